Context: an optimization exercise on an open-source flow, tuned for small area and a short achievable clock period. The choices shown serve that exercise and are no tape-out recipe.
Where RTL was checked, it was by simulation tests only, not by an equivalence proof against the original.
Runs are listed by start time; runs that overlapped did not see each other's results, and the first one shown may already differ from the original design.
The series may have gaps, and a smaller design here may also do less where the tests do not look.
The RTL of run 16 was laid out without a check of its function.
The clock port is modelled as an ideal driver; clocking choices that lean on that would not hold on a real chip.

`flow/run.sh`:
```
#!/bin/bash
# synth_recipe.tcl (not shown) runs the flow's synth.tcl, then flattens the netlist and writes it again
# the make line also repeats each setting of config.mk as NAME=value (left out here)
make -C /OpenROAD-flow-scripts/flow DESIGN_CONFIG=/design/flow/config.mk WORK_HOME=/design/flow/orfs CLKGATE_MAP_FILE= SYNTH_SCRIPT=/design/flow/synth_recipe.tcl finish
```
`flow/config.mk`:
```
export PLATFORM = sky130hd
export DESIGN_NAME = div16_reg
export DESIGN_NICKNAME = div16_reg
export VERILOG_FILES = /design/flow/design.v
export SDC_FILE = /design/flow/constraint.sdc
export NUM_CORES = 4
export LEC_CHECK = 0
export CAP_MARGIN = 20
export CORE_MARGIN = 2
export CORE_UTILIZATION = 40
export SLEW_MARGIN = 20
export SYNTH_HIERARCHICAL = 1
export SYNTH_MINIMUM_KEEP_SIZE = 0
```
`flow/constraint.sdc`:
```
create_clock -name core_clock -period 36.0 [get_ports {clk}]
set_input_delay 7.2000 -clock core_clock [delete_from_list [all_inputs] [get_ports {clk}]]
set_output_delay 7.2000 -clock core_clock [all_outputs]
set_load 0.01 [all_outputs]
```
`flow/design.v`:
```
module div16_reg (
    input wire clk,
    input wire [15:0] A,
    input wire [7:0] B,
    output reg [15:0] result,
    output reg [15:0] odd
);
reg [15:0] a_q;
reg [7:0] b_q;
wire [15:0] result_d;
wire [15:0] odd_d;
div_16bit u_div (
    .A(a_q),
    .B(b_q),
    .result(result_d),
    .odd(odd_d)
);
always @(posedge clk) begin
    a_q <= A;
    b_q <= B;
    result <= result_d;
    odd <= odd_d;
end
endmodule

module div_16bit (
    input  [15:0] A,
    input  [7:0]  B,
    output [15:0] result,
    output [15:0] odd
);
wire [7:0] nb = ~B;
wire zero = ~|B;
wire [7:1] zb, zbn;
genvar w;
generate for (w = 1; w < 8; w = w + 1) begin : zbg
    assign zb[w] = ~|B[7:w];
    assign zbn[w] = |B[7:w];
end endgenerate
wire [15:0] q;
wire g15_1;
g_nor2 u1_nor2 (.y(g15_1), .a(A[15]), .b(nb[0]));
g_nor2 u2_nor2 (.y(q[15]), .a(zbn[1]), .b(g15_1));
wire m15_3;
g_nand2 u3_nand2 (.y(m15_3), .a(q[15]), .b(B[0]));
wire r15_4;
g_xnor2 u4_xnor2 (.y(r15_4), .a(A[15]), .b(m15_3));
wire g14_5;
g_nor2 u5_nor2 (.y(g14_5), .a(A[14]), .b(nb[0]));
wire g14_6;
g_nand2 u6_nand2 (.y(g14_6), .a(r15_4), .b(nb[1]));
wire p14_7;
g_nor2 u7_nor2 (.y(p14_7), .a(r15_4), .b(nb[1]));
wire G14_8;
g_o21ai u8_o21ai (.y(G14_8), .a(p14_7), .b(g14_5), .c(g14_6));
g_and2 u9_and2 (.y(q[14]), .a(zb[2]), .b(G14_8));
wire m14_10;
g_nand2 u10_nand2 (.y(m14_10), .a(q[14]), .b(B[0]));
wire r14_11;
g_xnor2 u11_xnor2 (.y(r14_11), .a(A[14]), .b(m14_10));
wire t14_12;
g_xor2 u12_xor2 (.y(t14_12), .a(nb[1]), .b(g14_5));
wire iv_13;
g_inv u13_inv (.y(iv_13), .a(t14_12));
wire m14_14;
g_nand2 u14_nand2 (.y(m14_14), .a(q[14]), .b(iv_13));
wire r14_15;
g_xnor2 u15_xnor2 (.y(r14_15), .a(r15_4), .b(m14_14));
wire g13_16;
g_nor2 u16_nor2 (.y(g13_16), .a(A[13]), .b(nb[0]));
wire g13_17;
g_nand2 u17_nand2 (.y(g13_17), .a(r14_11), .b(nb[1]));
wire p13_18;
g_nor2 u18_nor2 (.y(p13_18), .a(r14_11), .b(nb[1]));
wire g13_19;
g_nand2 u19_nand2 (.y(g13_19), .a(r14_15), .b(nb[2]));
wire p13_20;
g_nor2 u20_nor2 (.y(p13_20), .a(r14_15), .b(nb[2]));
wire G13_21;
g_o21ai u21_o21ai (.y(G13_21), .a(p13_18), .b(g13_16), .c(g13_17));
wire iv_22;
g_inv u22_inv (.y(iv_22), .a(G13_21));
wire G13_23;
g_o21ai u23_o21ai (.y(G13_23), .a(p13_20), .b(iv_22), .c(g13_19));
g_and2 u24_and2 (.y(q[13]), .a(zb[3]), .b(G13_23));
wire m13_25;
g_nand2 u25_nand2 (.y(m13_25), .a(q[13]), .b(B[0]));
wire r13_26;
g_xnor2 u26_xnor2 (.y(r13_26), .a(A[13]), .b(m13_25));
wire t13_27;
g_xor2 u27_xor2 (.y(t13_27), .a(nb[1]), .b(g13_16));
wire iv_28;
g_inv u28_inv (.y(iv_28), .a(t13_27));
wire m13_29;
g_nand2 u29_nand2 (.y(m13_29), .a(q[13]), .b(iv_28));
wire r13_30;
g_xnor2 u30_xnor2 (.y(r13_30), .a(r14_11), .b(m13_29));
wire t13_31;
g_xor2 u31_xor2 (.y(t13_31), .a(nb[2]), .b(G13_21));
wire m13_32;
g_nand2 u32_nand2 (.y(m13_32), .a(q[13]), .b(t13_31));
wire r13_33;
g_xnor2 u33_xnor2 (.y(r13_33), .a(r14_15), .b(m13_32));
wire g12_34;
g_nor2 u34_nor2 (.y(g12_34), .a(A[12]), .b(nb[0]));
wire g12_35;
g_nand2 u35_nand2 (.y(g12_35), .a(r13_26), .b(nb[1]));
wire p12_36;
g_nor2 u36_nor2 (.y(p12_36), .a(r13_26), .b(nb[1]));
wire g12_37;
g_nand2 u37_nand2 (.y(g12_37), .a(r13_30), .b(nb[2]));
wire p12_38;
g_nor2 u38_nor2 (.y(p12_38), .a(r13_30), .b(nb[2]));
wire g12_39;
g_nand2 u39_nand2 (.y(g12_39), .a(r13_33), .b(nb[3]));
wire p12_40;
g_nor2 u40_nor2 (.y(p12_40), .a(r13_33), .b(nb[3]));
wire G12_41;
g_o21ai u41_o21ai (.y(G12_41), .a(p12_36), .b(g12_34), .c(g12_35));
wire G12_42;
g_o21ai u42_o21ai (.y(G12_42), .a(p12_40), .b(g12_37), .c(g12_39));
wire P12_43;
g_nor2 u43_nor2 (.y(P12_43), .a(p12_40), .b(p12_38));
wire G12_44;
g_a21oi u44_a21oi (.y(G12_44), .a(P12_43), .b(G12_41), .c(G12_42));
wire iv_45;
g_inv u45_inv (.y(iv_45), .a(G12_41));
wire G12_46;
g_o21ai u46_o21ai (.y(G12_46), .a(p12_38), .b(iv_45), .c(g12_37));
g_nor2 u47_nor2 (.y(q[12]), .a(zbn[4]), .b(G12_44));
wire m12_48;
g_nand2 u48_nand2 (.y(m12_48), .a(q[12]), .b(B[0]));
wire r12_49;
g_xnor2 u49_xnor2 (.y(r12_49), .a(A[12]), .b(m12_48));
wire t12_50;
g_xor2 u50_xor2 (.y(t12_50), .a(nb[1]), .b(g12_34));
wire iv_51;
g_inv u51_inv (.y(iv_51), .a(t12_50));
wire m12_52;
g_nand2 u52_nand2 (.y(m12_52), .a(q[12]), .b(iv_51));
wire r12_53;
g_xnor2 u53_xnor2 (.y(r12_53), .a(r13_26), .b(m12_52));
wire t12_54;
g_xor2 u54_xor2 (.y(t12_54), .a(nb[2]), .b(G12_41));
wire m12_55;
g_nand2 u55_nand2 (.y(m12_55), .a(q[12]), .b(t12_54));
wire r12_56;
g_xnor2 u56_xnor2 (.y(r12_56), .a(r13_30), .b(m12_55));
wire t12_57;
g_xor2 u57_xor2 (.y(t12_57), .a(nb[3]), .b(G12_46));
wire m12_58;
g_nand2 u58_nand2 (.y(m12_58), .a(q[12]), .b(t12_57));
wire r12_59;
g_xnor2 u59_xnor2 (.y(r12_59), .a(r13_33), .b(m12_58));
wire g11_60;
g_nor2 u60_nor2 (.y(g11_60), .a(A[11]), .b(nb[0]));
wire g11_61;
g_nand2 u61_nand2 (.y(g11_61), .a(r12_49), .b(nb[1]));
wire p11_62;
g_nor2 u62_nor2 (.y(p11_62), .a(r12_49), .b(nb[1]));
wire g11_63;
g_nand2 u63_nand2 (.y(g11_63), .a(r12_53), .b(nb[2]));
wire p11_64;
g_nor2 u64_nor2 (.y(p11_64), .a(r12_53), .b(nb[2]));
wire g11_65;
g_nand2 u65_nand2 (.y(g11_65), .a(r12_56), .b(nb[3]));
wire p11_66;
g_nor2 u66_nor2 (.y(p11_66), .a(r12_56), .b(nb[3]));
wire g11_67;
g_nand2 u67_nand2 (.y(g11_67), .a(r12_59), .b(nb[4]));
wire p11_68;
g_nor2 u68_nor2 (.y(p11_68), .a(r12_59), .b(nb[4]));
wire G11_69;
g_o21ai u69_o21ai (.y(G11_69), .a(p11_62), .b(g11_60), .c(g11_61));
wire G11_70;
g_o21ai u70_o21ai (.y(G11_70), .a(p11_66), .b(g11_63), .c(g11_65));
wire P11_71;
g_nor2 u71_nor2 (.y(P11_71), .a(p11_66), .b(p11_64));
wire G11_72;
g_a21oi u72_a21oi (.y(G11_72), .a(P11_71), .b(G11_69), .c(G11_70));
wire iv_73;
g_inv u73_inv (.y(iv_73), .a(G11_69));
wire G11_74;
g_o21ai u74_o21ai (.y(G11_74), .a(p11_64), .b(iv_73), .c(g11_63));
wire G11_75;
g_o21ai u75_o21ai (.y(G11_75), .a(p11_68), .b(G11_72), .c(g11_67));
g_and2 u76_and2 (.y(q[11]), .a(zb[5]), .b(G11_75));
wire m11_77;
g_nand2 u77_nand2 (.y(m11_77), .a(q[11]), .b(B[0]));
wire r11_78;
g_xnor2 u78_xnor2 (.y(r11_78), .a(A[11]), .b(m11_77));
wire t11_79;
g_xor2 u79_xor2 (.y(t11_79), .a(nb[1]), .b(g11_60));
wire iv_80;
g_inv u80_inv (.y(iv_80), .a(t11_79));
wire m11_81;
g_nand2 u81_nand2 (.y(m11_81), .a(q[11]), .b(iv_80));
wire r11_82;
g_xnor2 u82_xnor2 (.y(r11_82), .a(r12_49), .b(m11_81));
wire t11_83;
g_xor2 u83_xor2 (.y(t11_83), .a(nb[2]), .b(G11_69));
wire m11_84;
g_nand2 u84_nand2 (.y(m11_84), .a(q[11]), .b(t11_83));
wire r11_85;
g_xnor2 u85_xnor2 (.y(r11_85), .a(r12_53), .b(m11_84));
wire t11_86;
g_xor2 u86_xor2 (.y(t11_86), .a(nb[3]), .b(G11_74));
wire m11_87;
g_nand2 u87_nand2 (.y(m11_87), .a(q[11]), .b(t11_86));
wire r11_88;
g_xnor2 u88_xnor2 (.y(r11_88), .a(r12_56), .b(m11_87));
wire t11_89;
g_xor2 u89_xor2 (.y(t11_89), .a(nb[4]), .b(G11_72));
wire iv_90;
g_inv u90_inv (.y(iv_90), .a(t11_89));
wire m11_91;
g_nand2 u91_nand2 (.y(m11_91), .a(q[11]), .b(iv_90));
wire r11_92;
g_xnor2 u92_xnor2 (.y(r11_92), .a(r12_59), .b(m11_91));
wire g10_93;
g_nor2 u93_nor2 (.y(g10_93), .a(A[10]), .b(nb[0]));
wire g10_94;
g_nand2 u94_nand2 (.y(g10_94), .a(r11_78), .b(nb[1]));
wire p10_95;
g_nor2 u95_nor2 (.y(p10_95), .a(r11_78), .b(nb[1]));
wire g10_96;
g_nand2 u96_nand2 (.y(g10_96), .a(r11_82), .b(nb[2]));
wire p10_97;
g_nor2 u97_nor2 (.y(p10_97), .a(r11_82), .b(nb[2]));
wire g10_98;
g_nand2 u98_nand2 (.y(g10_98), .a(r11_85), .b(nb[3]));
wire p10_99;
g_nor2 u99_nor2 (.y(p10_99), .a(r11_85), .b(nb[3]));
wire g10_100;
g_nand2 u100_nand2 (.y(g10_100), .a(r11_88), .b(nb[4]));
wire p10_101;
g_nor2 u101_nor2 (.y(p10_101), .a(r11_88), .b(nb[4]));
wire g10_102;
g_nand2 u102_nand2 (.y(g10_102), .a(r11_92), .b(nb[5]));
wire p10_103;
g_nor2 u103_nor2 (.y(p10_103), .a(r11_92), .b(nb[5]));
wire G10_104;
g_o21ai u104_o21ai (.y(G10_104), .a(p10_95), .b(g10_93), .c(g10_94));
wire G10_105;
g_o21ai u105_o21ai (.y(G10_105), .a(p10_99), .b(g10_96), .c(g10_98));
wire P10_106;
g_nor2 u106_nor2 (.y(P10_106), .a(p10_99), .b(p10_97));
wire G10_107;
g_o21ai u107_o21ai (.y(G10_107), .a(p10_103), .b(g10_100), .c(g10_102));
wire P10_108;
g_nor2 u108_nor2 (.y(P10_108), .a(p10_103), .b(p10_101));
wire G10_109;
g_a21oi u109_a21oi (.y(G10_109), .a(P10_106), .b(G10_104), .c(G10_105));
wire iv_110;
g_inv u110_inv (.y(iv_110), .a(G10_109));
wire G10_111;
g_a21oi u111_a21oi (.y(G10_111), .a(P10_108), .b(iv_110), .c(G10_107));
wire iv_112;
g_inv u112_inv (.y(iv_112), .a(G10_104));
wire G10_113;
g_o21ai u113_o21ai (.y(G10_113), .a(p10_97), .b(iv_112), .c(g10_96));
wire G10_114;
g_o21ai u114_o21ai (.y(G10_114), .a(p10_101), .b(G10_109), .c(g10_100));
g_nor2 u115_nor2 (.y(q[10]), .a(zbn[6]), .b(G10_111));
wire m10_116;
g_nand2 u116_nand2 (.y(m10_116), .a(q[10]), .b(B[0]));
wire r10_117;
g_xnor2 u117_xnor2 (.y(r10_117), .a(A[10]), .b(m10_116));
wire t10_118;
g_xor2 u118_xor2 (.y(t10_118), .a(nb[1]), .b(g10_93));
wire iv_119;
g_inv u119_inv (.y(iv_119), .a(t10_118));
wire m10_120;
g_nand2 u120_nand2 (.y(m10_120), .a(q[10]), .b(iv_119));
wire r10_121;
g_xnor2 u121_xnor2 (.y(r10_121), .a(r11_78), .b(m10_120));
wire t10_122;
g_xor2 u122_xor2 (.y(t10_122), .a(nb[2]), .b(G10_104));
wire m10_123;
g_nand2 u123_nand2 (.y(m10_123), .a(q[10]), .b(t10_122));
wire r10_124;
g_xnor2 u124_xnor2 (.y(r10_124), .a(r11_82), .b(m10_123));
wire t10_125;
g_xor2 u125_xor2 (.y(t10_125), .a(nb[3]), .b(G10_113));
wire m10_126;
g_nand2 u126_nand2 (.y(m10_126), .a(q[10]), .b(t10_125));
wire r10_127;
g_xnor2 u127_xnor2 (.y(r10_127), .a(r11_85), .b(m10_126));
wire t10_128;
g_xor2 u128_xor2 (.y(t10_128), .a(nb[4]), .b(G10_109));
wire iv_129;
g_inv u129_inv (.y(iv_129), .a(t10_128));
wire m10_130;
g_nand2 u130_nand2 (.y(m10_130), .a(q[10]), .b(iv_129));
wire r10_131;
g_xnor2 u131_xnor2 (.y(r10_131), .a(r11_88), .b(m10_130));
wire t10_132;
g_xor2 u132_xor2 (.y(t10_132), .a(nb[5]), .b(G10_114));
wire m10_133;
g_nand2 u133_nand2 (.y(m10_133), .a(q[10]), .b(t10_132));
wire r10_134;
g_xnor2 u134_xnor2 (.y(r10_134), .a(r11_92), .b(m10_133));
wire g9_135;
g_nor2 u135_nor2 (.y(g9_135), .a(A[9]), .b(nb[0]));
wire g9_136;
g_nand2 u136_nand2 (.y(g9_136), .a(r10_117), .b(nb[1]));
wire p9_137;
g_nor2 u137_nor2 (.y(p9_137), .a(r10_117), .b(nb[1]));
wire g9_138;
g_nand2 u138_nand2 (.y(g9_138), .a(r10_121), .b(nb[2]));
wire p9_139;
g_nor2 u139_nor2 (.y(p9_139), .a(r10_121), .b(nb[2]));
wire g9_140;
g_nand2 u140_nand2 (.y(g9_140), .a(r10_124), .b(nb[3]));
wire p9_141;
g_nor2 u141_nor2 (.y(p9_141), .a(r10_124), .b(nb[3]));
wire g9_142;
g_nand2 u142_nand2 (.y(g9_142), .a(r10_127), .b(nb[4]));
wire p9_143;
g_nor2 u143_nor2 (.y(p9_143), .a(r10_127), .b(nb[4]));
wire g9_144;
g_nand2 u144_nand2 (.y(g9_144), .a(r10_131), .b(nb[5]));
wire p9_145;
g_nor2 u145_nor2 (.y(p9_145), .a(r10_131), .b(nb[5]));
wire g9_146;
g_nand2 u146_nand2 (.y(g9_146), .a(r10_134), .b(nb[6]));
wire p9_147;
g_nor2 u147_nor2 (.y(p9_147), .a(r10_134), .b(nb[6]));
wire G9_148;
g_o21ai u148_o21ai (.y(G9_148), .a(p9_137), .b(g9_135), .c(g9_136));
wire G9_149;
g_o21ai u149_o21ai (.y(G9_149), .a(p9_141), .b(g9_138), .c(g9_140));
wire P9_150;
g_nor2 u150_nor2 (.y(P9_150), .a(p9_141), .b(p9_139));
wire G9_151;
g_o21ai u151_o21ai (.y(G9_151), .a(p9_145), .b(g9_142), .c(g9_144));
wire P9_152;
g_nor2 u152_nor2 (.y(P9_152), .a(p9_145), .b(p9_143));
wire G9_153;
g_a21oi u153_a21oi (.y(G9_153), .a(P9_150), .b(G9_148), .c(G9_149));
wire iv_154;
g_inv u154_inv (.y(iv_154), .a(G9_153));
wire G9_155;
g_a21oi u155_a21oi (.y(G9_155), .a(P9_152), .b(iv_154), .c(G9_151));
wire iv_156;
g_inv u156_inv (.y(iv_156), .a(G9_148));
wire G9_157;
g_o21ai u157_o21ai (.y(G9_157), .a(p9_139), .b(iv_156), .c(g9_138));
wire G9_158;
g_o21ai u158_o21ai (.y(G9_158), .a(p9_143), .b(G9_153), .c(g9_142));
wire G9_159;
g_o21ai u159_o21ai (.y(G9_159), .a(p9_147), .b(G9_155), .c(g9_146));
g_and2 u160_and2 (.y(q[9]), .a(zb[7]), .b(G9_159));
wire m9_161;
g_nand2 u161_nand2 (.y(m9_161), .a(q[9]), .b(B[0]));
wire r9_162;
g_xnor2 u162_xnor2 (.y(r9_162), .a(A[9]), .b(m9_161));
wire t9_163;
g_xor2 u163_xor2 (.y(t9_163), .a(nb[1]), .b(g9_135));
wire iv_164;
g_inv u164_inv (.y(iv_164), .a(t9_163));
wire m9_165;
g_nand2 u165_nand2 (.y(m9_165), .a(q[9]), .b(iv_164));
wire r9_166;
g_xnor2 u166_xnor2 (.y(r9_166), .a(r10_117), .b(m9_165));
wire t9_167;
g_xor2 u167_xor2 (.y(t9_167), .a(nb[2]), .b(G9_148));
wire m9_168;
g_nand2 u168_nand2 (.y(m9_168), .a(q[9]), .b(t9_167));
wire r9_169;
g_xnor2 u169_xnor2 (.y(r9_169), .a(r10_121), .b(m9_168));
wire t9_170;
g_xor2 u170_xor2 (.y(t9_170), .a(nb[3]), .b(G9_157));
wire m9_171;
g_nand2 u171_nand2 (.y(m9_171), .a(q[9]), .b(t9_170));
wire r9_172;
g_xnor2 u172_xnor2 (.y(r9_172), .a(r10_124), .b(m9_171));
wire t9_173;
g_xor2 u173_xor2 (.y(t9_173), .a(nb[4]), .b(G9_153));
wire iv_174;
g_inv u174_inv (.y(iv_174), .a(t9_173));
wire m9_175;
g_nand2 u175_nand2 (.y(m9_175), .a(q[9]), .b(iv_174));
wire r9_176;
g_xnor2 u176_xnor2 (.y(r9_176), .a(r10_127), .b(m9_175));
wire t9_177;
g_xor2 u177_xor2 (.y(t9_177), .a(nb[5]), .b(G9_158));
wire m9_178;
g_nand2 u178_nand2 (.y(m9_178), .a(q[9]), .b(t9_177));
wire r9_179;
g_xnor2 u179_xnor2 (.y(r9_179), .a(r10_131), .b(m9_178));
wire t9_180;
g_xor2 u180_xor2 (.y(t9_180), .a(nb[6]), .b(G9_155));
wire iv_181;
g_inv u181_inv (.y(iv_181), .a(t9_180));
wire m9_182;
g_nand2 u182_nand2 (.y(m9_182), .a(q[9]), .b(iv_181));
wire r9_183;
g_xnor2 u183_xnor2 (.y(r9_183), .a(r10_134), .b(m9_182));
wire g8_184;
g_nor2 u184_nor2 (.y(g8_184), .a(A[8]), .b(nb[0]));
wire g8_185;
g_nand2 u185_nand2 (.y(g8_185), .a(r9_162), .b(nb[1]));
wire p8_186;
g_nor2 u186_nor2 (.y(p8_186), .a(r9_162), .b(nb[1]));
wire g8_187;
g_nand2 u187_nand2 (.y(g8_187), .a(r9_166), .b(nb[2]));
wire p8_188;
g_nor2 u188_nor2 (.y(p8_188), .a(r9_166), .b(nb[2]));
wire g8_189;
g_nand2 u189_nand2 (.y(g8_189), .a(r9_169), .b(nb[3]));
wire p8_190;
g_nor2 u190_nor2 (.y(p8_190), .a(r9_169), .b(nb[3]));
wire g8_191;
g_nand2 u191_nand2 (.y(g8_191), .a(r9_172), .b(nb[4]));
wire p8_192;
g_nor2 u192_nor2 (.y(p8_192), .a(r9_172), .b(nb[4]));
wire g8_193;
g_nand2 u193_nand2 (.y(g8_193), .a(r9_176), .b(nb[5]));
wire p8_194;
g_nor2 u194_nor2 (.y(p8_194), .a(r9_176), .b(nb[5]));
wire g8_195;
g_nand2 u195_nand2 (.y(g8_195), .a(r9_179), .b(nb[6]));
wire p8_196;
g_nor2 u196_nor2 (.y(p8_196), .a(r9_179), .b(nb[6]));
wire g8_197;
g_nand2 u197_nand2 (.y(g8_197), .a(r9_183), .b(nb[7]));
wire p8_198;
g_nor2 u198_nor2 (.y(p8_198), .a(r9_183), .b(nb[7]));
wire G8_199;
g_o21ai u199_o21ai (.y(G8_199), .a(p8_186), .b(g8_184), .c(g8_185));
wire G8_200;
g_o21ai u200_o21ai (.y(G8_200), .a(p8_190), .b(g8_187), .c(g8_189));
wire P8_201;
g_nor2 u201_nor2 (.y(P8_201), .a(p8_190), .b(p8_188));
wire G8_202;
g_o21ai u202_o21ai (.y(G8_202), .a(p8_194), .b(g8_191), .c(g8_193));
wire P8_203;
g_nor2 u203_nor2 (.y(P8_203), .a(p8_194), .b(p8_192));
wire G8_204;
g_o21ai u204_o21ai (.y(G8_204), .a(p8_198), .b(g8_195), .c(g8_197));
wire P8_205;
g_nor2 u205_nor2 (.y(P8_205), .a(p8_198), .b(p8_196));
wire G8_206;
g_a21oi u206_a21oi (.y(G8_206), .a(P8_201), .b(G8_199), .c(G8_200));
wire G8_207;
g_a21oi u207_a21oi (.y(G8_207), .a(P8_205), .b(G8_202), .c(G8_204));
wire P8_208;
g_nand2 u208_nand2 (.y(P8_208), .a(P8_205), .b(P8_203));
wire G8_209;
g_o21ai u209_o21ai (.y(G8_209), .a(P8_208), .b(G8_206), .c(G8_207));
wire iv_210;
g_inv u210_inv (.y(iv_210), .a(G8_206));
wire G8_211;
g_a21oi u211_a21oi (.y(G8_211), .a(P8_203), .b(iv_210), .c(G8_202));
wire iv_212;
g_inv u212_inv (.y(iv_212), .a(G8_199));
wire G8_213;
g_o21ai u213_o21ai (.y(G8_213), .a(p8_188), .b(iv_212), .c(g8_187));
wire G8_214;
g_o21ai u214_o21ai (.y(G8_214), .a(p8_192), .b(G8_206), .c(g8_191));
wire G8_215;
g_o21ai u215_o21ai (.y(G8_215), .a(p8_196), .b(G8_211), .c(g8_195));
g_buf u216_buf (.y(q[8]), .a(G8_209));
wire m8_217;
g_nand2 u217_nand2 (.y(m8_217), .a(q[8]), .b(B[0]));
wire r8_218;
g_xnor2 u218_xnor2 (.y(r8_218), .a(A[8]), .b(m8_217));
wire t8_219;
g_xor2 u219_xor2 (.y(t8_219), .a(nb[1]), .b(g8_184));
wire iv_220;
g_inv u220_inv (.y(iv_220), .a(t8_219));
wire m8_221;
g_nand2 u221_nand2 (.y(m8_221), .a(q[8]), .b(iv_220));
wire r8_222;
g_xnor2 u222_xnor2 (.y(r8_222), .a(r9_162), .b(m8_221));
wire t8_223;
g_xor2 u223_xor2 (.y(t8_223), .a(nb[2]), .b(G8_199));
wire m8_224;
g_nand2 u224_nand2 (.y(m8_224), .a(q[8]), .b(t8_223));
wire r8_225;
g_xnor2 u225_xnor2 (.y(r8_225), .a(r9_166), .b(m8_224));
wire t8_226;
g_xor2 u226_xor2 (.y(t8_226), .a(nb[3]), .b(G8_213));
wire m8_227;
g_nand2 u227_nand2 (.y(m8_227), .a(q[8]), .b(t8_226));
wire r8_228;
g_xnor2 u228_xnor2 (.y(r8_228), .a(r9_169), .b(m8_227));
wire t8_229;
g_xor2 u229_xor2 (.y(t8_229), .a(nb[4]), .b(G8_206));
wire iv_230;
g_inv u230_inv (.y(iv_230), .a(t8_229));
wire m8_231;
g_nand2 u231_nand2 (.y(m8_231), .a(q[8]), .b(iv_230));
wire r8_232;
g_xnor2 u232_xnor2 (.y(r8_232), .a(r9_172), .b(m8_231));
wire t8_233;
g_xor2 u233_xor2 (.y(t8_233), .a(nb[5]), .b(G8_214));
wire m8_234;
g_nand2 u234_nand2 (.y(m8_234), .a(q[8]), .b(t8_233));
wire r8_235;
g_xnor2 u235_xnor2 (.y(r8_235), .a(r9_176), .b(m8_234));
wire t8_236;
g_xor2 u236_xor2 (.y(t8_236), .a(nb[6]), .b(G8_211));
wire iv_237;
g_inv u237_inv (.y(iv_237), .a(t8_236));
wire m8_238;
g_nand2 u238_nand2 (.y(m8_238), .a(q[8]), .b(iv_237));
wire r8_239;
g_xnor2 u239_xnor2 (.y(r8_239), .a(r9_179), .b(m8_238));
wire t8_240;
g_xor2 u240_xor2 (.y(t8_240), .a(nb[7]), .b(G8_215));
wire m8_241;
g_nand2 u241_nand2 (.y(m8_241), .a(q[8]), .b(t8_240));
wire r8_242;
g_xnor2 u242_xnor2 (.y(r8_242), .a(r9_183), .b(m8_241));
wire g7_243;
g_nor2 u243_nor2 (.y(g7_243), .a(A[7]), .b(nb[0]));
wire g7_244;
g_nand2 u244_nand2 (.y(g7_244), .a(r8_218), .b(nb[1]));
wire p7_245;
g_nor2 u245_nor2 (.y(p7_245), .a(r8_218), .b(nb[1]));
wire g7_246;
g_nand2 u246_nand2 (.y(g7_246), .a(r8_222), .b(nb[2]));
wire p7_247;
g_nor2 u247_nor2 (.y(p7_247), .a(r8_222), .b(nb[2]));
wire g7_248;
g_nand2 u248_nand2 (.y(g7_248), .a(r8_225), .b(nb[3]));
wire p7_249;
g_nor2 u249_nor2 (.y(p7_249), .a(r8_225), .b(nb[3]));
wire g7_250;
g_nand2 u250_nand2 (.y(g7_250), .a(r8_228), .b(nb[4]));
wire p7_251;
g_nor2 u251_nor2 (.y(p7_251), .a(r8_228), .b(nb[4]));
wire g7_252;
g_nand2 u252_nand2 (.y(g7_252), .a(r8_232), .b(nb[5]));
wire p7_253;
g_nor2 u253_nor2 (.y(p7_253), .a(r8_232), .b(nb[5]));
wire g7_254;
g_nand2 u254_nand2 (.y(g7_254), .a(r8_235), .b(nb[6]));
wire p7_255;
g_nor2 u255_nor2 (.y(p7_255), .a(r8_235), .b(nb[6]));
wire g7_256;
g_nand2 u256_nand2 (.y(g7_256), .a(r8_239), .b(nb[7]));
wire p7_257;
g_nor2 u257_nor2 (.y(p7_257), .a(r8_239), .b(nb[7]));
wire G7_258;
g_o21ai u258_o21ai (.y(G7_258), .a(p7_245), .b(g7_243), .c(g7_244));
wire G7_259;
g_o21ai u259_o21ai (.y(G7_259), .a(p7_249), .b(g7_246), .c(g7_248));
wire P7_260;
g_nor2 u260_nor2 (.y(P7_260), .a(p7_249), .b(p7_247));
wire G7_261;
g_o21ai u261_o21ai (.y(G7_261), .a(p7_253), .b(g7_250), .c(g7_252));
wire P7_262;
g_nor2 u262_nor2 (.y(P7_262), .a(p7_253), .b(p7_251));
wire G7_263;
g_o21ai u263_o21ai (.y(G7_263), .a(p7_257), .b(g7_254), .c(g7_256));
wire P7_264;
g_nor2 u264_nor2 (.y(P7_264), .a(p7_257), .b(p7_255));
wire G7_265;
g_a21oi u265_a21oi (.y(G7_265), .a(P7_260), .b(G7_258), .c(G7_259));
wire G7_266;
g_a21oi u266_a21oi (.y(G7_266), .a(P7_264), .b(G7_261), .c(G7_263));
wire P7_267;
g_nand2 u267_nand2 (.y(P7_267), .a(P7_264), .b(P7_262));
wire G7_268;
g_o21ai u268_o21ai (.y(G7_268), .a(P7_267), .b(G7_265), .c(G7_266));
wire iv_269;
g_inv u269_inv (.y(iv_269), .a(G7_265));
wire G7_270;
g_a21oi u270_a21oi (.y(G7_270), .a(P7_262), .b(iv_269), .c(G7_261));
wire iv_271;
g_inv u271_inv (.y(iv_271), .a(G7_258));
wire G7_272;
g_o21ai u272_o21ai (.y(G7_272), .a(p7_247), .b(iv_271), .c(g7_246));
wire G7_273;
g_o21ai u273_o21ai (.y(G7_273), .a(p7_251), .b(G7_265), .c(g7_250));
wire G7_274;
g_o21ai u274_o21ai (.y(G7_274), .a(p7_255), .b(G7_270), .c(g7_254));
wire iv_275;
g_inv u275_inv (.y(iv_275), .a(r8_242));
wire iv_276;
g_inv u276_inv (.y(iv_276), .a(G7_268));
g_nand2 u277_nand2 (.y(q[7]), .a(iv_275), .b(iv_276));
wire m7_278;
g_nand2 u278_nand2 (.y(m7_278), .a(q[7]), .b(B[0]));
wire r7_279;
g_xnor2 u279_xnor2 (.y(r7_279), .a(A[7]), .b(m7_278));
wire t7_280;
g_xor2 u280_xor2 (.y(t7_280), .a(nb[1]), .b(g7_243));
wire iv_281;
g_inv u281_inv (.y(iv_281), .a(t7_280));
wire m7_282;
g_nand2 u282_nand2 (.y(m7_282), .a(q[7]), .b(iv_281));
wire r7_283;
g_xnor2 u283_xnor2 (.y(r7_283), .a(r8_218), .b(m7_282));
wire t7_284;
g_xor2 u284_xor2 (.y(t7_284), .a(nb[2]), .b(G7_258));
wire m7_285;
g_nand2 u285_nand2 (.y(m7_285), .a(q[7]), .b(t7_284));
wire r7_286;
g_xnor2 u286_xnor2 (.y(r7_286), .a(r8_222), .b(m7_285));
wire t7_287;
g_xor2 u287_xor2 (.y(t7_287), .a(nb[3]), .b(G7_272));
wire m7_288;
g_nand2 u288_nand2 (.y(m7_288), .a(q[7]), .b(t7_287));
wire r7_289;
g_xnor2 u289_xnor2 (.y(r7_289), .a(r8_225), .b(m7_288));
wire t7_290;
g_xor2 u290_xor2 (.y(t7_290), .a(nb[4]), .b(G7_265));
wire iv_291;
g_inv u291_inv (.y(iv_291), .a(t7_290));
wire m7_292;
g_nand2 u292_nand2 (.y(m7_292), .a(q[7]), .b(iv_291));
wire r7_293;
g_xnor2 u293_xnor2 (.y(r7_293), .a(r8_228), .b(m7_292));
wire t7_294;
g_xor2 u294_xor2 (.y(t7_294), .a(nb[5]), .b(G7_273));
wire m7_295;
g_nand2 u295_nand2 (.y(m7_295), .a(q[7]), .b(t7_294));
wire r7_296;
g_xnor2 u296_xnor2 (.y(r7_296), .a(r8_232), .b(m7_295));
wire t7_297;
g_xor2 u297_xor2 (.y(t7_297), .a(nb[6]), .b(G7_270));
wire iv_298;
g_inv u298_inv (.y(iv_298), .a(t7_297));
wire m7_299;
g_nand2 u299_nand2 (.y(m7_299), .a(q[7]), .b(iv_298));
wire r7_300;
g_xnor2 u300_xnor2 (.y(r7_300), .a(r8_235), .b(m7_299));
wire t7_301;
g_xor2 u301_xor2 (.y(t7_301), .a(nb[7]), .b(G7_274));
wire m7_302;
g_nand2 u302_nand2 (.y(m7_302), .a(q[7]), .b(t7_301));
wire r7_303;
g_xnor2 u303_xnor2 (.y(r7_303), .a(r8_239), .b(m7_302));
wire g6_304;
g_nor2 u304_nor2 (.y(g6_304), .a(A[6]), .b(nb[0]));
wire g6_305;
g_nand2 u305_nand2 (.y(g6_305), .a(r7_279), .b(nb[1]));
wire p6_306;
g_nor2 u306_nor2 (.y(p6_306), .a(r7_279), .b(nb[1]));
wire g6_307;
g_nand2 u307_nand2 (.y(g6_307), .a(r7_283), .b(nb[2]));
wire p6_308;
g_nor2 u308_nor2 (.y(p6_308), .a(r7_283), .b(nb[2]));
wire g6_309;
g_nand2 u309_nand2 (.y(g6_309), .a(r7_286), .b(nb[3]));
wire p6_310;
g_nor2 u310_nor2 (.y(p6_310), .a(r7_286), .b(nb[3]));
wire g6_311;
g_nand2 u311_nand2 (.y(g6_311), .a(r7_289), .b(nb[4]));
wire p6_312;
g_nor2 u312_nor2 (.y(p6_312), .a(r7_289), .b(nb[4]));
wire g6_313;
g_nand2 u313_nand2 (.y(g6_313), .a(r7_293), .b(nb[5]));
wire p6_314;
g_nor2 u314_nor2 (.y(p6_314), .a(r7_293), .b(nb[5]));
wire g6_315;
g_nand2 u315_nand2 (.y(g6_315), .a(r7_296), .b(nb[6]));
wire p6_316;
g_nor2 u316_nor2 (.y(p6_316), .a(r7_296), .b(nb[6]));
wire g6_317;
g_nand2 u317_nand2 (.y(g6_317), .a(r7_300), .b(nb[7]));
wire p6_318;
g_nor2 u318_nor2 (.y(p6_318), .a(r7_300), .b(nb[7]));
wire G6_319;
g_o21ai u319_o21ai (.y(G6_319), .a(p6_306), .b(g6_304), .c(g6_305));
wire G6_320;
g_o21ai u320_o21ai (.y(G6_320), .a(p6_310), .b(g6_307), .c(g6_309));
wire P6_321;
g_nor2 u321_nor2 (.y(P6_321), .a(p6_310), .b(p6_308));
wire G6_322;
g_o21ai u322_o21ai (.y(G6_322), .a(p6_314), .b(g6_311), .c(g6_313));
wire P6_323;
g_nor2 u323_nor2 (.y(P6_323), .a(p6_314), .b(p6_312));
wire G6_324;
g_o21ai u324_o21ai (.y(G6_324), .a(p6_318), .b(g6_315), .c(g6_317));
wire P6_325;
g_nor2 u325_nor2 (.y(P6_325), .a(p6_318), .b(p6_316));
wire G6_326;
g_a21oi u326_a21oi (.y(G6_326), .a(P6_321), .b(G6_319), .c(G6_320));
wire G6_327;
g_a21oi u327_a21oi (.y(G6_327), .a(P6_325), .b(G6_322), .c(G6_324));
wire P6_328;
g_nand2 u328_nand2 (.y(P6_328), .a(P6_325), .b(P6_323));
wire G6_329;
g_o21ai u329_o21ai (.y(G6_329), .a(P6_328), .b(G6_326), .c(G6_327));
wire iv_330;
g_inv u330_inv (.y(iv_330), .a(G6_326));
wire G6_331;
g_a21oi u331_a21oi (.y(G6_331), .a(P6_323), .b(iv_330), .c(G6_322));
wire iv_332;
g_inv u332_inv (.y(iv_332), .a(G6_319));
wire G6_333;
g_o21ai u333_o21ai (.y(G6_333), .a(p6_308), .b(iv_332), .c(g6_307));
wire G6_334;
g_o21ai u334_o21ai (.y(G6_334), .a(p6_312), .b(G6_326), .c(g6_311));
wire G6_335;
g_o21ai u335_o21ai (.y(G6_335), .a(p6_316), .b(G6_331), .c(g6_315));
wire iv_336;
g_inv u336_inv (.y(iv_336), .a(r7_303));
wire iv_337;
g_inv u337_inv (.y(iv_337), .a(G6_329));
g_nand2 u338_nand2 (.y(q[6]), .a(iv_336), .b(iv_337));
wire m6_339;
g_nand2 u339_nand2 (.y(m6_339), .a(q[6]), .b(B[0]));
wire r6_340;
g_xnor2 u340_xnor2 (.y(r6_340), .a(A[6]), .b(m6_339));
wire t6_341;
g_xor2 u341_xor2 (.y(t6_341), .a(nb[1]), .b(g6_304));
wire iv_342;
g_inv u342_inv (.y(iv_342), .a(t6_341));
wire m6_343;
g_nand2 u343_nand2 (.y(m6_343), .a(q[6]), .b(iv_342));
wire r6_344;
g_xnor2 u344_xnor2 (.y(r6_344), .a(r7_279), .b(m6_343));
wire t6_345;
g_xor2 u345_xor2 (.y(t6_345), .a(nb[2]), .b(G6_319));
wire m6_346;
g_nand2 u346_nand2 (.y(m6_346), .a(q[6]), .b(t6_345));
wire r6_347;
g_xnor2 u347_xnor2 (.y(r6_347), .a(r7_283), .b(m6_346));
wire t6_348;
g_xor2 u348_xor2 (.y(t6_348), .a(nb[3]), .b(G6_333));
wire m6_349;
g_nand2 u349_nand2 (.y(m6_349), .a(q[6]), .b(t6_348));
wire r6_350;
g_xnor2 u350_xnor2 (.y(r6_350), .a(r7_286), .b(m6_349));
wire t6_351;
g_xor2 u351_xor2 (.y(t6_351), .a(nb[4]), .b(G6_326));
wire iv_352;
g_inv u352_inv (.y(iv_352), .a(t6_351));
wire m6_353;
g_nand2 u353_nand2 (.y(m6_353), .a(q[6]), .b(iv_352));
wire r6_354;
g_xnor2 u354_xnor2 (.y(r6_354), .a(r7_289), .b(m6_353));
wire t6_355;
g_xor2 u355_xor2 (.y(t6_355), .a(nb[5]), .b(G6_334));
wire m6_356;
g_nand2 u356_nand2 (.y(m6_356), .a(q[6]), .b(t6_355));
wire r6_357;
g_xnor2 u357_xnor2 (.y(r6_357), .a(r7_293), .b(m6_356));
wire t6_358;
g_xor2 u358_xor2 (.y(t6_358), .a(nb[6]), .b(G6_331));
wire iv_359;
g_inv u359_inv (.y(iv_359), .a(t6_358));
wire m6_360;
g_nand2 u360_nand2 (.y(m6_360), .a(q[6]), .b(iv_359));
wire r6_361;
g_xnor2 u361_xnor2 (.y(r6_361), .a(r7_296), .b(m6_360));
wire t6_362;
g_xor2 u362_xor2 (.y(t6_362), .a(nb[7]), .b(G6_335));
wire m6_363;
g_nand2 u363_nand2 (.y(m6_363), .a(q[6]), .b(t6_362));
wire r6_364;
g_xnor2 u364_xnor2 (.y(r6_364), .a(r7_300), .b(m6_363));
wire g5_365;
g_nor2 u365_nor2 (.y(g5_365), .a(A[5]), .b(nb[0]));
wire g5_366;
g_nand2 u366_nand2 (.y(g5_366), .a(r6_340), .b(nb[1]));
wire p5_367;
g_nor2 u367_nor2 (.y(p5_367), .a(r6_340), .b(nb[1]));
wire g5_368;
g_nand2 u368_nand2 (.y(g5_368), .a(r6_344), .b(nb[2]));
wire p5_369;
g_nor2 u369_nor2 (.y(p5_369), .a(r6_344), .b(nb[2]));
wire g5_370;
g_nand2 u370_nand2 (.y(g5_370), .a(r6_347), .b(nb[3]));
wire p5_371;
g_nor2 u371_nor2 (.y(p5_371), .a(r6_347), .b(nb[3]));
wire g5_372;
g_nand2 u372_nand2 (.y(g5_372), .a(r6_350), .b(nb[4]));
wire p5_373;
g_nor2 u373_nor2 (.y(p5_373), .a(r6_350), .b(nb[4]));
wire g5_374;
g_nand2 u374_nand2 (.y(g5_374), .a(r6_354), .b(nb[5]));
wire p5_375;
g_nor2 u375_nor2 (.y(p5_375), .a(r6_354), .b(nb[5]));
wire g5_376;
g_nand2 u376_nand2 (.y(g5_376), .a(r6_357), .b(nb[6]));
wire p5_377;
g_nor2 u377_nor2 (.y(p5_377), .a(r6_357), .b(nb[6]));
wire g5_378;
g_nand2 u378_nand2 (.y(g5_378), .a(r6_361), .b(nb[7]));
wire p5_379;
g_nor2 u379_nor2 (.y(p5_379), .a(r6_361), .b(nb[7]));
wire G5_380;
g_o21ai u380_o21ai (.y(G5_380), .a(p5_367), .b(g5_365), .c(g5_366));
wire G5_381;
g_o21ai u381_o21ai (.y(G5_381), .a(p5_371), .b(g5_368), .c(g5_370));
wire P5_382;
g_nor2 u382_nor2 (.y(P5_382), .a(p5_371), .b(p5_369));
wire G5_383;
g_o21ai u383_o21ai (.y(G5_383), .a(p5_375), .b(g5_372), .c(g5_374));
wire P5_384;
g_nor2 u384_nor2 (.y(P5_384), .a(p5_375), .b(p5_373));
wire G5_385;
g_o21ai u385_o21ai (.y(G5_385), .a(p5_379), .b(g5_376), .c(g5_378));
wire P5_386;
g_nor2 u386_nor2 (.y(P5_386), .a(p5_379), .b(p5_377));
wire G5_387;
g_a21oi u387_a21oi (.y(G5_387), .a(P5_382), .b(G5_380), .c(G5_381));
wire G5_388;
g_a21oi u388_a21oi (.y(G5_388), .a(P5_386), .b(G5_383), .c(G5_385));
wire P5_389;
g_nand2 u389_nand2 (.y(P5_389), .a(P5_386), .b(P5_384));
wire G5_390;
g_o21ai u390_o21ai (.y(G5_390), .a(P5_389), .b(G5_387), .c(G5_388));
wire iv_391;
g_inv u391_inv (.y(iv_391), .a(G5_387));
wire G5_392;
g_a21oi u392_a21oi (.y(G5_392), .a(P5_384), .b(iv_391), .c(G5_383));
wire iv_393;
g_inv u393_inv (.y(iv_393), .a(G5_380));
wire G5_394;
g_o21ai u394_o21ai (.y(G5_394), .a(p5_369), .b(iv_393), .c(g5_368));
wire G5_395;
g_o21ai u395_o21ai (.y(G5_395), .a(p5_373), .b(G5_387), .c(g5_372));
wire G5_396;
g_o21ai u396_o21ai (.y(G5_396), .a(p5_377), .b(G5_392), .c(g5_376));
wire iv_397;
g_inv u397_inv (.y(iv_397), .a(r6_364));
wire iv_398;
g_inv u398_inv (.y(iv_398), .a(G5_390));
g_nand2 u399_nand2 (.y(q[5]), .a(iv_397), .b(iv_398));
wire m5_400;
g_nand2 u400_nand2 (.y(m5_400), .a(q[5]), .b(B[0]));
wire r5_401;
g_xnor2 u401_xnor2 (.y(r5_401), .a(A[5]), .b(m5_400));
wire t5_402;
g_xor2 u402_xor2 (.y(t5_402), .a(nb[1]), .b(g5_365));
wire iv_403;
g_inv u403_inv (.y(iv_403), .a(t5_402));
wire m5_404;
g_nand2 u404_nand2 (.y(m5_404), .a(q[5]), .b(iv_403));
wire r5_405;
g_xnor2 u405_xnor2 (.y(r5_405), .a(r6_340), .b(m5_404));
wire t5_406;
g_xor2 u406_xor2 (.y(t5_406), .a(nb[2]), .b(G5_380));
wire m5_407;
g_nand2 u407_nand2 (.y(m5_407), .a(q[5]), .b(t5_406));
wire r5_408;
g_xnor2 u408_xnor2 (.y(r5_408), .a(r6_344), .b(m5_407));
wire t5_409;
g_xor2 u409_xor2 (.y(t5_409), .a(nb[3]), .b(G5_394));
wire m5_410;
g_nand2 u410_nand2 (.y(m5_410), .a(q[5]), .b(t5_409));
wire r5_411;
g_xnor2 u411_xnor2 (.y(r5_411), .a(r6_347), .b(m5_410));
wire t5_412;
g_xor2 u412_xor2 (.y(t5_412), .a(nb[4]), .b(G5_387));
wire iv_413;
g_inv u413_inv (.y(iv_413), .a(t5_412));
wire m5_414;
g_nand2 u414_nand2 (.y(m5_414), .a(q[5]), .b(iv_413));
wire r5_415;
g_xnor2 u415_xnor2 (.y(r5_415), .a(r6_350), .b(m5_414));
wire t5_416;
g_xor2 u416_xor2 (.y(t5_416), .a(nb[5]), .b(G5_395));
wire m5_417;
g_nand2 u417_nand2 (.y(m5_417), .a(q[5]), .b(t5_416));
wire r5_418;
g_xnor2 u418_xnor2 (.y(r5_418), .a(r6_354), .b(m5_417));
wire t5_419;
g_xor2 u419_xor2 (.y(t5_419), .a(nb[6]), .b(G5_392));
wire iv_420;
g_inv u420_inv (.y(iv_420), .a(t5_419));
wire m5_421;
g_nand2 u421_nand2 (.y(m5_421), .a(q[5]), .b(iv_420));
wire r5_422;
g_xnor2 u422_xnor2 (.y(r5_422), .a(r6_357), .b(m5_421));
wire t5_423;
g_xor2 u423_xor2 (.y(t5_423), .a(nb[7]), .b(G5_396));
wire m5_424;
g_nand2 u424_nand2 (.y(m5_424), .a(q[5]), .b(t5_423));
wire r5_425;
g_xnor2 u425_xnor2 (.y(r5_425), .a(r6_361), .b(m5_424));
wire g4_426;
g_nor2 u426_nor2 (.y(g4_426), .a(A[4]), .b(nb[0]));
wire g4_427;
g_nand2 u427_nand2 (.y(g4_427), .a(r5_401), .b(nb[1]));
wire p4_428;
g_nor2 u428_nor2 (.y(p4_428), .a(r5_401), .b(nb[1]));
wire g4_429;
g_nand2 u429_nand2 (.y(g4_429), .a(r5_405), .b(nb[2]));
wire p4_430;
g_nor2 u430_nor2 (.y(p4_430), .a(r5_405), .b(nb[2]));
wire g4_431;
g_nand2 u431_nand2 (.y(g4_431), .a(r5_408), .b(nb[3]));
wire p4_432;
g_nor2 u432_nor2 (.y(p4_432), .a(r5_408), .b(nb[3]));
wire g4_433;
g_nand2 u433_nand2 (.y(g4_433), .a(r5_411), .b(nb[4]));
wire p4_434;
g_nor2 u434_nor2 (.y(p4_434), .a(r5_411), .b(nb[4]));
wire g4_435;
g_nand2 u435_nand2 (.y(g4_435), .a(r5_415), .b(nb[5]));
wire p4_436;
g_nor2 u436_nor2 (.y(p4_436), .a(r5_415), .b(nb[5]));
wire g4_437;
g_nand2 u437_nand2 (.y(g4_437), .a(r5_418), .b(nb[6]));
wire p4_438;
g_nor2 u438_nor2 (.y(p4_438), .a(r5_418), .b(nb[6]));
wire g4_439;
g_nand2 u439_nand2 (.y(g4_439), .a(r5_422), .b(nb[7]));
wire p4_440;
g_nor2 u440_nor2 (.y(p4_440), .a(r5_422), .b(nb[7]));
wire G4_441;
g_o21ai u441_o21ai (.y(G4_441), .a(p4_428), .b(g4_426), .c(g4_427));
wire G4_442;
g_o21ai u442_o21ai (.y(G4_442), .a(p4_432), .b(g4_429), .c(g4_431));
wire P4_443;
g_nor2 u443_nor2 (.y(P4_443), .a(p4_432), .b(p4_430));
wire G4_444;
g_o21ai u444_o21ai (.y(G4_444), .a(p4_436), .b(g4_433), .c(g4_435));
wire P4_445;
g_nor2 u445_nor2 (.y(P4_445), .a(p4_436), .b(p4_434));
wire G4_446;
g_o21ai u446_o21ai (.y(G4_446), .a(p4_440), .b(g4_437), .c(g4_439));
wire P4_447;
g_nor2 u447_nor2 (.y(P4_447), .a(p4_440), .b(p4_438));
wire G4_448;
g_a21oi u448_a21oi (.y(G4_448), .a(P4_443), .b(G4_441), .c(G4_442));
wire G4_449;
g_a21oi u449_a21oi (.y(G4_449), .a(P4_447), .b(G4_444), .c(G4_446));
wire P4_450;
g_nand2 u450_nand2 (.y(P4_450), .a(P4_447), .b(P4_445));
wire G4_451;
g_o21ai u451_o21ai (.y(G4_451), .a(P4_450), .b(G4_448), .c(G4_449));
wire iv_452;
g_inv u452_inv (.y(iv_452), .a(G4_448));
wire G4_453;
g_a21oi u453_a21oi (.y(G4_453), .a(P4_445), .b(iv_452), .c(G4_444));
wire iv_454;
g_inv u454_inv (.y(iv_454), .a(G4_441));
wire G4_455;
g_o21ai u455_o21ai (.y(G4_455), .a(p4_430), .b(iv_454), .c(g4_429));
wire G4_456;
g_o21ai u456_o21ai (.y(G4_456), .a(p4_434), .b(G4_448), .c(g4_433));
wire G4_457;
g_o21ai u457_o21ai (.y(G4_457), .a(p4_438), .b(G4_453), .c(g4_437));
wire iv_458;
g_inv u458_inv (.y(iv_458), .a(r5_425));
wire iv_459;
g_inv u459_inv (.y(iv_459), .a(G4_451));
g_nand2 u460_nand2 (.y(q[4]), .a(iv_458), .b(iv_459));
wire m4_461;
g_nand2 u461_nand2 (.y(m4_461), .a(q[4]), .b(B[0]));
wire r4_462;
g_xnor2 u462_xnor2 (.y(r4_462), .a(A[4]), .b(m4_461));
wire t4_463;
g_xor2 u463_xor2 (.y(t4_463), .a(nb[1]), .b(g4_426));
wire iv_464;
g_inv u464_inv (.y(iv_464), .a(t4_463));
wire m4_465;
g_nand2 u465_nand2 (.y(m4_465), .a(q[4]), .b(iv_464));
wire r4_466;
g_xnor2 u466_xnor2 (.y(r4_466), .a(r5_401), .b(m4_465));
wire t4_467;
g_xor2 u467_xor2 (.y(t4_467), .a(nb[2]), .b(G4_441));
wire m4_468;
g_nand2 u468_nand2 (.y(m4_468), .a(q[4]), .b(t4_467));
wire r4_469;
g_xnor2 u469_xnor2 (.y(r4_469), .a(r5_405), .b(m4_468));
wire t4_470;
g_xor2 u470_xor2 (.y(t4_470), .a(nb[3]), .b(G4_455));
wire m4_471;
g_nand2 u471_nand2 (.y(m4_471), .a(q[4]), .b(t4_470));
wire r4_472;
g_xnor2 u472_xnor2 (.y(r4_472), .a(r5_408), .b(m4_471));
wire t4_473;
g_xor2 u473_xor2 (.y(t4_473), .a(nb[4]), .b(G4_448));
wire iv_474;
g_inv u474_inv (.y(iv_474), .a(t4_473));
wire m4_475;
g_nand2 u475_nand2 (.y(m4_475), .a(q[4]), .b(iv_474));
wire r4_476;
g_xnor2 u476_xnor2 (.y(r4_476), .a(r5_411), .b(m4_475));
wire t4_477;
g_xor2 u477_xor2 (.y(t4_477), .a(nb[5]), .b(G4_456));
wire m4_478;
g_nand2 u478_nand2 (.y(m4_478), .a(q[4]), .b(t4_477));
wire r4_479;
g_xnor2 u479_xnor2 (.y(r4_479), .a(r5_415), .b(m4_478));
wire t4_480;
g_xor2 u480_xor2 (.y(t4_480), .a(nb[6]), .b(G4_453));
wire iv_481;
g_inv u481_inv (.y(iv_481), .a(t4_480));
wire m4_482;
g_nand2 u482_nand2 (.y(m4_482), .a(q[4]), .b(iv_481));
wire r4_483;
g_xnor2 u483_xnor2 (.y(r4_483), .a(r5_418), .b(m4_482));
wire t4_484;
g_xor2 u484_xor2 (.y(t4_484), .a(nb[7]), .b(G4_457));
wire m4_485;
g_nand2 u485_nand2 (.y(m4_485), .a(q[4]), .b(t4_484));
wire r4_486;
g_xnor2 u486_xnor2 (.y(r4_486), .a(r5_422), .b(m4_485));
wire g3_487;
g_nor2 u487_nor2 (.y(g3_487), .a(A[3]), .b(nb[0]));
wire g3_488;
g_nand2 u488_nand2 (.y(g3_488), .a(r4_462), .b(nb[1]));
wire p3_489;
g_nor2 u489_nor2 (.y(p3_489), .a(r4_462), .b(nb[1]));
wire g3_490;
g_nand2 u490_nand2 (.y(g3_490), .a(r4_466), .b(nb[2]));
wire p3_491;
g_nor2 u491_nor2 (.y(p3_491), .a(r4_466), .b(nb[2]));
wire g3_492;
g_nand2 u492_nand2 (.y(g3_492), .a(r4_469), .b(nb[3]));
wire p3_493;
g_nor2 u493_nor2 (.y(p3_493), .a(r4_469), .b(nb[3]));
wire g3_494;
g_nand2 u494_nand2 (.y(g3_494), .a(r4_472), .b(nb[4]));
wire p3_495;
g_nor2 u495_nor2 (.y(p3_495), .a(r4_472), .b(nb[4]));
wire g3_496;
g_nand2 u496_nand2 (.y(g3_496), .a(r4_476), .b(nb[5]));
wire p3_497;
g_nor2 u497_nor2 (.y(p3_497), .a(r4_476), .b(nb[5]));
wire g3_498;
g_nand2 u498_nand2 (.y(g3_498), .a(r4_479), .b(nb[6]));
wire p3_499;
g_nor2 u499_nor2 (.y(p3_499), .a(r4_479), .b(nb[6]));
wire g3_500;
g_nand2 u500_nand2 (.y(g3_500), .a(r4_483), .b(nb[7]));
wire p3_501;
g_nor2 u501_nor2 (.y(p3_501), .a(r4_483), .b(nb[7]));
wire G3_502;
g_o21ai u502_o21ai (.y(G3_502), .a(p3_489), .b(g3_487), .c(g3_488));
wire G3_503;
g_o21ai u503_o21ai (.y(G3_503), .a(p3_493), .b(g3_490), .c(g3_492));
wire P3_504;
g_nor2 u504_nor2 (.y(P3_504), .a(p3_493), .b(p3_491));
wire G3_505;
g_o21ai u505_o21ai (.y(G3_505), .a(p3_497), .b(g3_494), .c(g3_496));
wire P3_506;
g_nor2 u506_nor2 (.y(P3_506), .a(p3_497), .b(p3_495));
wire G3_507;
g_o21ai u507_o21ai (.y(G3_507), .a(p3_501), .b(g3_498), .c(g3_500));
wire P3_508;
g_nor2 u508_nor2 (.y(P3_508), .a(p3_501), .b(p3_499));
wire G3_509;
g_a21oi u509_a21oi (.y(G3_509), .a(P3_504), .b(G3_502), .c(G3_503));
wire G3_510;
g_a21oi u510_a21oi (.y(G3_510), .a(P3_508), .b(G3_505), .c(G3_507));
wire P3_511;
g_nand2 u511_nand2 (.y(P3_511), .a(P3_508), .b(P3_506));
wire G3_512;
g_o21ai u512_o21ai (.y(G3_512), .a(P3_511), .b(G3_509), .c(G3_510));
wire iv_513;
g_inv u513_inv (.y(iv_513), .a(G3_509));
wire G3_514;
g_a21oi u514_a21oi (.y(G3_514), .a(P3_506), .b(iv_513), .c(G3_505));
wire iv_515;
g_inv u515_inv (.y(iv_515), .a(G3_502));
wire G3_516;
g_o21ai u516_o21ai (.y(G3_516), .a(p3_491), .b(iv_515), .c(g3_490));
wire G3_517;
g_o21ai u517_o21ai (.y(G3_517), .a(p3_495), .b(G3_509), .c(g3_494));
wire G3_518;
g_o21ai u518_o21ai (.y(G3_518), .a(p3_499), .b(G3_514), .c(g3_498));
wire iv_519;
g_inv u519_inv (.y(iv_519), .a(r4_486));
wire iv_520;
g_inv u520_inv (.y(iv_520), .a(G3_512));
g_nand2 u521_nand2 (.y(q[3]), .a(iv_519), .b(iv_520));
wire m3_522;
g_nand2 u522_nand2 (.y(m3_522), .a(q[3]), .b(B[0]));
wire r3_523;
g_xnor2 u523_xnor2 (.y(r3_523), .a(A[3]), .b(m3_522));
wire t3_524;
g_xor2 u524_xor2 (.y(t3_524), .a(nb[1]), .b(g3_487));
wire iv_525;
g_inv u525_inv (.y(iv_525), .a(t3_524));
wire m3_526;
g_nand2 u526_nand2 (.y(m3_526), .a(q[3]), .b(iv_525));
wire r3_527;
g_xnor2 u527_xnor2 (.y(r3_527), .a(r4_462), .b(m3_526));
wire t3_528;
g_xor2 u528_xor2 (.y(t3_528), .a(nb[2]), .b(G3_502));
wire m3_529;
g_nand2 u529_nand2 (.y(m3_529), .a(q[3]), .b(t3_528));
wire r3_530;
g_xnor2 u530_xnor2 (.y(r3_530), .a(r4_466), .b(m3_529));
wire t3_531;
g_xor2 u531_xor2 (.y(t3_531), .a(nb[3]), .b(G3_516));
wire m3_532;
g_nand2 u532_nand2 (.y(m3_532), .a(q[3]), .b(t3_531));
wire r3_533;
g_xnor2 u533_xnor2 (.y(r3_533), .a(r4_469), .b(m3_532));
wire t3_534;
g_xor2 u534_xor2 (.y(t3_534), .a(nb[4]), .b(G3_509));
wire iv_535;
g_inv u535_inv (.y(iv_535), .a(t3_534));
wire m3_536;
g_nand2 u536_nand2 (.y(m3_536), .a(q[3]), .b(iv_535));
wire r3_537;
g_xnor2 u537_xnor2 (.y(r3_537), .a(r4_472), .b(m3_536));
wire t3_538;
g_xor2 u538_xor2 (.y(t3_538), .a(nb[5]), .b(G3_517));
wire m3_539;
g_nand2 u539_nand2 (.y(m3_539), .a(q[3]), .b(t3_538));
wire r3_540;
g_xnor2 u540_xnor2 (.y(r3_540), .a(r4_476), .b(m3_539));
wire t3_541;
g_xor2 u541_xor2 (.y(t3_541), .a(nb[6]), .b(G3_514));
wire iv_542;
g_inv u542_inv (.y(iv_542), .a(t3_541));
wire m3_543;
g_nand2 u543_nand2 (.y(m3_543), .a(q[3]), .b(iv_542));
wire r3_544;
g_xnor2 u544_xnor2 (.y(r3_544), .a(r4_479), .b(m3_543));
wire t3_545;
g_xor2 u545_xor2 (.y(t3_545), .a(nb[7]), .b(G3_518));
wire m3_546;
g_nand2 u546_nand2 (.y(m3_546), .a(q[3]), .b(t3_545));
wire r3_547;
g_xnor2 u547_xnor2 (.y(r3_547), .a(r4_483), .b(m3_546));
wire g2_548;
g_nor2 u548_nor2 (.y(g2_548), .a(A[2]), .b(nb[0]));
wire g2_549;
g_nand2 u549_nand2 (.y(g2_549), .a(r3_523), .b(nb[1]));
wire p2_550;
g_nor2 u550_nor2 (.y(p2_550), .a(r3_523), .b(nb[1]));
wire g2_551;
g_nand2 u551_nand2 (.y(g2_551), .a(r3_527), .b(nb[2]));
wire p2_552;
g_nor2 u552_nor2 (.y(p2_552), .a(r3_527), .b(nb[2]));
wire g2_553;
g_nand2 u553_nand2 (.y(g2_553), .a(r3_530), .b(nb[3]));
wire p2_554;
g_nor2 u554_nor2 (.y(p2_554), .a(r3_530), .b(nb[3]));
wire g2_555;
g_nand2 u555_nand2 (.y(g2_555), .a(r3_533), .b(nb[4]));
wire p2_556;
g_nor2 u556_nor2 (.y(p2_556), .a(r3_533), .b(nb[4]));
wire g2_557;
g_nand2 u557_nand2 (.y(g2_557), .a(r3_537), .b(nb[5]));
wire p2_558;
g_nor2 u558_nor2 (.y(p2_558), .a(r3_537), .b(nb[5]));
wire g2_559;
g_nand2 u559_nand2 (.y(g2_559), .a(r3_540), .b(nb[6]));
wire p2_560;
g_nor2 u560_nor2 (.y(p2_560), .a(r3_540), .b(nb[6]));
wire g2_561;
g_nand2 u561_nand2 (.y(g2_561), .a(r3_544), .b(nb[7]));
wire p2_562;
g_nor2 u562_nor2 (.y(p2_562), .a(r3_544), .b(nb[7]));
wire G2_563;
g_o21ai u563_o21ai (.y(G2_563), .a(p2_550), .b(g2_548), .c(g2_549));
wire G2_564;
g_o21ai u564_o21ai (.y(G2_564), .a(p2_554), .b(g2_551), .c(g2_553));
wire P2_565;
g_nor2 u565_nor2 (.y(P2_565), .a(p2_554), .b(p2_552));
wire G2_566;
g_o21ai u566_o21ai (.y(G2_566), .a(p2_558), .b(g2_555), .c(g2_557));
wire P2_567;
g_nor2 u567_nor2 (.y(P2_567), .a(p2_558), .b(p2_556));
wire G2_568;
g_o21ai u568_o21ai (.y(G2_568), .a(p2_562), .b(g2_559), .c(g2_561));
wire P2_569;
g_nor2 u569_nor2 (.y(P2_569), .a(p2_562), .b(p2_560));
wire G2_570;
g_a21oi u570_a21oi (.y(G2_570), .a(P2_565), .b(G2_563), .c(G2_564));
wire G2_571;
g_a21oi u571_a21oi (.y(G2_571), .a(P2_569), .b(G2_566), .c(G2_568));
wire P2_572;
g_nand2 u572_nand2 (.y(P2_572), .a(P2_569), .b(P2_567));
wire G2_573;
g_o21ai u573_o21ai (.y(G2_573), .a(P2_572), .b(G2_570), .c(G2_571));
wire iv_574;
g_inv u574_inv (.y(iv_574), .a(G2_570));
wire G2_575;
g_a21oi u575_a21oi (.y(G2_575), .a(P2_567), .b(iv_574), .c(G2_566));
wire iv_576;
g_inv u576_inv (.y(iv_576), .a(G2_563));
wire G2_577;
g_o21ai u577_o21ai (.y(G2_577), .a(p2_552), .b(iv_576), .c(g2_551));
wire G2_578;
g_o21ai u578_o21ai (.y(G2_578), .a(p2_556), .b(G2_570), .c(g2_555));
wire G2_579;
g_o21ai u579_o21ai (.y(G2_579), .a(p2_560), .b(G2_575), .c(g2_559));
wire iv_580;
g_inv u580_inv (.y(iv_580), .a(r3_547));
wire iv_581;
g_inv u581_inv (.y(iv_581), .a(G2_573));
g_nand2 u582_nand2 (.y(q[2]), .a(iv_580), .b(iv_581));
wire m2_583;
g_nand2 u583_nand2 (.y(m2_583), .a(q[2]), .b(B[0]));
wire r2_584;
g_xnor2 u584_xnor2 (.y(r2_584), .a(A[2]), .b(m2_583));
wire t2_585;
g_xor2 u585_xor2 (.y(t2_585), .a(nb[1]), .b(g2_548));
wire iv_586;
g_inv u586_inv (.y(iv_586), .a(t2_585));
wire m2_587;
g_nand2 u587_nand2 (.y(m2_587), .a(q[2]), .b(iv_586));
wire r2_588;
g_xnor2 u588_xnor2 (.y(r2_588), .a(r3_523), .b(m2_587));
wire t2_589;
g_xor2 u589_xor2 (.y(t2_589), .a(nb[2]), .b(G2_563));
wire m2_590;
g_nand2 u590_nand2 (.y(m2_590), .a(q[2]), .b(t2_589));
wire r2_591;
g_xnor2 u591_xnor2 (.y(r2_591), .a(r3_527), .b(m2_590));
wire t2_592;
g_xor2 u592_xor2 (.y(t2_592), .a(nb[3]), .b(G2_577));
wire m2_593;
g_nand2 u593_nand2 (.y(m2_593), .a(q[2]), .b(t2_592));
wire r2_594;
g_xnor2 u594_xnor2 (.y(r2_594), .a(r3_530), .b(m2_593));
wire t2_595;
g_xor2 u595_xor2 (.y(t2_595), .a(nb[4]), .b(G2_570));
wire iv_596;
g_inv u596_inv (.y(iv_596), .a(t2_595));
wire m2_597;
g_nand2 u597_nand2 (.y(m2_597), .a(q[2]), .b(iv_596));
wire r2_598;
g_xnor2 u598_xnor2 (.y(r2_598), .a(r3_533), .b(m2_597));
wire t2_599;
g_xor2 u599_xor2 (.y(t2_599), .a(nb[5]), .b(G2_578));
wire m2_600;
g_nand2 u600_nand2 (.y(m2_600), .a(q[2]), .b(t2_599));
wire r2_601;
g_xnor2 u601_xnor2 (.y(r2_601), .a(r3_537), .b(m2_600));
wire t2_602;
g_xor2 u602_xor2 (.y(t2_602), .a(nb[6]), .b(G2_575));
wire iv_603;
g_inv u603_inv (.y(iv_603), .a(t2_602));
wire m2_604;
g_nand2 u604_nand2 (.y(m2_604), .a(q[2]), .b(iv_603));
wire r2_605;
g_xnor2 u605_xnor2 (.y(r2_605), .a(r3_540), .b(m2_604));
wire t2_606;
g_xor2 u606_xor2 (.y(t2_606), .a(nb[7]), .b(G2_579));
wire m2_607;
g_nand2 u607_nand2 (.y(m2_607), .a(q[2]), .b(t2_606));
wire r2_608;
g_xnor2 u608_xnor2 (.y(r2_608), .a(r3_544), .b(m2_607));
wire g1_609;
g_nor2 u609_nor2 (.y(g1_609), .a(A[1]), .b(nb[0]));
wire g1_610;
g_nand2 u610_nand2 (.y(g1_610), .a(r2_584), .b(nb[1]));
wire p1_611;
g_nor2 u611_nor2 (.y(p1_611), .a(r2_584), .b(nb[1]));
wire g1_612;
g_nand2 u612_nand2 (.y(g1_612), .a(r2_588), .b(nb[2]));
wire p1_613;
g_nor2 u613_nor2 (.y(p1_613), .a(r2_588), .b(nb[2]));
wire g1_614;
g_nand2 u614_nand2 (.y(g1_614), .a(r2_591), .b(nb[3]));
wire p1_615;
g_nor2 u615_nor2 (.y(p1_615), .a(r2_591), .b(nb[3]));
wire g1_616;
g_nand2 u616_nand2 (.y(g1_616), .a(r2_594), .b(nb[4]));
wire p1_617;
g_nor2 u617_nor2 (.y(p1_617), .a(r2_594), .b(nb[4]));
wire g1_618;
g_nand2 u618_nand2 (.y(g1_618), .a(r2_598), .b(nb[5]));
wire p1_619;
g_nor2 u619_nor2 (.y(p1_619), .a(r2_598), .b(nb[5]));
wire g1_620;
g_nand2 u620_nand2 (.y(g1_620), .a(r2_601), .b(nb[6]));
wire p1_621;
g_nor2 u621_nor2 (.y(p1_621), .a(r2_601), .b(nb[6]));
wire g1_622;
g_nand2 u622_nand2 (.y(g1_622), .a(r2_605), .b(nb[7]));
wire p1_623;
g_nor2 u623_nor2 (.y(p1_623), .a(r2_605), .b(nb[7]));
wire G1_624;
g_o21ai u624_o21ai (.y(G1_624), .a(p1_611), .b(g1_609), .c(g1_610));
wire G1_625;
g_o21ai u625_o21ai (.y(G1_625), .a(p1_615), .b(g1_612), .c(g1_614));
wire P1_626;
g_nor2 u626_nor2 (.y(P1_626), .a(p1_615), .b(p1_613));
wire G1_627;
g_o21ai u627_o21ai (.y(G1_627), .a(p1_619), .b(g1_616), .c(g1_618));
wire P1_628;
g_nor2 u628_nor2 (.y(P1_628), .a(p1_619), .b(p1_617));
wire G1_629;
g_o21ai u629_o21ai (.y(G1_629), .a(p1_623), .b(g1_620), .c(g1_622));
wire P1_630;
g_nor2 u630_nor2 (.y(P1_630), .a(p1_623), .b(p1_621));
wire G1_631;
g_a21oi u631_a21oi (.y(G1_631), .a(P1_626), .b(G1_624), .c(G1_625));
wire G1_632;
g_a21oi u632_a21oi (.y(G1_632), .a(P1_630), .b(G1_627), .c(G1_629));
wire P1_633;
g_nand2 u633_nand2 (.y(P1_633), .a(P1_630), .b(P1_628));
wire G1_634;
g_o21ai u634_o21ai (.y(G1_634), .a(P1_633), .b(G1_631), .c(G1_632));
wire iv_635;
g_inv u635_inv (.y(iv_635), .a(G1_631));
wire G1_636;
g_a21oi u636_a21oi (.y(G1_636), .a(P1_628), .b(iv_635), .c(G1_627));
wire iv_637;
g_inv u637_inv (.y(iv_637), .a(G1_624));
wire G1_638;
g_o21ai u638_o21ai (.y(G1_638), .a(p1_613), .b(iv_637), .c(g1_612));
wire G1_639;
g_o21ai u639_o21ai (.y(G1_639), .a(p1_617), .b(G1_631), .c(g1_616));
wire G1_640;
g_o21ai u640_o21ai (.y(G1_640), .a(p1_621), .b(G1_636), .c(g1_620));
wire iv_641;
g_inv u641_inv (.y(iv_641), .a(r2_608));
wire iv_642;
g_inv u642_inv (.y(iv_642), .a(G1_634));
g_nand2 u643_nand2 (.y(q[1]), .a(iv_641), .b(iv_642));
wire m1_644;
g_nand2 u644_nand2 (.y(m1_644), .a(q[1]), .b(B[0]));
wire r1_645;
g_xnor2 u645_xnor2 (.y(r1_645), .a(A[1]), .b(m1_644));
wire t1_646;
g_xor2 u646_xor2 (.y(t1_646), .a(nb[1]), .b(g1_609));
wire iv_647;
g_inv u647_inv (.y(iv_647), .a(t1_646));
wire m1_648;
g_nand2 u648_nand2 (.y(m1_648), .a(q[1]), .b(iv_647));
wire r1_649;
g_xnor2 u649_xnor2 (.y(r1_649), .a(r2_584), .b(m1_648));
wire t1_650;
g_xor2 u650_xor2 (.y(t1_650), .a(nb[2]), .b(G1_624));
wire m1_651;
g_nand2 u651_nand2 (.y(m1_651), .a(q[1]), .b(t1_650));
wire r1_652;
g_xnor2 u652_xnor2 (.y(r1_652), .a(r2_588), .b(m1_651));
wire t1_653;
g_xor2 u653_xor2 (.y(t1_653), .a(nb[3]), .b(G1_638));
wire m1_654;
g_nand2 u654_nand2 (.y(m1_654), .a(q[1]), .b(t1_653));
wire r1_655;
g_xnor2 u655_xnor2 (.y(r1_655), .a(r2_591), .b(m1_654));
wire t1_656;
g_xor2 u656_xor2 (.y(t1_656), .a(nb[4]), .b(G1_631));
wire iv_657;
g_inv u657_inv (.y(iv_657), .a(t1_656));
wire m1_658;
g_nand2 u658_nand2 (.y(m1_658), .a(q[1]), .b(iv_657));
wire r1_659;
g_xnor2 u659_xnor2 (.y(r1_659), .a(r2_594), .b(m1_658));
wire t1_660;
g_xor2 u660_xor2 (.y(t1_660), .a(nb[5]), .b(G1_639));
wire m1_661;
g_nand2 u661_nand2 (.y(m1_661), .a(q[1]), .b(t1_660));
wire r1_662;
g_xnor2 u662_xnor2 (.y(r1_662), .a(r2_598), .b(m1_661));
wire t1_663;
g_xor2 u663_xor2 (.y(t1_663), .a(nb[6]), .b(G1_636));
wire iv_664;
g_inv u664_inv (.y(iv_664), .a(t1_663));
wire m1_665;
g_nand2 u665_nand2 (.y(m1_665), .a(q[1]), .b(iv_664));
wire r1_666;
g_xnor2 u666_xnor2 (.y(r1_666), .a(r2_601), .b(m1_665));
wire t1_667;
g_xor2 u667_xor2 (.y(t1_667), .a(nb[7]), .b(G1_640));
wire m1_668;
g_nand2 u668_nand2 (.y(m1_668), .a(q[1]), .b(t1_667));
wire r1_669;
g_xnor2 u669_xnor2 (.y(r1_669), .a(r2_605), .b(m1_668));
wire g0_670;
g_nor2 u670_nor2 (.y(g0_670), .a(A[0]), .b(nb[0]));
wire g0_671;
g_nand2 u671_nand2 (.y(g0_671), .a(r1_645), .b(nb[1]));
wire p0_672;
g_nor2 u672_nor2 (.y(p0_672), .a(r1_645), .b(nb[1]));
wire g0_673;
g_nand2 u673_nand2 (.y(g0_673), .a(r1_649), .b(nb[2]));
wire p0_674;
g_nor2 u674_nor2 (.y(p0_674), .a(r1_649), .b(nb[2]));
wire g0_675;
g_nand2 u675_nand2 (.y(g0_675), .a(r1_652), .b(nb[3]));
wire p0_676;
g_nor2 u676_nor2 (.y(p0_676), .a(r1_652), .b(nb[3]));
wire g0_677;
g_nand2 u677_nand2 (.y(g0_677), .a(r1_655), .b(nb[4]));
wire p0_678;
g_nor2 u678_nor2 (.y(p0_678), .a(r1_655), .b(nb[4]));
wire g0_679;
g_nand2 u679_nand2 (.y(g0_679), .a(r1_659), .b(nb[5]));
wire p0_680;
g_nor2 u680_nor2 (.y(p0_680), .a(r1_659), .b(nb[5]));
wire g0_681;
g_nand2 u681_nand2 (.y(g0_681), .a(r1_662), .b(nb[6]));
wire p0_682;
g_nor2 u682_nor2 (.y(p0_682), .a(r1_662), .b(nb[6]));
wire g0_683;
g_nand2 u683_nand2 (.y(g0_683), .a(r1_666), .b(nb[7]));
wire p0_684;
g_nor2 u684_nor2 (.y(p0_684), .a(r1_666), .b(nb[7]));
wire G0_685;
g_o21ai u685_o21ai (.y(G0_685), .a(p0_672), .b(g0_670), .c(g0_671));
wire G0_686;
g_o21ai u686_o21ai (.y(G0_686), .a(p0_676), .b(g0_673), .c(g0_675));
wire P0_687;
g_nor2 u687_nor2 (.y(P0_687), .a(p0_676), .b(p0_674));
wire G0_688;
g_o21ai u688_o21ai (.y(G0_688), .a(p0_680), .b(g0_677), .c(g0_679));
wire P0_689;
g_nor2 u689_nor2 (.y(P0_689), .a(p0_680), .b(p0_678));
wire G0_690;
g_o21ai u690_o21ai (.y(G0_690), .a(p0_684), .b(g0_681), .c(g0_683));
wire P0_691;
g_nor2 u691_nor2 (.y(P0_691), .a(p0_684), .b(p0_682));
wire G0_692;
g_a21oi u692_a21oi (.y(G0_692), .a(P0_687), .b(G0_685), .c(G0_686));
wire G0_693;
g_a21oi u693_a21oi (.y(G0_693), .a(P0_691), .b(G0_688), .c(G0_690));
wire P0_694;
g_nand2 u694_nand2 (.y(P0_694), .a(P0_691), .b(P0_689));
wire G0_695;
g_o21ai u695_o21ai (.y(G0_695), .a(P0_694), .b(G0_692), .c(G0_693));
wire iv_696;
g_inv u696_inv (.y(iv_696), .a(G0_692));
wire G0_697;
g_a21oi u697_a21oi (.y(G0_697), .a(P0_689), .b(iv_696), .c(G0_688));
wire iv_698;
g_inv u698_inv (.y(iv_698), .a(G0_685));
wire G0_699;
g_o21ai u699_o21ai (.y(G0_699), .a(p0_674), .b(iv_698), .c(g0_673));
wire G0_700;
g_o21ai u700_o21ai (.y(G0_700), .a(p0_678), .b(G0_692), .c(g0_677));
wire G0_701;
g_o21ai u701_o21ai (.y(G0_701), .a(p0_682), .b(G0_697), .c(g0_681));
wire iv_702;
g_inv u702_inv (.y(iv_702), .a(r1_669));
wire iv_703;
g_inv u703_inv (.y(iv_703), .a(G0_695));
g_nand2 u704_nand2 (.y(q[0]), .a(iv_702), .b(iv_703));
wire m0_705;
g_nand2 u705_nand2 (.y(m0_705), .a(q[0]), .b(B[0]));
wire r0_706;
g_xnor2 u706_xnor2 (.y(r0_706), .a(A[0]), .b(m0_705));
wire t0_707;
g_xor2 u707_xor2 (.y(t0_707), .a(nb[1]), .b(g0_670));
wire iv_708;
g_inv u708_inv (.y(iv_708), .a(t0_707));
wire m0_709;
g_nand2 u709_nand2 (.y(m0_709), .a(q[0]), .b(iv_708));
wire r0_710;
g_xnor2 u710_xnor2 (.y(r0_710), .a(r1_645), .b(m0_709));
wire t0_711;
g_xor2 u711_xor2 (.y(t0_711), .a(nb[2]), .b(G0_685));
wire m0_712;
g_nand2 u712_nand2 (.y(m0_712), .a(q[0]), .b(t0_711));
wire r0_713;
g_xnor2 u713_xnor2 (.y(r0_713), .a(r1_649), .b(m0_712));
wire t0_714;
g_xor2 u714_xor2 (.y(t0_714), .a(nb[3]), .b(G0_699));
wire m0_715;
g_nand2 u715_nand2 (.y(m0_715), .a(q[0]), .b(t0_714));
wire r0_716;
g_xnor2 u716_xnor2 (.y(r0_716), .a(r1_652), .b(m0_715));
wire t0_717;
g_xor2 u717_xor2 (.y(t0_717), .a(nb[4]), .b(G0_692));
wire iv_718;
g_inv u718_inv (.y(iv_718), .a(t0_717));
wire m0_719;
g_nand2 u719_nand2 (.y(m0_719), .a(q[0]), .b(iv_718));
wire r0_720;
g_xnor2 u720_xnor2 (.y(r0_720), .a(r1_655), .b(m0_719));
wire t0_721;
g_xor2 u721_xor2 (.y(t0_721), .a(nb[5]), .b(G0_700));
wire m0_722;
g_nand2 u722_nand2 (.y(m0_722), .a(q[0]), .b(t0_721));
wire r0_723;
g_xnor2 u723_xnor2 (.y(r0_723), .a(r1_659), .b(m0_722));
wire t0_724;
g_xor2 u724_xor2 (.y(t0_724), .a(nb[6]), .b(G0_697));
wire iv_725;
g_inv u725_inv (.y(iv_725), .a(t0_724));
wire m0_726;
g_nand2 u726_nand2 (.y(m0_726), .a(q[0]), .b(iv_725));
wire r0_727;
g_xnor2 u727_xnor2 (.y(r0_727), .a(r1_662), .b(m0_726));
wire t0_728;
g_xor2 u728_xor2 (.y(t0_728), .a(nb[7]), .b(G0_701));
wire m0_729;
g_nand2 u729_nand2 (.y(m0_729), .a(q[0]), .b(t0_728));
wire r0_730;
g_xnor2 u730_xnor2 (.y(r0_730), .a(r1_666), .b(m0_729));
assign result = zero ? 16'd0 : q;
assign odd    = {zero ? A[15:8] : 8'd0, r0_730, r0_727, r0_723, r0_720, r0_716, r0_713, r0_710, r0_706};
endmodule
module g_a21oi (input a, b, c, output y);
assign y = ~((a & b) | c);
endmodule
module g_and2 (input a, b, output y);
assign y = a & b;
endmodule
module g_buf (input a, output y);
assign y = a;
endmodule
module g_inv (input a, output y);
assign y = ~a;
endmodule
module g_nand2 (input a, b, output y);
assign y = ~(a & b);
endmodule
module g_nor2 (input a, b, output y);
assign y = ~(a | b);
endmodule
module g_o21ai (input a, b, c, output y);
assign y = ~((a | b) & c);
endmodule
module g_xnor2 (input a, b, output y);
assign y = ~(a ^ b);
endmodule
module g_xor2 (input a, b, output y);
assign y = a ^ b;
endmodule
```
==> results.yml, run 1 <==
critical_path:
  cp.arrival_ps: 20550
  rr_endpoint: "odd[7]$_DFF_P_"
  end_kind: "flip-flop"
  rrSetupSlack_ps: 15620
  cpMostUsedCell: "o21ai_1"
  critPathLaunchType: "flip-flop"
  worstPathMaxFanout: 43
  crit-reg2reg-launch: "b_q[2]$_DFF_P_"
  slowest_delay_ps: 500
  r2r.worst_path.cells: 119
  crit_path_top_delay_cell: "o21ai_1"
  critPathKind: "reg2reg"
  cp.required_ps: 36170
job:
  drv_cap: 0
die:
  pin_count: 57
  dieArea_sq_um: 14600
  fp.dieW_um: 121
  dieHeight_um: 121
  initial_core_util_pct: 41.0
  num_rows: 42
  core_sq_um: 13300
synth:
  synth_warnings: 7
  syn_area_per_cell_sq_um: 6.50
  synth-seq-area-share_pct: 20.6
  synth.distinct_cells: 19
  ys_seq_elements: 56
  syn_inst: 838
  netlist_area_sq_um: 5450
  synthesis.nets: 863
global_routing:
  antenna_found_initial: 0
  grt_max_degree: 47
  grt_pass1_vias: 4576
  grt_pass1_wl_um: 20800
  track_usage_pct: 17.1
  grt_overflow: 0
cts:
  htreeDepth: 2
  hold_buffers: 0
  cts_setup_buffers: 0
  insertion_delay_ps: 290
  cts_root_buf: "clkbuf_16"
  ctsResizeCount: 0
  cts_buffers: 5
  cts_buffer_depth: 2
  cts.clk_slew.worst_paths_ps: 70
  numClockSinks: 56
  cts_tree: "yes"
min_path:
  hold_depth: 1
  hold_end: "odd[0]$_DFF_P_"
  hold_path.class: "reg2reg"
  hold_path_startpoint: "a_q[0]$_DFF_P_"
placement:
  gp_congestion: 0.822
  io_buffers: 56
  place_hpwl_um: 8970
sta:
  fmax_ghz: 0.0491
  hold_viol: 0
  min_period_ps: 20380
  worstMarginPinSlew_ps: 1030
  skew_ps: 4.41
  slew_viol_final: 0
  tns_ps: 0
  rsz0062_at_grt: "false"
  final.period_utilization_pct: 56.6
  setup_viol: 0
  max_slew_margin_pct: 31.2
cells_and_area:
  area_growth_pct: 16.8
  antenna_cells: 0
  layout-drive-gt1-share_pct: 6.47
  finalCoreUtilization_pct: 47.9
  nNetsFinal: 921
routing:
  post-route-drc-count: 0
  totalWireLength_um: 11900
  ant_nets: 0
  wl_per_cell_um: 11.1
  drt-initial-drc-count: 194
  post_drt_via_cell_ratio: 4.64
  vias: 4983
  dr.pass1.iters: 4
outcome:
  status: "complete, no violations"
-- critical path, delay by kind of cell, from the launching register on --
family | cells | cell delay, ps
buf+inv | 13 | 1160
compound gates | 41 | 7410
simple gates | 48 | 6480
xor+xnor | 17 | 4850
flops | 1 | 350
-- cells by family (layout without fill, tap and decap cells) --
logic type | count (synthesis) | in the layout | share of synthesized area, %
AO/OA/AOI/OAI | 142 | 142 | 16.0
XOR/XNOR | 184 | 184 | 29.6
flip-flops | 56 | 56 | 20.6
AND/OR/NAND/NOR | 356 | 356 | 26.0
buffers and inverters | 100 | 159 | 7.81
-- final cells by class --
class	instances	area, sq um
fill	1378	6930
multi-input combinational	682	3900
sequential	56	1120
timing repair buffer	64	621
inverter	87	327
tap	176	220
clock buffer	5	125
clock inverter	3	46.3
-- stage by stage --
step | hold WS, ps | cells | instance area (sq um) | worst slack [ps]
detailed placement | 443 | 1065 | 6190 | 15660
floorplan | 487 | 838 | 5450 | 17600
global route | 484 | 1073 | 6360 | 12690
CTS | 453 | 1073 | 6360 | 15500
global placement | 444 | 1065 | 6190 | 16150
finish | 449 | 1073 | 6360 | 15620
-- worst max path at each step --
stage | startpoint | to | slack (ps)
6_report | b_q[2]$_DFF_P_ | odd[7]$_DFF_P_ | 15620
5_1_grt | b_q[3]$_DFF_P_ | odd[2]$_DFF_P_ | 12690
4_1_cts | b_q[3]$_DFF_P_ | odd[7]$_DFF_P_ | 15500
3_5_place_dp | b_q[3]$_DFF_P_ | odd[7]$_DFF_P_ | 15660
3_3_place_gp | b_q[3]$_DFF_P_ | odd[7]$_DFF_P_ | 16150
2_1_floorplan | b_q[1]$_DFF_P_ | odd[7]$_DFF_P_ | 17600
-- modules after synthesis (local to each module, per instance), a selection --
module,copies in the design,area [sq um],cells inside
div16_reg,1,1120,56
g_xor2,84,8.76,1
g_o21ai,93,5.00,1
g_nand2,201,3.75,1
g_xnor2,100,8.76,1
g_nor2,136,3.75,1
g_and2,4,6.26,1
div_16bit,1,373,52
-- layout by cell type (no fill, tap or decap) --
cell / n
nand2_1: 201
nor2_1: 138
xnor2_1: 100
o21ai_1: 93
inv_1: 86
xor2_1: 84
dfxtp_1: 56
clkdlybuf4s50_1: 56
a21oi_2: 33
a21boi_0: 16
buf_4: 8
clkbuf_16: 5
and3_1: 4
and3_2: 4
and2_1: 4
nor4_4: 2
or2_2: 1
inv_2: 1
nor3_2: 1
nand4_1: 1
clkinvlp_4: 1
bufinv_16: 1
inv_6: 1
-- sequential cells by signal, indices dropped and copies added (netlist names) --
name	count
result	16
a_q	16
odd	16
b_q	8
-- cells in the mapped netlist, drive strengths merged --
| library cell | instances | area (sq um) |
|---|---|---|
| xor2 | 84 | 736 |
| nand4 | 1 | 6.26 |
| dfxtp | 56 | 1120 |
| nor4 | 2 | 42.5 |
| nand2 | 201 | 754 |
| a21oi | 33 | 289 |
| clkbuf | 1 | 5.00 |
| o21ai | 93 | 465 |
| and2 | 4 | 25.0 |
| nor2 | 138 | 518 |
| and3 | 8 | 55.1 |
| inv | 87 | 327 |
| xnor2 | 100 | 876 |
| or2 | 1 | 6.26 |
| buf | 12 | 93.8 |
| a21boi | 16 | 120 |
| nor3 | 1 | 10.0 |
-- metal layers --
layer	up-vias	global-route usage, %	part of all wire (%)
met1	2165	21.4	47
met5	-	0	0
met4	0	4.00	1.7
met2	81	30.8	49
li1	2723	-	-
met3	14	2.45	2.6
Power of run 1 is not shown: default switching activity piles up to over one toggle a cycle in this logic, so the estimate is an artifact.
==> inputs of run 2 (changes only) <==
==> flow/flow/run.sh (new file) <==
#!/bin/bash
set -euo pipefail
bash standard.sh \
  BUFFER_PORTS_ARGS="-buffer_cell sky130_fd_sc_hd__buf_1" \
  SETUP_SLACK_MARGIN=20 \
  finish > standard.log 2>&1
==> flow/standard.sh (new file) <==
#!/bin/bash
# synth_recipe.tcl (not shown) runs the flow's synth.tcl, then flattens the netlist and writes it again
# the make line also repeats each setting of config.mk as NAME=value (left out here)
make -C /OpenROAD-flow-scripts/flow DESIGN_CONFIG=/design/flow/config.mk WORK_HOME=/design/flow/orfs CLKGATE_MAP_FILE= SYNTH_SCRIPT=/design/flow/synth_recipe.tcl "${@:-finish}"
removed: flow/run.sh
==> run 2 against run 1 <==
Against the previous run: still clean on timing, DRC and antenna; via count grew 21%; synthesized area stayed put; worst hold slack gained 0.77 ps; clock skew is essentially flat; routed wire length grew 39%; maximum frequency up 22%.
==> results.yml, run 2 <==
outcome:
  status: "complete, no violations"
sta:
  fmax_ghz: 0.0599
  max_slew_margin_pct: 18.2
  tns_ps: 0
  setup_viol: 0
  rsz0062_at_grt: "true"
  worstMarginPinSlew_ps: 1230
  hold_viol: 0
  min_period_ps: 16710
  skew_ps: 4.44
  final.period_utilization_pct: 46.4
  slew_viol_final: 0
critical_path:
  startpoint: "b_q[5]$_DFF_P_"
  worstPathBufferInverterCount: 15
  cp.arrival_ps: 16920
  crit_path_top_delay_cell: "dfxtp_4"
  worstPathMaxFanout: 8
  critPathKind: "reg2reg"
  end_kind: "flip-flop"
  critPathLaunchType: "flip-flop"
  crit_family: "simple AND/OR/NAND/NOR gates"
  path_depth: 120
  crit-reg2reg-launch: "b_q[5]$_DFF_P_"
  r2r.worst_path.cells: 120
  slowest_delay_ps: 360
  cp.required_ps: 36210
cts:
  cts_tree: "yes"
  cts_buffer_depth: 2
  cts_root_buf: "clkbuf_16"
  cts_buffers: 5
  htreeDepth: 2
  cts.clk_slew.worst_paths_ps: 70
  insertion_delay_ps: 290
  numClockSinks: 56
  hold_buffers: 0
cells_and_area:
  finalCoreUtilization_pct: 66.6
  layout_common_cells: "buf_4, nand2_1, nor2_1, xor2_1, inv_1"
  fillers: 1054
  layout-drive-gt1-share_pct: 46.4
  final_common_cell: "buf_4"
  area_growth_pct: 62.5
  nNetsFinal: 1091
  antenna_cells: 0
  reg_top3: "a_q (16), odd (16), result (16)"
routing:
  post-route-drc-count: 0
  wl_per_cell_um: 13.3
  totalWireLength_um: 16500
  drt-initial-drc-count: 209
  dr.pass1.iters: 5
  post_drt_via_cell_ratio: 4.86
  vias: 6028
  ant_nets: 0
synth:
  syn_area_per_cell_sq_um: 6.50
  syn_inst: 838
  netlist_area_sq_um: 5450
  synth_warnings: 7
  synth_edf_count: 0
  synth.distinct_cells: 19
  synth-seq-area-share_pct: 20.6
  synth_top_area_share_pct: 20.6
  synthTopCellsByCount: "nand2_1, nor2_1, xnor2_1, o21ai_1, inv_1"
  synth.most_common_cell: "nand2_1"
  async_flop_share_pct: 0
  synth_flop_cell: "dfxtp_1"
  ys_seq_elements: 56
  synthesis.nets: 863
  ys_top_cells_by_area: "dfxtp_1, xnor2_1, nand2_1"
  yosys.area.top_type: "dfxtp_1"
die:
  dieHeight_um: 121
  num_rows: 42
  dieArea_sq_um: 14600
  fp.dieW_um: 121
  initial_core_util_pct: 41.0
  pin_count: 57
  core_sq_um: 13300
min_path:
  hold_path_startpoint: "a_q[0]$_DFF_P_"
  hold_path.class: "reg2reg"
  hold_depth: 1
global_routing:
  grt_pass1_vias: 5187
  antenna_found_initial: 0
  grt_pass1_wl_um: 23400
  grt_busiest_layer: "met2"
  use_met1_pct: 23.0
  grt.met3_usage_pct: 2.55
  use_met2_pct: 38.3
  grt_max_degree: 37
  track_usage_pct: 19.6
  grt_overflow: 0
job:
  drv_cap: 0
placement:
  place_hpwl_um: 8830
  io_buffers: 56
  gp_congestion: 0.802
## run 2: routing by layer
metal / up-vias / wire length [um]
met5: - / 0
met4: 0 / 218
met3: 20 / 396
met2: 98 / 9350
met1: 2850 / 6580
li1: 3060 / -
## run 2: Yosys stat by module (local to each module, per instance)
module	cell area [sq um]	cells
div16_reg	1120	56
g_a21oi	8.76	1
g_xnor2	8.76	1
g_buf	7.51	1
g_xor2	8.76	1
g_nor2	3.75	1
g_o21ai	5.00	1
div_16bit	373	52
g_inv	3.75	1
g_nand2	3.75	1
g_and2	6.26	1
## run 2: repair_timing
| item | in CTS | in global routing |
|---|---|---|
| setup buffers | 85 | 79 |
| setup endpoints to repair | 11 | 10 |
| endpoints found under the hold margin | 0 | 0 |
| resized for setup | 103 | 192 |
| cloned | 9 | 1 |
| pin swaps | 118 | 202 |
## run 2: layout make-up
type	instances	area [sq um]	area share [%]
Multi-Input combinational cell	685	5450	61.5
Timing Repair Buffer	225	1530	17.3
Sequential cell	56	1130	12.7
Inverter	87	342	3.86
Tap cell	176	220	2.49
Clock buffer	5	125	1.41
Clock inverter	1	30.0	0.339
Timing Repair inverter	6	30.0	0.339
## run 2: cells by family after synthesis
logic type,synth area share (%)
buf+inv,7.81
xor+xnor,29.6
flops,20.6
simple gates,26.0
compound gates,16.0
## run 2: path summary, 6_finish.rpt
check	end	slack (ps)
max	odd[3]$_DFF_P_	19290
min	odd[0]$_DFF_P_	450
max reg2reg	odd[3]$_DFF_P_	19290
min reg2reg	odd[0]$_DFF_P_	450
## run 2: per-stage QoR
| step | area (sq um) | cells | hold slack [ps] | setup slack [ps] |
|---|---|---|---|---|
| after floorplan | 5680 | 838 | 507 | 20010 |
| after global placement | 6040 | 1061 | 445 | 17180 |
| after detailed placement | 6040 | 1061 | 442 | 17160 |
| after CTS | 7490 | 1161 | 452 | 20010 |
| after global routing | 8860 | 1241 | 475 | 18120 |
| final | 8860 | 1241 | 450 | 19290 |
Power of run 2 is left out for the same reason.
==> inputs of run 3 (changes only) <==
==> flow/flow/run.sh (replaced) <==
#!/bin/bash
set -euo pipefail
bash standard.sh \
  BUFFER_PORTS_ARGS="-buffer_cell sky130_fd_sc_hd__buf_1" \
  SETUP_SLACK_MARGIN=17 \
  finish > standard.log 2>&1
==> run 3 against run 2 <==
Against the previous run: still clean; first-iteration DRC count shrank 7.7%; maximum frequency shrank 3.1%; clock skew shrank 1.4 ps; clock-buffer cell count is the same; via count shrank 14%; sequential cell count is the same; design area shrank 24%.
==> results.yml, run 3 <==
sta:
  min_period_ps: 17250
  hold_viol: 0
  max_slew_margin_pct: 70.6
  whs_ps: 463
  final.period_utilization_pct: 47.9
  slew_viol_final: 0
  skew_ps: 3.05
  fmax_ghz: 0.0580
  setup_slack_ps: 18750
  worstMarginPinSlew_ps: 438
  tns_ps: 0
  rsz0062_at_grt: "false"
  setup_viol: 0
global_routing:
  grt_pass1_vias: 4704
  grt.met3_usage_pct: 2.26
  grt_overflow: 0
  antenna_found_initial: 0
  track_usage_pct: 17.3
  use_met1_pct: 20.8
  grt_max_degree: 47
  grt_busiest_layer: "met2"
  use_met2_pct: 32.2
  grt_pass1_wl_um: 21000
critical_path:
  cp.required_ps: 36180
  rrSetupSlack_ps: 18750
  crit-reg2reg-launch: "b_q[3]$_DFF_P_"
  startpoint: "b_q[3]$_DFF_P_"
  end_kind: "flip-flop"
  critPathLaunchType: "flip-flop"
  cpMostUsedCell: "nand2_1"
  critPathKind: "reg2reg"
  rr_endpoint: "odd[7]$_DFF_P_"
  cp.arrival_ps: 17430
  crit_path_top_delay_cell: "dfxtp_1"
  r2r.worst_path.cells: 119
  worstPathMaxFanout: 40
  slowest_delay_ps: 370
routing:
  vias: 5157
  totalWireLength_um: 12500
  post_drt_via_cell_ratio: 4.74
  drt-initial-drc-count: 193
  post-route-drc-count: 0
  wl_per_cell_um: 11.4
  ant_nets: 0
  dr.pass1.iters: 4
cells_and_area:
  layout_common_cells: "nand2_1, nor2_1, inv_1, xor2_1, o21ai_1"
  final_common_cell: "nand2_1"
  layout-drive-gt1-share_pct: 17.6
  nNetsFinal: 937
  area_growth_pct: 23.7
  fillers: 1305
  reg_top3: "a_q (16), odd (16), result (16)"
  antenna_cells: 0
cts:
  cts_buffer_depth: 2
  cts_tree: "yes"
  hold_buffers: 0
  cts_buffers: 5
  numClockSinks: 56
  insertion_delay_ps: 300
  cts_root_buf: "clkbuf_16"
  cts.clk_slew.worst_paths_ps: 70
  htreeDepth: 2
synth:
  synth_edf_count: 0
  async_flop_share_pct: 0
  synthTopCellsByCount: "nand2_1, nor2_1, xnor2_1, o21ai_1, inv_1"
  synth.most_common_cell: "nand2_1"
  syn_inst: 838
  synth_warnings: 7
  synthesis.nets: 863
  synth_top_area_share_pct: 20.6
  yosys.area.top_type: "dfxtp_1"
  synth_flop_cell: "dfxtp_1"
  ys_seq_elements: 56
  syn_area_per_cell_sq_um: 6.50
  synth.distinct_cells: 19
  ys_top_cells_by_area: "dfxtp_1, xnor2_1, nand2_1"
  synth-seq-area-share_pct: 20.6
  netlist_area_sq_um: 5450
die:
  dieArea_sq_um: 14600
  fp.dieW_um: 121
  initial_core_util_pct: 41.0
  num_rows: 42
  dieHeight_um: 121
  pin_count: 57
  core_sq_um: 13300
min_path:
  hold_depth: 1
  hold_path_startpoint: "a_q[0]$_DFF_P_"
  hold_end: "odd[0]$_DFF_P_"
  hold_path.class: "reg2reg"
job:
  drv_cap: 0
outcome:
  status: "complete, no violations"
placement:
  dp_slack_ps: 15460
  place_hpwl_um: 8850
  io_buffers: 56
  gp_congestion: 0.781
## run 3: cell counts after synthesis
No cell type changed its count.
## run 3: worst max-delay path by stage
stage                     end  slack (ps)
2_1_floorplan  odd[7]$_DFF_P_       17600
3_3_place_gp   odd[7]$_DFF_P_       15880
3_5_place_dp   odd[7]$_DFF_P_       15460
4_1_cts        odd[7]$_DFF_P_       17020
5_1_grt        odd[7]$_DFF_P_       16810
6_report       odd[7]$_DFF_P_       18750
## run 3: layer usage
| metal | share of wire [%] | routed length [um] |
|---|---|---|
| met3 | 3.3 | 406 |
| met4 | 1.6 | 195 |
| met1 | 45 | 5630 |
| met5 | 0 | 0 |
| met2 | 50 | 6240 |
## run 3: cell type report
cell class              instances  area (sq um)  area share (%)
repair buffers                 80           448            6.64
flip-flops and latches         56          1120            16.6
clock buffers                   5           125            1.86
inverters                      87           330            4.90
multi-input cells             682          4470            66.3
clock inverters                 3          26.3           0.390
well taps                     176           220            3.27
## run 3: timing repair
item | 4_1_cts | 5_1_grt
gates resized for setup | 26 | 76
pin swaps | 0 | 25
setup buffers | 1 | 13
endpoints found under the setup margin | 10 | 10
cloned | 0 | 0
## run 3: cell families after synthesis
group,after synthesis,synth area share (%)
flops,56,20.6
compound gates,142,16.0
xor+xnor,184,29.6
simple gates,356,26.0
buf+inv,100,7.81
## run 3: critical path, delay by kind of cell, from the launching register on
family | cells | cell delay [ps]
flops | 1 | 370
compound gates | 40 | 5400
simple gates | 49 | 6120
xor+xnor | 17 | 4150
buf+inv | 13 | 1070
## run 3: modules after synthesis (local to each module, per instance)
module / cell area (sq um) / flops+latches / cells / times used
g_buf: 7.51 / 0 / 1 / 1
g_xor2: 8.76 / 0 / 1 / 84
g_xnor2: 8.76 / 0 / 1 / 100
g_and2: 6.26 / 0 / 1 / 4
g_nor2: 3.75 / 0 / 1 / 136
div16_reg: 1120 / 56 / 56 / 1
g_a21oi: 8.76 / 0 / 1 / 33
g_nand2: 3.75 / 0 / 1 / 201
g_inv: 3.75 / 0 / 1 / 78
g_o21ai: 5.00 / 0 / 1 / 93
div_16bit: 373 / 0 / 52 / 1
## run 3: through the flow
step / instances / cell area (sq um) / utilization, %
2_1_floorplan: 838 / 5450 / -
3_5_place_dp: 1066 / 5850 / 44.0
3_3_place_gp: 1066 / 5850 / 44.0
4_1_cts: 1075 / 6130 / 46.1
6_report: 1089 / 6740 / 50.7
5_1_grt: 1089 / 6740 / 50.7
Power of run 3 is left out for the same reason.
==> inputs of run 4 (changes only) <==
==> flow/flow/run.sh (replaced) <==
#!/bin/bash
# The standard layout, except that the port buffers are the smallest
# buffer (buf_1) rather than the resizer's pick.
set -euo pipefail
bash standard.sh \
  BUFFER_PORTS_ARGS="-buffer_cell sky130_fd_sc_hd__buf_1" \
  finish > standard.log 2>&1
==> run 4 against run 3 <==
Against the previous run: synthesized cell count did not move; cell count down 1.3%; highest routed layer unchanged; worst hold slack improved by 1.1 ps; largest cell class unchanged; synthesized area unchanged; critical path depth fell by 1; die area unchanged.
==> results.yml, run 4 <==
global_routing:
  grt_max_degree: 47
  track_usage_pct: 17.1
  antenna_found_initial: 0
  grt_overflow: 0
  grt_pass1_wl_um: 20800
  grt_pass1_vias: 4658
sta:
  skew_ps: 4.43
  hold_viol: 0
  max_slew_margin_pct: 56.6
  worstMarginPinSlew_ps: 650
  rsz0062_at_grt: "false"
  slew_viol_final: 0
  fmax_ghz: 0.0486
  setup_viol: 0
  min_period_ps: 20570
  final.period_utilization_pct: 57.1
  tns_ps: 0
cells_and_area:
  layout-drive-gt1-share_pct: 6.56
  final_common_cell: "nand2_1"
  reg_top3: "a_q (16), odd (16), result (16)"
  layout_common_cells: "nand2_1, nor2_1, xnor2_1, o21ai_1, inv_1"
  nNetsFinal: 923
  area_growth_pct: 10.6
  antenna_cells: 0
  finalCoreUtilization_pct: 45.3
  layout.cells.non_filler: 1075
job:
  drv_cap: 0
routing:
  wl_per_cell_um: 11.1
  dr.pass1.iters: 5
  post_drt_via_cell_ratio: 4.66
  ant_nets: 0
  drt-initial-drc-count: 248
  vias: 5010
  top_layer: "met4"
  wl_met2_um: 5660
  totalWireLength_um: 11900
  post-route-drc-count: 0
  wl_met3_um: 266
  drt-met1-wl_um: 5790
synth:
  ys_top_cells_by_area: "dfxtp_1, xnor2_1, nand2_1"
  synth_flop_cell: "dfxtp_1"
  ys_seq_elements: 56
  syn_area_per_cell_sq_um: 6.50
  async_flop_share_pct: 0
  synth_edf_count: 0
  synth-seq-area-share_pct: 20.6
  synth.distinct_cells: 19
  synthTopCellsByCount: "nand2_1, nor2_1, xnor2_1, o21ai_1, inv_1"
  yosys.area.top_type: "dfxtp_1"
  syn_inst: 838
  synthesis.nets: 863
  netlist_area_sq_um: 5450
  synth_warnings: 7
  synth_top_area_share_pct: 20.6
  synth.most_common_cell: "nand2_1"
die:
  initial_core_util_pct: 41.0
  core_sq_um: 13300
  fp.dieW_um: 121
  num_rows: 42
  dieArea_sq_um: 14600
  dieHeight_um: 121
  pin_count: 57
placement:
  dp.cells: 1066
  gp_congestion: 0.781
  io_buffers: 56
  place_hpwl_um: 8850
cts:
  hold_buffers: 0
  ctsResizeCount: 0
  cts_buffer_depth: 2
  cts_tree: "yes"
  numClockSinks: 56
  cts.clk_slew.worst_paths_ps: 70
  htreeDepth: 2
  cts_root_buf: "clkbuf_16"
  cts_setup_buffers: 0
  insertion_delay_ps: 300
  cts_buffers: 5
critical_path:
  critPathLaunchType: "flip-flop"
  cp.required_ps: 36180
  cp.arrival_ps: 20750
  crit_path_top_delay_cell: "inv_1"
  critPathKind: "reg2reg"
  crit-reg2reg-launch: "b_q[0]$_DFF_P_"
  startpoint: "b_q[0]$_DFF_P_"
  worstPathBufferInverterCount: 13
  cpMostUsedCell: "o21ai_1"
  slowest_delay_ps: 510
  worstPathMaxFanout: 18
  end_kind: "flip-flop"
  crit_family: "compound AO/OA/AOI/OAI gates"
min_path:
  hold_path_startpoint: "a_q[0]$_DFF_P_"
  hold_path.class: "reg2reg"
outcome:
  status: "complete, no violations"
[run 4: cell counts after synthesis]
Identical to the previous run, type by type.
[run 4: logic make-up after synthesis]
| group | count (synthesis) | share of synthesized area (%) |
|---|---|---|
| flops | 56 | 20.6 |
| simple gates | 356 | 26.0 |
| xor+xnor | 184 | 29.6 |
| buf+inv | 100 | 7.81 |
| compound gates | 142 | 16.0 |
[run 4: path summary, 6_finish.rpt]
path / endpoint / slack [ps] / cells past startpoint
hold reg to reg: odd[0]$_DFF_P_ / 460 / 1
hold / removal: odd[0]$_DFF_P_ / 460 / 1
setup reg to reg: odd[1]$_DFF_P_ / 15430 / 118
setup / recovery: odd[1]$_DFF_P_ / 15430 / 118
[run 4: cell type report]
class / instances / area (sq um)
Fill cell: 1387 / 7270
Multi-Input combinational cell: 682 / 3900
Sequential cell: 56 / 1120
Inverter: 87 / 327
Timing Repair Buffer: 66 / 305
Tap cell: 176 / 220
Clock buffer: 5 / 125
Clock inverter: 3 / 26.3
[run 4: through the flow]
| step | setup WS, ps | cell area [sq um] | hold slack, ps |
|---|---|---|---|
| floorplan | 17600 | 5450 | 487 |
| global placement | 15880 | 5850 | 461 |
| detailed placement | 15460 | 5850 | 447 |
| CTS | 15340 | 6000 | 462 |
| global route | 12650 | 6030 | 473 |
| finish | 15430 | 6030 | 464 |
[run 4: per-layer routing]
| layer | GRT usage, % | up-vias |
|---|---|---|
| li1 | - | 2727 |
| met1 | 20.7 | 2206 |
| met2 | 31.8 | 63 |
| met3 | 2.26 | 14 |
| met4 | 3.85 | 0 |
| met5 | 0 | - |
[run 4: worst reg2reg max path, delay by kind of cell, from the launching register on]
kind | cells | cell delay (ps)
buffers and inverters | 13 | 1370
and+or+nand+nor | 47 | 6380
AOI/OAI and AO/OA | 42 | 7820
DFF | 1 | 300
xor gates and xnor gates | 16 | 4640
[run 4: modules after synthesis, one instance, submodules excluded]
module / cells inside / cell area [sq um] / copies in the design / flip-flops and latches
g_and2: 1 / 6.26 / 4 / 0
g_o21ai: 1 / 5.00 / 93 / 0
g_nand2: 1 / 3.75 / 201 / 0
div16_reg: 56 / 1120 / 1 / 56
g_buf: 1 / 7.51 / 1 / 0
g_inv: 1 / 3.75 / 78 / 0
g_xor2: 1 / 8.76 / 84 / 0
g_nor2: 1 / 3.75 / 136 / 0
g_xnor2: 1 / 8.76 / 100 / 0
div_16bit: 52 / 373 / 1 / 0
g_a21oi: 1 / 8.76 / 33 / 0
Power of run 4 is left out for the same reason.
==> inputs of run 5 (changes only) <==
==> flow/flow/run.sh (replaced) <==
#!/bin/bash
set -euo pipefail
bash standard.sh \
  BUFFER_PORTS_ARGS="-buffer_cell sky130_fd_sc_hd__buf_1" \
  SETUP_SLACK_MARGIN=15 \
  finish > standard.log 2>&1
==> run 5 against run 4 <==
Against the previous run: non-clock buffer count increased by 2; highest routed layer unchanged; critical path type unchanged; register-to-register slack improved by 1900 ps; sequential share of layout area decreased by 0.75 points; sequential cell count unchanged; largest cell class unchanged.
==> results.yml, run 5 <==
die:
  num_rows: 42
  fp.dieW_um: 121
  dieHeight_um: 121
  pin_count: 57
  dieArea_sq_um: 14600
  initial_core_util_pct: 41.0
  core_sq_um: 13300
global_routing:
  grt_pass1_wl_um: 20800
  antenna_found_initial: 0
  grt_max_degree: 47
  grt_overflow: 0
  track_usage_pct: 17.1
  grt_pass1_vias: 4658
synth:
  synth.distinct_cells: 19
  async_flop_share_pct: 0
  synthTopCellsByCount: "nand2_1, nor2_1, xnor2_1, o21ai_1, inv_1"
  netlist_area_sq_um: 5450
  synthesis.nets: 863
  synth_flop_cell: "dfxtp_1"
  yosys.area.top_type: "dfxtp_1"
  synth-seq-area-share_pct: 20.6
  synth_top_area_share_pct: 20.6
  ys_seq_elements: 56
  synth.most_common_cell: "nand2_1"
  synth_warnings: 7
  ys_top_cells_by_area: "dfxtp_1, xnor2_1, nand2_1"
  syn_area_per_cell_sq_um: 6.50
  synth_edf_count: 0
  syn_inst: 838
sta:
  slew_viol_final: 0
  hold_viol: 0
  setup_viol: 0
  skew_ps: 3.90
  max_slew_margin_pct: 69.9
  fmax_ghz: 0.0535
  tns_ps: 0
  rsz0062_at_grt: "false"
  min_period_ps: 18710
  worstMarginPinSlew_ps: 448
  final.period_utilization_pct: 52.0
cells_and_area:
  final_common_cell: "nand2_1"
  layout_common_cells: "nand2_1, nor2_1, inv_1, o21ai_1, xor2_1"
  nNetsFinal: 925
  reg_top3: "a_q (16), odd (16), result (16)"
  area_growth_pct: 15.2
  antenna_cells: 0
  layout-drive-gt1-share_pct: 10.9
critical_path:
  end_kind: "flip-flop"
  cp.required_ps: 36180
  crit-reg2reg-launch: "b_q[2]$_DFF_P_"
  cp.arrival_ps: 18890
  critPathLaunchType: "flip-flop"
  crit_path_top_delay_cell: "xnor2_1"
  startpoint: "b_q[2]$_DFF_P_"
  worstPathMaxFanout: 43
  critPathKind: "reg2reg"
  slowest_delay_ps: 370
routing:
  drt-initial-drc-count: 207
  ant_nets: 0
  vias: 5069
  wl_per_cell_um: 11.2
  totalWireLength_um: 12000
  post_drt_via_cell_ratio: 4.71
  post-route-drc-count: 0
  dr.pass1.iters: 5
placement:
  io_buffers: 56
  place_hpwl_um: 8850
  gp_congestion: 0.781
cts:
  cts.clk_slew.worst_paths_ps: 70
  hold_buffers: 0
  cts_buffer_depth: 2
  cts_root_buf: "clkbuf_16"
  htreeDepth: 2
  cts_buffers: 5
  cts_tree: "yes"
  numClockSinks: 56
  insertion_delay_ps: 300
min_path:
  hold_path_startpoint: "a_q[0]$_DFF_P_"
  hold_path.class: "reg2reg"
outcome:
  status: "complete, no violations"
job:
  drv_cap: 0
-- run 5: cell counts after synthesis --
Identical to the previous run, type by type.
-- run 5: critical path, delay by kind of cell (launching register included) --
| family | cells | cell delay (ps) |
|---|---|---|
| simple gates | 46 | 5890 |
| buf+inv | 13 | 1100 |
| flops | 1 | 360 |
| xor+xnor | 17 | 4380 |
| compound gates | 43 | 6820 |
-- run 5: logic make-up (layout without fill, tap and decap cells) --
kind of cell	count (synthesis)	in the layout	synth area share, %
AO/OA/AOI/OAI	142	142	16.0
XOR/XNOR	184	184	29.6
buffers and inverters	100	163	7.81
flip-flops	56	56	20.6
AND/OR/NAND/NOR	356	356	26.0
-- run 5: cell type report --
| class | count | area (sq um) |
|---|---|---|
| timing repair buffer | 68 | 337 |
| inverter | 87 | 330 |
| clock buffer | 5 | 125 |
| multi-input combinational | 682 | 4120 |
| sequential | 56 | 1120 |
| tap | 176 | 220 |
| fill | 1363 | 7010 |
| clock inverter | 3 | 26.3 |
-- run 5: final timing paths --
check,cells after the start,endpoint,slack [ps]
worst max-delay path,119,odd[7]$_DFF_P_,17290
worst min-delay path,1,odd[0]$_DFF_P_,460
worst max register to register,119,odd[7]$_DFF_P_,17290
worst min register to register,1,odd[0]$_DFF_P_,460
-- run 5: per-layer routing --
metal / wire [um] / share of wire, % / up-vias / track usage (%)
li1: - / - / 2730 / -
met1: 5720 / 48 / 2257 / 20.7
met2: 5850 / 49 / 69 / 31.8
met3: 333 / 2.8 / 13 / 2.26
met4: 139 / 1.2 / 0 / 3.85
met5: 0 / 0 / - / 0
-- run 5: through the flow --
step	area (sq um)	hold WS (ps)	utilization, %	cells	setup WS, ps
finish	6280	464	47.2	1077	17290
global route	6280	473	47.2	1077	14970
CTS	6000	462	45.1	1074	15340
detailed placement	5850	447	44.0	1066	15460
global placement	5850	461	44.0	1066	15880
floorplan	5450	487	-	838	17600
-- run 5: repair_timing --
item | 4_1_cts | 5_1_grt
endpoints found under the setup margin | 0 | 10
resized for setup | 0 | 43
setup buffers | 0 | 2
-- run 5: Yosys stat by module (local to each module, per instance) --
| module | flops+latches | area (sq um) |
|---|---|---|
| g_and2 | 0 | 6.26 |
| div_16bit | 0 | 373 |
| g_nor2 | 0 | 3.75 |
| g_xor2 | 0 | 8.76 |
| div16_reg | 56 | 1120 |
| g_inv | 0 | 3.75 |
| g_a21oi | 0 | 8.76 |
| g_xnor2 | 0 | 8.76 |
| g_nand2 | 0 | 3.75 |
| g_o21ai | 0 | 5.00 |
| g_buf | 0 | 7.51 |
Power of run 5 is left out for the same reason.
==> inputs of run 6 (changes only) <==
==> flow/flow/run.sh (replaced) <==
#!/bin/bash
set -euo pipefail
bash standard.sh \
  BUFFER_PORTS_ARGS="-buffer_cell sky130_fd_sc_hd__buf_1" \
  SETUP_SLACK_MARGIN=18 \
  finish > standard.log 2>&1
==> run 6 against run 5 <==
Against the previous run: clock skew up 3.1 ps; global-route usage about the same; synthesized cell count unchanged; die area unchanged; utilization up 8.4 points; design area up 18%; sequential share of layout area down 2.6 points; highest routed layer unchanged.
==> results.yml, run 6 <==
cells_and_area:
  final_cell_area_sq_um: 7400
  area_growth_pct: 35.7
  antenna_cells: 0
  reg_top3: "a_q (16), odd (16), result (16)"
  layout-drive-gt1-share_pct: 27.7
  nNetsFinal: 988
  layout_common_cells: "nand2_1, nor2_1, xor2_1, inv_1, xnor2_2"
  final_common_cell: "nand2_1"
job:
  drv_cap: 0
sta:
  rsz0062_at_grt: "false"
  max_slew_margin_pct: 30.2
  min_period_ps: 17010
  worstMarginPinSlew_ps: 1050
  skew_ps: 7.03
  final.period_utilization_pct: 47.3
  tns_ps: 0
  slew_viol_final: 0
  fmax_ghz: 0.0588
  hold_viol: 0
  setup_viol: 0
critical_path:
  slowest_delay_ps: 650
  r2r.worst_path.cells: 120
  cp.arrival_ps: 17190
  critPathKind: "reg2reg"
  crit_path_top_delay_cell: "dfxtp_2"
  critPathLaunchType: "flip-flop"
  worstPathMaxFanout: 18
  cpMostUsedCell: "nand2_1"
  end_kind: "flip-flop"
  cp.required_ps: 36180
synth:
  synthTopCellsByCount: "nand2_1, nor2_1, xnor2_1, o21ai_1, inv_1"
  synth.most_common_cell: "nand2_1"
  synthesis.nets: 863
  synth-seq-area-share_pct: 20.6
  synth_flop_cell: "dfxtp_1"
  synth_edf_count: 0
  synth.distinct_cells: 19
  syn_area_per_cell_sq_um: 6.50
  async_flop_share_pct: 0
  yosys.area.top_type: "dfxtp_1"
  synth_top_area_share_pct: 20.6
  ys_top_cells_by_area: "dfxtp_1, xnor2_1, nand2_1"
  syn_inst: 838
  synth_warnings: 7
  netlist_area_sq_um: 5450
  ys_seq_elements: 56
outcome:
  status: "complete, no violations"
routing:
  wl_met2_um: 7490
  drt-met1-wl_um: 6040
  vias: 5437
  ant_nets: 0
  dr.pass1.iters: 4
  totalWireLength_um: 14200
  post-route-drc-count: 0
  post_drt_via_cell_ratio: 4.77
  wl_per_cell_um: 12.5
  top_layer: "met4"
  wl_met3_um: 459
  drt-initial-drc-count: 223
global_routing:
  grt_pass1_vias: 4617
  antenna_found_initial: 0
  grt_max_degree: 41
  track_usage_pct: 17.1
  grt_overflow: 0
  grt_pass1_wl_um: 20800
die:
  fp.dieW_um: 121
  core_sq_um: 13300
  initial_core_util_pct: 41.0
  num_rows: 42
  pin_count: 57
  dieArea_sq_um: 14600
  dieHeight_um: 121
placement:
  place_hpwl_um: 8750
  dpl_cell_area_sq_um: 5830
  io_buffers: 56
  gp_congestion: 0.848
min_path:
  hold_path.class: "reg2reg"
  hold_depth: 1
cts:
  htreeDepth: 2
  cts_buffers: 5
  cts.clk_slew.worst_paths_ps: 70
  cts_tree: "yes"
  hold_buffers: 0
  cts_buffer_depth: 2
  insertion_delay_ps: 300
  numClockSinks: 56
  cts_root_buf: "clkbuf_16"
[run 6: layout make-up]
class	count	area (sq um)
multi-input combinational	686	4790
tap	176	220
fill	1228	5900
clock buffer	6	129
timing repair inverter	4	20.0
inverter	87	338
sequential	56	1120
clock inverter	2	13.8
timing repair buffer	123	758
[run 6: cell families (layout without fill, tap and decap cells)]
group                  after synthesis  count (layout)  share of synthesized area, %
AO/OA/AOI/OAI                      142             142                          16.0
buffers and inverters              100             222                          7.81
AND/OR/NAND/NOR                    356             360                          26.0
XOR/XNOR                           184             184                          29.6
flip-flops                          56              56                          20.6
[run 6: Yosys stat by module (local to each module, per instance)]
| module | cells | copies in the design | flops+latches |
|---|---|---|---|
| g_a21oi | 1 | 33 | 0 |
| g_nor2 | 1 | 136 | 0 |
| g_xnor2 | 1 | 100 | 0 |
| g_buf | 1 | 1 | 0 |
| g_o21ai | 1 | 93 | 0 |
| g_xor2 | 1 | 84 | 0 |
| div16_reg | 56 | 1 | 56 |
| div_16bit | 52 | 1 | 0 |
| g_nand2 | 1 | 201 | 0 |
| g_inv | 1 | 78 | 0 |
| g_and2 | 1 | 4 | 0 |
[run 6: layer usage]
metal,global-route usage [%],up-vias
met5,0,-
met4,3.34,0
met3,2.97,19
met2,32.1,72
met1,20.1,2488
li1,-,2858
[run 6: through the flow]
| stage | utilization [%] | setup WS (ps) | cells | hold slack, ps |
|---|---|---|---|---|
| 2_1_floorplan | - | 18030 | 838 | 487 |
| 3_3_place_gp | 43.7 | 15090 | 1060 | 453 |
| 3_5_place_dp | 43.8 | 14640 | 1061 | 445 |
| 4_1_cts | 47.6 | 18000 | 1076 | 456 |
| 5_1_grt | 55.6 | 17500 | 1140 | 476 |
| 6_report | 55.6 | 18990 | 1140 | 453 |
[run 6: critical path: cells and delay by family (launching register included)]
kind	cells	cell delay, ps
flip-flops	1	650
XOR/XNOR	20	3830
AND/OR/NAND/NOR	49	5270
buffers and inverters	16	1510
AO/OA/AOI/OAI	35	5620
[run 6: repair_timing]
| item | CTS | global route |
|---|---|---|
| pin swaps | 1 | 96 |
| buffers inserted | 3 | 58 |
| setup endpoints to repair | 11 | 10 |
| gates resized for setup | 58 | 108 |
| cloned | 4 | 5 |
[run 6: final timing paths]
| path | from | endpoint | slack (ps) |
|---|---|---|---|
| setup / recovery | b_q[0]$_DFF_P_ | odd[7]$_DFF_P_ | 18990 |
| hold / removal | a_q[0]$_DFF_P_ | odd[0]$_DFF_P_ | 450 |
| setup reg to reg | b_q[0]$_DFF_P_ | odd[7]$_DFF_P_ | 18990 |
| hold reg to reg | a_q[0]$_DFF_P_ | odd[0]$_DFF_P_ | 450 |
Power of run 6 is left out for the same reason.
==> inputs of run 7 (changes only) <==
==> flow/design.v (replaced) <==
module div16_reg (
    input wire clk,
    input wire [15:0] A,
    input wire [7:0] B,
    output reg [15:0] result,
    output reg [15:0] odd
);
reg [15:0] a_q;
reg [7:0] b_q;
wire [15:0] result_d;
wire [15:0] odd_d;
div_16bit u_div (
    .A(a_q),
    .B(b_q),
    .result(result_d),
    .odd(odd_d)
);
always @(posedge clk) begin
    a_q <= A;
    b_q <= B;
    result <= result_d;
    odd <= odd_d;
end
endmodule

module div_16bit (
    input  [15:0] A,
    input  [7:0]  B,
    output [15:0] result,
    output [15:0] odd
);
wire [7:0] nb = ~B;
wire zero = ~|B;
wire [7:1] zb, zbn;
genvar w;
generate for (w = 1; w < 8; w = w + 1) begin : zbg
    assign zb[w] = ~|B[7:w] & |B[w-1:0];
    assign zbn[w] = ~zb[w];
end endgenerate
wire [15:0] q;
wire g15_1;
g_nor2 u1 (.y(g15_1), .a(A[15]), .b(nb[0]));
wire q15_2;
g_nor2 u2 (.y(q15_2), .a(g15_1), .b(zbn[1]));
assign q[15] = q15_2;
wire m15_3;
g_nand2 u3 (.y(m15_3), .a(q15_2), .b(B[0]));
wire r15_4;
g_xnor2 u4 (.y(r15_4), .a(A[15]), .b(m15_3));
wire g14_5;
g_nor2 u5 (.y(g14_5), .a(A[14]), .b(nb[0]));
wire g14_6;
g_nand2 u6 (.y(g14_6), .a(r15_4), .b(nb[1]));
wire p14_7;
g_nor2 u7 (.y(p14_7), .a(r15_4), .b(nb[1]));
wire G14_8;
g_o21ai u8 (.y(G14_8), .a(p14_7), .b(g14_5), .c(g14_6));
wire q14_9;
g_nor2b u9 (.y(q14_9), .a(G14_8), .b(zbn[2]));
assign q[14] = q14_9;
wire m14_10;
g_nand2 u10 (.y(m14_10), .a(q14_9), .b(B[0]));
wire r14_11;
g_xnor2 u11 (.y(r14_11), .a(A[14]), .b(m14_10));
wire t14_12;
g_xnor2 u12 (.y(t14_12), .a(nb[1]), .b(g14_5));
wire m14_13;
g_nand2 u13 (.y(m14_13), .a(q14_9), .b(t14_12));
wire r14_14;
g_xnor2 u14 (.y(r14_14), .a(r15_4), .b(m14_13));
wire g13_15;
g_nor2 u15 (.y(g13_15), .a(A[13]), .b(nb[0]));
wire g13_16;
g_nand2 u16 (.y(g13_16), .a(r14_11), .b(nb[1]));
wire p13_17;
g_nor2 u17 (.y(p13_17), .a(r14_11), .b(nb[1]));
wire g13_18;
g_nand2 u18 (.y(g13_18), .a(r14_14), .b(nb[2]));
wire p13_19;
g_nor2 u19 (.y(p13_19), .a(r14_14), .b(nb[2]));
wire G13_20;
g_o21ai u20 (.y(G13_20), .a(p13_17), .b(g13_15), .c(g13_16));
wire iv_21;
g_inv u21 (.y(iv_21), .a(G13_20));
wire G13_22;
g_o21ai u22 (.y(G13_22), .a(p13_19), .b(iv_21), .c(g13_18));
wire q13_23;
g_nor2b u23 (.y(q13_23), .a(G13_22), .b(zbn[3]));
assign q[13] = q13_23;
wire m13_24;
g_nand2 u24 (.y(m13_24), .a(q13_23), .b(B[0]));
wire r13_25;
g_xnor2 u25 (.y(r13_25), .a(A[13]), .b(m13_24));
wire t13_26;
g_xnor2 u26 (.y(t13_26), .a(nb[1]), .b(g13_15));
wire m13_27;
g_nand2 u27 (.y(m13_27), .a(q13_23), .b(t13_26));
wire r13_28;
g_xnor2 u28 (.y(r13_28), .a(r14_11), .b(m13_27));
wire t13_29;
g_xor2 u29 (.y(t13_29), .a(nb[2]), .b(G13_20));
wire m13_30;
g_nand2 u30 (.y(m13_30), .a(q13_23), .b(t13_29));
wire r13_31;
g_xnor2 u31 (.y(r13_31), .a(r14_14), .b(m13_30));
wire g12_32;
g_nor2 u32 (.y(g12_32), .a(A[12]), .b(nb[0]));
wire g12_33;
g_nand2 u33 (.y(g12_33), .a(r13_25), .b(nb[1]));
wire p12_34;
g_nor2 u34 (.y(p12_34), .a(r13_25), .b(nb[1]));
wire g12_35;
g_nand2 u35 (.y(g12_35), .a(r13_28), .b(nb[2]));
wire p12_36;
g_nor2 u36 (.y(p12_36), .a(r13_28), .b(nb[2]));
wire g12_37;
g_nand2 u37 (.y(g12_37), .a(r13_31), .b(nb[3]));
wire p12_38;
g_nor2 u38 (.y(p12_38), .a(r13_31), .b(nb[3]));
wire G12_39;
g_o21ai u39 (.y(G12_39), .a(p12_34), .b(g12_32), .c(g12_33));
wire G12_40;
g_o21ai u40 (.y(G12_40), .a(p12_38), .b(g12_35), .c(g12_37));
wire P12_41;
g_nor2 u41 (.y(P12_41), .a(p12_38), .b(p12_36));
wire G12_42;
g_a21oi u42 (.y(G12_42), .a(P12_41), .b(G12_39), .c(G12_40));
wire iv_43;
g_inv u43 (.y(iv_43), .a(G12_39));
wire G12_44;
g_o21ai u44 (.y(G12_44), .a(p12_36), .b(iv_43), .c(g12_35));
wire q12_45;
g_nor2 u45 (.y(q12_45), .a(G12_42), .b(zbn[4]));
assign q[12] = q12_45;
wire m12_46;
g_nand2 u46 (.y(m12_46), .a(q12_45), .b(B[0]));
wire r12_47;
g_xnor2 u47 (.y(r12_47), .a(A[12]), .b(m12_46));
wire t12_48;
g_xnor2 u48 (.y(t12_48), .a(nb[1]), .b(g12_32));
wire m12_49;
g_nand2 u49 (.y(m12_49), .a(q12_45), .b(t12_48));
wire r12_50;
g_xnor2 u50 (.y(r12_50), .a(r13_25), .b(m12_49));
wire t12_51;
g_xor2 u51 (.y(t12_51), .a(nb[2]), .b(G12_39));
wire m12_52;
g_nand2 u52 (.y(m12_52), .a(q12_45), .b(t12_51));
wire r12_53;
g_xnor2 u53 (.y(r12_53), .a(r13_28), .b(m12_52));
wire t12_54;
g_xor2 u54 (.y(t12_54), .a(nb[3]), .b(G12_44));
wire m12_55;
g_nand2 u55 (.y(m12_55), .a(q12_45), .b(t12_54));
wire r12_56;
g_xnor2 u56 (.y(r12_56), .a(r13_31), .b(m12_55));
wire g11_57;
g_nor2 u57 (.y(g11_57), .a(A[11]), .b(nb[0]));
wire g11_58;
g_nand2 u58 (.y(g11_58), .a(r12_47), .b(nb[1]));
wire p11_59;
g_nor2 u59 (.y(p11_59), .a(r12_47), .b(nb[1]));
wire g11_60;
g_nand2 u60 (.y(g11_60), .a(r12_50), .b(nb[2]));
wire p11_61;
g_nor2 u61 (.y(p11_61), .a(r12_50), .b(nb[2]));
wire g11_62;
g_nand2 u62 (.y(g11_62), .a(r12_53), .b(nb[3]));
wire p11_63;
g_nor2 u63 (.y(p11_63), .a(r12_53), .b(nb[3]));
wire g11_64;
g_nand2 u64 (.y(g11_64), .a(r12_56), .b(nb[4]));
wire p11_65;
g_nor2 u65 (.y(p11_65), .a(r12_56), .b(nb[4]));
wire G11_66;
g_o21ai u66 (.y(G11_66), .a(p11_59), .b(g11_57), .c(g11_58));
wire G11_67;
g_o21ai u67 (.y(G11_67), .a(p11_63), .b(g11_60), .c(g11_62));
wire P11_68;
g_nor2 u68 (.y(P11_68), .a(p11_63), .b(p11_61));
wire G11_69;
g_a21oi u69 (.y(G11_69), .a(P11_68), .b(G11_66), .c(G11_67));
wire iv_70;
g_inv u70 (.y(iv_70), .a(G11_66));
wire G11_71;
g_o21ai u71 (.y(G11_71), .a(p11_61), .b(iv_70), .c(g11_60));
wire G11_72;
g_o21ai u72 (.y(G11_72), .a(p11_65), .b(G11_69), .c(g11_64));
wire q11_73;
g_nor2b u73 (.y(q11_73), .a(G11_72), .b(zbn[5]));
assign q[11] = q11_73;
wire m11_74;
g_nand2 u74 (.y(m11_74), .a(q11_73), .b(B[0]));
wire r11_75;
g_xnor2 u75 (.y(r11_75), .a(A[11]), .b(m11_74));
wire t11_76;
g_xnor2 u76 (.y(t11_76), .a(nb[1]), .b(g11_57));
wire m11_77;
g_nand2 u77 (.y(m11_77), .a(q11_73), .b(t11_76));
wire r11_78;
g_xnor2 u78 (.y(r11_78), .a(r12_47), .b(m11_77));
wire t11_79;
g_xor2 u79 (.y(t11_79), .a(nb[2]), .b(G11_66));
wire m11_80;
g_nand2 u80 (.y(m11_80), .a(q11_73), .b(t11_79));
wire r11_81;
g_xnor2 u81 (.y(r11_81), .a(r12_50), .b(m11_80));
wire t11_82;
g_xor2 u82 (.y(t11_82), .a(nb[3]), .b(G11_71));
wire m11_83;
g_nand2 u83 (.y(m11_83), .a(q11_73), .b(t11_82));
wire r11_84;
g_xnor2 u84 (.y(r11_84), .a(r12_53), .b(m11_83));
wire t11_85;
g_xnor2 u85 (.y(t11_85), .a(nb[4]), .b(G11_69));
wire m11_86;
g_nand2 u86 (.y(m11_86), .a(q11_73), .b(t11_85));
wire r11_87;
g_xnor2 u87 (.y(r11_87), .a(r12_56), .b(m11_86));
wire g10_88;
g_nor2 u88 (.y(g10_88), .a(A[10]), .b(nb[0]));
wire g10_89;
g_nand2 u89 (.y(g10_89), .a(r11_75), .b(nb[1]));
wire p10_90;
g_nor2 u90 (.y(p10_90), .a(r11_75), .b(nb[1]));
wire g10_91;
g_nand2 u91 (.y(g10_91), .a(r11_78), .b(nb[2]));
wire p10_92;
g_nor2 u92 (.y(p10_92), .a(r11_78), .b(nb[2]));
wire g10_93;
g_nand2 u93 (.y(g10_93), .a(r11_81), .b(nb[3]));
wire p10_94;
g_nor2 u94 (.y(p10_94), .a(r11_81), .b(nb[3]));
wire g10_95;
g_nand2 u95 (.y(g10_95), .a(r11_84), .b(nb[4]));
wire p10_96;
g_nor2 u96 (.y(p10_96), .a(r11_84), .b(nb[4]));
wire g10_97;
g_nand2 u97 (.y(g10_97), .a(r11_87), .b(nb[5]));
wire p10_98;
g_nor2 u98 (.y(p10_98), .a(r11_87), .b(nb[5]));
wire G10_99;
g_o21ai u99 (.y(G10_99), .a(p10_90), .b(g10_88), .c(g10_89));
wire G10_100;
g_o21ai u100 (.y(G10_100), .a(p10_94), .b(g10_91), .c(g10_93));
wire P10_101;
g_nor2 u101 (.y(P10_101), .a(p10_94), .b(p10_92));
wire G10_102;
g_o21ai u102 (.y(G10_102), .a(p10_98), .b(g10_95), .c(g10_97));
wire P10_103;
g_nor2 u103 (.y(P10_103), .a(p10_98), .b(p10_96));
wire G10_104;
g_a21oi u104 (.y(G10_104), .a(P10_101), .b(G10_99), .c(G10_100));
wire iv_105;
g_inv u105 (.y(iv_105), .a(G10_104));
wire G10_106;
g_a21oi u106 (.y(G10_106), .a(P10_103), .b(iv_105), .c(G10_102));
wire iv_107;
g_inv u107 (.y(iv_107), .a(G10_99));
wire G10_108;
g_o21ai u108 (.y(G10_108), .a(p10_92), .b(iv_107), .c(g10_91));
wire G10_109;
g_o21ai u109 (.y(G10_109), .a(p10_96), .b(G10_104), .c(g10_95));
wire q10_110;
g_nor2 u110 (.y(q10_110), .a(G10_106), .b(zbn[6]));
assign q[10] = q10_110;
wire m10_111;
g_nand2 u111 (.y(m10_111), .a(q10_110), .b(B[0]));
wire r10_112;
g_xnor2 u112 (.y(r10_112), .a(A[10]), .b(m10_111));
wire t10_113;
g_xnor2 u113 (.y(t10_113), .a(nb[1]), .b(g10_88));
wire m10_114;
g_nand2 u114 (.y(m10_114), .a(q10_110), .b(t10_113));
wire r10_115;
g_xnor2 u115 (.y(r10_115), .a(r11_75), .b(m10_114));
wire t10_116;
g_xor2 u116 (.y(t10_116), .a(nb[2]), .b(G10_99));
wire m10_117;
g_nand2 u117 (.y(m10_117), .a(q10_110), .b(t10_116));
wire r10_118;
g_xnor2 u118 (.y(r10_118), .a(r11_78), .b(m10_117));
wire t10_119;
g_xor2 u119 (.y(t10_119), .a(nb[3]), .b(G10_108));
wire m10_120;
g_nand2 u120 (.y(m10_120), .a(q10_110), .b(t10_119));
wire r10_121;
g_xnor2 u121 (.y(r10_121), .a(r11_81), .b(m10_120));
wire t10_122;
g_xnor2 u122 (.y(t10_122), .a(nb[4]), .b(G10_104));
wire m10_123;
g_nand2 u123 (.y(m10_123), .a(q10_110), .b(t10_122));
wire r10_124;
g_xnor2 u124 (.y(r10_124), .a(r11_84), .b(m10_123));
wire t10_125;
g_xor2 u125 (.y(t10_125), .a(nb[5]), .b(G10_109));
wire m10_126;
g_nand2 u126 (.y(m10_126), .a(q10_110), .b(t10_125));
wire r10_127;
g_xnor2 u127 (.y(r10_127), .a(r11_87), .b(m10_126));
wire g9_128;
g_nor2 u128 (.y(g9_128), .a(A[9]), .b(nb[0]));
wire g9_129;
g_nand2 u129 (.y(g9_129), .a(r10_112), .b(nb[1]));
wire p9_130;
g_nor2 u130 (.y(p9_130), .a(r10_112), .b(nb[1]));
wire g9_131;
g_nand2 u131 (.y(g9_131), .a(r10_115), .b(nb[2]));
wire p9_132;
g_nor2 u132 (.y(p9_132), .a(r10_115), .b(nb[2]));
wire g9_133;
g_nand2 u133 (.y(g9_133), .a(r10_118), .b(nb[3]));
wire p9_134;
g_nor2 u134 (.y(p9_134), .a(r10_118), .b(nb[3]));
wire g9_135;
g_nand2 u135 (.y(g9_135), .a(r10_121), .b(nb[4]));
wire p9_136;
g_nor2 u136 (.y(p9_136), .a(r10_121), .b(nb[4]));
wire g9_137;
g_nand2 u137 (.y(g9_137), .a(r10_124), .b(nb[5]));
wire p9_138;
g_nor2 u138 (.y(p9_138), .a(r10_124), .b(nb[5]));
wire g9_139;
g_nand2 u139 (.y(g9_139), .a(r10_127), .b(nb[6]));
wire p9_140;
g_nor2 u140 (.y(p9_140), .a(r10_127), .b(nb[6]));
wire G9_141;
g_o21ai u141 (.y(G9_141), .a(p9_130), .b(g9_128), .c(g9_129));
wire G9_142;
g_o21ai u142 (.y(G9_142), .a(p9_134), .b(g9_131), .c(g9_133));
wire P9_143;
g_nor2 u143 (.y(P9_143), .a(p9_134), .b(p9_132));
wire G9_144;
g_o21ai u144 (.y(G9_144), .a(p9_138), .b(g9_135), .c(g9_137));
wire P9_145;
g_nor2 u145 (.y(P9_145), .a(p9_138), .b(p9_136));
wire G9_146;
g_a21oi u146 (.y(G9_146), .a(P9_143), .b(G9_141), .c(G9_142));
wire iv_147;
g_inv u147 (.y(iv_147), .a(G9_146));
wire G9_148;
g_a21oi u148 (.y(G9_148), .a(P9_145), .b(iv_147), .c(G9_144));
wire iv_149;
g_inv u149 (.y(iv_149), .a(G9_141));
wire G9_150;
g_o21ai u150 (.y(G9_150), .a(p9_132), .b(iv_149), .c(g9_131));
wire G9_151;
g_o21ai u151 (.y(G9_151), .a(p9_136), .b(G9_146), .c(g9_135));
wire G9_152;
g_o21ai u152 (.y(G9_152), .a(p9_140), .b(G9_148), .c(g9_139));
wire q9_153;
g_nor2b u153 (.y(q9_153), .a(G9_152), .b(zbn[7]));
assign q[9] = q9_153;
wire m9_154;
g_nand2 u154 (.y(m9_154), .a(q9_153), .b(B[0]));
wire r9_155;
g_xnor2 u155 (.y(r9_155), .a(A[9]), .b(m9_154));
wire t9_156;
g_xnor2 u156 (.y(t9_156), .a(nb[1]), .b(g9_128));
wire m9_157;
g_nand2 u157 (.y(m9_157), .a(q9_153), .b(t9_156));
wire r9_158;
g_xnor2 u158 (.y(r9_158), .a(r10_112), .b(m9_157));
wire t9_159;
g_xor2 u159 (.y(t9_159), .a(nb[2]), .b(G9_141));
wire m9_160;
g_nand2 u160 (.y(m9_160), .a(q9_153), .b(t9_159));
wire r9_161;
g_xnor2 u161 (.y(r9_161), .a(r10_115), .b(m9_160));
wire t9_162;
g_xor2 u162 (.y(t9_162), .a(nb[3]), .b(G9_150));
wire m9_163;
g_nand2 u163 (.y(m9_163), .a(q9_153), .b(t9_162));
wire r9_164;
g_xnor2 u164 (.y(r9_164), .a(r10_118), .b(m9_163));
wire t9_165;
g_xnor2 u165 (.y(t9_165), .a(nb[4]), .b(G9_146));
wire m9_166;
g_nand2 u166 (.y(m9_166), .a(q9_153), .b(t9_165));
wire r9_167;
g_xnor2 u167 (.y(r9_167), .a(r10_121), .b(m9_166));
wire t9_168;
g_xor2 u168 (.y(t9_168), .a(nb[5]), .b(G9_151));
wire m9_169;
g_nand2 u169 (.y(m9_169), .a(q9_153), .b(t9_168));
wire r9_170;
g_xnor2 u170 (.y(r9_170), .a(r10_124), .b(m9_169));
wire t9_171;
g_xnor2 u171 (.y(t9_171), .a(nb[6]), .b(G9_148));
wire m9_172;
g_nand2 u172 (.y(m9_172), .a(q9_153), .b(t9_171));
wire r9_173;
g_xnor2 u173 (.y(r9_173), .a(r10_127), .b(m9_172));
wire g8_174;
g_nor2 u174 (.y(g8_174), .a(A[8]), .b(nb[0]));
wire g8_175;
g_nand2 u175 (.y(g8_175), .a(r9_155), .b(nb[1]));
wire p8_176;
g_nor2 u176 (.y(p8_176), .a(r9_155), .b(nb[1]));
wire g8_177;
g_nand2 u177 (.y(g8_177), .a(r9_158), .b(nb[2]));
wire p8_178;
g_nor2 u178 (.y(p8_178), .a(r9_158), .b(nb[2]));
wire g8_179;
g_nand2 u179 (.y(g8_179), .a(r9_161), .b(nb[3]));
wire p8_180;
g_nor2 u180 (.y(p8_180), .a(r9_161), .b(nb[3]));
wire g8_181;
g_nand2 u181 (.y(g8_181), .a(r9_164), .b(nb[4]));
wire p8_182;
g_nor2 u182 (.y(p8_182), .a(r9_164), .b(nb[4]));
wire g8_183;
g_nand2 u183 (.y(g8_183), .a(r9_167), .b(nb[5]));
wire p8_184;
g_nor2 u184 (.y(p8_184), .a(r9_167), .b(nb[5]));
wire g8_185;
g_nand2 u185 (.y(g8_185), .a(r9_170), .b(nb[6]));
wire p8_186;
g_nor2 u186 (.y(p8_186), .a(r9_170), .b(nb[6]));
wire g8_187;
g_nand2 u187 (.y(g8_187), .a(r9_173), .b(nb[7]));
wire p8_188;
g_nor2 u188 (.y(p8_188), .a(r9_173), .b(nb[7]));
wire G8_189;
g_o21ai u189 (.y(G8_189), .a(p8_176), .b(g8_174), .c(g8_175));
wire G8_190;
g_o21ai u190 (.y(G8_190), .a(p8_180), .b(g8_177), .c(g8_179));
wire P8_191;
g_nor2 u191 (.y(P8_191), .a(p8_180), .b(p8_178));
wire G8_192;
g_o21ai u192 (.y(G8_192), .a(p8_184), .b(g8_181), .c(g8_183));
wire P8_193;
g_nor2 u193 (.y(P8_193), .a(p8_184), .b(p8_182));
wire G8_194;
g_o21ai u194 (.y(G8_194), .a(p8_188), .b(g8_185), .c(g8_187));
wire P8_195;
g_nor2 u195 (.y(P8_195), .a(p8_188), .b(p8_186));
wire G8_196;
g_a21oi u196 (.y(G8_196), .a(P8_191), .b(G8_189), .c(G8_190));
wire G8_197;
g_a21oi u197 (.y(G8_197), .a(P8_195), .b(G8_192), .c(G8_194));
wire P8_198;
g_nand2 u198 (.y(P8_198), .a(P8_195), .b(P8_193));
wire G8_199;
g_o21ai u199 (.y(G8_199), .a(P8_198), .b(G8_196), .c(G8_197));
wire iv_200;
g_inv u200 (.y(iv_200), .a(G8_196));
wire G8_201;
g_a21oi u201 (.y(G8_201), .a(P8_193), .b(iv_200), .c(G8_192));
wire iv_202;
g_inv u202 (.y(iv_202), .a(G8_189));
wire G8_203;
g_o21ai u203 (.y(G8_203), .a(p8_178), .b(iv_202), .c(g8_177));
wire G8_204;
g_o21ai u204 (.y(G8_204), .a(p8_182), .b(G8_196), .c(g8_181));
wire G8_205;
g_o21ai u205 (.y(G8_205), .a(p8_186), .b(G8_201), .c(g8_185));
assign q[8] = G8_199;
wire m8_206;
g_nand2 u206 (.y(m8_206), .a(G8_199), .b(B[0]));
wire r8_207;
g_xnor2 u207 (.y(r8_207), .a(A[8]), .b(m8_206));
wire t8_208;
g_xnor2 u208 (.y(t8_208), .a(nb[1]), .b(g8_174));
wire m8_209;
g_nand2 u209 (.y(m8_209), .a(G8_199), .b(t8_208));
wire r8_210;
g_xnor2 u210 (.y(r8_210), .a(r9_155), .b(m8_209));
wire t8_211;
g_xor2 u211 (.y(t8_211), .a(nb[2]), .b(G8_189));
wire m8_212;
g_nand2 u212 (.y(m8_212), .a(G8_199), .b(t8_211));
wire r8_213;
g_xnor2 u213 (.y(r8_213), .a(r9_158), .b(m8_212));
wire t8_214;
g_xor2 u214 (.y(t8_214), .a(nb[3]), .b(G8_203));
wire m8_215;
g_nand2 u215 (.y(m8_215), .a(G8_199), .b(t8_214));
wire r8_216;
g_xnor2 u216 (.y(r8_216), .a(r9_161), .b(m8_215));
wire t8_217;
g_xnor2 u217 (.y(t8_217), .a(nb[4]), .b(G8_196));
wire m8_218;
g_nand2 u218 (.y(m8_218), .a(G8_199), .b(t8_217));
wire r8_219;
g_xnor2 u219 (.y(r8_219), .a(r9_164), .b(m8_218));
wire t8_220;
g_xor2 u220 (.y(t8_220), .a(nb[5]), .b(G8_204));
wire m8_221;
g_nand2 u221 (.y(m8_221), .a(G8_199), .b(t8_220));
wire r8_222;
g_xnor2 u222 (.y(r8_222), .a(r9_167), .b(m8_221));
wire t8_223;
g_xnor2 u223 (.y(t8_223), .a(nb[6]), .b(G8_201));
wire m8_224;
g_nand2 u224 (.y(m8_224), .a(G8_199), .b(t8_223));
wire r8_225;
g_xnor2 u225 (.y(r8_225), .a(r9_170), .b(m8_224));
wire t8_226;
g_xor2 u226 (.y(t8_226), .a(nb[7]), .b(G8_205));
wire m8_227;
g_nand2 u227 (.y(m8_227), .a(G8_199), .b(t8_226));
wire r8_228;
g_xnor2 u228 (.y(r8_228), .a(r9_173), .b(m8_227));
wire g7_229;
g_nor2 u229 (.y(g7_229), .a(A[7]), .b(nb[0]));
wire g7_230;
g_nand2 u230 (.y(g7_230), .a(r8_207), .b(nb[1]));
wire p7_231;
g_nor2 u231 (.y(p7_231), .a(r8_207), .b(nb[1]));
wire g7_232;
g_nand2 u232 (.y(g7_232), .a(r8_210), .b(nb[2]));
wire p7_233;
g_nor2 u233 (.y(p7_233), .a(r8_210), .b(nb[2]));
wire g7_234;
g_nand2 u234 (.y(g7_234), .a(r8_213), .b(nb[3]));
wire p7_235;
g_nor2 u235 (.y(p7_235), .a(r8_213), .b(nb[3]));
wire g7_236;
g_nand2 u236 (.y(g7_236), .a(r8_216), .b(nb[4]));
wire p7_237;
g_nor2 u237 (.y(p7_237), .a(r8_216), .b(nb[4]));
wire g7_238;
g_nand2 u238 (.y(g7_238), .a(r8_219), .b(nb[5]));
wire p7_239;
g_nor2 u239 (.y(p7_239), .a(r8_219), .b(nb[5]));
wire g7_240;
g_nand2 u240 (.y(g7_240), .a(r8_222), .b(nb[6]));
wire p7_241;
g_nor2 u241 (.y(p7_241), .a(r8_222), .b(nb[6]));
wire g7_242;
g_nand2 u242 (.y(g7_242), .a(r8_225), .b(nb[7]));
wire p7_243;
g_nor2 u243 (.y(p7_243), .a(r8_225), .b(nb[7]));
wire G7_244;
g_o21ai u244 (.y(G7_244), .a(p7_231), .b(g7_229), .c(g7_230));
wire G7_245;
g_o21ai u245 (.y(G7_245), .a(p7_235), .b(g7_232), .c(g7_234));
wire P7_246;
g_nor2 u246 (.y(P7_246), .a(p7_235), .b(p7_233));
wire G7_247;
g_o21ai u247 (.y(G7_247), .a(p7_239), .b(g7_236), .c(g7_238));
wire P7_248;
g_nor2 u248 (.y(P7_248), .a(p7_239), .b(p7_237));
wire G7_249;
g_o21ai u249 (.y(G7_249), .a(p7_243), .b(g7_240), .c(g7_242));
wire P7_250;
g_nor2 u250 (.y(P7_250), .a(p7_243), .b(p7_241));
wire G7_251;
g_a21oi u251 (.y(G7_251), .a(P7_246), .b(G7_244), .c(G7_245));
wire G7_252;
g_a21oi u252 (.y(G7_252), .a(P7_250), .b(G7_247), .c(G7_249));
wire P7_253;
g_nand2 u253 (.y(P7_253), .a(P7_250), .b(P7_248));
wire G7_254;
g_o21ai u254 (.y(G7_254), .a(P7_253), .b(G7_251), .c(G7_252));
wire iv_255;
g_inv u255 (.y(iv_255), .a(G7_251));
wire G7_256;
g_a21oi u256 (.y(G7_256), .a(P7_248), .b(iv_255), .c(G7_247));
wire iv_257;
g_inv u257 (.y(iv_257), .a(G7_244));
wire G7_258;
g_o21ai u258 (.y(G7_258), .a(p7_233), .b(iv_257), .c(g7_232));
wire G7_259;
g_o21ai u259 (.y(G7_259), .a(p7_237), .b(G7_251), .c(g7_236));
wire G7_260;
g_o21ai u260 (.y(G7_260), .a(p7_241), .b(G7_256), .c(g7_240));
wire q7_261;
g_nor2 u261 (.y(q7_261), .a(G7_254), .b(r8_228));
assign q[7] = ~q7_261;
wire m7_262;
g_nor2 u262 (.y(m7_262), .a(q7_261), .b(nb[0]));
wire r7_263;
g_xor2 u263 (.y(r7_263), .a(A[7]), .b(m7_262));
wire t7_264;
g_xor2 u264 (.y(t7_264), .a(nb[1]), .b(g7_229));
wire m7_265;
g_nor2 u265 (.y(m7_265), .a(q7_261), .b(t7_264));
wire r7_266;
g_xor2 u266 (.y(r7_266), .a(r8_207), .b(m7_265));
wire t7_267;
g_xnor2 u267 (.y(t7_267), .a(nb[2]), .b(G7_244));
wire m7_268;
g_nor2 u268 (.y(m7_268), .a(q7_261), .b(t7_267));
wire r7_269;
g_xor2 u269 (.y(r7_269), .a(r8_210), .b(m7_268));
wire t7_270;
g_xnor2 u270 (.y(t7_270), .a(nb[3]), .b(G7_258));
wire m7_271;
g_nor2 u271 (.y(m7_271), .a(q7_261), .b(t7_270));
wire r7_272;
g_xor2 u272 (.y(r7_272), .a(r8_213), .b(m7_271));
wire t7_273;
g_xor2 u273 (.y(t7_273), .a(nb[4]), .b(G7_251));
wire m7_274;
g_nor2 u274 (.y(m7_274), .a(q7_261), .b(t7_273));
wire r7_275;
g_xor2 u275 (.y(r7_275), .a(r8_216), .b(m7_274));
wire t7_276;
g_xnor2 u276 (.y(t7_276), .a(nb[5]), .b(G7_259));
wire m7_277;
g_nor2 u277 (.y(m7_277), .a(q7_261), .b(t7_276));
wire r7_278;
g_xor2 u278 (.y(r7_278), .a(r8_219), .b(m7_277));
wire t7_279;
g_xor2 u279 (.y(t7_279), .a(nb[6]), .b(G7_256));
wire m7_280;
g_nor2 u280 (.y(m7_280), .a(q7_261), .b(t7_279));
wire r7_281;
g_xor2 u281 (.y(r7_281), .a(r8_222), .b(m7_280));
wire t7_282;
g_xnor2 u282 (.y(t7_282), .a(nb[7]), .b(G7_260));
wire m7_283;
g_nor2 u283 (.y(m7_283), .a(q7_261), .b(t7_282));
wire r7_284;
g_xor2 u284 (.y(r7_284), .a(r8_225), .b(m7_283));
wire g6_285;
g_nor2 u285 (.y(g6_285), .a(A[6]), .b(nb[0]));
wire g6_286;
g_nand2 u286 (.y(g6_286), .a(r7_263), .b(nb[1]));
wire p6_287;
g_nor2 u287 (.y(p6_287), .a(r7_263), .b(nb[1]));
wire g6_288;
g_nand2 u288 (.y(g6_288), .a(r7_266), .b(nb[2]));
wire p6_289;
g_nor2 u289 (.y(p6_289), .a(r7_266), .b(nb[2]));
wire g6_290;
g_nand2 u290 (.y(g6_290), .a(r7_269), .b(nb[3]));
wire p6_291;
g_nor2 u291 (.y(p6_291), .a(r7_269), .b(nb[3]));
wire g6_292;
g_nand2 u292 (.y(g6_292), .a(r7_272), .b(nb[4]));
wire p6_293;
g_nor2 u293 (.y(p6_293), .a(r7_272), .b(nb[4]));
wire g6_294;
g_nand2 u294 (.y(g6_294), .a(r7_275), .b(nb[5]));
wire p6_295;
g_nor2 u295 (.y(p6_295), .a(r7_275), .b(nb[5]));
wire g6_296;
g_nand2 u296 (.y(g6_296), .a(r7_278), .b(nb[6]));
wire p6_297;
g_nor2 u297 (.y(p6_297), .a(r7_278), .b(nb[6]));
wire g6_298;
g_nand2 u298 (.y(g6_298), .a(r7_281), .b(nb[7]));
wire p6_299;
g_nor2 u299 (.y(p6_299), .a(r7_281), .b(nb[7]));
wire G6_300;
g_o21ai u300 (.y(G6_300), .a(p6_287), .b(g6_285), .c(g6_286));
wire G6_301;
g_o21ai u301 (.y(G6_301), .a(p6_291), .b(g6_288), .c(g6_290));
wire P6_302;
g_nor2 u302 (.y(P6_302), .a(p6_291), .b(p6_289));
wire G6_303;
g_o21ai u303 (.y(G6_303), .a(p6_295), .b(g6_292), .c(g6_294));
wire P6_304;
g_nor2 u304 (.y(P6_304), .a(p6_295), .b(p6_293));
wire G6_305;
g_o21ai u305 (.y(G6_305), .a(p6_299), .b(g6_296), .c(g6_298));
wire P6_306;
g_nor2 u306 (.y(P6_306), .a(p6_299), .b(p6_297));
wire G6_307;
g_a21oi u307 (.y(G6_307), .a(P6_302), .b(G6_300), .c(G6_301));
wire G6_308;
g_a21oi u308 (.y(G6_308), .a(P6_306), .b(G6_303), .c(G6_305));
wire P6_309;
g_nand2 u309 (.y(P6_309), .a(P6_306), .b(P6_304));
wire G6_310;
g_o21ai u310 (.y(G6_310), .a(P6_309), .b(G6_307), .c(G6_308));
wire iv_311;
g_inv u311 (.y(iv_311), .a(G6_307));
wire G6_312;
g_a21oi u312 (.y(G6_312), .a(P6_304), .b(iv_311), .c(G6_303));
wire iv_313;
g_inv u313 (.y(iv_313), .a(G6_300));
wire G6_314;
g_o21ai u314 (.y(G6_314), .a(p6_289), .b(iv_313), .c(g6_288));
wire G6_315;
g_o21ai u315 (.y(G6_315), .a(p6_293), .b(G6_307), .c(g6_292));
wire G6_316;
g_o21ai u316 (.y(G6_316), .a(p6_297), .b(G6_312), .c(g6_296));
wire q6_317;
g_nor2 u317 (.y(q6_317), .a(G6_310), .b(r7_284));
assign q[6] = ~q6_317;
wire m6_318;
g_nor2 u318 (.y(m6_318), .a(q6_317), .b(nb[0]));
wire r6_319;
g_xor2 u319 (.y(r6_319), .a(A[6]), .b(m6_318));
wire t6_320;
g_xor2 u320 (.y(t6_320), .a(nb[1]), .b(g6_285));
wire m6_321;
g_nor2 u321 (.y(m6_321), .a(q6_317), .b(t6_320));
wire r6_322;
g_xor2 u322 (.y(r6_322), .a(r7_263), .b(m6_321));
wire t6_323;
g_xnor2 u323 (.y(t6_323), .a(nb[2]), .b(G6_300));
wire m6_324;
g_nor2 u324 (.y(m6_324), .a(q6_317), .b(t6_323));
wire r6_325;
g_xor2 u325 (.y(r6_325), .a(r7_266), .b(m6_324));
wire t6_326;
g_xnor2 u326 (.y(t6_326), .a(nb[3]), .b(G6_314));
wire m6_327;
g_nor2 u327 (.y(m6_327), .a(q6_317), .b(t6_326));
wire r6_328;
g_xor2 u328 (.y(r6_328), .a(r7_269), .b(m6_327));
wire t6_329;
g_xor2 u329 (.y(t6_329), .a(nb[4]), .b(G6_307));
wire m6_330;
g_nor2 u330 (.y(m6_330), .a(q6_317), .b(t6_329));
wire r6_331;
g_xor2 u331 (.y(r6_331), .a(r7_272), .b(m6_330));
wire t6_332;
g_xnor2 u332 (.y(t6_332), .a(nb[5]), .b(G6_315));
wire m6_333;
g_nor2 u333 (.y(m6_333), .a(q6_317), .b(t6_332));
wire r6_334;
g_xor2 u334 (.y(r6_334), .a(r7_275), .b(m6_333));
wire t6_335;
g_xor2 u335 (.y(t6_335), .a(nb[6]), .b(G6_312));
wire m6_336;
g_nor2 u336 (.y(m6_336), .a(q6_317), .b(t6_335));
wire r6_337;
g_xor2 u337 (.y(r6_337), .a(r7_278), .b(m6_336));
wire t6_338;
g_xnor2 u338 (.y(t6_338), .a(nb[7]), .b(G6_316));
wire m6_339;
g_nor2 u339 (.y(m6_339), .a(q6_317), .b(t6_338));
wire r6_340;
g_xor2 u340 (.y(r6_340), .a(r7_281), .b(m6_339));
wire g5_341;
g_nor2 u341 (.y(g5_341), .a(A[5]), .b(nb[0]));
wire g5_342;
g_nand2 u342 (.y(g5_342), .a(r6_319), .b(nb[1]));
wire p5_343;
g_nor2 u343 (.y(p5_343), .a(r6_319), .b(nb[1]));
wire g5_344;
g_nand2 u344 (.y(g5_344), .a(r6_322), .b(nb[2]));
wire p5_345;
g_nor2 u345 (.y(p5_345), .a(r6_322), .b(nb[2]));
wire g5_346;
g_nand2 u346 (.y(g5_346), .a(r6_325), .b(nb[3]));
wire p5_347;
g_nor2 u347 (.y(p5_347), .a(r6_325), .b(nb[3]));
wire g5_348;
g_nand2 u348 (.y(g5_348), .a(r6_328), .b(nb[4]));
wire p5_349;
g_nor2 u349 (.y(p5_349), .a(r6_328), .b(nb[4]));
wire g5_350;
g_nand2 u350 (.y(g5_350), .a(r6_331), .b(nb[5]));
wire p5_351;
g_nor2 u351 (.y(p5_351), .a(r6_331), .b(nb[5]));
wire g5_352;
g_nand2 u352 (.y(g5_352), .a(r6_334), .b(nb[6]));
wire p5_353;
g_nor2 u353 (.y(p5_353), .a(r6_334), .b(nb[6]));
wire g5_354;
g_nand2 u354 (.y(g5_354), .a(r6_337), .b(nb[7]));
wire p5_355;
g_nor2 u355 (.y(p5_355), .a(r6_337), .b(nb[7]));
wire G5_356;
g_o21ai u356 (.y(G5_356), .a(p5_343), .b(g5_341), .c(g5_342));
wire G5_357;
g_o21ai u357 (.y(G5_357), .a(p5_347), .b(g5_344), .c(g5_346));
wire P5_358;
g_nor2 u358 (.y(P5_358), .a(p5_347), .b(p5_345));
wire G5_359;
g_o21ai u359 (.y(G5_359), .a(p5_351), .b(g5_348), .c(g5_350));
wire P5_360;
g_nor2 u360 (.y(P5_360), .a(p5_351), .b(p5_349));
wire G5_361;
g_o21ai u361 (.y(G5_361), .a(p5_355), .b(g5_352), .c(g5_354));
wire P5_362;
g_nor2 u362 (.y(P5_362), .a(p5_355), .b(p5_353));
wire G5_363;
g_a21oi u363 (.y(G5_363), .a(P5_358), .b(G5_356), .c(G5_357));
wire G5_364;
g_a21oi u364 (.y(G5_364), .a(P5_362), .b(G5_359), .c(G5_361));
wire P5_365;
g_nand2 u365 (.y(P5_365), .a(P5_362), .b(P5_360));
wire G5_366;
g_o21ai u366 (.y(G5_366), .a(P5_365), .b(G5_363), .c(G5_364));
wire iv_367;
g_inv u367 (.y(iv_367), .a(G5_363));
wire G5_368;
g_a21oi u368 (.y(G5_368), .a(P5_360), .b(iv_367), .c(G5_359));
wire iv_369;
g_inv u369 (.y(iv_369), .a(G5_356));
wire G5_370;
g_o21ai u370 (.y(G5_370), .a(p5_345), .b(iv_369), .c(g5_344));
wire G5_371;
g_o21ai u371 (.y(G5_371), .a(p5_349), .b(G5_363), .c(g5_348));
wire G5_372;
g_o21ai u372 (.y(G5_372), .a(p5_353), .b(G5_368), .c(g5_352));
wire q5_373;
g_nor2 u373 (.y(q5_373), .a(G5_366), .b(r6_340));
assign q[5] = ~q5_373;
wire m5_374;
g_nor2 u374 (.y(m5_374), .a(q5_373), .b(nb[0]));
wire r5_375;
g_xor2 u375 (.y(r5_375), .a(A[5]), .b(m5_374));
wire t5_376;
g_xor2 u376 (.y(t5_376), .a(nb[1]), .b(g5_341));
wire m5_377;
g_nor2 u377 (.y(m5_377), .a(q5_373), .b(t5_376));
wire r5_378;
g_xor2 u378 (.y(r5_378), .a(r6_319), .b(m5_377));
wire t5_379;
g_xnor2 u379 (.y(t5_379), .a(nb[2]), .b(G5_356));
wire m5_380;
g_nor2 u380 (.y(m5_380), .a(q5_373), .b(t5_379));
wire r5_381;
g_xor2 u381 (.y(r5_381), .a(r6_322), .b(m5_380));
wire t5_382;
g_xnor2 u382 (.y(t5_382), .a(nb[3]), .b(G5_370));
wire m5_383;
g_nor2 u383 (.y(m5_383), .a(q5_373), .b(t5_382));
wire r5_384;
g_xor2 u384 (.y(r5_384), .a(r6_325), .b(m5_383));
wire t5_385;
g_xor2 u385 (.y(t5_385), .a(nb[4]), .b(G5_363));
wire m5_386;
g_nor2 u386 (.y(m5_386), .a(q5_373), .b(t5_385));
wire r5_387;
g_xor2 u387 (.y(r5_387), .a(r6_328), .b(m5_386));
wire t5_388;
g_xnor2 u388 (.y(t5_388), .a(nb[5]), .b(G5_371));
wire m5_389;
g_nor2 u389 (.y(m5_389), .a(q5_373), .b(t5_388));
wire r5_390;
g_xor2 u390 (.y(r5_390), .a(r6_331), .b(m5_389));
wire t5_391;
g_xor2 u391 (.y(t5_391), .a(nb[6]), .b(G5_368));
wire m5_392;
g_nor2 u392 (.y(m5_392), .a(q5_373), .b(t5_391));
wire r5_393;
g_xor2 u393 (.y(r5_393), .a(r6_334), .b(m5_392));
wire t5_394;
g_xnor2 u394 (.y(t5_394), .a(nb[7]), .b(G5_372));
wire m5_395;
g_nor2 u395 (.y(m5_395), .a(q5_373), .b(t5_394));
wire r5_396;
g_xor2 u396 (.y(r5_396), .a(r6_337), .b(m5_395));
wire g4_397;
g_nor2 u397 (.y(g4_397), .a(A[4]), .b(nb[0]));
wire g4_398;
g_nand2 u398 (.y(g4_398), .a(r5_375), .b(nb[1]));
wire p4_399;
g_nor2 u399 (.y(p4_399), .a(r5_375), .b(nb[1]));
wire g4_400;
g_nand2 u400 (.y(g4_400), .a(r5_378), .b(nb[2]));
wire p4_401;
g_nor2 u401 (.y(p4_401), .a(r5_378), .b(nb[2]));
wire g4_402;
g_nand2 u402 (.y(g4_402), .a(r5_381), .b(nb[3]));
wire p4_403;
g_nor2 u403 (.y(p4_403), .a(r5_381), .b(nb[3]));
wire g4_404;
g_nand2 u404 (.y(g4_404), .a(r5_384), .b(nb[4]));
wire p4_405;
g_nor2 u405 (.y(p4_405), .a(r5_384), .b(nb[4]));
wire g4_406;
g_nand2 u406 (.y(g4_406), .a(r5_387), .b(nb[5]));
wire p4_407;
g_nor2 u407 (.y(p4_407), .a(r5_387), .b(nb[5]));
wire g4_408;
g_nand2 u408 (.y(g4_408), .a(r5_390), .b(nb[6]));
wire p4_409;
g_nor2 u409 (.y(p4_409), .a(r5_390), .b(nb[6]));
wire g4_410;
g_nand2 u410 (.y(g4_410), .a(r5_393), .b(nb[7]));
wire p4_411;
g_nor2 u411 (.y(p4_411), .a(r5_393), .b(nb[7]));
wire G4_412;
g_o21ai u412 (.y(G4_412), .a(p4_399), .b(g4_397), .c(g4_398));
wire G4_413;
g_o21ai u413 (.y(G4_413), .a(p4_403), .b(g4_400), .c(g4_402));
wire P4_414;
g_nor2 u414 (.y(P4_414), .a(p4_403), .b(p4_401));
wire G4_415;
g_o21ai u415 (.y(G4_415), .a(p4_407), .b(g4_404), .c(g4_406));
wire P4_416;
g_nor2 u416 (.y(P4_416), .a(p4_407), .b(p4_405));
wire G4_417;
g_o21ai u417 (.y(G4_417), .a(p4_411), .b(g4_408), .c(g4_410));
wire P4_418;
g_nor2 u418 (.y(P4_418), .a(p4_411), .b(p4_409));
wire G4_419;
g_a21oi u419 (.y(G4_419), .a(P4_414), .b(G4_412), .c(G4_413));
wire G4_420;
g_a21oi u420 (.y(G4_420), .a(P4_418), .b(G4_415), .c(G4_417));
wire P4_421;
g_nand2 u421 (.y(P4_421), .a(P4_418), .b(P4_416));
wire G4_422;
g_o21ai u422 (.y(G4_422), .a(P4_421), .b(G4_419), .c(G4_420));
wire iv_423;
g_inv u423 (.y(iv_423), .a(G4_419));
wire G4_424;
g_a21oi u424 (.y(G4_424), .a(P4_416), .b(iv_423), .c(G4_415));
wire iv_425;
g_inv u425 (.y(iv_425), .a(G4_412));
wire G4_426;
g_o21ai u426 (.y(G4_426), .a(p4_401), .b(iv_425), .c(g4_400));
wire G4_427;
g_o21ai u427 (.y(G4_427), .a(p4_405), .b(G4_419), .c(g4_404));
wire G4_428;
g_o21ai u428 (.y(G4_428), .a(p4_409), .b(G4_424), .c(g4_408));
wire q4_429;
g_nor2 u429 (.y(q4_429), .a(G4_422), .b(r5_396));
assign q[4] = ~q4_429;
wire m4_430;
g_nor2 u430 (.y(m4_430), .a(q4_429), .b(nb[0]));
wire r4_431;
g_xor2 u431 (.y(r4_431), .a(A[4]), .b(m4_430));
wire t4_432;
g_xor2 u432 (.y(t4_432), .a(nb[1]), .b(g4_397));
wire m4_433;
g_nor2 u433 (.y(m4_433), .a(q4_429), .b(t4_432));
wire r4_434;
g_xor2 u434 (.y(r4_434), .a(r5_375), .b(m4_433));
wire t4_435;
g_xnor2 u435 (.y(t4_435), .a(nb[2]), .b(G4_412));
wire m4_436;
g_nor2 u436 (.y(m4_436), .a(q4_429), .b(t4_435));
wire r4_437;
g_xor2 u437 (.y(r4_437), .a(r5_378), .b(m4_436));
wire t4_438;
g_xnor2 u438 (.y(t4_438), .a(nb[3]), .b(G4_426));
wire m4_439;
g_nor2 u439 (.y(m4_439), .a(q4_429), .b(t4_438));
wire r4_440;
g_xor2 u440 (.y(r4_440), .a(r5_381), .b(m4_439));
wire t4_441;
g_xor2 u441 (.y(t4_441), .a(nb[4]), .b(G4_419));
wire m4_442;
g_nor2 u442 (.y(m4_442), .a(q4_429), .b(t4_441));
wire r4_443;
g_xor2 u443 (.y(r4_443), .a(r5_384), .b(m4_442));
wire t4_444;
g_xnor2 u444 (.y(t4_444), .a(nb[5]), .b(G4_427));
wire m4_445;
g_nor2 u445 (.y(m4_445), .a(q4_429), .b(t4_444));
wire r4_446;
g_xor2 u446 (.y(r4_446), .a(r5_387), .b(m4_445));
wire t4_447;
g_xor2 u447 (.y(t4_447), .a(nb[6]), .b(G4_424));
wire m4_448;
g_nor2 u448 (.y(m4_448), .a(q4_429), .b(t4_447));
wire r4_449;
g_xor2 u449 (.y(r4_449), .a(r5_390), .b(m4_448));
wire t4_450;
g_xnor2 u450 (.y(t4_450), .a(nb[7]), .b(G4_428));
wire m4_451;
g_nor2 u451 (.y(m4_451), .a(q4_429), .b(t4_450));
wire r4_452;
g_xor2 u452 (.y(r4_452), .a(r5_393), .b(m4_451));
wire g3_453;
g_nor2 u453 (.y(g3_453), .a(A[3]), .b(nb[0]));
wire g3_454;
g_nand2 u454 (.y(g3_454), .a(r4_431), .b(nb[1]));
wire p3_455;
g_nor2 u455 (.y(p3_455), .a(r4_431), .b(nb[1]));
wire g3_456;
g_nand2 u456 (.y(g3_456), .a(r4_434), .b(nb[2]));
wire p3_457;
g_nor2 u457 (.y(p3_457), .a(r4_434), .b(nb[2]));
wire g3_458;
g_nand2 u458 (.y(g3_458), .a(r4_437), .b(nb[3]));
wire p3_459;
g_nor2 u459 (.y(p3_459), .a(r4_437), .b(nb[3]));
wire g3_460;
g_nand2 u460 (.y(g3_460), .a(r4_440), .b(nb[4]));
wire p3_461;
g_nor2 u461 (.y(p3_461), .a(r4_440), .b(nb[4]));
wire g3_462;
g_nand2 u462 (.y(g3_462), .a(r4_443), .b(nb[5]));
wire p3_463;
g_nor2 u463 (.y(p3_463), .a(r4_443), .b(nb[5]));
wire g3_464;
g_nand2 u464 (.y(g3_464), .a(r4_446), .b(nb[6]));
wire p3_465;
g_nor2 u465 (.y(p3_465), .a(r4_446), .b(nb[6]));
wire g3_466;
g_nand2 u466 (.y(g3_466), .a(r4_449), .b(nb[7]));
wire p3_467;
g_nor2 u467 (.y(p3_467), .a(r4_449), .b(nb[7]));
wire G3_468;
g_o21ai u468 (.y(G3_468), .a(p3_455), .b(g3_453), .c(g3_454));
wire G3_469;
g_o21ai u469 (.y(G3_469), .a(p3_459), .b(g3_456), .c(g3_458));
wire P3_470;
g_nor2 u470 (.y(P3_470), .a(p3_459), .b(p3_457));
wire G3_471;
g_o21ai u471 (.y(G3_471), .a(p3_463), .b(g3_460), .c(g3_462));
wire P3_472;
g_nor2 u472 (.y(P3_472), .a(p3_463), .b(p3_461));
wire G3_473;
g_o21ai u473 (.y(G3_473), .a(p3_467), .b(g3_464), .c(g3_466));
wire P3_474;
g_nor2 u474 (.y(P3_474), .a(p3_467), .b(p3_465));
wire G3_475;
g_a21oi u475 (.y(G3_475), .a(P3_470), .b(G3_468), .c(G3_469));
wire G3_476;
g_a21oi u476 (.y(G3_476), .a(P3_474), .b(G3_471), .c(G3_473));
wire P3_477;
g_nand2 u477 (.y(P3_477), .a(P3_474), .b(P3_472));
wire G3_478;
g_o21ai u478 (.y(G3_478), .a(P3_477), .b(G3_475), .c(G3_476));
wire iv_479;
g_inv u479 (.y(iv_479), .a(G3_475));
wire G3_480;
g_a21oi u480 (.y(G3_480), .a(P3_472), .b(iv_479), .c(G3_471));
wire iv_481;
g_inv u481 (.y(iv_481), .a(G3_468));
wire G3_482;
g_o21ai u482 (.y(G3_482), .a(p3_457), .b(iv_481), .c(g3_456));
wire G3_483;
g_o21ai u483 (.y(G3_483), .a(p3_461), .b(G3_475), .c(g3_460));
wire G3_484;
g_o21ai u484 (.y(G3_484), .a(p3_465), .b(G3_480), .c(g3_464));
wire q3_485;
g_nor2 u485 (.y(q3_485), .a(G3_478), .b(r4_452));
assign q[3] = ~q3_485;
wire m3_486;
g_nor2 u486 (.y(m3_486), .a(q3_485), .b(nb[0]));
wire r3_487;
g_xor2 u487 (.y(r3_487), .a(A[3]), .b(m3_486));
wire t3_488;
g_xor2 u488 (.y(t3_488), .a(nb[1]), .b(g3_453));
wire m3_489;
g_nor2 u489 (.y(m3_489), .a(q3_485), .b(t3_488));
wire r3_490;
g_xor2 u490 (.y(r3_490), .a(r4_431), .b(m3_489));
wire t3_491;
g_xnor2 u491 (.y(t3_491), .a(nb[2]), .b(G3_468));
wire m3_492;
g_nor2 u492 (.y(m3_492), .a(q3_485), .b(t3_491));
wire r3_493;
g_xor2 u493 (.y(r3_493), .a(r4_434), .b(m3_492));
wire t3_494;
g_xnor2 u494 (.y(t3_494), .a(nb[3]), .b(G3_482));
wire m3_495;
g_nor2 u495 (.y(m3_495), .a(q3_485), .b(t3_494));
wire r3_496;
g_xor2 u496 (.y(r3_496), .a(r4_437), .b(m3_495));
wire t3_497;
g_xor2 u497 (.y(t3_497), .a(nb[4]), .b(G3_475));
wire m3_498;
g_nor2 u498 (.y(m3_498), .a(q3_485), .b(t3_497));
wire r3_499;
g_xor2 u499 (.y(r3_499), .a(r4_440), .b(m3_498));
wire t3_500;
g_xnor2 u500 (.y(t3_500), .a(nb[5]), .b(G3_483));
wire m3_501;
g_nor2 u501 (.y(m3_501), .a(q3_485), .b(t3_500));
wire r3_502;
g_xor2 u502 (.y(r3_502), .a(r4_443), .b(m3_501));
wire t3_503;
g_xor2 u503 (.y(t3_503), .a(nb[6]), .b(G3_480));
wire m3_504;
g_nor2 u504 (.y(m3_504), .a(q3_485), .b(t3_503));
wire r3_505;
g_xor2 u505 (.y(r3_505), .a(r4_446), .b(m3_504));
wire t3_506;
g_xnor2 u506 (.y(t3_506), .a(nb[7]), .b(G3_484));
wire m3_507;
g_nor2 u507 (.y(m3_507), .a(q3_485), .b(t3_506));
wire r3_508;
g_xor2 u508 (.y(r3_508), .a(r4_449), .b(m3_507));
wire g2_509;
g_nor2 u509 (.y(g2_509), .a(A[2]), .b(nb[0]));
wire g2_510;
g_nand2 u510 (.y(g2_510), .a(r3_487), .b(nb[1]));
wire p2_511;
g_nor2 u511 (.y(p2_511), .a(r3_487), .b(nb[1]));
wire g2_512;
g_nand2 u512 (.y(g2_512), .a(r3_490), .b(nb[2]));
wire p2_513;
g_nor2 u513 (.y(p2_513), .a(r3_490), .b(nb[2]));
wire g2_514;
g_nand2 u514 (.y(g2_514), .a(r3_493), .b(nb[3]));
wire p2_515;
g_nor2 u515 (.y(p2_515), .a(r3_493), .b(nb[3]));
wire g2_516;
g_nand2 u516 (.y(g2_516), .a(r3_496), .b(nb[4]));
wire p2_517;
g_nor2 u517 (.y(p2_517), .a(r3_496), .b(nb[4]));
wire g2_518;
g_nand2 u518 (.y(g2_518), .a(r3_499), .b(nb[5]));
wire p2_519;
g_nor2 u519 (.y(p2_519), .a(r3_499), .b(nb[5]));
wire g2_520;
g_nand2 u520 (.y(g2_520), .a(r3_502), .b(nb[6]));
wire p2_521;
g_nor2 u521 (.y(p2_521), .a(r3_502), .b(nb[6]));
wire g2_522;
g_nand2 u522 (.y(g2_522), .a(r3_505), .b(nb[7]));
wire p2_523;
g_nor2 u523 (.y(p2_523), .a(r3_505), .b(nb[7]));
wire G2_524;
g_o21ai u524 (.y(G2_524), .a(p2_511), .b(g2_509), .c(g2_510));
wire G2_525;
g_o21ai u525 (.y(G2_525), .a(p2_515), .b(g2_512), .c(g2_514));
wire P2_526;
g_nor2 u526 (.y(P2_526), .a(p2_515), .b(p2_513));
wire G2_527;
g_o21ai u527 (.y(G2_527), .a(p2_519), .b(g2_516), .c(g2_518));
wire P2_528;
g_nor2 u528 (.y(P2_528), .a(p2_519), .b(p2_517));
wire G2_529;
g_o21ai u529 (.y(G2_529), .a(p2_523), .b(g2_520), .c(g2_522));
wire P2_530;
g_nor2 u530 (.y(P2_530), .a(p2_523), .b(p2_521));
wire G2_531;
g_a21oi u531 (.y(G2_531), .a(P2_526), .b(G2_524), .c(G2_525));
wire G2_532;
g_a21oi u532 (.y(G2_532), .a(P2_530), .b(G2_527), .c(G2_529));
wire P2_533;
g_nand2 u533 (.y(P2_533), .a(P2_530), .b(P2_528));
wire G2_534;
g_o21ai u534 (.y(G2_534), .a(P2_533), .b(G2_531), .c(G2_532));
wire iv_535;
g_inv u535 (.y(iv_535), .a(G2_531));
wire G2_536;
g_a21oi u536 (.y(G2_536), .a(P2_528), .b(iv_535), .c(G2_527));
wire iv_537;
g_inv u537 (.y(iv_537), .a(G2_524));
wire G2_538;
g_o21ai u538 (.y(G2_538), .a(p2_513), .b(iv_537), .c(g2_512));
wire G2_539;
g_o21ai u539 (.y(G2_539), .a(p2_517), .b(G2_531), .c(g2_516));
wire G2_540;
g_o21ai u540 (.y(G2_540), .a(p2_521), .b(G2_536), .c(g2_520));
wire q2_541;
g_nor2 u541 (.y(q2_541), .a(G2_534), .b(r3_508));
assign q[2] = ~q2_541;
wire m2_542;
g_nor2 u542 (.y(m2_542), .a(q2_541), .b(nb[0]));
wire r2_543;
g_xor2 u543 (.y(r2_543), .a(A[2]), .b(m2_542));
wire t2_544;
g_xor2 u544 (.y(t2_544), .a(nb[1]), .b(g2_509));
wire m2_545;
g_nor2 u545 (.y(m2_545), .a(q2_541), .b(t2_544));
wire r2_546;
g_xor2 u546 (.y(r2_546), .a(r3_487), .b(m2_545));
wire t2_547;
g_xnor2 u547 (.y(t2_547), .a(nb[2]), .b(G2_524));
wire m2_548;
g_nor2 u548 (.y(m2_548), .a(q2_541), .b(t2_547));
wire r2_549;
g_xor2 u549 (.y(r2_549), .a(r3_490), .b(m2_548));
wire t2_550;
g_xnor2 u550 (.y(t2_550), .a(nb[3]), .b(G2_538));
wire m2_551;
g_nor2 u551 (.y(m2_551), .a(q2_541), .b(t2_550));
wire r2_552;
g_xor2 u552 (.y(r2_552), .a(r3_493), .b(m2_551));
wire t2_553;
g_xor2 u553 (.y(t2_553), .a(nb[4]), .b(G2_531));
wire m2_554;
g_nor2 u554 (.y(m2_554), .a(q2_541), .b(t2_553));
wire r2_555;
g_xor2 u555 (.y(r2_555), .a(r3_496), .b(m2_554));
wire t2_556;
g_xnor2 u556 (.y(t2_556), .a(nb[5]), .b(G2_539));
wire m2_557;
g_nor2 u557 (.y(m2_557), .a(q2_541), .b(t2_556));
wire r2_558;
g_xor2 u558 (.y(r2_558), .a(r3_499), .b(m2_557));
wire t2_559;
g_xor2 u559 (.y(t2_559), .a(nb[6]), .b(G2_536));
wire m2_560;
g_nor2 u560 (.y(m2_560), .a(q2_541), .b(t2_559));
wire r2_561;
g_xor2 u561 (.y(r2_561), .a(r3_502), .b(m2_560));
wire t2_562;
g_xnor2 u562 (.y(t2_562), .a(nb[7]), .b(G2_540));
wire m2_563;
g_nor2 u563 (.y(m2_563), .a(q2_541), .b(t2_562));
wire r2_564;
g_xor2 u564 (.y(r2_564), .a(r3_505), .b(m2_563));
wire g1_565;
g_nor2 u565 (.y(g1_565), .a(A[1]), .b(nb[0]));
wire g1_566;
g_nand2 u566 (.y(g1_566), .a(r2_543), .b(nb[1]));
wire p1_567;
g_nor2 u567 (.y(p1_567), .a(r2_543), .b(nb[1]));
wire g1_568;
g_nand2 u568 (.y(g1_568), .a(r2_546), .b(nb[2]));
wire p1_569;
g_nor2 u569 (.y(p1_569), .a(r2_546), .b(nb[2]));
wire g1_570;
g_nand2 u570 (.y(g1_570), .a(r2_549), .b(nb[3]));
wire p1_571;
g_nor2 u571 (.y(p1_571), .a(r2_549), .b(nb[3]));
wire g1_572;
g_nand2 u572 (.y(g1_572), .a(r2_552), .b(nb[4]));
wire p1_573;
g_nor2 u573 (.y(p1_573), .a(r2_552), .b(nb[4]));
wire g1_574;
g_nand2 u574 (.y(g1_574), .a(r2_555), .b(nb[5]));
wire p1_575;
g_nor2 u575 (.y(p1_575), .a(r2_555), .b(nb[5]));
wire g1_576;
g_nand2 u576 (.y(g1_576), .a(r2_558), .b(nb[6]));
wire p1_577;
g_nor2 u577 (.y(p1_577), .a(r2_558), .b(nb[6]));
wire g1_578;
g_nand2 u578 (.y(g1_578), .a(r2_561), .b(nb[7]));
wire p1_579;
g_nor2 u579 (.y(p1_579), .a(r2_561), .b(nb[7]));
wire G1_580;
g_o21ai u580 (.y(G1_580), .a(p1_567), .b(g1_565), .c(g1_566));
wire G1_581;
g_o21ai u581 (.y(G1_581), .a(p1_571), .b(g1_568), .c(g1_570));
wire P1_582;
g_nor2 u582 (.y(P1_582), .a(p1_571), .b(p1_569));
wire G1_583;
g_o21ai u583 (.y(G1_583), .a(p1_575), .b(g1_572), .c(g1_574));
wire P1_584;
g_nor2 u584 (.y(P1_584), .a(p1_575), .b(p1_573));
wire G1_585;
g_o21ai u585 (.y(G1_585), .a(p1_579), .b(g1_576), .c(g1_578));
wire P1_586;
g_nor2 u586 (.y(P1_586), .a(p1_579), .b(p1_577));
wire G1_587;
g_a21oi u587 (.y(G1_587), .a(P1_582), .b(G1_580), .c(G1_581));
wire G1_588;
g_a21oi u588 (.y(G1_588), .a(P1_586), .b(G1_583), .c(G1_585));
wire P1_589;
g_nand2 u589 (.y(P1_589), .a(P1_586), .b(P1_584));
wire G1_590;
g_o21ai u590 (.y(G1_590), .a(P1_589), .b(G1_587), .c(G1_588));
wire iv_591;
g_inv u591 (.y(iv_591), .a(G1_587));
wire G1_592;
g_a21oi u592 (.y(G1_592), .a(P1_584), .b(iv_591), .c(G1_583));
wire iv_593;
g_inv u593 (.y(iv_593), .a(G1_580));
wire G1_594;
g_o21ai u594 (.y(G1_594), .a(p1_569), .b(iv_593), .c(g1_568));
wire G1_595;
g_o21ai u595 (.y(G1_595), .a(p1_573), .b(G1_587), .c(g1_572));
wire G1_596;
g_o21ai u596 (.y(G1_596), .a(p1_577), .b(G1_592), .c(g1_576));
wire q1_597;
g_nor2 u597 (.y(q1_597), .a(G1_590), .b(r2_564));
assign q[1] = ~q1_597;
wire m1_598;
g_nor2 u598 (.y(m1_598), .a(q1_597), .b(nb[0]));
wire r1_599;
g_xor2 u599 (.y(r1_599), .a(A[1]), .b(m1_598));
wire t1_600;
g_xor2 u600 (.y(t1_600), .a(nb[1]), .b(g1_565));
wire m1_601;
g_nor2 u601 (.y(m1_601), .a(q1_597), .b(t1_600));
wire r1_602;
g_xor2 u602 (.y(r1_602), .a(r2_543), .b(m1_601));
wire t1_603;
g_xnor2 u603 (.y(t1_603), .a(nb[2]), .b(G1_580));
wire m1_604;
g_nor2 u604 (.y(m1_604), .a(q1_597), .b(t1_603));
wire r1_605;
g_xor2 u605 (.y(r1_605), .a(r2_546), .b(m1_604));
wire t1_606;
g_xnor2 u606 (.y(t1_606), .a(nb[3]), .b(G1_594));
wire m1_607;
g_nor2 u607 (.y(m1_607), .a(q1_597), .b(t1_606));
wire r1_608;
g_xor2 u608 (.y(r1_608), .a(r2_549), .b(m1_607));
wire t1_609;
g_xor2 u609 (.y(t1_609), .a(nb[4]), .b(G1_587));
wire m1_610;
g_nor2 u610 (.y(m1_610), .a(q1_597), .b(t1_609));
wire r1_611;
g_xor2 u611 (.y(r1_611), .a(r2_552), .b(m1_610));
wire t1_612;
g_xnor2 u612 (.y(t1_612), .a(nb[5]), .b(G1_595));
wire m1_613;
g_nor2 u613 (.y(m1_613), .a(q1_597), .b(t1_612));
wire r1_614;
g_xor2 u614 (.y(r1_614), .a(r2_555), .b(m1_613));
wire t1_615;
g_xor2 u615 (.y(t1_615), .a(nb[6]), .b(G1_592));
wire m1_616;
g_nor2 u616 (.y(m1_616), .a(q1_597), .b(t1_615));
wire r1_617;
g_xor2 u617 (.y(r1_617), .a(r2_558), .b(m1_616));
wire t1_618;
g_xnor2 u618 (.y(t1_618), .a(nb[7]), .b(G1_596));
wire m1_619;
g_nor2 u619 (.y(m1_619), .a(q1_597), .b(t1_618));
wire r1_620;
g_xor2 u620 (.y(r1_620), .a(r2_561), .b(m1_619));
wire g0_621;
g_nor2 u621 (.y(g0_621), .a(A[0]), .b(nb[0]));
wire g0_622;
g_nand2 u622 (.y(g0_622), .a(r1_599), .b(nb[1]));
wire p0_623;
g_nor2 u623 (.y(p0_623), .a(r1_599), .b(nb[1]));
wire g0_624;
g_nand2 u624 (.y(g0_624), .a(r1_602), .b(nb[2]));
wire p0_625;
g_nor2 u625 (.y(p0_625), .a(r1_602), .b(nb[2]));
wire g0_626;
g_nand2 u626 (.y(g0_626), .a(r1_605), .b(nb[3]));
wire p0_627;
g_nor2 u627 (.y(p0_627), .a(r1_605), .b(nb[3]));
wire g0_628;
g_nand2 u628 (.y(g0_628), .a(r1_608), .b(nb[4]));
wire p0_629;
g_nor2 u629 (.y(p0_629), .a(r1_608), .b(nb[4]));
wire g0_630;
g_nand2 u630 (.y(g0_630), .a(r1_611), .b(nb[5]));
wire p0_631;
g_nor2 u631 (.y(p0_631), .a(r1_611), .b(nb[5]));
wire g0_632;
g_nand2 u632 (.y(g0_632), .a(r1_614), .b(nb[6]));
wire p0_633;
g_nor2 u633 (.y(p0_633), .a(r1_614), .b(nb[6]));
wire g0_634;
g_nand2 u634 (.y(g0_634), .a(r1_617), .b(nb[7]));
wire p0_635;
g_nor2 u635 (.y(p0_635), .a(r1_617), .b(nb[7]));
wire G0_636;
g_o21ai u636 (.y(G0_636), .a(p0_623), .b(g0_621), .c(g0_622));
wire G0_637;
g_o21ai u637 (.y(G0_637), .a(p0_627), .b(g0_624), .c(g0_626));
wire P0_638;
g_nor2 u638 (.y(P0_638), .a(p0_627), .b(p0_625));
wire G0_639;
g_o21ai u639 (.y(G0_639), .a(p0_631), .b(g0_628), .c(g0_630));
wire P0_640;
g_nor2 u640 (.y(P0_640), .a(p0_631), .b(p0_629));
wire G0_641;
g_o21ai u641 (.y(G0_641), .a(p0_635), .b(g0_632), .c(g0_634));
wire P0_642;
g_nor2 u642 (.y(P0_642), .a(p0_635), .b(p0_633));
wire G0_643;
g_a21oi u643 (.y(G0_643), .a(P0_638), .b(G0_636), .c(G0_637));
wire G0_644;
g_a21oi u644 (.y(G0_644), .a(P0_642), .b(G0_639), .c(G0_641));
wire P0_645;
g_nand2 u645 (.y(P0_645), .a(P0_642), .b(P0_640));
wire G0_646;
g_o21ai u646 (.y(G0_646), .a(P0_645), .b(G0_643), .c(G0_644));
wire iv_647;
g_inv u647 (.y(iv_647), .a(G0_643));
wire G0_648;
g_a21oi u648 (.y(G0_648), .a(P0_640), .b(iv_647), .c(G0_639));
wire iv_649;
g_inv u649 (.y(iv_649), .a(G0_636));
wire G0_650;
g_o21ai u650 (.y(G0_650), .a(p0_625), .b(iv_649), .c(g0_624));
wire G0_651;
g_o21ai u651 (.y(G0_651), .a(p0_629), .b(G0_643), .c(g0_628));
wire G0_652;
g_o21ai u652 (.y(G0_652), .a(p0_633), .b(G0_648), .c(g0_632));
wire q0_653;
g_nor2 u653 (.y(q0_653), .a(G0_646), .b(r1_620));
assign q[0] = ~q0_653;
wire m0_654;
g_nor2 u654 (.y(m0_654), .a(q0_653), .b(nb[0]));
wire r0_655;
g_xor2 u655 (.y(r0_655), .a(A[0]), .b(m0_654));
wire t0_656;
g_xor2 u656 (.y(t0_656), .a(nb[1]), .b(g0_621));
wire m0_657;
g_nor2 u657 (.y(m0_657), .a(q0_653), .b(t0_656));
wire r0_658;
g_xor2 u658 (.y(r0_658), .a(r1_599), .b(m0_657));
wire t0_659;
g_xnor2 u659 (.y(t0_659), .a(nb[2]), .b(G0_636));
wire m0_660;
g_nor2 u660 (.y(m0_660), .a(q0_653), .b(t0_659));
wire r0_661;
g_xor2 u661 (.y(r0_661), .a(r1_602), .b(m0_660));
wire t0_662;
g_xnor2 u662 (.y(t0_662), .a(nb[3]), .b(G0_650));
wire m0_663;
g_nor2 u663 (.y(m0_663), .a(q0_653), .b(t0_662));
wire r0_664;
g_xor2 u664 (.y(r0_664), .a(r1_605), .b(m0_663));
wire t0_665;
g_xor2 u665 (.y(t0_665), .a(nb[4]), .b(G0_643));
wire m0_666;
g_nor2 u666 (.y(m0_666), .a(q0_653), .b(t0_665));
wire r0_667;
g_xor2 u667 (.y(r0_667), .a(r1_608), .b(m0_666));
wire t0_668;
g_xnor2 u668 (.y(t0_668), .a(nb[5]), .b(G0_651));
wire m0_669;
g_nor2 u669 (.y(m0_669), .a(q0_653), .b(t0_668));
wire r0_670;
g_xor2 u670 (.y(r0_670), .a(r1_611), .b(m0_669));
wire t0_671;
g_xor2 u671 (.y(t0_671), .a(nb[6]), .b(G0_648));
wire m0_672;
g_nor2 u672 (.y(m0_672), .a(q0_653), .b(t0_671));
wire r0_673;
g_xor2 u673 (.y(r0_673), .a(r1_614), .b(m0_672));
wire t0_674;
g_xnor2 u674 (.y(t0_674), .a(nb[7]), .b(G0_652));
wire m0_675;
g_nor2 u675 (.y(m0_675), .a(q0_653), .b(t0_674));
wire r0_676;
g_xor2 u676 (.y(r0_676), .a(r1_617), .b(m0_675));
assign result = {q[15:9], zero ? 9'd0 : q[8:0]};
assign odd    = {zero ? A[15:8] : 8'd0, r0_676, r0_673, r0_670, r0_667, r0_664, r0_661, r0_658, r0_655};
endmodule
module g_a21oi (input a, b, c, output y);
assign y = ~((a & b) | c);
endmodule
module g_inv (input a, output y);
assign y = ~a;
endmodule
module g_nand2 (input a, b, output y);
assign y = ~(a & b);
endmodule
module g_nor2 (input a, b, output y);
assign y = ~(a | b);
endmodule
module g_nor2b (input a, b, output y);
assign y = ~(~a | b);
endmodule
module g_o21ai (input a, b, c, output y);
assign y = ~((a | b) & c);
endmodule
module g_xnor2 (input a, b, output y);
assign y = ~(a ^ b);
endmodule
module g_xor2 (input a, b, output y);
assign y = a ^ b;
endmodule
==> flow/flow/run.sh (replaced) <==
#!/bin/bash
set -euo pipefail
bash standard.sh \
  BUFFER_PORTS_ARGS="-buffer_cell sky130_fd_sc_hd__buf_1" \
  SETUP_SLACK_MARGIN=16 \
  ABC_LOAD_IN_FF=1 \
  finish > standard.log 2>&1
==> run 7 against run 6 <==
Against the previous run: still clean on timing, DRC and antenna; first-iteration DRC count down 4.9%; utilization down 7.5 points; clock-buffer cell count down 1; non-clock buffer count down 51; synthesized cell count down 6.1%; via count down 10%; routed wire length down 17%; sequential share of layout area up 3.3 points; design area down 18%; maximum frequency down 6.3%; die area down 5.9%; critical path type unchanged; critical endpoint unchanged.
==> results.yml, run 7 <==
die:
  dieHeight_um: 117
  pin_count: 57
  dieArea_sq_um: 13700
  fp.dieW_um: 117
  initial_core_util_pct: 40.7
  core_sq_um: 12600
  num_rows: 41
routing:
  wl_per_cell_um: 11.5
  totalWireLength_um: 11800
  wl_met2_um: 5480
  dr.pass1.iters: 5
  drt-initial-drc-count: 212
  drt-met1-wl_um: 5830
  top_layer: "met4"
  wl_met3_um: 409
  vias: 4890
  post-route-drc-count: 0
  ant_nets: 0
  post_drt_via_cell_ratio: 4.78
global_routing:
  antenna_found_initial: 0
  track_usage_pct: 17.4
  grt_pass1_wl_um: 19300
  grt_overflow: 0
  grt_pass1_vias: 4153
  grt_max_degree: 46
min_path:
  hold_path.class: "reg2reg"
  hold_path_startpoint: "a_q[0]$_DFF_P_"
  hold_end: "odd[0]$_DFF_P_"
  hold_depth: 1
critical_path:
  cp.arrival_ps: 18350
  r2r.worst_path.cells: 114
  slowest_delay_ps: 360
  crit_path_top_delay_cell: "xnor2_1"
  startpoint: "b_q[5]$_DFF_P_"
  crit-reg2reg-launch: "b_q[5]$_DFF_P_"
  critPathKind: "reg2reg"
  rrSetupSlack_ps: 17840
  cpMostUsedCell: "nor2_1"
  critPathLaunchType: "flip-flop"
  worstPathMaxFanout: 21
  cp.required_ps: 36190
  rr_endpoint: "odd[7]$_DFF_P_"
  end_kind: "flip-flop"
synth:
  synth_top_family_by_area: "XOR/XNOR gates"
  synthAdderAreaFrac_pct: 0
  netlist_area_sq_um: 5120
  synth.distinct_cells: 25
  synth.area.mux_share_pct: 0
  ys_seq_elements: 56
  yosys.area.top_type: "dfxtp_1"
  synthSimpleGateAreaFrac_pct: 27.5
  synth_flop_cell: "dfxtp_1"
  synth-seq-area-share_pct: 21.9
  synth.most_common_cell: "nor2_1"
  synth_edf_count: 0
  async_flop_share_pct: 0
  synthXorXnorAreaFrac_pct: 31.5
  syn_area_per_cell_sq_um: 6.50
  synth_top_area_share_pct: 21.9
  synthTopCellsByCount: "nor2_1, nand2_1, xor2_1, o21ai_1, xnor2_1"
  synth_warnings: 7
  syn_inst: 787
  ys_top_cells_by_area: "dfxtp_1, xor2_1, nor2_1"
  synthesis.nets: 812
  synth_compound_area_share_pct: 14.1
placement:
  place_hpwl_um: 8390
  io_buffers: 56
  gp_congestion: 0.802
cts:
  cts_tree: "yes"
  cts.clk_slew.worst_paths_ps: 80
  htreeDepth: 2
  numClockSinks: 56
  insertion_delay_ps: 310
  cts_buffer_depth: 2
  cts_root_buf: "clkbuf_16"
  cts_buffers: 5
cells_and_area:
  layout-drive-gt1-share_pct: 11.5
  layout_common_cells: "nor2_1, nand2_1, xor2_1, o21ai_1, xnor2_1"
  area_growth_pct: 18.3
  finalCoreUtilization_pct: 48.2
  antenna_cells: 0
  final_common_cell: "nor2_1"
  nNetsFinal: 874
  reg_top3: "a_q (16), odd (16), result (16)"
sta:
  fmax_ghz: 0.0551
  worstMarginPinSlew_ps: 642
  rsz0062_at_grt: "false"
  hold_viol: 0
  tns_ps: 0
  setup_viol: 0
  skew_ps: 8.82
  min_period_ps: 18160
  final.period_utilization_pct: 50.4
  slew_viol_final: 0
  max_slew_margin_pct: 57.2
outcome:
  status: "complete, no violations"
job:
  drv_cap: 0
run 7: cell count changes after synthesis, moves of 3 or more:
cell,previous run,this run
xor2_1,84,103
and3_1,4,1
and2_1,4,0
a21oi_2,33,0
nor2b_1,0,4
and3_2,4,7
buf_4,11,15
nand2_1,201,130
inv_1,87,33
nor2_1,138,210
a21oi_1,0,41
a21boi_0,16,1
xnor2_1,100,81
run 7: Yosys stat by module, one instance, submodules excluded:
module / copies in the design / flops+latches
g_nand2: 129 / 0
g_nor2b: 4 / 0
g_o21ai: 93 / 0
g_xnor2: 81 / 0
g_nor2: 208 / 0
g_xor2: 103 / 0
div16_reg: 1 / 56
g_inv: 25 / 0
g_a21oi: 33 / 0
div_16bit: 1 / 0
run 7: area by class of cell:
class / instances / area [sq um]
repair buffers: 72 / 342
inverters: 33 / 128
fillers: 1303 / 6520
clock buffers: 5 / 125
multi-input cells: 680 / 4090
repair inverters: 1 / 5.00
well taps: 172 / 215
clock inverters: 3 / 26.3
flip-flops and latches: 56 / 1120
run 7: cell families after synthesis:
kind of cell | Yosys count
AOI/OAI and AO/OA | 140
DFF | 56
buffers and inverters | 51
and+or+nand+nor | 356
xor gates and xnor gates | 184
run 7: layer usage:
layer	up-vias	GRT usage, %
met4	0	3.53
met3	6	2.52
li1	2629	-
met2	86	29.3
met1	2169	23.7
met5	-	0
run 7: worst max-delay path by stage:
stage | slack (ps) | end
after global placement | 14050 | odd[5]$_DFF_P_
after CTS | 16060 | odd[7]$_DFF_P_
after floorplan | 16640 | odd[7]$_DFF_P_
after global routing | 15940 | odd[7]$_DFF_P_
after detailed placement | 13640 | odd[1]$_DFF_P_
final | 17840 | odd[7]$_DFF_P_
run 7: worst max-delay path: cells and delay by family (launching register included):
family	cells	cell delay [ps]
xor gates and xnor gates	18	4100
DFF	1	350
and+or+nand+nor	51	6420
AOI/OAI and AO/OA	39	6490
buffers and inverters	6	600
run 7: stage by stage:
stage | area (sq um) | hold slack, ps | setup WS (ps) | cells
after floorplan | 5120 | 487 | 16640 | 787
after global placement | 5470 | 443 | 14050 | 1004
after detailed placement | 5470 | 454 | 13640 | 1004
after CTS | 5700 | 465 | 16060 | 1014
after global routing | 6050 | 501 | 15940 | 1022
final | 6050 | 462 | 17840 | 1022
run 7: timing repair:
action,in CTS,in global routing
endpoints found under the setup margin,10,10
gates cloned,1,0
buffers inserted,1,7
resized for setup,19,52
pin swaps,1,8
hold buffers,0,0
Power of run 7 is left out for the same reason.
==> inputs of run 8 (changes only) <==
--- a/flow/config.mk
+++ b/flow/config.mk
@@ -10,2 +10,3 @@
 export CORE_UTILIZATION = 40
+export CTS_BUF_LIST = sky130_fd_sc_hd__clkbuf_8
 export SLEW_MARGIN = 20
==> run 8 against run 7 <==
Against the previous run: still clean on timing, DRC and antenna; routed wire length is essentially flat; sequential share of layout area is 0.17 points higher; synthesized cell count is the same; sequential cell count unchanged; critical path depth unchanged; first-iteration DRC count rose by 25%; cell count unchanged; utilization fell by 0.45 points; worst setup slack worse by 28 ps; non-clock buffer count unchanged; register-to-register slack worse by 30 ps; critical path type unchanged.
==> results.yml, run 8 <==
sta:
  max_slew_margin_pct: 57.1
  slew_viol_final: 0
  tns_ps: 0
  final.period_utilization_pct: 50.5
  hold_viol: 0
  skew_ps: 8.81
  min_period_ps: 18190
  rsz0062_at_grt: "false"
  fmax_ghz: 0.0550
  worstMarginPinSlew_ps: 643
  setup_viol: 0
routing:
  post-route-drc-count: 0
  dr.pass1.iters: 5
  wl_per_cell_um: 11.5
  vias: 4893
  drt-initial-drc-count: 266
  totalWireLength_um: 11800
  ant_nets: 0
  post_drt_via_cell_ratio: 4.79
die:
  fp.dieW_um: 117
  initial_core_util_pct: 40.7
  dieArea_sq_um: 13700
  num_rows: 41
  dieHeight_um: 117
  core_sq_um: 12600
  pin_count: 57
cells_and_area:
  final_cell_area_sq_um: 6000
  finalCoreUtilization_pct: 47.7
  layout-drive-gt1-share_pct: 11.5
  antenna_cells: 0
  reg_top3: "a_q (16), odd (16), result (16)"
  layout_common_cells: "nor2_1, nand2_1, xor2_1, o21ai_1, xnor2_1"
  fillers: 1318
  layout.cells.non_filler: 1022
  final_common_cell: "nor2_1"
  area_growth_pct: 17.2
  nNetsFinal: 874
critical_path:
  crit-reg2reg-launch: "b_q[5]$_DFF_P_"
  crit_path_top_delay_cell: "dfxtp_1"
  slowest_delay_ps: 360
  worstPathMaxFanout: 21
  end_kind: "flip-flop"
  critPathLaunchType: "flip-flop"
  startpoint: "b_q[5]$_DFF_P_"
  cp.arrival_ps: 18410
  critPathKind: "reg2reg"
  cpMostUsedCell: "nor2_1"
  cp.required_ps: 36220
synth:
  synth_warnings: 7
  async_flop_share_pct: 0
  synth-seq-area-share_pct: 21.9
  synthTopCellsByCount: "nor2_1, nand2_1, xor2_1, o21ai_1, xnor2_1"
  synth_flop_cell: "dfxtp_1"
  ys_seq_elements: 56
  synthesis.nets: 812
  netlist_area_sq_um: 5120
  yosys.area.top_type: "dfxtp_1"
  syn_area_per_cell_sq_um: 6.50
  synth.distinct_cells: 25
  synth_top_area_share_pct: 21.9
  ys_top_cells_by_area: "dfxtp_1, xor2_1, nor2_1"
  synth_edf_count: 0
  synth.most_common_cell: "nor2_1"
  syn_inst: 787
global_routing:
  grt_pass1_vias: 4166
  grt_pass1_wl_um: 19300
  antenna_found_initial: 0
  track_usage_pct: 17.4
  grt_overflow: 0
  grt_max_degree: 46
placement:
  gp_congestion: 0.802
  place_hpwl_um: 8390
  dpl_cell_area_sq_um: 5470
  io_buffers: 56
  dp.cells: 1004
cts:
  htreeDepth: 2
  cts_root_buf: "clkbuf_8"
  cts.clk_slew.worst_paths_ps: 110
  numClockSinks: 56
  insertion_delay_ps: 340
  cts_buffers: 5
  cts_tree: "yes"
  hold_buffers: 0
  cts_buffer_depth: 2
min_path:
  hold_path_startpoint: "a_q[0]$_DFF_P_"
  hold_path.class: "reg2reg"
outcome:
  status: "complete, no violations"
job:
  drv_cap: 0
[run 8: cell counts after synthesis]
Identical to the previous run, type by type.
[run 8: critical path, delay by kind of cell (launching register included)]
kind | cells | cell delay, ps
AO/OA/AOI/OAI | 39 | 6500
AND/OR/NAND/NOR | 51 | 6470
XOR/XNOR | 18 | 4120
flip-flops | 1 | 360
buffers and inverters | 6 | 590
[run 8: cell type report]
type                    instances  area [sq um]  area share (%)
multi-input cells             680          4090            68.2
well taps                     172           215            3.59
flip-flops and latches         56          1120            18.7
clock buffers                   5          68.8            1.15
repair inverters                1          5.00          0.0835
repair buffers                 72           342            5.70
clock inverters                 3          26.3           0.438
inverters                      33           128            2.13
[run 8: Yosys stat by module (local to each module, per instance)]
module / cells inside / times used / cell area (sq um)
g_nor2b: 1 / 4 / 6.26
g_xnor2: 1 / 81 / 8.76
g_inv: 1 / 25 / 3.75
div16_reg: 56 / 1 / 1120
div_16bit: 55 / 1 / 372
g_a21oi: 1 / 33 / 5.00
g_xor2: 1 / 103 / 8.76
g_nor2: 1 / 208 / 3.75
g_o21ai: 1 / 93 / 5.00
g_nand2: 1 / 129 / 3.75
[run 8: worst paths after layout]
check | to | slack [ps] | cells past startpoint
max | odd[7]$_DFF_P_ | 17810 | 114
min reg2reg | odd[0]$_DFF_P_ | 470 | 1
min | odd[0]$_DFF_P_ | 470 | 1
max reg2reg | odd[7]$_DFF_P_ | 17810 | 114
[run 8: through the flow]
step,hold WS [ps],setup WS (ps)
floorplan,487,16640
global placement,443,14050
detailed placement,454,13640
CTS,470,16040
global route,507,15940
finish,467,17810
[run 8: kinds of logic after synthesis]
logic type	Yosys count	synth area share (%)
AO/OA/AOI/OAI	140	14.1
XOR/XNOR	184	31.5
buffers and inverters	51	5.01
flip-flops	56	21.9
AND/OR/NAND/NOR	356	27.5
[run 8: what timing repair did]
action,4_1_cts,5_1_grt
pin swaps,1,8
endpoints found under the setup margin,10,10
endpoints found under the hold margin,0,0
resized for setup,20,51
gates cloned,1,0
setup buffers,1,7
[run 8: per-layer routing]
layer | GRT usage (%) | vias up | wire length (um)
met1 | 23.6 | 2168 | 5890
met4 | 3.06 | 0 | 72
met5 | 0 | - | 0
met2 | 29.5 | 85 | 5410
li1 | - | 2633 | -
met3 | 2.68 | 7 | 428
Power of run 8 is left out for the same reason.
==> inputs of run 9 (changes only) <==
--- a/flow/config.mk
+++ b/flow/config.mk
@@ -9,4 +9,4 @@
 export CORE_MARGIN = 2
-export CORE_UTILIZATION = 40
-export CTS_BUF_LIST = sky130_fd_sc_hd__clkbuf_8
+export CORE_UTILIZATION = 60
+export PLACE_DENSITY = 0.7
 export SLEW_MARGIN = 20
==> run 9 against run 8 <==
Against the previous run: still clean; synthesized cell count did not move; clock-buffer cell count rose by 1; maximum frequency fell by 2.2%; design area fell by 1.8%; synthesized area did not move; critical path depth fell by 3; via count rose by 3.1%; utilization rose by 24 points; die area fell by 32%; cell count fell by 6.7%; clock skew fell by 5.9 ps; non-clock buffer count fell by 1.
==> results.yml, run 9 <==
synth:
  netlist_area_sq_um: 5120
  ys_top_cells_by_area: "dfxtp_1, xor2_1, nor2_1"
  synthTopCellsByCount: "nor2_1, nand2_1, xor2_1, o21ai_1, xnor2_1"
  syn_area_per_cell_sq_um: 6.50
  synth_edf_count: 0
  yosys.area.top_type: "dfxtp_1"
  ys_seq_elements: 56
  synth_warnings: 7
  synth_top_area_share_pct: 21.9
  async_flop_share_pct: 0
  syn_inst: 787
  synth.distinct_cells: 25
  synth-seq-area-share_pct: 21.9
  synth.most_common_cell: "nor2_1"
  synth_flop_cell: "dfxtp_1"
  synthesis.nets: 812
global_routing:
  grt_pass1_vias: 4284
  grt_overflow: 0
  grt_pass1_wl_um: 18900
  track_usage_pct: 25.3
  antenna_found_initial: 0
  grt_max_degree: 46
critical_path:
  worstPathMaxFanout: 9
  rr_endpoint: "odd[7]$_DFF_P_"
  critPathLaunchType: "flip-flop"
  crit-reg2reg-launch: "b_q[4]$_DFF_P_"
  crit_path_top_delay_cell: "dfxtp_1"
  cp.required_ps: 36180
  rrSetupSlack_ps: 17400
  startpoint: "b_q[4]$_DFF_P_"
  crit_family: "compound AO/OA/AOI/OAI gates"
  end_kind: "flip-flop"
  cpMostUsedCell: "nor2_1"
  slowest_delay_ps: 370
  cp.arrival_ps: 18790
  r2r.worst_path.cells: 111
  worstPathBufferInverterCount: 4
  critPathKind: "reg2reg"
sta:
  worstMarginPinSlew_ps: 1050
  rsz0062_at_grt: "false"
  min_period_ps: 18600
  slew_viol_final: 0
  fmax_ghz: 0.0538
  final.period_utilization_pct: 51.7
  setup_viol: 0
  setup_slack_ps: 17400
  max_slew_margin_pct: 29.9
  tns_ps: 0
  skew_ps: 2.94
  hold_viol: 0
die:
  dieHeight_um: 96.4
  pin_count: 57
  fp.dieW_um: 96.4
  num_rows: 33
  initial_core_util_pct: 62.0
  dieArea_sq_um: 9290
  core_sq_um: 8260
routing:
  vias: 5046
  wl_per_cell_um: 12.6
  ant_nets: 0
  drt-initial-drc-count: 201
  post_drt_via_cell_ratio: 5.29
  post-route-drc-count: 0
  totalWireLength_um: 12000
  dr.pass1.iters: 4
min_path:
  hold_depth: 1
  hold_end: "odd[0]$_DFF_P_"
  hold_path.class: "reg2reg"
  hold_path_startpoint: "a_q[0]$_DFF_P_"
outcome:
  status: "complete, no violations"
cells_and_area:
  finalCoreUtilization_pct: 71.3
  reg_top3: "a_q (16), odd (16), result (16)"
  antenna_cells: 0
  nNetsFinal: 873
  regArea_sq_um: 1120
  fillers: 683
  layout_common_cells: "nor2_1, nand2_1, xor2_1, o21ai_1, xnor2_1"
  layout-drive-gt1-share_pct: 10.8
  area_growth_pct: 15.0
  multi_input_area_sq_um: 4070
  final_common_cell: "nor2_1"
cts:
  cts_buffers: 5
  cts_tree: "yes"
  cts_root_buf: "clkbuf_8"
  cts.clk_slew.worst_paths_ps: 100
  insertion_delay_ps: 300
  numClockSinks: 56
  cts_buffer_depth: 2
  hold_buffers: 0
  htreeDepth: 2
placement:
  io_buffers: 56
  gp_congestion: 0.846
  place_hpwl_um: 8520
  dp_slack_ps: 13650
job:
  drv_cap: 0
## run 9: layout make-up
cell class | count | share of cell area [%]
multi-input cells | 680 | 69.1
flip-flops and latches | 56 | 19.1
repair buffers | 71 | 5.48
well taps | 105 | 2.23
inverters | 33 | 2.17
clock buffers | 6 | 1.23
clock inverters | 2 | 0.659
repair inverters | 1 | 0.0850
## run 9: per-stage QoR
stage               hold slack, ps  area [sq um]  std cells
floorplan                      487          5120        787
global placement               444          5390        937
detailed placement             454          5390        937
CTS                            469          5580        947
global route                   487          5890        954
finish                         468          5890        954
## run 9: Yosys stat by module, one instance, submodules excluded
module	cells	times used	flops+latches	cell area [sq um]
g_nand2	1	129	0	3.75
g_nor2	1	208	0	3.75
div16_reg	56	1	56	1120
g_xor2	1	103	0	8.76
div_16bit	55	1	0	372
g_o21ai	1	93	0	5.00
g_inv	1	25	0	3.75
g_nor2b	1	4	0	6.26
g_a21oi	1	33	0	5.00
g_xnor2	1	81	0	8.76
## run 9: cell families (layout without fill, tap and decap cells)
| logic type | Yosys count | count (layout) | synth area share [%] |
|---|---|---|---|
| buf+inv | 51 | 113 | 5.01 |
| flops | 56 | 56 | 21.9 |
| compound gates | 140 | 140 | 14.1 |
| xor+xnor | 184 | 184 | 31.5 |
| simple gates | 356 | 356 | 27.5 |
## run 9: timing repair
action / in CTS / in global routing
cloned: 1 / 0
setup endpoints to repair: 10 / 10
buffers inserted: 1 / 7
resized for setup: 20 / 46
pin swaps: 1 / 10
## run 9: metal layers
metal  track usage [%]  up-vias  routed length (um)
li1                  -     2630                   -
met1              31.2     2318                5340
met2              47.5       90                6200
met3              3.05        8                 399
met4              4.34        0                  73
met5                 0        -                   0
## run 9: worst max-delay path by stage
stage	end	cells past startpoint	slack, ps
final	odd[7]$_DFF_P_	111	17400
after global routing	odd[7]$_DFF_P_	113	15740
after CTS	odd[7]$_DFF_P_	111	16040
after detailed placement	odd[7]$_DFF_P_	109	13650
after global placement	odd[1]$_DFF_P_	109	14470
after floorplan	odd[7]$_DFF_P_	112	16640
Power of run 9 is left out for the same reason.
==> inputs of run 10 (changes only) <==
--- a/flow/design.v
+++ b/flow/design.v
@@ -32,3 +32,6 @@
 wire [7:0] nb = ~B;
-wire zero = ~|B;
+wire zero, zlo, zhi;
+g_nor4 uz0 (.y(zhi), .a(B[7]), .b(B[6]), .c(B[5]), .d(B[4]));
+g_nor4 uz1 (.y(zlo), .a(B[3]), .b(B[2]), .c(B[1]), .d(B[0]));
+g_and2 uz2 (.y(zero), .a(zhi), .b(zlo));
 wire [7:1] zb, zbn;
@@ -1414,2 +1417,5 @@
 endmodule
+module g_and2 (input a, b, output y);
+assign y = a & b;
+endmodule
 module g_inv (input a, output y);
@@ -1426,2 +1432,5 @@
 endmodule
+module g_nor4 (input a, b, c, d, output y);
+assign y = ~(a | b | c | d);
+endmodule
 module g_o21ai (input a, b, c, output y);
--- a/flow/config.mk
+++ b/flow/config.mk
@@ -9,4 +9,4 @@
 export CORE_MARGIN = 2
-export CORE_UTILIZATION = 60
-export PLACE_DENSITY = 0.7
+export CORE_UTILIZATION = 40
+export CTS_BUF_LIST = sky130_fd_sc_hd__clkbuf_8
 export SLEW_MARGIN = 20
==> run 10 against run 9 <==
Against the previous run: still clean on timing, DRC and antenna; worst hold slack worse by 6.1 ps; critical path depth unchanged; synthesized area down 0.90%; worst setup slack better by 630 ps; clock-buffer cell count down 1; critical endpoint unchanged; largest cell class unchanged; highest routed layer unchanged.
==> results.yml, run 10 <==
outcome:
  status: "complete, no violations"
sta:
  final.period_utilization_pct: 49.9
  skew_ps: 7.93
  setup_viol: 0
  hold_viol: 0
  slew_viol_final: 0
  worstMarginPinSlew_ps: 576
  max_slew_margin_pct: 61.1
  rsz0062_at_grt: "false"
  fmax_ghz: 0.0556
  min_period_ps: 17980
  tns_ps: 0
critical_path:
  r2r.worst_path.cells: 111
  slowest_delay_ps: 380
  end_kind: "flip-flop"
  crit_path_top_delay_cell: "dfxtp_1"
  startpoint: "b_q[5]$_DFF_P_"
  cp.arrival_ps: 18210
  rrSetupSlack_ps: 18020
  critPathKind: "reg2reg"
  crit-reg2reg-launch: "b_q[5]$_DFF_P_"
  cp.required_ps: 36230
  rr_endpoint: "odd[7]$_DFF_P_"
  cpMostUsedCell: "nor2_1"
  worstPathMaxFanout: 9
  crit_path_end: "odd[7]$_DFF_P_"
  critPathLaunchType: "flip-flop"
synth:
  synth_warnings: 7
  syn_area_per_cell_sq_um: 6.45
  synth_top_area_share_pct: 22.1
  netlist_area_sq_um: 5070
  async_flop_share_pct: 0
  synth.distinct_cells: 20
  synthTopCellsByCount: "nor2_1, nand2_1, xor2_1, o21ai_1, xnor2_1"
  syn_inst: 786
  synthesis.nets: 811
  ys_seq_elements: 56
  yosys.area.top_type: "dfxtp_1"
  synth_edf_count: 0
  synth-seq-area-share_pct: 22.1
  synth.most_common_cell: "nor2_1"
  ys_top_cells_by_area: "dfxtp_1, xor2_1, nor2_1"
  synth_flop_cell: "dfxtp_1"
cells_and_area:
  layout-drive-gt1-share_pct: 10.7
  reg_top3: "a_q (16), odd (16), result (16)"
  area_growth_pct: 17.9
  final_cell_area_sq_um: 5980
  layout_common_cells: "nor2_1, nand2_1, xor2_1, o21ai_1, xnor2_1"
  nNetsFinal: 874
  final_common_cell: "nor2_1"
  antenna_cells: 0
  fillers: 1353
cts:
  insertion_delay_ps: 340
  cts_root_buf: "clkbuf_8"
  htreeDepth: 2
  cts_tree: "yes"
  cts_buffers: 5
  hold_buffers: 0
  cts.clk_slew.worst_paths_ps: 110
  numClockSinks: 56
  cts_buffer_depth: 2
die:
  dieHeight_um: 117
  fp.dieW_um: 117
  num_rows: 41
  initial_core_util_pct: 40.5
  dieArea_sq_um: 13600
  core_sq_um: 12500
  pin_count: 57
routing:
  totalWireLength_um: 11500
  vias: 4873
  drt-initial-drc-count: 193
  dr.pass1.iters: 5
  post_drt_via_cell_ratio: 4.77
  post-route-drc-count: 0
  wl_per_cell_um: 11.3
  ant_nets: 0
placement:
  gp_congestion: 0.773
  place_hpwl_um: 8150
  dpl_cell_area_sq_um: 5440
  io_buffers: 56
global_routing:
  grt_pass1_vias: 4031
  track_usage_pct: 17.2
  grt_overflow: 0
  grt_pass1_wl_um: 19000
  antenna_found_initial: 0
  grt_max_degree: 46
min_path:
  hold_path.class: "reg2reg"
  hold_path_startpoint: "a_q[0]$_DFF_P_"
job:
  drv_cap: 0
## run 10: how the worst min path moves through the flow
| stage | cells after the start | end |
|---|---|---|
| 4_1_cts | 1 | odd[0]$_DFF_P_ |
| 3_3_place_gp | 1 | odd[0]$_DFF_P_ |
| 2_1_floorplan | 1 | odd[10]$_DFF_P_ |
| 6_report | 1 | odd[0]$_DFF_P_ |
| 3_5_place_dp | 1 | odd[0]$_DFF_P_ |
| 5_1_grt | 1 | odd[0]$_DFF_P_ |
## run 10: layout make-up
class / count / area, sq um / share of cell area, %
multi-input combinational: 681 / 4090 / 68.4
sequential: 56 / 1120 / 18.8
timing repair buffer: 71 / 323 / 5.40
tap: 172 / 215 / 3.60
inverter: 33 / 128 / 2.13
clock buffer: 5 / 68.8 / 1.15
clock inverter: 3 / 26.3 / 0.439
timing repair inverter: 1 / 5.00 / 0.0837
## run 10: per-layer routing
metal  vias to the layer above  part of all wire, %  track usage, %
met3                        10                  3.4            2.91
met5                         -                    0               0
met4                         0                  1.0            3.22
met1                      2178                   49            23.5
li1                       2625                    -               -
met2                        60                   47            29.0
## run 10: logic make-up (layout without fill, tap and decap cells)
kind of cell / count (synthesis) / after routing / synth area share (%)
xor gates and xnor gates: 184 / 184 / 31.8
and+or+nand+nor: 366 / 366 / 28.1
AOI/OAI and AO/OA: 131 / 131 / 13.3
buffers and inverters: 49 / 113 / 4.74
DFF: 56 / 56 / 22.1
## run 10: what timing repair did
action                     4_1_cts  5_1_grt
buffers inserted                 2        5
gates cloned                     1        0
setup endpoints to repair       10       10
resized for setup               16       61
pin swaps                        1        8
## run 10: per-stage QoR
step,util [%],worst slack (ps),hold slack [ps],std cells
after floorplan,-,16690,478,786
after global placement,43.5,14050,441,1006
after detailed placement,43.5,13600,443,1006
after CTS,44.8,16020,460,1017
after global routing,47.8,15880,469,1022
final,47.8,18020,462,1022
## run 10: Yosys stat by module (local to each module, per instance), excerpt
module	cells inside	flip-flops and latches	times used
g_nor2	1	0	208
g_and2	1	0	1
g_nand2	1	0	129
g_xnor2	1	0	81
g_a21oi	1	0	33
div_16bit	51	0	1
g_inv	1	0	25
## run 10: worst max-delay path: cells and delay by family (launching register included)
family | cells | cell delay [ps]
buffers and inverters | 4 | 310
AO/OA/AOI/OAI | 41 | 7010
AND/OR/NAND/NOR | 49 | 6050
XOR/XNOR | 17 | 4090
flip-flops | 1 | 380
Power of run 10 is left out for the same reason.
==> inputs of run 11 (changes only) <==
==> flow/flow/run.sh (replaced) <==
#!/bin/bash
set -euo pipefail
bash standard.sh \
  BUFFER_PORTS_ARGS="-buffer_cell sky130_fd_sc_hd__buf_1" \
  SETUP_SLACK_MARGIN=15 \
  ABC_LOAD_IN_FF=1 \
  finish > standard.log 2>&1
==> run 11 against run 10 <==
Against the previous run: synthesized area is the same; worst hold slack lost 5.8 ps; die area is the same; non-clock buffer count shrank 3; critical path depth is the same; critical endpoint unchanged; largest cell class unchanged.
==> results.yml, run 11 <==
outcome:
  status: "complete, no violations"
synth:
  synth_top_family_by_area: "XOR/XNOR gates"
  yosys.area.top_type: "dfxtp_1"
  synth_compound_area_share_pct: 13.3
  netlist_area_sq_um: 5070
  synth.distinct_cells: 20
  synthAdderAreaFrac_pct: 0
  synth_warnings: 7
  synth_flop_cell: "dfxtp_1"
  synthXorXnorAreaFrac_pct: 31.8
  ys_top_cells_by_area: "dfxtp_1, xor2_1, nor2_1"
  synth.area.mux_share_pct: 0
  synthesis.nets: 811
  synth-seq-area-share_pct: 22.1
  synth.most_common_cell: "nor2_1"
  synthSimpleGateAreaFrac_pct: 28.1
  async_flop_share_pct: 0
  ys_seq_elements: 56
  synthTopCellsByCount: "nor2_1, nand2_1, xor2_1, o21ai_1, xnor2_1"
  syn_area_per_cell_sq_um: 6.45
  synth_edf_count: 0
  syn_inst: 786
  synth_top_area_share_pct: 22.1
critical_path:
  worstPathMaxFanout: 9
  r2r.worst_path.cells: 111
  cpMostUsedCell: "nor2_1"
  slowest_delay_ps: 380
  crit_path_top_delay_cell: "dfxtp_1"
  cp.arrival_ps: 18850
  critPathLaunchType: "flip-flop"
  cp.required_ps: 36230
  end_kind: "flip-flop"
  critPathKind: "reg2reg"
die:
  fp.dieW_um: 117
  core_sq_um: 12500
  pin_count: 57
  initial_core_util_pct: 40.5
  num_rows: 41
  dieArea_sq_um: 13600
  dieHeight_um: 117
cells_and_area:
  reg_top3: "a_q (16), odd (16), result (16)"
  layout_common_cells: "nor2_1, nand2_1, xor2_1, o21ai_1, xnor2_1"
  nNetsFinal: 871
  final_common_cell: "nor2_1"
  area_growth_pct: 14.7
  layout.cells.non_filler: 1019
  finalCoreUtilization_pct: 46.5
  antenna_cells: 0
  fillers: 1370
  layout-drive-gt1-share_pct: 7.56
routing:
  wl_per_cell_um: 11.1
  post-route-drc-count: 0
  totalWireLength_um: 11300
  post_drt_via_cell_ratio: 4.76
  drt-initial-drc-count: 225
  ant_nets: 0
  vias: 4852
  dr.pass1.iters: 5
placement:
  place_hpwl_um: 8150
  dp.cells: 1006
  gp_congestion: 0.773
  io_buffers: 56
sta:
  setup_viol: 0
  min_period_ps: 18620
  tns_ps: 0
  skew_ps: 8.37
  rsz0062_at_grt: "false"
  fmax_ghz: 0.0537
  max_slew_margin_pct: 61.2
  hold_viol: 0
  final.period_utilization_pct: 51.7
  slew_viol_final: 0
  worstMarginPinSlew_ps: 575
global_routing:
  grt_pass1_vias: 3999
  grt_pass1_wl_um: 19000
  grt_overflow: 0
  antenna_found_initial: 0
  grt_max_degree: 46
  track_usage_pct: 17.2
min_path:
  hold_path.class: "reg2reg"
  hold_depth: 1
cts:
  numClockSinks: 56
  cts.clk_slew.worst_paths_ps: 110
  htreeDepth: 2
  cts_buffer_depth: 2
  cts_tree: "yes"
  cts_root_buf: "clkbuf_8"
  cts_buffers: 5
  hold_buffers: 0
  insertion_delay_ps: 340
job:
  drv_cap: 0
## run 11: cell counts after synthesis
No cell type changed its count.
## run 11: layout make-up
type | count | area, sq um | share of cell area [%]
clock buffers | 5 | 68.8 | 1.18
clock inverters | 3 | 26.3 | 0.452
inverters | 33 | 128 | 2.19
multi-input cells | 681 | 3950 | 67.9
flip-flops and latches | 56 | 1120 | 19.3
well taps | 172 | 215 | 3.70
repair buffers | 68 | 300 | 5.16
repair inverters | 1 | 5.00 | 0.0861
## run 11: critical path, delay by kind of cell (launching register included)
family | cells | cell delay, ps
buf+inv | 4 | 290
flops | 1 | 380
simple gates | 49 | 6090
compound gates | 41 | 7590
xor+xnor | 17 | 4110
## run 11: per-layer routing
metal / part of all wire, % / global-route usage (%)
met1: 49 / 23.4
met2: 46 / 28.6
met3: 4.6 / 2.85
met4: 1.0 / 3.69
met5: 0 / 0
## run 11: final timing paths
kind / slack [ps] / end / from
max: 17380 / odd[7]$_DFF_P_ / b_q[5]$_DFF_P_
min reg2reg: 460 / odd[0]$_DFF_P_ / a_q[0]$_DFF_P_
min: 460 / odd[0]$_DFF_P_ / a_q[0]$_DFF_P_
max reg2reg: 17380 / odd[7]$_DFF_P_ / b_q[5]$_DFF_P_
## run 11: per-stage QoR
| step | instance area, sq um | worst slack (ps) | hold WS, ps |
|---|---|---|---|
| 2_1_floorplan | 5070 | 16690 | 478 |
| 3_3_place_gp | 5440 | 14050 | 441 |
| 3_5_place_dp | 5440 | 13600 | 443 |
| 4_1_cts | 5570 | 15150 | 460 |
| 5_1_grt | 5820 | 14950 | 469 |
| 6_report | 5820 | 17380 | 456 |
## run 11: cells by family (layout without fill, tap and decap cells)
family,Yosys count,after routing
and+or+nand+nor,366,366
xor gates and xnor gates,184,184
AOI/OAI and AO/OA,131,131
DFF,56,56
buffers and inverters,49,110
## run 11: modules after synthesis (local to each module, per instance), a selection
module	flops+latches	cells	cell area, sq um
div16_reg	56	56	1120
div_16bit	0	51	307
g_a21oi	0	1	5.00
g_and2	0	1	6.26
g_nand2	0	1	3.75
g_nor2	0	1	3.75
g_nor2b	0	1	6.26
g_o21ai	0	1	5.00
g_xnor2	0	1	8.76
## run 11: repair_timing
item / CTS / global route
setup endpoints to repair: 9 / 10
buffers inserted: 0 / 4
gates resized for setup: 10 / 42
cloned: 1 / 0
pin swaps: 0 / 3
Power of run 11 is left out for the same reason.
==> inputs of run 12 (changes only) <==
==> flow/flow/run.sh (replaced) <==
#!/bin/bash
set -euo pipefail
bash standard.sh \
  BUFFER_PORTS_ARGS="-buffer_cell sky130_fd_sc_hd__buf_1" \
  SETUP_SLACK_MARGIN=17 \
  ABC_LOAD_IN_FF=1 \
  finish > standard.log 2>&1
==> run 12 against run 11 <==
Against the previous run: still clean; synthesized cell count did not move; clock skew up 6.9 ps; critical path type unchanged; global-route usage about the same; non-clock buffer count rose by 40; die area unchanged; highest routed layer unchanged; via count increased by 3.8%.
==> results.yml, run 12 <==
global_routing:
  grt_max_degree: 43
  grt_overflow: 0
  grt_pass1_wl_um: 19000
  track_usage_pct: 17.2
  grt_pass1_vias: 4147
  antenna_found_initial: 1
min_path:
  hold_path_startpoint: "a_q[0]$_DFF_P_"
  hold_depth: 1
  hold_end: "odd[0]$_DFF_P_"
  hold_path.class: "reg2reg"
routing:
  wl_per_cell_um: 11.3
  ant_nets: 0
  dr.pass1.iters: 4
  post-route-drc-count: 0
  totalWireLength_um: 12000
  post_drt_via_cell_ratio: 4.74
  vias: 5034
  drt-initial-drc-count: 229
cts:
  cts_tree: "yes"
  cts_root_buf: "clkbuf_8"
  numClockSinks: 56
  cts.clk_slew.worst_paths_ps: 130
  insertion_delay_ps: 340
  cts_buffers: 5
  htreeDepth: 2
  cts_buffer_depth: 2
placement:
  gp_congestion: 0.818
  io_buffers: 56
  dp_slack_ps: 13430
  dpl_cell_area_sq_um: 5440
  place_hpwl_um: 7940
cells_and_area:
  antenna_cells: 0
  layout_common_cells: "nor2_1, nand2_1, xor2_1, o21ai_1, buf_1"
  reg_top3: "a_q (16), odd (16), result (16)"
  final_cell_area_sq_um: 6420
  final_common_cell: "nor2_1"
  layout-drive-gt1-share_pct: 17.4
  area_growth_pct: 26.7
  nNetsFinal: 913
sta:
  skew_ps: 15.3
  final.period_utilization_pct: 48.6
  max_slew_margin_pct: 42.5
  setup_slack_ps: 18490
  worstMarginPinSlew_ps: 859
  min_period_ps: 17510
  whs_ps: 469
  setup_viol: 0
  rsz0062_at_grt: "false"
  slew_viol_final: 0
  tns_ps: 0
  fmax_ghz: 0.0571
  hold_viol: 0
critical_path:
  slowest_delay_ps: 380
  end_kind: "flip-flop"
  rrSetupSlack_ps: 18490
  cp.arrival_ps: 17750
  cp.required_ps: 36240
  critPathKind: "reg2reg"
  cpMostUsedCell: "nor2_1"
  crit_path_top_delay_cell: "dfxtp_1"
  critPathLaunchType: "flip-flop"
  worstPathMaxFanout: 9
  r2r.worst_path.cells: 113
  crit-reg2reg-launch: "b_q[5]$_DFF_P_"
  rr_endpoint: "odd[7]$_DFF_P_"
synth:
  yosys.area.top_type: "dfxtp_1"
  ys_seq_elements: 56
  syn_area_per_cell_sq_um: 6.45
  syn_inst: 786
  synth-seq-area-share_pct: 22.1
  ys_top_cells_by_area: "dfxtp_1, xor2_1, nor2_1"
  synth.most_common_cell: "nor2_1"
  async_flop_share_pct: 0
  synth_top_area_share_pct: 22.1
  synth_flop_cell: "dfxtp_1"
  synth_warnings: 7
  synth_edf_count: 0
  synthTopCellsByCount: "nor2_1, nand2_1, xor2_1, o21ai_1, xnor2_1"
  synth.distinct_cells: 20
  synthesis.nets: 811
  netlist_area_sq_um: 5070
die:
  num_rows: 41
  dieHeight_um: 117
  pin_count: 57
  core_sq_um: 12500
  fp.dieW_um: 117
  initial_core_util_pct: 40.5
  dieArea_sq_um: 13600
outcome:
  status: "complete, no violations"
job:
  drv_cap: 0
run 12: area by class of cell:
type	count	area (sq um)
well taps	172	215
clock inverters	3	33.8
inverters	33	128
flip-flops and latches	56	1120
fillers	1271	6090
repair buffers	108	598
multi-input cells	682	4250
repair inverters	2	10.0
clock buffers	5	68.8
run 12: what timing repair did:
action                     CTS  global route
hold endpoints to repair     0             0
gates resized for setup     38            68
pin swaps                    1            39
hold buffers                 0             0
setup buffers                3            42
cloned                       2             1
setup endpoints to repair   11            10
run 12: through the flow:
stage	instances	utilization [%]
4_1_cts	1018	45.9
3_5_place_dp	1005	43.4
2_1_floorplan	786	-
6_report	1061	51.3
5_1_grt	1061	51.3
3_3_place_gp	1005	43.4
run 12: how the worst max path moves through the flow:
stage                         startpoint              to  slack (ps)  depth (start not counted)
after floorplan           b_q[1]$_DFF_P_  odd[7]$_DFF_P_       17170                        112
after detailed placement  b_q[1]$_DFF_P_  odd[6]$_DFF_P_       13430                        109
after CTS                 b_q[6]$_DFF_P_  odd[7]$_DFF_P_       17010                        111
final                     b_q[5]$_DFF_P_  odd[7]$_DFF_P_       18490                        113
after global placement    b_q[1]$_DFF_P_  odd[5]$_DFF_P_       13870                        109
after global routing      b_q[7]$_DFF_P_  odd[7]$_DFF_P_       16660                        115
run 12: per-module statistics from Yosys, one instance, submodules excluded:
| module | flip-flops and latches | times used | cells inside |
|---|---|---|---|
| g_xnor2 | 0 | 81 | 1 |
| g_nor4 | 0 | 2 | 1 |
| div_16bit | 0 | 1 | 51 |
| g_and2 | 0 | 1 | 1 |
| g_inv | 0 | 25 | 1 |
| div16_reg | 56 | 1 | 56 |
| g_nor2b | 0 | 4 | 1 |
| g_xor2 | 0 | 103 | 1 |
| g_nor2 | 0 | 208 | 1 |
| g_nand2 | 0 | 129 | 1 |
| g_o21ai | 0 | 93 | 1 |
| g_a21oi | 0 | 33 | 1 |
run 12: metal layers:
layer / GRT usage (%) / share of wire [%] / vias to the layer above
li1: - / - / 2685
met1: 23.3 / 48 / 2259
met2: 29.4 / 47 / 82
met3: 2.91 / 3.9 / 8
met4: 2.59 / 0.73 / 0
met5: 0 / 0 / -
run 12: logic make-up after synthesis:
family	after synthesis	share of synthesized area, %
xor+xnor	184	31.8
simple gates	366	28.1
buf+inv	49	4.74
compound gates	131	13.3
flops	56	22.1
run 12: worst max-delay path, delay by kind of cell, from the launching register on:
family / cells / cell delay [ps]
AOI/OAI and AO/OA: 41 / 6310
and+or+nand+nor: 49 / 6270
xor gates and xnor gates: 17 / 3820
buffers and inverters: 6 / 630
DFF: 1 / 380
Power of run 12 is left out for the same reason.
==> inputs of run 13 (changes only) <==
==> flow/flow/run.sh (replaced) <==
#!/bin/bash
set -euo pipefail
bash standard.sh \
  BUFFER_PORTS_ARGS="-buffer_cell sky130_fd_sc_hd__buf_1" \
  SETUP_SLACK_MARGIN=16 \
  ABC_LOAD_IN_FF=1 \
  finish > standard.log 2>&1
--- a/flow/config.mk
+++ b/flow/config.mk
@@ -9,3 +9,3 @@
 export CORE_MARGIN = 2
-export CORE_UTILIZATION = 40
+export CORE_UTILIZATION = 50
 export CTS_BUF_LIST = sky130_fd_sc_hd__clkbuf_8
==> run 13 against run 12 <==
Against the previous run: synthesized area unchanged; sequential cell count stayed put; clock skew fell by 6.9 ps; global-route usage increased by 4.1 points; non-clock buffer count down 30; synthesized cell count is the same; largest cell class unchanged; worst setup slack got worse by 740 ps; highest routed layer unchanged; critical path type unchanged; register-to-register slack got worse by 740 ps.
==> results.yml, run 13 <==
min_path:
  hold_depth: 1
  hold_path.class: "reg2reg"
  hold_path_startpoint: "a_q[0]$_DFF_P_"
  hold_end: "odd[0]$_DFF_P_"
placement:
  io_buffers: 56
  gp_congestion: 0.808
  place_hpwl_um: 8480
sta:
  hold_viol: 0
  setup_viol: 0
  tns_ps: 0
  skew_ps: 8.38
  max_slew_margin_pct: 30.1
  fmax_ghz: 0.0548
  rsz0062_at_grt: "false"
  min_period_ps: 18250
  final.period_utilization_pct: 50.7
  slew_viol_final: 0
  worstMarginPinSlew_ps: 1040
synth:
  synth_top_area_share_pct: 22.1
  synth_flop_cell: "dfxtp_1"
  syn_area_per_cell_sq_um: 6.45
  synthesis.nets: 811
  async_flop_share_pct: 0
  syn_inst: 786
  yosys.area.top_type: "dfxtp_1"
  ys_top_cells_by_area: "dfxtp_1, xor2_1, nor2_1"
  synth-seq-area-share_pct: 22.1
  synth_edf_count: 0
  ys_seq_elements: 56
  synth.most_common_cell: "nor2_1"
  synth_warnings: 7
  netlist_area_sq_um: 5070
  synth.distinct_cells: 20
  synthTopCellsByCount: "nor2_1, nand2_1, xor2_1, o21ai_1, xnor2_1"
die:
  initial_core_util_pct: 51.7
  num_rows: 36
  pin_count: 57
  core_sq_um: 9820
  dieArea_sq_um: 11000
  dieHeight_um: 105
  fp.dieW_um: 105
critical_path:
  worstPathMaxFanout: 9
  cpMostUsedCell: "nor2_1"
  crit_path_top_delay_cell: "dfxtp_1"
  r2r.worst_path.cells: 114
  rr_endpoint: "odd[7]$_DFF_P_"
  cp.required_ps: 36220
  slowest_delay_ps: 380
  end_kind: "flip-flop"
  crit-reg2reg-launch: "b_q[6]$_DFF_P_"
  cp.arrival_ps: 18470
  startpoint: "b_q[6]$_DFF_P_"
  critPathKind: "reg2reg"
  critPathLaunchType: "flip-flop"
  rrSetupSlack_ps: 17750
cells_and_area:
  area_growth_pct: 18.9
  fillers: 980
  layout_common_cells: "nor2_1, nand2_1, xor2_1, o21ai_1, xnor2_1"
  reg_top3: "a_q (16), odd (16), result (16)"
  antenna_cells: 0
  final_common_cell: "nor2_1"
  finalCoreUtilization_pct: 61.4
  layout-drive-gt1-share_pct: 12.4
  nNetsFinal: 880
cts:
  cts_buffers: 5
  hold_buffers: 0
  cts_root_buf: "clkbuf_8"
  cts_buffer_depth: 2
  cts.clk_slew.worst_paths_ps: 110
  htreeDepth: 2
  insertion_delay_ps: 340
  cts_tree: "yes"
  numClockSinks: 56
routing:
  totalWireLength_um: 12300
  drt-initial-drc-count: 248
  post_drt_via_cell_ratio: 5.09
  wl_per_cell_um: 12.4
  dr.pass1.iters: 5
  vias: 5033
  ant_nets: 0
  post-route-drc-count: 0
job:
  drv_cap: 0
global_routing:
  grt_pass1_wl_um: 19600
  grt_max_degree: 46
  grt_pass1_vias: 4353
  antenna_found_initial: 0
  track_usage_pct: 21.3
  grt_overflow: 0
outcome:
  status: "complete, no violations"
[run 13: cell counts after synthesis]
Identical to the previous run, type by type.
[run 13: cells by family (layout without fill, tap and decap cells)]
kind of cell	after synthesis	count (layout)	synth area share (%)
compound gates	131	131	13.3
xor+xnor	184	184	31.8
buf+inv	49	119	4.74
flops	56	56	22.1
simple gates	366	366	28.1
[run 13: metrics by stage]
step / cells / setup slack (ps) / instance area (sq um) / hold WS (ps)
floorplan: 786 / 16690 / 5070 / 478
global placement: 966 / 14050 / 5390 / 442
detailed placement: 966 / 13630 / 5390 / 452
CTS: 975 / 16010 / 5620 / 474
global route: 989 / 15740 / 6030 / 496
finish: 989 / 17750 / 6030 / 470
[run 13: worst max-delay path by stage]
stage	endpoint	cells past startpoint
CTS	odd[7]$_DFF_P_	111
finish	odd[7]$_DFF_P_	114
floorplan	odd[7]$_DFF_P_	112
detailed placement	odd[7]$_DFF_P_	109
global placement	odd[2]$_DFF_P_	109
global route	odd[7]$_DFF_P_	114
[run 13: area by class of cell]
type                    count  area, sq um  area share, %
flip-flops and latches     56         1120           18.6
inverters                  33          124           2.05
multi-input cells         681         4140           68.7
clock buffers               5         68.8           1.14
repair buffers             78          375           6.22
well taps                 133          166           2.76
clock inverters             3         33.8          0.560
[run 13: per-module statistics from Yosys (local to each module, per instance)]
module     cell area (sq um)  flip-flops and latches
g_o21ai                 5.00                       0
g_nor4                  6.26                       0
g_inv                   3.75                       0
g_a21oi                 5.00                       0
div16_reg               1120                      56
g_nor2                  3.75                       0
g_xor2                  8.76                       0
g_nand2                 3.75                       0
g_and2                  6.26                       0
g_xnor2                 8.76                       0
g_nor2b                 6.26                       0
div_16bit                307                       0
[run 13: per-layer routing]
| metal | GRT usage (%) | wire, um | up-vias |
|---|---|---|---|
| li1 | - | - | 2621 |
| met1 | 26.1 | 5600 | 2330 |
| met2 | 38.2 | 6120 | 71 |
| met3 | 4.87 | 425 | 11 |
| met4 | 4.38 | 121 | 0 |
| met5 | 0 | 0 | - |
[run 13: worst max-delay path, delay by kind of cell (launching register included)]
family          cells  cell delay (ps)
compound gates     38             6220
xor+xnor           18             4410
buf+inv             7              630
flops               1              380
simple gates       51             6470
[run 13: repair_timing]
action,CTS,global route
endpoints found under the setup margin,10,10
gates resized for setup,28,58
setup buffers,1,14
pin swaps,2,15
cloned,0,0
Power of run 13 is left out for the same reason.
==> inputs of run 14 (changes only) <==
--- a/flow/flow/run.sh
+++ b/flow/flow/run.sh
@@ -1,3 +1,11 @@
 #!/bin/bash
+# The standard layout, with these changes to how it is made:
+#  - the port buffers are the smallest buffer (buf_1) rather than the resizer's pick;
+#  - after clock tree synthesis, flow/skew.tcl gives the registers that
+#    capture the divider's last results a later clock (useful skew for the
+#    register-to-register path); the later repair steps fix hold.
 set -euo pipefail
+export POST_CTS_TCL="$(pwd)/flow/skew.tcl"
+export SKEW_CELLS=2
+export SKEW_REGS="result:0-5 odd:0-7"
 bash standard.sh \
==> flow/flow/skew.tcl (new file) <==
# Useful skew for the divider: the registers that capture the divider's
# late results get their clock through a delay chain, so the long
# register-to-register path through the divider gets more time. Only
# register-to-register paths gain: these registers launch output paths,
# which lose the same time, and no input path changes.
#   SKEW_CELLS   number of delay cells in the chain
#   SKEW_REGS    registers to delay, as NAME:LO-HI items (bits LO..HI of NAME)
set skew_cells $::env(SKEW_CELLS)
set skew_regs $::env(SKEW_REGS)
set skew_dly_cell sky130_fd_sc_hd__dlygate4sd3_1
set skew_buf_cell sky130_fd_sc_hd__clkbuf_8

set db [ord::get_db]
set block [ord::get_db_block]
set dly_master [$db findMaster $skew_dly_cell]
set buf_master [$db findMaster $skew_buf_cell]

# registers to delay
set caps {}
foreach inst [$block getInsts] {
  if {[$inst findITerm CLK] eq "NULL"} { continue }
  set name [string map {"\\" ""} [$inst getName]]
  if {![regexp {^([A-Za-z_0-9]+)\[([0-9]+)\]} $name -> base bit]} { continue }
  foreach item $skew_regs {
    lassign [split $item ":-"] rb lo hi
    if {$base eq $rb && $bit >= $lo && $bit <= $hi} {
      lappend caps $inst
      break
    }
  }
}
puts "skew: [llength $caps] registers, $skew_cells delay cells"

# the clock root net: the net driven by the buffer the clock port drives
set port_net [$block findNet clk]
set root_net ""
foreach it [$port_net getITerms] {
  set inst [$it getInst]
  set out [$inst findITerm X]
  if {$out ne "NULL"} { set root_net [$out getNet] }
}
set root_drv_loc [[[lindex [$port_net getITerms] 0] getInst] getLocation]

# centroid of the delayed registers
set sx 0; set sy 0
foreach ff $caps { set l [$ff getLocation]; set sx [expr {$sx + [lindex $l 0]}]; set sy [expr {$sy + [lindex $l 1]}] }
set cx [expr {int($sx / [llength $caps])}]
set cy [expr {int($sy / [llength $caps])}]
set rx [lindex $root_drv_loc 0]; set ry [lindex $root_drv_loc 1]

set prev $root_net
for {set i 0} {$i < $skew_cells} {incr i} {
  set inst [odb::dbInst_create $block $dly_master "skew_dly_$i"]
  set net [odb::dbNet_create $block "skew_net_$i"]
  $net setSigType CLOCK
  [$inst findITerm A] connect $prev
  [$inst findITerm X] connect $net
  set f [expr {($i + 1.0) / ($skew_cells + 1)}]
  $inst setLocation [expr {int($rx + $f * ($cx - $rx))}] [expr {int($ry + $f * ($cy - $ry))}]
  $inst setPlacementStatus PLACED
  set prev $net
}
set buf [odb::dbInst_create $block $buf_master "skew_buf"]
set late [odb::dbNet_create $block "skew_clk"]
$late setSigType CLOCK
[$buf findITerm A] connect $prev
[$buf findITerm X] connect $late
$buf setLocation $cx $cy
$buf setPlacementStatus PLACED

set old_nets {}
foreach ff $caps {
  set it [$ff findITerm CLK]
  set n [$it getNet]
  if {[lsearch $old_nets $n] < 0} { lappend old_nets $n }
  $it disconnect
  $it connect $late
}
# drop clock buffers left without loads
foreach n $old_nets {
  set loads 0
  set drv ""
  foreach it [$n getITerms] {
    if {[$it isOutputSignal]} { set drv [$it getInst] } else { incr loads }
  }
  if {$loads == 0 && $drv ne ""} {
    puts "skew: removing unloaded clock buffer [$drv getName]"
    odb::dbInst_destroy $drv
    odb::dbNet_destroy $n
  }
}

detailed_placement
set_propagated_clock [all_clocks]
estimate_parasitics -placement
report_clock_skew
report_worst_slack -max
report_worst_slack -min
--- a/flow/config.mk
+++ b/flow/config.mk
@@ -9,3 +9,3 @@
 export CORE_MARGIN = 2
-export CORE_UTILIZATION = 50
+export CORE_UTILIZATION = 40
 export CTS_BUF_LIST = sky130_fd_sc_hd__clkbuf_8
==> run 14 against run 13 <==
Against the previous run: the layout now fails its checks (hold timing); maximum frequency is 2.9% higher; synthesized area stayed put; utilization is 15 points lower; clock skew is 1200 ps higher; synthesized cell count stayed put; critical path depth is 3 lower; design area is 3.0% lower; global-route usage is 3.9 points lower; worst setup slack better by 520 ps; sequential share of layout area is 0.60 points higher.
==> results.yml, run 14 <==
synth:
  synth.distinct_cells: 20
  synth_flop_cell: "dfxtp_1"
  syn_inst: 786
  synth_edf_count: 0
  synthesis.nets: 811
  ys_seq_elements: 56
  netlist_area_sq_um: 5070
  ys_top_cells_by_area: "dfxtp_1, xor2_1, nor2_1"
  yosys.area.top_type: "dfxtp_1"
  synth_top_area_share_pct: 22.1
  async_flop_share_pct: 0
  synth.most_common_cell: "nor2_1"
  synthTopCellsByCount: "nor2_1, nand2_1, xor2_1, o21ai_1, xnor2_1"
  synth-seq-area-share_pct: 22.1
  synth_warnings: 7
  syn_area_per_cell_sq_um: 6.45
die:
  pin_count: 57
  dieArea_sq_um: 13600
  core_sq_um: 12500
  num_rows: 41
  initial_core_util_pct: 40.5
  fp.dieW_um: 117
  dieHeight_um: 117
cells_and_area:
  multi_input_area_sq_um: 3880
  layout_common_cells: "nor2_1, nand2_1, xor2_1, o21ai_1, xnor2_1"
  area_growth_pct: 15.3
  fillers: 1369
  layout-drive-gt1-share_pct: 6.30
  nNetsFinal: 881
  final_common_cell: "nor2_1"
  antenna_cells: 0
  regArea_sq_um: 1120
  reg_top3: "a_q (16), odd (16), result (16)"
sta:
  tns_ps: 0
  rsz0062_at_grt: "false"
  hold_viol: 7
  fmax_ghz: 0.0564
  setup_viol: 0
  skew_ps: 1190
  min_period_ps: 17730
  final.period_utilization_pct: 49.2
  whs_ps: -55.4
  worstMarginPinSlew_ps: 571
  slew_viol_final: 0
  max_slew_margin_pct: 61.5
global_routing:
  grt_busiest_layer: "met2"
  grt_overflow: 0
  antenna_found_initial: 0
  use_met1_pct: 23.8
  grt_pass1_wl_um: 19200
  grt.met3_usage_pct: 2.96
  grt_pass1_vias: 4073
  use_met2_pct: 29.2
  grt_max_degree: 46
  track_usage_pct: 17.4
outcome:
  so_faults: "hold timing"
  status: "finished with violations"
job:
  drv_cap: 0
routing:
  drt-initial-drc-count: 218
  post-route-drc-count: 0
  dr.pass1.iters: 5
  wl_per_cell_um: 11.2
  ant_nets: 0
  totalWireLength_um: 11500
  vias: 4872
  post_drt_via_cell_ratio: 4.73
critical_path:
  end_kind: "flip-flop"
  critPathLaunchType: "flip-flop"
  rrSetupSlack_ps: 18270
  cp.arrival_ps: 19100
  crit-reg2reg-launch: "b_q[5]$_DFF_P_"
  r2r.worst_path.cells: 111
  slowest_delay_ps: 380
  crit_path_top_delay_cell: "dfxtp_1"
  worstPathMaxFanout: 9
  cpMostUsedCell: "nor2_1"
  critPathKind: "reg2reg"
  rr_endpoint: "odd[7]$_DFF_P_"
  cp.required_ps: 37370
cts:
  cts_tree: "yes"
  insertion_delay_ps: 1480
  numClockSinks: 56
  cts.clk_slew.worst_paths_ps: 110
placement:
  io_buffers: 56
  place_hpwl_um: 8150
  gp_congestion: 0.773
min_path:
  hold_path_startpoint: "a_q[2]$_DFF_P_"
  hold_depth: 6
  hold_path.class: "reg2reg"
  hold_end: "result[2]$_DFF_P_"
==> run 14: cell type report, without the clock buffers <==
type	instances	area share (%)
Multi-Input combinational cell	681	66.3
Sequential cell	56	19.2
Timing Repair Buffer	75	6.37
Tap cell	172	3.68
Inverter	33	2.18
Buffer	3	0.578
Clock inverter	3	0.449
Timing Repair inverter	1	0.0856
==> run 14: logic make-up (layout without fill, tap and decap cells) <==
kind of cell	count (synthesis)	after routing	synth area share (%)
and+or+nand+nor	366	366	28.1
xor gates and xnor gates	184	184	31.8
AOI/OAI and AO/OA	131	131	13.3
DFF	56	56	22.1
buffers and inverters	49	120	4.74
==> run 14: critical path: cells and delay by family (launching register included) <==
family	cells	cell delay, ps
flops	1	380
compound gates	43	8190
xor+xnor	17	4220
simple gates	47	5660
buf+inv	4	300
==> run 14: metal layers <==
layer	routed length (um)	vias to the layer above
met3	399	14
met2	5310	69
met4	125	0
li1	-	2641
met1	5700	2148
met5	0	-
==> run 14: how the worst max path moves through the flow <==
stage / start / endpoint / slack [ps] / cells past startpoint
floorplan: b_q[1]$_DFF_P_ / odd[7]$_DFF_P_ / 16690 / 112
global placement: b_q[0]$_DFF_P_ / odd[4]$_DFF_P_ / 14050 / 109
finish: b_q[5]$_DFF_P_ / odd[7]$_DFF_P_ / 18270 / 111
detailed placement: b_q[0]$_DFF_P_ / odd[6]$_DFF_P_ / 13600 / 109
global route: b_q[6]$_DFF_P_ / odd[7]$_DFF_P_ / 15910 / 111
==> run 14: stage by stage <==
step / area, sq um / instances / util [%] / setup WS [ps]
final: 5850 / 1029 / 46.7 / 18270
after global routing: 5850 / 1029 / 46.7 / 15910
after detailed placement: 5440 / 1006 / 43.5 / 13600
after global placement: 5440 / 1006 / 43.5 / 14050
after floorplan: 5070 / 786 / - / 16690
==> run 14: Yosys stat by module (local to each module, per instance), excerpt <==
module     area (sq um)  cells  times used
g_nor4             6.26      1           2
g_a21oi            5.00      1          33
g_nand2            3.75      1         129
g_xnor2            8.76      1          81
g_xor2             8.76      1         103
div_16bit           307     51           1
g_and2             6.26      1           1
Power of run 14 is left out for the same reason.
==> inputs of run 15 (changes only) <==
==> flow/flow/run.sh (replaced) <==
#!/bin/bash
set -euo pipefail
bash standard.sh \
  BUFFER_PORTS_ARGS="-buffer_cell sky130_fd_sc_hd__buf_1" \
  SETUP_SLACK_MARGIN=16 \
  ABC_LOAD_IN_FF=1 \
  finish > standard.log 2>&1
--- a/flow/config.mk
+++ b/flow/config.mk
@@ -9,3 +9,3 @@
 export CORE_MARGIN = 2
-export CORE_UTILIZATION = 40
+export CORE_UTILIZATION = 30
 export CTS_BUF_LIST = sky130_fd_sc_hd__clkbuf_8
removed: flow/flow/skew.tcl
==> run 15 against run 14 <==
Against the previous run: the run now finishes clean; via count increased by 1.6%; sequential cell count unchanged; utilization decreased by 10 points; routed wire length increased by 4.7%; global-route usage decreased by 4.3 points; die area increased by 32%; worst setup slack got worse by 300 ps; clock skew decreased by 1200 ps; sequential share of layout area decreased by 0.73 points; cell count increased by 4.4%; worst hold slack improved by 510 ps.
==> results.yml, run 15 <==
outcome:
  status: "complete, no violations"
cells_and_area:
  layout_common_cells: "nor2_1, nand2_1, xor2_1, o21ai_1, xnor2_1"
  nNetsFinal: 878
  layout.cells.non_filler: 1074
  reg_top3: "a_q (16), odd (16), result (16)"
  regArea_sq_um: 1120
  layout-drive-gt1-share_pct: 11.0
  fillers: 1795
  antenna_cells: 0
  multi_input_area_sq_um: 4090
  final_common_cell: "nor2_1"
  area_growth_pct: 19.9
critical_path:
  crit_family: "simple AND/OR/NAND/NOR gates"
  crit-reg2reg-launch: "b_q[6]$_DFF_P_"
  worstPathBufferInverterCount: 7
  end_kind: "flip-flop"
  cpMostUsedCell: "nor2_1"
  slowest_delay_ps: 380
  startpoint: "b_q[6]$_DFF_P_"
  crit_path_top_delay_cell: "dfxtp_1"
  critPathLaunchType: "flip-flop"
  cp.required_ps: 36240
  cp.arrival_ps: 18270
  critPathKind: "reg2reg"
  worstPathMaxFanout: 9
synth:
  ys_top_cells_by_area: "dfxtp_1, xor2_1, nor2_1"
  synth.area.mux_share_pct: 0
  synth-seq-area-share_pct: 22.1
  async_flop_share_pct: 0
  synth_compound_area_share_pct: 13.3
  ys_seq_elements: 56
  synthXorXnorAreaFrac_pct: 31.8
  synth_flop_cell: "dfxtp_1"
  synth.most_common_cell: "nor2_1"
  netlist_area_sq_um: 5070
  synthesis.nets: 811
  yosys.area.top_type: "dfxtp_1"
  synthTopCellsByCount: "nor2_1, nand2_1, xor2_1, o21ai_1, xnor2_1"
  synth_top_area_share_pct: 22.1
  synth_warnings: 7
  synth_top_family_by_area: "XOR/XNOR gates"
  syn_area_per_cell_sq_um: 6.45
  synth_edf_count: 0
  synthAdderAreaFrac_pct: 0
  syn_inst: 786
  synthSimpleGateAreaFrac_pct: 28.1
  synth.distinct_cells: 20
sta:
  tns_ps: 0
  skew_ps: 22.6
  setup_viol: 0
  max_slew_margin_pct: 32.2
  hold_viol: 0
  min_period_ps: 18030
  whs_ps: 458
  worstMarginPinSlew_ps: 1010
  final.period_utilization_pct: 50.1
  fmax_ghz: 0.0555
  slew_viol_final: 0
  rsz0062_at_grt: "false"
global_routing:
  track_usage_pct: 13.1
  use_met1_pct: 16.6
  grt_overflow: 0
  grt_max_degree: 47
  grt.met3_usage_pct: 2.46
  grt_pass1_vias: 4213
  grt_pass1_wl_um: 19700
  antenna_found_initial: 0
  grt_busiest_layer: "met2"
  use_met2_pct: 22.6
die:
  dieHeight_um: 134
  num_rows: 47
  dieArea_sq_um: 18000
  core_sq_um: 16600
  pin_count: 57
  initial_core_util_pct: 30.6
  fp.dieW_um: 134
routing:
  dr.pass1.iters: 4
  drt-initial-drc-count: 242
  wl_per_cell_um: 11.2
  ant_nets: 0
  post_drt_via_cell_ratio: 4.61
  totalWireLength_um: 12100
  vias: 4952
  post-route-drc-count: 0
placement:
  dp.cells: 1051
  place_hpwl_um: 8580
  gp_congestion: 0.796
  io_buffers: 56
cts:
  cts_root_buf: "clkbuf_8"
  numClockSinks: 56
  cts_buffers: 5
  cts.clk_slew.worst_paths_ps: 120
  insertion_delay_ps: 350
  cts_tree: "yes"
  cts_buffer_depth: 2
  htreeDepth: 2
  hold_buffers: 0
job:
  drv_cap: 0
min_path:
  hold_path_startpoint: "a_q[0]$_DFF_P_"
  hold_path.class: "reg2reg"
## run 15: cell counts after synthesis
Identical to the previous run, type by type.
## run 15: path summary, 6_finish.rpt
kind / slack, ps / cells after the start / endpoint
setup reg to reg: 17970 / 115 / odd[7]$_DFF_P_
hold reg to reg: 460 / 1 / odd[0]$_DFF_P_
hold / removal: 460 / 1 / odd[0]$_DFF_P_
setup / recovery: 17970 / 115 / odd[7]$_DFF_P_
## run 15: kinds of logic (layout without fill, tap and decap cells)
| kind of cell | Yosys count | in the layout |
|---|---|---|
| compound gates | 131 | 131 |
| xor+xnor | 184 | 184 |
| buf+inv | 49 | 117 |
| flops | 56 | 56 |
| simple gates | 366 | 366 |
## run 15: per-module statistics from Yosys, one instance, submodules excluded, a selection
module	copies in the design	area [sq um]	flops+latches
div16_reg	1	1120	56
g_xnor2	81	8.76	0
g_xor2	103	8.76	0
g_and2	1	6.26	0
g_a21oi	33	5.00	0
g_o21ai	93	5.00	0
g_nor2	208	3.75	0
## run 15: layout make-up
cell class              instances  area share (%)
clock buffers                   6            1.36
inverters                      33            2.10
multi-input cells             681            67.2
clock inverters                 2           0.226
well taps                     220            4.53
repair buffers                 75            6.05
repair inverters                1          0.0823
flip-flops and latches         56            18.5
## run 15: layer usage
layer  share of wire, %  vias to the layer above  routed length [um]
li1                   -                     2627                   -
met1                 46                     2216                5550
met2                 48                       85                5850
met3                3.3                       24                 402
met4                2.3                        0                 276
met5                  0                        -                   0
## run 15: repair_timing
item	in CTS	in global routing
pin swaps	1	11
endpoints found under the setup margin	10	10
gates cloned	1	0
buffers inserted	1	13
gates resized for setup	18	59
## run 15: per-stage QoR
step | area [sq um] | setup slack [ps] | utilization [%]
2_1_floorplan | 5070 | 16690 | -
3_5_place_dp | 5490 | 13430 | 33.1
6_report | 6080 | 17970 | 36.7
3_3_place_gp | 5470 | 13960 | 33.0
5_1_grt | 6080 | 15760 | 36.7
4_1_cts | 5650 | 16070 | 34.1
Power of run 15 is left out for the same reason.
==> inputs of run 16 (changes only) <==
--- a/flow/design.v
+++ b/flow/design.v
@@ -1342,73 +1342,79 @@
 g_nor2 u642 (.y(P0_642), .a(p0_635), .b(p0_633));
-wire G0_643;
-g_a21oi u643 (.y(G0_643), .a(P0_638), .b(G0_636), .c(G0_637));
+wire iv_643;
+g_inv u643 (.y(iv_643), .a(G0_636));
 wire G0_644;
-g_a21oi u644 (.y(G0_644), .a(P0_642), .b(G0_639), .c(G0_641));
-wire P0_645;
-g_nand2 u645 (.y(P0_645), .a(P0_642), .b(P0_640));
-wire G0_646;
-g_o21ai u646 (.y(G0_646), .a(P0_645), .b(G0_643), .c(G0_644));
-wire iv_647;
-g_inv u647 (.y(iv_647), .a(G0_643));
-wire G0_648;
-g_a21oi u648 (.y(G0_648), .a(P0_640), .b(iv_647), .c(G0_639));
-wire iv_649;
-g_inv u649 (.y(iv_649), .a(G0_636));
-wire G0_650;
-g_o21ai u650 (.y(G0_650), .a(p0_625), .b(iv_649), .c(g0_624));
+g_o21ai u644 (.y(G0_644), .a(p0_625), .b(iv_643), .c(g0_624));
+wire G0_645;
+g_a21oi u645 (.y(G0_645), .a(P0_638), .b(G0_636), .c(G0_637));
+wire iv_646;
+g_inv u646 (.y(iv_646), .a(G0_639));
+wire G0_647;
+g_o21ai u647 (.y(G0_647), .a(p0_633), .b(iv_646), .c(g0_632));
+wire P0_648;
+g_nor2b u648 (.y(P0_648), .a(P0_640), .b(p0_633));
+wire G0_649;
+g_a21oi u649 (.y(G0_649), .a(P0_642), .b(G0_639), .c(G0_641));
+wire P0_650;
+g_nand2 u650 (.y(P0_650), .a(P0_642), .b(P0_640));
 wire G0_651;
-g_o21ai u651 (.y(G0_651), .a(p0_629), .b(G0_643), .c(g0_628));
-wire G0_652;
-g_o21ai u652 (.y(G0_652), .a(p0_633), .b(G0_648), .c(g0_632));
-wire q0_653;
-g_nor2 u653 (.y(q0_653), .a(G0_646), .b(r1_620));
-assign q[0] = ~q0_653;
-wire m0_654;
-g_nor2 u654 (.y(m0_654), .a(q0_653), .b(nb[0]));
-wire r0_655;
-g_xor2 u655 (.y(r0_655), .a(A[0]), .b(m0_654));
-wire t0_656;
-g_xor2 u656 (.y(t0_656), .a(nb[1]), .b(g0_621));
+g_o21ai u651 (.y(G0_651), .a(p0_629), .b(G0_645), .c(g0_628));
+wire iv_652;
+g_inv u652 (.y(iv_652), .a(G0_645));
+wire G0_653;
+g_a21oi u653 (.y(G0_653), .a(P0_640), .b(iv_652), .c(G0_639));
+wire G0_654;
+g_a21oi u654 (.y(G0_654), .a(P0_648), .b(iv_652), .c(G0_647));
+wire G0_655;
+g_o21ai u655 (.y(G0_655), .a(P0_650), .b(G0_645), .c(G0_649));
+wire q0_656;
+g_nor2 u656 (.y(q0_656), .a(G0_655), .b(r1_620));
+assign q[0] = ~q0_656;
 wire m0_657;
-g_nor2 u657 (.y(m0_657), .a(q0_653), .b(t0_656));
+g_nor2 u657 (.y(m0_657), .a(q0_656), .b(nb[0]));
 wire r0_658;
-g_xor2 u658 (.y(r0_658), .a(r1_599), .b(m0_657));
+g_xor2 u658 (.y(r0_658), .a(A[0]), .b(m0_657));
 wire t0_659;
-g_xnor2 u659 (.y(t0_659), .a(nb[2]), .b(G0_636));
+g_xor2 u659 (.y(t0_659), .a(nb[1]), .b(g0_621));
 wire m0_660;
-g_nor2 u660 (.y(m0_660), .a(q0_653), .b(t0_659));
+g_nor2 u660 (.y(m0_660), .a(q0_656), .b(t0_659));
 wire r0_661;
-g_xor2 u661 (.y(r0_661), .a(r1_602), .b(m0_660));
+g_xor2 u661 (.y(r0_661), .a(r1_599), .b(m0_660));
 wire t0_662;
-g_xnor2 u662 (.y(t0_662), .a(nb[3]), .b(G0_650));
+g_xnor2 u662 (.y(t0_662), .a(nb[2]), .b(G0_636));
 wire m0_663;
-g_nor2 u663 (.y(m0_663), .a(q0_653), .b(t0_662));
+g_nor2 u663 (.y(m0_663), .a(q0_656), .b(t0_662));
 wire r0_664;
-g_xor2 u664 (.y(r0_664), .a(r1_605), .b(m0_663));
+g_xor2 u664 (.y(r0_664), .a(r1_602), .b(m0_663));
 wire t0_665;
-g_xor2 u665 (.y(t0_665), .a(nb[4]), .b(G0_643));
+g_xnor2 u665 (.y(t0_665), .a(nb[3]), .b(G0_644));
 wire m0_666;
-g_nor2 u666 (.y(m0_666), .a(q0_653), .b(t0_665));
+g_nor2 u666 (.y(m0_666), .a(q0_656), .b(t0_665));
 wire r0_667;
-g_xor2 u667 (.y(r0_667), .a(r1_608), .b(m0_666));
+g_xor2 u667 (.y(r0_667), .a(r1_605), .b(m0_666));
 wire t0_668;
-g_xnor2 u668 (.y(t0_668), .a(nb[5]), .b(G0_651));
+g_xor2 u668 (.y(t0_668), .a(nb[4]), .b(G0_645));
 wire m0_669;
-g_nor2 u669 (.y(m0_669), .a(q0_653), .b(t0_668));
+g_nor2 u669 (.y(m0_669), .a(q0_656), .b(t0_668));
 wire r0_670;
-g_xor2 u670 (.y(r0_670), .a(r1_611), .b(m0_669));
+g_xor2 u670 (.y(r0_670), .a(r1_608), .b(m0_669));
 wire t0_671;
-g_xor2 u671 (.y(t0_671), .a(nb[6]), .b(G0_648));
+g_xnor2 u671 (.y(t0_671), .a(nb[5]), .b(G0_651));
 wire m0_672;
-g_nor2 u672 (.y(m0_672), .a(q0_653), .b(t0_671));
+g_nor2 u672 (.y(m0_672), .a(q0_656), .b(t0_671));
 wire r0_673;
-g_xor2 u673 (.y(r0_673), .a(r1_614), .b(m0_672));
+g_xor2 u673 (.y(r0_673), .a(r1_611), .b(m0_672));
 wire t0_674;
-g_xnor2 u674 (.y(t0_674), .a(nb[7]), .b(G0_652));
+g_xor2 u674 (.y(t0_674), .a(nb[6]), .b(G0_653));
 wire m0_675;
-g_nor2 u675 (.y(m0_675), .a(q0_653), .b(t0_674));
+g_nor2 u675 (.y(m0_675), .a(q0_656), .b(t0_674));
 wire r0_676;
-g_xor2 u676 (.y(r0_676), .a(r1_617), .b(m0_675));
+g_xor2 u676 (.y(r0_676), .a(r1_614), .b(m0_675));
+wire t0_677;
+g_xor2 u677 (.y(t0_677), .a(nb[7]), .b(G0_654));
+wire m0_678;
+g_nor2 u678 (.y(m0_678), .a(q0_656), .b(t0_677));
+wire r0_679;
+g_xor2 u679 (.y(r0_679), .a(r1_617), .b(m0_678));
 assign result = {q[15:9], zero ? 9'd0 : q[8:0]};
-assign odd    = {zero ? A[15:8] : 8'd0, r0_676, r0_673, r0_670, r0_667, r0_664, r0_661, r0_658, r0_655};
+assign odd    = {zero ? A[15:8] : 8'd0, r0_679, r0_676, r0_673, r0_670, r0_667, r0_664, r0_661, r0_658};
 endmodule
--- a/flow/config.mk
+++ b/flow/config.mk
@@ -9,3 +9,3 @@
 export CORE_MARGIN = 2
-export CORE_UTILIZATION = 30
+export CORE_UTILIZATION = 40
 export CTS_BUF_LIST = sky130_fd_sc_hd__clkbuf_8
==> run 16 against run 15 <==
Against the previous run: sequential cell count stayed put; utilization is 12 points higher; synthesized cell count is 0.38% higher; design area is 0.37% higher; critical endpoint is now odd[6]$_DFF_P_.
==> results.yml, run 16 <==
outcome:
  status: "complete, no violations"
cells_and_area:
  layout_common_cells: "nor2_1, nand2_1, xor2_1, o21ai_1, xnor2_1"
  area_growth_pct: 19.9
  layout-drive-gt1-share_pct: 11.0
  final_cell_area_sq_um: 6100
  nNetsFinal: 879
  finalCoreUtilization_pct: 48.8
  final_common_cell: "nor2_1"
  antenna_cells: 0
  reg_top3: "a_q (16), odd (16), result (16)"
synth:
  synthTopCellsByCount: "nor2_1, nand2_1, xor2_1, o21ai_1, xnor2_1"
  synth.distinct_cells: 20
  synth-seq-area-share_pct: 22.0
  synthesis.nets: 814
  synth_warnings: 7
  synth.most_common_cell: "nor2_1"
  ys_seq_elements: 56
  synth_top_area_share_pct: 22.0
  syn_area_per_cell_sq_um: 6.45
  ys_top_cells_by_area: "dfxtp_1, xor2_1, nor2_1"
  synth_edf_count: 0
  syn_inst: 789
  netlist_area_sq_um: 5090
  yosys.area.top_type: "dfxtp_1"
  async_flop_share_pct: 0
  synth_flop_cell: "dfxtp_1"
sta:
  skew_ps: 11.7
  setup_viol: 0
  final.period_utilization_pct: 50.1
  tns_ps: 0
  fmax_ghz: 0.0554
  min_period_ps: 18050
  slew_viol_final: 0
  rsz0062_at_grt: "false"
  max_slew_margin_pct: 53.7
  worstMarginPinSlew_ps: 693
  hold_viol: 0
die:
  core_sq_um: 12500
  num_rows: 41
  dieHeight_um: 117
  fp.dieW_um: 117
  initial_core_util_pct: 40.6
  pin_count: 57
  dieArea_sq_um: 13600
routing:
  ant_nets: 0
  post-route-drc-count: 0
  drt-initial-drc-count: 228
  dr.pass1.iters: 6
  totalWireLength_um: 11400
  vias: 4793
  post_drt_via_cell_ratio: 4.67
  wl_per_cell_um: 11.1
cts:
  insertion_delay_ps: 340
  cts_root_buf: "clkbuf_8"
  cts_buffer_depth: 2
  numClockSinks: 56
  cts.clk_slew.worst_paths_ps: 110
  htreeDepth: 2
  cts_tree: "yes"
  cts_buffers: 5
placement:
  place_hpwl_um: 7950
  gp_congestion: 0.799
  dpl_cell_area_sq_um: 5450
  io_buffers: 56
critical_path:
  worstPathMaxFanout: 9
  end_kind: "flip-flop"
  cpMostUsedCell: "nor2_1"
  crit_path_top_delay_cell: "dfxtp_1"
  cp.required_ps: 36220
  cp.arrival_ps: 18270
  critPathKind: "reg2reg"
  critPathLaunchType: "flip-flop"
  slowest_delay_ps: 380
global_routing:
  antenna_found_initial: 0
  grt_overflow: 0
  grt_pass1_vias: 4018
  track_usage_pct: 16.5
  grt_pass1_wl_um: 18500
  grt_max_degree: 47
job:
  drv_cap: 0
min_path:
  hold_path.class: "reg2reg"
[run 16: changes by cell type in the layout (fill, tap and decap cells not counted), moves of 2 or more]
cell / delta
a21oi_2: -2
a21oi_4: +2
bufinv_16: +2
inv_1: +3
xor2_1: -3
xor2_2: +4
[run 16: what timing repair did]
action,CTS,global route
gates resized for setup,18,64
hold buffers,0,0
buffers inserted,0,10
cloned,0,0
pin swaps,0,7
setup endpoints to repair,10,10
[run 16: cell type report]
cell class	count	area [sq um]
Tap cell	172	215
Clock buffer	5	68.8
Timing Repair Buffer	74	360
Clock inverter	3	68.8
Sequential cell	56	1120
Multi-Input combinational cell	683	4140
Fill cell	1271	6410
Inverter	34	128
[run 16: metal layers]
| metal | share of wire, % | GRT usage, % | up-vias | wire, um |
|---|---|---|---|---|
| met5 | 0 | 0 | - | 0 |
| met4 | 0.63 | 2.98 | 0 | 72 |
| met3 | 2.8 | 2.57 | 8 | 313 |
| met2 | 45 | 27.8 | 70 | 5150 |
| met1 | 51 | 22.7 | 2085 | 5830 |
| li1 | - | - | 2630 | - |
[run 16: worst paths after layout]
kind	startpoint	to	slack [ps]	cells past startpoint
hold reg to reg	a_q[0]$_DFF_P_	odd[0]$_DFF_P_	450	1
hold / removal	a_q[0]$_DFF_P_	odd[0]$_DFF_P_	450	1
setup / recovery	b_q[6]$_DFF_P_	odd[6]$_DFF_P_	17950	112
setup reg to reg	b_q[6]$_DFF_P_	odd[6]$_DFF_P_	17950	112
[run 16: logic make-up after synthesis]
| group | Yosys count | share of synthesized area [%] |
|---|---|---|
| buf+inv | 50 | 4.80 |
| simple gates | 367 | 28.2 |
| flops | 56 | 22.0 |
| xor+xnor | 184 | 31.7 |
| compound gates | 132 | 13.3 |
[run 16: per-module statistics from Yosys, one instance, submodules excluded, excerpt]
module / cells inside / flops+latches / area [sq um] / times used
g_xor2: 1 / 0 / 8.76 / 104
div16_reg: 56 / 56 / 1120 / 1
g_nand2: 1 / 0 / 3.75 / 129
g_nor2: 1 / 0 / 3.75 / 208
g_inv: 1 / 0 / 3.75 / 26
g_xnor2: 1 / 0 / 8.76 / 80
div_16bit: 51 / 0 / 307 / 1
g_nor4: 1 / 0 / 6.26 / 2
g_and2: 1 / 0 / 6.26 / 1
[run 16: per-stage QoR]
| step | cells | worst slack [ps] | hold slack (ps) |
|---|---|---|---|
| after floorplan | 789 | 16740 | 478 |
| after global placement | 1008 | 14050 | 442 |
| after detailed placement | 1008 | 13810 | 438 |
| after CTS | 1016 | 16030 | 454 |
| after global routing | 1027 | 15890 | 479 |
| final | 1027 | 17950 | 453 |
[run 16: critical path, delay by kind of cell, from the launching register on]
kind	cells	cell delay [ps]
xor+xnor	17	3960
flops	1	380
buf+inv	6	660
compound gates	40	6760
simple gates	49	6100
Power of run 16 is left out for the same reason.
==> inputs of run 17 (changes only) <==
==> flow/design.v: back to that of run 10 <==
--- a/flow/flow/run.sh
+++ b/flow/flow/run.sh
@@ -5,2 +5,3 @@
   SETUP_SLACK_MARGIN=16 \
+  SETUP_MOVE_SEQUENCE=unbuffer,sizeup,swap \
   ABC_LOAD_IN_FF=1 \
==> run 17 against run 16 <==
Against the previous run: still clean; register-to-register slack about the same; clock-buffer cell count unchanged; design area decreased by 2.5%; synthesized area fell by 0.30%; non-clock buffer count is 10 lower; sequential cell count is the same; critical endpoint is now odd[7]$_DFF_P_.
==> results.yml, run 17 <==
outcome:
  status: "complete, no violations"
synth:
  yosys.area.top_type: "dfxtp_1"
  synth_edf_count: 0
  synthXorXnorAreaFrac_pct: 31.8
  synth_flop_cell: "dfxtp_1"
  synth_top_area_share_pct: 22.1
  synth_warnings: 7
  syn_inst: 786
  synth.most_common_cell: "nor2_1"
  netlist_area_sq_um: 5070
  synth_compound_area_share_pct: 13.3
  ys_top_cells_by_area: "dfxtp_1, xor2_1, nor2_1"
  synth-seq-area-share_pct: 22.1
  ys_seq_elements: 56
  synthTopCellsByCount: "nor2_1, nand2_1, xor2_1, o21ai_1, xnor2_1"
  synth_top_family_by_area: "XOR/XNOR gates"
  synth.area.mux_share_pct: 0
  syn_area_per_cell_sq_um: 6.45
  synthesis.nets: 811
  synth.distinct_cells: 20
  async_flop_share_pct: 0
  synthAdderAreaFrac_pct: 0
  synthSimpleGateAreaFrac_pct: 28.1
min_path:
  hold_path.class: "reg2reg"
sta:
  worstMarginPinSlew_ps: 577
  min_period_ps: 18050
  tns_ps: 0
  fmax_ghz: 0.0554
  hold_viol: 0
  whs_ps: 462
  rsz0062_at_grt: "false"
  max_slew_margin_pct: 61.0
  slew_viol_final: 0
  skew_ps: 7.27
  setup_viol: 0
  final.period_utilization_pct: 50.1
critical_path:
  cpMostUsedCell: "nor2_1"
  end_kind: "flip-flop"
  worstPathBufferInverterCount: 5
  slowest_delay_ps: 480
  cp.arrival_ps: 18270
  crit_path_top_delay_cell: "dfxtp_4"
  critPathLaunchType: "flip-flop"
  cp.required_ps: 36230
  worstPathMaxFanout: 24
  crit_family: "compound AO/OA/AOI/OAI gates"
  critPathKind: "reg2reg"
global_routing:
  grt_pass1_wl_um: 18900
  antenna_found_initial: 0
  track_usage_pct: 17.2
  grt_max_degree: 46
  grt_pass1_vias: 4012
  grt_overflow: 0
die:
  num_rows: 41
  core_sq_um: 12500
  fp.dieW_um: 117
  dieArea_sq_um: 13600
  dieHeight_um: 117
  initial_core_util_pct: 40.5
  pin_count: 57
routing:
  vias: 4783
  ant_nets: 0
  post_drt_via_cell_ratio: 4.72
  drt-initial-drc-count: 234
  wl_per_cell_um: 11.3
  dr.pass1.iters: 4
  totalWireLength_um: 11500
  post-route-drc-count: 0
cts:
  cts_root_buf: "clkbuf_8"
  numClockSinks: 56
  cts.clk_slew.worst_paths_ps: 110
  hold_buffers: 0
  cts_setup_buffers: 0
  cts_buffers: 5
  cts_tree: "yes"
  htreeDepth: 2
  cts_buffer_depth: 2
  insertion_delay_ps: 340
cells_and_area:
  nNetsFinal: 866
  layout-drive-gt1-share_pct: 10.6
  finalCoreUtilization_pct: 47.6
  area_growth_pct: 17.3
  reg_top3: "a_q (16), odd (16), result (16)"
  antenna_cells: 0
  final_common_cell: "nor2_1"
  layout_common_cells: "nor2_1, nand2_1, xor2_1, o21ai_1, xnor2_1"
placement:
  place_hpwl_um: 8150
  io_buffers: 56
  gp_congestion: 0.773
job:
  drv_cap: 0
## run 17: cell types whose count changed after synthesis
cell,delta
a21oi_1,-1
inv_1,-1
nor2b_1,-1
xnor2_1,+1
xor2_1,-1
## run 17: what timing repair did
item	in CTS	in global routing
gates resized for setup	19	66
setup endpoints to repair	10	10
pin swaps	1	20
## run 17: cell type report
cell class	count	area [sq um]
Clock buffer	5	68.8
Clock inverter	3	26.3
Fill cell	1358	6570
Inverter	33	128
Multi-Input combinational cell	681	4120
Sequential cell	56	1120
Tap cell	172	215
Timing Repair Buffer	64	270
## run 17: per-module statistics from Yosys (local to each module, per instance), a selection
module | flops+latches | cells
div_16bit | 0 | 51
g_nand2 | 0 | 1
g_xor2 | 0 | 1
g_inv | 0 | 1
g_nor4 | 0 | 1
g_nor2 | 0 | 1
g_and2 | 0 | 1
## run 17: layer usage
layer | vias up | track usage [%] | routed length (um)
met4 | 0 | 3.22 | 124
met1 | 2113 | 23.4 | 5700
li1 | 2602 | - | -
met2 | 58 | 28.8 | 5300
met5 | - | 0 | 0
met3 | 10 | 2.91 | 379
## run 17: path summary, 6_finish.rpt
path                     to  depth (start not counted)  slack (ps)           start
max          odd[7]$_DFF_P_                        111       17950  b_q[0]$_DFF_P_
min reg2reg  odd[0]$_DFF_P_                          1         460  a_q[0]$_DFF_P_
max reg2reg  odd[7]$_DFF_P_                        111       17950  b_q[0]$_DFF_P_
min          odd[0]$_DFF_P_                          1         460  a_q[0]$_DFF_P_
## run 17: cell families after synthesis
group,after synthesis
AND/OR/NAND/NOR,366
XOR/XNOR,184
AO/OA/AOI/OAI,131
flip-flops,56
buffers and inverters,49
## run 17: stage by stage
step                      std cells  instance area (sq um)  setup slack [ps]
after floorplan                 786                   5070             16690
after global placement         1006                   5440             14050
after detailed placement       1006                   5440             13600
after CTS                      1014                   5600             16090
after global routing           1014                   5950             15880
final                          1014                   5950             17950
Power of run 17 is left out for the same reason.
==> inputs of run 18 (changes only) <==
==> flow/flow/run.sh (replaced) <==
#!/bin/bash
# The standard layout (standard.sh), with these changes to how it is made:
#  - the port buffers are the smallest buffer (buf_1) rather than the
#    resizer's pick;
#  - ABC maps the divider's small gate modules for a light load
#    (ABC_LOAD_IN_FF=1), so they start at the smallest drive strength;
set -euo pipefail
bash standard.sh \
  BUFFER_PORTS_ARGS="-buffer_cell sky130_fd_sc_hd__buf_1" \
  SETUP_SLACK_MARGIN=16 \
  ABC_LOAD_IN_FF=1 \
  finish > standard.log 2>&1
--- a/flow/config.mk
+++ b/flow/config.mk
@@ -10,3 +10,2 @@
 export CORE_UTILIZATION = 40
-export CTS_BUF_LIST = sky130_fd_sc_hd__clkbuf_8
 export SLEW_MARGIN = 20
==> run 18 against run 17 <==
Against the previous run: utilization increased by 0.75 points; worst hold slack got worse by 4.5 ps; register-to-register slack improved by 20 ps; clock skew decreased by 2.9 ps; still clean on timing, DRC and antenna; highest routed layer unchanged; critical endpoint unchanged; synthesized area unchanged.
==> results.yml, run 18 <==
sta:
  final.period_utilization_pct: 50.1
  setup_slack_ps: 17980
  worstMarginPinSlew_ps: 578
  max_slew_margin_pct: 61.0
  hold_viol: 0
  slew_viol_final: 0
  rsz0062_at_grt: "false"
  tns_ps: 0
  skew_ps: 4.34
  setup_viol: 0
  min_period_ps: 18020
  fmax_ghz: 0.0555
critical_path:
  slowest_delay_ps: 370
  cp.required_ps: 36190
  worstPathMaxFanout: 9
  end_kind: "flip-flop"
  cpMostUsedCell: "nor2_1"
  critPathLaunchType: "flip-flop"
  critPathKind: "reg2reg"
  cp.arrival_ps: 18210
  crit_path_top_delay_cell: "dfxtp_1"
placement:
  place_hpwl_um: 8150
  gp_congestion: 0.773
  dp_slack_ps: 13600
  io_buffers: 56
die:
  dieHeight_um: 117
  pin_count: 57
  num_rows: 41
  initial_core_util_pct: 40.5
  fp.dieW_um: 117
  dieArea_sq_um: 13600
  core_sq_um: 12500
global_routing:
  grt_pass1_wl_um: 19100
  antenna_found_initial: 0
  grt_overflow: 0
  grt_max_degree: 46
  track_usage_pct: 17.3
  grt_pass1_vias: 4058
synth:
  synth-seq-area-share_pct: 22.1
  synth_edf_count: 0
  syn_inst: 786
  synthTopCellsByCount: "nor2_1, nand2_1, xor2_1, o21ai_1, xnor2_1"
  ys_top_cells_by_area: "dfxtp_1, xor2_1, nor2_1"
  synthAdderAreaFrac_pct: 0
  synth.most_common_cell: "nor2_1"
  ys_seq_elements: 56
  synthXorXnorAreaFrac_pct: 31.8
  syn_area_per_cell_sq_um: 6.45
  synthSimpleGateAreaFrac_pct: 28.1
  synth_warnings: 7
  synth.distinct_cells: 20
  synthesis.nets: 811
  synth.area.mux_share_pct: 0
  synth_top_area_share_pct: 22.1
  synth_compound_area_share_pct: 13.3
  async_flop_share_pct: 0
  yosys.area.top_type: "dfxtp_1"
  synth_flop_cell: "dfxtp_1"
  synth_top_family_by_area: "XOR/XNOR gates"
  netlist_area_sq_um: 5070
cells_and_area:
  area_growth_pct: 19.2
  layout_common_cells: "nor2_1, nand2_1, xor2_1, o21ai_1, xnor2_1"
  nNetsFinal: 874
  finalCoreUtilization_pct: 48.3
  antenna_cells: 0
  layout-drive-gt1-share_pct: 10.8
  final_common_cell: "nor2_1"
  fillers: 1340
  reg_top3: "a_q (16), odd (16), result (16)"
  regArea_sq_um: 1120
  multi_input_area_sq_um: 4100
routing:
  vias: 4871
  ant_nets: 0
  drt-initial-drc-count: 209
  dr.pass1.iters: 5
  post-route-drc-count: 0
  wl_per_cell_um: 11.4
  post_drt_via_cell_ratio: 4.77
  totalWireLength_um: 11600
cts:
  numClockSinks: 56
  cts_buffer_depth: 2
  htreeDepth: 2
  hold_buffers: 0
  cts_buffers: 5
  cts_tree: "yes"
  cts.clk_slew.worst_paths_ps: 80
  cts_root_buf: "clkbuf_16"
  insertion_delay_ps: 310
outcome:
  status: "complete, no violations"
job:
  drv_cap: 0
min_path:
  hold_path.class: "reg2reg"
==> run 18: Yosys stat by module, one instance, submodules excluded <==
module / flops+latches / cells inside / cell area [sq um] / copies in the design
div16_reg: 56 / 56 / 1120 / 1
div_16bit: 0 / 51 / 307 / 1
g_a21oi: 0 / 1 / 5.00 / 33
g_and2: 0 / 1 / 6.26 / 1
g_inv: 0 / 1 / 3.75 / 25
g_nand2: 0 / 1 / 3.75 / 129
g_nor2: 0 / 1 / 3.75 / 208
g_nor2b: 0 / 1 / 6.26 / 4
g_nor4: 0 / 1 / 6.26 / 2
g_o21ai: 0 / 1 / 5.00 / 93
g_xnor2: 0 / 1 / 8.76 / 81
g_xor2: 0 / 1 / 8.76 / 103
==> run 18: what timing repair did <==
action | 4_1_cts | 5_1_grt
endpoints found under the setup margin | 10 | 10
pin swaps | 1 | 8
gates cloned | 1 | 0
resized for setup | 17 | 61
buffers inserted | 2 | 5
==> run 18: worst paths after layout <==
check            startpoint             end  slack (ps)  cells after the start
max          b_q[5]$_DFF_P_  odd[7]$_DFF_P_       17980                    111
min          a_q[0]$_DFF_P_  odd[0]$_DFF_P_         460                      1
max reg2reg  b_q[5]$_DFF_P_  odd[7]$_DFF_P_       17980                    111
min reg2reg  a_q[0]$_DFF_P_  odd[0]$_DFF_P_         460                      1
==> run 18: area by class of cell <==
cell class	instances	area share (%)
inverters	33	2.11
multi-input cells	681	67.8
repair inverters	1	0.0828
clock inverters	3	0.435
flip-flops and latches	56	18.6
clock buffers	5	2.07
repair buffers	71	5.34
well taps	172	3.56
==> run 18: worst max-delay path: cells and delay by family, from the launching register on <==
kind            cells  cell delay, ps
compound gates     41            7000
simple gates       49            6110
xor+xnor           17            4050
flops               1             370
buf+inv             4             310
==> run 18: cell families after synthesis <==
group / Yosys count
simple gates: 366
compound gates: 131
xor+xnor: 184
buf+inv: 49
flops: 56
==> run 18: per-layer routing <==
layer | vias up | track usage (%) | part of all wire, %
met5 | - | 0 | 0
met4 | 0 | 3.22 | 1.0
met3 | 11 | 2.91 | 3.4
met2 | 60 | 29.3 | 47
met1 | 2180 | 23.4 | 48
li1 | 2620 | - | -
==> run 18: stage by stage <==
stage	hold slack [ps]	instance area [sq um]	cells
final	458	6050	1022
after global routing	463	6050	1022
after CTS	454	5670	1017
after detailed placement	443	5440	1006
after global placement	441	5440	1006
after floorplan	478	5070	786
Power of run 18 is left out for the same reason.
==> inputs of run 19 (changes only) <==
--- a/flow/config.mk
+++ b/flow/config.mk
@@ -10,2 +10,3 @@
 export CORE_UTILIZATION = 40
+export CTS_BUF_LIST = sky130_fd_sc_hd__clkbuf_8
 export SLEW_MARGIN = 20
==> run 19 against run 18 <==
Against the previous run: design area shrank 1.1%; critical endpoint unchanged; global-route usage is 0.065 points lower; register-to-register slack better by 50 ps; via count is essentially flat; first-iteration DRC count is 7.7% lower.
==> results.yml, run 19 <==
outcome:
  status: "complete, no violations"
sta:
  tns_ps: 0
  setup_viol: 0
  max_slew_margin_pct: 61.1
  min_period_ps: 17980
  skew_ps: 7.93
  rsz0062_at_grt: "false"
  final.period_utilization_pct: 49.9
  hold_viol: 0
  slew_viol_final: 0
  worstMarginPinSlew_ps: 576
  fmax_ghz: 0.0556
die:
  fp.dieW_um: 117
  core_sq_um: 12500
  num_rows: 41
  dieArea_sq_um: 13600
  initial_core_util_pct: 40.5
  dieHeight_um: 117
  pin_count: 57
synth:
  syn_area_per_cell_sq_um: 6.45
  synth.most_common_cell: "nor2_1"
  synth.distinct_cells: 20
  netlist_area_sq_um: 5070
  synth_edf_count: 0
  synthesis.nets: 811
  async_flop_share_pct: 0
  ys_seq_elements: 56
  synthTopCellsByCount: "nor2_1, nand2_1, xor2_1, o21ai_1, xnor2_1"
  yosys.area.top_type: "dfxtp_1"
  synth-seq-area-share_pct: 22.1
  syn_inst: 786
  synth_flop_cell: "dfxtp_1"
  synth_top_area_share_pct: 22.1
  ys_top_cells_by_area: "dfxtp_1, xor2_1, nor2_1"
  synth_warnings: 7
critical_path:
  cp.arrival_ps: 18210
  worstPathBufferInverterCount: 4
  cpMostUsedCell: "nor2_1"
  critPathLaunchType: "flip-flop"
  cp.required_ps: 36230
  critPathKind: "reg2reg"
  crit_family: "compound AO/OA/AOI/OAI gates"
  slowest_delay_ps: 380
  end_kind: "flip-flop"
  crit_path_top_delay_cell: "dfxtp_1"
  worstPathMaxFanout: 9
routing:
  post-route-drc-count: 0
  totalWireLength_um: 11500
  drt-initial-drc-count: 193
  dr.pass1.iters: 5
  vias: 4873
  ant_nets: 0
  post_drt_via_cell_ratio: 4.77
  wl_per_cell_um: 11.3
global_routing:
  grt_pass1_vias: 4031
  antenna_found_initial: 0
  grt_overflow: 0
  grt_pass1_wl_um: 19000
  grt_max_degree: 46
  track_usage_pct: 17.2
placement:
  place_hpwl_um: 8150
  gp_congestion: 0.773
  io_buffers: 56
cells_and_area:
  antenna_cells: 0
  layout-drive-gt1-share_pct: 10.7
  reg_top3: "a_q (16), odd (16), result (16)"
  final_common_cell: "nor2_1"
  nNetsFinal: 874
  area_growth_pct: 17.9
  fillers: 1353
  layout_common_cells: "nor2_1, nand2_1, xor2_1, o21ai_1, xnor2_1"
cts:
  numClockSinks: 56
  cts_buffer_depth: 2
  htreeDepth: 2
  cts_buffers: 5
  insertion_delay_ps: 340
  cts_root_buf: "clkbuf_8"
  cts.clk_slew.worst_paths_ps: 110
  cts_tree: "yes"
min_path:
  hold_path.class: "reg2reg"
job:
  drv_cap: 0
run 19: cell type report:
class                      count  area, sq um  share of cell area [%]
sequential                    56         1120                    18.8
clock buffer                   5         68.8                    1.15
timing repair inverter         1         5.00                  0.0837
tap                          172          215                    3.60
timing repair buffer          71          323                    5.40
clock inverter                 3         26.3                   0.439
multi-input combinational    681         4090                    68.4
inverter                      33          128                    2.13
run 19: final timing paths:
kind             startpoint             end  slack (ps)  cells after the start
min reg2reg  a_q[0]$_DFF_P_  odd[0]$_DFF_P_         460                      1
max          b_q[5]$_DFF_P_  odd[7]$_DFF_P_       18020                    111
min          a_q[0]$_DFF_P_  odd[0]$_DFF_P_         460                      1
max reg2reg  b_q[5]$_DFF_P_  odd[7]$_DFF_P_       18020                    111
run 19: per-layer routing:
metal	vias up	GRT usage [%]	routed length (um)
met5	-	0	0
met4	0	3.22	118
met3	10	2.91	393
met2	60	29.0	5430
met1	2178	23.5	5610
li1	2625	-	-
run 19: per-module statistics from Yosys (local to each module, per instance), excerpt:
| module | copies in the design | area (sq um) | flops+latches | cells inside |
|---|---|---|---|---|
| g_nand2 | 129 | 3.75 | 0 | 1 |
| g_nor2b | 4 | 6.26 | 0 | 1 |
| g_xor2 | 103 | 8.76 | 0 | 1 |
| g_nor2 | 208 | 3.75 | 0 | 1 |
| g_o21ai | 93 | 5.00 | 0 | 1 |
| g_nor4 | 2 | 6.26 | 0 | 1 |
| div16_reg | 1 | 1120 | 56 | 56 |
| g_a21oi | 33 | 5.00 | 0 | 1 |
| g_xnor2 | 81 | 8.76 | 0 | 1 |
run 19: repair_timing:
action	4_1_cts	5_1_grt
gates cloned	1	0
hold buffers	0	0
gates resized for setup	16	61
hold endpoints to repair	0	0
setup buffers	2	5
pin swaps	1	8
endpoints found under the setup margin	10	10
run 19: cell families after synthesis:
family	share of synthesized area, %
AOI/OAI and AO/OA	13.3
DFF	22.1
buffers and inverters	4.74
and+or+nand+nor	28.1
xor gates and xnor gates	31.8
run 19: stage by stage:
stage	setup slack, ps	cells	hold WS [ps]	util [%]	cell area (sq um)
floorplan	16690	786	478	-	5070
global placement	14050	1006	441	43.5	5440
detailed placement	13600	1006	443	43.5	5440
CTS	16020	1017	460	44.8	5610
global route	15880	1022	469	47.8	5980
finish	18020	1022	462	47.8	5980
Power of run 19 is left out for the same reason.

[separate check: timing with driven ports]
No port has a modelled driver above. Below, the same layouts with a new extraction and two added sets of constraints. Step 1, drivers: a clkbuf_16 drives clk and a buf_2 each remaining input, both assumed. Step 2, shift: input delay + t, output delay - t, t = (earliest + latest rising clock arrival at the registers) / 2. This alone moves slack from input paths to output paths. Three values: ideal ports, drivers, drivers and shift; two values: the first two.
run | t, ns | setup WS [ns] | hold WS [ns] | latest minus earliest clock arrival (ns) | slew at the worst register clock pin (ns) | worst data-port slew with drivers (ns)
run 1 | 0.324 | 15.615 / 15.615 / 15.615 | 0.449 / 0.449 / 0.449 | 0.005 / 0.005 | 0.07 / 0.07 | 0.06
run 2 | 0.329 | 19.293 / 19.293 / 19.293 | 0.450 / 0.450 / 0.450 | 0.004 / 0.005 | 0.07 / 0.07 | 0.04
run 3 | 0.338 | 18.751 / 18.751 / 18.751 | 0.463 / 0.463 / 0.463 | 0.003 / 0.003 | 0.07 / 0.07 | 0.05
run 4 | 0.337 | 15.429 / 15.429 / 15.429 | 0.464 / 0.464 / 0.464 | 0.004 / 0.004 | 0.07 / 0.07 | 0.05
run 5 | 0.336 | 17.291 / 17.291 / 17.291 | 0.464 / 0.464 / 0.464 | 0.004 / 0.004 | 0.07 / 0.07 | 0.05
run 6 | 0.334 | 18.986 / 18.986 / 18.986 | 0.453 / 0.453 / 0.453 | 0.007 / 0.007 | 0.07 / 0.07 | 0.05
run 7 | 0.341 | 17.841 / 17.841 / 17.841 | 0.462 / 0.462 / 0.462 | 0.009 / 0.009 | 0.08 / 0.08 | 0.03
run 8 | 0.364 | 17.813 / 17.813 / 17.813 | 0.467 / 0.467 / 0.467 | 0.009 / 0.009 | 0.12 / 0.12 | 0.03
run 9 | 0.330 | 17.396 / 17.396 / 17.396 | 0.468 / 0.468 / 0.468 | 0.003 / 0.003 | 0.10 / 0.10 | 0.05
run 10 | 0.362 | 18.023 / 18.023 / 18.023 | 0.462 / 0.462 / 0.462 | 0.008 / 0.008 | 0.11 / 0.11 | 0.05
run 11 | 0.367 | 17.380 / 17.380 / 17.380 | 0.456 / 0.456 / 0.456 | 0.008 / 0.008 | 0.11 / 0.11 | 0.05
run 12 | 0.367 | 18.491 / 18.491 / 18.491 | 0.469 / 0.469 / 0.469 | 0.015 / 0.015 | 0.13 / 0.13 | 0.05
run 13 | 0.372 | 17.751 / 17.751 / 17.751 | 0.470 / 0.470 / 0.470 | 0.008 / 0.009 | 0.12 / 0.12 | 0.05
run 14 | 0.920 | 18.273 / 18.273 / 18.273 | -0.055 / -0.055 / -0.055 | 1.187 / 1.187 | 0.11 / 0.11 | 0.05
run 15 | 0.370 | 17.972 / 17.972 / 17.972 | 0.458 / 0.458 / 0.458 | 0.022 / 0.023 | 0.12 / 0.12 | 0.05
run 16 | 0.361 | 17.949 / 17.949 / 17.949 | 0.453 / 0.453 / 0.453 | 0.013 / 0.013 | 0.12 / 0.12 | 0.04
run 17 | 0.363 | 17.955 / 17.955 / 17.955 | 0.462 / 0.462 / 0.462 | 0.008 / 0.008 | 0.11 / 0.11 | 0.05
run 18 | 0.340 | 17.976 / 17.976 / 17.976 | 0.458 / 0.458 / 0.458 | 0.004 / 0.005 | 0.08 / 0.08 | 0.05
run 19 | 0.362 | 18.023 / 18.023 / 18.023 | 0.462 / 0.462 / 0.462 | 0.008 / 0.008 | 0.11 / 0.11 | 0.05
In run 14 the clock reaches the registers at very different times; t lies between them, and the last value is a rough guide only.
